What follows belongs to an exercise in optimizing a design on an open flow for small area and a short achievable clock period; a production flow would make more cautious choices. At most, simulation tests tie the RTL to the original design; equivalence was not proved. Order is by start time. A run may have started before the one above it ended, and the first run may already hold edits. Some runs may be left out. An edit can pass the tests and still lose a function that they never use. Only the layout flow was run in runs 1 and 2; the RTL was not checked for function there. Power and IR drop assume default switching activity.

## flow/design.v

```verilog
module fifo_ptr_logic #(parameter AWIDTH=8) (
    input wire      clk,
    input wire      resn,
    input   wire    shift_in,
    input   wire    shift_out,
    output  reg     full,
    output  reg     almost_full,
    output  reg     empty,
    output  reg     almost_empty,
    output reg [AWIDTH-1:0] write_pointer,
    output reg [AWIDTH-1:0] read_pointer,
    output wire     reading,
    output wire     writing
);
    wire [AWIDTH-1:0] read_pointer_plus_one = (read_pointer + 1'd1);
    wire [AWIDTH-1:0] read_pointer_plus_two = (read_pointer + 2'd2);
    wire [AWIDTH-1:0] write_pointer_plus_one = (write_pointer + 1'd1);
    wire [AWIDTH-1:0] write_pointer_plus_two = (write_pointer + 2'd2);
    assign reading = shift_out && !empty;
	assign writing = shift_in && !full;
    always @(posedge clk) begin
        if (!resn) begin
			full <= 0;
			almost_full <= 0;
			empty <= 1;
			almost_empty <= 1;
			write_pointer <= {AWIDTH{1'b0}};
			read_pointer <= {AWIDTH{1'b0}}; 
        end
        else begin
            if (reading) begin
				read_pointer <= read_pointer + 1'b1;
			end
			if (writing) begin
				write_pointer <= write_pointer+ 1'b1;
			end
			if (writing && !reading &&    write_pointer_plus_one == read_pointer) begin
				full <= 1'b1;
			end
			else if (reading && full) begin 
				full <= 1'b0;
			end 
			if (writing && !reading &&  write_pointer_plus_two == read_pointer) begin
				almost_full <= 1'b1;
			end
			else if (reading && !writing && !full) begin 
				almost_full <= 1'b0;
			end 
			if (reading && !writing && read_pointer_plus_one ==write_pointer) begin 
				empty <= 1'b1;
			end
			else if (writing && empty) begin 
				empty <= 1'b0;
			end
			if (reading && !writing &&  read_pointer_plus_two == write_pointer) begin
				almost_empty <= 1'b1;
			end
			else if (writing && !reading && !empty) begin 
				almost_empty <= 1'b0;
			end 
        end
    end
endmodule
module mini_fwft_fifo #(parameter AWIDTH = 2,parameter DWIDTH=8) (
    input wire clk, 
    input wire resn,
    output reg full, 
    output reg almost_full,
    output reg empty, 
    output reg almost_empty,
    input wire write,
    input wire read,
    input  wire [DWIDTH-1:0] data_in,
    output reg [DWIDTH-1:0] data_out,
    output reg [AWIDTH:0] rd_data_count
);
    wire reading,writing;
    wire [AWIDTH-1:0] write_pointer, read_pointer;
    fifo_ptr_logic # (
        .AWIDTH(AWIDTH)
    )
    fifo_ptr_logic_inst (
        .clk(clk),
        .resn(resn),
        .shift_in(write),
        .shift_out(read),
        .full(full),
        .almost_full(almost_full),
        .empty(empty),
        .almost_empty(almost_empty),
        .reading(reading),
        .writing(writing),
        .write_pointer(write_pointer),
        .read_pointer(read_pointer)
    );
    reg [DWIDTH-1:0] mem [2**AWIDTH];
    wire write_in_to_out = (writing && empty) || (writing && reading && almost_empty);
    always @(posedge clk) begin
        if (!resn) begin
            rd_data_count <= 'b0;
        end else begin
            if (writing && !write_in_to_out) begin
                mem[write_pointer - 1'b1] <= data_in;
            end
            if (write_in_to_out) begin
                data_out            <= data_in;
            end
            else if (reading && !write_in_to_out) begin
                data_out <= mem[read_pointer];
            end
            if (writing && !reading) begin
                rd_data_count <= rd_data_count + 1;
            end
            else if (!writing && reading) begin
                rd_data_count <= rd_data_count - 1;
            end
        end
    end
endmodule
module rfg_axis_protocol  #(
    parameter DATA_WIDTH = 8,
    parameter ID_DEST_WIDTH = 8,
    parameter AXIS_MASTER_DEST = 0) (
    input wire                      aclk,
    input wire                      aresetn,
    output wire [DATA_WIDTH-1:0]    m_axis_tdata,
    output wire                     m_axis_tvalid,
    input  wire                     m_axis_tready,
    output wire                     m_axis_tlast,
    output reg  [ID_DEST_WIDTH-1:0] m_axis_tid,  
    output reg  [ID_DEST_WIDTH-1:0] m_axis_tdest,  
    input  wire [DATA_WIDTH-1:0]    s_axis_tdata,
    input  wire                     s_axis_tvalid,
    output reg                      s_axis_tready,
    input  wire [ID_DEST_WIDTH-1:0] s_axis_tid,  
    output reg [15:0]               rfg_address,
    output reg [7:0]                rfg_write_value,
    output reg                      rfg_write,
    output reg                      rfg_write_last,
    output wire                     rfg_read,
    input  wire                     rfg_read_valid,
    input  wire [7:0]               rfg_read_value,
    output reg                      debug_got_byte,
    output reg [3:0]                debug_state  
);
        reg [DATA_WIDTH-1:0]    switch_m_axis_tdata;
        reg                     switch_m_axis_tvalid;
        reg                     switch_m_axis_tlast;
        assign m_axis_tdata             = switch_m_axis_tdata;
        assign m_axis_tvalid            = switch_m_axis_tvalid;
        assign m_axis_tlast             = switch_m_axis_tlast;
        wire m_axis_write_valid         = switch_m_axis_tvalid && m_axis_tready;
        wire m_axis_write_stall         = switch_m_axis_tvalid && !m_axis_tready;
        wire m_axis_write_invalid       = !switch_m_axis_tvalid;
        wire m_axis_write_available     = m_axis_tready;
        wire axis_sink_byte_valid       = s_axis_tready && s_axis_tvalid;
        typedef struct packed {
            bit [7:4] vchannel;
            bit extended_address;
            bit address_increment;
            bit read;
            bit write;
        } header_t;
        header_t rfg_header;
        reg [15:0] rfg_length;
        reg [15:0] rfg_current_length;
        reg [15:0] rfg_master_length;
        wire rfg_header_write        = rfg_header[0];
        wire rfg_header_incr_address = rfg_header[1];
        reg read_buffer_write;
        reg read_buffer_read;
        wire read_buffer_full;
        wire read_buffer_almost_full;
        wire read_buffer_empty;
        wire read_buffer_almost_empty;
        reg [7:0] read_buffer_data_in;
        wire [7:0] read_buffer_data_out;
        mini_fwft_fifo # (
            .AWIDTH(2),
            .DWIDTH(8)
        )
        mini_fwft_fifo_inst (
            .clk(aclk),
            .resn(aresetn),
            .full(read_buffer_full),
            .almost_full(read_buffer_almost_full),
            .empty(read_buffer_empty),
            .almost_empty(read_buffer_almost_empty),
            .write(read_buffer_write),
            .read(!m_axis_write_stall),
            .data_in(read_buffer_data_in),
            .data_out(read_buffer_data_out),
            .rd_data_count()
        );
        typedef enum logic [3:0] {
            RFP_HEADER,
            RFP_ADDRESS,
            RFP_ADDRESSB,
            RFP_LENGTHA,
            RFP_LENGTHB,
            RFP_WRITE_VALUE,
            RFP_READ_VALUE,
            RFP_READ,
            RFP_FORWARD,
            RFP_READ_FINISH
        }   rf_protocol_states;
        rf_protocol_states rfp_state;
        assign rfg_read = !read_buffer_almost_full && rfp_state == RFP_READ;
        always @(posedge aclk) begin 
            if (aresetn==0) begin 
                rfp_state       <= RFP_HEADER;
                rfg_write       <= 1'b0;
                rfg_write_last  <= 1'b0;
                s_axis_tready <= 1'b0;
                switch_m_axis_tvalid <= 1'b0;
                switch_m_axis_tlast  <= 1'b0;
                read_buffer_write <= 1'b0;
                read_buffer_read  <= 1'b0;
                debug_got_byte <= 1'b0;
            end
            else begin 
                debug_state <= rfp_state;
                case (rfp_state)
                    RFP_READ,RFP_READ_FINISH: begin 
                        if (read_buffer_empty && m_axis_write_valid && rfp_state == RFP_READ_FINISH) begin 
                            begin switch_m_axis_tvalid <= 1'b0; switch_m_axis_tlast <= 1'b0; end
                        end
                        else if ((!read_buffer_empty && read_buffer_read && !m_axis_tvalid) || (!read_buffer_empty && m_axis_write_valid)) begin 
                            switch_m_axis_tvalid <= 1'b1;
                            switch_m_axis_tdata  <= read_buffer_data_out;
                            if (rfg_master_length==1) begin 
                                switch_m_axis_tlast <= 1'b1;
                            end
                        end
                        read_buffer_read <= m_axis_tready;
                        if (!m_axis_write_stall && !read_buffer_empty) begin 
                            rfg_master_length <= rfg_master_length -1'd1;
                        end
                    end
                    default: begin 
                        read_buffer_read <= 1'b1;
                    end
                endcase
                if (axis_sink_byte_valid) begin
                    debug_got_byte <= 1'b1;
                end
                case (rfp_state)
                    RFP_HEADER: begin 
                        s_axis_tready   <= 1'b1;
                        rfg_write       <= 1'b0;
                        rfg_write_last  <= 1'b0;
                        begin switch_m_axis_tvalid <= 1'b0; switch_m_axis_tlast <= 1'b0; end
                        if (axis_sink_byte_valid && (s_axis_tdata[0] || s_axis_tdata[1])) begin 
                            rfp_state     <= RFP_ADDRESS;
                            rfg_header    <= s_axis_tdata;
                            m_axis_tdest <= s_axis_tid;
                        end
                    end
                    RFP_ADDRESS: begin 
                        if (axis_sink_byte_valid && rfg_header.extended_address) begin 
                            rfp_state     <= RFP_ADDRESSB;
                            rfg_address[7:0]   <= s_axis_tdata;
                        end
                        else if (axis_sink_byte_valid) begin
                            rfp_state     <= RFP_LENGTHA;
                            rfg_address   <= {8'h00,s_axis_tdata};
                        end
                    end
                    RFP_ADDRESSB: begin
                        if (axis_sink_byte_valid) begin
                            rfg_address[15:8]   <= s_axis_tdata;
                            rfp_state           <= RFP_LENGTHA;
                        end
                    end
                    RFP_LENGTHA: begin 
                        if (axis_sink_byte_valid) begin 
                            rfp_state       <= RFP_LENGTHB;
                            rfg_length[7:0] <= s_axis_tdata;
                        end
                    end
                    RFP_LENGTHB: begin 
                        if (axis_sink_byte_valid) begin 
                            rfg_length[15:8]    <= s_axis_tdata;
                            rfg_current_length  <= {s_axis_tdata,rfg_length[7:0]};
                            rfg_master_length   <= {s_axis_tdata,rfg_length[7:0]};
                            m_axis_tid <= {4'h00,rfg_header.vchannel};
                            if (rfg_header.write) begin 
                                rfp_state   <= RFP_WRITE_VALUE;
                            end
                            else if (rfg_header.read) begin 
                                rfp_state   <= RFP_READ;
                            end
                            else begin 
                                rfp_state   <= RFP_HEADER;
                            end
                        end
                    end
                    RFP_READ_FINISH: begin 
                        if (rfg_read_valid) begin 
                            read_buffer_write       <= 1'b1;
                            read_buffer_data_in    <= rfg_read_value;
                        end else if (read_buffer_write && !read_buffer_full) begin
                            read_buffer_write       <= 1'b0;
                        end
                        if (read_buffer_empty && m_axis_write_valid) begin 
                            rfp_state               <= RFP_HEADER;
                        end
                    end
                    RFP_READ: begin 
                        if (rfg_current_length==1 && rfg_read  ) begin 
                            rfp_state               <= RFP_READ_FINISH;
                        end
                        if (rfg_read_valid) begin 
                            read_buffer_write       <= 1'b1;
                            read_buffer_data_in    <= rfg_read_value;
                        end
                        else if (!(read_buffer_write && read_buffer_full)) begin 
                            read_buffer_write       <= 1'b0;
                        end
                        if (  rfg_read) begin 
                            rfg_current_length  <= rfg_current_length - 1'd1; 
                        end
                        if (rfg_read && rfg_header.address_increment) begin
                            rfg_address <= rfg_address + 1'd1;
                        end
                    end
                    RFP_WRITE_VALUE: begin 
                        if (axis_sink_byte_valid) begin 
                            rfg_write       <= 1'b1;
                            rfg_write_value <= s_axis_tdata;
                            rfg_write_last  <= rfg_current_length == 1'b1;
                            if (rfg_current_length == 1 ) begin 
                                rfp_state           <= RFP_HEADER;
                            end
                            else begin
                                rfg_current_length  <= rfg_current_length - 1'd1; 
                            end
                        end
                        else begin
                            rfg_write       <= 1'b0; 
                            rfg_write_last  <= 1'b0;
                        end
                        if (rfg_write && rfg_header.address_increment) begin
                            rfg_address <= rfg_address + 1'd1;
                        end
                    end
                endcase
            end
        end
endmodule
module main_rfg(
    input  wire                clk,
    input  wire                resn,
    input  wire  [7:0]         rfg_address,
    input  wire  [7:0]         rfg_write_value,
    input  wire                rfg_write,
    input  wire                rfg_write_last,
    input  wire                rfg_read,
    output reg                 rfg_read_valid,
    output reg  [7:0]          rfg_read_value,
    input  wire [15:0]            hk_xadc_temperature,
    input  wire                  hk_xadc_temperature_write,
    input  wire [15:0]            hk_xadc_vccint,
    input  wire                  hk_xadc_vccint_write,
    output wire [31:0]            hk_conversion_trigger,
    output  reg                  hk_conversion_trigger_interrupt,
    input   wire                  hk_stat_conversions_counter_enable,
    output wire [7:0]            hk_ctrl,
    output wire [2:0]            hk_ctrl_select_adc,
    output reg [7:0]             hk_adcdac_mosi_fifo_m_axis_tdata,
    output reg                   hk_adcdac_mosi_fifo_m_axis_tvalid,
    input  wire                  hk_adcdac_mosi_fifo_m_axis_tready,
    output reg            hk_adcdac_mosi_fifo_m_axis_tlast,
    input  wire [7:0]            hk_adc_miso_fifo_s_axis_tdata,
    input  wire                  hk_adc_miso_fifo_s_axis_tvalid,
    output wire                  hk_adc_miso_fifo_s_axis_tready,
    input  wire [31:0]            hk_adc_miso_fifo_read_size,
    input  wire                  hk_adc_miso_fifo_read_size_write,
    output wire [7:0]            layer_0_cfg_ctrl,
    output wire                  layer_0_cfg_ctrl_hold,
    output wire                  layer_0_cfg_ctrl_reset,
    output wire                  layer_0_cfg_ctrl_disable_autoread,
    output wire                  layer_0_cfg_ctrl_cs,
    output wire                  layer_0_cfg_ctrl_disable_miso,
    output wire                  layer_0_cfg_ctrl_loopback,
    output wire [7:0]            layer_1_cfg_ctrl,
    output wire                  layer_1_cfg_ctrl_hold,
    output wire                  layer_1_cfg_ctrl_reset,
    output wire                  layer_1_cfg_ctrl_disable_autoread,
    output wire                  layer_1_cfg_ctrl_cs,
    output wire                  layer_1_cfg_ctrl_disable_miso,
    output wire                  layer_1_cfg_ctrl_loopback,
    output wire [7:0]            layer_2_cfg_ctrl,
    output wire                  layer_2_cfg_ctrl_hold,
    output wire                  layer_2_cfg_ctrl_reset,
    output wire                  layer_2_cfg_ctrl_disable_autoread,
    output wire                  layer_2_cfg_ctrl_cs,
    output wire                  layer_2_cfg_ctrl_disable_miso,
    output wire                  layer_2_cfg_ctrl_loopback,
    output wire [7:0]            layer_0_status,
    input  wire                  layer_0_status_interruptn,
    input  wire                  layer_0_status_frame_decoding,
    output wire [7:0]            layer_1_status,
    input  wire                  layer_1_status_interruptn,
    input  wire                  layer_1_status_frame_decoding,
    output wire [7:0]            layer_2_status,
    input  wire                  layer_2_status_interruptn,
    input  wire                  layer_2_status_frame_decoding,
    input   wire                  layer_0_stat_frame_counter_enable,
    input   wire                  layer_1_stat_frame_counter_enable,
    input   wire                  layer_2_stat_frame_counter_enable,
    input   wire                  layer_0_stat_idle_counter_enable,
    input   wire                  layer_1_stat_idle_counter_enable,
    input   wire                  layer_2_stat_idle_counter_enable,
    output reg [7:0]             layer_0_mosi_m_axis_tdata,
    output reg                   layer_0_mosi_m_axis_tvalid,
    input  wire                  layer_0_mosi_m_axis_tready,
    output reg            layer_0_mosi_m_axis_tlast,
    input  wire [31:0]            layer_0_mosi_write_size,
    input  wire                  layer_0_mosi_write_size_write,
    output reg [7:0]             layer_1_mosi_m_axis_tdata,
    output reg                   layer_1_mosi_m_axis_tvalid,
    input  wire                  layer_1_mosi_m_axis_tready,
    output reg            layer_1_mosi_m_axis_tlast,
    input  wire [31:0]            layer_1_mosi_write_size,
    input  wire                  layer_1_mosi_write_size_write,
    output reg [7:0]             layer_2_mosi_m_axis_tdata,
    output reg                   layer_2_mosi_m_axis_tvalid,
    input  wire                  layer_2_mosi_m_axis_tready,
    output reg            layer_2_mosi_m_axis_tlast,
    input  wire [31:0]            layer_2_mosi_write_size,
    input  wire                  layer_2_mosi_write_size_write,
    output reg [7:0]             layer_0_loopback_miso_m_axis_tdata,
    output reg                   layer_0_loopback_miso_m_axis_tvalid,
    input  wire                  layer_0_loopback_miso_m_axis_tready,
    input  wire [31:0]            layer_0_loopback_miso_write_size,
    input  wire                  layer_0_loopback_miso_write_size_write,
    output reg [7:0]             layer_1_loopback_miso_m_axis_tdata,
    output reg                   layer_1_loopback_miso_m_axis_tvalid,
    input  wire                  layer_1_loopback_miso_m_axis_tready,
    input  wire [31:0]            layer_1_loopback_miso_write_size,
    input  wire                  layer_1_loopback_miso_write_size_write,
    output reg [7:0]             layer_2_loopback_miso_m_axis_tdata,
    output reg                   layer_2_loopback_miso_m_axis_tvalid,
    input  wire                  layer_2_loopback_miso_m_axis_tready,
    input  wire [31:0]            layer_2_loopback_miso_write_size,
    input  wire                  layer_2_loopback_miso_write_size_write,
    input  wire [7:0]            layer_0_loopback_mosi_s_axis_tdata,
    input  wire                  layer_0_loopback_mosi_s_axis_tvalid,
    output wire                  layer_0_loopback_mosi_s_axis_tready,
    input  wire [31:0]            layer_0_loopback_mosi_read_size,
    input  wire                  layer_0_loopback_mosi_read_size_write,
    input  wire [7:0]            layer_1_loopback_mosi_s_axis_tdata,
    input  wire                  layer_1_loopback_mosi_s_axis_tvalid,
    output wire                  layer_1_loopback_mosi_s_axis_tready,
    input  wire [31:0]            layer_1_loopback_mosi_read_size,
    input  wire                  layer_1_loopback_mosi_read_size_write,
    input  wire [7:0]            layer_2_loopback_mosi_s_axis_tdata,
    input  wire                  layer_2_loopback_mosi_s_axis_tvalid,
    output wire                  layer_2_loopback_mosi_s_axis_tready,
    input  wire [31:0]            layer_2_loopback_mosi_read_size,
    input  wire                  layer_2_loopback_mosi_read_size_write,
    output wire [7:0]            layers_cfg_frame_tag_counter_ctrl,
    output wire                  layers_cfg_frame_tag_counter_ctrl_enable,
    output wire                  layers_cfg_frame_tag_counter_ctrl_force_count,
    output wire [31:0]            layers_cfg_frame_tag_counter_trigger,
    output  reg                  layers_cfg_frame_tag_counter_trigger_interrupt,
    input   wire                  layers_cfg_frame_tag_counter_trigger_enable,
    output wire [31:0]            layers_cfg_frame_tag_counter,
    input   wire                  layers_cfg_frame_tag_counter_enable,
    output wire [7:0]            layers_cfg_nodata_continue,
    output wire [7:0]            layers_sr_out,
    output wire                  layers_sr_out_ck1,
    output wire                  layers_sr_out_ck2,
    output wire                  layers_sr_out_sin,
    output wire                  layers_sr_out_ld0,
    output wire                  layers_sr_out_ld1,
    output wire                  layers_sr_out_ld2,
    output wire [7:0]            layers_sr_in,
    output wire                  layers_sr_in_rb,
    input  wire                  layers_sr_in_sout0,
    input  wire                  layers_sr_in_sout1,
    input  wire                  layers_sr_in_sout2,
    output wire [7:0]            layers_inj_ctrl,
    output wire                  layers_inj_ctrl_reset,
    output wire                  layers_inj_ctrl_suspend,
    output wire                  layers_inj_ctrl_synced,
    output wire                  layers_inj_ctrl_trigger,
    output wire                  layers_inj_ctrl_write,
    input  wire                  layers_inj_ctrl_done,
    input  wire                  layers_inj_ctrl_running,
    output wire [3:0]            layers_inj_waddr,
    output wire [7:0]            layers_inj_wdata,
    input  wire [7:0]            layers_readout_s_axis_tdata,
    input  wire                  layers_readout_s_axis_tvalid,
    output wire                  layers_readout_s_axis_tready,
    input  wire [31:0]            layers_readout_read_size,
    input  wire                  layers_readout_read_size_write,
    output wire [7:0]            io_ctrl,
    output wire                  io_ctrl_sample_clock_enable,
    output wire                  io_ctrl_timestamp_clock_enable,
    output wire                  io_ctrl_gecco_sample_clock_se,
    output wire                  io_ctrl_gecco_inj_enable,
    output wire [7:0]            io_led,
    output wire [7:0]            gecco_sr_ctrl,
    output wire                  gecco_sr_ctrl_ck,
    output wire                  gecco_sr_ctrl_sin,
    output wire                  gecco_sr_ctrl_ld,
    output wire [31:0]            hk_conversion_trigger_match,
    output wire [31:0]            layers_cfg_frame_tag_counter_trigger_match,
    output wire [7:0]             spi_layers_ckdivider_value,
    output wire [7:0]             spi_hk_ckdivider_value
    );
    reg [15:0] hk_xadc_temperature_reg;
    reg [15:0] hk_xadc_vccint_reg;
    reg hk_conversion_trigger_up;
    reg [31:0] hk_adc_miso_fifo_read_size_reg;
    reg [7:0] spi_layers_ckdivider_reg;
    reg [7:0] spi_hk_ckdivider_reg;
    assign spi_layers_ckdivider_value = spi_layers_ckdivider_reg;
    assign spi_hk_ckdivider_value = spi_hk_ckdivider_reg;
    reg [31:0] layer_0_mosi_write_size_reg;
    reg [31:0] layer_1_mosi_write_size_reg;
    reg [31:0] layer_2_mosi_write_size_reg;
    reg [31:0] layer_0_loopback_miso_write_size_reg;
    reg [31:0] layer_1_loopback_miso_write_size_reg;
    reg [31:0] layer_2_loopback_miso_write_size_reg;
    reg [31:0] layer_0_loopback_mosi_read_size_reg;
    reg [31:0] layer_1_loopback_mosi_read_size_reg;
    reg [31:0] layer_2_loopback_mosi_read_size_reg;
    reg layers_cfg_frame_tag_counter_trigger_up;
    reg [31:0] layers_readout_read_size_reg;
    reg [31:0] hk_firmware_id_reg;
    reg [31:0] hk_firmware_version_reg;
    reg [31:0] hk_conversion_trigger_reg;
    assign hk_conversion_trigger = hk_conversion_trigger_reg;
    reg [31:0] hk_stat_conversions_counter_reg;
    reg [7:0] hk_ctrl_reg;
    assign hk_ctrl = hk_ctrl_reg;
    reg [7:0] layer_0_cfg_ctrl_reg;
    assign layer_0_cfg_ctrl = layer_0_cfg_ctrl_reg;
    reg [7:0] layer_1_cfg_ctrl_reg;
    assign layer_1_cfg_ctrl = layer_1_cfg_ctrl_reg;
    reg [7:0] layer_2_cfg_ctrl_reg;
    assign layer_2_cfg_ctrl = layer_2_cfg_ctrl_reg;
    reg [7:0] layer_0_status_reg;
    assign layer_0_status = layer_0_status_reg;
    reg [7:0] layer_1_status_reg;
    assign layer_1_status = layer_1_status_reg;
    reg [7:0] layer_2_status_reg;
    assign layer_2_status = layer_2_status_reg;
    reg [31:0] layer_0_stat_frame_counter_reg;
    reg [31:0] layer_1_stat_frame_counter_reg;
    reg [31:0] layer_2_stat_frame_counter_reg;
    reg [31:0] layer_0_stat_idle_counter_reg;
    reg [31:0] layer_1_stat_idle_counter_reg;
    reg [31:0] layer_2_stat_idle_counter_reg;
    reg [7:0] layers_cfg_frame_tag_counter_ctrl_reg;
    assign layers_cfg_frame_tag_counter_ctrl = layers_cfg_frame_tag_counter_ctrl_reg;
    reg [31:0] layers_cfg_frame_tag_counter_trigger_reg;
    assign layers_cfg_frame_tag_counter_trigger = layers_cfg_frame_tag_counter_trigger_reg;
    reg [31:0] layers_cfg_frame_tag_counter_reg;
    assign layers_cfg_frame_tag_counter = layers_cfg_frame_tag_counter_reg;
    reg [7:0] layers_cfg_nodata_continue_reg;
    assign layers_cfg_nodata_continue = layers_cfg_nodata_continue_reg;
    reg [7:0] layers_sr_out_reg;
    assign layers_sr_out = layers_sr_out_reg;
    reg [7:0] layers_sr_in_reg;
    assign layers_sr_in = layers_sr_in_reg;
    reg [7:0] layers_inj_ctrl_reg;
    assign layers_inj_ctrl = layers_inj_ctrl_reg;
    reg [3:0] layers_inj_waddr_reg;
    assign layers_inj_waddr = layers_inj_waddr_reg;
    reg [7:0] layers_inj_wdata_reg;
    assign layers_inj_wdata = layers_inj_wdata_reg;
    reg [7:0] io_ctrl_reg;
    assign io_ctrl = io_ctrl_reg;
    reg [7:0] io_led_reg;
    assign io_led = io_led_reg;
    reg [7:0] gecco_sr_ctrl_reg;
    assign gecco_sr_ctrl = gecco_sr_ctrl_reg;
    reg [31:0] hk_conversion_trigger_match_reg;
    assign hk_conversion_trigger_match = hk_conversion_trigger_match_reg;
    reg [31:0] layers_cfg_frame_tag_counter_trigger_match_reg;
    assign layers_cfg_frame_tag_counter_trigger_match = layers_cfg_frame_tag_counter_trigger_match_reg;
    assign hk_ctrl_select_adc = hk_ctrl_reg[2:0];
    assign layer_0_cfg_ctrl_hold = layer_0_cfg_ctrl_reg[0];
    assign layer_0_cfg_ctrl_reset = layer_0_cfg_ctrl_reg[1];
    assign layer_0_cfg_ctrl_disable_autoread = layer_0_cfg_ctrl_reg[2];
    assign layer_0_cfg_ctrl_cs = layer_0_cfg_ctrl_reg[3];
    assign layer_0_cfg_ctrl_disable_miso = layer_0_cfg_ctrl_reg[4];
    assign layer_0_cfg_ctrl_loopback = layer_0_cfg_ctrl_reg[5];
    assign layer_1_cfg_ctrl_hold = layer_1_cfg_ctrl_reg[0];
    assign layer_1_cfg_ctrl_reset = layer_1_cfg_ctrl_reg[1];
    assign layer_1_cfg_ctrl_disable_autoread = layer_1_cfg_ctrl_reg[2];
    assign layer_1_cfg_ctrl_cs = layer_1_cfg_ctrl_reg[3];
    assign layer_1_cfg_ctrl_disable_miso = layer_1_cfg_ctrl_reg[4];
    assign layer_1_cfg_ctrl_loopback = layer_1_cfg_ctrl_reg[5];
    assign layer_2_cfg_ctrl_hold = layer_2_cfg_ctrl_reg[0];
    assign layer_2_cfg_ctrl_reset = layer_2_cfg_ctrl_reg[1];
    assign layer_2_cfg_ctrl_disable_autoread = layer_2_cfg_ctrl_reg[2];
    assign layer_2_cfg_ctrl_cs = layer_2_cfg_ctrl_reg[3];
    assign layer_2_cfg_ctrl_disable_miso = layer_2_cfg_ctrl_reg[4];
    assign layer_2_cfg_ctrl_loopback = layer_2_cfg_ctrl_reg[5];
    assign layers_cfg_frame_tag_counter_ctrl_enable = layers_cfg_frame_tag_counter_ctrl_reg[0];
    assign layers_cfg_frame_tag_counter_ctrl_force_count = layers_cfg_frame_tag_counter_ctrl_reg[1];
    assign layers_sr_out_ck1 = layers_sr_out_reg[0];
    assign layers_sr_out_ck2 = layers_sr_out_reg[1];
    assign layers_sr_out_sin = layers_sr_out_reg[2];
    assign layers_sr_out_ld0 = layers_sr_out_reg[3];
    assign layers_sr_out_ld1 = layers_sr_out_reg[4];
    assign layers_sr_out_ld2 = layers_sr_out_reg[5];
    assign layers_sr_in_rb = layers_sr_in_reg[0];
    assign layers_inj_ctrl_reset = layers_inj_ctrl_reg[0];
    assign layers_inj_ctrl_suspend = layers_inj_ctrl_reg[1];
    assign layers_inj_ctrl_synced = layers_inj_ctrl_reg[2];
    assign layers_inj_ctrl_trigger = layers_inj_ctrl_reg[3];
    assign layers_inj_ctrl_write = layers_inj_ctrl_reg[4];
    assign io_ctrl_sample_clock_enable = io_ctrl_reg[0];
    assign io_ctrl_timestamp_clock_enable = io_ctrl_reg[1];
    assign io_ctrl_gecco_sample_clock_se = io_ctrl_reg[2];
    assign io_ctrl_gecco_inj_enable = io_ctrl_reg[3];
    assign gecco_sr_ctrl_ck = gecco_sr_ctrl_reg[0];
    assign gecco_sr_ctrl_sin = gecco_sr_ctrl_reg[1];
    assign gecco_sr_ctrl_ld = gecco_sr_ctrl_reg[2];
    always@(posedge clk) begin
        if (!resn) begin
            hk_firmware_id_reg <= 32'h0000ff00;
            hk_firmware_version_reg <= 32'd2024112001;
            hk_xadc_temperature_reg <= 0;
            hk_xadc_vccint_reg <= 0;
            hk_conversion_trigger_reg <= 0;
            hk_conversion_trigger_up <= 1'b1;
            hk_stat_conversions_counter_reg <= 0;
            hk_ctrl_reg <= 0;
            hk_adcdac_mosi_fifo_m_axis_tvalid <= 1'b0;
            hk_adcdac_mosi_fifo_m_axis_tlast  <= 1'b0;
            hk_adc_miso_fifo_read_size_reg <= 0;
            spi_layers_ckdivider_reg <= 8'h4;
            spi_hk_ckdivider_reg <= 8'h4;
            layer_0_cfg_ctrl_reg <= 8'b00000111;
            layer_1_cfg_ctrl_reg <= 8'b00000111;
            layer_2_cfg_ctrl_reg <= 8'b00000111;
            layer_0_status_reg <= 0;
            layer_1_status_reg <= 0;
            layer_2_status_reg <= 0;
            layer_0_stat_frame_counter_reg <= 0;
            layer_1_stat_frame_counter_reg <= 0;
            layer_2_stat_frame_counter_reg <= 0;
            layer_0_stat_idle_counter_reg <= 0;
            layer_1_stat_idle_counter_reg <= 0;
            layer_2_stat_idle_counter_reg <= 0;
            layer_0_mosi_m_axis_tvalid <= 1'b0;
            layer_0_mosi_m_axis_tlast  <= 1'b0;
            layer_0_mosi_write_size_reg <= 0;
            layer_1_mosi_m_axis_tvalid <= 1'b0;
            layer_1_mosi_m_axis_tlast  <= 1'b0;
            layer_1_mosi_write_size_reg <= 0;
            layer_2_mosi_m_axis_tvalid <= 1'b0;
            layer_2_mosi_m_axis_tlast  <= 1'b0;
            layer_2_mosi_write_size_reg <= 0;
            layer_0_loopback_miso_m_axis_tvalid <= 1'b0;
            layer_0_loopback_miso_write_size_reg <= 0;
            layer_1_loopback_miso_m_axis_tvalid <= 1'b0;
            layer_1_loopback_miso_write_size_reg <= 0;
            layer_2_loopback_miso_m_axis_tvalid <= 1'b0;
            layer_2_loopback_miso_write_size_reg <= 0;
            layer_0_loopback_mosi_read_size_reg <= 0;
            layer_1_loopback_mosi_read_size_reg <= 0;
            layer_2_loopback_mosi_read_size_reg <= 0;
            layers_cfg_frame_tag_counter_ctrl_reg <= 8'h1;
            layers_cfg_frame_tag_counter_trigger_reg <= 0;
            layers_cfg_frame_tag_counter_trigger_up <= 1'b1;
            layers_cfg_frame_tag_counter_reg <= 0;
            layers_cfg_nodata_continue_reg <= 8'd5;
            layers_sr_out_reg <= 0;
            layers_sr_in_reg <= 0;
            layers_inj_ctrl_reg <= 8'b00000110;
            layers_inj_waddr_reg <= 0;
            layers_inj_wdata_reg <= 0;
            layers_readout_read_size_reg <= 0;
            io_ctrl_reg <= 8'b00001000;
            io_led_reg <= 0;
            gecco_sr_ctrl_reg <= 0;
            hk_conversion_trigger_match_reg <= 32'd10;
            layers_cfg_frame_tag_counter_trigger_match_reg <= 32'd4;
        end else begin
            layer_0_status_reg[0] <= layer_0_status_interruptn;
            layer_0_status_reg[1] <= layer_0_status_frame_decoding;
            layer_1_status_reg[0] <= layer_1_status_interruptn;
            layer_1_status_reg[1] <= layer_1_status_frame_decoding;
            layer_2_status_reg[0] <= layer_2_status_interruptn;
            layer_2_status_reg[1] <= layer_2_status_frame_decoding;
            layers_sr_in_reg[1] <= layers_sr_in_sout0;
            layers_sr_in_reg[2] <= layers_sr_in_sout1;
            layers_sr_in_reg[3] <= layers_sr_in_sout2;
            layers_inj_ctrl_reg[5] <= layers_inj_ctrl_done;
            layers_inj_ctrl_reg[6] <= layers_inj_ctrl_running;
            case({rfg_write,rfg_address})
                {1'b1,8'hc}: begin
                    hk_conversion_trigger_reg[7:0] <= rfg_write_value;
                end
                {1'b1,8'hd}: begin
                    hk_conversion_trigger_reg[15:8] <= rfg_write_value;
                end
                {1'b1,8'he}: begin
                    hk_conversion_trigger_reg[23:16] <= rfg_write_value;
                end
                {1'b1,8'hf}: begin
                    hk_conversion_trigger_reg[31:24] <= rfg_write_value;
                end
                {1'b1,8'h14}: begin
                    hk_ctrl_reg[7:0] <= rfg_write_value;
                end
                {1'b1,8'h1b}: begin
                    spi_layers_ckdivider_reg <= rfg_write_value;
                end
                {1'b1,8'h1c}: begin
                    spi_hk_ckdivider_reg <= rfg_write_value;
                end
                {1'b1,8'h1d}: begin
                    layer_0_cfg_ctrl_reg[7:0] <= rfg_write_value;
                end
                {1'b1,8'h1e}: begin
                    layer_1_cfg_ctrl_reg[7:0] <= rfg_write_value;
                end
                {1'b1,8'h1f}: begin
                    layer_2_cfg_ctrl_reg[7:0] <= rfg_write_value;
                end
                {1'b1,8'h23}: begin
                    layer_0_stat_frame_counter_reg[7:0] <= rfg_write_value;
                end
                {1'b1,8'h24}: begin
                    layer_0_stat_frame_counter_reg[15:8] <= rfg_write_value;
                end
                {1'b1,8'h25}: begin
                    layer_0_stat_frame_counter_reg[23:16] <= rfg_write_value;
                end
                {1'b1,8'h26}: begin
                    layer_0_stat_frame_counter_reg[31:24] <= rfg_write_value;
                end
                {1'b1,8'h27}: begin
                    layer_1_stat_frame_counter_reg[7:0] <= rfg_write_value;
                end
                {1'b1,8'h28}: begin
                    layer_1_stat_frame_counter_reg[15:8] <= rfg_write_value;
                end
                {1'b1,8'h29}: begin
                    layer_1_stat_frame_counter_reg[23:16] <= rfg_write_value;
                end
                {1'b1,8'h2a}: begin
                    layer_1_stat_frame_counter_reg[31:24] <= rfg_write_value;
                end
                {1'b1,8'h2b}: begin
                    layer_2_stat_frame_counter_reg[7:0] <= rfg_write_value;
                end
                {1'b1,8'h2c}: begin
                    layer_2_stat_frame_counter_reg[15:8] <= rfg_write_value;
                end
                {1'b1,8'h2d}: begin
                    layer_2_stat_frame_counter_reg[23:16] <= rfg_write_value;
                end
                {1'b1,8'h2e}: begin
                    layer_2_stat_frame_counter_reg[31:24] <= rfg_write_value;
                end
                {1'b1,8'h2f}: begin
                    layer_0_stat_idle_counter_reg[7:0] <= rfg_write_value;
                end
                {1'b1,8'h30}: begin
                    layer_0_stat_idle_counter_reg[15:8] <= rfg_write_value;
                end
                {1'b1,8'h31}: begin
                    layer_0_stat_idle_counter_reg[23:16] <= rfg_write_value;
                end
                {1'b1,8'h32}: begin
                    layer_0_stat_idle_counter_reg[31:24] <= rfg_write_value;
                end
                {1'b1,8'h33}: begin
                    layer_1_stat_idle_counter_reg[7:0] <= rfg_write_value;
                end
                {1'b1,8'h34}: begin
                    layer_1_stat_idle_counter_reg[15:8] <= rfg_write_value;
                end
                {1'b1,8'h35}: begin
                    layer_1_stat_idle_counter_reg[23:16] <= rfg_write_value;
                end
                {1'b1,8'h36}: begin
                    layer_1_stat_idle_counter_reg[31:24] <= rfg_write_value;
                end
                {1'b1,8'h37}: begin
                    layer_2_stat_idle_counter_reg[7:0] <= rfg_write_value;
                end
                {1'b1,8'h38}: begin
                    layer_2_stat_idle_counter_reg[15:8] <= rfg_write_value;
                end
                {1'b1,8'h39}: begin
                    layer_2_stat_idle_counter_reg[23:16] <= rfg_write_value;
                end
                {1'b1,8'h3a}: begin
                    layer_2_stat_idle_counter_reg[31:24] <= rfg_write_value;
                end
                {1'b1,8'h68}: begin
                    layers_cfg_frame_tag_counter_ctrl_reg[7:0] <= rfg_write_value;
                end
                {1'b1,8'h69}: begin
                    layers_cfg_frame_tag_counter_trigger_reg[7:0] <= rfg_write_value;
                end
                {1'b1,8'h6a}: begin
                    layers_cfg_frame_tag_counter_trigger_reg[15:8] <= rfg_write_value;
                end
                {1'b1,8'h6b}: begin
                    layers_cfg_frame_tag_counter_trigger_reg[23:16] <= rfg_write_value;
                end
                {1'b1,8'h6c}: begin
                    layers_cfg_frame_tag_counter_trigger_reg[31:24] <= rfg_write_value;
                end
                {1'b1,8'h6d}: begin
                    layers_cfg_frame_tag_counter_reg[7:0] <= rfg_write_value;
                end
                {1'b1,8'h6e}: begin
                    layers_cfg_frame_tag_counter_reg[15:8] <= rfg_write_value;
                end
                {1'b1,8'h6f}: begin
                    layers_cfg_frame_tag_counter_reg[23:16] <= rfg_write_value;
                end
                {1'b1,8'h70}: begin
                    layers_cfg_frame_tag_counter_reg[31:24] <= rfg_write_value;
                end
                {1'b1,8'h71}: begin
                    layers_cfg_nodata_continue_reg[7:0] <= rfg_write_value;
                end
                {1'b1,8'h72}: begin
                    layers_sr_out_reg[7:0] <= rfg_write_value;
                end
                {1'b1,8'h73}: begin
                    layers_sr_in_reg[7:0] <= rfg_write_value;
                end
                {1'b1,8'h74}: begin
                    layers_inj_ctrl_reg[7:0] <= rfg_write_value;
                end
                {1'b1,8'h75}: begin
                    layers_inj_waddr_reg[3:0] <= rfg_write_value[3:0];
                end
                {1'b1,8'h76}: begin
                    layers_inj_wdata_reg[7:0] <= rfg_write_value;
                end
                {1'b1,8'h7c}: begin
                    io_ctrl_reg[7:0] <= rfg_write_value;
                end
                {1'b1,8'h7d}: begin
                    io_led_reg[7:0] <= rfg_write_value;
                end
                {1'b1,8'h7e}: begin
                    gecco_sr_ctrl_reg[7:0] <= rfg_write_value;
                end
                {1'b1,8'h7f}: begin
                    hk_conversion_trigger_match_reg[7:0] <= rfg_write_value;
                end
                {1'b1,8'h80}: begin
                    hk_conversion_trigger_match_reg[15:8] <= rfg_write_value;
                end
                {1'b1,8'h81}: begin
                    hk_conversion_trigger_match_reg[23:16] <= rfg_write_value;
                end
                {1'b1,8'h82}: begin
                    hk_conversion_trigger_match_reg[31:24] <= rfg_write_value;
                end
                {1'b1,8'h83}: begin
                    layers_cfg_frame_tag_counter_trigger_match_reg[7:0] <= rfg_write_value;
                end
                {1'b1,8'h84}: begin
                    layers_cfg_frame_tag_counter_trigger_match_reg[15:8] <= rfg_write_value;
                end
                {1'b1,8'h85}: begin
                    layers_cfg_frame_tag_counter_trigger_match_reg[23:16] <= rfg_write_value;
                end
                {1'b1,8'h86}: begin
                    layers_cfg_frame_tag_counter_trigger_match_reg[31:24] <= rfg_write_value;
                end
                default: begin
                end
            endcase
            if(rfg_write && rfg_address==8'h15) begin
                hk_adcdac_mosi_fifo_m_axis_tvalid <= 1'b1;
                hk_adcdac_mosi_fifo_m_axis_tdata  <= rfg_write_value;
                hk_adcdac_mosi_fifo_m_axis_tlast  <= rfg_write_last;
            end else begin
                hk_adcdac_mosi_fifo_m_axis_tvalid <= 1'b0;
                hk_adcdac_mosi_fifo_m_axis_tlast  <= 1'b0;
            end
            if(rfg_write && rfg_address==8'h3b) begin
                layer_0_mosi_m_axis_tvalid <= 1'b1;
                layer_0_mosi_m_axis_tdata  <= rfg_write_value;
                layer_0_mosi_m_axis_tlast  <= rfg_write_last;
            end else begin
                layer_0_mosi_m_axis_tvalid <= 1'b0;
                layer_0_mosi_m_axis_tlast  <= 1'b0;
            end
            if(rfg_write && rfg_address==8'h40) begin
                layer_1_mosi_m_axis_tvalid <= 1'b1;
                layer_1_mosi_m_axis_tdata  <= rfg_write_value;
                layer_1_mosi_m_axis_tlast  <= rfg_write_last;
            end else begin
                layer_1_mosi_m_axis_tvalid <= 1'b0;
                layer_1_mosi_m_axis_tlast  <= 1'b0;
            end
            if(rfg_write && rfg_address==8'h45) begin
                layer_2_mosi_m_axis_tvalid <= 1'b1;
                layer_2_mosi_m_axis_tdata  <= rfg_write_value;
                layer_2_mosi_m_axis_tlast  <= rfg_write_last;
            end else begin
                layer_2_mosi_m_axis_tvalid <= 1'b0;
                layer_2_mosi_m_axis_tlast  <= 1'b0;
            end
            if(rfg_write && rfg_address==8'h4a) begin
                layer_0_loopback_miso_m_axis_tvalid <= 1'b1;
                layer_0_loopback_miso_m_axis_tdata  <= rfg_write_value;
            end else begin
                layer_0_loopback_miso_m_axis_tvalid <= 1'b0;
            end
            if(rfg_write && rfg_address==8'h4f) begin
                layer_1_loopback_miso_m_axis_tvalid <= 1'b1;
                layer_1_loopback_miso_m_axis_tdata  <= rfg_write_value;
            end else begin
                layer_1_loopback_miso_m_axis_tvalid <= 1'b0;
            end
            if(rfg_write && rfg_address==8'h54) begin
                layer_2_loopback_miso_m_axis_tvalid <= 1'b1;
                layer_2_loopback_miso_m_axis_tdata  <= rfg_write_value;
            end else begin
                layer_2_loopback_miso_m_axis_tvalid <= 1'b0;
            end
            if(hk_xadc_temperature_write) begin
                hk_xadc_temperature_reg <= hk_xadc_temperature ;
            end
            if(hk_xadc_vccint_write) begin
                hk_xadc_vccint_reg <= hk_xadc_vccint ;
            end
            if(hk_adc_miso_fifo_read_size_write) begin
                hk_adc_miso_fifo_read_size_reg <= hk_adc_miso_fifo_read_size ;
            end
            if(layer_0_mosi_write_size_write) begin
                layer_0_mosi_write_size_reg <= layer_0_mosi_write_size ;
            end
            if(layer_1_mosi_write_size_write) begin
                layer_1_mosi_write_size_reg <= layer_1_mosi_write_size ;
            end
            if(layer_2_mosi_write_size_write) begin
                layer_2_mosi_write_size_reg <= layer_2_mosi_write_size ;
            end
            if(layer_0_loopback_miso_write_size_write) begin
                layer_0_loopback_miso_write_size_reg <= layer_0_loopback_miso_write_size ;
            end
            if(layer_1_loopback_miso_write_size_write) begin
                layer_1_loopback_miso_write_size_reg <= layer_1_loopback_miso_write_size ;
            end
            if(layer_2_loopback_miso_write_size_write) begin
                layer_2_loopback_miso_write_size_reg <= layer_2_loopback_miso_write_size ;
            end
            if(layer_0_loopback_mosi_read_size_write) begin
                layer_0_loopback_mosi_read_size_reg <= layer_0_loopback_mosi_read_size ;
            end
            if(layer_1_loopback_mosi_read_size_write) begin
                layer_1_loopback_mosi_read_size_reg <= layer_1_loopback_mosi_read_size ;
            end
            if(layer_2_loopback_mosi_read_size_write) begin
                layer_2_loopback_mosi_read_size_reg <= layer_2_loopback_mosi_read_size ;
            end
            if(layers_readout_read_size_write) begin
                layers_readout_read_size_reg <= layers_readout_read_size ;
            end
            if(!(rfg_write && rfg_address==8'hc)) begin
                hk_conversion_trigger_reg <= hk_conversion_trigger_up ? hk_conversion_trigger_reg + 1 : hk_conversion_trigger_reg -1 ;
            end
            if(( (hk_conversion_trigger_up && hk_conversion_trigger_reg == (hk_conversion_trigger_match_reg - 1)) || (!hk_conversion_trigger_up && hk_conversion_trigger_reg==1 )) ) begin
                hk_conversion_trigger_interrupt <= 1'b1;
                hk_conversion_trigger_up <= !hk_conversion_trigger_up;
            end else begin
                hk_conversion_trigger_interrupt <= 1'b0;
            end
            if(hk_stat_conversions_counter_enable) begin
                hk_stat_conversions_counter_reg <= hk_stat_conversions_counter_reg + 1 ;
            end
            if(!(rfg_write && rfg_address==8'h23) && layer_0_stat_frame_counter_enable) begin
                layer_0_stat_frame_counter_reg <= layer_0_stat_frame_counter_reg + 1 ;
            end
            if(!(rfg_write && rfg_address==8'h27) && layer_1_stat_frame_counter_enable) begin
                layer_1_stat_frame_counter_reg <= layer_1_stat_frame_counter_reg + 1 ;
            end
            if(!(rfg_write && rfg_address==8'h2b) && layer_2_stat_frame_counter_enable) begin
                layer_2_stat_frame_counter_reg <= layer_2_stat_frame_counter_reg + 1 ;
            end
            if(!(rfg_write && rfg_address==8'h2f) && layer_0_stat_idle_counter_enable) begin
                layer_0_stat_idle_counter_reg <= layer_0_stat_idle_counter_reg + 1 ;
            end
            if(!(rfg_write && rfg_address==8'h33) && layer_1_stat_idle_counter_enable) begin
                layer_1_stat_idle_counter_reg <= layer_1_stat_idle_counter_reg + 1 ;
            end
            if(!(rfg_write && rfg_address==8'h37) && layer_2_stat_idle_counter_enable) begin
                layer_2_stat_idle_counter_reg <= layer_2_stat_idle_counter_reg + 1 ;
            end
            if(!(rfg_write && rfg_address==8'h69) && layers_cfg_frame_tag_counter_trigger_enable) begin
                layers_cfg_frame_tag_counter_trigger_reg <= layers_cfg_frame_tag_counter_trigger_up ? layers_cfg_frame_tag_counter_trigger_reg + 1 : layers_cfg_frame_tag_counter_trigger_reg -1 ;
            end
            if(( (layers_cfg_frame_tag_counter_trigger_up && layers_cfg_frame_tag_counter_trigger_reg == (layers_cfg_frame_tag_counter_trigger_match_reg - 1)) || (!layers_cfg_frame_tag_counter_trigger_up && layers_cfg_frame_tag_counter_trigger_reg==1 )) && layers_cfg_frame_tag_counter_trigger_enable) begin
                layers_cfg_frame_tag_counter_trigger_interrupt <= 1'b1;
                layers_cfg_frame_tag_counter_trigger_up <= !layers_cfg_frame_tag_counter_trigger_up;
            end else begin
                layers_cfg_frame_tag_counter_trigger_interrupt <= 1'b0;
            end
            if(!(rfg_write && rfg_address==8'h6d) && layers_cfg_frame_tag_counter_enable) begin
                layers_cfg_frame_tag_counter_reg <= layers_cfg_frame_tag_counter_reg + 1 ;
            end
        end
    end
    assign hk_adc_miso_fifo_s_axis_tready = rfg_read && rfg_address==8'h16;
    assign layer_0_loopback_mosi_s_axis_tready = rfg_read && rfg_address==8'h59;
    assign layer_1_loopback_mosi_s_axis_tready = rfg_read && rfg_address==8'h5e;
    assign layer_2_loopback_mosi_s_axis_tready = rfg_read && rfg_address==8'h63;
    assign layers_readout_s_axis_tready = rfg_read && rfg_address==8'h77;
    always@(posedge clk) begin
        if (!resn) begin
            rfg_read_valid <= 0;
            rfg_read_value <= 0;
        end else begin
            case({rfg_read,rfg_address})
                {1'b1,8'h0}: begin
                    rfg_read_value <= hk_firmware_id_reg[7:0];
                    rfg_read_valid <= 1 ;
                end
                {1'b1,8'h1}: begin
                    rfg_read_value <= hk_firmware_id_reg[15:8];
                    rfg_read_valid <= 1 ;
                end
                {1'b1,8'h2}: begin
                    rfg_read_value <= hk_firmware_id_reg[23:16];
                    rfg_read_valid <= 1 ;
                end
                {1'b1,8'h3}: begin
                    rfg_read_value <= hk_firmware_id_reg[31:24];
                    rfg_read_valid <= 1 ;
                end
                {1'b1,8'h4}: begin
                    rfg_read_value <= hk_firmware_version_reg[7:0];
                    rfg_read_valid <= 1 ;
                end
                {1'b1,8'h5}: begin
                    rfg_read_value <= hk_firmware_version_reg[15:8];
                    rfg_read_valid <= 1 ;
                end
                {1'b1,8'h6}: begin
                    rfg_read_value <= hk_firmware_version_reg[23:16];
                    rfg_read_valid <= 1 ;
                end
                {1'b1,8'h7}: begin
                    rfg_read_value <= hk_firmware_version_reg[31:24];
                    rfg_read_valid <= 1 ;
                end
                {1'b1,8'h8}: begin
                    rfg_read_value <= hk_xadc_temperature_reg[7:0];
                    rfg_read_valid <= 1 ;
                end
                {1'b1,8'h9}: begin
                    rfg_read_value <= hk_xadc_temperature_reg[15:8];
                    rfg_read_valid <= 1 ;
                end
                {1'b1,8'ha}: begin
                    rfg_read_value <= hk_xadc_vccint_reg[7:0];
                    rfg_read_valid <= 1 ;
                end
                {1'b1,8'hb}: begin
                    rfg_read_value <= hk_xadc_vccint_reg[15:8];
                    rfg_read_valid <= 1 ;
                end
                {1'b1,8'hc}: begin
                    rfg_read_value <= hk_conversion_trigger_reg[7:0];
                    rfg_read_valid <= 1 ;
                end
                {1'b1,8'hd}: begin
                    rfg_read_value <= hk_conversion_trigger_reg[15:8];
                    rfg_read_valid <= 1 ;
                end
                {1'b1,8'he}: begin
                    rfg_read_value <= hk_conversion_trigger_reg[23:16];
                    rfg_read_valid <= 1 ;
                end
                {1'b1,8'hf}: begin
                    rfg_read_value <= hk_conversion_trigger_reg[31:24];
                    rfg_read_valid <= 1 ;
                end
                {1'b1,8'h10}: begin
                    rfg_read_value <= hk_stat_conversions_counter_reg[7:0];
                    rfg_read_valid <= 1 ;
                end
                {1'b1,8'h11}: begin
                    rfg_read_value <= hk_stat_conversions_counter_reg[15:8];
                    rfg_read_valid <= 1 ;
                end
                {1'b1,8'h12}: begin
                    rfg_read_value <= hk_stat_conversions_counter_reg[23:16];
                    rfg_read_valid <= 1 ;
                end
                {1'b1,8'h13}: begin
                    rfg_read_value <= hk_stat_conversions_counter_reg[31:24];
                    rfg_read_valid <= 1 ;
                end
                {1'b1,8'h14}: begin
                    rfg_read_value <= hk_ctrl_reg[7:0];
                    rfg_read_valid <= 1 ;
                end
                {1'b1,8'h16}: begin
                    rfg_read_value <= hk_adc_miso_fifo_s_axis_tvalid ? hk_adc_miso_fifo_s_axis_tdata : 8'hff;
                    rfg_read_valid <= 1 ;
                end
                {1'b1,8'h17}: begin
                    rfg_read_value <= hk_adc_miso_fifo_read_size_reg[7:0];
                    rfg_read_valid <= 1 ;
                end
                {1'b1,8'h18}: begin
                    rfg_read_value <= hk_adc_miso_fifo_read_size_reg[15:8];
                    rfg_read_valid <= 1 ;
                end
                {1'b1,8'h19}: begin
                    rfg_read_value <= hk_adc_miso_fifo_read_size_reg[23:16];
                    rfg_read_valid <= 1 ;
                end
                {1'b1,8'h1a}: begin
                    rfg_read_value <= hk_adc_miso_fifo_read_size_reg[31:24];
                    rfg_read_valid <= 1 ;
                end
                {1'b1,8'h1b}: begin
                    rfg_read_value <= spi_layers_ckdivider_reg[7:0];
                    rfg_read_valid <= 1 ;
                end
                {1'b1,8'h1c}: begin
                    rfg_read_value <= spi_hk_ckdivider_reg[7:0];
                    rfg_read_valid <= 1 ;
                end
                {1'b1,8'h1d}: begin
                    rfg_read_value <= layer_0_cfg_ctrl_reg[7:0];
                    rfg_read_valid <= 1 ;
                end
                {1'b1,8'h1e}: begin
                    rfg_read_value <= layer_1_cfg_ctrl_reg[7:0];
                    rfg_read_valid <= 1 ;
                end
                {1'b1,8'h1f}: begin
                    rfg_read_value <= layer_2_cfg_ctrl_reg[7:0];
                    rfg_read_valid <= 1 ;
                end
                {1'b1,8'h20}: begin
                    rfg_read_value <= layer_0_status_reg[7:0];
                    rfg_read_valid <= 1 ;
                end
                {1'b1,8'h21}: begin
                    rfg_read_value <= layer_1_status_reg[7:0];
                    rfg_read_valid <= 1 ;
                end
                {1'b1,8'h22}: begin
                    rfg_read_value <= layer_2_status_reg[7:0];
                    rfg_read_valid <= 1 ;
                end
                {1'b1,8'h23}: begin
                    rfg_read_value <= layer_0_stat_frame_counter_reg[7:0];
                    rfg_read_valid <= 1 ;
                end
                {1'b1,8'h24}: begin
                    rfg_read_value <= layer_0_stat_frame_counter_reg[15:8];
                    rfg_read_valid <= 1 ;
                end
                {1'b1,8'h25}: begin
                    rfg_read_value <= layer_0_stat_frame_counter_reg[23:16];
                    rfg_read_valid <= 1 ;
                end
                {1'b1,8'h26}: begin
                    rfg_read_value <= layer_0_stat_frame_counter_reg[31:24];
                    rfg_read_valid <= 1 ;
                end
                {1'b1,8'h27}: begin
                    rfg_read_value <= layer_1_stat_frame_counter_reg[7:0];
                    rfg_read_valid <= 1 ;
                end
                {1'b1,8'h28}: begin
                    rfg_read_value <= layer_1_stat_frame_counter_reg[15:8];
                    rfg_read_valid <= 1 ;
                end
                {1'b1,8'h29}: begin
                    rfg_read_value <= layer_1_stat_frame_counter_reg[23:16];
                    rfg_read_valid <= 1 ;
                end
                {1'b1,8'h2a}: begin
                    rfg_read_value <= layer_1_stat_frame_counter_reg[31:24];
                    rfg_read_valid <= 1 ;
                end
                {1'b1,8'h2b}: begin
                    rfg_read_value <= layer_2_stat_frame_counter_reg[7:0];
                    rfg_read_valid <= 1 ;
                end
                {1'b1,8'h2c}: begin
                    rfg_read_value <= layer_2_stat_frame_counter_reg[15:8];
                    rfg_read_valid <= 1 ;
                end
                {1'b1,8'h2d}: begin
                    rfg_read_value <= layer_2_stat_frame_counter_reg[23:16];
                    rfg_read_valid <= 1 ;
                end
                {1'b1,8'h2e}: begin
                    rfg_read_value <= layer_2_stat_frame_counter_reg[31:24];
                    rfg_read_valid <= 1 ;
                end
                {1'b1,8'h2f}: begin
                    rfg_read_value <= layer_0_stat_idle_counter_reg[7:0];
                    rfg_read_valid <= 1 ;
                end
                {1'b1,8'h30}: begin
                    rfg_read_value <= layer_0_stat_idle_counter_reg[15:8];
                    rfg_read_valid <= 1 ;
                end
                {1'b1,8'h31}: begin
                    rfg_read_value <= layer_0_stat_idle_counter_reg[23:16];
                    rfg_read_valid <= 1 ;
                end
                {1'b1,8'h32}: begin
                    rfg_read_value <= layer_0_stat_idle_counter_reg[31:24];
                    rfg_read_valid <= 1 ;
                end
                {1'b1,8'h33}: begin
                    rfg_read_value <= layer_1_stat_idle_counter_reg[7:0];
                    rfg_read_valid <= 1 ;
                end
                {1'b1,8'h34}: begin
                    rfg_read_value <= layer_1_stat_idle_counter_reg[15:8];
                    rfg_read_valid <= 1 ;
                end
                {1'b1,8'h35}: begin
                    rfg_read_value <= layer_1_stat_idle_counter_reg[23:16];
                    rfg_read_valid <= 1 ;
                end
                {1'b1,8'h36}: begin
                    rfg_read_value <= layer_1_stat_idle_counter_reg[31:24];
                    rfg_read_valid <= 1 ;
                end
                {1'b1,8'h37}: begin
                    rfg_read_value <= layer_2_stat_idle_counter_reg[7:0];
                    rfg_read_valid <= 1 ;
                end
                {1'b1,8'h38}: begin
                    rfg_read_value <= layer_2_stat_idle_counter_reg[15:8];
                    rfg_read_valid <= 1 ;
                end
                {1'b1,8'h39}: begin
                    rfg_read_value <= layer_2_stat_idle_counter_reg[23:16];
                    rfg_read_valid <= 1 ;
                end
                {1'b1,8'h3a}: begin
                    rfg_read_value <= layer_2_stat_idle_counter_reg[31:24];
                    rfg_read_valid <= 1 ;
                end
                {1'b1,8'h3c}: begin
                    rfg_read_value <= layer_0_mosi_write_size_reg[7:0];
                    rfg_read_valid <= 1 ;
                end
                {1'b1,8'h3d}: begin
                    rfg_read_value <= layer_0_mosi_write_size_reg[15:8];
                    rfg_read_valid <= 1 ;
                end
                {1'b1,8'h3e}: begin
                    rfg_read_value <= layer_0_mosi_write_size_reg[23:16];
                    rfg_read_valid <= 1 ;
                end
                {1'b1,8'h3f}: begin
                    rfg_read_value <= layer_0_mosi_write_size_reg[31:24];
                    rfg_read_valid <= 1 ;
                end
                {1'b1,8'h41}: begin
                    rfg_read_value <= layer_1_mosi_write_size_reg[7:0];
                    rfg_read_valid <= 1 ;
                end
                {1'b1,8'h42}: begin
                    rfg_read_value <= layer_1_mosi_write_size_reg[15:8];
                    rfg_read_valid <= 1 ;
                end
                {1'b1,8'h43}: begin
                    rfg_read_value <= layer_1_mosi_write_size_reg[23:16];
                    rfg_read_valid <= 1 ;
                end
                {1'b1,8'h44}: begin
                    rfg_read_value <= layer_1_mosi_write_size_reg[31:24];
                    rfg_read_valid <= 1 ;
                end
                {1'b1,8'h46}: begin
                    rfg_read_value <= layer_2_mosi_write_size_reg[7:0];
                    rfg_read_valid <= 1 ;
                end
                {1'b1,8'h47}: begin
                    rfg_read_value <= layer_2_mosi_write_size_reg[15:8];
                    rfg_read_valid <= 1 ;
                end
                {1'b1,8'h48}: begin
                    rfg_read_value <= layer_2_mosi_write_size_reg[23:16];
                    rfg_read_valid <= 1 ;
                end
                {1'b1,8'h49}: begin
                    rfg_read_value <= layer_2_mosi_write_size_reg[31:24];
                    rfg_read_valid <= 1 ;
                end
                {1'b1,8'h4b}: begin
                    rfg_read_value <= layer_0_loopback_miso_write_size_reg[7:0];
                    rfg_read_valid <= 1 ;
                end
                {1'b1,8'h4c}: begin
                    rfg_read_value <= layer_0_loopback_miso_write_size_reg[15:8];
                    rfg_read_valid <= 1 ;
                end
                {1'b1,8'h4d}: begin
                    rfg_read_value <= layer_0_loopback_miso_write_size_reg[23:16];
                    rfg_read_valid <= 1 ;
                end
                {1'b1,8'h4e}: begin
                    rfg_read_value <= layer_0_loopback_miso_write_size_reg[31:24];
                    rfg_read_valid <= 1 ;
                end
                {1'b1,8'h50}: begin
                    rfg_read_value <= layer_1_loopback_miso_write_size_reg[7:0];
                    rfg_read_valid <= 1 ;
                end
                {1'b1,8'h51}: begin
                    rfg_read_value <= layer_1_loopback_miso_write_size_reg[15:8];
                    rfg_read_valid <= 1 ;
                end
                {1'b1,8'h52}: begin
                    rfg_read_value <= layer_1_loopback_miso_write_size_reg[23:16];
                    rfg_read_valid <= 1 ;
                end
                {1'b1,8'h53}: begin
                    rfg_read_value <= layer_1_loopback_miso_write_size_reg[31:24];
                    rfg_read_valid <= 1 ;
                end
                {1'b1,8'h55}: begin
                    rfg_read_value <= layer_2_loopback_miso_write_size_reg[7:0];
                    rfg_read_valid <= 1 ;
                end
                {1'b1,8'h56}: begin
                    rfg_read_value <= layer_2_loopback_miso_write_size_reg[15:8];
                    rfg_read_valid <= 1 ;
                end
                {1'b1,8'h57}: begin
                    rfg_read_value <= layer_2_loopback_miso_write_size_reg[23:16];
                    rfg_read_valid <= 1 ;
                end
                {1'b1,8'h58}: begin
                    rfg_read_value <= layer_2_loopback_miso_write_size_reg[31:24];
                    rfg_read_valid <= 1 ;
                end
                {1'b1,8'h59}: begin
                    rfg_read_value <= layer_0_loopback_mosi_s_axis_tvalid ? layer_0_loopback_mosi_s_axis_tdata : 8'hff;
                    rfg_read_valid <= 1 ;
                end
                {1'b1,8'h5a}: begin
                    rfg_read_value <= layer_0_loopback_mosi_read_size_reg[7:0];
                    rfg_read_valid <= 1 ;
                end
                {1'b1,8'h5b}: begin
                    rfg_read_value <= layer_0_loopback_mosi_read_size_reg[15:8];
                    rfg_read_valid <= 1 ;
                end
                {1'b1,8'h5c}: begin
                    rfg_read_value <= layer_0_loopback_mosi_read_size_reg[23:16];
                    rfg_read_valid <= 1 ;
                end
                {1'b1,8'h5d}: begin
                    rfg_read_value <= layer_0_loopback_mosi_read_size_reg[31:24];
                    rfg_read_valid <= 1 ;
                end
                {1'b1,8'h5e}: begin
                    rfg_read_value <= layer_1_loopback_mosi_s_axis_tvalid ? layer_1_loopback_mosi_s_axis_tdata : 8'hff;
                    rfg_read_valid <= 1 ;
                end
                {1'b1,8'h5f}: begin
                    rfg_read_value <= layer_1_loopback_mosi_read_size_reg[7:0];
                    rfg_read_valid <= 1 ;
                end
                {1'b1,8'h60}: begin
                    rfg_read_value <= layer_1_loopback_mosi_read_size_reg[15:8];
                    rfg_read_valid <= 1 ;
                end
                {1'b1,8'h61}: begin
                    rfg_read_value <= layer_1_loopback_mosi_read_size_reg[23:16];
                    rfg_read_valid <= 1 ;
                end
                {1'b1,8'h62}: begin
                    rfg_read_value <= layer_1_loopback_mosi_read_size_reg[31:24];
                    rfg_read_valid <= 1 ;
                end
                {1'b1,8'h63}: begin
                    rfg_read_value <= layer_2_loopback_mosi_s_axis_tvalid ? layer_2_loopback_mosi_s_axis_tdata : 8'hff;
                    rfg_read_valid <= 1 ;
                end
                {1'b1,8'h64}: begin
                    rfg_read_value <= layer_2_loopback_mosi_read_size_reg[7:0];
                    rfg_read_valid <= 1 ;
                end
                {1'b1,8'h65}: begin
                    rfg_read_value <= layer_2_loopback_mosi_read_size_reg[15:8];
                    rfg_read_valid <= 1 ;
                end
                {1'b1,8'h66}: begin
                    rfg_read_value <= layer_2_loopback_mosi_read_size_reg[23:16];
                    rfg_read_valid <= 1 ;
                end
                {1'b1,8'h67}: begin
                    rfg_read_value <= layer_2_loopback_mosi_read_size_reg[31:24];
                    rfg_read_valid <= 1 ;
                end
                {1'b1,8'h68}: begin
                    rfg_read_value <= layers_cfg_frame_tag_counter_ctrl_reg[7:0];
                    rfg_read_valid <= 1 ;
                end
                {1'b1,8'h69}: begin
                    rfg_read_value <= layers_cfg_frame_tag_counter_trigger_reg[7:0];
                    rfg_read_valid <= 1 ;
                end
                {1'b1,8'h6a}: begin
                    rfg_read_value <= layers_cfg_frame_tag_counter_trigger_reg[15:8];
                    rfg_read_valid <= 1 ;
                end
                {1'b1,8'h6b}: begin
                    rfg_read_value <= layers_cfg_frame_tag_counter_trigger_reg[23:16];
                    rfg_read_valid <= 1 ;
                end
                {1'b1,8'h6c}: begin
                    rfg_read_value <= layers_cfg_frame_tag_counter_trigger_reg[31:24];
                    rfg_read_valid <= 1 ;
                end
                {1'b1,8'h6d}: begin
                    rfg_read_value <= layers_cfg_frame_tag_counter_reg[7:0];
                    rfg_read_valid <= 1 ;
                end
                {1'b1,8'h6e}: begin
                    rfg_read_value <= layers_cfg_frame_tag_counter_reg[15:8];
                    rfg_read_valid <= 1 ;
                end
                {1'b1,8'h6f}: begin
                    rfg_read_value <= layers_cfg_frame_tag_counter_reg[23:16];
                    rfg_read_valid <= 1 ;
                end
                {1'b1,8'h70}: begin
                    rfg_read_value <= layers_cfg_frame_tag_counter_reg[31:24];
                    rfg_read_valid <= 1 ;
                end
                {1'b1,8'h71}: begin
                    rfg_read_value <= layers_cfg_nodata_continue_reg[7:0];
                    rfg_read_valid <= 1 ;
                end
                {1'b1,8'h72}: begin
                    rfg_read_value <= layers_sr_out_reg[7:0];
                    rfg_read_valid <= 1 ;
                end
                {1'b1,8'h73}: begin
                    rfg_read_value <= layers_sr_in_reg[7:0];
                    rfg_read_valid <= 1 ;
                end
                {1'b1,8'h74}: begin
                    rfg_read_value <= layers_inj_ctrl_reg[7:0];
                    rfg_read_valid <= 1 ;
                end
                {1'b1,8'h76}: begin
                    rfg_read_value <= layers_inj_wdata_reg[7:0];
                    rfg_read_valid <= 1 ;
                end
                {1'b1,8'h77}: begin
                    rfg_read_value <= layers_readout_s_axis_tvalid ? layers_readout_s_axis_tdata : 8'hff;
                    rfg_read_valid <= 1 ;
                end
                {1'b1,8'h78}: begin
                    rfg_read_value <= layers_readout_read_size_reg[7:0];
                    rfg_read_valid <= 1 ;
                end
                {1'b1,8'h79}: begin
                    rfg_read_value <= layers_readout_read_size_reg[15:8];
                    rfg_read_valid <= 1 ;
                end
                {1'b1,8'h7a}: begin
                    rfg_read_value <= layers_readout_read_size_reg[23:16];
                    rfg_read_valid <= 1 ;
                end
                {1'b1,8'h7b}: begin
                    rfg_read_value <= layers_readout_read_size_reg[31:24];
                    rfg_read_valid <= 1 ;
                end
                {1'b1,8'h7c}: begin
                    rfg_read_value <= io_ctrl_reg[7:0];
                    rfg_read_valid <= 1 ;
                end
                {1'b1,8'h7d}: begin
                    rfg_read_value <= io_led_reg[7:0];
                    rfg_read_valid <= 1 ;
                end
                {1'b1,8'h7e}: begin
                    rfg_read_value <= gecco_sr_ctrl_reg[7:0];
                    rfg_read_valid <= 1 ;
                end
                {1'b1,8'h7f}: begin
                    rfg_read_value <= hk_conversion_trigger_match_reg[7:0];
                    rfg_read_valid <= 1 ;
                end
                {1'b1,8'h80}: begin
                    rfg_read_value <= hk_conversion_trigger_match_reg[15:8];
                    rfg_read_valid <= 1 ;
                end
                {1'b1,8'h81}: begin
                    rfg_read_value <= hk_conversion_trigger_match_reg[23:16];
                    rfg_read_valid <= 1 ;
                end
                {1'b1,8'h82}: begin
                    rfg_read_value <= hk_conversion_trigger_match_reg[31:24];
                    rfg_read_valid <= 1 ;
                end
                {1'b1,8'h83}: begin
                    rfg_read_value <= layers_cfg_frame_tag_counter_trigger_match_reg[7:0];
                    rfg_read_valid <= 1 ;
                end
                {1'b1,8'h84}: begin
                    rfg_read_value <= layers_cfg_frame_tag_counter_trigger_match_reg[15:8];
                    rfg_read_valid <= 1 ;
                end
                {1'b1,8'h85}: begin
                    rfg_read_value <= layers_cfg_frame_tag_counter_trigger_match_reg[23:16];
                    rfg_read_valid <= 1 ;
                end
                {1'b1,8'h86}: begin
                    rfg_read_value <= layers_cfg_frame_tag_counter_trigger_match_reg[31:24];
                    rfg_read_valid <= 1 ;
                end
                default: begin
                rfg_read_valid <= 0 ;
                end
            endcase
        end
    end
endmodule
module rfg_host (
    input  wire        clk,
    input  wire        resn,
    input  wire [7:0]  s_axis_tdata,
    input  wire        s_axis_tvalid,
    output wire        s_axis_tready,
    input  wire [7:0]  s_axis_tid,
    output wire [7:0]  m_axis_tdata,
    output wire        m_axis_tvalid,
    input  wire        m_axis_tready,
    output wire        m_axis_tlast,
    output wire [7:0]  m_axis_tid,
    output wire [7:0]  m_axis_tdest,
    output wire        debug_got_byte,
    output wire [3:0]  debug_state,
    input  wire [15:0]   hk_xadc_temperature,
    input  wire          hk_xadc_temperature_write,
    input  wire [15:0]   hk_xadc_vccint,
    input  wire          hk_xadc_vccint_write,
    output wire [31:0]   hk_conversion_trigger,
    output wire          hk_conversion_trigger_interrupt,
    input  wire          hk_stat_conversions_counter_enable,
    output wire [7:0]    hk_ctrl,
    output wire [2:0]    hk_ctrl_select_adc,
    output wire [7:0]    hk_adcdac_mosi_fifo_m_axis_tdata,
    output wire          hk_adcdac_mosi_fifo_m_axis_tvalid,
    input  wire          hk_adcdac_mosi_fifo_m_axis_tready,
    output wire          hk_adcdac_mosi_fifo_m_axis_tlast,
    input  wire [7:0]    hk_adc_miso_fifo_s_axis_tdata,
    input  wire          hk_adc_miso_fifo_s_axis_tvalid,
    output wire          hk_adc_miso_fifo_s_axis_tready,
    input  wire [31:0]   hk_adc_miso_fifo_read_size,
    input  wire          hk_adc_miso_fifo_read_size_write,
    output wire [7:0]    layer_0_cfg_ctrl,
    output wire          layer_0_cfg_ctrl_hold,
    output wire          layer_0_cfg_ctrl_reset,
    output wire          layer_0_cfg_ctrl_disable_autoread,
    output wire          layer_0_cfg_ctrl_cs,
    output wire          layer_0_cfg_ctrl_disable_miso,
    output wire          layer_0_cfg_ctrl_loopback,
    output wire [7:0]    layer_1_cfg_ctrl,
    output wire          layer_1_cfg_ctrl_hold,
    output wire          layer_1_cfg_ctrl_reset,
    output wire          layer_1_cfg_ctrl_disable_autoread,
    output wire          layer_1_cfg_ctrl_cs,
    output wire          layer_1_cfg_ctrl_disable_miso,
    output wire          layer_1_cfg_ctrl_loopback,
    output wire [7:0]    layer_2_cfg_ctrl,
    output wire          layer_2_cfg_ctrl_hold,
    output wire          layer_2_cfg_ctrl_reset,
    output wire          layer_2_cfg_ctrl_disable_autoread,
    output wire          layer_2_cfg_ctrl_cs,
    output wire          layer_2_cfg_ctrl_disable_miso,
    output wire          layer_2_cfg_ctrl_loopback,
    output wire [7:0]    layer_0_status,
    input  wire          layer_0_status_interruptn,
    input  wire          layer_0_status_frame_decoding,
    output wire [7:0]    layer_1_status,
    input  wire          layer_1_status_interruptn,
    input  wire          layer_1_status_frame_decoding,
    output wire [7:0]    layer_2_status,
    input  wire          layer_2_status_interruptn,
    input  wire          layer_2_status_frame_decoding,
    input  wire          layer_0_stat_frame_counter_enable,
    input  wire          layer_1_stat_frame_counter_enable,
    input  wire          layer_2_stat_frame_counter_enable,
    input  wire          layer_0_stat_idle_counter_enable,
    input  wire          layer_1_stat_idle_counter_enable,
    input  wire          layer_2_stat_idle_counter_enable,
    output wire [7:0]    layer_0_mosi_m_axis_tdata,
    output wire          layer_0_mosi_m_axis_tvalid,
    input  wire          layer_0_mosi_m_axis_tready,
    output wire          layer_0_mosi_m_axis_tlast,
    input  wire [31:0]   layer_0_mosi_write_size,
    input  wire          layer_0_mosi_write_size_write,
    output wire [7:0]    layer_1_mosi_m_axis_tdata,
    output wire          layer_1_mosi_m_axis_tvalid,
    input  wire          layer_1_mosi_m_axis_tready,
    output wire          layer_1_mosi_m_axis_tlast,
    input  wire [31:0]   layer_1_mosi_write_size,
    input  wire          layer_1_mosi_write_size_write,
    output wire [7:0]    layer_2_mosi_m_axis_tdata,
    output wire          layer_2_mosi_m_axis_tvalid,
    input  wire          layer_2_mosi_m_axis_tready,
    output wire          layer_2_mosi_m_axis_tlast,
    input  wire [31:0]   layer_2_mosi_write_size,
    input  wire          layer_2_mosi_write_size_write,
    output wire [7:0]    layer_0_loopback_miso_m_axis_tdata,
    output wire          layer_0_loopback_miso_m_axis_tvalid,
    input  wire          layer_0_loopback_miso_m_axis_tready,
    input  wire [31:0]   layer_0_loopback_miso_write_size,
    input  wire          layer_0_loopback_miso_write_size_write,
    output wire [7:0]    layer_1_loopback_miso_m_axis_tdata,
    output wire          layer_1_loopback_miso_m_axis_tvalid,
    input  wire          layer_1_loopback_miso_m_axis_tready,
    input  wire [31:0]   layer_1_loopback_miso_write_size,
    input  wire          layer_1_loopback_miso_write_size_write,
    output wire [7:0]    layer_2_loopback_miso_m_axis_tdata,
    output wire          layer_2_loopback_miso_m_axis_tvalid,
    input  wire          layer_2_loopback_miso_m_axis_tready,
    input  wire [31:0]   layer_2_loopback_miso_write_size,
    input  wire          layer_2_loopback_miso_write_size_write,
    input  wire [7:0]    layer_0_loopback_mosi_s_axis_tdata,
    input  wire          layer_0_loopback_mosi_s_axis_tvalid,
    output wire          layer_0_loopback_mosi_s_axis_tready,
    input  wire [31:0]   layer_0_loopback_mosi_read_size,
    input  wire          layer_0_loopback_mosi_read_size_write,
    input  wire [7:0]    layer_1_loopback_mosi_s_axis_tdata,
    input  wire          layer_1_loopback_mosi_s_axis_tvalid,
    output wire          layer_1_loopback_mosi_s_axis_tready,
    input  wire [31:0]   layer_1_loopback_mosi_read_size,
    input  wire          layer_1_loopback_mosi_read_size_write,
    input  wire [7:0]    layer_2_loopback_mosi_s_axis_tdata,
    input  wire          layer_2_loopback_mosi_s_axis_tvalid,
    output wire          layer_2_loopback_mosi_s_axis_tready,
    input  wire [31:0]   layer_2_loopback_mosi_read_size,
    input  wire          layer_2_loopback_mosi_read_size_write,
    output wire [7:0]    layers_cfg_frame_tag_counter_ctrl,
    output wire          layers_cfg_frame_tag_counter_ctrl_enable,
    output wire          layers_cfg_frame_tag_counter_ctrl_force_count,
    output wire [31:0]   layers_cfg_frame_tag_counter_trigger,
    output wire          layers_cfg_frame_tag_counter_trigger_interrupt,
    input  wire          layers_cfg_frame_tag_counter_trigger_enable,
    output wire [31:0]   layers_cfg_frame_tag_counter,
    input  wire          layers_cfg_frame_tag_counter_enable,
    output wire [7:0]    layers_cfg_nodata_continue,
    output wire [7:0]    layers_sr_out,
    output wire          layers_sr_out_ck1,
    output wire          layers_sr_out_ck2,
    output wire          layers_sr_out_sin,
    output wire          layers_sr_out_ld0,
    output wire          layers_sr_out_ld1,
    output wire          layers_sr_out_ld2,
    output wire [7:0]    layers_sr_in,
    output wire          layers_sr_in_rb,
    input  wire          layers_sr_in_sout0,
    input  wire          layers_sr_in_sout1,
    input  wire          layers_sr_in_sout2,
    output wire [7:0]    layers_inj_ctrl,
    output wire          layers_inj_ctrl_reset,
    output wire          layers_inj_ctrl_suspend,
    output wire          layers_inj_ctrl_synced,
    output wire          layers_inj_ctrl_trigger,
    output wire          layers_inj_ctrl_write,
    input  wire          layers_inj_ctrl_done,
    input  wire          layers_inj_ctrl_running,
    output wire [3:0]    layers_inj_waddr,
    output wire [7:0]    layers_inj_wdata,
    input  wire [7:0]    layers_readout_s_axis_tdata,
    input  wire          layers_readout_s_axis_tvalid,
    output wire          layers_readout_s_axis_tready,
    input  wire [31:0]   layers_readout_read_size,
    input  wire          layers_readout_read_size_write,
    output wire [7:0]    io_ctrl,
    output wire          io_ctrl_sample_clock_enable,
    output wire          io_ctrl_timestamp_clock_enable,
    output wire          io_ctrl_gecco_sample_clock_se,
    output wire          io_ctrl_gecco_inj_enable,
    output wire [7:0]    io_led,
    output wire [7:0]    gecco_sr_ctrl,
    output wire          gecco_sr_ctrl_ck,
    output wire          gecco_sr_ctrl_sin,
    output wire          gecco_sr_ctrl_ld,
    output wire [31:0]   hk_conversion_trigger_match,
    output wire [31:0]   layers_cfg_frame_tag_counter_trigger_match,
    output wire [7:0]    spi_layers_ckdivider_value,
    output wire [7:0]    spi_hk_ckdivider_value
);
    wire [15:0] rfg_address;
    wire [7:0]  rfg_write_value;
    wire        rfg_write;
    wire        rfg_write_last;
    wire        rfg_read;
    wire        rfg_read_valid;
    wire [7:0]  rfg_read_value;
    rfg_axis_protocol rfg_protocol (
        .aclk(clk),
        .aresetn(resn),
        .m_axis_tdata(m_axis_tdata),
        .m_axis_tvalid(m_axis_tvalid),
        .m_axis_tready(m_axis_tready),
        .m_axis_tlast(m_axis_tlast),
        .m_axis_tid(m_axis_tid),
        .m_axis_tdest(m_axis_tdest),
        .s_axis_tdata(s_axis_tdata),
        .s_axis_tvalid(s_axis_tvalid),
        .s_axis_tready(s_axis_tready),
        .s_axis_tid(s_axis_tid),
        .rfg_address(rfg_address),
        .rfg_write_value(rfg_write_value),
        .rfg_write(rfg_write),
        .rfg_write_last(rfg_write_last),
        .rfg_read(rfg_read),
        .rfg_read_valid(rfg_read_valid),
        .rfg_read_value(rfg_read_value),
        .debug_got_byte(debug_got_byte),
        .debug_state(debug_state)
    );
    main_rfg main_rfg_I (
        .clk(clk),
        .resn(resn),
        .rfg_address(rfg_address[7:0]),
        .rfg_write_value(rfg_write_value),
        .rfg_write(rfg_write),
        .rfg_write_last(rfg_write_last),
        .rfg_read(rfg_read),
        .rfg_read_valid(rfg_read_valid),
        .rfg_read_value(rfg_read_value),
        .hk_xadc_temperature(hk_xadc_temperature),
        .hk_xadc_temperature_write(hk_xadc_temperature_write),
        .hk_xadc_vccint(hk_xadc_vccint),
        .hk_xadc_vccint_write(hk_xadc_vccint_write),
        .hk_conversion_trigger(hk_conversion_trigger),
        .hk_conversion_trigger_interrupt(hk_conversion_trigger_interrupt),
        .hk_stat_conversions_counter_enable(hk_stat_conversions_counter_enable),
        .hk_ctrl(hk_ctrl),
        .hk_ctrl_select_adc(hk_ctrl_select_adc),
        .hk_adcdac_mosi_fifo_m_axis_tdata(hk_adcdac_mosi_fifo_m_axis_tdata),
        .hk_adcdac_mosi_fifo_m_axis_tvalid(hk_adcdac_mosi_fifo_m_axis_tvalid),
        .hk_adcdac_mosi_fifo_m_axis_tready(hk_adcdac_mosi_fifo_m_axis_tready),
        .hk_adcdac_mosi_fifo_m_axis_tlast(hk_adcdac_mosi_fifo_m_axis_tlast),
        .hk_adc_miso_fifo_s_axis_tdata(hk_adc_miso_fifo_s_axis_tdata),
        .hk_adc_miso_fifo_s_axis_tvalid(hk_adc_miso_fifo_s_axis_tvalid),
        .hk_adc_miso_fifo_s_axis_tready(hk_adc_miso_fifo_s_axis_tready),
        .hk_adc_miso_fifo_read_size(hk_adc_miso_fifo_read_size),
        .hk_adc_miso_fifo_read_size_write(hk_adc_miso_fifo_read_size_write),
        .layer_0_cfg_ctrl(layer_0_cfg_ctrl),
        .layer_0_cfg_ctrl_hold(layer_0_cfg_ctrl_hold),
        .layer_0_cfg_ctrl_reset(layer_0_cfg_ctrl_reset),
        .layer_0_cfg_ctrl_disable_autoread(layer_0_cfg_ctrl_disable_autoread),
        .layer_0_cfg_ctrl_cs(layer_0_cfg_ctrl_cs),
        .layer_0_cfg_ctrl_disable_miso(layer_0_cfg_ctrl_disable_miso),
        .layer_0_cfg_ctrl_loopback(layer_0_cfg_ctrl_loopback),
        .layer_1_cfg_ctrl(layer_1_cfg_ctrl),
        .layer_1_cfg_ctrl_hold(layer_1_cfg_ctrl_hold),
        .layer_1_cfg_ctrl_reset(layer_1_cfg_ctrl_reset),
        .layer_1_cfg_ctrl_disable_autoread(layer_1_cfg_ctrl_disable_autoread),
        .layer_1_cfg_ctrl_cs(layer_1_cfg_ctrl_cs),
        .layer_1_cfg_ctrl_disable_miso(layer_1_cfg_ctrl_disable_miso),
        .layer_1_cfg_ctrl_loopback(layer_1_cfg_ctrl_loopback),
        .layer_2_cfg_ctrl(layer_2_cfg_ctrl),
        .layer_2_cfg_ctrl_hold(layer_2_cfg_ctrl_hold),
        .layer_2_cfg_ctrl_reset(layer_2_cfg_ctrl_reset),
        .layer_2_cfg_ctrl_disable_autoread(layer_2_cfg_ctrl_disable_autoread),
        .layer_2_cfg_ctrl_cs(layer_2_cfg_ctrl_cs),
        .layer_2_cfg_ctrl_disable_miso(layer_2_cfg_ctrl_disable_miso),
        .layer_2_cfg_ctrl_loopback(layer_2_cfg_ctrl_loopback),
        .layer_0_status(layer_0_status),
        .layer_0_status_interruptn(layer_0_status_interruptn),
        .layer_0_status_frame_decoding(layer_0_status_frame_decoding),
        .layer_1_status(layer_1_status),
        .layer_1_status_interruptn(layer_1_status_interruptn),
        .layer_1_status_frame_decoding(layer_1_status_frame_decoding),
        .layer_2_status(layer_2_status),
        .layer_2_status_interruptn(layer_2_status_interruptn),
        .layer_2_status_frame_decoding(layer_2_status_frame_decoding),
        .layer_0_stat_frame_counter_enable(layer_0_stat_frame_counter_enable),
        .layer_1_stat_frame_counter_enable(layer_1_stat_frame_counter_enable),
        .layer_2_stat_frame_counter_enable(layer_2_stat_frame_counter_enable),
        .layer_0_stat_idle_counter_enable(layer_0_stat_idle_counter_enable),
        .layer_1_stat_idle_counter_enable(layer_1_stat_idle_counter_enable),
        .layer_2_stat_idle_counter_enable(layer_2_stat_idle_counter_enable),
        .layer_0_mosi_m_axis_tdata(layer_0_mosi_m_axis_tdata),
        .layer_0_mosi_m_axis_tvalid(layer_0_mosi_m_axis_tvalid),
        .layer_0_mosi_m_axis_tready(layer_0_mosi_m_axis_tready),
        .layer_0_mosi_m_axis_tlast(layer_0_mosi_m_axis_tlast),
        .layer_0_mosi_write_size(layer_0_mosi_write_size),
        .layer_0_mosi_write_size_write(layer_0_mosi_write_size_write),
        .layer_1_mosi_m_axis_tdata(layer_1_mosi_m_axis_tdata),
        .layer_1_mosi_m_axis_tvalid(layer_1_mosi_m_axis_tvalid),
        .layer_1_mosi_m_axis_tready(layer_1_mosi_m_axis_tready),
        .layer_1_mosi_m_axis_tlast(layer_1_mosi_m_axis_tlast),
        .layer_1_mosi_write_size(layer_1_mosi_write_size),
        .layer_1_mosi_write_size_write(layer_1_mosi_write_size_write),
        .layer_2_mosi_m_axis_tdata(layer_2_mosi_m_axis_tdata),
        .layer_2_mosi_m_axis_tvalid(layer_2_mosi_m_axis_tvalid),
        .layer_2_mosi_m_axis_tready(layer_2_mosi_m_axis_tready),
        .layer_2_mosi_m_axis_tlast(layer_2_mosi_m_axis_tlast),
        .layer_2_mosi_write_size(layer_2_mosi_write_size),
        .layer_2_mosi_write_size_write(layer_2_mosi_write_size_write),
        .layer_0_loopback_miso_m_axis_tdata(layer_0_loopback_miso_m_axis_tdata),
        .layer_0_loopback_miso_m_axis_tvalid(layer_0_loopback_miso_m_axis_tvalid),
        .layer_0_loopback_miso_m_axis_tready(layer_0_loopback_miso_m_axis_tready),
        .layer_0_loopback_miso_write_size(layer_0_loopback_miso_write_size),
        .layer_0_loopback_miso_write_size_write(layer_0_loopback_miso_write_size_write),
        .layer_1_loopback_miso_m_axis_tdata(layer_1_loopback_miso_m_axis_tdata),
        .layer_1_loopback_miso_m_axis_tvalid(layer_1_loopback_miso_m_axis_tvalid),
        .layer_1_loopback_miso_m_axis_tready(layer_1_loopback_miso_m_axis_tready),
        .layer_1_loopback_miso_write_size(layer_1_loopback_miso_write_size),
        .layer_1_loopback_miso_write_size_write(layer_1_loopback_miso_write_size_write),
        .layer_2_loopback_miso_m_axis_tdata(layer_2_loopback_miso_m_axis_tdata),
        .layer_2_loopback_miso_m_axis_tvalid(layer_2_loopback_miso_m_axis_tvalid),
        .layer_2_loopback_miso_m_axis_tready(layer_2_loopback_miso_m_axis_tready),
        .layer_2_loopback_miso_write_size(layer_2_loopback_miso_write_size),
        .layer_2_loopback_miso_write_size_write(layer_2_loopback_miso_write_size_write),
        .layer_0_loopback_mosi_s_axis_tdata(layer_0_loopback_mosi_s_axis_tdata),
        .layer_0_loopback_mosi_s_axis_tvalid(layer_0_loopback_mosi_s_axis_tvalid),
        .layer_0_loopback_mosi_s_axis_tready(layer_0_loopback_mosi_s_axis_tready),
        .layer_0_loopback_mosi_read_size(layer_0_loopback_mosi_read_size),
        .layer_0_loopback_mosi_read_size_write(layer_0_loopback_mosi_read_size_write),
        .layer_1_loopback_mosi_s_axis_tdata(layer_1_loopback_mosi_s_axis_tdata),
        .layer_1_loopback_mosi_s_axis_tvalid(layer_1_loopback_mosi_s_axis_tvalid),
        .layer_1_loopback_mosi_s_axis_tready(layer_1_loopback_mosi_s_axis_tready),
        .layer_1_loopback_mosi_read_size(layer_1_loopback_mosi_read_size),
        .layer_1_loopback_mosi_read_size_write(layer_1_loopback_mosi_read_size_write),
        .layer_2_loopback_mosi_s_axis_tdata(layer_2_loopback_mosi_s_axis_tdata),
        .layer_2_loopback_mosi_s_axis_tvalid(layer_2_loopback_mosi_s_axis_tvalid),
        .layer_2_loopback_mosi_s_axis_tready(layer_2_loopback_mosi_s_axis_tready),
        .layer_2_loopback_mosi_read_size(layer_2_loopback_mosi_read_size),
        .layer_2_loopback_mosi_read_size_write(layer_2_loopback_mosi_read_size_write),
        .layers_cfg_frame_tag_counter_ctrl(layers_cfg_frame_tag_counter_ctrl),
        .layers_cfg_frame_tag_counter_ctrl_enable(layers_cfg_frame_tag_counter_ctrl_enable),
        .layers_cfg_frame_tag_counter_ctrl_force_count(layers_cfg_frame_tag_counter_ctrl_force_count),
        .layers_cfg_frame_tag_counter_trigger(layers_cfg_frame_tag_counter_trigger),
        .layers_cfg_frame_tag_counter_trigger_interrupt(layers_cfg_frame_tag_counter_trigger_interrupt),
        .layers_cfg_frame_tag_counter_trigger_enable(layers_cfg_frame_tag_counter_trigger_enable),
        .layers_cfg_frame_tag_counter(layers_cfg_frame_tag_counter),
        .layers_cfg_frame_tag_counter_enable(layers_cfg_frame_tag_counter_enable),
        .layers_cfg_nodata_continue(layers_cfg_nodata_continue),
        .layers_sr_out(layers_sr_out),
        .layers_sr_out_ck1(layers_sr_out_ck1),
        .layers_sr_out_ck2(layers_sr_out_ck2),
        .layers_sr_out_sin(layers_sr_out_sin),
        .layers_sr_out_ld0(layers_sr_out_ld0),
        .layers_sr_out_ld1(layers_sr_out_ld1),
        .layers_sr_out_ld2(layers_sr_out_ld2),
        .layers_sr_in(layers_sr_in),
        .layers_sr_in_rb(layers_sr_in_rb),
        .layers_sr_in_sout0(layers_sr_in_sout0),
        .layers_sr_in_sout1(layers_sr_in_sout1),
        .layers_sr_in_sout2(layers_sr_in_sout2),
        .layers_inj_ctrl(layers_inj_ctrl),
        .layers_inj_ctrl_reset(layers_inj_ctrl_reset),
        .layers_inj_ctrl_suspend(layers_inj_ctrl_suspend),
        .layers_inj_ctrl_synced(layers_inj_ctrl_synced),
        .layers_inj_ctrl_trigger(layers_inj_ctrl_trigger),
        .layers_inj_ctrl_write(layers_inj_ctrl_write),
        .layers_inj_ctrl_done(layers_inj_ctrl_done),
        .layers_inj_ctrl_running(layers_inj_ctrl_running),
        .layers_inj_waddr(layers_inj_waddr),
        .layers_inj_wdata(layers_inj_wdata),
        .layers_readout_s_axis_tdata(layers_readout_s_axis_tdata),
        .layers_readout_s_axis_tvalid(layers_readout_s_axis_tvalid),
        .layers_readout_s_axis_tready(layers_readout_s_axis_tready),
        .layers_readout_read_size(layers_readout_read_size),
        .layers_readout_read_size_write(layers_readout_read_size_write),
        .io_ctrl(io_ctrl),
        .io_ctrl_sample_clock_enable(io_ctrl_sample_clock_enable),
        .io_ctrl_timestamp_clock_enable(io_ctrl_timestamp_clock_enable),
        .io_ctrl_gecco_sample_clock_se(io_ctrl_gecco_sample_clock_se),
        .io_ctrl_gecco_inj_enable(io_ctrl_gecco_inj_enable),
        .io_led(io_led),
        .gecco_sr_ctrl(gecco_sr_ctrl),
        .gecco_sr_ctrl_ck(gecco_sr_ctrl_ck),
        .gecco_sr_ctrl_sin(gecco_sr_ctrl_sin),
        .gecco_sr_ctrl_ld(gecco_sr_ctrl_ld),
        .hk_conversion_trigger_match(hk_conversion_trigger_match),
        .layers_cfg_frame_tag_counter_trigger_match(layers_cfg_frame_tag_counter_trigger_match),
        .spi_layers_ckdivider_value(spi_layers_ckdivider_value),
        .spi_hk_ckdivider_value(spi_hk_ckdivider_value)
    );
endmodule
```

## flow/run.sh

```bash
#!/bin/bash
# synth_recipe.tcl (not shown) runs the flow's synth.tcl, then flattens the netlist and writes it again
# the make line also repeats each setting of config.mk as NAME=value (left out here)
make -C /OpenROAD-flow-scripts/flow DESIGN_CONFIG=/design/flow/config.mk WORK_HOME=/design/flow/orfs CLKGATE_MAP_FILE= SYNTH_SCRIPT=/design/flow/synth_recipe.tcl finish
```

## flow/config.mk

```make
export PLATFORM = sky130hd
export DESIGN_NAME = rfg_host
export DESIGN_NICKNAME = rfg_host
export VERILOG_FILES = /design/flow/design.v
export SDC_FILE = /design/flow/constraint.sdc
export NUM_CORES = 4
export LEC_CHECK = 0
export CAP_MARGIN = 20
export CORE_AREA = 10 10 510 510
export DIE_AREA = 0 0 520 520
export SLEW_MARGIN = 20
```

## flow/constraint.sdc

```tcl
create_clock -name core_clock -period 6.0 [get_ports {clk}]
set_input_delay 1.2000 -clock core_clock [delete_from_list [all_inputs] [get_ports {clk}]]
set_output_delay 1.2000 -clock core_clock [all_outputs]
set_load 0.01 [all_outputs]
```

==> impl_summary.log, run 1 <==
[metrics] most used cells in the layout excluding fill and tap cells: 941 x dfxtp_1, 914 x nor2_1, 902 x clkdlybuf4s50_1
[metrics] clock root cell: clkbuf_16
[metrics] core box area: between 0.2 and 0.25 mm^2
[metrics] Critical Path Sink Type: primary output
[metrics] clock edge transition at the registers on the reported setup and hold paths: approximately 60 ps
[metrics] Initial DRC Count: 11200
[metrics] GPL Wtd Cong: 1.12
[metrics] quantity of gates resized following cts: 0
[metrics] initial antenna violation count: 88
[metrics] number of setup violations in the final report: 0
[metrics] count of max-cap constraint violations: 0
[metrics] number of clock sinks seen by CTS: about 1100
[metrics] worst slew margin relative to its limit: 14.3%
[metrics] final std cell area, no fill: 0.0783 mm^2
[metrics] layout cells sized above 1: 9.80%
[metrics] full die area: 0.270 mm^2
[metrics] sum of net half-perimeters after detailed placement: 384 mm
[metrics] sequential share of the synthesized area: 41.8%
[metrics] port buffer count: slightly above 900
[metrics] Period minus WS final: 5570 ps
[metrics] maximum clock insertion buffer count: 3
[metrics] Pleak: ~28 nW
[metrics] path category of the worst min-delay check: flip-flop to flip-flop
[metrics] total clock buffers created by CTS: around 140
[metrics] register bit total from synthesis: 1136
[metrics] H-tree depth reported by CTS: 4
[metrics] slack of the worst reg-to-reg path: 490 ps
[metrics] number of vias in the routed layout: 67600
[metrics] gate count after technology mapping: 6920
[metrics] Final Hold Viols: 0
[metrics] area growth from synthesis to layout: 32.5%
[metrics] worst IR drop on VDD: 248 uV
[metrics] Buf/Inv on CP: 2
[metrics] Synth cell types: 98
[metrics] Die Span Y: 520 um
[metrics] global routing usage summed across all routing layers: about a third
[metrics] number of nets in the finished design: 8251
[metrics] Final Hold Slack: 421 ps
[metrics] path type of the worst setup path: flip-flop to primary output
[metrics] total congestion overflow after global routing: 0
[metrics] count of buffers added by post-CTS timing repair for setup: 0
[metrics] setup repair after global routing missed its margin: false
[metrics] router iterations before antenna repair: 8
[metrics] Die X: approximately 520 um
[metrics] Total Wirelength: 489 mm
[metrics] Syn. warnings: 4
[metrics] TritonCTS clock tree: built
[metrics] Crit-path slowest cell: dfxtp_1
[metrics] transition at the pin with the smallest max-transition slack: between 1000 and 1500 ps
[metrics] DRC violation count after routing: 0
[metrics] crit share post-route: between 90% and 100%
[metrics] power per cell area: 255 mW/mm^2
[metrics] final worst clock skew: 37.0 ps
[metrics] post-synthesis average cell area: 8.54 um^2
[metrics] Hold-fix buffers, CTS: 0
[metrics] post-detailed-route wirelength per cell: 43.5 um
[metrics] clk latency of the worst-skew pair: 840 ps
[metrics] run status: complete, no violations
[metrics] Boundary Pins: between 900 and 1000
[metrics] Synth Cell Area: roughly 0.059 mm^2
[metrics] largest fanout on the critical path: 21
[metrics] largest net degree at the start of global routing: 176
[metrics] vias in the first global route: between 60000 and 70000
[metrics] most frequently used flop master after synthesis: dfxtp_1
[metrics] kind of cell with the highest combined delay on the critical path: simple AND/OR/NAND/NOR gates
[metrics] maximum clock rate: 0.180 GHz
[metrics] WP data arrival: 4370 ps
[metrics] cells along the critical path: and3_1, nand4_1, inv_1, clkdlybuf4s50_1
[metrics] Row Count: around 180
[metrics] Async S/R FF share, synth: 0%
[metrics] Post-DP Area: 0.0732 mm^2
[metrics] final setup TNS: 0 ps
[metrics] pins over their slew limit: 0
[metrics] filler cell count in the final layout: between 20000 and 30000
[metrics] Vias per Instance: 6.01
[metrics] number of nets still failing antenna checks after routing: 0
[metrics] most common cell after layout, fill and taps aside: dfxtp_1
[metrics] global-route wire length before repair: 626 mm
[metrics] delay contributed by the slowest stage of the critical path: 1110 ps
[metrics] count of flip-flops with a built-in enable after synthesis: 194
[metrics] Worst Setup Start Kind: flip-flop
[metrics] starting density of the core: 23.8%
[metrics] critical path data required time: approximately 4800 ps
==> power breakdown <==
group	switching, W	internal [W]	leakage, nW
clock network	0.00377	0.00545	2.40
logic	0.00137	0.000848	15.9
registers	0.000544	0.00801	9.46
total	0.00569	0.0143	27.8
==> layout make-up <==
cell class / instances / area (um^2) / area share, %
Multi-Input combinational cell: 5105 / 31800 / 40.6
Sequential cell: 1136 / 24700 / 31.5
Timing Repair Buffer: 1283 / 12300 / 15.7
Tap cell: 3330 / 4170 / 5.32
Clock buffer: 184 / 3950 / 5.05
Clock inverter: 64 / 963 / 1.23
Inverter: 72 / 278 / 0.355
Antenna cell: 64 / 160 / 0.205
==> cells in the mapped netlist, types with 16 or more instances <==
master | count | area, um^2
a311oi_1 | 64 | 561
buf_4 | 72 | 541
o22ai_1 | 74 | 463
o211ai_1 | 26 | 195
a222oi_1 | 25 | 250
nor4_1 | 87 | 544
and2_1 | 61 | 382
edfxtp_1 | 194 | 5830
a32oi_1 | 34 | 298
a32o_1 | 22 | 220
nor3_1 | 163 | 816
xor2_1 | 104 | 911
and3_1 | 105 | 657
mux2i_1 | 465 | 4650
and4_1 | 36 | 315
nand2b_1 | 30 | 188
nand4_1 | 117 | 732
buf_1 | 56 | 210
a31oi_1 | 59 | 369
a21oi_1 | 457 | 2290
clkbuf_1 | 406 | 1520
ha_1 | 28 | 350
a211o_1 | 16 | 140
mux2_2 | 24 | 270
dfxtp_1 | 942 | 18900
or3_1 | 51 | 319
buf_2 | 89 | 445
a22o_1 | 47 | 412
a22oi_1 | 210 | 1580
nand3_1 | 329 | 1650
nand2_1 | 549 | 2060
inv_1 | 71 | 267
a221oi_1 | 28 | 245
o221ai_1 | 25 | 219
or4_1 | 31 | 233
o21ai_0 | 333 | 1670
a211oi_1 | 145 | 1090
xnor2_1 | 122 | 1070
a2111oi_0 | 22 | 193
nor3b_1 | 16 | 120
nor2_1 | 922 | 3460
==> metal layers <==
layer  GRT usage [%]  vias to the layer above  routed length, um  part of all wire [%]
met2            49.4                     5367             200000                    41
met3            10.5                     1370              53100                    11
met1            42.1                    33600             188000                    38
met5               0                        -                223                 0.046
li1                -                    27200                  -                     -
met4            26.5                       34              48400                   9.9
==> path summary, 6_finish.rpt <==
check	from	to	depth (start not counted)
min reg2reg	rfg_protocol.mini_fwft_fifo_inst.data_out[4]	rfg_protocol.switch_m_axis_tdata[4]	0
max	rfg_protocol.rfp_state[0]	hk_adc_miso_fifo_s_axis_tready	4
min	rfg_protocol.mini_fwft_fifo_inst.data_out[4]	rfg_protocol.switch_m_axis_tdata[4]	0
max reg2reg	rfg_protocol.rfp_state[0]	main_rfg_I.rfg_read_value[2]	9
==> through the flow <==
step	utilization [%]	setup slack [ps]	power [W]	cells
after floorplan	-	2560	0.00935	6941
after global placement	29.4	1160	0.0108	10900
after detailed placement	29.4	1120	0.0108	10900
after CTS	31.4	645	0.0199	11200
after global routing	31.4	622	0.0204	11200
final	31.5	433	0.0200	11200
==> cells by family after synthesis <==
family | Yosys count | share of synthesized area, %
muxes | 497 | 8.64
xor gates and xnor gates | 226 | 3.35
and+or+nand+nor | 2625 | 21.4
adders and majority gates | 28 | 0.593
AOI/OAI and AO/OA | 1707 | 19.0
other | 1 | 0.00635
buffers and inverters | 700 | 5.16
DFF | 1136 | 41.8
==> run 2: changes to the inputs <==
--- a/flow/config.mk
+++ b/flow/config.mk
@@ -7,5 +7,6 @@
 export LEC_CHECK = 0
 export CAP_MARGIN = 20
-export CORE_AREA = 10 10 510 510
-export DIE_AREA = 0 0 520 520
+export CORE_AREA = 10 10 330 330
+export DIE_AREA = 0 0 340 340
+export SETUP_SLACK_MARGIN = 3.0
 export SLEW_MARGIN = 20
==> run 2 against run 1 <==
Net effect:
- the run now fails in 5_1_grt
- synthesized cell count did not move
- synthesized area did not move
==> impl_summary.log, run 2 <==
[metrics] global routing usage summed across all routing layers: 72.7%
[metrics] clock root cell: clkbuf_16
[metrics] number of clock sinks seen by CTS: 1136 (unchanged)
[metrics] largest net degree at the start of global routing: 198
[metrics] Die Span Y: 340 um (-35%)
[metrics] port buffer count: 915 (unchanged)
[metrics] run status: stopped before the end
[metrics] post-synthesis average cell area: 8.54 um^2 (unchanged)
[metrics] sequential share of the synthesized area: 41.8% (unchanged)
[metrics] GPL Wtd Cong: 1.36 (+22%)
[metrics] Row Count: 117 (-36%)
[metrics] cell types occupying the most area after synthesis: dfxtp_1 32%, edfxtp_1 9.9%, mux2i_1 7.9%
[metrics] H-tree depth reported by CTS: 3 (-1)
[metrics] Boundary Pins: 945 (unchanged)
[metrics] sum of net half-perimeters after detailed placement: 284 mm (-26%)
[metrics] starting density of the core: 58.1% (+34 points)
[metrics] first error in the log: [ERROR GRT-0232] Routing congestion too high. Check the congestion heatmap in the GUI.
[metrics] total clock buffers created by CTS: 112 (-18%)
[metrics] count of flip-flops with a built-in enable after synthesis: 194 (unchanged)
[metrics] most frequently used flop master after synthesis: dfxtp_1
[metrics] cell with the most instances after synthesis: dfxtp_1
[metrics] Synth cell types: 98 (unchanged)
[metrics] Last stage: 5_1_grt
[metrics] gate count after technology mapping: 6920 (unchanged)
[metrics] Async S/R FF share, synth: 0% (unchanged)
[metrics] cell type with the highest aggregate area in the netlist: dfxtp_1
[metrics] leading cell types by count after synthesis: 942 x dfxtp_1, 922 x nor2_1, 549 x nand2_1, 465 x mux2i_1, 457 x a21oi_1
[metrics] Die X: 340 um (-35%)
[metrics] register bit total from synthesis: 1136 (unchanged)
[metrics] total congestion overflow after global routing: 6
[metrics] post-synth top area share: 31.9% (unchanged)
[metrics] Hold-fix buffers, CTS: 0 (unchanged)
[metrics] maximum clock insertion buffer count: 3 (unchanged)
[metrics] Syn. warnings: 4 (unchanged)
[metrics] Synth Cell Area: 0.0591 mm^2 (unchanged)
[run 2: cell counts after synthesis]
No cell type changed its count.
[run 2: worst max path at each step]
stage	startpoint	end	slack [ps]	cells after the start
floorplan	resn	rfg_protocol.m_axis_tdest[0]	3020	4
global placement	rfg_protocol.rfg_address[6]	layer_0_loopback_mosi_s_axis_tready	1490	6
detailed placement	rfg_protocol.rfg_address[6]	layer_0_loopback_mosi_s_axis_tready	1410	6
CTS	rfg_protocol.rfg_address[5]	layer_0_loopback_mosi_s_axis_tready	2220	8
[run 2: logic make-up after synthesis]
| kind of cell | Yosys count | synth area share, % |
|---|---|---|
| AOI/OAI and AO/OA | 1707 | 19.0 |
| xor gates and xnor gates | 226 | 3.35 |
| adders and majority gates | 28 | 0.593 |
| buffers and inverters | 700 | 5.16 |
| DFF | 1136 | 41.8 |
| muxes | 497 | 8.64 |
| other | 1 | 0.00635 |
| and+or+nand+nor | 2625 | 21.4 |
[run 2: repair_timing]
action,4_1_cts
setup buffers,195
pin swaps,85
resized for setup,890
gates cloned,10
endpoints found under the setup margin,804
[run 2: routing by layer]
metal | GRT usage (%) | GRT overflow
met1 | 70.4 | 1
met2 | 88.1 | 1
met3 | 61.3 | 2
met4 | 70.6 | 2
met5 | 40.6 | 0
[run 2: per-stage QoR]
stage               hold slack [ps]  utilization (%)  cells  cell area (um^2)  setup slack (ps)
floorplan                       400                -   6941             59200              3020
global placement                400             68.0   8808             69100              1490
detailed placement              405             68.0   8808             69200              1410
CTS                             422             75.7   9224             77000              2220
[run 2: power groups by stage]
stage                     sequential (W)  clock [W]  combinational (W)
after CTS                        0.00835    0.00714            0.00220
after detailed placement         0.00858          0            0.00192
after floorplan                  0.00833          0            0.00102
after global placement           0.00857          0            0.00185
==> run 3: changes to the inputs <==
==> flow/design.v (replaced) <==
module fifo_ptr_logic #(parameter AWIDTH=8) (
    input wire      clk,
    input wire      resn,
    input   wire    shift_in,
    input   wire    shift_out,
    output  reg     full,
    output  reg     almost_full,
    output  reg     empty,
    output  reg     almost_empty,
    output reg [AWIDTH-1:0] write_pointer,
    output reg [AWIDTH-1:0] read_pointer,
    output wire     reading,
    output wire     writing,
    output wire     almost_full_next
);
    wire [AWIDTH-1:0] read_pointer_plus_one  = read_pointer + 1'd1;
    wire [AWIDTH-1:0] read_pointer_plus_two  = read_pointer + 2'd2;
    wire [AWIDTH-1:0] write_pointer_plus_one = write_pointer + 1'd1;
    wire [AWIDTH-1:0] write_pointer_plus_two = write_pointer + 2'd2;
    assign reading = shift_out && !empty;
    assign writing = shift_in && !full;
    reg full_n, almost_full_n, empty_n, almost_empty_n;
    always @* begin
        full_n = full;
        if (writing && !reading && write_pointer_plus_one == read_pointer) full_n = 1'b1;
        else if (reading && full) full_n = 1'b0;
        almost_full_n = almost_full;
        if (writing && !reading && write_pointer_plus_two == read_pointer) almost_full_n = 1'b1;
        else if (reading && !writing && !full) almost_full_n = 1'b0;
        empty_n = empty;
        if (reading && !writing && read_pointer_plus_one == write_pointer) empty_n = 1'b1;
        else if (writing && empty) empty_n = 1'b0;
        almost_empty_n = almost_empty;
        if (reading && !writing && read_pointer_plus_two == write_pointer) almost_empty_n = 1'b1;
        else if (writing && !reading && !empty) almost_empty_n = 1'b0;
    end
    assign almost_full_next = resn && almost_full_n;
    always @(posedge clk) begin
        if (!resn) begin
            full <= 1'b0;
            almost_full <= 1'b0;
            empty <= 1'b1;
            almost_empty <= 1'b1;
            write_pointer <= {AWIDTH{1'b0}};
            read_pointer <= {AWIDTH{1'b0}};
        end else begin
            if (reading) read_pointer <= read_pointer_plus_one;
            if (writing) write_pointer <= write_pointer_plus_one;
            full <= full_n;
            almost_full <= almost_full_n;
            empty <= empty_n;
            almost_empty <= almost_empty_n;
        end
    end
endmodule
module mini_fwft_fifo #(parameter AWIDTH = 2,parameter DWIDTH=8) (
    input wire clk,
    input wire resn,
    output wire full,
    output wire almost_full,
    output wire empty,
    output wire almost_empty,
    output wire almost_full_next,
    input wire write,
    input wire read,
    input  wire [DWIDTH-1:0] data_in,
    output reg  [DWIDTH-1:0] data_out
);
    wire reading, writing;
    wire [AWIDTH-1:0] write_pointer, read_pointer;
    fifo_ptr_logic #(
        .AWIDTH(AWIDTH)
    ) fifo_ptr_logic_inst (
        .clk(clk),
        .resn(resn),
        .shift_in(write),
        .shift_out(read),
        .full(full),
        .almost_full(almost_full),
        .empty(empty),
        .almost_empty(almost_empty),
        .reading(reading),
        .writing(writing),
        .write_pointer(write_pointer),
        .read_pointer(read_pointer),
        .almost_full_next(almost_full_next)
    );
    reg [DWIDTH-1:0] mem [2**AWIDTH];
    wire write_in_to_out = (writing && empty) || (writing && reading && almost_empty);
    always @(posedge clk) begin
        if (resn) begin
            if (writing && !write_in_to_out) begin
                mem[write_pointer - 1'b1] <= data_in;
            end
            if (write_in_to_out) begin
                data_out <= data_in;
            end else if (reading) begin
                data_out <= mem[read_pointer];
            end
        end
    end
endmodule
module rfg_axis_protocol (
    input  wire        aclk,
    input  wire        aresetn,
    output reg  [7:0]  m_axis_tdata,
    output reg         m_axis_tvalid,
    input  wire        m_axis_tready,
    output reg         m_axis_tlast,
    output wire [7:0]  m_axis_tid,
    output reg  [7:0]  m_axis_tdest,
    input  wire [7:0]  s_axis_tdata,
    input  wire        s_axis_tvalid,
    output reg         s_axis_tready,
    input  wire [7:0]  s_axis_tid,
    output reg  [7:0]  rfg_address,        
    output wire [7:0]  rfg_address_next,
    output reg  [7:0]  rfg_write_value,
    output reg         rfg_write,
    output reg         rfg_write_last,
    output reg         rfg_read,
    output wire        rfg_read_next,
    input  wire        rfg_read_valid,
    input  wire [7:0]  rfg_read_value,
    output reg         debug_got_byte,
    output reg  [3:0]  debug_state
);
    localparam [3:0] RFP_HEADER      = 4'd0,
                     RFP_ADDRESS     = 4'd1,
                     RFP_ADDRESSB    = 4'd2,
                     RFP_LENGTHA     = 4'd3,
                     RFP_LENGTHB     = 4'd4,
                     RFP_WRITE_VALUE = 4'd5,
                     RFP_READ        = 4'd7,
                     RFP_READ_FINISH = 4'd9;
    reg [3:0]  rfp_state;
    reg [7:0]  rfg_header;       
    reg [7:0]  rfg_length_lo;
    reg [15:0] rfg_current_length;
    reg [15:0] rfg_master_length;
    reg        read_buffer_write;
    reg        read_buffer_read;
    reg [7:0]  read_buffer_data_in;
    wire       read_buffer_full, read_buffer_almost_full, read_buffer_empty, read_buffer_almost_empty;
    wire       read_buffer_almost_full_next;
    wire [7:0] read_buffer_data_out;
    assign m_axis_tid = {4'h0, rfg_header[7:4]};
    wire m_axis_write_valid   = m_axis_tvalid && m_axis_tready;
    wire m_axis_write_stall   = m_axis_tvalid && !m_axis_tready;
    wire axis_sink_byte_valid = s_axis_tready && s_axis_tvalid;
    mini_fwft_fifo #(
        .AWIDTH(2),
        .DWIDTH(8)
    ) mini_fwft_fifo_inst (
        .clk(aclk),
        .resn(aresetn),
        .full(read_buffer_full),
        .almost_full(read_buffer_almost_full),
        .empty(read_buffer_empty),
        .almost_empty(read_buffer_almost_empty),
        .almost_full_next(read_buffer_almost_full_next),
        .write(read_buffer_write),
        .read(!m_axis_write_stall),
        .data_in(read_buffer_data_in),
        .data_out(read_buffer_data_out)
    );
    reg [3:0]  state_n;
    reg [7:0]  header_n, addr_n, length_lo_n, tdest_n, wvalue_n, tdata_n, rbdin_n;
    reg [15:0] cur_len_n, mst_len_n;
    reg        write_n, write_last_n, tvalid_n, tlast_n, rbwrite_n, rbread_n;
    always @* begin
        state_n      = rfp_state;
        header_n     = rfg_header;
        addr_n       = rfg_address;
        length_lo_n  = rfg_length_lo;
        cur_len_n    = rfg_current_length;
        mst_len_n    = rfg_master_length;
        tdest_n      = m_axis_tdest;
        write_n      = rfg_write;
        write_last_n = rfg_write_last;
        wvalue_n     = rfg_write_value;
        tvalid_n     = m_axis_tvalid;
        tlast_n      = m_axis_tlast;
        tdata_n      = m_axis_tdata;
        rbwrite_n    = read_buffer_write;
        rbread_n     = read_buffer_read;
        rbdin_n      = read_buffer_data_in;
        if (rfp_state == RFP_READ || rfp_state == RFP_READ_FINISH) begin
            if (read_buffer_empty && m_axis_write_valid && rfp_state == RFP_READ_FINISH) begin
                tvalid_n = 1'b0;
                tlast_n  = 1'b0;
            end else if ((!read_buffer_empty && read_buffer_read && !m_axis_tvalid) || (!read_buffer_empty && m_axis_write_valid)) begin
                tvalid_n = 1'b1;
                tdata_n  = read_buffer_data_out;
                if (rfg_master_length == 16'd1) tlast_n = 1'b1;
            end
            rbread_n = m_axis_tready;
            if (!m_axis_write_stall && !read_buffer_empty) mst_len_n = rfg_master_length - 1'd1;
        end else begin
            rbread_n = 1'b1;
        end
        case (rfp_state)
            RFP_HEADER: begin
                write_n      = 1'b0;
                write_last_n = 1'b0;
                tvalid_n     = 1'b0;
                tlast_n      = 1'b0;
                if (axis_sink_byte_valid && (s_axis_tdata[0] || s_axis_tdata[1])) begin
                    state_n  = RFP_ADDRESS;
                    header_n = s_axis_tdata;
                    tdest_n  = s_axis_tid;
                end
            end
            RFP_ADDRESS: begin
                if (axis_sink_byte_valid) begin
                    addr_n  = s_axis_tdata;
                    state_n = rfg_header[3] ? RFP_ADDRESSB : RFP_LENGTHA;
                end
            end
            RFP_ADDRESSB: begin
                if (axis_sink_byte_valid) state_n = RFP_LENGTHA;
            end
            RFP_LENGTHA: begin
                if (axis_sink_byte_valid) begin
                    state_n     = RFP_LENGTHB;
                    length_lo_n = s_axis_tdata;
                end
            end
            RFP_LENGTHB: begin
                if (axis_sink_byte_valid) begin
                    cur_len_n = {s_axis_tdata, rfg_length_lo};
                    mst_len_n = {s_axis_tdata, rfg_length_lo};
                    if (rfg_header[0])      state_n = RFP_WRITE_VALUE;
                    else if (rfg_header[1]) state_n = RFP_READ;
                    else                    state_n = RFP_HEADER;
                end
            end
            RFP_READ_FINISH: begin
                if (rfg_read_valid) begin
                    rbwrite_n = 1'b1;
                    rbdin_n   = rfg_read_value;
                end else if (read_buffer_write && !read_buffer_full) begin
                    rbwrite_n = 1'b0;
                end
                if (read_buffer_empty && m_axis_write_valid) state_n = RFP_HEADER;
            end
            RFP_READ: begin
                if (rfg_current_length == 16'd1 && rfg_read) state_n = RFP_READ_FINISH;
                if (rfg_read_valid) begin
                    rbwrite_n = 1'b1;
                    rbdin_n   = rfg_read_value;
                end else if (!(read_buffer_write && read_buffer_full)) begin
                    rbwrite_n = 1'b0;
                end
                if (rfg_read) cur_len_n = rfg_current_length - 1'd1;
                if (rfg_read && rfg_header[2]) addr_n = rfg_address + 1'd1;
            end
            RFP_WRITE_VALUE: begin
                if (axis_sink_byte_valid) begin
                    write_n      = 1'b1;
                    wvalue_n     = s_axis_tdata;
                    write_last_n = rfg_current_length == 16'd1;
                    if (rfg_current_length == 16'd1) state_n = RFP_HEADER;
                    else cur_len_n = rfg_current_length - 1'd1;
                end else begin
                    write_n      = 1'b0;
                    write_last_n = 1'b0;
                end
                if (rfg_write && rfg_header[2]) addr_n = rfg_address + 1'd1;
            end
            default: ;
        endcase
    end
    assign rfg_address_next = addr_n;
    assign rfg_read_next    = aresetn && !read_buffer_almost_full_next && state_n == RFP_READ;
    always @(posedge aclk) begin
        if (!aresetn) begin
            rfp_state         <= RFP_HEADER;
            rfg_write         <= 1'b0;
            rfg_write_last    <= 1'b0;
            s_axis_tready     <= 1'b0;
            m_axis_tvalid     <= 1'b0;
            m_axis_tlast      <= 1'b0;
            read_buffer_write <= 1'b0;
            read_buffer_read  <= 1'b0;
            debug_got_byte    <= 1'b0;
        end else begin
            rfp_state         <= state_n;
            rfg_write         <= write_n;
            rfg_write_last    <= write_last_n;
            s_axis_tready     <= 1'b1;
            m_axis_tvalid     <= tvalid_n;
            m_axis_tlast      <= tlast_n;
            read_buffer_write <= rbwrite_n;
            read_buffer_read  <= rbread_n;
            debug_got_byte    <= debug_got_byte || axis_sink_byte_valid;
        end
        rfg_read <= rfg_read_next;
        debug_state         <= rfp_state;
        rfg_header          <= header_n;
        rfg_address         <= addr_n;
        rfg_length_lo       <= length_lo_n;
        rfg_current_length  <= cur_len_n;
        rfg_master_length   <= mst_len_n;
        m_axis_tdest        <= tdest_n;
        rfg_write_value     <= wvalue_n;
        m_axis_tdata        <= tdata_n;
        read_buffer_data_in <= rbdin_n;
    end
endmodule
module main_rfg(
    input  wire                clk,
    input  wire                resn,
    input  wire  [7:0]         rfg_address,
    input  wire  [7:0]         rfg_write_value,
    input  wire                rfg_write,
    input  wire                rfg_write_last,
    input  wire                rfg_read,
    input  wire                rfg_read_next,      
    input  wire  [7:0]         rfg_address_next,   
    output reg                 rfg_read_valid,
    output reg  [7:0]          rfg_read_value,
    input  wire [15:0]            hk_xadc_temperature,
    input  wire                  hk_xadc_temperature_write,
    input  wire [15:0]            hk_xadc_vccint,
    input  wire                  hk_xadc_vccint_write,
    output wire [31:0]            hk_conversion_trigger,
    output  wire                 hk_conversion_trigger_interrupt,
    input   wire                  hk_stat_conversions_counter_enable,
    output wire [7:0]            hk_ctrl,
    output wire [2:0]            hk_ctrl_select_adc,
    output wire [7:0]             hk_adcdac_mosi_fifo_m_axis_tdata,
    output reg                   hk_adcdac_mosi_fifo_m_axis_tvalid,
    input  wire                  hk_adcdac_mosi_fifo_m_axis_tready,
    output reg            hk_adcdac_mosi_fifo_m_axis_tlast,
    input  wire [7:0]            hk_adc_miso_fifo_s_axis_tdata,
    input  wire                  hk_adc_miso_fifo_s_axis_tvalid,
    output reg                   hk_adc_miso_fifo_s_axis_tready,
    input  wire [31:0]            hk_adc_miso_fifo_read_size,
    input  wire                  hk_adc_miso_fifo_read_size_write,
    output wire [7:0]            layer_0_cfg_ctrl,
    output wire                  layer_0_cfg_ctrl_hold,
    output wire                  layer_0_cfg_ctrl_reset,
    output wire                  layer_0_cfg_ctrl_disable_autoread,
    output wire                  layer_0_cfg_ctrl_cs,
    output wire                  layer_0_cfg_ctrl_disable_miso,
    output wire                  layer_0_cfg_ctrl_loopback,
    output wire [7:0]            layer_1_cfg_ctrl,
    output wire                  layer_1_cfg_ctrl_hold,
    output wire                  layer_1_cfg_ctrl_reset,
    output wire                  layer_1_cfg_ctrl_disable_autoread,
    output wire                  layer_1_cfg_ctrl_cs,
    output wire                  layer_1_cfg_ctrl_disable_miso,
    output wire                  layer_1_cfg_ctrl_loopback,
    output wire [7:0]            layer_2_cfg_ctrl,
    output wire                  layer_2_cfg_ctrl_hold,
    output wire                  layer_2_cfg_ctrl_reset,
    output wire                  layer_2_cfg_ctrl_disable_autoread,
    output wire                  layer_2_cfg_ctrl_cs,
    output wire                  layer_2_cfg_ctrl_disable_miso,
    output wire                  layer_2_cfg_ctrl_loopback,
    output wire [7:0]            layer_0_status,
    input  wire                  layer_0_status_interruptn,
    input  wire                  layer_0_status_frame_decoding,
    output wire [7:0]            layer_1_status,
    input  wire                  layer_1_status_interruptn,
    input  wire                  layer_1_status_frame_decoding,
    output wire [7:0]            layer_2_status,
    input  wire                  layer_2_status_interruptn,
    input  wire                  layer_2_status_frame_decoding,
    input   wire                  layer_0_stat_frame_counter_enable,
    input   wire                  layer_1_stat_frame_counter_enable,
    input   wire                  layer_2_stat_frame_counter_enable,
    input   wire                  layer_0_stat_idle_counter_enable,
    input   wire                  layer_1_stat_idle_counter_enable,
    input   wire                  layer_2_stat_idle_counter_enable,
    output wire [7:0]             layer_0_mosi_m_axis_tdata,
    output reg                   layer_0_mosi_m_axis_tvalid,
    input  wire                  layer_0_mosi_m_axis_tready,
    output reg            layer_0_mosi_m_axis_tlast,
    input  wire [31:0]            layer_0_mosi_write_size,
    input  wire                  layer_0_mosi_write_size_write,
    output wire [7:0]             layer_1_mosi_m_axis_tdata,
    output reg                   layer_1_mosi_m_axis_tvalid,
    input  wire                  layer_1_mosi_m_axis_tready,
    output reg            layer_1_mosi_m_axis_tlast,
    input  wire [31:0]            layer_1_mosi_write_size,
    input  wire                  layer_1_mosi_write_size_write,
    output wire [7:0]             layer_2_mosi_m_axis_tdata,
    output reg                   layer_2_mosi_m_axis_tvalid,
    input  wire                  layer_2_mosi_m_axis_tready,
    output reg            layer_2_mosi_m_axis_tlast,
    input  wire [31:0]            layer_2_mosi_write_size,
    input  wire                  layer_2_mosi_write_size_write,
    output wire [7:0]             layer_0_loopback_miso_m_axis_tdata,
    output reg                   layer_0_loopback_miso_m_axis_tvalid,
    input  wire                  layer_0_loopback_miso_m_axis_tready,
    input  wire [31:0]            layer_0_loopback_miso_write_size,
    input  wire                  layer_0_loopback_miso_write_size_write,
    output wire [7:0]             layer_1_loopback_miso_m_axis_tdata,
    output reg                   layer_1_loopback_miso_m_axis_tvalid,
    input  wire                  layer_1_loopback_miso_m_axis_tready,
    input  wire [31:0]            layer_1_loopback_miso_write_size,
    input  wire                  layer_1_loopback_miso_write_size_write,
    output wire [7:0]             layer_2_loopback_miso_m_axis_tdata,
    output reg                   layer_2_loopback_miso_m_axis_tvalid,
    input  wire                  layer_2_loopback_miso_m_axis_tready,
    input  wire [31:0]            layer_2_loopback_miso_write_size,
    input  wire                  layer_2_loopback_miso_write_size_write,
    input  wire [7:0]            layer_0_loopback_mosi_s_axis_tdata,
    input  wire                  layer_0_loopback_mosi_s_axis_tvalid,
    output reg                   layer_0_loopback_mosi_s_axis_tready,
    input  wire [31:0]            layer_0_loopback_mosi_read_size,
    input  wire                  layer_0_loopback_mosi_read_size_write,
    input  wire [7:0]            layer_1_loopback_mosi_s_axis_tdata,
    input  wire                  layer_1_loopback_mosi_s_axis_tvalid,
    output reg                   layer_1_loopback_mosi_s_axis_tready,
    input  wire [31:0]            layer_1_loopback_mosi_read_size,
    input  wire                  layer_1_loopback_mosi_read_size_write,
    input  wire [7:0]            layer_2_loopback_mosi_s_axis_tdata,
    input  wire                  layer_2_loopback_mosi_s_axis_tvalid,
    output reg                   layer_2_loopback_mosi_s_axis_tready,
    input  wire [31:0]            layer_2_loopback_mosi_read_size,
    input  wire                  layer_2_loopback_mosi_read_size_write,
    output wire [7:0]            layers_cfg_frame_tag_counter_ctrl,
    output wire                  layers_cfg_frame_tag_counter_ctrl_enable,
    output wire                  layers_cfg_frame_tag_counter_ctrl_force_count,
    output wire [31:0]            layers_cfg_frame_tag_counter_trigger,
    output  wire                 layers_cfg_frame_tag_counter_trigger_interrupt,
    input   wire                  layers_cfg_frame_tag_counter_trigger_enable,
    output wire [31:0]            layers_cfg_frame_tag_counter,
    input   wire                  layers_cfg_frame_tag_counter_enable,
    output wire [7:0]            layers_cfg_nodata_continue,
    output wire [7:0]            layers_sr_out,
    output wire                  layers_sr_out_ck1,
    output wire                  layers_sr_out_ck2,
    output wire                  layers_sr_out_sin,
    output wire                  layers_sr_out_ld0,
    output wire                  layers_sr_out_ld1,
    output wire                  layers_sr_out_ld2,
    output wire [7:0]            layers_sr_in,
    output wire                  layers_sr_in_rb,
    input  wire                  layers_sr_in_sout0,
    input  wire                  layers_sr_in_sout1,
    input  wire                  layers_sr_in_sout2,
    output wire [7:0]            layers_inj_ctrl,
    output wire                  layers_inj_ctrl_reset,
    output wire                  layers_inj_ctrl_suspend,
    output wire                  layers_inj_ctrl_synced,
    output wire                  layers_inj_ctrl_trigger,
    output wire                  layers_inj_ctrl_write,
    input  wire                  layers_inj_ctrl_done,
    input  wire                  layers_inj_ctrl_running,
    output wire [3:0]            layers_inj_waddr,
    output wire [7:0]            layers_inj_wdata,
    input  wire [7:0]            layers_readout_s_axis_tdata,
    input  wire                  layers_readout_s_axis_tvalid,
    output reg                   layers_readout_s_axis_tready,
    input  wire [31:0]            layers_readout_read_size,
    input  wire                  layers_readout_read_size_write,
    output wire [7:0]            io_ctrl,
    output wire                  io_ctrl_sample_clock_enable,
    output wire                  io_ctrl_timestamp_clock_enable,
    output wire                  io_ctrl_gecco_sample_clock_se,
    output wire                  io_ctrl_gecco_inj_enable,
    output wire [7:0]            io_led,
    output wire [7:0]            gecco_sr_ctrl,
    output wire                  gecco_sr_ctrl_ck,
    output wire                  gecco_sr_ctrl_sin,
    output wire                  gecco_sr_ctrl_ld,
    output wire [31:0]            hk_conversion_trigger_match,
    output wire [31:0]            layers_cfg_frame_tag_counter_trigger_match,
    output wire [7:0]             spi_layers_ckdivider_value,
    output wire [7:0]             spi_hk_ckdivider_value
    );
    wire [7:0] wd = rfg_write_value;
    reg [8:0]  a_hi;
    reg [15:0] a_lo;
    always @(posedge clk) begin
        a_hi <= 9'b1 << rfg_address_next[7:4];
        a_lo <= 16'b1 << rfg_address_next[3:0];
    end
    reg [7:0] hk_ctrl_reg, spi_layers_ckdivider_reg, spi_hk_ckdivider_reg;
    reg [7:0] layer_0_cfg_ctrl_reg, layer_1_cfg_ctrl_reg, layer_2_cfg_ctrl_reg;
    reg [7:0] layers_cfg_frame_tag_counter_ctrl_reg, layers_cfg_nodata_continue_reg, layers_sr_out_reg;
    reg [7:0] layers_sr_in_reg, layers_inj_ctrl_reg, layers_inj_wdata_reg;
    reg [3:0] layers_inj_waddr_reg;
    reg [7:0] io_ctrl_reg, io_led_reg, gecco_sr_ctrl_reg;
    reg [31:0] hk_conversion_trigger_match_reg, layers_cfg_frame_tag_counter_trigger_match_reg;
    reg [1:0] layer_0_status_reg, layer_1_status_reg, layer_2_status_reg;
    wire [7:0] wd_r0 = wd & {8{resn}};     
    wire [7:0] wd_r1 = wd | {8{!resn}};    
    function automatic [7:0] wd_rst(input [7:0] rst);
        wd_rst = (wd_r0 & ~rst) | (wd_r1 & rst);
    endfunction
    always @(posedge clk) if (!resn || (rfg_write && a_hi[1] && a_lo[4])) hk_ctrl_reg <= wd_rst(8'h0);
    always @(posedge clk) if (!resn || (rfg_write && a_hi[1] && a_lo[11])) spi_layers_ckdivider_reg <= wd_rst(8'h4);
    always @(posedge clk) if (!resn || (rfg_write && a_hi[1] && a_lo[12])) spi_hk_ckdivider_reg <= wd_rst(8'h4);
    always @(posedge clk) if (!resn || (rfg_write && a_hi[1] && a_lo[13])) layer_0_cfg_ctrl_reg <= wd_rst(8'b00000111);
    always @(posedge clk) if (!resn || (rfg_write && a_hi[1] && a_lo[14])) layer_1_cfg_ctrl_reg <= wd_rst(8'b00000111);
    always @(posedge clk) if (!resn || (rfg_write && a_hi[1] && a_lo[15])) layer_2_cfg_ctrl_reg <= wd_rst(8'b00000111);
    always @(posedge clk) if (!resn || (rfg_write && a_hi[6] && a_lo[8])) layers_cfg_frame_tag_counter_ctrl_reg <= wd_rst(8'h1);
    always @(posedge clk) if (!resn || (rfg_write && a_hi[7] && a_lo[1])) layers_cfg_nodata_continue_reg <= wd_rst(8'd5);
    always @(posedge clk) if (!resn || (rfg_write && a_hi[7] && a_lo[2])) layers_sr_out_reg <= wd_rst(8'h0);
    always @(posedge clk) if (!resn || (rfg_write && a_hi[7] && a_lo[5])) layers_inj_waddr_reg <= wd_rst(4'h0) & 4'hf;
    always @(posedge clk) if (!resn || (rfg_write && a_hi[7] && a_lo[6])) layers_inj_wdata_reg <= wd_rst(8'h0);
    always @(posedge clk) if (!resn || (rfg_write && a_hi[7] && a_lo[12])) io_ctrl_reg <= wd_rst(8'b00001000);
    always @(posedge clk) if (!resn || (rfg_write && a_hi[7] && a_lo[13])) io_led_reg <= wd_rst(8'h0);
    always @(posedge clk) if (!resn || (rfg_write && a_hi[7] && a_lo[14])) gecco_sr_ctrl_reg <= wd_rst(8'h0);
    always @(posedge clk) if (!resn || (rfg_write && a_hi[7] && a_lo[15])) hk_conversion_trigger_match_reg[7:0] <= wd_rst((32'd10) >> 0);
    always @(posedge clk) if (!resn || (rfg_write && a_hi[8] && a_lo[0])) hk_conversion_trigger_match_reg[15:8] <= wd_rst((32'd10) >> 8);
    always @(posedge clk) if (!resn || (rfg_write && a_hi[8] && a_lo[1])) hk_conversion_trigger_match_reg[23:16] <= wd_rst((32'd10) >> 16);
    always @(posedge clk) if (!resn || (rfg_write && a_hi[8] && a_lo[2])) hk_conversion_trigger_match_reg[31:24] <= wd_rst((32'd10) >> 24);
    always @(posedge clk) if (!resn || (rfg_write && a_hi[8] && a_lo[3])) layers_cfg_frame_tag_counter_trigger_match_reg[7:0] <= wd_rst((32'd4) >> 0);
    always @(posedge clk) if (!resn || (rfg_write && a_hi[8] && a_lo[4])) layers_cfg_frame_tag_counter_trigger_match_reg[15:8] <= wd_rst((32'd4) >> 8);
    always @(posedge clk) if (!resn || (rfg_write && a_hi[8] && a_lo[5])) layers_cfg_frame_tag_counter_trigger_match_reg[23:16] <= wd_rst((32'd4) >> 16);
    always @(posedge clk) if (!resn || (rfg_write && a_hi[8] && a_lo[6])) layers_cfg_frame_tag_counter_trigger_match_reg[31:24] <= wd_rst((32'd4) >> 24);
    always @(posedge clk) begin
        if (!resn) begin
            layers_sr_in_reg <= 8'h0;
            layers_inj_ctrl_reg <= 8'b00000110;
            layer_0_status_reg <= 2'b0;
            layer_1_status_reg <= 2'b0;
            layer_2_status_reg <= 2'b0;
        end else begin
            layer_0_status_reg <= {layer_0_status_frame_decoding, layer_0_status_interruptn};
            layer_1_status_reg <= {layer_1_status_frame_decoding, layer_1_status_interruptn};
            layer_2_status_reg <= {layer_2_status_frame_decoding, layer_2_status_interruptn};
            if (rfg_write && a_hi[7] && a_lo[3]) layers_sr_in_reg <= wd;
            else layers_sr_in_reg[3:1] <= {layers_sr_in_sout2, layers_sr_in_sout1, layers_sr_in_sout0};
            if (rfg_write && a_hi[7] && a_lo[4]) layers_inj_ctrl_reg <= wd;
            else layers_inj_ctrl_reg[6:5] <= {layers_inj_ctrl_running, layers_inj_ctrl_done};
        end
    end
    assign hk_ctrl = hk_ctrl_reg;
    assign spi_layers_ckdivider_value = spi_layers_ckdivider_reg;
    assign spi_hk_ckdivider_value = spi_hk_ckdivider_reg;
    assign layer_0_cfg_ctrl = layer_0_cfg_ctrl_reg;
    assign layer_1_cfg_ctrl = layer_1_cfg_ctrl_reg;
    assign layer_2_cfg_ctrl = layer_2_cfg_ctrl_reg;
    assign layer_0_status = {6'b0, layer_0_status_reg};
    assign layer_1_status = {6'b0, layer_1_status_reg};
    assign layer_2_status = {6'b0, layer_2_status_reg};
    assign layers_cfg_frame_tag_counter_ctrl = layers_cfg_frame_tag_counter_ctrl_reg;
    assign layers_cfg_nodata_continue = layers_cfg_nodata_continue_reg;
    assign layers_sr_out = layers_sr_out_reg;
    assign layers_sr_in = layers_sr_in_reg;
    assign layers_inj_ctrl = layers_inj_ctrl_reg;
    assign layers_inj_waddr = layers_inj_waddr_reg;
    assign layers_inj_wdata = layers_inj_wdata_reg;
    assign io_ctrl = io_ctrl_reg;
    assign io_led = io_led_reg;
    assign gecco_sr_ctrl = gecco_sr_ctrl_reg;
    assign hk_conversion_trigger_match = hk_conversion_trigger_match_reg;
    assign layers_cfg_frame_tag_counter_trigger_match = layers_cfg_frame_tag_counter_trigger_match_reg;
    assign hk_ctrl_select_adc = hk_ctrl_reg[2:0];
    assign layer_0_cfg_ctrl_hold = layer_0_cfg_ctrl_reg[0];
    assign layer_0_cfg_ctrl_reset = layer_0_cfg_ctrl_reg[1];
    assign layer_0_cfg_ctrl_disable_autoread = layer_0_cfg_ctrl_reg[2];
    assign layer_0_cfg_ctrl_cs = layer_0_cfg_ctrl_reg[3];
    assign layer_0_cfg_ctrl_disable_miso = layer_0_cfg_ctrl_reg[4];
    assign layer_0_cfg_ctrl_loopback = layer_0_cfg_ctrl_reg[5];
    assign layer_1_cfg_ctrl_hold = layer_1_cfg_ctrl_reg[0];
    assign layer_1_cfg_ctrl_reset = layer_1_cfg_ctrl_reg[1];
    assign layer_1_cfg_ctrl_disable_autoread = layer_1_cfg_ctrl_reg[2];
    assign layer_1_cfg_ctrl_cs = layer_1_cfg_ctrl_reg[3];
    assign layer_1_cfg_ctrl_disable_miso = layer_1_cfg_ctrl_reg[4];
    assign layer_1_cfg_ctrl_loopback = layer_1_cfg_ctrl_reg[5];
    assign layer_2_cfg_ctrl_hold = layer_2_cfg_ctrl_reg[0];
    assign layer_2_cfg_ctrl_reset = layer_2_cfg_ctrl_reg[1];
    assign layer_2_cfg_ctrl_disable_autoread = layer_2_cfg_ctrl_reg[2];
    assign layer_2_cfg_ctrl_cs = layer_2_cfg_ctrl_reg[3];
    assign layer_2_cfg_ctrl_disable_miso = layer_2_cfg_ctrl_reg[4];
    assign layer_2_cfg_ctrl_loopback = layer_2_cfg_ctrl_reg[5];
    assign layers_cfg_frame_tag_counter_ctrl_enable = layers_cfg_frame_tag_counter_ctrl_reg[0];
    assign layers_cfg_frame_tag_counter_ctrl_force_count = layers_cfg_frame_tag_counter_ctrl_reg[1];
    assign layers_sr_out_ck1 = layers_sr_out_reg[0];
    assign layers_sr_out_ck2 = layers_sr_out_reg[1];
    assign layers_sr_out_sin = layers_sr_out_reg[2];
    assign layers_sr_out_ld0 = layers_sr_out_reg[3];
    assign layers_sr_out_ld1 = layers_sr_out_reg[4];
    assign layers_sr_out_ld2 = layers_sr_out_reg[5];
    assign layers_sr_in_rb = layers_sr_in_reg[0];
    assign layers_inj_ctrl_reset = layers_inj_ctrl_reg[0];
    assign layers_inj_ctrl_suspend = layers_inj_ctrl_reg[1];
    assign layers_inj_ctrl_synced = layers_inj_ctrl_reg[2];
    assign layers_inj_ctrl_trigger = layers_inj_ctrl_reg[3];
    assign layers_inj_ctrl_write = layers_inj_ctrl_reg[4];
    assign io_ctrl_sample_clock_enable = io_ctrl_reg[0];
    assign io_ctrl_timestamp_clock_enable = io_ctrl_reg[1];
    assign io_ctrl_gecco_sample_clock_se = io_ctrl_reg[2];
    assign io_ctrl_gecco_inj_enable = io_ctrl_reg[3];
    assign gecco_sr_ctrl_ck = gecco_sr_ctrl_reg[0];
    assign gecco_sr_ctrl_sin = gecco_sr_ctrl_reg[1];
    assign gecco_sr_ctrl_ld = gecco_sr_ctrl_reg[2];
    wire [15:0] hk_xadc_temperature_val, hk_xadc_vccint_val;
    wire [31:0] hk_adc_miso_fifo_read_size_val;
    wire [31:0] layer_0_mosi_write_size_val, layer_1_mosi_write_size_val, layer_2_mosi_write_size_val;
    wire [31:0] layer_0_loopback_miso_write_size_val, layer_1_loopback_miso_write_size_val, layer_2_loopback_miso_write_size_val;
    wire [31:0] layer_0_loopback_mosi_read_size_val, layer_1_loopback_mosi_read_size_val, layer_2_loopback_mosi_read_size_val;
    wire [31:0] layers_readout_read_size_val;
    rfg_capture #(16) hk_xadc_temperature_cap (clk, resn, hk_xadc_temperature_write, hk_xadc_temperature, hk_xadc_temperature_val);
    rfg_capture #(16) hk_xadc_vccint_cap (clk, resn, hk_xadc_vccint_write, hk_xadc_vccint, hk_xadc_vccint_val);
    rfg_capture #(32) hk_adc_miso_fifo_read_size_cap (clk, resn, hk_adc_miso_fifo_read_size_write, hk_adc_miso_fifo_read_size, hk_adc_miso_fifo_read_size_val);
    rfg_capture #(32) layer_0_mosi_write_size_cap (clk, resn, layer_0_mosi_write_size_write, layer_0_mosi_write_size, layer_0_mosi_write_size_val);
    rfg_capture #(32) layer_1_mosi_write_size_cap (clk, resn, layer_1_mosi_write_size_write, layer_1_mosi_write_size, layer_1_mosi_write_size_val);
    rfg_capture #(32) layer_2_mosi_write_size_cap (clk, resn, layer_2_mosi_write_size_write, layer_2_mosi_write_size, layer_2_mosi_write_size_val);
    rfg_capture #(32) layer_0_loopback_miso_write_size_cap (clk, resn, layer_0_loopback_miso_write_size_write, layer_0_loopback_miso_write_size, layer_0_loopback_miso_write_size_val);
    rfg_capture #(32) layer_1_loopback_miso_write_size_cap (clk, resn, layer_1_loopback_miso_write_size_write, layer_1_loopback_miso_write_size, layer_1_loopback_miso_write_size_val);
    rfg_capture #(32) layer_2_loopback_miso_write_size_cap (clk, resn, layer_2_loopback_miso_write_size_write, layer_2_loopback_miso_write_size, layer_2_loopback_miso_write_size_val);
    rfg_capture #(32) layer_0_loopback_mosi_read_size_cap (clk, resn, layer_0_loopback_mosi_read_size_write, layer_0_loopback_mosi_read_size, layer_0_loopback_mosi_read_size_val);
    rfg_capture #(32) layer_1_loopback_mosi_read_size_cap (clk, resn, layer_1_loopback_mosi_read_size_write, layer_1_loopback_mosi_read_size, layer_1_loopback_mosi_read_size_val);
    rfg_capture #(32) layer_2_loopback_mosi_read_size_cap (clk, resn, layer_2_loopback_mosi_read_size_write, layer_2_loopback_mosi_read_size, layer_2_loopback_mosi_read_size_val);
    rfg_capture #(32) layers_readout_read_size_cap (clk, resn, layers_readout_read_size_write, layers_readout_read_size, layers_readout_read_size_val);
    wire [31:0] hk_stat_conversions_counter_val;
    wire [31:0] layer_0_stat_frame_counter_val, layer_1_stat_frame_counter_val, layer_2_stat_frame_counter_val;
    wire [31:0] layer_0_stat_idle_counter_val, layer_1_stat_idle_counter_val, layer_2_stat_idle_counter_val;
    rfg_counter hk_stat_conversions_counter_cnt (clk, resn, hk_stat_conversions_counter_enable, 4'b0000, wd, hk_stat_conversions_counter_val);
    rfg_counter layer_0_stat_frame_counter_cnt (clk, resn, layer_0_stat_frame_counter_enable,
        {(rfg_write && a_hi[2] && a_lo[6]), (rfg_write && a_hi[2] && a_lo[5]), (rfg_write && a_hi[2] && a_lo[4]), (rfg_write && a_hi[2] && a_lo[3])}, wd, layer_0_stat_frame_counter_val);
    rfg_counter layer_1_stat_frame_counter_cnt (clk, resn, layer_1_stat_frame_counter_enable,
        {(rfg_write && a_hi[2] && a_lo[10]), (rfg_write && a_hi[2] && a_lo[9]), (rfg_write && a_hi[2] && a_lo[8]), (rfg_write && a_hi[2] && a_lo[7])}, wd, layer_1_stat_frame_counter_val);
    rfg_counter layer_2_stat_frame_counter_cnt (clk, resn, layer_2_stat_frame_counter_enable,
        {(rfg_write && a_hi[2] && a_lo[14]), (rfg_write && a_hi[2] && a_lo[13]), (rfg_write && a_hi[2] && a_lo[12]), (rfg_write && a_hi[2] && a_lo[11])}, wd, layer_2_stat_frame_counter_val);
    rfg_counter layer_0_stat_idle_counter_cnt (clk, resn, layer_0_stat_idle_counter_enable,
        {(rfg_write && a_hi[3] && a_lo[2]), (rfg_write && a_hi[3] && a_lo[1]), (rfg_write && a_hi[3] && a_lo[0]), (rfg_write && a_hi[2] && a_lo[15])}, wd, layer_0_stat_idle_counter_val);
    rfg_counter layer_1_stat_idle_counter_cnt (clk, resn, layer_1_stat_idle_counter_enable,
        {(rfg_write && a_hi[3] && a_lo[6]), (rfg_write && a_hi[3] && a_lo[5]), (rfg_write && a_hi[3] && a_lo[4]), (rfg_write && a_hi[3] && a_lo[3])}, wd, layer_1_stat_idle_counter_val);
    rfg_counter layer_2_stat_idle_counter_cnt (clk, resn, layer_2_stat_idle_counter_enable,
        {(rfg_write && a_hi[3] && a_lo[10]), (rfg_write && a_hi[3] && a_lo[9]), (rfg_write && a_hi[3] && a_lo[8]), (rfg_write && a_hi[3] && a_lo[7])}, wd, layer_2_stat_idle_counter_val);
    rfg_counter layers_cfg_frame_tag_counter_cnt (clk, resn, layers_cfg_frame_tag_counter_enable,
        {(rfg_write && a_hi[7] && a_lo[0]), (rfg_write && a_hi[6] && a_lo[15]), (rfg_write && a_hi[6] && a_lo[14]), (rfg_write && a_hi[6] && a_lo[13])}, wd, layers_cfg_frame_tag_counter);
    rfg_updown_counter hk_conversion_trigger_cnt (clk, resn, 1'b1,
        {(rfg_write && a_hi[0] && a_lo[15]), (rfg_write && a_hi[0] && a_lo[14]), (rfg_write && a_hi[0] && a_lo[13]), (rfg_write && a_hi[0] && a_lo[12])}, wd, hk_conversion_trigger_match_reg,
        hk_conversion_trigger, hk_conversion_trigger_interrupt);
    rfg_updown_counter layers_cfg_frame_tag_counter_trigger_cnt (clk, resn, layers_cfg_frame_tag_counter_trigger_enable,
        {(rfg_write && a_hi[6] && a_lo[12]), (rfg_write && a_hi[6] && a_lo[11]), (rfg_write && a_hi[6] && a_lo[10]), (rfg_write && a_hi[6] && a_lo[9])}, wd, layers_cfg_frame_tag_counter_trigger_match_reg,
        layers_cfg_frame_tag_counter_trigger, layers_cfg_frame_tag_counter_trigger_interrupt);
    reg [7:0] fifo_wdata_reg;
    always @(posedge clk) fifo_wdata_reg <= rfg_write_value;
    assign hk_adcdac_mosi_fifo_m_axis_tdata   = fifo_wdata_reg;
    assign layer_0_mosi_m_axis_tdata          = fifo_wdata_reg;
    assign layer_1_mosi_m_axis_tdata          = fifo_wdata_reg;
    assign layer_2_mosi_m_axis_tdata          = fifo_wdata_reg;
    assign layer_0_loopback_miso_m_axis_tdata = fifo_wdata_reg;
    assign layer_1_loopback_miso_m_axis_tdata = fifo_wdata_reg;
    assign layer_2_loopback_miso_m_axis_tdata = fifo_wdata_reg;
    always @(posedge clk) begin
        if (!resn) begin
            hk_adcdac_mosi_fifo_m_axis_tvalid <= 1'b0;
            hk_adcdac_mosi_fifo_m_axis_tlast  <= 1'b0;
            layer_0_mosi_m_axis_tvalid <= 1'b0;
            layer_0_mosi_m_axis_tlast  <= 1'b0;
            layer_1_mosi_m_axis_tvalid <= 1'b0;
            layer_1_mosi_m_axis_tlast  <= 1'b0;
            layer_2_mosi_m_axis_tvalid <= 1'b0;
            layer_2_mosi_m_axis_tlast  <= 1'b0;
            layer_0_loopback_miso_m_axis_tvalid <= 1'b0;
            layer_1_loopback_miso_m_axis_tvalid <= 1'b0;
            layer_2_loopback_miso_m_axis_tvalid <= 1'b0;
        end else begin
            hk_adcdac_mosi_fifo_m_axis_tvalid <= (rfg_write && a_hi[1] && a_lo[5]);
            hk_adcdac_mosi_fifo_m_axis_tlast  <= (rfg_write && a_hi[1] && a_lo[5]) && rfg_write_last;
            layer_0_mosi_m_axis_tvalid <= (rfg_write && a_hi[3] && a_lo[11]);
            layer_0_mosi_m_axis_tlast  <= (rfg_write && a_hi[3] && a_lo[11]) && rfg_write_last;
            layer_1_mosi_m_axis_tvalid <= (rfg_write && a_hi[4] && a_lo[0]);
            layer_1_mosi_m_axis_tlast  <= (rfg_write && a_hi[4] && a_lo[0]) && rfg_write_last;
            layer_2_mosi_m_axis_tvalid <= (rfg_write && a_hi[4] && a_lo[5]);
            layer_2_mosi_m_axis_tlast  <= (rfg_write && a_hi[4] && a_lo[5]) && rfg_write_last;
            layer_0_loopback_miso_m_axis_tvalid <= (rfg_write && a_hi[4] && a_lo[10]);
            layer_1_loopback_miso_m_axis_tvalid <= (rfg_write && a_hi[4] && a_lo[15]);
            layer_2_loopback_miso_m_axis_tvalid <= (rfg_write && a_hi[5] && a_lo[4]);
        end
    end
    always @(posedge clk) begin
        hk_adc_miso_fifo_s_axis_tready      <= rfg_read_next && rfg_address_next == 8'h16;
        layer_0_loopback_mosi_s_axis_tready <= rfg_read_next && rfg_address_next == 8'h59;
        layer_1_loopback_mosi_s_axis_tready <= rfg_read_next && rfg_address_next == 8'h5e;
        layer_2_loopback_mosi_s_axis_tready <= rfg_read_next && rfg_address_next == 8'h63;
        layers_readout_s_axis_tready        <= rfg_read_next && rfg_address_next == 8'h77;
    end
    wire [7:0] rd_grp_0 =
        ({8{a_lo[1]}} & (8'hff)) |
        ({8{a_lo[4]}} & (8'h81)) |
        ({8{a_lo[5]}} & (8'h7f)) |
        ({8{a_lo[6]}} & (8'ha5)) |
        ({8{a_lo[7]}} & (8'h78)) |
        ({8{a_lo[8]}} & (hk_xadc_temperature_val[7:0])) |
        ({8{a_lo[9]}} & (hk_xadc_temperature_val[15:8])) |
        ({8{a_lo[10]}} & (hk_xadc_vccint_val[7:0])) |
        ({8{a_lo[11]}} & (hk_xadc_vccint_val[15:8])) |
        ({8{a_lo[12]}} & (hk_conversion_trigger[7:0])) |
        ({8{a_lo[13]}} & (hk_conversion_trigger[15:8])) |
        ({8{a_lo[14]}} & (hk_conversion_trigger[23:16])) |
        ({8{a_lo[15]}} & (hk_conversion_trigger[31:24]));
    wire rd_ok_0 = a_lo[0] | a_lo[1] | a_lo[2] | a_lo[3] | a_lo[4] | a_lo[5] | a_lo[6] | a_lo[7] | a_lo[8] | a_lo[9] | a_lo[10] | a_lo[11] | a_lo[12] | a_lo[13] | a_lo[14] | a_lo[15];
    wire [7:0] rd_grp_1 =
        ({8{a_lo[0]}} & (hk_stat_conversions_counter_val[7:0])) |
        ({8{a_lo[1]}} & (hk_stat_conversions_counter_val[15:8])) |
        ({8{a_lo[2]}} & (hk_stat_conversions_counter_val[23:16])) |
        ({8{a_lo[3]}} & (hk_stat_conversions_counter_val[31:24])) |
        ({8{a_lo[4]}} & (hk_ctrl_reg)) |
        ({8{a_lo[6]}} & (hk_adc_miso_fifo_s_axis_tvalid ? hk_adc_miso_fifo_s_axis_tdata : 8'hff)) |
        ({8{a_lo[7]}} & (hk_adc_miso_fifo_read_size_val[7:0])) |
        ({8{a_lo[8]}} & (hk_adc_miso_fifo_read_size_val[15:8])) |
        ({8{a_lo[9]}} & (hk_adc_miso_fifo_read_size_val[23:16])) |
        ({8{a_lo[10]}} & (hk_adc_miso_fifo_read_size_val[31:24])) |
        ({8{a_lo[11]}} & (spi_layers_ckdivider_reg)) |
        ({8{a_lo[12]}} & (spi_hk_ckdivider_reg)) |
        ({8{a_lo[13]}} & (layer_0_cfg_ctrl_reg)) |
        ({8{a_lo[14]}} & (layer_1_cfg_ctrl_reg)) |
        ({8{a_lo[15]}} & (layer_2_cfg_ctrl_reg));
    wire rd_ok_1 = a_lo[0] | a_lo[1] | a_lo[2] | a_lo[3] | a_lo[4] | a_lo[6] | a_lo[7] | a_lo[8] | a_lo[9] | a_lo[10] | a_lo[11] | a_lo[12] | a_lo[13] | a_lo[14] | a_lo[15];
    wire [7:0] rd_grp_2 =
        ({8{a_lo[0]}} & ({6'b0, layer_0_status_reg})) |
        ({8{a_lo[1]}} & ({6'b0, layer_1_status_reg})) |
        ({8{a_lo[2]}} & ({6'b0, layer_2_status_reg})) |
        ({8{a_lo[3]}} & (layer_0_stat_frame_counter_val[7:0])) |
        ({8{a_lo[4]}} & (layer_0_stat_frame_counter_val[15:8])) |
        ({8{a_lo[5]}} & (layer_0_stat_frame_counter_val[23:16])) |
        ({8{a_lo[6]}} & (layer_0_stat_frame_counter_val[31:24])) |
        ({8{a_lo[7]}} & (layer_1_stat_frame_counter_val[7:0])) |
        ({8{a_lo[8]}} & (layer_1_stat_frame_counter_val[15:8])) |
        ({8{a_lo[9]}} & (layer_1_stat_frame_counter_val[23:16])) |
        ({8{a_lo[10]}} & (layer_1_stat_frame_counter_val[31:24])) |
        ({8{a_lo[11]}} & (layer_2_stat_frame_counter_val[7:0])) |
        ({8{a_lo[12]}} & (layer_2_stat_frame_counter_val[15:8])) |
        ({8{a_lo[13]}} & (layer_2_stat_frame_counter_val[23:16])) |
        ({8{a_lo[14]}} & (layer_2_stat_frame_counter_val[31:24])) |
        ({8{a_lo[15]}} & (layer_0_stat_idle_counter_val[7:0]));
    wire rd_ok_2 = a_lo[0] | a_lo[1] | a_lo[2] | a_lo[3] | a_lo[4] | a_lo[5] | a_lo[6] | a_lo[7] | a_lo[8] | a_lo[9] | a_lo[10] | a_lo[11] | a_lo[12] | a_lo[13] | a_lo[14] | a_lo[15];
    wire [7:0] rd_grp_3 =
        ({8{a_lo[0]}} & (layer_0_stat_idle_counter_val[15:8])) |
        ({8{a_lo[1]}} & (layer_0_stat_idle_counter_val[23:16])) |
        ({8{a_lo[2]}} & (layer_0_stat_idle_counter_val[31:24])) |
        ({8{a_lo[3]}} & (layer_1_stat_idle_counter_val[7:0])) |
        ({8{a_lo[4]}} & (layer_1_stat_idle_counter_val[15:8])) |
        ({8{a_lo[5]}} & (layer_1_stat_idle_counter_val[23:16])) |
        ({8{a_lo[6]}} & (layer_1_stat_idle_counter_val[31:24])) |
        ({8{a_lo[7]}} & (layer_2_stat_idle_counter_val[7:0])) |
        ({8{a_lo[8]}} & (layer_2_stat_idle_counter_val[15:8])) |
        ({8{a_lo[9]}} & (layer_2_stat_idle_counter_val[23:16])) |
        ({8{a_lo[10]}} & (layer_2_stat_idle_counter_val[31:24])) |
        ({8{a_lo[12]}} & (layer_0_mosi_write_size_val[7:0])) |
        ({8{a_lo[13]}} & (layer_0_mosi_write_size_val[15:8])) |
        ({8{a_lo[14]}} & (layer_0_mosi_write_size_val[23:16])) |
        ({8{a_lo[15]}} & (layer_0_mosi_write_size_val[31:24]));
    wire rd_ok_3 = a_lo[0] | a_lo[1] | a_lo[2] | a_lo[3] | a_lo[4] | a_lo[5] | a_lo[6] | a_lo[7] | a_lo[8] | a_lo[9] | a_lo[10] | a_lo[12] | a_lo[13] | a_lo[14] | a_lo[15];
    wire [7:0] rd_grp_4 =
        ({8{a_lo[1]}} & (layer_1_mosi_write_size_val[7:0])) |
        ({8{a_lo[2]}} & (layer_1_mosi_write_size_val[15:8])) |
        ({8{a_lo[3]}} & (layer_1_mosi_write_size_val[23:16])) |
        ({8{a_lo[4]}} & (layer_1_mosi_write_size_val[31:24])) |
        ({8{a_lo[6]}} & (layer_2_mosi_write_size_val[7:0])) |
        ({8{a_lo[7]}} & (layer_2_mosi_write_size_val[15:8])) |
        ({8{a_lo[8]}} & (layer_2_mosi_write_size_val[23:16])) |
        ({8{a_lo[9]}} & (layer_2_mosi_write_size_val[31:24])) |
        ({8{a_lo[11]}} & (layer_0_loopback_miso_write_size_val[7:0])) |
        ({8{a_lo[12]}} & (layer_0_loopback_miso_write_size_val[15:8])) |
        ({8{a_lo[13]}} & (layer_0_loopback_miso_write_size_val[23:16])) |
        ({8{a_lo[14]}} & (layer_0_loopback_miso_write_size_val[31:24]));
    wire rd_ok_4 = a_lo[1] | a_lo[2] | a_lo[3] | a_lo[4] | a_lo[6] | a_lo[7] | a_lo[8] | a_lo[9] | a_lo[11] | a_lo[12] | a_lo[13] | a_lo[14];
    wire [7:0] rd_grp_5 =
        ({8{a_lo[0]}} & (layer_1_loopback_miso_write_size_val[7:0])) |
        ({8{a_lo[1]}} & (layer_1_loopback_miso_write_size_val[15:8])) |
        ({8{a_lo[2]}} & (layer_1_loopback_miso_write_size_val[23:16])) |
        ({8{a_lo[3]}} & (layer_1_loopback_miso_write_size_val[31:24])) |
        ({8{a_lo[5]}} & (layer_2_loopback_miso_write_size_val[7:0])) |
        ({8{a_lo[6]}} & (layer_2_loopback_miso_write_size_val[15:8])) |
        ({8{a_lo[7]}} & (layer_2_loopback_miso_write_size_val[23:16])) |
        ({8{a_lo[8]}} & (layer_2_loopback_miso_write_size_val[31:24])) |
        ({8{a_lo[9]}} & (layer_0_loopback_mosi_s_axis_tvalid ? layer_0_loopback_mosi_s_axis_tdata : 8'hff)) |
        ({8{a_lo[10]}} & (layer_0_loopback_mosi_read_size_val[7:0])) |
        ({8{a_lo[11]}} & (layer_0_loopback_mosi_read_size_val[15:8])) |
        ({8{a_lo[12]}} & (layer_0_loopback_mosi_read_size_val[23:16])) |
        ({8{a_lo[13]}} & (layer_0_loopback_mosi_read_size_val[31:24])) |
        ({8{a_lo[14]}} & (layer_1_loopback_mosi_s_axis_tvalid ? layer_1_loopback_mosi_s_axis_tdata : 8'hff)) |
        ({8{a_lo[15]}} & (layer_1_loopback_mosi_read_size_val[7:0]));
    wire rd_ok_5 = a_lo[0] | a_lo[1] | a_lo[2] | a_lo[3] | a_lo[5] | a_lo[6] | a_lo[7] | a_lo[8] | a_lo[9] | a_lo[10] | a_lo[11] | a_lo[12] | a_lo[13] | a_lo[14] | a_lo[15];
    wire [7:0] rd_grp_6 =
        ({8{a_lo[0]}} & (layer_1_loopback_mosi_read_size_val[15:8])) |
        ({8{a_lo[1]}} & (layer_1_loopback_mosi_read_size_val[23:16])) |
        ({8{a_lo[2]}} & (layer_1_loopback_mosi_read_size_val[31:24])) |
        ({8{a_lo[3]}} & (layer_2_loopback_mosi_s_axis_tvalid ? layer_2_loopback_mosi_s_axis_tdata : 8'hff)) |
        ({8{a_lo[4]}} & (layer_2_loopback_mosi_read_size_val[7:0])) |
        ({8{a_lo[5]}} & (layer_2_loopback_mosi_read_size_val[15:8])) |
        ({8{a_lo[6]}} & (layer_2_loopback_mosi_read_size_val[23:16])) |
        ({8{a_lo[7]}} & (layer_2_loopback_mosi_read_size_val[31:24])) |
        ({8{a_lo[8]}} & (layers_cfg_frame_tag_counter_ctrl_reg)) |
        ({8{a_lo[9]}} & (layers_cfg_frame_tag_counter_trigger[7:0])) |
        ({8{a_lo[10]}} & (layers_cfg_frame_tag_counter_trigger[15:8])) |
        ({8{a_lo[11]}} & (layers_cfg_frame_tag_counter_trigger[23:16])) |
        ({8{a_lo[12]}} & (layers_cfg_frame_tag_counter_trigger[31:24])) |
        ({8{a_lo[13]}} & (layers_cfg_frame_tag_counter[7:0])) |
        ({8{a_lo[14]}} & (layers_cfg_frame_tag_counter[15:8])) |
        ({8{a_lo[15]}} & (layers_cfg_frame_tag_counter[23:16]));
    wire rd_ok_6 = a_lo[0] | a_lo[1] | a_lo[2] | a_lo[3] | a_lo[4] | a_lo[5] | a_lo[6] | a_lo[7] | a_lo[8] | a_lo[9] | a_lo[10] | a_lo[11] | a_lo[12] | a_lo[13] | a_lo[14] | a_lo[15];
    wire [7:0] rd_grp_7 =
        ({8{a_lo[0]}} & (layers_cfg_frame_tag_counter[31:24])) |
        ({8{a_lo[1]}} & (layers_cfg_nodata_continue_reg)) |
        ({8{a_lo[2]}} & (layers_sr_out_reg)) |
        ({8{a_lo[3]}} & (layers_sr_in_reg)) |
        ({8{a_lo[4]}} & (layers_inj_ctrl_reg)) |
        ({8{a_lo[6]}} & (layers_inj_wdata_reg)) |
        ({8{a_lo[7]}} & (layers_readout_s_axis_tvalid ? layers_readout_s_axis_tdata : 8'hff)) |
        ({8{a_lo[8]}} & (layers_readout_read_size_val[7:0])) |
        ({8{a_lo[9]}} & (layers_readout_read_size_val[15:8])) |
        ({8{a_lo[10]}} & (layers_readout_read_size_val[23:16])) |
        ({8{a_lo[11]}} & (layers_readout_read_size_val[31:24])) |
        ({8{a_lo[12]}} & (io_ctrl_reg)) |
        ({8{a_lo[13]}} & (io_led_reg)) |
        ({8{a_lo[14]}} & (gecco_sr_ctrl_reg)) |
        ({8{a_lo[15]}} & (hk_conversion_trigger_match_reg[7:0]));
    wire rd_ok_7 = a_lo[0] | a_lo[1] | a_lo[2] | a_lo[3] | a_lo[4] | a_lo[6] | a_lo[7] | a_lo[8] | a_lo[9] | a_lo[10] | a_lo[11] | a_lo[12] | a_lo[13] | a_lo[14] | a_lo[15];
    wire [7:0] rd_grp_8 =
        ({8{a_lo[0]}} & (hk_conversion_trigger_match_reg[15:8])) |
        ({8{a_lo[1]}} & (hk_conversion_trigger_match_reg[23:16])) |
        ({8{a_lo[2]}} & (hk_conversion_trigger_match_reg[31:24])) |
        ({8{a_lo[3]}} & (layers_cfg_frame_tag_counter_trigger_match_reg[7:0])) |
        ({8{a_lo[4]}} & (layers_cfg_frame_tag_counter_trigger_match_reg[15:8])) |
        ({8{a_lo[5]}} & (layers_cfg_frame_tag_counter_trigger_match_reg[23:16])) |
        ({8{a_lo[6]}} & (layers_cfg_frame_tag_counter_trigger_match_reg[31:24]));
    wire rd_ok_8 = a_lo[0] | a_lo[1] | a_lo[2] | a_lo[3] | a_lo[4] | a_lo[5] | a_lo[6];
    wire [7:0] rd_value =
        ({8{a_hi[0]}} & rd_grp_0) |
        ({8{a_hi[1]}} & rd_grp_1) |
        ({8{a_hi[2]}} & rd_grp_2) |
        ({8{a_hi[3]}} & rd_grp_3) |
        ({8{a_hi[4]}} & rd_grp_4) |
        ({8{a_hi[5]}} & rd_grp_5) |
        ({8{a_hi[6]}} & rd_grp_6) |
        ({8{a_hi[7]}} & rd_grp_7) |
        ({8{a_hi[8]}} & rd_grp_8);
    wire rd_ok =
        (a_hi[0] & rd_ok_0) |
        (a_hi[1] & rd_ok_1) |
        (a_hi[2] & rd_ok_2) |
        (a_hi[3] & rd_ok_3) |
        (a_hi[4] & rd_ok_4) |
        (a_hi[5] & rd_ok_5) |
        (a_hi[6] & rd_ok_6) |
        (a_hi[7] & rd_ok_7) |
        (a_hi[8] & rd_ok_8);
    always @(posedge clk) begin
        if (!resn) rfg_read_valid <= 1'b0;
        else       rfg_read_valid <= rfg_read && rd_ok;
        rfg_read_value <= rd_value;
    end
endmodule
module rfg_capture #(parameter W = 32) (
    input  wire         clk,
    input  wire         resn,
    input  wire         write,
    input  wire [W-1:0] value,
    output wire [W-1:0] q
);
    reg [W-1:0] data;
    reg         valid;
    always @(posedge clk) begin
        if (write) data <= value;
        valid <= resn && (valid || write);
    end
    assign q = valid ? data : {W{1'b0}};
endmodule
module rfg_counter (
    input  wire        clk,
    input  wire        resn,
    input  wire        enable,
    input  wire [3:0]  write_byte,
    input  wire [7:0]  wd,
    output reg  [31:0] q
);
    wire count = resn && enable && !write_byte[0];
    wire [31:0] toggle;
    genvar i;
    assign toggle[0] = count;
    generate
        for (i = 1; i < 32; i = i + 1) begin : g_toggle
            assign toggle[i] = count && &q[i-1:0];
        end
    endgenerate
    wire [3:0] load = (write_byte | {4{!resn}}) & {4{!count}};
    wire [7:0] wdm = wd & {8{resn}};
    wire [31:0] load_bits = {{8{load[3]}}, {8{load[2]}}, {8{load[1]}}, {8{load[0]}}};
    always @(posedge clk)
        q <= (load_bits & {4{wdm}}) | (~load_bits & (q ^ toggle));
endmodule
module rfg_updown_counter (
    input  wire        clk,
    input  wire        resn,
    input  wire        enable,
    input  wire [3:0]  write_byte,
    input  wire [7:0]  wd,
    input  wire [31:0] match,
    output reg  [31:0] q,
    output reg         interrupt
);
    reg up;
    wire [31:0] x = up ? q : ~q;
    wire [31:0] toggle;
    genvar i;
    assign toggle[0] = 1'b1;
    generate
        for (i = 1; i < 32; i = i + 1) begin : g_toggle
            assign toggle[i] = &x[i-1:0];
        end
    endgenerate
    wire [31:0] step = q ^ toggle;
    wire at_top = step == match;
    wire at_one = q == 32'd1;
    wire turn = enable && (up ? at_top : at_one);
    wire count = resn && enable && !write_byte[0];
    wire [3:0] load = (write_byte | {4{!resn}}) & {4{!count}};
    wire [7:0] wdm = wd & {8{resn}};
    wire [31:0] load_bits = {{8{load[3]}}, {8{load[2]}}, {8{load[1]}}, {8{load[0]}}};
    wire [31:0] keep_bits = ~load_bits & {32{!count}};
    wire [31:0] count_bits = {32{count}};
    always @(posedge clk) begin
        interrupt <= turn;
        q <= (load_bits & {4{wdm}}) | (count_bits & step) | (keep_bits & q);
        if (!resn) up <= 1'b1;
        else if (turn) up <= !up;
    end
endmodule
module rfg_host (
    input  wire        clk,
    input  wire        resn,
    input  wire [7:0]  s_axis_tdata,
    input  wire        s_axis_tvalid,
    output wire        s_axis_tready,
    input  wire [7:0]  s_axis_tid,
    output wire [7:0]  m_axis_tdata,
    output wire        m_axis_tvalid,
    input  wire        m_axis_tready,
    output wire        m_axis_tlast,
    output wire [7:0]  m_axis_tid,
    output wire [7:0]  m_axis_tdest,
    output wire        debug_got_byte,
    output wire [3:0]  debug_state,
    input  wire [15:0]   hk_xadc_temperature,
    input  wire          hk_xadc_temperature_write,
    input  wire [15:0]   hk_xadc_vccint,
    input  wire          hk_xadc_vccint_write,
    output wire [31:0]   hk_conversion_trigger,
    output wire          hk_conversion_trigger_interrupt,
    input  wire          hk_stat_conversions_counter_enable,
    output wire [7:0]    hk_ctrl,
    output wire [2:0]    hk_ctrl_select_adc,
    output wire [7:0]    hk_adcdac_mosi_fifo_m_axis_tdata,
    output wire          hk_adcdac_mosi_fifo_m_axis_tvalid,
    input  wire          hk_adcdac_mosi_fifo_m_axis_tready,
    output wire          hk_adcdac_mosi_fifo_m_axis_tlast,
    input  wire [7:0]    hk_adc_miso_fifo_s_axis_tdata,
    input  wire          hk_adc_miso_fifo_s_axis_tvalid,
    output wire          hk_adc_miso_fifo_s_axis_tready,
    input  wire [31:0]   hk_adc_miso_fifo_read_size,
    input  wire          hk_adc_miso_fifo_read_size_write,
    output wire [7:0]    layer_0_cfg_ctrl,
    output wire          layer_0_cfg_ctrl_hold,
    output wire          layer_0_cfg_ctrl_reset,
    output wire          layer_0_cfg_ctrl_disable_autoread,
    output wire          layer_0_cfg_ctrl_cs,
    output wire          layer_0_cfg_ctrl_disable_miso,
    output wire          layer_0_cfg_ctrl_loopback,
    output wire [7:0]    layer_1_cfg_ctrl,
    output wire          layer_1_cfg_ctrl_hold,
    output wire          layer_1_cfg_ctrl_reset,
    output wire          layer_1_cfg_ctrl_disable_autoread,
    output wire          layer_1_cfg_ctrl_cs,
    output wire          layer_1_cfg_ctrl_disable_miso,
    output wire          layer_1_cfg_ctrl_loopback,
    output wire [7:0]    layer_2_cfg_ctrl,
    output wire          layer_2_cfg_ctrl_hold,
    output wire          layer_2_cfg_ctrl_reset,
    output wire          layer_2_cfg_ctrl_disable_autoread,
    output wire          layer_2_cfg_ctrl_cs,
    output wire          layer_2_cfg_ctrl_disable_miso,
    output wire          layer_2_cfg_ctrl_loopback,
    output wire [7:0]    layer_0_status,
    input  wire          layer_0_status_interruptn,
    input  wire          layer_0_status_frame_decoding,
    output wire [7:0]    layer_1_status,
    input  wire          layer_1_status_interruptn,
    input  wire          layer_1_status_frame_decoding,
    output wire [7:0]    layer_2_status,
    input  wire          layer_2_status_interruptn,
    input  wire          layer_2_status_frame_decoding,
    input  wire          layer_0_stat_frame_counter_enable,
    input  wire          layer_1_stat_frame_counter_enable,
    input  wire          layer_2_stat_frame_counter_enable,
    input  wire          layer_0_stat_idle_counter_enable,
    input  wire          layer_1_stat_idle_counter_enable,
    input  wire          layer_2_stat_idle_counter_enable,
    output wire [7:0]    layer_0_mosi_m_axis_tdata,
    output wire          layer_0_mosi_m_axis_tvalid,
    input  wire          layer_0_mosi_m_axis_tready,
    output wire          layer_0_mosi_m_axis_tlast,
    input  wire [31:0]   layer_0_mosi_write_size,
    input  wire          layer_0_mosi_write_size_write,
    output wire [7:0]    layer_1_mosi_m_axis_tdata,
    output wire          layer_1_mosi_m_axis_tvalid,
    input  wire          layer_1_mosi_m_axis_tready,
    output wire          layer_1_mosi_m_axis_tlast,
    input  wire [31:0]   layer_1_mosi_write_size,
    input  wire          layer_1_mosi_write_size_write,
    output wire [7:0]    layer_2_mosi_m_axis_tdata,
    output wire          layer_2_mosi_m_axis_tvalid,
    input  wire          layer_2_mosi_m_axis_tready,
    output wire          layer_2_mosi_m_axis_tlast,
    input  wire [31:0]   layer_2_mosi_write_size,
    input  wire          layer_2_mosi_write_size_write,
    output wire [7:0]    layer_0_loopback_miso_m_axis_tdata,
    output wire          layer_0_loopback_miso_m_axis_tvalid,
    input  wire          layer_0_loopback_miso_m_axis_tready,
    input  wire [31:0]   layer_0_loopback_miso_write_size,
    input  wire          layer_0_loopback_miso_write_size_write,
    output wire [7:0]    layer_1_loopback_miso_m_axis_tdata,
    output wire          layer_1_loopback_miso_m_axis_tvalid,
    input  wire          layer_1_loopback_miso_m_axis_tready,
    input  wire [31:0]   layer_1_loopback_miso_write_size,
    input  wire          layer_1_loopback_miso_write_size_write,
    output wire [7:0]    layer_2_loopback_miso_m_axis_tdata,
    output wire          layer_2_loopback_miso_m_axis_tvalid,
    input  wire          layer_2_loopback_miso_m_axis_tready,
    input  wire [31:0]   layer_2_loopback_miso_write_size,
    input  wire          layer_2_loopback_miso_write_size_write,
    input  wire [7:0]    layer_0_loopback_mosi_s_axis_tdata,
    input  wire          layer_0_loopback_mosi_s_axis_tvalid,
    output wire          layer_0_loopback_mosi_s_axis_tready,
    input  wire [31:0]   layer_0_loopback_mosi_read_size,
    input  wire          layer_0_loopback_mosi_read_size_write,
    input  wire [7:0]    layer_1_loopback_mosi_s_axis_tdata,
    input  wire          layer_1_loopback_mosi_s_axis_tvalid,
    output wire          layer_1_loopback_mosi_s_axis_tready,
    input  wire [31:0]   layer_1_loopback_mosi_read_size,
    input  wire          layer_1_loopback_mosi_read_size_write,
    input  wire [7:0]    layer_2_loopback_mosi_s_axis_tdata,
    input  wire          layer_2_loopback_mosi_s_axis_tvalid,
    output wire          layer_2_loopback_mosi_s_axis_tready,
    input  wire [31:0]   layer_2_loopback_mosi_read_size,
    input  wire          layer_2_loopback_mosi_read_size_write,
    output wire [7:0]    layers_cfg_frame_tag_counter_ctrl,
    output wire          layers_cfg_frame_tag_counter_ctrl_enable,
    output wire          layers_cfg_frame_tag_counter_ctrl_force_count,
    output wire [31:0]   layers_cfg_frame_tag_counter_trigger,
    output wire          layers_cfg_frame_tag_counter_trigger_interrupt,
    input  wire          layers_cfg_frame_tag_counter_trigger_enable,
    output wire [31:0]   layers_cfg_frame_tag_counter,
    input  wire          layers_cfg_frame_tag_counter_enable,
    output wire [7:0]    layers_cfg_nodata_continue,
    output wire [7:0]    layers_sr_out,
    output wire          layers_sr_out_ck1,
    output wire          layers_sr_out_ck2,
    output wire          layers_sr_out_sin,
    output wire          layers_sr_out_ld0,
    output wire          layers_sr_out_ld1,
    output wire          layers_sr_out_ld2,
    output wire [7:0]    layers_sr_in,
    output wire          layers_sr_in_rb,
    input  wire          layers_sr_in_sout0,
    input  wire          layers_sr_in_sout1,
    input  wire          layers_sr_in_sout2,
    output wire [7:0]    layers_inj_ctrl,
    output wire          layers_inj_ctrl_reset,
    output wire          layers_inj_ctrl_suspend,
    output wire          layers_inj_ctrl_synced,
    output wire          layers_inj_ctrl_trigger,
    output wire          layers_inj_ctrl_write,
    input  wire          layers_inj_ctrl_done,
    input  wire          layers_inj_ctrl_running,
    output wire [3:0]    layers_inj_waddr,
    output wire [7:0]    layers_inj_wdata,
    input  wire [7:0]    layers_readout_s_axis_tdata,
    input  wire          layers_readout_s_axis_tvalid,
    output wire          layers_readout_s_axis_tready,
    input  wire [31:0]   layers_readout_read_size,
    input  wire          layers_readout_read_size_write,
    output wire [7:0]    io_ctrl,
    output wire          io_ctrl_sample_clock_enable,
    output wire          io_ctrl_timestamp_clock_enable,
    output wire          io_ctrl_gecco_sample_clock_se,
    output wire          io_ctrl_gecco_inj_enable,
    output wire [7:0]    io_led,
    output wire [7:0]    gecco_sr_ctrl,
    output wire          gecco_sr_ctrl_ck,
    output wire          gecco_sr_ctrl_sin,
    output wire          gecco_sr_ctrl_ld,
    output wire [31:0]   hk_conversion_trigger_match,
    output wire [31:0]   layers_cfg_frame_tag_counter_trigger_match,
    output wire [7:0]    spi_layers_ckdivider_value,
    output wire [7:0]    spi_hk_ckdivider_value
);
    wire [7:0]  rfg_address;
    wire [7:0]  rfg_address_next;
    wire        rfg_read_next;
    wire [7:0]  rfg_write_value;
    wire        rfg_write;
    wire        rfg_write_last;
    wire        rfg_read;
    wire        rfg_read_valid;
    wire [7:0]  rfg_read_value;
    rfg_axis_protocol rfg_protocol (
        .aclk(clk),
        .aresetn(resn),
        .m_axis_tdata(m_axis_tdata),
        .m_axis_tvalid(m_axis_tvalid),
        .m_axis_tready(m_axis_tready),
        .m_axis_tlast(m_axis_tlast),
        .m_axis_tid(m_axis_tid),
        .m_axis_tdest(m_axis_tdest),
        .s_axis_tdata(s_axis_tdata),
        .s_axis_tvalid(s_axis_tvalid),
        .s_axis_tready(s_axis_tready),
        .s_axis_tid(s_axis_tid),
        .rfg_address(rfg_address),
        .rfg_address_next(rfg_address_next),
        .rfg_write_value(rfg_write_value),
        .rfg_write(rfg_write),
        .rfg_write_last(rfg_write_last),
        .rfg_read(rfg_read),
        .rfg_read_next(rfg_read_next),
        .rfg_read_valid(rfg_read_valid),
        .rfg_read_value(rfg_read_value),
        .debug_got_byte(debug_got_byte),
        .debug_state(debug_state)
    );
    main_rfg main_rfg_I (
        .clk(clk),
        .resn(resn),
        .rfg_address(rfg_address),
        .rfg_address_next(rfg_address_next),
        .rfg_write_value(rfg_write_value),
        .rfg_write(rfg_write),
        .rfg_write_last(rfg_write_last),
        .rfg_read(rfg_read),
        .rfg_read_next(rfg_read_next),
        .rfg_read_valid(rfg_read_valid),
        .rfg_read_value(rfg_read_value),
        .hk_xadc_temperature(hk_xadc_temperature),
        .hk_xadc_temperature_write(hk_xadc_temperature_write),
        .hk_xadc_vccint(hk_xadc_vccint),
        .hk_xadc_vccint_write(hk_xadc_vccint_write),
        .hk_conversion_trigger(hk_conversion_trigger),
        .hk_conversion_trigger_interrupt(hk_conversion_trigger_interrupt),
        .hk_stat_conversions_counter_enable(hk_stat_conversions_counter_enable),
        .hk_ctrl(hk_ctrl),
        .hk_ctrl_select_adc(hk_ctrl_select_adc),
        .hk_adcdac_mosi_fifo_m_axis_tdata(hk_adcdac_mosi_fifo_m_axis_tdata),
        .hk_adcdac_mosi_fifo_m_axis_tvalid(hk_adcdac_mosi_fifo_m_axis_tvalid),
        .hk_adcdac_mosi_fifo_m_axis_tready(hk_adcdac_mosi_fifo_m_axis_tready),
        .hk_adcdac_mosi_fifo_m_axis_tlast(hk_adcdac_mosi_fifo_m_axis_tlast),
        .hk_adc_miso_fifo_s_axis_tdata(hk_adc_miso_fifo_s_axis_tdata),
        .hk_adc_miso_fifo_s_axis_tvalid(hk_adc_miso_fifo_s_axis_tvalid),
        .hk_adc_miso_fifo_s_axis_tready(hk_adc_miso_fifo_s_axis_tready),
        .hk_adc_miso_fifo_read_size(hk_adc_miso_fifo_read_size),
        .hk_adc_miso_fifo_read_size_write(hk_adc_miso_fifo_read_size_write),
        .layer_0_cfg_ctrl(layer_0_cfg_ctrl),
        .layer_0_cfg_ctrl_hold(layer_0_cfg_ctrl_hold),
        .layer_0_cfg_ctrl_reset(layer_0_cfg_ctrl_reset),
        .layer_0_cfg_ctrl_disable_autoread(layer_0_cfg_ctrl_disable_autoread),
        .layer_0_cfg_ctrl_cs(layer_0_cfg_ctrl_cs),
        .layer_0_cfg_ctrl_disable_miso(layer_0_cfg_ctrl_disable_miso),
        .layer_0_cfg_ctrl_loopback(layer_0_cfg_ctrl_loopback),
        .layer_1_cfg_ctrl(layer_1_cfg_ctrl),
        .layer_1_cfg_ctrl_hold(layer_1_cfg_ctrl_hold),
        .layer_1_cfg_ctrl_reset(layer_1_cfg_ctrl_reset),
        .layer_1_cfg_ctrl_disable_autoread(layer_1_cfg_ctrl_disable_autoread),
        .layer_1_cfg_ctrl_cs(layer_1_cfg_ctrl_cs),
        .layer_1_cfg_ctrl_disable_miso(layer_1_cfg_ctrl_disable_miso),
        .layer_1_cfg_ctrl_loopback(layer_1_cfg_ctrl_loopback),
        .layer_2_cfg_ctrl(layer_2_cfg_ctrl),
        .layer_2_cfg_ctrl_hold(layer_2_cfg_ctrl_hold),
        .layer_2_cfg_ctrl_reset(layer_2_cfg_ctrl_reset),
        .layer_2_cfg_ctrl_disable_autoread(layer_2_cfg_ctrl_disable_autoread),
        .layer_2_cfg_ctrl_cs(layer_2_cfg_ctrl_cs),
        .layer_2_cfg_ctrl_disable_miso(layer_2_cfg_ctrl_disable_miso),
        .layer_2_cfg_ctrl_loopback(layer_2_cfg_ctrl_loopback),
        .layer_0_status(layer_0_status),
        .layer_0_status_interruptn(layer_0_status_interruptn),
        .layer_0_status_frame_decoding(layer_0_status_frame_decoding),
        .layer_1_status(layer_1_status),
        .layer_1_status_interruptn(layer_1_status_interruptn),
        .layer_1_status_frame_decoding(layer_1_status_frame_decoding),
        .layer_2_status(layer_2_status),
        .layer_2_status_interruptn(layer_2_status_interruptn),
        .layer_2_status_frame_decoding(layer_2_status_frame_decoding),
        .layer_0_stat_frame_counter_enable(layer_0_stat_frame_counter_enable),
        .layer_1_stat_frame_counter_enable(layer_1_stat_frame_counter_enable),
        .layer_2_stat_frame_counter_enable(layer_2_stat_frame_counter_enable),
        .layer_0_stat_idle_counter_enable(layer_0_stat_idle_counter_enable),
        .layer_1_stat_idle_counter_enable(layer_1_stat_idle_counter_enable),
        .layer_2_stat_idle_counter_enable(layer_2_stat_idle_counter_enable),
        .layer_0_mosi_m_axis_tdata(layer_0_mosi_m_axis_tdata),
        .layer_0_mosi_m_axis_tvalid(layer_0_mosi_m_axis_tvalid),
        .layer_0_mosi_m_axis_tready(layer_0_mosi_m_axis_tready),
        .layer_0_mosi_m_axis_tlast(layer_0_mosi_m_axis_tlast),
        .layer_0_mosi_write_size(layer_0_mosi_write_size),
        .layer_0_mosi_write_size_write(layer_0_mosi_write_size_write),
        .layer_1_mosi_m_axis_tdata(layer_1_mosi_m_axis_tdata),
        .layer_1_mosi_m_axis_tvalid(layer_1_mosi_m_axis_tvalid),
        .layer_1_mosi_m_axis_tready(layer_1_mosi_m_axis_tready),
        .layer_1_mosi_m_axis_tlast(layer_1_mosi_m_axis_tlast),
        .layer_1_mosi_write_size(layer_1_mosi_write_size),
        .layer_1_mosi_write_size_write(layer_1_mosi_write_size_write),
        .layer_2_mosi_m_axis_tdata(layer_2_mosi_m_axis_tdata),
        .layer_2_mosi_m_axis_tvalid(layer_2_mosi_m_axis_tvalid),
        .layer_2_mosi_m_axis_tready(layer_2_mosi_m_axis_tready),
        .layer_2_mosi_m_axis_tlast(layer_2_mosi_m_axis_tlast),
        .layer_2_mosi_write_size(layer_2_mosi_write_size),
        .layer_2_mosi_write_size_write(layer_2_mosi_write_size_write),
        .layer_0_loopback_miso_m_axis_tdata(layer_0_loopback_miso_m_axis_tdata),
        .layer_0_loopback_miso_m_axis_tvalid(layer_0_loopback_miso_m_axis_tvalid),
        .layer_0_loopback_miso_m_axis_tready(layer_0_loopback_miso_m_axis_tready),
        .layer_0_loopback_miso_write_size(layer_0_loopback_miso_write_size),
        .layer_0_loopback_miso_write_size_write(layer_0_loopback_miso_write_size_write),
        .layer_1_loopback_miso_m_axis_tdata(layer_1_loopback_miso_m_axis_tdata),
        .layer_1_loopback_miso_m_axis_tvalid(layer_1_loopback_miso_m_axis_tvalid),
        .layer_1_loopback_miso_m_axis_tready(layer_1_loopback_miso_m_axis_tready),
        .layer_1_loopback_miso_write_size(layer_1_loopback_miso_write_size),
        .layer_1_loopback_miso_write_size_write(layer_1_loopback_miso_write_size_write),
        .layer_2_loopback_miso_m_axis_tdata(layer_2_loopback_miso_m_axis_tdata),
        .layer_2_loopback_miso_m_axis_tvalid(layer_2_loopback_miso_m_axis_tvalid),
        .layer_2_loopback_miso_m_axis_tready(layer_2_loopback_miso_m_axis_tready),
        .layer_2_loopback_miso_write_size(layer_2_loopback_miso_write_size),
        .layer_2_loopback_miso_write_size_write(layer_2_loopback_miso_write_size_write),
        .layer_0_loopback_mosi_s_axis_tdata(layer_0_loopback_mosi_s_axis_tdata),
        .layer_0_loopback_mosi_s_axis_tvalid(layer_0_loopback_mosi_s_axis_tvalid),
        .layer_0_loopback_mosi_s_axis_tready(layer_0_loopback_mosi_s_axis_tready),
        .layer_0_loopback_mosi_read_size(layer_0_loopback_mosi_read_size),
        .layer_0_loopback_mosi_read_size_write(layer_0_loopback_mosi_read_size_write),
        .layer_1_loopback_mosi_s_axis_tdata(layer_1_loopback_mosi_s_axis_tdata),
        .layer_1_loopback_mosi_s_axis_tvalid(layer_1_loopback_mosi_s_axis_tvalid),
        .layer_1_loopback_mosi_s_axis_tready(layer_1_loopback_mosi_s_axis_tready),
        .layer_1_loopback_mosi_read_size(layer_1_loopback_mosi_read_size),
        .layer_1_loopback_mosi_read_size_write(layer_1_loopback_mosi_read_size_write),
        .layer_2_loopback_mosi_s_axis_tdata(layer_2_loopback_mosi_s_axis_tdata),
        .layer_2_loopback_mosi_s_axis_tvalid(layer_2_loopback_mosi_s_axis_tvalid),
        .layer_2_loopback_mosi_s_axis_tready(layer_2_loopback_mosi_s_axis_tready),
        .layer_2_loopback_mosi_read_size(layer_2_loopback_mosi_read_size),
        .layer_2_loopback_mosi_read_size_write(layer_2_loopback_mosi_read_size_write),
        .layers_cfg_frame_tag_counter_ctrl(layers_cfg_frame_tag_counter_ctrl),
        .layers_cfg_frame_tag_counter_ctrl_enable(layers_cfg_frame_tag_counter_ctrl_enable),
        .layers_cfg_frame_tag_counter_ctrl_force_count(layers_cfg_frame_tag_counter_ctrl_force_count),
        .layers_cfg_frame_tag_counter_trigger(layers_cfg_frame_tag_counter_trigger),
        .layers_cfg_frame_tag_counter_trigger_interrupt(layers_cfg_frame_tag_counter_trigger_interrupt),
        .layers_cfg_frame_tag_counter_trigger_enable(layers_cfg_frame_tag_counter_trigger_enable),
        .layers_cfg_frame_tag_counter(layers_cfg_frame_tag_counter),
        .layers_cfg_frame_tag_counter_enable(layers_cfg_frame_tag_counter_enable),
        .layers_cfg_nodata_continue(layers_cfg_nodata_continue),
        .layers_sr_out(layers_sr_out),
        .layers_sr_out_ck1(layers_sr_out_ck1),
        .layers_sr_out_ck2(layers_sr_out_ck2),
        .layers_sr_out_sin(layers_sr_out_sin),
        .layers_sr_out_ld0(layers_sr_out_ld0),
        .layers_sr_out_ld1(layers_sr_out_ld1),
        .layers_sr_out_ld2(layers_sr_out_ld2),
        .layers_sr_in(layers_sr_in),
        .layers_sr_in_rb(layers_sr_in_rb),
        .layers_sr_in_sout0(layers_sr_in_sout0),
        .layers_sr_in_sout1(layers_sr_in_sout1),
        .layers_sr_in_sout2(layers_sr_in_sout2),
        .layers_inj_ctrl(layers_inj_ctrl),
        .layers_inj_ctrl_reset(layers_inj_ctrl_reset),
        .layers_inj_ctrl_suspend(layers_inj_ctrl_suspend),
        .layers_inj_ctrl_synced(layers_inj_ctrl_synced),
        .layers_inj_ctrl_trigger(layers_inj_ctrl_trigger),
        .layers_inj_ctrl_write(layers_inj_ctrl_write),
        .layers_inj_ctrl_done(layers_inj_ctrl_done),
        .layers_inj_ctrl_running(layers_inj_ctrl_running),
        .layers_inj_waddr(layers_inj_waddr),
        .layers_inj_wdata(layers_inj_wdata),
        .layers_readout_s_axis_tdata(layers_readout_s_axis_tdata),
        .layers_readout_s_axis_tvalid(layers_readout_s_axis_tvalid),
        .layers_readout_s_axis_tready(layers_readout_s_axis_tready),
        .layers_readout_read_size(layers_readout_read_size),
        .layers_readout_read_size_write(layers_readout_read_size_write),
        .io_ctrl(io_ctrl),
        .io_ctrl_sample_clock_enable(io_ctrl_sample_clock_enable),
        .io_ctrl_timestamp_clock_enable(io_ctrl_timestamp_clock_enable),
        .io_ctrl_gecco_sample_clock_se(io_ctrl_gecco_sample_clock_se),
        .io_ctrl_gecco_inj_enable(io_ctrl_gecco_inj_enable),
        .io_led(io_led),
        .gecco_sr_ctrl(gecco_sr_ctrl),
        .gecco_sr_ctrl_ck(gecco_sr_ctrl_ck),
        .gecco_sr_ctrl_sin(gecco_sr_ctrl_sin),
        .gecco_sr_ctrl_ld(gecco_sr_ctrl_ld),
        .hk_conversion_trigger_match(hk_conversion_trigger_match),
        .layers_cfg_frame_tag_counter_trigger_match(layers_cfg_frame_tag_counter_trigger_match),
        .spi_layers_ckdivider_value(spi_layers_ckdivider_value),
        .spi_hk_ckdivider_value(spi_hk_ckdivider_value)
    );
endmodule
==> flow/flow/run.sh (new file) <==
#!/bin/bash
set -o pipefail
cp standard.sh standard_sh_copy.log
export BUFFER_PORTS_ARGS="-buffer_cell sky130_fd_sc_hd__buf_1"
bash standard.sh > standard.log 2>&1
==> flow/standard.sh (new file) <==
#!/bin/bash
# synth_recipe.tcl (not shown) runs the flow's synth.tcl, then flattens the netlist and writes it again
# the make line also repeats each setting of config.mk as NAME=value (left out here)
make -C /OpenROAD-flow-scripts/flow DESIGN_CONFIG=/design/flow/config.mk WORK_HOME=/design/flow/orfs CLKGATE_MAP_FILE= SYNTH_SCRIPT=/design/flow/synth_recipe.tcl "${@:-finish}"
--- a/flow/config.mk
+++ b/flow/config.mk
@@ -7,6 +7,8 @@
 export LEC_CHECK = 0
 export CAP_MARGIN = 20
-export CORE_AREA = 10 10 330 330
-export DIE_AREA = 0 0 340 340
-export SETUP_SLACK_MARGIN = 3.0
+export CORE_AREA = 10 10 380 380
+export CTS_CLUSTER_DIAMETER = 120
+export CTS_CLUSTER_SIZE = 25
+export DIE_AREA = 0 0 390 390
+export SETUP_SLACK_MARGIN = 3.3
 export SLEW_MARGIN = 20
removed: flow/run.sh
==> run 3 against run 2 <==
Net effect:
- now clean on timing, DRC and antenna
- synthesized area shrank 13%
- synthesized cell count decreased by 30%
==> impl_summary.log, run 3 <==
[metrics] run status: complete, no violations
[metrics] Post-DP Area: 0.0562 mm^2 (-19%)
[metrics] number of clock sinks seen by CTS: 1128 (-0.70%)
[metrics] largest net degree at the start of global routing: 69
[metrics] GPL Wtd Cong: 0.963 (-29%)
[metrics] count of max-cap constraint violations: 0
[metrics] Syn. warnings: 8 (+4)
[metrics] most used cells in the layout excluding fill and tap cells: 830 x buf_1, 660 x edfxtp_1, 517 x nand2_1
[metrics] number of vias in the routed layout: 45100
[metrics] number of setup violations in the final report: 0
[metrics] sum of net half-perimeters after detailed placement: 173 mm (-39%)
[metrics] Int Power: approximately 0.012 W
[metrics] DRC violation count after routing: 0
[metrics] maximum clock rate: 0.339 GHz
[metrics] Worst Setup Start Kind: flip-flop
[metrics] area growth from synthesis to layout: 17.4%
[metrics] routed metal-1 wire length: 93.9 mm
[metrics] Met3 Routed Length: 25.4 mm
[metrics] core box area: 0.136 mm^2
[metrics] full die area: ~0.15 mm^2
[metrics] critical path data required time: 6570 ps
[metrics] worst IR drop on VDD: 271 uV
[metrics] H-tree depth reported by CTS: 2 (-1)
[metrics] starting density of the core: 38.1% (-20 points)
[metrics] total clock buffers created by CTS: 52 (-54%)
[metrics] relative contribution of sequential cells to total power: between 50% and 60%
[metrics] path type of the worst setup path: flip-flop to flip-flop
[metrics] post-synthesis average cell area: 10.6 um^2 (+24%)
[metrics] Row Count: 135 (+15%)
[metrics] clock root cell: clkbuf_16
[metrics] Final Hold Viols: 0
[metrics] layout cells sized above 1: 12.9%
[metrics] final std cell area, no fill: between 0.06 and 0.07 mm^2
[metrics] delay contributed by the slowest stage of the critical path: between 800 and 900 ps
[metrics] post-synth top area share: 38.4% (+6.4 points)
[metrics] register bit total from synthesis: 1128 (-0.70%)
[metrics] post-detailed-route wirelength per cell: 32.4 um
[metrics] Total Wirelength: ~240 mm
[metrics] Synth Cell Area: 0.0517 mm^2 (-13%)
[metrics] number of nets still failing antenna checks after routing: 0
[metrics] leading cell types by count after synthesis: 660 x edfxtp_1, 526 x nand2_1, 468 x dfxtp_1, 394 x nor2_1, 269 x clkbuf_1
[metrics] largest fanout on the critical path: 7
[metrics] total congestion overflow after global routing: 0
[metrics] Boundary Pins: 945 (unchanged)
[metrics] clock network power share: 24.3%
[metrics] cells along the critical path: buf_8, a22o_1, a22oi_2, nand4_1, a222oi_1, nand4_1
[metrics] setup repair after global routing missed its margin: true
[metrics] cell types occupying the most area after synthesis: edfxtp_1 38%, dfxtp_1 18%, nand2_1 3.8%
[metrics] WP data arrival: 3530 ps
[metrics] port buffer count: 915 (unchanged)
[metrics] switching part of the total power: 34.2%
[metrics] cell type with the highest aggregate area in the netlist: edfxtp_1
[metrics] path category of the worst min-delay check: flip-flop to flip-flop
[metrics] kind of cell with the highest combined delay on the critical path: compound AO/OA/AOI/OAI gates
[metrics] maximum clock insertion buffer count: 3 (unchanged)
[metrics] sequential share of the synthesized area: 56.5% (+15 points)
[metrics] final setup TNS: 0 ps
[metrics] Initial DRC Count: 5622
[metrics] number of cells on the critical path: 6
[metrics] Synth cell types: 92 (-6.1%)
[metrics] clk latency of the worst-skew pair: around 730 ps
[metrics] Buf/Inv on CP: 1
[metrics] router iterations before antenna repair: 10
[metrics] vias in the first global route: 42800
[metrics] detailed-routed wire length on met2: 110 mm
[metrics] Crit-path slowest cell: a222oi_1
[metrics] Pleak: 20.9 nW
[metrics] Die Span Y: 390 um (+15%)
[metrics] transition at the pin with the smallest max-transition slack: 1220 ps
[metrics] Register-to-Register Path Depth: 6
[metrics] uppermost metal layer occupied by signal nets: met5
[metrics] Period minus WS final: 2950 ps
[metrics] Critical Path Sink Type: flip-flop
[metrics] crit share post-route: 49.2%
[metrics] Gate power share: approximately 23%
[metrics] cell repeated most along the worst path: nand4_1
[metrics] global-route wire length before repair: 330 mm
[metrics] power spent charging and discharging nets: 0.00616 W
[metrics] slack of the worst reg-to-reg path: just over 3000 ps
[metrics] power per cell area: 297 mW/mm^2
[metrics] most frequently used flop master after synthesis: edfxtp_1
[metrics] initial antenna violation count: 21
[metrics] TritonCTS clock tree: built
[metrics] count of flip-flops with a built-in enable after synthesis: 660 (+240%)
[metrics] global routing usage summed across all routing layers: 30.1%
[metrics] Async S/R FF share, synth: 0% (unchanged)
[metrics] most common cell after layout, fill and taps aside: buf_1
[metrics] gate count after technology mapping: 4870 (-30%)
[metrics] cell with the most instances after synthesis: edfxtp_1
[metrics] number of nets in the finished design: between 6000 and 7000
[metrics] Die X: 390 um (+15%)
[metrics] core occupancy in the finished layout: 44.7%
[metrics] Vias per Instance: 6.02
[metrics] final worst clock skew: 46.9 ps
[metrics] Hold Crit Depth: 0
[metrics] pins over their slew limit: 0
[metrics] worst slew margin relative to its limit: 18.8%
[metrics] clock edge transition at the registers on the reported setup and hold paths: 110 ps
[run 3: changes by cell type after synthesis, moves of 86 or more]
cell      delta
a21oi_1    -259
edfxtp_1   +466
clkbuf_1   -137
mux2i_1    -450
nor2_1     -528
dfxtp_1    -474
nand3_1    -139
nor3_1      -86
[run 3: per-stage QoR]
stage	worst slack, ps	hold WS, ps	total power (W)	cells
after detailed placement	1800	418	0.0132	7208
after global routing	3070	450	0.0185	7488
final	3050	431	0.0180	7491
after CTS	3100	433	0.0178	7415
after global placement	1810	412	0.0132	7208
after floorplan	2790	329	0.0113	4891
[run 3: area by class of cell]
cell class | count | area [um^2]
diodes | 7 | 17.5
clock buffers | 88 | 1480
clock inverters | 9 | 77.6
fillers | 13000 | 75100
inverters | 74 | 292
multi-input cells | 3241 | 21200
flip-flops and latches | 1128 | 29400
well taps | 1781 | 2230
repair buffers | 1163 | 5980
[run 3: logic make-up after synthesis]
family | share of synthesized area (%)
simple gates | 15.2
xor+xnor | 6.30
mux | 1.08
other cells | 0.00726
compound gates | 15.9
buf+inv | 4.70
fa+ha+maj | 0.412
flops | 56.5
[run 3: power groups by stage]
| stage | Clock (W) | Sequential, W | Combinational, W |
|---|---|---|---|
| floorplan | 0 | 0.00928 | 0.00198 |
| global placement | 0 | 0.00992 | 0.00329 |
| detailed placement | 0 | 0.00993 | 0.00331 |
| CTS | 0.00441 | 0.00960 | 0.00383 |
| global route | 0.00466 | 0.00963 | 0.00420 |
| finish | 0.00437 | 0.00958 | 0.00404 |
[run 3: worst reg2reg max path, cell delays in order, from the launching register on]
cell	delay, ps
dfxtp_4	440
buf_8	190
a22o_1	250
a22oi_2	580
nand4_1	310
a222oi_1	880
nand4_1	170
[run 3: timing repair]
item / 4_1_cts / 5_1_grt
hold buffers: 0 / 0
pin swaps: 53 / 54
buffers inserted: 109 / 68
resized for setup: 291 / 121
endpoints found under the setup margin: 491 / 152
cloned: 1 / 1
[run 3: worst paths after layout]
path / startpoint / end
worst max-delay path: main_rfg_I.a_lo[11] / main_rfg_I.rfg_read_value[5]
worst min-delay path: rfg_protocol.mini_fwft_fifo_inst.data_out[2] / rfg_protocol.m_axis_tdata[2]
worst max register to register: main_rfg_I.a_lo[11] / main_rfg_I.rfg_read_value[5]
worst min register to register: rfg_protocol.mini_fwft_fifo_inst.data_out[2] / rfg_protocol.m_axis_tdata[2]
[run 3: routing by layer]
metal	global-route usage, %	vias to the layer above
met3	7.47	539
met5	0	-
li1	-	19500
met2	47.9	2927
met1	38.4	22100
met4	13.8	18
==> run 4: changes to the inputs <==
--- a/flow/design.v
+++ b/flow/design.v
@@ -320,5 +320,5 @@
     input  wire  [7:0]         rfg_address_next,   
     output reg                 rfg_read_valid,
-    output reg  [7:0]          rfg_read_value,
+    output wire [7:0]          rfg_read_value,
     input  wire [15:0]            hk_xadc_temperature,
     input  wire                  hk_xadc_temperature_write,
@@ -701,5 +701,4 @@
         ({8{a_lo[3]}} & (hk_stat_conversions_counter_val[31:24])) |
         ({8{a_lo[4]}} & (hk_ctrl_reg)) |
-        ({8{a_lo[6]}} & (hk_adc_miso_fifo_s_axis_tvalid ? hk_adc_miso_fifo_s_axis_tdata : 8'hff)) |
         ({8{a_lo[7]}} & (hk_adc_miso_fifo_read_size_val[7:0])) |
         ({8{a_lo[8]}} & (hk_adc_miso_fifo_read_size_val[15:8])) |
@@ -770,10 +769,8 @@
         ({8{a_lo[7]}} & (layer_2_loopback_miso_write_size_val[23:16])) |
         ({8{a_lo[8]}} & (layer_2_loopback_miso_write_size_val[31:24])) |
-        ({8{a_lo[9]}} & (layer_0_loopback_mosi_s_axis_tvalid ? layer_0_loopback_mosi_s_axis_tdata : 8'hff)) |
         ({8{a_lo[10]}} & (layer_0_loopback_mosi_read_size_val[7:0])) |
         ({8{a_lo[11]}} & (layer_0_loopback_mosi_read_size_val[15:8])) |
         ({8{a_lo[12]}} & (layer_0_loopback_mosi_read_size_val[23:16])) |
         ({8{a_lo[13]}} & (layer_0_loopback_mosi_read_size_val[31:24])) |
-        ({8{a_lo[14]}} & (layer_1_loopback_mosi_s_axis_tvalid ? layer_1_loopback_mosi_s_axis_tdata : 8'hff)) |
         ({8{a_lo[15]}} & (layer_1_loopback_mosi_read_size_val[7:0]));
     wire rd_ok_5 = a_lo[0] | a_lo[1] | a_lo[2] | a_lo[3] | a_lo[5] | a_lo[6] | a_lo[7] | a_lo[8] | a_lo[9] | a_lo[10] | a_lo[11] | a_lo[12] | a_lo[13] | a_lo[14] | a_lo[15];
@@ -782,5 +779,4 @@
         ({8{a_lo[1]}} & (layer_1_loopback_mosi_read_size_val[23:16])) |
         ({8{a_lo[2]}} & (layer_1_loopback_mosi_read_size_val[31:24])) |
-        ({8{a_lo[3]}} & (layer_2_loopback_mosi_s_axis_tvalid ? layer_2_loopback_mosi_s_axis_tdata : 8'hff)) |
         ({8{a_lo[4]}} & (layer_2_loopback_mosi_read_size_val[7:0])) |
         ({8{a_lo[5]}} & (layer_2_loopback_mosi_read_size_val[15:8])) |
@@ -803,5 +799,4 @@
         ({8{a_lo[4]}} & (layers_inj_ctrl_reg)) |
         ({8{a_lo[6]}} & (layers_inj_wdata_reg)) |
-        ({8{a_lo[7]}} & (layers_readout_s_axis_tvalid ? layers_readout_s_axis_tdata : 8'hff)) |
         ({8{a_lo[8]}} & (layers_readout_read_size_val[7:0])) |
         ({8{a_lo[9]}} & (layers_readout_read_size_val[15:8])) |
@@ -822,4 +817,10 @@
         ({8{a_lo[6]}} & (layers_cfg_frame_tag_counter_trigger_match_reg[31:24]));
     wire rd_ok_8 = a_lo[0] | a_lo[1] | a_lo[2] | a_lo[3] | a_lo[4] | a_lo[5] | a_lo[6];
+    wire [7:0] rd_value_port =
+        ({8{a_hi[1] & a_lo[6]}} & (hk_adc_miso_fifo_s_axis_tvalid ? hk_adc_miso_fifo_s_axis_tdata : 8'hff)) |
+        ({8{a_hi[5] & a_lo[9]}} & (layer_0_loopback_mosi_s_axis_tvalid ? layer_0_loopback_mosi_s_axis_tdata : 8'hff)) |
+        ({8{a_hi[5] & a_lo[14]}} & (layer_1_loopback_mosi_s_axis_tvalid ? layer_1_loopback_mosi_s_axis_tdata : 8'hff)) |
+        ({8{a_hi[6] & a_lo[3]}} & (layer_2_loopback_mosi_s_axis_tvalid ? layer_2_loopback_mosi_s_axis_tdata : 8'hff)) |
+        ({8{a_hi[7] & a_lo[7]}} & (layers_readout_s_axis_tvalid ? layers_readout_s_axis_tdata : 8'hff));
     wire [7:0] rd_value =
         ({8{a_hi[0]}} & rd_grp_0) |
@@ -842,9 +843,12 @@
         (a_hi[7] & rd_ok_7) |
         (a_hi[8] & rd_ok_8);
+    reg [7:0] rd_value_reg, rd_value_port_reg;
     always @(posedge clk) begin
         if (!resn) rfg_read_valid <= 1'b0;
         else       rfg_read_valid <= rfg_read && rd_ok;
-        rfg_read_value <= rd_value;
+        rd_value_reg      <= rd_value;
+        rd_value_port_reg <= rd_value_port;
     end
+    assign rfg_read_value = rd_value_reg | rd_value_port_reg;
 endmodule
 module rfg_capture #(parameter W = 32) (
@@ -907,5 +911,6 @@
     endgenerate
     wire [31:0] step = q ^ toggle;
-    wire at_top = step == match;
+    wire [31:0] c = q ^ match;
+    wire at_top = c[0] && (c[31:1] == (q[30:0] & c[30:0]));
     wire at_one = q == 32'd1;
     wire turn = enable && (up ? at_top : at_one);
--- a/flow/config.mk
+++ b/flow/config.mk
@@ -7,8 +7,8 @@
 export LEC_CHECK = 0
 export CAP_MARGIN = 20
-export CORE_AREA = 10 10 380 380
+export CORE_AREA = 10 10 345 345
 export CTS_CLUSTER_DIAMETER = 120
 export CTS_CLUSTER_SIZE = 25
-export DIE_AREA = 0 0 390 390
-export SETUP_SLACK_MARGIN = 3.3
+export DIE_AREA = 0 0 355 355
+export SETUP_SLACK_MARGIN = 3.4
 export SLEW_MARGIN = 20
==> run 4 against run 3 <==
Net effect:
- non-clock buffer count up 65
- combinational power fell by 3%
- critical path type unchanged
- largest cell class unchanged
- synthesized area increased by 0.68%
- clock skew up 13 ps
- sequential cell count grew 8
- wire length up 1.7%
- count of clock-buffer cells in the layout is 2 higher
==> impl_summary.log, run 4 <==
[metrics] most used cells in the layout excluding fill and tap cells: 734 x buf_1, 660 x edfxtp_1, 518 x nand2_1
[metrics] post-detailed-route wirelength per cell: 34.1 um (+5.0%)
[metrics] routed metal-1 wire length: 88.5 mm (-5.8%)
[metrics] cell type with the highest aggregate area in the netlist: edfxtp_1
[metrics] router iterations before antenna repair: 12 (+2)
[metrics] cell types occupying the most area after synthesis: edfxtp_1 38%, dfxtp_1 18%, xnor2_1 3.9%
[metrics] Hold-fix buffers, CTS: 0 (unchanged)
[metrics] Final Hold Viols: 0 (unchanged)
[metrics] cell with the most instances after synthesis: edfxtp_1
[metrics] Worst Setup Start Kind: flip-flop
[metrics] area occupied by multi-input gates: 0.0213 mm^2 (+0.45%)
[metrics] kind of cell with the highest combined delay on the critical path: compound AO/OA/AOI/OAI gates
[metrics] count of flip-flops with a built-in enable after synthesis: 660 (unchanged)
[metrics] pins over their slew limit: 0 (unchanged)
[metrics] Buf/Inv on CP: 1 (unchanged)
[metrics] clock edge transition at the registers on the reported setup and hold paths: 110 ps (about the same)
[metrics] final setup TNS: 0 ps (unchanged)
[metrics] path category of the worst min-delay check: flip-flop to flip-flop
[metrics] transition at the pin with the smallest max-transition slack: 1180 ps (-36.9 ps)
[metrics] GPL Wtd Cong: 0.971 (+0.86%)
[metrics] clk latency of the worst-skew pair: 740 ps (about the same)
[metrics] most frequently used flop master after synthesis: edfxtp_1
[metrics] Cells after DPL: 6891 (-4.4%)
[metrics] Synth Cell Area: 0.0520 mm^2 (+0.68%)
[metrics] number of vias in the routed layout: 46300 (+2.6%)
[metrics] maximum clock rate: 0.327 GHz (-3.6%)
[metrics] worst slew margin relative to its limit: 21.3% (+2.5 points)
[metrics] Critical Path Sink Type: flip-flop
[metrics] worst slack at placement: 1850 ps (+51.7 ps)
[metrics] FF+latch area: 0.0297 mm^2 (+1.1%)
[metrics] Crit-path slowest cell: a222oi_1
[metrics] post-synth top area share: 38.1% (-0.26 points)
[metrics] uppermost metal layer occupied by signal nets: met5
[metrics] setup repair after global routing missed its margin: true
[metrics] number of clock sinks seen by CTS: 1136 (+0.71%)
[metrics] Synth cell types: 88 (-4.3%)
[metrics] WP data arrival: 3550 ps (+20 ps)
[metrics] detailed-routed wire length on met2: 108 mm (-1.8%)
[metrics] Row Count: 122 (-9.6%)
[metrics] Vias per Instance: 6.38 (+5.9%)
[metrics] path type of the worst setup path: flip-flop to flip-flop
[metrics] worst IR drop on VDD: 251 uV (-7.3%)
[metrics] layout cells sized above 1: 15.8% (+2.9 points)
[metrics] total clock buffers created by CTS: 52 (unchanged)
[metrics] global routing usage summed across all routing layers: 37.0% (+6.9 points)
[metrics] Die X: 355 um (-9.0%)
[metrics] non-filler cells in the finished layout: 7257 (-3.1%)
[metrics] most common cell after layout, fill and taps aside: buf_1
[metrics] Async S/R FF share, synth: 0% (unchanged)
[metrics] register bit total from synthesis: 1136 (+0.71%)
[metrics] delay contributed by the slowest stage of the critical path: 1030 ps (+150 ps)
[metrics] largest net degree at the start of global routing: 71 (+2.9%)
[metrics] gate count after technology mapping: 4830 (-0.82%)
[metrics] post-synthesis average cell area: 10.8 um^2 (+1.5%)
[metrics] clock root cell: clkbuf_16
[metrics] Boundary Pins: 945 (unchanged)
[metrics] full die area: 0.126 mm^2 (-17%)
[metrics] critical path data required time: 6490 ps (-80 ps)
[metrics] area growth from synthesis to layout: 19.3%
[metrics] initial antenna violation count: 34 (+62%)
[metrics] number of setup violations in the final report: 0 (unchanged)
[metrics] number of nets still failing antenna checks after routing: 0 (unchanged)
[metrics] cells along the critical path: buf_6, a22o_4, a221oi_4, nand4_1, a222oi_1, nand4_1
[metrics] final worst clock skew: 59.8 ps (+12.9 ps)
[metrics] DRC violation count after routing: 0 (unchanged)
[metrics] total congestion overflow after global routing: 0 (unchanged)
[metrics] Period minus WS final: 3060 ps (+111 ps)
[metrics] core occupancy in the finished layout: 55.9% (+11 points)
[metrics] core box area: 0.111 mm^2 (-18%)
[metrics] Die Span Y: 355 um (-9.0%)
[metrics] TritonCTS clock tree: built
[metrics] starting density of the core: 46.8% (+8.8 points)
[metrics] Syn. warnings: 8 (unchanged)
[metrics] H-tree depth reported by CTS: 2 (unchanged)
[metrics] vias in the first global route: 42200 (-1.3%)
[metrics] Met3 Routed Length: 36.4 mm (+43%)
[metrics] run status: complete, no violations
[metrics] power per cell area: 285 mW/mm^2 (-3.9%)
[metrics] Total Wirelength: 247 mm (+1.7%)
[metrics] cell repeated most along the worst path: nand4_1
[metrics] crit share post-route: 51.0% (+1.8 points)
[metrics] leading cell types by count after synthesis: 660 x edfxtp_1, 526 x nand2_1, 476 x dfxtp_1, 290 x nor2_1, 239 x a22oi_1
[metrics] global-route wire length before repair: 335 mm (+1.3%)
[metrics] number of nets in the finished design: 6278 (+1.8%)
[metrics] filler cell count in the final layout: 9755 (-25%)
[metrics] Pleak: 22.0 nW (+5.1%)
[metrics] Initial DRC Count: 7537 (+34%)
[metrics] count of max-cap constraint violations: 0 (unchanged)
[metrics] port buffer count: 915 (unchanged)
[metrics] largest fanout on the critical path: 5 (-2)
[metrics] maximum clock insertion buffer count: 3 (unchanged)
[metrics] sequential share of the synthesized area: 56.4% (-0.075 points)
[metrics] setup slack after layout: 2940 ps (-111 ps)
[metrics] sum of net half-perimeters after detailed placement: 173 mm (about the same)
==> run 4: changes by cell type in the layout (fill, tap and decap cells not counted), sizes merged, moves of 24 or more <==
cell	change
nor2	-104
buf	+26
inv	+69
nor3	+34
xor2	-28
xnor2	+43
ha	+62
a21oi	-79
o22ai	+24
nand2b	-27
clkbuf	+39
nor2b	+25
a22o	-32
==> run 4: cells by family (layout without fill, tap and decap cells) <==
family          count (synthesis)  count (layout)  synth area share, %
simple gates                 1572            1572                 14.8
flops                        1136            1136                 56.4
compound gates               1056            1056                 14.5
buf+inv                       566            1468                 4.98
xor+xnor                      384             384                 6.46
fa+ha+maj                      79              79                 1.90
mux                            36              36                0.909
other cells                     1              38              0.00721
==> run 4: path summary, 6_finish.rpt <==
path	from	to	slack [ps]	cells after the start
min reg2reg	rfg_protocol.mini_fwft_fifo_inst.data_out[7]	rfg_protocol.m_axis_tdata[7]	430	0
max reg2reg	main_rfg_I.a_lo[15]	main_rfg_I.rd_value_reg[0]	2940	6
max	main_rfg_I.a_lo[15]	main_rfg_I.rd_value_reg[0]	2940	6
min	rfg_protocol.mini_fwft_fifo_inst.data_out[7]	rfg_protocol.m_axis_tdata[7]	430	0
==> run 4: through the flow <==
stage               total power [W]  hold WS, ps  area (um^2)
CTS                          0.0173          431        60800
detailed placement           0.0126          407        56300
floorplan                    0.0109          346        52600
finish                       0.0177          435        62100
global route                 0.0181          435        62100
global placement             0.0126          401        56300
==> run 4: routing by layer <==
layer / track usage (%) / vias to the layer above
li1: - / 19500
met1: 47.0 / 22500
met2: 56.0 / 3537
met3: 13.3 / 654
met4: 17.4 / 20
met5: 0 / -
==> run 4: final cells by class <==
class	count	share of cell area (%)
clock buffers	90	2.34
multi-input cells	3149	34.3
diodes	16	0.0645
well taps	1488	3.00
flip-flops and latches	1136	47.9
repair buffers	1228	11.4
inverters	143	0.891
clock inverters	7	0.145
==> run 4: timing repair <==
item | in CTS | in global routing
setup buffers | 168 | 74
gates resized for setup | 514 | 189
gates cloned | 5 | 1
endpoints found under the setup margin | 756 | 350
pin swaps | 49 | 52
==> run 4: worst register-to-register path, cell delays in order (launching register included) <==
cell	delay (ps)
dfxtp_4	410
buf_6	140
a22o_4	250
a221oi_4	270
nand4_1	360
a222oi_1	1030
nand4_1	350
==> run 4: report_power, final <==
group	switching (W)	internal (W)	total, W
clock network	0.00265	0.00170	0.00435
registers	0.000650	0.00876	0.00941
logic	0.00263	0.00130	0.00393
==> run 5: changes to the inputs <==
--- a/flow/design.v
+++ b/flow/design.v
@@ -823,14 +823,26 @@
         ({8{a_hi[6] & a_lo[3]}} & (layer_2_loopback_mosi_s_axis_tvalid ? layer_2_loopback_mosi_s_axis_tdata : 8'hff)) |
         ({8{a_hi[7] & a_lo[7]}} & (layers_readout_s_axis_tvalid ? layers_readout_s_axis_tdata : 8'hff));
-    wire [7:0] rd_value =
-        ({8{a_hi[0]}} & rd_grp_0) |
-        ({8{a_hi[1]}} & rd_grp_1) |
-        ({8{a_hi[2]}} & rd_grp_2) |
-        ({8{a_hi[3]}} & rd_grp_3) |
-        ({8{a_hi[4]}} & rd_grp_4) |
-        ({8{a_hi[5]}} & rd_grp_5) |
-        ({8{a_hi[6]}} & rd_grp_6) |
-        ({8{a_hi[7]}} & rd_grp_7) |
-        ({8{a_hi[8]}} & rd_grp_8);
+    reg [7:0] rd_grp_reg_0, rd_grp_reg_1, rd_grp_reg_2, rd_grp_reg_3, rd_grp_reg_4, rd_grp_reg_5, rd_grp_reg_6, rd_grp_reg_7, rd_grp_reg_8;
+    always @(posedge clk) begin
+        rd_grp_reg_0 <= {8{a_hi[0]}} & rd_grp_0;
+        rd_grp_reg_1 <= {8{a_hi[1]}} & rd_grp_1;
+        rd_grp_reg_2 <= {8{a_hi[2]}} & rd_grp_2;
+        rd_grp_reg_3 <= {8{a_hi[3]}} & rd_grp_3;
+        rd_grp_reg_4 <= {8{a_hi[4]}} & rd_grp_4;
+        rd_grp_reg_5 <= {8{a_hi[5]}} & rd_grp_5;
+        rd_grp_reg_6 <= {8{a_hi[6]}} & rd_grp_6;
+        rd_grp_reg_7 <= {8{a_hi[7]}} & rd_grp_7;
+        rd_grp_reg_8 <= {8{a_hi[8]}} & rd_grp_8;
+    end
+    wire [7:0] rd_value_groups =
+        rd_grp_reg_0 |
+        rd_grp_reg_1 |
+        rd_grp_reg_2 |
+        rd_grp_reg_3 |
+        rd_grp_reg_4 |
+        rd_grp_reg_5 |
+        rd_grp_reg_6 |
+        rd_grp_reg_7 |
+        rd_grp_reg_8;
     wire rd_ok =
         (a_hi[0] & rd_ok_0) |
@@ -843,12 +855,11 @@
         (a_hi[7] & rd_ok_7) |
         (a_hi[8] & rd_ok_8);
-    reg [7:0] rd_value_reg, rd_value_port_reg;
+    reg [7:0] rd_value_port_reg;
     always @(posedge clk) begin
         if (!resn) rfg_read_valid <= 1'b0;
         else       rfg_read_valid <= rfg_read && rd_ok;
-        rd_value_reg      <= rd_value;
         rd_value_port_reg <= rd_value_port;
     end
-    assign rfg_read_value = rd_value_reg | rd_value_port_reg;
+    assign rfg_read_value = rd_value_groups | rd_value_port_reg;
 endmodule
 module rfg_capture #(parameter W = 32) (
--- a/flow/config.mk
+++ b/flow/config.mk
@@ -7,8 +7,8 @@
 export LEC_CHECK = 0
 export CAP_MARGIN = 20
-export CORE_AREA = 10 10 345 345
+export CORE_AREA = 10 10 365 365
 export CTS_CLUSTER_DIAMETER = 120
 export CTS_CLUSTER_SIZE = 25
-export DIE_AREA = 0 0 355 355
+export DIE_AREA = 0 0 375 375
 export SETUP_SLACK_MARGIN = 3.4
 export SLEW_MARGIN = 20
==> run 5 against run 4 <==
Net effect:
- register-to-register slack better by 430 ps
- utilization is 6.5 points lower
- clock skew is 14 ps lower
- die area is 12% higher
- wire length is 3.0% lower
- global-route usage is 4.8 points lower
- sequential share of layout area is 2.2 points higher
- critical path depth is 4 lower
- combinational power is 34% lower
- critical path type is now flip-flop to primary output
- highest routed layer unchanged
==> impl_summary.log, run 5 <==
[metrics] run status: complete, no violations
[metrics] final worst clock skew: 46.1 ps (-13.7 ps)
[metrics] most common cell after layout, fill and taps aside: buf_1
[metrics] clock edge transition at the registers on the reported setup and hold paths: 120 ps (about the same)
[metrics] final setup TNS: 0 ps (unchanged)
[metrics] clock root cell: clkbuf_16
[metrics] Synth cell types: 87 (-1.1%)
[metrics] post-synth top area share: 37.3% (-0.78 points)
[metrics] global-route wire length before repair: 327 mm (-2.3%)
[metrics] Vias per Instance: 6.14 (-3.7%)
[metrics] sequential share of the synthesized area: 57.7% (+1.3 points)
[metrics] path category of the worst min-delay check: flip-flop to flip-flop
[metrics] cell with the most instances after synthesis: edfxtp_1
[metrics] total congestion overflow after global routing: 0 (unchanged)
[metrics] Final Hold Viols: 0 (unchanged)
[metrics] filler cell count in the final layout: 11500 (+18%)
[metrics] total clock buffers created by CTS: 55 (+5.8%)
[metrics] maximum clock insertion buffer count: 3 (unchanged)
[metrics] leading cell types by count after synthesis: 660 x edfxtp_1, 540 x dfxtp_1, 429 x nand2_1, 357 x nor2_1, 242 x clkbuf_1
[metrics] DRC violation count after routing: 0 (unchanged)
[metrics] Synth Cell Area: 0.0531 mm^2 (+2.1%)
[metrics] clk latency of the worst-skew pair: 760 ps (+20 ps)
[metrics] GPL Wtd Cong: 0.972 (about the same)
[metrics] maximum clock rate: 0.367 GHz (+12%)
[metrics] number of nets in the finished design: 6260 (-0.29%)
[metrics] number of setup violations in the final report: 0 (unchanged)
[metrics] power per cell area: 274 mW/mm^2 (-3.7%)
[metrics] Async S/R FF share, synth: 0% (unchanged)
[metrics] pins over their slew limit: 0 (unchanged)
[metrics] largest fanout on the critical path: 2 (-3)
[metrics] Initial DRC Count: 6670 (-12%)
[metrics] number of clock sinks seen by CTS: 1200 (+5.6%)
[metrics] Boundary Pins: 945 (unchanged)
[metrics] starting density of the core: 42.4% (-4.5 points)
[metrics] full die area: 0.141 mm^2 (+12%)
[metrics] Die Span Y: 375 um (+5.6%)
[metrics] path type of the worst setup path: flip-flop to primary output
[metrics] most frequently used flop master after synthesis: edfxtp_1
[metrics] cell type with the highest aggregate area in the netlist: edfxtp_1
[metrics] number of vias in the routed layout: 45500 (-1.7%)
[metrics] Period minus WS final: 2720 ps (-337 ps)
[metrics] initial antenna violation count: 27 (-21%)
[metrics] setup repair after global routing missed its margin: true
[metrics] post-synthesis average cell area: 10.9 um^2 (+1.1%)
[metrics] post-detailed-route wirelength per cell: 32.4 um (-4.9%)
[metrics] area growth from synthesis to layout: 16.6%
[metrics] port buffer count: 915 (unchanged)
[metrics] Worst Setup Start Kind: flip-flop
[metrics] Row Count: 130 (+6.6%)
[metrics] largest net degree at the start of global routing: 71 (unchanged)
[metrics] gate count after technology mapping: 4877 (+0.97%)
[metrics] sum of net half-perimeters after detailed placement: 175 mm (+0.82%)
[metrics] core occupancy in the finished layout: 49.4% (-6.5 points)
[metrics] worst IR drop on VDD: 246 uV (-2.1%)
[metrics] Hold-fix buffers, CTS: 0 (unchanged)
[metrics] global routing usage summed across all routing layers: 32.2% (-4.8 points)
[metrics] count of max-cap constraint violations: 0 (unchanged)
[metrics] total power of the final layout: 0.0170 W (-3.9%)
[metrics] Final Hold Slack: 471 ps (+36.0 ps)
[metrics] transition at the pin with the smallest max-transition slack: 1080 ps (-101 ps)
[metrics] WP data arrival: 1520 ps (-2030 ps)
[metrics] Die X: 375 um (+5.6%)
[metrics] worst slew margin relative to its limit: 27.3% (+6.0 points)
[metrics] crit share post-route: 45.4% (-5.6 points)
[metrics] number of nets still failing antenna checks after routing: 0 (unchanged)
[metrics] critical path data required time: 4800 ps (-1690 ps)
[metrics] router iterations before antenna repair: 10 (-2)
[metrics] Critical Path Sink Type: primary output
[metrics] TritonCTS clock tree: built
[metrics] layout cells sized above 1: 13.4% (-2.4 points)
[metrics] register bit total from synthesis: 1200 (+5.6%)
[metrics] count of flip-flops with a built-in enable after synthesis: 660 (unchanged)
[metrics] most used cells in the layout excluding fill and tap cells: 736 x buf_1, 660 x edfxtp_1, 425 x nand2_1
[metrics] cell types occupying the most area after synthesis: edfxtp_1 37%, dfxtp_1 20%, xor2_1 3.3%
[metrics] vias in the first global route: 42100 (-0.23%)
[metrics] Syn. warnings: 8 (unchanged)
[metrics] core box area: 0.125 mm^2 (+13%)
[metrics] Pleak: 21.7 nW (-1.4%)
[metrics] Total Wirelength: 240 mm (-3.0%)
[metrics] H-tree depth reported by CTS: 2 (unchanged)
-- run 5: cell types whose count changed in the layout (fill, tap and decap cells not counted), sizes merged, moves of 44 or more --
cell / previous run / this run
a21oi: 119 / 241
buf: 1168 / 1094
dfxtp: 476 / 540
nand2: 526 / 429
nor2: 290 / 357
o21ai: 230 / 157
xor2: 154 / 198
-- run 5: area by class of cell --
type / instances / area (um^2) / share of cell area [%]
Clock inverter: 9 / 139 / 0.224
Multi-Input combinational cell: 3153 / 20700 / 33.4
Tap cell: 1650 / 2060 / 3.33
Antenna cell: 15 / 37.5 / 0.0606
Clock buffer: 92 / 1520 / 2.45
Timing Repair Buffer: 1152 / 5990 / 9.67
Sequential cell: 1200 / 31000 / 50.1
Inverter: 130 / 503 / 0.812
-- run 5: worst max-delay path, stage by stage (launching register included) --
cell	delay, ps
edfxtp_1	460
buf_6	170
buf_8	140
-- run 5: per-layer routing --
layer  routed length (um)  global-route usage, %  up-vias
met5                   50                      0        -
met2               107000                   50.1     3111
li1                     -                      -    19500
met1                91800                   42.4    22300
met4                13200                   14.2        8
met3                27900                   8.01      571
-- run 5: path summary, 6_finish.rpt --
kind / start / to / slack [ps] / cells after the start
max: main_rfg_I.io_ctrl_reg[3] / io_ctrl_gecco_inj_enable / 3280 / 2
min: rfg_protocol.mini_fwft_fifo_inst.data_out[1] / rfg_protocol.m_axis_tdata[1] / 470 / 0
max reg2reg: main_rfg_I.a_hi[5] / main_rfg_I.rd_value_port_reg[5] / 3370 / 5
min reg2reg: rfg_protocol.mini_fwft_fifo_inst.data_out[1] / rfg_protocol.m_axis_tdata[1] / 470 / 0
-- run 5: what timing repair did --
action	in CTS	in global routing
pin swaps	6	7
gates resized for setup	460	114
endpoints found under the setup margin	857	248
gates cloned	3	0
buffers inserted	122	44
-- run 5: cells by family after synthesis --
logic type / count (synthesis) / synth area share (%)
flops: 1200 / 57.7
other cells: 1 / 0.00706
fa+ha+maj: 79 / 1.86
simple gates: 1526 / 14.1
xor+xnor: 388 / 6.40
mux: 36 / 0.900
compound gates: 1100 / 14.4
buf+inv: 547 / 4.75
-- run 5: through the flow --
step                area (um^2)  worst slack [ps]  instances
floorplan                 53500              3240       4898
global placement          57500              1760       7114
detailed placement        57500              1710       7115
CTS                       61300              3250       7341
global route              61900              3250       7395
finish                    62000              3280       7401
-- run 5: report_power, final --
part	internal (W)	switching, W
sequential	0.00915	0.000651
clock	0.00179	0.00282
combinational	0.000882	0.00171
==> run 6: changes to the inputs <==
--- a/flow/config.mk
+++ b/flow/config.mk
@@ -7,8 +7,8 @@
 export LEC_CHECK = 0
 export CAP_MARGIN = 20
-export CORE_AREA = 10 10 365 365
+export CORE_AREA = 10 10 380 380
 export CTS_CLUSTER_DIAMETER = 120
 export CTS_CLUSTER_SIZE = 25
-export DIE_AREA = 0 0 375 375
-export SETUP_SLACK_MARGIN = 3.4
+export DIE_AREA = 0 0 390 390
+export SETUP_SLACK_MARGIN = 3.3
 export SLEW_MARGIN = 20
==> run 6 against run 5 <==
Net effect:
- largest power group unchanged
- global-route usage down 2.3 points
- count of clock-buffer cells in the layout up 5
- sequential share of layout area up 0.50 points
- sequential power about the same
- critical path depth down 1
- cell count up 0.42%
- final area down 1.6%
==> impl_summary.log, run 6 <==
[metrics] register bit total from synthesis: 1200 (unchanged)
[metrics] final setup TNS: 0 ps (unchanged)
[metrics] path type of the worst setup path: flip-flop to primary output
[metrics] full die area: 0.152 mm^2 (+8.2%)
[metrics] maximum clock rate: 0.361 GHz (-1.5%)
[metrics] Hold-fix buffers, CTS: 0 (unchanged)
[metrics] Async S/R FF share, synth: 0% (unchanged)
[metrics] start of the worst register-to-register path: main_rfg_I.a_lo[6]
[metrics] Die Span Y: 390 um (+4.0%)
[metrics] WP data arrival: 1570 ps (+50 ps)
[metrics] Initial DRC Count: 6631 (-0.58%)
[metrics] initial antenna violation count: 30 (+11%)
[metrics] endpoint of the worst register-to-register path: main_rfg_I.rd_value_port_reg[3]
[metrics] power per cell area: 282 mW/mm^2 (+2.8%)
[metrics] pins over their slew limit: 0 (unchanged)
[metrics] port buffer count: 915 (unchanged)
[metrics] H-tree depth reported by CTS: 2 (unchanged)
[metrics] DRC violation count after routing: 0 (unchanged)
[metrics] layout cells sized above 1: 10.0% (-3.4 points)
[metrics] Syn. warnings: 8 (unchanged)
[metrics] count of flip-flops with a built-in enable after synthesis: 660 (unchanged)
[metrics] filler cell count in the final layout: 13000 (+13%)
[metrics] Vias per Instance: 6.02 (-2.1%)
[metrics] largest fanout on the critical path: 3 (+1)
[metrics] count of max-cap constraint violations: 0 (unchanged)
[metrics] post-synthesis average cell area: 10.9 um^2 (unchanged)
[metrics] worst slew margin relative to its limit: 18.9% (-8.4 points)
[metrics] slack of the worst reg-to-reg path: 3240 ps (-130 ps)
[metrics] most frequently used flop master after synthesis: edfxtp_1
[metrics] cells along the critical path: clkbuf_2
[metrics] Row Count: 135 (+3.8%)
[metrics] global-route wire length before repair: 328 mm (+0.27%)
[metrics] path category of the worst min-delay check: flip-flop to flip-flop
[metrics] total clock buffers created by CTS: 57 (+3.6%)
[metrics] kind of cell with the highest combined delay on the critical path: flip-flops
[metrics] post-detailed-route wirelength per cell: 32.4 um (+0.15%)
[metrics] clock edge transition at the registers on the reported setup and hold paths: 110 ps (about the same)
[metrics] Total Wirelength: 241 mm (+0.57%)
[metrics] number of nets still failing antenna checks after routing: 0 (unchanged)
[metrics] global routing usage summed across all routing layers: 29.9% (-2.3 points)
[metrics] TritonCTS clock tree: built
[metrics] starting density of the core: 39.1% (-3.2 points)
[metrics] maximum clock insertion buffer count: 3 (unchanged)
[metrics] Worst Min Path Start: rfg_protocol.mini_fwft_fifo_inst.data_out[1]
[metrics] Register-to-Register Path Depth: 4 (-1)
[metrics] Worst Setup Start Kind: flip-flop
[metrics] GPL Wtd Cong: 0.977 (+0.56%)
[metrics] setup repair after global routing missed its margin: true
[metrics] post-synth top area share: 37.3% (unchanged)
[metrics] Synth Cell Area: 0.0531 mm^2 (unchanged)
[metrics] largest net degree at the start of global routing: 79 (+11%)
[metrics] Crit-path slowest cell: edfxtp_1
[metrics] most used cells in the layout excluding fill and tap cells: 797 x buf_1, 660 x edfxtp_1, 435 x dfxtp_1
[metrics] worst IR drop on VDD: 293 uV (+19%)
[metrics] cell with the most instances after synthesis: edfxtp_1
[metrics] transition at the pin with the smallest max-transition slack: 1220 ps (+136 ps)
[metrics] Worst Hold Endpoint: rfg_protocol.m_axis_tdata[1]
[metrics] number of setup violations in the final report: 0 (unchanged)
[metrics] final worst clock skew: 88.9 ps (+42.9 ps)
[metrics] number of clock sinks seen by CTS: 1200 (unchanged)
[metrics] clk latency of the worst-skew pair: 780 ps (+20 ps)
[metrics] sum of net half-perimeters after detailed placement: 180 mm (+3.2%)
[metrics] cell types occupying the most area after synthesis: edfxtp_1 37%, dfxtp_1 20%, xor2_1 3.3%
[metrics] number of nets in the finished design: 6161 (-1.6%)
[metrics] Cells after DPL: 7245 (+1.8%)
[metrics] gate count after technology mapping: 4877 (unchanged)
[metrics] sequential share of the synthesized area: 57.7% (unchanged)
[metrics] run status: complete, no violations
[metrics] Final Hold Viols: 0 (unchanged)
[metrics] leading cell types by count after synthesis: 660 x edfxtp_1, 540 x dfxtp_1, 429 x nand2_1, 357 x nor2_1, 242 x clkbuf_1
[metrics] Buf/Inv on CP: 1 (-1)
[metrics] crit share post-route: 46.1% (+0.71 points)
[metrics] Pleak: 21.0 nW (-3.4%)
[metrics] Die X: 390 um (+4.0%)
[metrics] most common cell after layout, fill and taps aside: buf_1
[metrics] Synth cell types: 87 (unchanged)
[metrics] total congestion overflow after global routing: 0 (unchanged)
[metrics] Hold Crit Depth: 0 (unchanged)
[metrics] core box area: 0.136 mm^2 (+8.3%)
[metrics] Boundary Pins: 945 (unchanged)
[metrics] Critical Path Sink Type: primary output
[metrics] router iterations before antenna repair: 9 (-1)
[metrics] non-filler cells in the finished layout: 7432 (+0.42%)
[metrics] number of vias in the routed layout: 44700 (-1.6%)
[metrics] area growth from synthesis to layout: 14.8%
[metrics] delay contributed by the slowest stage of the critical path: 600 ps (+140 ps)
[metrics] Period minus WS final: 2770 ps (+42.7 ps)
[metrics] critical path data required time: 4800 ps (about the same)
[metrics] vias in the first global route: 41800 (-0.81%)
[metrics] clock root cell: clkbuf_16
[metrics] cell type with the highest aggregate area in the netlist: edfxtp_1
==> run 6: cell types whose count changed in the layout (fill, tap and decap cells not counted), sizes merged <==
cell,change
buf,-71
bufinv,+1
diode,-6
clkinv,+6
or4b,-2
inv,-6
clkinvlp,+1
clkbuf,-23
==> run 6: timing repair <==
action	4_1_cts	5_1_grt
pin swaps	7	5
gates cloned	0	1
endpoints found under the setup margin	592	191
setup buffers	58	11
gates resized for setup	283	72
endpoints found under the hold margin	0	0
==> run 6: metrics by stage <==
| stage | worst slack [ps] | total power, W | utilization (%) | hold WS [ps] | area (um^2) |
|---|---|---|---|---|---|
| after floorplan | 3210 | 0.0110 | - | 326 | 53400 |
| after global placement | 1950 | 0.0123 | 42.4 | 401 | 57600 |
| after detailed placement | 1900 | 0.0124 | 42.4 | 405 | 57600 |
| after CTS | 3220 | 0.0171 | 44.6 | 429 | 60600 |
| after global routing | 3250 | 0.0177 | 44.9 | 443 | 61000 |
| final | 3230 | 0.0172 | 44.9 | 430 | 61000 |
==> run 6: worst reg2reg max path, stage by stage, from the launching register on <==
cell and delay [ps]:
dfxtp_4 810, nand2_1 470, o22ai_1 1030, a31oi_1 80, o221ai_1 240
==> run 6: worst max-delay path by stage <==
stage | cells past startpoint | end | slack [ps] | startpoint
after floorplan | 7 | main_rfg_I.layer_0_stat_idle_counter_cnt.q[31] | 3210 | resn
after global placement | 8 | main_rfg_I.layer_0_stat_idle_counter_cnt.q[31] | 1950 | resn
after detailed placement | 8 | main_rfg_I.layer_0_stat_idle_counter_cnt.q[31] | 1900 | resn
after CTS | 1 | gecco_sr_ctrl_ck | 3220 | main_rfg_I.gecco_sr_ctrl_reg[0]
after global routing | 1 | gecco_sr_ctrl[2] | 3250 | main_rfg_I.gecco_sr_ctrl_reg[2]
final | 1 | layer_0_cfg_ctrl[5] | 3230 | main_rfg_I.layer_0_cfg_ctrl_reg[5]
==> run 6: cell families after synthesis <==
kind of cell               share of synthesized area [%]
and+or+nand+nor                                     14.1
DFF                                                 57.7
AOI/OAI and AO/OA                                   14.4
buffers and inverters                               4.75
xor gates and xnor gates                            6.40
adders and majority gates                           1.86
muxes                                              0.900
other                                            0.00706
==> run 6: where the power goes <==
group / leakage (nW) / internal, W / switching, W / total (W)
registers: 10.9 / 0.00916 / 0.000670 / 0.00983
clock network: 0.860 / 0.00192 / 0.00289 / 0.00481
logic: 9.21 / 0.000838 / 0.00171 / 0.00255
total: 21.0 / 0.0119 / 0.00527 / 0.0172
==> run 6: final cells by class <==
cell class / count / area (um^2) / share of cell area, %
multi-input combinational: 3151 / 20500 / 33.6
inverter: 130 / 504 / 0.827
antenna: 9 / 22.5 / 0.0369
clock buffer: 97 / 1610 / 2.64
sequential: 1200 / 30800 / 50.6
timing repair buffer: 1053 / 5040 / 8.26
tap: 1781 / 2230 / 3.66
clock inverter: 11 / 223 / 0.365
==> run 6: routing by layer <==
| layer | routed length [um] | global-route usage, % | vias up | share of wire (%) |
|---|---|---|---|---|
| met5 | 115 | 0 | - | 0.048 |
| met4 | 12800 | 13.0 | 20 | 5.3 |
| met3 | 27100 | 6.77 | 486 | 11 |
| met2 | 107000 | 46.4 | 2927 | 45 |
| met1 | 93700 | 39.9 | 22000 | 39 |
| li1 | - | - | 19300 | - |
==> run 7: changes to the inputs <==
==> flow/config.mk (replaced) <==
export PLATFORM = sky130hd
export DESIGN_NAME = rfg_host
export DESIGN_NICKNAME = rfg_host
export VERILOG_FILES = /design/flow/design.v
export SDC_FILE = /design/flow/constraint.sdc
export NUM_CORES = 4
export LEC_CHECK = 0
export CAP_MARGIN = 10
export CORE_AREA = 10 10 365 365
export CTS_CLUSTER_DIAMETER = 120
export CTS_CLUSTER_SIZE = 25
export DIE_AREA = 0 0 375 375
export SETUP_SLACK_MARGIN = 3.4
export SLEW_MARGIN = 10
==> run 7 against run 6 <==
Net effect:
- cell count shrank 0.73%
- worst hold slack better by 57 ps
- combinational power hardly changed
- via count grew 1.2%
- worst setup slack improved by 54 ps
- register-to-register slack improved by 50 ps
- sequential power is essentially flat
- sequential cell count unchanged
- critical endpoint is now main_rfg_I.rd_grp_reg_6[3]
- largest cell class unchanged
==> impl_summary.log, run 7 <==
[metrics] clock root cell: clkbuf_16
[metrics] worst IR drop on VDD: 295 uV (+0.68%)
[metrics] area growth from synthesis to layout: 16.2%
[metrics] total congestion overflow after global routing: 0 (unchanged)
[metrics] worst slack at placement: 1730 ps (-168 ps)
[metrics] number of vias in the routed layout: 45300 (+1.2%)
[metrics] Worst Setup Start Kind: flip-flop
[metrics] layout cells sized above 1: 12.3% (+2.3 points)
[metrics] post-detailed-route wirelength per cell: 32.5 um (about the same)
[metrics] most frequently used flop master after synthesis: edfxtp_1
[metrics] cell with the most instances after synthesis: edfxtp_1
[metrics] transition at the pin with the smallest max-transition slack: 1300 ps (+87.0 ps)
[metrics] port buffer count: 915 (unchanged)
[metrics] number of setup violations in the final report: 0 (unchanged)
[metrics] Synth Cell Area: 0.0531 mm^2 (unchanged)
[metrics] Period minus WS final: 2710 ps (-53.6 ps)
[metrics] Final Hold Viols: 0 (unchanged)
[metrics] setup slack after layout: 3290 ps (+53.6 ps)
[metrics] number of nets still failing antenna checks after routing: 0 (unchanged)
[metrics] global routing usage summed across all routing layers: 32.1% (+2.2 points)
[metrics] Async S/R FF share, synth: 0% (unchanged)
[metrics] XOR/XNOR share of the synthesized area: 6.40% (unchanged)
[metrics] most used cells in the layout excluding fill and tap cells: 772 x buf_1, 660 x edfxtp_1, 424 x nand2_1
[metrics] Total Wirelength: 240 mm (-0.64%)
[metrics] power per cell area: 276 mW/mm^2 (-2.1%)
[metrics] worst slew margin relative to its limit: 12.4% (-6.6 points)
[metrics] compound-gate portion of the synthesized area: 14.4% (unchanged)
[metrics] critical path data required time: 6540 ps (+1740 ps)
[metrics] starting density of the core: 42.4% (+3.2 points)
[metrics] Initial DRC Count: 6612 (-0.29%)
[metrics] adder-cell area share of the yosys netlist: 1.86% (unchanged)
[metrics] Boundary Pins: 945 (unchanged)
[metrics] Die X: 375 um (-3.8%)
[metrics] final setup TNS: 0 ps (unchanged)
[metrics] Die Span Y: 375 um (-3.8%)
[metrics] gate count after technology mapping: 4877 (unchanged)
[metrics] H-tree depth reported by CTS: 2 (unchanged)
[metrics] cells along the critical path: buf_4, a22o_1, a221oi_1, nand3_1, a21oi_1, a21boi_0
[metrics] pins over their slew limit: 0 (unchanged)
[metrics] path type of the worst setup path: flip-flop to flip-flop
[metrics] Pleak: 21.5 nW (+2.4%)
[metrics] Row Count: 130 (-3.7%)
[metrics] filler cell count in the final layout: 11500 (-11%)
[metrics] count of flip-flops with a built-in enable after synthesis: 660 (unchanged)
[metrics] sequential share of the synthesized area: 57.7% (unchanged)
[metrics] Synth cell types: 87 (unchanged)
[metrics] number of nets in the finished design: 6233 (+1.2%)
[metrics] register bit total from synthesis: 1200 (unchanged)
[metrics] kind of cell with the highest combined delay on the critical path: compound AO/OA/AOI/OAI gates
[metrics] run status: complete, no violations
[metrics] vias in the first global route: 41900 (+0.36%)
[metrics] delay contributed by the slowest stage of the critical path: 780 ps (+180 ps)
[metrics] full die area: 0.141 mm^2 (-7.5%)
[metrics] total clock buffers created by CTS: 55 (-3.5%)
[metrics] Vias per Instance: 6.13 (+1.9%)
[metrics] cell types occupying the most area after synthesis: edfxtp_1 37%, dfxtp_1 20%, xor2_1 3.3%
[metrics] Syn. warnings: 8 (unchanged)
[metrics] post-synth top area share: 37.3% (unchanged)
[metrics] GPL Wtd Cong: 0.972 (-0.55%)
[metrics] largest fanout on the critical path: 25 (+22)
[metrics] Crit-path slowest cell: a21oi_1
[metrics] Critical Path Sink Type: flip-flop
[metrics] mux share of post-synthesis cell area: 0.900% (unchanged)
[metrics] router iterations before antenna repair: 6 (-3)
[metrics] largest net degree at the start of global routing: 71 (-10%)
[metrics] most common cell after layout, fill and taps aside: buf_1
[metrics] WP data arrival: 3260 ps (+1690 ps)
[metrics] cell type with the highest aggregate area in the netlist: edfxtp_1
[metrics] basic-gate share of the synthesized area counting and, or, nand and nor cells: 14.1% (unchanged)
[metrics] core box area: 0.125 mm^2 (-7.7%)
[metrics] global-route wire length before repair: 326 mm (-0.51%)
[metrics] Buf/Inv on CP: 1 (unchanged)
[metrics] leading cell types by count after synthesis: 660 x edfxtp_1, 540 x dfxtp_1, 429 x nand2_1, 357 x nor2_1, 242 x clkbuf_1
[metrics] main combinational cell family by area after synthesis: compound AO/OA/AOI/OAI gates
[metrics] maximum clock insertion buffer count: 3 (unchanged)
[metrics] crit share post-route: 45.2% (-0.89 points)
[metrics] setup repair after global routing missed its margin: true
[metrics] clk latency of the worst-skew pair: 740 ps (-40 ps)
[metrics] initial antenna violation count: 27 (-10%)
[metrics] count of max-cap constraint violations: 0 (unchanged)
[metrics] post-synthesis average cell area: 10.9 um^2 (unchanged)
[metrics] maximum clock rate: 0.369 GHz (+2.0%)
[metrics] number of clock sinks seen by CTS: 1200 (unchanged)
[metrics] final worst clock skew: 34.8 ps (-54.1 ps)
[metrics] sum of net half-perimeters after detailed placement: 175 mm (-3.1%)
[metrics] clock edge transition at the registers on the reported setup and hold paths: 100 ps (about the same)
[metrics] TritonCTS clock tree: built
[metrics] DRC violation count after routing: 0 (unchanged)
[metrics] path category of the worst min-delay check: flip-flop to flip-flop
## run 7: cell counts after synthesis
No cell type changed its count.
## run 7: final timing paths
| path | start | endpoint | slack, ps | cells past startpoint |
|---|---|---|---|---|
| worst max-delay path | main_rfg_I.a_lo[14] | main_rfg_I.rd_grp_reg_6[3] | 3290 | 6 |
| worst min-delay path | rfg_protocol.mini_fwft_fifo_inst.data_out[1] | rfg_protocol.m_axis_tdata[1] | 490 | 0 |
| worst max register to register | main_rfg_I.a_lo[14] | main_rfg_I.rd_grp_reg_6[3] | 3290 | 6 |
| worst min register to register | rfg_protocol.mini_fwft_fifo_inst.data_out[1] | rfg_protocol.m_axis_tdata[1] | 490 | 0 |
## run 7: logic make-up (layout without fill, tap and decap cells)
family | Yosys count | in the layout
muxes | 36 | 36
adders and majority gates | 79 | 79
DFF | 1200 | 1200
buffers and inverters | 547 | 1358
and+or+nand+nor | 1526 | 1528
other | 1 | 39
xor gates and xnor gates | 388 | 388
AOI/OAI and AO/OA | 1100 | 1100
## run 7: report_power, final
| part | total (W) | switching, W | leakage [nW] | internal (W) |
|---|---|---|---|---|
| logic | 0.00258 | 0.00171 | 9.74 | 0.000875 |
| registers | 0.00981 | 0.000657 | 10.9 | 0.00915 |
| clock network | 0.00464 | 0.00281 | 0.795 | 0.00183 |
## run 7: area by class of cell
class	instances	area (um^2)	share of cell area, %
flip-flops and latches	1200	31000	50.3
multi-input cells	3153	20600	33.5
repair buffers	1125	5770	9.34
well taps	1650	2060	3.35
clock buffers	93	1530	2.48
inverters	130	505	0.819
clock inverters	10	135	0.219
diodes	17	42.5	0.0689
## run 7: routing by layer
| layer | vias up | part of all wire (%) | track usage [%] |
|---|---|---|---|
| met3 | 560 | 11 | 7.72 |
| li1 | 19500 | - | - |
| met1 | 22300 | 39 | 42.4 |
| met2 | 2974 | 45 | 49.9 |
| met4 | 10 | 5.3 | 14.0 |
| met5 | - | 0.030 | 0 |
## run 7: timing repair
| item | 4_1_cts | 5_1_grt |
|---|---|---|
| setup endpoints to repair | 855 | 278 |
| gates cloned | 2 | 1 |
| gates resized for setup | 437 | 93 |
| pin swaps | 9 | 7 |
| hold buffers | 0 | 0 |
| buffers inserted | 115 | 26 |
## run 7: stage by stage
step | total power, W | area [um^2] | util (%) | hold WS, ps | std cells
after floorplan | 0.0110 | 53500 | - | 326 | 4898
after global placement | 0.0123 | 57500 | 45.8 | 462 | 7114
after CTS | 0.0169 | 61200 | 48.8 | 499 | 7334
final | 0.0170 | 61700 | 49.2 | 486 | 7378
after detailed placement | 0.0123 | 57500 | 45.8 | 472 | 7114
after global routing | 0.0175 | 61700 | 49.2 | 502 | 7373
==> run 8: changes to the inputs <==
--- a/flow/design.v
+++ b/flow/design.v
@@ -823,26 +823,18 @@
         ({8{a_hi[6] & a_lo[3]}} & (layer_2_loopback_mosi_s_axis_tvalid ? layer_2_loopback_mosi_s_axis_tdata : 8'hff)) |
         ({8{a_hi[7] & a_lo[7]}} & (layers_readout_s_axis_tvalid ? layers_readout_s_axis_tdata : 8'hff));
-    reg [7:0] rd_grp_reg_0, rd_grp_reg_1, rd_grp_reg_2, rd_grp_reg_3, rd_grp_reg_4, rd_grp_reg_5, rd_grp_reg_6, rd_grp_reg_7, rd_grp_reg_8;
+    reg [7:0] rd_pair_reg_0, rd_pair_reg_1, rd_pair_reg_2, rd_pair_reg_3, rd_pair_reg_4;
     always @(posedge clk) begin
-        rd_grp_reg_0 <= {8{a_hi[0]}} & rd_grp_0;
-        rd_grp_reg_1 <= {8{a_hi[1]}} & rd_grp_1;
-        rd_grp_reg_2 <= {8{a_hi[2]}} & rd_grp_2;
-        rd_grp_reg_3 <= {8{a_hi[3]}} & rd_grp_3;
-        rd_grp_reg_4 <= {8{a_hi[4]}} & rd_grp_4;
-        rd_grp_reg_5 <= {8{a_hi[5]}} & rd_grp_5;
-        rd_grp_reg_6 <= {8{a_hi[6]}} & rd_grp_6;
-        rd_grp_reg_7 <= {8{a_hi[7]}} & rd_grp_7;
-        rd_grp_reg_8 <= {8{a_hi[8]}} & rd_grp_8;
+        rd_pair_reg_0 <= ({8{a_hi[0]}} & rd_grp_0) | ({8{a_hi[1]}} & rd_grp_1);
+        rd_pair_reg_1 <= ({8{a_hi[2]}} & rd_grp_2) | ({8{a_hi[3]}} & rd_grp_3);
+        rd_pair_reg_2 <= ({8{a_hi[4]}} & rd_grp_4) | ({8{a_hi[5]}} & rd_grp_5);
+        rd_pair_reg_3 <= ({8{a_hi[6]}} & rd_grp_6) | ({8{a_hi[7]}} & rd_grp_7);
+        rd_pair_reg_4 <= ({8{a_hi[8]}} & rd_grp_8);
     end
     wire [7:0] rd_value_groups =
-        rd_grp_reg_0 |
-        rd_grp_reg_1 |
-        rd_grp_reg_2 |
-        rd_grp_reg_3 |
-        rd_grp_reg_4 |
-        rd_grp_reg_5 |
-        rd_grp_reg_6 |
-        rd_grp_reg_7 |
-        rd_grp_reg_8;
+        rd_pair_reg_0 |
+        rd_pair_reg_1 |
+        rd_pair_reg_2 |
+        rd_pair_reg_3 |
+        rd_pair_reg_4;
     wire rd_ok =
         (a_hi[0] & rd_ok_0) |
--- a/flow/config.mk
+++ b/flow/config.mk
@@ -6,5 +6,5 @@
 export NUM_CORES = 4
 export LEC_CHECK = 0
-export CAP_MARGIN = 10
+export CAP_MARGIN = 20
 export CORE_AREA = 10 10 365 365
 export CTS_CLUSTER_DIAMETER = 120
@@ -12,3 +12,3 @@
 export DIE_AREA = 0 0 375 375
 export SETUP_SLACK_MARGIN = 3.4
-export SLEW_MARGIN = 10
+export SLEW_MARGIN = 20
==> run 8 against run 7 <==
Net effect:
- via count is essentially flat
- worst hold slack improved by 5.1 ps
- count of clock-buffer cells in the layout fell by 1
- non-clock buffer count rose by 17
- utilization is 0.28 points lower
- global-route usage is 0.59 points lower
- critical path depth down 5
- sequential power shrank 1%
- cell count increased by 0.35%
- combinational power rose by 8.5%
- highest routed layer unchanged
==> impl_summary.log, run 8 <==
[metrics] run status: complete, no violations
[metrics] Period minus WS final: 2670 ps (-41.3 ps)
[metrics] Die Span Y: 375 um (unchanged)
[metrics] filler cell count in the final layout: 11500 (+0.078%)
[metrics] H-tree depth reported by CTS: 2 (unchanged)
[metrics] basic-gate share of the synthesized area counting and, or, nand and nor cells: 14.6% (+0.58 points)
[metrics] adder-cell area share of the yosys netlist: 1.88% (+0.017 points)
[metrics] setup slack after layout: 3330 ps (+41.3 ps)
[metrics] WP data arrival: 1470 ps (-1790 ps)
[metrics] compound-gate portion of the synthesized area: 14.6% (+0.24 points)
[metrics] most frequently used flop master after synthesis: edfxtp_1
[metrics] gate count after technology mapping: 4902 (+0.51%)
[metrics] count of max-cap constraint violations: 0 (unchanged)
[metrics] post-synth top area share: 37.7% (+0.35 points)
[metrics] Hold Crit Depth: 2 (+2)
[metrics] worst slack at placement: 2220 ps (+490 ps)
[metrics] Worst Hold Endpoint: rfg_protocol.read_buffer_data_in[3]
[metrics] Vias per Instance: 6.12 (-0.26%)
[metrics] Worst Setup Start Kind: flip-flop
[metrics] count of flip-flops with a built-in enable after synthesis: 660 (unchanged)
[metrics] most used cells in the layout excluding fill and tap cells: 791 x buf_1, 660 x edfxtp_1, 496 x nand2_1
[metrics] Syn. warnings: 8 (unchanged)
[metrics] Register-to-Register Path Depth: 6 (unchanged)
[metrics] final worst clock skew: 43.2 ps (+8.42 ps)
[metrics] Final Hold Viols: 0 (unchanged)
[metrics] XOR/XNOR share of the synthesized area: 6.36% (-0.040 points)
[metrics] cell type with the highest aggregate area in the netlist: edfxtp_1
[metrics] vias in the first global route: 42000 (+0.15%)
[metrics] number of nets in the finished design: 6264 (+0.50%)
[metrics] transition at the pin with the smallest max-transition slack: 1120 ps (-180 ps)
[metrics] endpoint of the worst register-to-register path: main_rfg_I.rd_value_port_reg[1]
[metrics] switching part of the total power: 31.1% (+0.69 points)
[metrics] cell types occupying the most area after synthesis: edfxtp_1 38%, dfxtp_1 19%, a22oi_1 4.2%
[metrics] Cells after DPL: 7128 (+0.20%)
[metrics] layout cells sized above 1: 12.8% (+0.46 points)
[metrics] TritonCTS clock tree: built
[metrics] maximum clock rate: 0.374 GHz (+1.5%)
[metrics] worst slew margin relative to its limit: 25.2% (+13 points)
[metrics] global-route wire length before repair: 322 mm (-1.4%)
[metrics] final setup TNS: 0 ps (unchanged)
[metrics] Total Wirelength: 235 mm (-1.9%)
[metrics] post-synthesis average cell area: 10.7 um^2 (-1.4%)
[metrics] number of clock sinks seen by CTS: 1168 (-2.7%)
[metrics] Synth Cell Area: 0.0526 mm^2 (-0.92%)
[metrics] Final Hold Slack: 491 ps (+5.10 ps)
[metrics] Worst Min Path Start: main_rfg_I.rd_pair_reg_0[3]
[metrics] Critical Path Sink Type: primary output
[metrics] start of the worst register-to-register path: main_rfg_I.a_lo[6]
[metrics] total clock buffers created by CTS: 53 (-3.6%)
[metrics] Pleak: 21.6 nW (+0.59%)
[metrics] DRC violation count after routing: 0 (unchanged)
[metrics] cell with the most instances after synthesis: edfxtp_1
[metrics] clock root cell: clkbuf_16
[metrics] mux share of post-synthesis cell area: 0.737% (-0.16 points)
[metrics] clock edge transition at the registers on the reported setup and hold paths: 100 ps (about the same)
[metrics] power per cell area: 277 mW/mm^2 (+0.23%)
[metrics] cells along the critical path: clkbuf_2
[metrics] Hold-fix buffers, CTS: 0 (unchanged)
[metrics] register bit total from synthesis: 1168 (-2.7%)
[metrics] global routing usage summed across all routing layers: 31.5% (-0.59 points)
[metrics] largest fanout on the critical path: 3 (-88%)
[metrics] port buffer count: 915 (unchanged)
[metrics] GPL Wtd Cong: 0.974 (+0.21%)
[metrics] Boundary Pins: 945 (unchanged)
[metrics] Row Count: 130 (unchanged)
[metrics] critical path data required time: 4800 ps (-1740 ps)
[metrics] path type of the worst setup path: flip-flop to primary output
[metrics] Crit-path slowest cell: edfxtp_1
[metrics] most common cell after layout, fill and taps aside: buf_1
[metrics] Synth cell types: 85 (-2.3%)
[metrics] post-detailed-route wirelength per cell: 31.8 um (-2.2%)
[metrics] area growth from synthesis to layout: 16.6%
[metrics] Die X: 375 um (unchanged)
[metrics] router iterations before antenna repair: 7 (+1)
[metrics] number of setup violations in the final report: 0 (unchanged)
[metrics] relative contribution of sequential cells to total power: 57.0% (-0.6 points)
[metrics] setup repair after global routing missed its margin: true
[metrics] delay contributed by the slowest stage of the critical path: 540 ps (-240 ps)
[metrics] path category of the worst min-delay check: flip-flop to flip-flop
[metrics] power spent charging and discharging nets: 0.00527 W (+1.9%)
[metrics] sequential share of the synthesized area: 57.0% (-0.68 points)
[metrics] Initial DRC Count: 6611 (-0.015%)
[metrics] core box area: 0.125 mm^2 (unchanged)
[metrics] pins over their slew limit: 0 (unchanged)
[metrics] main combinational cell family by area after synthesis: simple AND/OR/NAND/NOR gates
[metrics] maximum clock insertion buffer count: 3 (unchanged)
[metrics] leading cell types by count after synthesis: 660 x edfxtp_1, 508 x dfxtp_1, 499 x nand2_1, 324 x nor2_1, 296 x a22oi_1
[metrics] number of nets still failing antenna checks after routing: 0 (unchanged)
[metrics] slack of the worst reg-to-reg path: 3360 ps (+70 ps)
[metrics] total congestion overflow after global routing: 0 (unchanged)
[metrics] Gate power share: 16.5% (+1.3 points)
[metrics] worst IR drop on VDD: 265 uV (-10%)
[metrics] non-filler cells in the finished layout: 7404 (+0.35%)
[metrics] full die area: 0.141 mm^2 (unchanged)
[metrics] sum of net half-perimeters after detailed placement: 170 mm (-2.8%)
[metrics] Async S/R FF share, synth: 0% (unchanged)
[metrics] crit share post-route: 44.5% (-0.69 points)
[metrics] Int Power: 0.0117 W (-1.3%)
[metrics] largest net degree at the start of global routing: 71 (unchanged)
[metrics] clock network power share: 26.5% (-0.7 points)
[metrics] kind of cell with the highest combined delay on the critical path: flip-flops
[metrics] clk latency of the worst-skew pair: 740 ps (about the same)
[metrics] number of vias in the routed layout: 45300 (+0.093%)
[metrics] initial antenna violation count: 30 (+11%)
[metrics] starting density of the core: 42.0% (-0.39 points)
[metrics] Buf/Inv on CP: 1 (unchanged)
run 8: power groups by stage:
stage,clock network (W),registers [W],logic (W)
after floorplan,0,0.00946,0.00150
after detailed placement,0,0.00987,0.00254
after global placement,0,0.00986,0.00253
final,0.00449,0.00967,0.00280
after global routing,0.00481,0.00971,0.00295
after CTS,0.00455,0.00964,0.00269
run 8: kinds of logic (layout without fill, tap and decap cells):
| family | count (synthesis) | in the layout |
|---|---|---|
| multiplexers | 27 | 27 |
| AND/OR/NAND/NOR | 1584 | 1584 |
| XOR/XNOR | 382 | 382 |
| AO/OA/AOI/OAI | 1108 | 1108 |
| other | 1 | 36 |
| adder cells (fa/ha/maj) | 79 | 79 |
| buffers and inverters | 553 | 1370 |
| flip-flops | 1168 | 1168 |
run 8: area by class of cell:
type,count,area (um^2),share of cell area [%]
sequential,1168,30400,49.5
multi-input combinational,3202,21100,34.4
timing repair buffer,1142,5640,9.20
tap,1650,2060,3.36
clock buffer,92,1480,2.42
inverter,129,499,0.814
clock inverter,7,120,0.196
antenna,14,35.0,0.0571
run 8: timing repair:
action | 4_1_cts | 5_1_grt
pin swaps | 13 | 15
resized for setup | 374 | 109
cloned | 1 | 1
setup buffers | 128 | 33
endpoints found under the setup margin | 846 | 277
run 8: metrics by stage:
stage               power, W  instance area (um^2)  util [%]
global placement      0.0124                 57100      45.5
finish                0.0170                 61400      48.9
floorplan             0.0110                 53300         -
global route          0.0175                 61300      48.9
CTS                   0.0169                 60600      48.3
detailed placement    0.0124                 57100      45.5
run 8: worst max path at each step:
stage | endpoint | from | slack, ps | cells past startpoint
floorplan | main_rfg_I.layer_2_stat_idle_counter_cnt.q[25] | layer_2_stat_idle_counter_enable | 3180 | 7
global placement | main_rfg_I.layer_2_stat_idle_counter_cnt.q[26] | resn | 2230 | 6
detailed placement | main_rfg_I.hk_stat_conversions_counter_cnt.q[19] | resn | 2220 | 8
CTS | main_rfg_I.layer_0_stat_frame_counter_cnt.q[23] | main_rfg_I.a_hi[2] | 3200 | 4
global route | layers_cfg_frame_tag_counter_ctrl_enable | flip-flop | 3290 | 2
finish | io_ctrl[1] | main_rfg_I.io_ctrl_reg[1] | 3330 | 1
run 8: worst min-delay path, delay by kind of cell, from the launching register on:
kind             cells  cell delay (ps)
and+or+nand+nor      2               80
DFF                  1              320
run 8: per-layer routing:
metal  vias to the layer above  GRT usage, %  part of all wire [%]
met5                         -             0                 0.032
met4                        12          14.2                   5.0
met3                       539          8.07                    11
met2                      3015          50.2                    46
met1                     22100          40.1                    38
li1                      19600             -                     -
==> run 9: changes to the inputs <==
--- a/flow/design.v
+++ b/flow/design.v
@@ -136,5 +136,4 @@
     reg [3:0]  rfp_state;
     reg [7:0]  rfg_header;       
-    reg [7:0]  rfg_length_lo;
     reg [15:0] rfg_current_length;
     reg [15:0] rfg_master_length;
@@ -166,5 +165,5 @@
     );
     reg [3:0]  state_n;
-    reg [7:0]  header_n, addr_n, length_lo_n, tdest_n, wvalue_n, tdata_n, rbdin_n;
+    reg [7:0]  header_n, addr_n, tdest_n, wvalue_n, tdata_n, rbdin_n;
     reg [15:0] cur_len_n, mst_len_n;
     reg        write_n, write_last_n, tvalid_n, tlast_n, rbwrite_n, rbread_n;
@@ -173,5 +172,4 @@
         header_n     = rfg_header;
         addr_n       = rfg_address;
-        length_lo_n  = rfg_length_lo;
         cur_len_n    = rfg_current_length;
         mst_len_n    = rfg_master_length;
@@ -223,12 +221,13 @@
             RFP_LENGTHA: begin
                 if (axis_sink_byte_valid) begin
-                    state_n     = RFP_LENGTHB;
-                    length_lo_n = s_axis_tdata;
+                    state_n          = RFP_LENGTHB;
+                    cur_len_n[7:0]   = s_axis_tdata;
+                    mst_len_n[7:0]   = s_axis_tdata;
                 end
             end
             RFP_LENGTHB: begin
                 if (axis_sink_byte_valid) begin
-                    cur_len_n = {s_axis_tdata, rfg_length_lo};
-                    mst_len_n = {s_axis_tdata, rfg_length_lo};
+                    cur_len_n[15:8] = s_axis_tdata;
+                    mst_len_n[15:8] = s_axis_tdata;
                     if (rfg_header[0])      state_n = RFP_WRITE_VALUE;
                     else if (rfg_header[1]) state_n = RFP_READ;
@@ -300,5 +299,4 @@
         rfg_header          <= header_n;
         rfg_address         <= addr_n;
-        rfg_length_lo       <= length_lo_n;
         rfg_current_length  <= cur_len_n;
         rfg_master_length   <= mst_len_n;
==> run 9 against run 8 <==
Net effect:
- still clean on timing, DRC and antenna
- critical path depth unchanged
- worst hold slack got worse by 54 ps
- utilization decreased by 0.40 points
- non-clock buffer count decreased by 33
- register-to-register slack improved by 50 ps
- die area unchanged
- critical endpoint is now gecco_sr_ctrl[0]
- largest power group unchanged
- highest routed layer unchanged
==> impl_summary.log, run 9 <==
[metrics] run status: complete, no violations
[metrics] path category of the worst min-delay check: flip-flop to flip-flop
[metrics] gate count after technology mapping: 4836 (-1.3%)
[metrics] Boundary Pins: 945 (unchanged)
[metrics] core occupancy in the finished layout: 48.5% (-0.40 points)
[metrics] main combinational cell family by area after synthesis: simple AND/OR/NAND/NOR gates
[metrics] Die X: 375 um (unchanged)
[metrics] endpoint of the worst register-to-register path: main_rfg_I.layer_2_loopback_mosi_s_axis_tready
[metrics] port buffer count: 915 (unchanged)
[metrics] Register-to-Register Path Depth: 8 (+2)
[metrics] cell types occupying the most area after synthesis: edfxtp_1 37%, dfxtp_1 19%, a22oi_1 4.3%
[metrics] worst slew margin relative to its limit: 27.7% (+2.6 points)
[metrics] sum of net half-perimeters after detailed placement: 168 mm (-1.1%)
[metrics] Die Span Y: 375 um (unchanged)
[metrics] kind of cell with the highest combined delay on the critical path: flip-flops
[metrics] slack of the worst reg-to-reg path: 3410 ps (+50 ps)
[metrics] transition at the pin with the smallest max-transition slack: 1080 ps (-38.6 ps)
[metrics] final setup TNS: 0 ps (unchanged)
[metrics] setup slack after layout: 3250 ps (-78.9 ps)
[metrics] initial antenna violation count: 20 (-33%)
[metrics] number of nets in the finished design: 6180 (-1.3%)
[metrics] number of setup violations in the final report: 0 (unchanged)
[metrics] router iterations before antenna repair: 8 (+1)
[metrics] global-route wire length before repair: 318 mm (-1.0%)
[metrics] delay contributed by the slowest stage of the critical path: 610 ps (+70 ps)
[metrics] register bit total from synthesis: 1160 (-0.68%)
[metrics] number of clock sinks seen by CTS: 1160 (-0.68%)
[metrics] compound-gate portion of the synthesized area: 14.5% (-0.081 points)
[metrics] starting density of the core: 41.9% (-0.096 points)
[metrics] Crit-path slowest cell: edfxtp_1
[metrics] Synth cell types: 100 (+18%)
[metrics] cell type with the highest aggregate area in the netlist: edfxtp_1
[metrics] post-detailed-route wirelength per cell: 31.9 um (+0.57%)
[metrics] H-tree depth reported by CTS: 2 (unchanged)
[metrics] maximum clock rate: 0.363 GHz (-2.9%)
[metrics] pins over their slew limit: 0 (unchanged)
[metrics] Pleak: 21.9 nW (+1.4%)
[metrics] power per cell area: 295 mW/mm^2 (+6.6%)
[metrics] DRC violation count after routing: 0 (unchanged)
[metrics] Period minus WS final: 2750 ps (+78.9 ps)
[metrics] Synth Cell Area: 0.0525 mm^2 (-0.23%)
[metrics] XOR/XNOR share of the synthesized area: 6.34% (-0.019 points)
[metrics] Critical Path Sink Type: primary output
[metrics] Syn. warnings: 8 (unchanged)
[metrics] clock edge transition at the registers on the reported setup and hold paths: 110 ps (about the same)
[metrics] Total Wirelength: 234 mm (-0.69%)
[metrics] Row Count: 130 (unchanged)
[metrics] WP data arrival: 1550 ps (+80 ps)
[metrics] most used cells in the layout excluding fill and tap cells: 702 x buf_1, 652 x edfxtp_1, 486 x nand2_1
[metrics] layout cells sized above 1: 13.7% (+0.87 points)
[metrics] maximum clock insertion buffer count: 3 (unchanged)
[metrics] TritonCTS clock tree: built
[metrics] clock root cell: clkbuf_16
[metrics] basic-gate share of the synthesized area counting and, or, nand and nor cells: 14.8% (+0.14 points)
[metrics] total congestion overflow after global routing: 0 (unchanged)
[metrics] cells along the critical path: buf_2
[metrics] leading cell types by count after synthesis: 652 x edfxtp_1, 508 x dfxtp_1, 493 x nand2_1, 302 x a22oi_1, 297 x nor2_1
[metrics] Vias per Instance: 6.05 (-1.1%)
[metrics] startpoint of the worst setup timing path: main_rfg_I.gecco_sr_ctrl_reg[0]
[metrics] sequential share of the synthesized area: 56.7% (-0.33 points)
[metrics] start of the worst register-to-register path: rfg_protocol.rfp_state[2]
[metrics] worst slack at placement: 1830 ps (-388 ps)
[metrics] full die area: 0.141 mm^2 (unchanged)
[metrics] global routing usage summed across all routing layers: 31.3% (-0.17 points)
[metrics] largest net degree at the start of global routing: 65 (-8.5%)
[metrics] Final Hold Viols: 0 (unchanged)
[metrics] number of cells on the critical path: 1 (unchanged)
[metrics] adder-cell area share of the yosys netlist: 1.88% (+0.0043 points)
[metrics] Buf/Inv on CP: 1 (unchanged)
[metrics] filler cell count in the final layout: 11700 (+1.1%)
[metrics] post-synth top area share: 37.3% (-0.37 points)
[metrics] most common cell after layout, fill and taps aside: buf_1
[metrics] worst IR drop on VDD: 233 uV (-12%)
[metrics] capture point of the critical path: gecco_sr_ctrl[0]
[metrics] GPL Wtd Cong: 0.963 (-1.1%)
[metrics] final worst clock skew: 35.9 ps (-7.32 ps)
[metrics] Async S/R FF share, synth: 0% (unchanged)
[metrics] clk latency of the worst-skew pair: 740 ps (about the same)
[metrics] critical path data required time: 4800 ps (about the same)
[metrics] post-synthesis average cell area: 10.9 um^2 (+1.1%)
[metrics] path type of the worst setup path: flip-flop to primary output
[metrics] area growth from synthesis to layout: 15.9%
[metrics] total clock buffers created by CTS: 54 (+1.9%)
[metrics] count of max-cap constraint violations: 0 (unchanged)
[metrics] Worst Setup Start Kind: flip-flop
[metrics] vias in the first global route: 41300 (-1.7%)
[metrics] number of vias in the routed layout: 44200 (-2.4%)
[metrics] Final Hold Slack: 437 ps (-54.3 ps)
[metrics] number of nets still failing antenna checks after routing: 0 (unchanged)
[metrics] most frequently used flop master after synthesis: edfxtp_1
[metrics] setup repair after global routing missed its margin: true
[metrics] Initial DRC Count: 6330 (-4.3%)
[metrics] core box area: 0.125 mm^2 (unchanged)
[metrics] count of flip-flops with a built-in enable after synthesis: 652 (-1.2%)
[metrics] cell with the most instances after synthesis: edfxtp_1
[metrics] largest fanout on the critical path: 3 (unchanged)
[metrics] crit share post-route: 45.9% (+1.3 points)
[metrics] mux share of post-synthesis cell area: 1.04% (+0.30 points)
[run 9: cell count changes in the layout (fill, tap and decap cells not counted), sizes merged, moves of 11 or more]
cell | before | now
buf | 1100 | 1059
nor2 | 324 | 297
nor4 | 83 | 58
and3 | 51 | 71
nor3 | 63 | 83
o21ai | 216 | 196
mux2i | 5 | 24
xnor2 | 182 | 170
a221oi | 29 | 40
and4 | 21 | 32
[run 9: stage by stage]
step / power (W) / cell area, um^2 / cells
4_1_cts: 0.0178 / 60300 / 7267
3_3_place_gp: 0.0132 / 56800 / 7068
3_5_place_dp: 0.0132 / 56800 / 7068
5_1_grt: 0.0184 / 60900 / 7308
6_report: 0.0179 / 60900 / 7311
2_1_floorplan: 0.0114 / 52900 / 4857
[run 9: routing by layer]
| metal | share of wire (%) | up-vias | global-route usage (%) |
|---|---|---|---|
| met4 | 5.5 | 8 | 14.3 |
| met5 | 0.021 | - | 0 |
| met3 | 11 | 441 | 8.15 |
| met2 | 45 | 2664 | 48.4 |
| li1 | - | 19300 | - |
| met1 | 39 | 21800 | 41.0 |
[run 9: power by group]
group	switching, W	total [W]	leakage (nW)	internal, W
logic	0.00234	0.00351	10.5	0.00117
clock network	0.00275	0.00454	0.785	0.00179
registers	0.000915	0.00989	10.6	0.00897
[run 9: area by class of cell]
cell class | count | area (um^2) | share of cell area, %
Inverter | 129 | 502 | 0.824
Tap cell | 1650 | 2060 | 3.39
Sequential cell | 1160 | 30100 | 49.5
Antenna cell | 9 | 22.5 | 0.0370
Clock buffer | 86 | 1520 | 2.50
Clock inverter | 10 | 103 | 0.169
Timing Repair Buffer | 1109 | 5610 | 9.21
Multi-Input combinational cell | 3158 | 20900 | 34.3
[run 9: cells by family after synthesis]
group / Yosys count
compound gates: 1090
xor+xnor: 380
fa+ha+maj: 79
buf+inv: 540
flops: 1160
mux: 42
other cells: 1
simple gates: 1544
[run 9: worst min path at each step]
stage | slack, ps | startpoint | endpoint | cells past startpoint
floorplan | 350 | rfg_protocol.rfg_write_value[1] | main_rfg_I.fifo_wdata_reg[1] | 0
global placement | 410 | rfg_protocol.mini_fwft_fifo_inst.data_out[0] | rfg_protocol.m_axis_tdata[0] | 0
detailed placement | 410 | rfg_protocol.mini_fwft_fifo_inst.data_out[6] | rfg_protocol.m_axis_tdata[6] | 0
CTS | 430 | rfg_protocol.mini_fwft_fifo_inst.data_out[6] | rfg_protocol.m_axis_tdata[6] | 0
global route | 440 | rfg_protocol.mini_fwft_fifo_inst.data_out[3] | rfg_protocol.m_axis_tdata[3] | 0
finish | 440 | rfg_protocol.mini_fwft_fifo_inst.data_out[6] | rfg_protocol.m_axis_tdata[6] | 0
[run 9: worst register-to-register path, stage by stage, from the launching register on]
cell,delay [ps]
dfxtp_4,530
nor2b_1,270
a2111o_1,300
or2_4,190
a221oi_4,80
buf_4,200
buf_4,160
nor4_4,320
nor4b_4,390
[run 9: timing repair]
item	in CTS	in global routing
cloned	2	1
endpoints found under the setup margin	655	268
gates resized for setup	474	113
pin swaps	13	15
setup buffers	101	34
hold buffers	0	0
==> run 10: changes to the inputs <==
--- a/flow/config.mk
+++ b/flow/config.mk
@@ -6,9 +6,9 @@
 export NUM_CORES = 4
 export LEC_CHECK = 0
-export CAP_MARGIN = 20
-export CORE_AREA = 10 10 365 365
+export CAP_MARGIN = 10
+export CORE_AREA = 10 10 350 350
 export CTS_CLUSTER_DIAMETER = 120
 export CTS_CLUSTER_SIZE = 25
-export DIE_AREA = 0 0 375 375
+export DIE_AREA = 0 0 360 360
 export SETUP_SLACK_MARGIN = 3.4
 export SLEW_MARGIN = 20
==> run 10 against run 9 <==
Net effect:
- still clean on timing, DRC and antenna
- fmax is 2.4% higher
- first-iteration DRC count fell by 2.9%
- cell count decreased by 2.2%
- worst hold slack got worse by 1.6 ps
- total power shrank 1.7%
- global-route usage increased by 1.6 points
- die area fell by 7.8%
==> impl_summary.log, run 10 <==
[metrics] number of nets still failing antenna checks after routing: 0 (unchanged)
[metrics] worst slack at placement: 1830 ps (-9.78 ps)
[metrics] basic-gate share of the synthesized area counting and, or, nand and nor cells: 14.8% (unchanged)
[metrics] starting density of the core: 45.9% (+4.0 points)
[metrics] path category of the worst min-delay check: flip-flop to flip-flop
[metrics] WP data arrival: 1490 ps (-60 ps)
[metrics] Final Hold Viols: 0 (unchanged)
[metrics] post-synth top area share: 37.3% (unchanged)
[metrics] global routing usage summed across all routing layers: 33.0% (+1.6 points)
[metrics] Async S/R FF share, synth: 0% (unchanged)
[metrics] power per cell area: 293 mW/mm^2 (-0.48%)
[metrics] area occupied by multi-input gates: 0.0209 mm^2 (about the same)
[metrics] path type of the worst setup path: flip-flop to primary output
[metrics] cells along the critical path: buf_6
[metrics] Worst Setup Start Kind: flip-flop
[metrics] area growth from synthesis to layout: 14.5%
[metrics] most frequently used flop master after synthesis: edfxtp_1
[metrics] total clock buffers created by CTS: 52 (-3.7%)
[metrics] XOR/XNOR share of the synthesized area: 6.34% (unchanged)
[metrics] full die area: 0.130 mm^2 (-7.8%)
[metrics] core occupancy in the finished layout: 52.5% (+4.0 points)
[metrics] post-detailed-route wirelength per cell: 31.7 um (-0.82%)
[metrics] sum of net half-perimeters after detailed placement: 163 mm (-2.8%)
[metrics] largest net degree at the start of global routing: 110 (+69%)
[metrics] transition at the pin with the smallest max-transition slack: 1220 ps (+140 ps)
[metrics] Synth Cell Area: 0.0525 mm^2 (unchanged)
[metrics] clock edge transition at the registers on the reported setup and hold paths: 110 ps (about the same)
[metrics] most common cell after layout, fill and taps aside: buf_1
[metrics] number of setup violations in the final report: 0 (unchanged)
[metrics] pins over their slew limit: 0 (unchanged)
[metrics] GPL Wtd Cong: 0.946 (-1.8%)
[metrics] setup slack after layout: 3310 ps (+63.3 ps)
[metrics] Vias per Instance: 6.20 (+2.6%)
[metrics] Period minus WS final: 2690 ps (-63.3 ps)
[metrics] final worst clock skew: 29.9 ps (-6.01 ps)
[metrics] final setup TNS: 0 ps (unchanged)
[metrics] worst IR drop on VDD: 230 uV (-1.4%)
[metrics] layout cells sized above 1: 11.1% (-2.5 points)
[metrics] Crit-path slowest cell: edfxtp_1
[metrics] leading cell types by count after synthesis: 652 x edfxtp_1, 508 x dfxtp_1, 493 x nand2_1, 302 x a22oi_1, 297 x nor2_1
[metrics] count of max-cap constraint violations: 0 (unchanged)
[metrics] cell types occupying the most area after synthesis: edfxtp_1 37%, dfxtp_1 19%, a22oi_1 4.3%
[metrics] clk latency of the worst-skew pair: 710 ps (-30 ps)
[metrics] global-route wire length before repair: 312 mm (-2.0%)
[metrics] H-tree depth reported by CTS: 2 (unchanged)
[metrics] count of flip-flops with a built-in enable after synthesis: 652 (unchanged)
[metrics] mux share of post-synthesis cell area: 1.04% (unchanged)
[metrics] kind of cell with the highest combined delay on the critical path: flip-flops
[metrics] sequential share of the synthesized area: 56.7% (unchanged)
[metrics] initial antenna violation count: 30 (+50%)
[metrics] Total Wirelength: 227 mm (-3.0%)
[metrics] filler cell count in the final layout: 10500 (-9.9%)
[metrics] run status: complete, no violations
[metrics] maximum clock rate: 0.372 GHz (+2.4%)
[metrics] number of vias in the routed layout: 44300 (+0.28%)
[metrics] delay contributed by the slowest stage of the critical path: 570 ps (-40 ps)
[metrics] Critical Path Sink Type: primary output
[metrics] TritonCTS clock tree: built
[metrics] Synth cell types: 100 (unchanged)
[metrics] port buffer count: 915 (unchanged)
[metrics] cell with the most instances after synthesis: edfxtp_1
[metrics] most used cells in the layout excluding fill and tap cells: 801 x buf_1, 652 x edfxtp_1, 487 x nand2_1
[metrics] vias in the first global route: 41300 (+0.056%)
[metrics] Die Span Y: 360 um (-4.0%)
[metrics] register bit total from synthesis: 1160 (unchanged)
[metrics] maximum clock insertion buffer count: 3 (unchanged)
[metrics] setup repair after global routing missed its margin: true
[metrics] Pleak: 21.3 nW (-2.8%)
[metrics] Syn. warnings: 8 (unchanged)
[metrics] Buf/Inv on CP: 1 (unchanged)
[metrics] post-synthesis average cell area: 10.9 um^2 (unchanged)
[metrics] Row Count: 124 (-4.6%)
[metrics] largest fanout on the critical path: 3 (unchanged)
[metrics] Initial DRC Count: 6144 (-2.9%)
[metrics] DRC violation count after routing: 0 (unchanged)
[metrics] router iterations before antenna repair: 10 (+2)
[metrics] core box area: 0.115 mm^2 (-8.7%)
[metrics] cell type with the highest aggregate area in the netlist: edfxtp_1
[metrics] Die X: 360 um (-4.0%)
[metrics] adder-cell area share of the yosys netlist: 1.88% (unchanged)
[metrics] main combinational cell family by area after synthesis: simple AND/OR/NAND/NOR gates
[metrics] worst slew margin relative to its limit: 18.3% (-9.4 points)
[metrics] clock root cell: clkbuf_16
[metrics] total congestion overflow after global routing: 0 (unchanged)
[metrics] Boundary Pins: 945 (unchanged)
[metrics] gate count after technology mapping: 4836 (unchanged)
[metrics] compound-gate portion of the synthesized area: 14.5% (unchanged)
[metrics] critical path data required time: 4800 ps (about the same)
[metrics] number of clock sinks seen by CTS: 1160 (unchanged)
[metrics] crit share post-route: 44.8% (-1.1 points)
[metrics] number of nets in the finished design: 6149 (-0.50%)
[metrics] FF+latch area: 0.0301 mm^2 (-0.16%)
## run 10: changes by cell type in the layout (fill, tap and decap cells not counted), moves of 9 or more
cell	before	now
a21oi_2	12	3
buf_1	702	801
buf_2	117	56
buf_4	190	144
buf_6	42	30
clkbuf_1	29	41
clkbuf_2	45	34
dfxtp_2	47	60
dfxtp_4	89	72
## run 10: kinds of logic after synthesis
family	after synthesis
simple gates	1544
flops	1160
compound gates	1090
buf+inv	540
xor+xnor	380
fa+ha+maj	79
mux	42
other cells	1
## run 10: final timing paths
kind              cells past startpoint                        endpoint  slack (ps)                                           from
setup / recovery                      1  hk_conversion_trigger_match[2]        3310  main_rfg_I.hk_conversion_trigger_match_reg[2]
hold / removal                        0    rfg_protocol.m_axis_tdata[1]         440   rfg_protocol.mini_fwft_fifo_inst.data_out[1]
setup reg to reg                      4     main_rfg_I.rd_pair_reg_3[4]        3340                             main_rfg_I.a_lo[1]
hold reg to reg                       0    rfg_protocol.m_axis_tdata[1]         440   rfg_protocol.mini_fwft_fifo_inst.data_out[1]
## run 10: layer usage
layer / vias to the layer above / part of all wire [%] / global-route usage (%)
met1: 21800 / 38 / 42.8
li1: 19300 / - / -
met5: - / 0.17 / 1.40
met3: 478 / 11 / 8.39
met2: 2781 / 45 / 51.3
met4: 24 / 5.6 / 15.3
## run 10: area by class of cell
cell class                 instances  share of cell area, %
sequential                      1160                   50.1
timing repair buffer            1080                   8.62
inverter                         129                  0.835
tap                             1512                   3.15
multi-input combinational       3158                   34.8
antenna                           12                 0.0500
clock buffer                      94                   2.46
clock inverter                     4                 0.0645
## run 10: through the flow
step | hold WS, ps | std cells | instance area, um^2 | total power [W]
after CTS | 432 | 7097 | 59400 | 0.0175
final | 436 | 7149 | 60100 | 0.0176
after global placement | 405 | 6934 | 56700 | 0.0131
after global routing | 447 | 7145 | 60100 | 0.0181
after floorplan | 346 | 4857 | 52900 | 0.0114
after detailed placement | 408 | 6934 | 56700 | 0.0132
## run 10: timing repair
action,in CTS,in global routing
setup endpoints to repair,723,305
hold buffers,0,0
endpoints found under the hold margin,0,0
buffers inserted,65,38
resized for setup,317,99
pin swaps,7,12
cloned,0,2
## run 10: power breakdown
part / leakage, nW / switching, W / internal, W
clock network: 0.721 / 0.00264 / 0.00170
logic: 9.95 / 0.00234 / 0.00112
registers: 10.6 / 0.000847 / 0.00898
==> run 11: changes to the inputs <==
--- a/flow/config.mk
+++ b/flow/config.mk
@@ -7,8 +7,8 @@
 export LEC_CHECK = 0
 export CAP_MARGIN = 10
-export CORE_AREA = 10 10 350 350
+export CORE_AREA = 10 10 365 365
 export CTS_CLUSTER_DIAMETER = 120
 export CTS_CLUSTER_SIZE = 25
-export DIE_AREA = 0 0 360 360
+export DIE_AREA = 0 0 375 375
 export SETUP_SLACK_MARGIN = 3.4
 export SLEW_MARGIN = 20
==> run 11 against run 10 <==
Net effect:
- highest routed layer unchanged
- via count shrank 0.28%
- cell count grew 2.3%
- worst setup slack lost 63 ps
==> impl_summary.log, run 11 <==
[metrics] kind of cell with the highest combined delay on the critical path: flip-flops
[metrics] worst IR drop on VDD: 233 uV (+1.4%)
[metrics] capture point of the critical path: gecco_sr_ctrl[0]
[metrics] starting density of the core: 41.9% (-4.0 points)
[metrics] total clock buffers created by CTS: 54 (+3.8%)
[metrics] Synth Cell Area: 0.0525 mm^2 (unchanged)
[metrics] most used cells in the layout excluding fill and tap cells: 702 x buf_1, 652 x edfxtp_1, 486 x nand2_1
[metrics] run status: complete, no violations
[metrics] layout cells sized above 1: 13.7% (+2.5 points)
[metrics] cell types occupying the most area after synthesis: edfxtp_1 37%, dfxtp_1 19%, a22oi_1 4.3%
[metrics] DRC violation count after routing: 0 (unchanged)
[metrics] TritonCTS clock tree: built
[metrics] register bit total from synthesis: 1160 (unchanged)
[metrics] largest net degree at the start of global routing: 65 (-41%)
[metrics] count of max-cap constraint violations: 0 (unchanged)
[metrics] Boundary Pins: 945 (unchanged)
[metrics] transition at the pin with the smallest max-transition slack: 1080 ps (-140 ps)
[metrics] Die Span Y: 375 um (+4.2%)
[metrics] pins over their slew limit: 0 (unchanged)
[metrics] Row Count: 130 (+4.8%)
[metrics] sequential share of the synthesized area: 56.7% (unchanged)
[metrics] clock root cell: clkbuf_16
[metrics] Final Hold Viols: 0 (unchanged)
[metrics] setup repair after global routing missed its margin: true
[metrics] Worst Setup Start Kind: flip-flop
[metrics] number of clock sinks seen by CTS: 1160 (unchanged)
[metrics] Syn. warnings: 8 (unchanged)
[metrics] number of nets still failing antenna checks after routing: 0 (unchanged)
[metrics] path type of the worst setup path: flip-flop to primary output
[metrics] most common cell after layout, fill and taps aside: buf_1
[metrics] count of flip-flops with a built-in enable after synthesis: 652 (unchanged)
[metrics] Buf/Inv on CP: 1 (unchanged)
[metrics] GPL Wtd Cong: 0.963 (+1.8%)
[metrics] power per cell area: 295 mW/mm^2 (+0.48%)
[metrics] Register-to-Register Path Depth: 8 (+4)
[metrics] clock edge transition at the registers on the reported setup and hold paths: 110 ps (about the same)
[metrics] Pleak: 21.9 nW (+2.9%)
[metrics] Async S/R FF share, synth: 0% (unchanged)
[metrics] largest fanout on the critical path: 3 (unchanged)
[metrics] full die area: 0.141 mm^2 (+8.5%)
[metrics] port buffer count: 915 (unchanged)
[metrics] area occupied by multi-input gates: 0.0209 mm^2 (about the same)
[metrics] number of setup violations in the final report: 0 (unchanged)
[metrics] critical path data required time: 4800 ps (about the same)
[metrics] vias in the first global route: 41300 (-0.056%)
[metrics] initial antenna violation count: 20 (-33%)
[metrics] Worst Min Path Start: rfg_protocol.mini_fwft_fifo_inst.data_out[6]
[metrics] delay contributed by the slowest stage of the critical path: 610 ps (+40 ps)
[metrics] post-detailed-route wirelength per cell: 31.9 um (+0.82%)
[metrics] most frequently used flop master after synthesis: edfxtp_1
[metrics] global routing usage summed across all routing layers: 31.3% (-1.6 points)
[metrics] worst slew margin relative to its limit: 27.7% (+9.4 points)
[metrics] Critical Path Sink Type: primary output
[metrics] post-synthesis average cell area: 10.9 um^2 (unchanged)
[metrics] cell type with the highest aggregate area in the netlist: edfxtp_1
[metrics] router iterations before antenna repair: 8 (-2)
[metrics] sum of net half-perimeters after detailed placement: 168 mm (+2.9%)
[metrics] startpoint of the worst setup timing path: main_rfg_I.gecco_sr_ctrl_reg[0]
[metrics] gate count after technology mapping: 4836 (unchanged)
[metrics] H-tree depth reported by CTS: 2 (unchanged)
[metrics] filler cell count in the final layout: 11700 (+11%)
[metrics] worst slack at placement: 1830 ps (+9.78 ps)
[metrics] endpoint of the worst register-to-register path: main_rfg_I.layer_2_loopback_mosi_s_axis_tready
[metrics] total congestion overflow after global routing: 0 (unchanged)
[metrics] maximum clock rate: 0.363 GHz (-2.3%)
[metrics] FF+latch area: 0.0301 mm^2 (+0.16%)
[metrics] leading cell types by count after synthesis: 652 x edfxtp_1, 508 x dfxtp_1, 493 x nand2_1, 302 x a22oi_1, 297 x nor2_1
[metrics] Vias per Instance: 6.05 (-2.5%)
[metrics] setup slack after layout: 3250 ps (-63.3 ps)
[metrics] Period minus WS final: 2750 ps (+63.3 ps)
[metrics] Synth cell types: 100 (unchanged)
[metrics] start of the worst register-to-register path: rfg_protocol.rfp_state[2]
[metrics] path category of the worst min-delay check: flip-flop to flip-flop
[metrics] cells along the critical path: buf_2
[metrics] WP data arrival: 1550 ps (+60 ps)
[metrics] Total Wirelength: 234 mm (+3.1%)
[metrics] global-route wire length before repair: 318 mm (+2.1%)
[metrics] slack of the worst reg-to-reg path: 3410 ps (+70 ps)
[metrics] maximum clock insertion buffer count: 3 (unchanged)
[metrics] number of vias in the routed layout: 44200 (-0.28%)
[metrics] cell with the most instances after synthesis: edfxtp_1
[metrics] post-synth top area share: 37.3% (unchanged)
[metrics] Initial DRC Count: 6330 (+3.0%)
[metrics] crit share post-route: 45.9% (+1.1 points)
[metrics] number of cells on the critical path: 1 (unchanged)
[metrics] final worst clock skew: 35.9 ps (+6.01 ps)
[metrics] clk latency of the worst-skew pair: 740 ps (+30 ps)
[metrics] final setup TNS: 0 ps (unchanged)
[metrics] number of nets in the finished design: 6180 (+0.50%)
[metrics] total power of the final layout: 0.0179 W (+1.8%)
[metrics] core box area: 0.125 mm^2 (+9.5%)
[metrics] Crit-path slowest cell: edfxtp_1
[metrics] Die X: 375 um (+4.2%)
[metrics] area growth from synthesis to layout: 15.9%
run 11: changes by cell type in the layout (fill, tap and decap cells not counted), moves of 4 or more:
cell | before | now
buf_6 | 30 | 42
dfxtp_2 | 60 | 47
dfxtp_4 | 72 | 89
dfxtp_1 | 376 | 372
a21oi_4 | 13 | 6
buf_2 | 56 | 117
clkbuf_1 | 41 | 29
buf_4 | 144 | 190
and2_2 | 9 | 5
clkbuf_2 | 34 | 45
buf_1 | 801 | 702
buf_12 | 10 | 6
a21oi_2 | 3 | 12
run 11: how the worst min path moves through the flow:
stage | endpoint | depth (start not counted) | slack, ps
after floorplan | main_rfg_I.fifo_wdata_reg[1] | 0 | 350
after global placement | rfg_protocol.m_axis_tdata[0] | 0 | 410
after detailed placement | rfg_protocol.m_axis_tdata[6] | 0 | 410
after CTS | rfg_protocol.m_axis_tdata[6] | 0 | 430
after global routing | rfg_protocol.m_axis_tdata[3] | 0 | 440
final | rfg_protocol.m_axis_tdata[6] | 0 | 440
run 11: cells by family after synthesis:
family / share of synthesized area (%)
AND/OR/NAND/NOR: 14.8
flip-flops: 56.7
AO/OA/AOI/OAI: 14.5
buffers and inverters: 4.78
XOR/XNOR: 6.34
adder cells (fa/ha/maj): 1.88
multiplexers: 1.04
other: 0.00714
run 11: layer usage:
| layer | GRT usage (%) | vias to the layer above | wire length, um |
|---|---|---|---|
| li1 | - | 19300 | - |
| met5 | 0 | - | 48 |
| met3 | 8.15 | 441 | 26100 |
| met2 | 48.4 | 2664 | 104000 |
| met1 | 41.0 | 21800 | 90600 |
| met4 | 14.3 | 8 | 12800 |
run 11: what timing repair did:
action                                  CTS  global route
resized for setup                       474           113
pin swaps                                13            15
endpoints found under the setup margin  655           268
gates cloned                              2             1
setup buffers                           101            34
hold buffers                              0             0
run 11: stage by stage:
step	hold slack, ps	utilization (%)	instances	cell area, um^2
2_1_floorplan	346	-	4857	52900
3_3_place_gp	409	45.3	7068	56800
3_5_place_dp	411	45.3	7068	56800
4_1_cts	433	48.1	7267	60300
5_1_grt	444	48.5	7308	60900
6_report	437	48.5	7311	60900
run 11: area by class of cell:
class / instances / area share (%)
Antenna cell: 9 / 0.0370
Clock buffer: 86 / 2.50
Clock inverter: 10 / 0.169
Inverter: 129 / 0.824
Multi-Input combinational cell: 3158 / 34.3
Sequential cell: 1160 / 49.5
Tap cell: 1650 / 3.39
Timing Repair Buffer: 1109 / 9.21
run 11: report_power, final:
part	switching, W	leakage [nW]	internal [W]
sequential	0.000915	10.6	0.00897
combinational	0.00234	10.5	0.00117
clock	0.00275	0.785	0.00179
total	0.00601	21.9	0.0119
==> run 12: changes to the inputs <==
--- a/flow/config.mk
+++ b/flow/config.mk
@@ -7,8 +7,8 @@
 export LEC_CHECK = 0
 export CAP_MARGIN = 10
-export CORE_AREA = 10 10 365 365
+export CORE_AREA = 10 10 335 335
 export CTS_CLUSTER_DIAMETER = 120
 export CTS_CLUSTER_SIZE = 25
-export DIE_AREA = 0 0 375 375
+export DIE_AREA = 0 0 345 345
 export SETUP_SLACK_MARGIN = 3.4
 export SLEW_MARGIN = 20
==> run 12 against run 11 <==
Net effect:
- still clean on timing, DRC and antenna
- clock skew is 14 ps higher
- synthesized cell count stayed put
- total power is 2.0% lower
- die area is 15% lower
- worst setup slack better by 45 ps
- synthesized area stayed put
- fmax is 1.7% higher
- clock power is 4.8% lower
- count of clock-buffer cells in the layout is 7 higher
- critical path type unchanged
- critical endpoint is now layers_cfg_nodata_continue[2]
- highest routed layer unchanged
==> impl_summary.log, run 12 <==
[metrics] run status: complete, no violations
[metrics] Critical Path Sink Type: primary output
[metrics] Async S/R FF share, synth: 0% (unchanged)
[metrics] Die X: 345 um (-8.0%)
[metrics] cell types occupying the most area after synthesis: edfxtp_1 37%, dfxtp_1 19%, a22oi_1 4.3%
[metrics] cells along the critical path: clkbuf_2
[metrics] crit share post-route: 45.1% (-0.75 points)
[metrics] most frequently used flop master after synthesis: edfxtp_1
[metrics] number of clock sinks seen by CTS: 1160 (unchanged)
[metrics] delay contributed by the slowest stage of the critical path: 570 ps (-40 ps)
[metrics] cell with the most instances after synthesis: edfxtp_1
[metrics] Crit-path slowest cell: edfxtp_1
[metrics] register bit total from synthesis: 1160 (unchanged)
[metrics] filler cell count in the final layout: 9389 (-19%)
[metrics] Die Span Y: 345 um (-8.0%)
[metrics] most common cell after layout, fill and taps aside: buf_1
[metrics] global-route wire length before repair: 307 mm (-3.5%)
[metrics] Period minus WS final: 2710 ps (-44.9 ps)
[metrics] clock root cell: clkbuf_16
[metrics] port buffer count: 915 (unchanged)
[metrics] TritonCTS clock tree: built
[metrics] number of setup violations in the final report: 0 (unchanged)
[metrics] Pleak: 21.3 nW (-2.8%)
[metrics] post-synth top area share: 37.3% (unchanged)
[metrics] Vias per Instance: 6.27 (+3.7%)
[metrics] area growth from synthesis to layout: 14.1%
[metrics] sequential share of the synthesized area: 56.7% (unchanged)
[metrics] number of nets in the finished design: 6146 (-0.55%)
[metrics] cell type with the highest aggregate area in the netlist: edfxtp_1
[metrics] final worst clock skew: 50.3 ps (+14.4 ps)
[metrics] startpoint of the worst setup timing path: main_rfg_I.layers_cfg_nodata_continue_reg[2]
[metrics] full die area: 0.119 mm^2 (-15%)
[metrics] setup repair after global routing missed its margin: true
[metrics] maximum clock insertion buffer count: 3 (unchanged)
[metrics] power per cell area: 293 mW/mm^2 (-0.50%)
[metrics] total clock buffers created by CTS: 52 (-3.7%)
[metrics] Synth cell types: 100 (unchanged)
[metrics] layout cells sized above 1: 10.9% (-2.7 points)
[metrics] Syn. warnings: 8 (unchanged)
[metrics] count of flip-flops with a built-in enable after synthesis: 652 (unchanged)
[metrics] leading cell types by count after synthesis: 652 x edfxtp_1, 508 x dfxtp_1, 493 x nand2_1, 302 x a22oi_1, 297 x nor2_1
[metrics] Worst Setup Start Kind: flip-flop
[metrics] number of vias in the routed layout: 44000 (-0.40%)
[metrics] H-tree depth reported by CTS: 2 (unchanged)
[metrics] Hold-fix buffers, CTS: 0 (unchanged)
[metrics] largest fanout on the critical path: 2 (-1)
[metrics] global routing usage summed across all routing layers: 35.2% (+3.8 points)
[metrics] gate count after technology mapping: 4836 (unchanged)
[metrics] Total Wirelength: 222 mm (-4.8%)
[metrics] clock edge transition at the registers on the reported setup and hold paths: 110 ps (about the same)
[metrics] critical path data required time: 4800 ps (about the same)
[metrics] sum of net half-perimeters after detailed placement: 159 mm (-5.3%)
[metrics] worst slew margin relative to its limit: 31.4% (+3.7 points)
[metrics] vias in the first global route: 41200 (-0.065%)
[metrics] count of max-cap constraint violations: 0 (unchanged)
[metrics] path type of the worst setup path: flip-flop to primary output
[metrics] most used cells in the layout excluding fill and tap cells: 805 x buf_1, 652 x edfxtp_1, 485 x nand2_1
[metrics] GPL Wtd Cong: 0.949 (-1.5%)
[metrics] clk latency of the worst-skew pair: 740 ps (about the same)
[metrics] post-synthesis average cell area: 10.9 um^2 (unchanged)
[metrics] transition at the pin with the smallest max-transition slack: 1030 ps (-55.3 ps)
[metrics] initial antenna violation count: 28 (+40%)
[metrics] maximum clock rate: 0.370 GHz (+1.7%)
[metrics] DRC violation count after routing: 0 (unchanged)
[metrics] pins over their slew limit: 0 (unchanged)
[metrics] number of nets still failing antenna checks after routing: 0 (unchanged)
[metrics] starting density of the core: 50.0% (+8.1 points)
[metrics] Row Count: 119 (-8.5%)
[metrics] post-detailed-route wirelength per cell: 31.7 um (-0.90%)
[metrics] kind of cell with the highest combined delay on the critical path: flip-flops
[metrics] Synth Cell Area: 0.0525 mm^2 (unchanged)
[metrics] worst IR drop on VDD: 300 uV (+29%)
[metrics] Boundary Pins: 945 (unchanged)
[metrics] Final Hold Slack: 483 ps (+46.1 ps)
[metrics] Initial DRC Count: 5999 (-5.2%)
[metrics] total congestion overflow after global routing: 0 (unchanged)
[metrics] Buf/Inv on CP: 1 (unchanged)
[metrics] path category of the worst min-delay check: flip-flop to flip-flop
[metrics] Worst Min Path Start: main_rfg_I.layers_sr_in_reg[7]
[metrics] final setup TNS: 0 ps (unchanged)
[metrics] Final Hold Viols: 0 (unchanged)
[metrics] router iterations before antenna repair: 9 (+1)
[metrics] largest net degree at the start of global routing: 72 (+11%)
[metrics] WP data arrival: 1510 ps (-40 ps)
[metrics] start of the worst register-to-register path: main_rfg_I.hk_conversion_trigger_match_reg[7]
[metrics] core box area: 0.105 mm^2 (-16%)
[run 12: cell counts after synthesis]
No cell type changed its count.
[run 12: cell type report]
class                      count  area [um^2]  area share, %
sequential                  1160        30100           50.2
multi-input combinational   3158        20900           34.8
timing repair buffer        1077         5160           8.61
tap                         1391         1740           2.90
clock buffer                  93         1460           2.43
inverter                     129          512          0.854
clock inverter                 4         61.3          0.102
antenna                       11         27.5         0.0459
[run 12: logic make-up after synthesis]
kind of cell             Yosys count  share of synthesized area, %
AO/OA/AOI/OAI                   1090                          14.5
XOR/XNOR                         380                          6.34
adder cells (fa/ha/maj)           79                          1.88
buffers and inverters            540                          4.78
flip-flops                      1160                          56.7
multiplexers                      42                          1.04
other                              1                       0.00714
AND/OR/NAND/NOR                 1544                          14.8
[run 12: metal layers]
layer	track usage, %	routed length [um]
met1	46.2	84800
met2	54.9	101000
met3	7.60	24000
met4	16.9	12500
met5	0	146
[run 12: timing repair]
action	CTS	global route
cloned	1	1
setup endpoints to repair	723	306
pin swaps	15	13
gates resized for setup	345	75
setup buffers	63	27
[run 12: final timing paths]
check,endpoint,slack [ps],cells past startpoint
worst max-delay path,layers_cfg_nodata_continue[2],3290,1
worst min-delay path,main_rfg_I.layers_sr_in_reg[7],480,2
worst max register to register,main_rfg_I.rd_pair_reg_3[7],3390,6
worst min register to register,main_rfg_I.layers_sr_in_reg[7],480,2
[run 12: through the flow]
step           total power [W]  util [%]  worst slack, ps  cell area [um^2]  cells
2_1_floorplan           0.0114         -             3270             52900   4857
3_3_place_gp            0.0131      53.8             1970             56600   6823
3_5_place_dp            0.0131      53.8             1950             56600   6823
6_report                0.0176      57.0             3290             59900   7023
4_1_cts                 0.0174      56.5             3310             59400   6984
5_1_grt                 0.0181      57.0             3290             59900   7021
[run 12: report_power, final]
| group | total, W | leakage (nW) | internal, W | switching (W) |
|---|---|---|---|---|
| Combinational | 0.00342 | 9.96 | 0.00114 | 0.00228 |
| Clock | 0.00432 | 0.718 | 0.00168 | 0.00264 |
| Sequential | 0.00984 | 10.6 | 0.00898 | 0.000860 |
| Total | 0.0176 | 21.3 | 0.0118 | 0.00578 |
==> run 13: changes to the inputs <==
--- a/flow/config.mk
+++ b/flow/config.mk
@@ -7,8 +7,9 @@
 export LEC_CHECK = 0
 export CAP_MARGIN = 10
-export CORE_AREA = 10 10 335 335
+export CORE_AREA = 10 10 350 350
 export CTS_CLUSTER_DIAMETER = 120
 export CTS_CLUSTER_SIZE = 25
-export DIE_AREA = 0 0 345 345
+export DIE_AREA = 0 0 360 360
+export GPL_TIMING_DRIVEN = 0
 export SETUP_SLACK_MARGIN = 3.4
 export SLEW_MARGIN = 20
==> run 13 against run 12 <==
Net effect:
- total power increased by 4.5%
- worst setup slack worse by 120 ps
- cell count increased by 7.5%
- wire length grew 18%
- non-clock buffer count up 397
- synthesized cell count is the same
- count of clock-buffer cells in the layout is 1 lower
- global-route usage increased by 3.2 points
- clock skew down 2.8 ps
- critical path depth is 1 higher
- synthesized area unchanged
- critical path type unchanged
- largest cell class unchanged
- highest routed layer unchanged
==> impl_summary.log, run 13 <==
[metrics] run status: complete, no violations
[metrics] cell type with the highest aggregate area in the netlist: edfxtp_1
[metrics] gate count after technology mapping: 4836 (unchanged)
[metrics] Row Count: 124 (+4.2%)
[metrics] clk latency of the worst-skew pair: 750 ps (about the same)
[metrics] post-synth top area share: 37.3% (unchanged)
[metrics] initial antenna violation count: 35 (+25%)
[metrics] H-tree depth reported by CTS: 2 (unchanged)
[metrics] sum of net half-perimeters after detailed placement: 198 mm (+24%)
[metrics] Critical Path Sink Type: primary output
[metrics] sequential share of the synthesized area: 56.7% (unchanged)
[metrics] Final Hold Viols: 0 (unchanged)
[metrics] most frequently used flop master after synthesis: edfxtp_1
[metrics] Die Span Y: 360 um (+4.3%)
[metrics] Hold-fix buffers, CTS: 0 (unchanged)
[metrics] most used cells in the layout excluding fill and tap cells: 677 x buf_1, 652 x edfxtp_1, 457 x nand2_1
[metrics] maximum clock rate: 0.353 GHz (-4.4%)
[metrics] largest fanout on the critical path: 3 (+1)
[metrics] post-synthesis average cell area: 10.9 um^2 (unchanged)
[metrics] core box area: 0.115 mm^2 (+8.9%)
[metrics] cell with the most instances after synthesis: edfxtp_1
[metrics] total congestion overflow after global routing: 0 (unchanged)
[metrics] Total Wirelength: 262 mm (+18%)
[metrics] Async S/R FF share, synth: 0% (unchanged)
[metrics] area growth from synthesis to layout: 20.6%
[metrics] filler cell count in the final layout: 10400 (+10%)
[metrics] layout cells sized above 1: 17.7% (+6.8 points)
[metrics] Worst Setup Start Kind: flip-flop
[metrics] clock root cell: clkbuf_16
[metrics] Boundary Pins: 945 (unchanged)
[metrics] setup slack after layout: 3170 ps (-124 ps)
[metrics] Cells after DPL: 7288 (+6.8%)
[metrics] Die X: 360 um (+4.3%)
[metrics] slack of the worst reg-to-reg path: 3230 ps (-160 ps)
[metrics] count of max-cap constraint violations: 0 (unchanged)
[metrics] full die area: 0.130 mm^2 (+8.9%)
[metrics] total power of the final layout: 0.0184 W (+4.5%)
[metrics] number of clock sinks seen by CTS: 1160 (unchanged)
[metrics] register bit total from synthesis: 1160 (unchanged)
[metrics] most common cell after layout, fill and taps aside: buf_1
[metrics] Final Hold Slack: 382 ps (-102 ps)
[metrics] Synth cell types: 100 (unchanged)
[metrics] number of nets still failing antenna checks after routing: 0 (unchanged)
[metrics] worst slew margin relative to its limit: 19.6% (-12 points)
[metrics] pins over their slew limit: 0 (unchanged)
[metrics] post-detailed-route wirelength per cell: 34.7 um (+9.5%)
[metrics] Vias per Instance: 6.30 (+0.41%)
[metrics] worst slack at placement: 915 ps (-1030 ps)
[metrics] core occupancy in the finished layout: 55.3% (-1.7 points)
[metrics] number of nets in the finished design: 6543 (+6.5%)
[metrics] DRC violation count after routing: 0 (unchanged)
[metrics] Syn. warnings: 8 (unchanged)
[metrics] GPL Wtd Cong: 1.04 (+9.6%)
[metrics] Pleak: 23.5 nW (+11%)
[metrics] path type of the worst setup path: flip-flop to primary output
[metrics] TritonCTS clock tree: built
[metrics] vias in the first global route: 44200 (+7.2%)
[metrics] critical path data required time: 4800 ps (about the same)
[metrics] Period minus WS final: 2830 ps (+124 ps)
[metrics] leading cell types by count after synthesis: 652 x edfxtp_1, 508 x dfxtp_1, 493 x nand2_1, 302 x a22oi_1, 297 x nor2_1
[metrics] worst IR drop on VDD: 253 uV (-16%)
[metrics] Initial DRC Count: 7547 (+26%)
[metrics] port buffer count: 914 (-0.11%)
[metrics] largest net degree at the start of global routing: 34 (-53%)
[metrics] crit share post-route: 47.2% (+2.1 points)
[metrics] final worst clock skew: 47.4 ps (-2.82 ps)
[metrics] starting density of the core: 45.9% (-4.1 points)
[metrics] count of flip-flops with a built-in enable after synthesis: 652 (unchanged)
[metrics] clock edge transition at the registers on the reported setup and hold paths: 110 ps (about the same)
[metrics] cell types occupying the most area after synthesis: edfxtp_1 37%, dfxtp_1 19%, a22oi_1 4.3%
[metrics] global-route wire length before repair: 353 mm (+15%)
[metrics] WP data arrival: 1630 ps (+120 ps)
[metrics] number of vias in the routed layout: 47500 (+7.9%)
[metrics] number of setup violations in the final report: 0 (unchanged)
[metrics] Synth Cell Area: 0.0525 mm^2 (unchanged)
[metrics] maximum clock insertion buffer count: 3 (unchanged)
[metrics] setup repair after global routing missed its margin: true
[metrics] router iterations before antenna repair: 8 (-1)
[metrics] power per cell area: 290 mW/mm^2 (-1.1%)
[metrics] transition at the pin with the smallest max-transition slack: 1210 ps (+177 ps)
[metrics] path category of the worst min-delay check: flip-flop to flip-flop
[metrics] non-filler cells in the finished layout: 7548 (+7.5%)
[metrics] total clock buffers created by CTS: 53 (+1.9%)
[metrics] global routing usage summed across all routing layers: 38.3% (+3.2 points)
## run 13: cell count changes in the layout (fill, tap and decap cells not counted), moves of 8 or more
cell / previous run / this run
clkbuf_2: 22 / 140
nand2_2: 7 / 22
clkbuf_8: 0 / 13
buf_6: 37 / 133
buf_4: 136 / 239
dfxtp_1: 377 / 388
clkbuf_4: 1 / 23
nand2_1: 485 / 457
o21ai_0: 187 / 179
buf_1: 805 / 677
nand2_4: 1 / 14
buf_2: 62 / 144
dfxtp_4: 77 / 67
clkbuf_1: 41 / 124
## run 13: layout make-up
class	instances	area, um^2	area share [%]
well taps	1512	1890	2.99
diodes	17	42.5	0.0672
flip-flops and latches	1160	30100	47.5
inverters	129	505	0.798
plain buffers	411	2790	4.40
clock buffers	92	1470	2.33
clock inverters	7	93.8	0.148
repair buffers	1063	5550	8.76
multi-input cells	3157	20900	33.0
## run 13: final timing paths
| check | start | endpoint | cells past startpoint |
|---|---|---|---|
| max reg2reg | main_rfg_I.a_lo[4] | main_rfg_I.rd_pair_reg_1[1] | 7 |
| min reg2reg | rfg_protocol.rfg_write_value[1] | main_rfg_I.fifo_wdata_reg[1] | 0 |
| max | main_rfg_I.io_ctrl_reg[3] | io_ctrl[3] | 2 |
| min | rfg_protocol.rfg_write_value[1] | main_rfg_I.fifo_wdata_reg[1] | 0 |
## run 13: timing repair
| item | CTS | global route |
|---|---|---|
| gates resized for setup | 751 | 234 |
| endpoints found under the setup margin | 1131 | 454 |
| pin swaps | 6 | 13 |
| setup buffers | 99 | 45 |
## run 13: critical path, cell delays in order, from the launching register on
cell,delay (ps)
edfxtp_1,570
buf_4,210
buf_6,110
## run 13: cells by family after synthesis
| kind of cell | synth area share, % |
|---|---|
| adders and majority gates | 1.88 |
| muxes | 1.04 |
| xor gates and xnor gates | 6.34 |
| other | 0.00714 |
| buffers and inverters | 4.78 |
| AOI/OAI and AO/OA | 14.5 |
| and+or+nand+nor | 14.8 |
| DFF | 56.7 |
## run 13: where the power goes
| group | switching [W] | internal, W |
|---|---|---|
| clock | 0.00274 | 0.00172 |
| combinational | 0.00312 | 0.00128 |
| sequential | 0.000545 | 0.00896 |
| total | 0.00641 | 0.0120 |
## run 13: per-layer routing
metal  wire length (um)  up-vias  track usage [%]
li1                   -    20100                -
met1              95600    23300             49.1
met2             112000     3433             56.6
met3              34100      745             11.3
met4              20000       28             23.9
met5                192        -                0
## run 13: stage by stage
| stage | cell area, um^2 | TNS (ps) |
|---|---|---|
| 2_1_floorplan | 52900 | 0 |
| 3_3_place_gp | 58200 | -795 |
| 3_5_place_dp | 58400 | 0 |
| 4_1_cts | 62400 | 0 |
| 5_1_grt | 63300 | 0 |
| 6_report | 63300 | 0 |
==> run 14: changes to the inputs <==
--- a/flow/config.mk
+++ b/flow/config.mk
@@ -7,9 +7,8 @@
 export LEC_CHECK = 0
 export CAP_MARGIN = 10
-export CORE_AREA = 10 10 350 350
+export CORE_AREA = 10 10 320 320
 export CTS_CLUSTER_DIAMETER = 120
 export CTS_CLUSTER_SIZE = 25
-export DIE_AREA = 0 0 360 360
-export GPL_TIMING_DRIVEN = 0
+export DIE_AREA = 0 0 330 330
 export SETUP_SLACK_MARGIN = 3.4
 export SLEW_MARGIN = 20
==> run 14 against run 13 <==
Net effect:
- synthesized cell count unchanged
- still clean on timing, DRC and antenna
- clock skew down 20 ps
- worst hold slack better by 100 ps
- final area down 6.5%
- cell count down 9.1%
- via count down 6.5%
- sequential cell count unchanged
- count of clock-buffer cells in the layout down 1
- wire length down 17%
- global-route usage down 0.57 points
- synthesized area unchanged
==> impl_summary.log, run 14 <==
[metrics] GPL Wtd Cong: 0.974 (-6.4%)
[metrics] count of max-cap constraint violations: 0 (unchanged)
[metrics] most frequently used flop master after synthesis: edfxtp_1
[metrics] Final Hold Viols: 0 (unchanged)
[metrics] maximum clock insertion buffer count: 3 (unchanged)
[metrics] Buf/Inv on CP: 1 (-1)
[metrics] kind of cell with the highest combined delay on the critical path: flip-flops
[metrics] Critical Path Sink Type: primary output
[metrics] port buffer count: 915 (+0.11%)
[metrics] Register-to-Register Path Depth: 7 (unchanged)
[metrics] critical path data required time: 4800 ps (about the same)
[metrics] Synth cell types: 100 (unchanged)
[metrics] start of the worst register-to-register path: main_rfg_I.a_lo[11]
[metrics] cell with the most instances after synthesis: edfxtp_1
[metrics] final worst clock skew: 27.3 ps (-20.2 ps)
[metrics] Crit-path slowest cell: edfxtp_1
[metrics] Async S/R FF share, synth: 0% (unchanged)
[metrics] sequential share of the synthesized area: 56.7% (unchanged)
[metrics] WP data arrival: 1500 ps (-130 ps)
[metrics] slack of the worst reg-to-reg path: 3350 ps (+120 ps)
[metrics] leading cell types by count after synthesis: 652 x edfxtp_1, 508 x dfxtp_1, 493 x nand2_1, 302 x a22oi_1, 297 x nor2_1
[metrics] total clock buffers created by CTS: 52 (-1.9%)
[metrics] Pleak: 20.9 nW (-11%)
[metrics] number of cells on the critical path: 1 (-1)
[metrics] global routing usage summed across all routing layers: 37.7% (-0.57 points)
[metrics] sum of net half-perimeters after detailed placement: 157 mm (-21%)
[metrics] capture point of the critical path: layers_cfg_frame_tag_counter_ctrl[0]
[metrics] crit share post-route: 45.0% (-2.2 points)
[metrics] endpoint of the worst register-to-register path: main_rfg_I.rd_pair_reg_3[1]
[metrics] cell type with the highest aggregate area in the netlist: edfxtp_1
[metrics] Worst Min Path Start: main_rfg_I.rd_pair_reg_0[3]
[metrics] most used cells in the layout excluding fill and tap cells: 844 x buf_1, 652 x edfxtp_1, 486 x nand2_1
[metrics] area growth from synthesis to layout: 12.8%
[metrics] most common cell after layout, fill and taps aside: buf_1
[metrics] power per cell area: 294 mW/mm^2 (+1.4%)
[metrics] core box area: 0.0952 mm^2 (-17%)
[metrics] final setup TNS: 0 ps (unchanged)
[metrics] Period minus WS final: 2700 ps (-132 ps)
[metrics] transition at the pin with the smallest max-transition slack: 1140 ps (-62.0 ps)
[metrics] Total Wirelength: 218 mm (-17%)
[metrics] H-tree depth reported by CTS: 2 (unchanged)
[metrics] full die area: 0.109 mm^2 (-16%)
[metrics] Syn. warnings: 8 (unchanged)
[metrics] path type of the worst setup path: flip-flop to primary output
[metrics] setup repair after global routing missed its margin: true
[metrics] Worst Setup Start Kind: flip-flop
[metrics] number of setup violations in the final report: 0 (unchanged)
[metrics] delay contributed by the slowest stage of the critical path: 590 ps (+20 ps)
[metrics] clock edge transition at the registers on the reported setup and hold paths: 110 ps (about the same)
[metrics] post-synth top area share: 37.3% (unchanged)
[metrics] Die Span Y: 330 um (-8.3%)
[metrics] starting density of the core: 55.2% (+9.3 points)
[metrics] run status: complete, no violations
[metrics] Synth Cell Area: 0.0525 mm^2 (unchanged)
[metrics] total power of the final layout: 0.0174 W (-5.2%)
[metrics] DRC violation count after routing: 0 (unchanged)
[metrics] filler cell count in the final layout: 8114 (-22%)
[metrics] count of flip-flops with a built-in enable after synthesis: 652 (unchanged)
[metrics] clk latency of the worst-skew pair: 710 ps (-40 ps)
[metrics] Row Count: 113 (-8.9%)
[metrics] post-synthesis average cell area: 10.9 um^2 (unchanged)
[metrics] gate count after technology mapping: 4836 (unchanged)
[metrics] number of nets still failing antenna checks after routing: 0 (unchanged)
[metrics] worst slew margin relative to its limit: 23.0% (+3.4 points)
[metrics] clock root cell: clkbuf_16
[metrics] number of clock sinks seen by CTS: 1160 (unchanged)
[metrics] initial antenna violation count: 23 (-34%)
[metrics] Hold-fix buffers, CTS: 0 (unchanged)
[metrics] Boundary Pins: 945 (unchanged)
[metrics] number of vias in the routed layout: 44400 (-6.5%)
[metrics] layout cells sized above 1: 9.66% (-8.1 points)
[metrics] cell types occupying the most area after synthesis: edfxtp_1 37%, dfxtp_1 19%, a22oi_1 4.3%
[metrics] global-route wire length before repair: 298 mm (-16%)
[metrics] Vias per Instance: 6.48 (+2.9%)
[metrics] largest net degree at the start of global routing: 62 (+82%)
[metrics] worst IR drop on VDD: 267 uV (+5.2%)
[metrics] number of nets in the finished design: 6108 (-6.6%)
[metrics] largest fanout on the critical path: 3 (unchanged)
[metrics] TritonCTS clock tree: built
[metrics] total congestion overflow after global routing: 0 (unchanged)
[metrics] router iterations before antenna repair: 6 (-2)
[metrics] vias in the first global route: 40500 (-8.4%)
[metrics] Initial DRC Count: 6524 (-14%)
[metrics] register bit total from synthesis: 1160 (unchanged)
[metrics] post-detailed-route wirelength per cell: 31.8 um (-8.3%)
[metrics] Die X: 330 um (-8.3%)
[metrics] pins over their slew limit: 0 (unchanged)
[metrics] path category of the worst min-delay check: flip-flop to flip-flop
[metrics] maximum clock rate: 0.371 GHz (+4.9%)
[metrics] cells along the critical path: buf_1
## run 14: logic make-up (layout without fill, tap and decap cells)
kind of cell	after synthesis	after routing	synth area share (%)
simple gates	1544	1546	14.8
flops	1160	1160	56.7
compound gates	1090	1090	14.5
buf+inv	540	1262	4.78
xor+xnor	380	380	6.34
fa+ha+maj	79	79	1.88
mux	42	42	1.04
other cells	1	34	0.00714
## run 14: power breakdown
part | switching [W] | internal, W
Clock | 0.00259 | 0.00167
Sequential | 0.000890 | 0.00898
Combinational | 0.00218 | 0.00111
Total | 0.00566 | 0.0118
## run 14: through the flow
stage | area [um^2] | instances | hold WS (ps) | worst slack (ps) | utilization (%)
global route | 59200 | 6855 | 498 | 3300 | 62.2
finish | 59200 | 6858 | 483 | 3300 | 62.3
CTS | 58800 | 6822 | 482 | 3310 | 61.8
global placement | 56300 | 6680 | 456 | 1750 | 59.2
detailed placement | 56300 | 6680 | 466 | 1740 | 59.2
floorplan | 52900 | 4857 | 346 | 3270 | -
## run 14: metal layers
metal	GRT usage (%)	vias to the layer above	share of wire [%]
li1	-	19200	-
met1	49.6	21700	37
met2	58.5	2989	45
met3	9.89	481	13
met4	16.8	14	5.1
met5	0	-	0.060
## run 14: how the worst min path moves through the flow
stage	cells past startpoint	slack [ps]	to
finish	2	480	rfg_protocol.read_buffer_data_in[3]
global route	2	500	rfg_protocol.read_buffer_data_in[3]
CTS	2	480	main_rfg_I.layers_inj_ctrl_reg[7]
detailed placement	2	470	rfg_protocol.read_buffer_data_in[6]
global placement	1	460	rfg_protocol.m_axis_tlast
floorplan	0	350	main_rfg_I.fifo_wdata_reg[1]
## run 14: final cells by class
type	instances	area [um^2]	share of cell area, %
antenna	12	30.0	0.0507
clock buffer	91	1450	2.44
clock inverter	4	46.3	0.0782
inverter	129	517	0.872
multi-input combinational	3159	20800	35.2
sequential	1160	30100	50.8
tap	1265	1580	2.67
timing repair buffer	1038	4680	7.90
## run 14: worst reg2reg max path, stage by stage, from the launching register on
cell	delay, ps
dfxtp_4	510
buf_4	400
a22o_1	340
a221oi_1	210
nand3_1	270
a21oi_1	280
o21ai_0	250
a22o_1	300
## run 14: repair_timing
item | in CTS | in global routing
gates cloned | 1 | 2
buffers inserted | 46 | 22
pin swaps | 8 | 11
setup endpoints to repair | 668 | 165
resized for setup | 286 | 62
==> run 15: changes to the inputs <==
--- a/flow/config.mk
+++ b/flow/config.mk
@@ -7,8 +7,8 @@
 export LEC_CHECK = 0
 export CAP_MARGIN = 10
-export CORE_AREA = 10 10 320 320
-export CTS_CLUSTER_DIAMETER = 120
-export CTS_CLUSTER_SIZE = 25
-export DIE_AREA = 0 0 330 330
+export CORE_AREA = 10 10 335 335
+export CTS_CLUSTER_DIAMETER = 80
+export CTS_CLUSTER_SIZE = 20
+export DIE_AREA = 0 0 345 345
 export SETUP_SLACK_MARGIN = 3.4
 export SLEW_MARGIN = 20
==> run 15 against run 14 <==
Net effect:
- worst hold slack got worse by 3.6 ps
- global-route usage fell by 2.5 points
- critical path type unchanged
- total power rose by 6.7%
- final area rose by 1.8%
- clock power rose by 25%
- sequential power barely moved
- critical endpoint is now hk_conversion_trigger_match[0]
- synthesized area did not move
- count of clock-buffer cells in the layout rose by 23
- sequential cell count did not move
- largest cell class unchanged
==> impl_summary.log, run 15 <==
[metrics] run status: complete, no violations
[metrics] switching part of the total power: 32.5% (about the same)
[metrics] post-synth top area share: 37.3% (unchanged)
[metrics] gate count after technology mapping: 4836 (unchanged)
[metrics] Synth cell types: 100 (unchanged)
[metrics] router iterations before antenna repair: 9 (+3)
[metrics] Vias per Instance: 6.25 (-3.5%)
[metrics] cell types occupying the most area after synthesis: edfxtp_1 37%, dfxtp_1 19%, a22oi_1 4.3%
[metrics] Boundary Pins: 945 (unchanged)
[metrics] most used cells in the layout excluding fill and tap cells: 841 x buf_1, 652 x edfxtp_1, 486 x nand2_1
[metrics] area growth from synthesis to layout: 14.8%
[metrics] Async S/R FF share, synth: 0% (unchanged)
[metrics] Die X: 345 um (+4.5%)
[metrics] GPL Wtd Cong: 0.949 (-2.5%)
[metrics] power per cell area: 308 mW/mm^2 (+4.8%)
[metrics] relative contribution of sequential cells to total power: 53.1% (-3.6 points)
[metrics] transition at the pin with the smallest max-transition slack: 1040 ps (-100 ps)
[metrics] count of max-cap constraint violations: 0 (unchanged)
[metrics] global-route wire length before repair: 308 mm (+3.1%)
[metrics] Buf/Inv on CP: 1 (unchanged)
[metrics] initial antenna violation count: 31 (+35%)
[metrics] sum of net half-perimeters after detailed placement: 159 mm (+1.5%)
[metrics] Total Wirelength: 223 mm (+2.5%)
[metrics] layout cells sized above 1: 10.1% (+0.46 points)
[metrics] Initial DRC Count: 6069 (-7.0%)
[metrics] cells along the critical path: buf_6
[metrics] largest fanout on the critical path: 2 (-1)
[metrics] WP data arrival: 1440 ps (-60 ps)
[metrics] number of clock sinks seen by CTS: 1160 (unchanged)
[metrics] Final Hold Viols: 0 (unchanged)
[metrics] Crit-path slowest cell: edfxtp_1
[metrics] clock network power share: 28.6% (+4.1 points)
[metrics] clk latency of the worst-skew pair: 690 ps (-20 ps)
[metrics] port buffer count: 915 (unchanged)
[metrics] vias in the first global route: 41300 (+1.9%)
[metrics] core box area: 0.105 mm^2 (+10%)
[metrics] cell type with the highest aggregate area in the netlist: edfxtp_1
[metrics] largest net degree at the start of global routing: 72 (+16%)
[metrics] total power of the final layout: 0.0186 W (+6.7%)
[metrics] critical path data required time: 4800 ps (about the same)
[metrics] path type of the worst setup path: flip-flop to primary output
[metrics] final worst clock skew: 26.8 ps (-0.546 ps)
[metrics] count of flip-flops with a built-in enable after synthesis: 652 (unchanged)
[metrics] pins over their slew limit: 0 (unchanged)
[metrics] final setup TNS: 0 ps (unchanged)
[metrics] power spent charging and discharging nets: 0.00603 W (+6.6%)
[metrics] most common cell after layout, fill and taps aside: buf_1
[metrics] Row Count: 119 (+5.3%)
[metrics] Worst Setup Start Kind: flip-flop
[metrics] Synth Cell Area: 0.0525 mm^2 (unchanged)
[metrics] register bit total from synthesis: 1160 (unchanged)
[metrics] Critical Path Sink Type: primary output
[metrics] total clock buffers created by CTS: 71 (+37%)
[metrics] DRC violation count after routing: 0 (unchanged)
[metrics] Gate power share: 18.3% (-0.6 points)
[metrics] cell with the most instances after synthesis: edfxtp_1
[metrics] Die Span Y: 345 um (+4.5%)
[metrics] path category of the worst min-delay check: flip-flop to flip-flop
[metrics] clock root cell: clkbuf_16
[metrics] Pleak: 21.4 nW (+2.4%)
[metrics] leading cell types by count after synthesis: 652 x edfxtp_1, 508 x dfxtp_1, 493 x nand2_1, 302 x a22oi_1, 297 x nor2_1
[metrics] starting density of the core: 50.0% (-5.2 points)
[metrics] Int Power: 0.0125 W (+6.7%)
[metrics] sequential share of the synthesized area: 56.7% (unchanged)
[metrics] worst slew margin relative to its limit: 30.4% (+7.4 points)
[metrics] setup repair after global routing missed its margin: true
[metrics] Syn. warnings: 8 (unchanged)
[metrics] number of setup violations in the final report: 0 (unchanged)
[metrics] crit share post-route: 43.9% (-1.0 points)
[metrics] post-synthesis average cell area: 10.9 um^2 (unchanged)
[metrics] clock edge transition at the registers on the reported setup and hold paths: 80 ps (-30 ps)
[metrics] delay contributed by the slowest stage of the critical path: 550 ps (-40 ps)
[metrics] global routing usage summed across all routing layers: 35.2% (-2.5 points)
[metrics] worst IR drop on VDD: 249 uV (-6.5%)
[metrics] kind of cell with the highest combined delay on the critical path: flip-flops
[metrics] maximum clock rate: 0.379 GHz (+2.3%)
[metrics] number of vias in the routed layout: 44000 (-0.91%)
[metrics] most frequently used flop master after synthesis: edfxtp_1
[metrics] number of nets in the finished design: 6145 (+0.61%)
[metrics] total congestion overflow after global routing: 0 (unchanged)
[metrics] post-detailed-route wirelength per cell: 31.7 um (-0.22%)
[metrics] Period minus WS final: 2640 ps (-61.0 ps)
[metrics] TritonCTS clock tree: built
[metrics] maximum clock insertion buffer count: 3 (unchanged)
[metrics] H-tree depth reported by CTS: 3 (+1)
[metrics] full die area: 0.119 mm^2 (+9.3%)
[metrics] number of nets still failing antenna checks after routing: 0 (unchanged)
-- run 15: cell families (layout without fill, tap and decap cells) --
kind of cell               Yosys count  after routing  share of synthesized area [%]
and+or+nand+nor                   1544           1545                           14.8
DFF                               1160           1160                           56.7
AOI/OAI and AO/OA                 1090           1090                           14.5
buffers and inverters              540           1316                           4.78
xor gates and xnor gates           380            380                           6.34
adders and majority gates           79             79                           1.88
muxes                               42             42                           1.04
other                                1             39                        0.00714
-- run 15: final timing paths --
kind              cells after the start                        endpoint  slack (ps)                                           from
setup / recovery                      1  hk_conversion_trigger_match[0]        3360  main_rfg_I.hk_conversion_trigger_match_reg[0]
hold / removal                        2  main_rfg_I.layers_sr_in_reg[6]         480                 main_rfg_I.layers_sr_in_reg[6]
setup reg to reg                      6     main_rfg_I.rd_pair_reg_2[1]        3400                             main_rfg_I.a_lo[2]
hold reg to reg                       2  main_rfg_I.layers_sr_in_reg[6]         480                 main_rfg_I.layers_sr_in_reg[6]
-- run 15: cell type report --
type | count | area [um^2]
sequential | 1160 | 30000
timing repair buffer | 1057 | 4930
antenna | 17 | 42.5
multi-input combinational | 3158 | 20800
clock buffer | 114 | 1990
inverter | 129 | 513
clock inverter | 16 | 233
tap | 1391 | 1740
fill | 9332 | 44800
-- run 15: power groups by stage --
stage / combinational [W] / sequential [W] / clock (W)
final: 0.00340 / 0.00986 / 0.00531
after floorplan: 0.00190 / 0.00948 / 0
after global placement: 0.00307 / 0.0100 / 0
after detailed placement: 0.00310 / 0.0100 / 0
after CTS: 0.00325 / 0.00982 / 0.00534
after global routing: 0.00355 / 0.00989 / 0.00562
-- run 15: timing repair --
action	CTS	global route
gates cloned	1	2
hold buffers	0	0
buffers inserted	49	20
pin swaps	17	12
resized for setup	238	78
endpoints found under the setup margin	683	240
-- run 15: metal layers --
layer,vias up,global-route usage (%),wire [um]
met5,-,0,196
met4,22,17.2,12500
met3,498,8.45,24600
met2,2711,54.9,101000
met1,21500,45.7,84600
li1,19300,-,-
-- run 15: stage by stage --
step / hold WS [ps] / instance area [um^2] / utilization, % / setup WS [ps] / std cells
2_1_floorplan: 346 / 52900 / - / 3270 / 4857
3_3_place_gp: 461 / 56600 / 53.8 / 1970 / 6823
3_5_place_dp: 466 / 56600 / 53.8 / 1950 / 6823
4_1_cts: 479 / 59800 / 56.9 / 3350 / 7003
5_1_grt: 510 / 60300 / 57.3 / 3320 / 7037
6_report: 480 / 60300 / 57.4 / 3360 / 7042
-- run 15: tightest hold or removal path, delay by kind of cell, from the launching register on --
kind / cells / cell delay (ps)
AOI/OAI and AO/OA: 1 / 50
DFF: 1 / 330
and+or+nand+nor: 1 / 60
==> run 16: changes to the inputs <==
--- a/flow/config.mk
+++ b/flow/config.mk
@@ -7,8 +7,8 @@
 export LEC_CHECK = 0
 export CAP_MARGIN = 10
-export CORE_AREA = 10 10 335 335
-export CTS_CLUSTER_DIAMETER = 80
-export CTS_CLUSTER_SIZE = 20
-export DIE_AREA = 0 0 345 345
+export CORE_AREA = 10 10 305 305
+export CTS_CLUSTER_DIAMETER = 120
+export CTS_CLUSTER_SIZE = 25
+export DIE_AREA = 0 0 315 315
 export SETUP_SLACK_MARGIN = 3.4
 export SLEW_MARGIN = 20
==> run 16 against run 15 <==
Net effect:
- worst setup slack lost 44 ps
- wire length shrank 4.0%
- utilization grew 11 points
- global-route usage grew 5.5 points
- worst hold slack lost 26 ps
- largest power group unchanged
- register-to-register slack lost 50 ps
- sequential power shrank 0.6%
- fmax shrank 1.6%
==> impl_summary.log, run 16 <==
[metrics] run status: complete, no violations
[metrics] critical path data required time: 4800 ps (about the same)
[metrics] number of vias in the routed layout: 44600 (+1.4%)
[metrics] Boundary Pins: 945 (unchanged)
[metrics] sequential share of the synthesized area: 56.7% (unchanged)
[metrics] final setup TNS: 0 ps (unchanged)
[metrics] total clock buffers created by CTS: 52 (-27%)
[metrics] area growth from synthesis to layout: 12.8%
[metrics] number of nets in the finished design: 6132 (-0.21%)
[metrics] clock root cell: clkbuf_16
[metrics] Critical Path Sink Type: primary output
[metrics] maximum clock rate: 0.373 GHz (-1.6%)
[metrics] Initial DRC Count: 7793 (+28%)
[metrics] full die area: 0.0992 mm^2 (-17%)
[metrics] Crit-path slowest cell: edfxtp_1
[metrics] count of max-cap constraint violations: 0 (unchanged)
[metrics] Post-DP Area: 0.0563 mm^2 (-0.55%)
[metrics] layout cells sized above 1: 9.64% (-0.48 points)
[metrics] cell type with the highest aggregate area in the netlist: edfxtp_1
[metrics] Final Hold Slack: 454 ps (-26.1 ps)
[metrics] Worst Setup Start Kind: flip-flop
[metrics] post-synth top area share: 37.3% (unchanged)
[metrics] clk latency of the worst-skew pair: 690 ps (about the same)
[metrics] final worst clock skew: 46.6 ps (+19.8 ps)
[metrics] worst IR drop on VDD: 297 uV (+19%)
[metrics] Total Wirelength: 214 mm (-4.0%)
[metrics] initial antenna violation count: 27 (-13%)
[metrics] Period minus WS final: 2680 ps (+43.9 ps)
[metrics] Buf/Inv on CP: 1 (unchanged)
[metrics] kind of cell with the highest combined delay on the critical path: flip-flops
[metrics] Die X: 315 um (-8.7%)
[metrics] Register-to-Register Path Depth: 6 (unchanged)
[metrics] router iterations before antenna repair: 9 (unchanged)
[metrics] number of clock sinks seen by CTS: 1160 (unchanged)
[metrics] cells along the critical path: clkbuf_2
[metrics] WP data arrival: 1480 ps (+40 ps)
[metrics] path type of the worst setup path: flip-flop to primary output
[metrics] cell with the most instances after synthesis: edfxtp_1
[metrics] delay contributed by the slowest stage of the critical path: 590 ps (+40 ps)
[metrics] crit share post-route: 44.7% (+0.73 points)
[metrics] most common cell after layout, fill and taps aside: buf_1
[metrics] vias in the first global route: 41300 (+0.14%)
[metrics] pins over their slew limit: 0 (unchanged)
[metrics] path category of the worst min-delay check: flip-flop to flip-flop
[metrics] TritonCTS clock tree: built
[metrics] GPL Wtd Cong: 1.03 (+9.0%)
[metrics] leading cell types by count after synthesis: 652 x edfxtp_1, 508 x dfxtp_1, 493 x nand2_1, 302 x a22oi_1, 297 x nor2_1
[metrics] largest fanout on the critical path: 2 (unchanged)
[metrics] clock edge transition at the registers on the reported setup and hold paths: 100 ps (+20 ps)
[metrics] number of cells on the critical path: 1 (unchanged)
[metrics] Die Span Y: 315 um (-8.7%)
[metrics] Pleak: 21.0 nW (-1.9%)
[metrics] startpoint of the worst setup timing path: main_rfg_I.io_ctrl_reg[5]
[metrics] slack of the worst reg-to-reg path: 3350 ps (-50 ps)
[metrics] count of flip-flops with a built-in enable after synthesis: 652 (unchanged)
[metrics] capture point of the critical path: io_ctrl[5]
[metrics] post-synthesis average cell area: 10.9 um^2 (unchanged)
[metrics] worst slew margin relative to its limit: 26.0% (-4.5 points)
[metrics] power per cell area: 295 mW/mm^2 (-4.4%)
[metrics] setup repair after global routing missed its margin: true
[metrics] gate count after technology mapping: 4836 (unchanged)
[metrics] global routing usage summed across all routing layers: 40.7% (+5.5 points)
[metrics] endpoint of the worst register-to-register path: main_rfg_I.layer_0_stat_frame_counter_cnt.q[26]
[metrics] Syn. warnings: 8 (unchanged)
[metrics] number of setup violations in the final report: 0 (unchanged)
[metrics] Vias per Instance: 6.59 (+5.5%)
[metrics] transition at the pin with the smallest max-transition slack: 1110 ps (+66.9 ps)
[metrics] most frequently used flop master after synthesis: edfxtp_1
[metrics] cell types occupying the most area after synthesis: edfxtp_1 37%, dfxtp_1 19%, a22oi_1 4.3%
[metrics] filler cell count in the final layout: 6827 (-27%)
[metrics] register bit total from synthesis: 1160 (unchanged)
[metrics] global-route wire length before repair: 294 mm (-4.3%)
[metrics] Synth cell types: 100 (unchanged)
[metrics] starting density of the core: 60.6% (+11 points)
[metrics] port buffer count: 915 (unchanged)
[metrics] final std cell area, no fill: 0.0592 mm^2 (-1.8%)
[metrics] largest net degree at the start of global routing: 86 (+19%)
[metrics] Final Hold Viols: 0 (unchanged)
[metrics] Async S/R FF share, synth: 0% (unchanged)
[metrics] number of nets still failing antenna checks after routing: 0 (unchanged)
[metrics] most used cells in the layout excluding fill and tap cells: 860 x buf_1, 652 x edfxtp_1, 486 x nand2_1
[metrics] Synth Cell Area: 0.0525 mm^2 (unchanged)
[metrics] DRC violation count after routing: 0 (unchanged)
[metrics] sum of net half-perimeters after detailed placement: 155 mm (-2.3%)
[metrics] post-detailed-route wirelength per cell: 31.7 um (-0.11%)
[metrics] maximum clock insertion buffer count: 3 (unchanged)
[metrics] Row Count: 108 (-9.2%)
[metrics] total congestion overflow after global routing: 0 (unchanged)
[metrics] core box area: 0.0866 mm^2 (-18%)
[metrics] H-tree depth reported by CTS: 2 (-1)
[metrics] start of the worst register-to-register path: rfg_protocol.rfg_write_value[2]
run 16: changes by cell type in the layout (fill, tap and decap cells not counted), moves of 3 or more:
| cell | previous run | this run |
|---|---|---|
| buf_6 | 32 | 11 |
| clkbuf_16 | 75 | 55 |
| buf_1 | 841 | 860 |
| buf_4 | 114 | 129 |
| buf_2 | 35 | 24 |
| dfxtp_2 | 65 | 76 |
| diode_2 | 17 | 10 |
| inv_6 | 7 | 0 |
| dfxtp_1 | 397 | 391 |
| dfxtp_4 | 46 | 41 |
| clkbuf_4 | 0 | 4 |
| clkinv_8 | 4 | 1 |
| inv_2 | 2 | 5 |
run 16: timing repair:
item,in CTS,in global routing
resized for setup,197,95
hold buffers,0,0
endpoints found under the setup margin,723,259
buffers inserted,46,35
pin swaps,12,14
gates cloned,0,3
run 16: power breakdown:
group	switching, W	internal [W]	leakage [nW]
sequential	0.000818	0.00898	10.6
clock	0.00253	0.00173	0.720
combinational	0.00227	0.00112	9.66
total	0.00562	0.0118	21.0
run 16: layout make-up:
cell class	count	area, um^2	area share [%]
sequential	1160	30000	50.6
inverter	129	503	0.849
multi-input combinational	3158	20900	35.3
clock buffer	92	1470	2.49
antenna	10	25.0	0.0422
clock inverter	2	46.3	0.0782
timing repair buffer	1063	4850	8.18
tap	1155	1450	2.44
run 16: worst min path at each step:
stage	to	slack, ps	start	cells past startpoint
after floorplan	main_rfg_I.fifo_wdata_reg[1]	350	rfg_protocol.rfg_write_value[1]	0
after global placement	rfg_protocol.m_axis_tdata[1]	410	rfg_protocol.mini_fwft_fifo_inst.data_out[1]	0
after detailed placement	rfg_protocol.m_axis_tdata[7]	430	rfg_protocol.mini_fwft_fifo_inst.data_out[7]	0
after CTS	rfg_protocol.m_axis_tdata[7]	450	rfg_protocol.mini_fwft_fifo_inst.data_out[7]	0
after global routing	rfg_protocol.m_axis_tdata[5]	460	rfg_protocol.mini_fwft_fifo_inst.data_out[5]	0
final	rfg_protocol.m_axis_tdata[7]	450	rfg_protocol.mini_fwft_fifo_inst.data_out[7]	0
run 16: cell families after synthesis:
logic type,count (synthesis),synth area share [%]
AND/OR/NAND/NOR,1544,14.8
flip-flops,1160,56.7
AO/OA/AOI/OAI,1090,14.5
buffers and inverters,540,4.78
XOR/XNOR,380,6.34
adder cells (fa/ha/maj),79,1.88
multiplexers,42,1.04
other,1,0.00714
run 16: metal layers:
layer,GRT usage (%),vias to the layer above,wire length (um)
met2,61.6,3401,94000
met5,0,-,162
met1,52.1,21300,74300
met4,22.6,24,14900
li1,-,19300,-
met3,12.0,646,31100
run 16: metrics by stage:
stage	worst slack, ps	utilization, %	cells	total power (W)
floorplan	3270	-	4857	0.0114
global placement	1770	64.9	6581	0.0130
detailed placement	1780	64.9	6581	0.0130
CTS	3350	67.6	6721	0.0172
global route	3320	68.4	6767	0.0178
finish	3320	68.4	6769	0.0174
==> run 17: changes to the inputs <==
--- a/flow/config.mk
+++ b/flow/config.mk
@@ -7,8 +7,8 @@
 export LEC_CHECK = 0
 export CAP_MARGIN = 10
-export CORE_AREA = 10 10 305 305
-export CTS_CLUSTER_DIAMETER = 120
-export CTS_CLUSTER_SIZE = 25
-export DIE_AREA = 0 0 315 315
+export CORE_AREA = 10 10 320 320
+export CTS_CLUSTER_DIAMETER = 80
+export CTS_CLUSTER_SIZE = 20
+export DIE_AREA = 0 0 330 330
 export SETUP_SLACK_MARGIN = 3.4
 export SLEW_MARGIN = 20
==> run 17 against run 16 <==
Net effect:
- synthesized cell count is the same
- combinational power shrank 3%
- critical path depth grew 5
- register-to-register slack lost 100 ps
- synthesized area is the same
- non-clock buffer count shrank 36
- highest routed layer unchanged
- still clean
==> impl_summary.log, run 17 <==
[metrics] router iterations before antenna repair: 7 (-2)
[metrics] Pleak: 21.0 nW (+0.42%)
[metrics] global-route wire length before repair: 299 mm (+1.5%)
[metrics] initial antenna violation count: 21 (-22%)
[metrics] WP data arrival: 3330 ps (+1850 ps)
[metrics] Synth Cell Area: 0.0525 mm^2 (unchanged)
[metrics] count of flip-flops with a built-in enable after synthesis: 652 (unchanged)
[metrics] cell with the most instances after synthesis: edfxtp_1
[metrics] number of nets in the finished design: 6115 (-0.28%)
[metrics] largest fanout on the critical path: 48 (+46)
[metrics] Worst Min Path Start: main_rfg_I.layers_inj_ctrl_reg[7]
[metrics] sum of net half-perimeters after detailed placement: 157 mm (+0.81%)
[metrics] total clock buffers created by CTS: 70 (+35%)
[metrics] Die Span Y: 330 um (+4.8%)
[metrics] maximum clock insertion buffer count: 3 (unchanged)
[metrics] GPL Wtd Cong: 0.974 (-5.9%)
[metrics] start of the worst register-to-register path: main_rfg_I.a_lo[15]
[metrics] worst slew margin relative to its limit: 25.2% (-0.82 points)
[metrics] clock root cell: clkbuf_16
[metrics] number of nets still failing antenna checks after routing: 0 (unchanged)
[metrics] clk latency of the worst-skew pair: 690 ps (about the same)
[metrics] Crit-path slowest cell: a22oi_1
[metrics] Register-to-Register Path Depth: 6 (unchanged)
[metrics] cell repeated most along the worst path: nand4_1
[metrics] Period minus WS final: 2750 ps (+71.1 ps)
[metrics] area growth from synthesis to layout: 13.7%
[metrics] most used cells in the layout excluding fill and tap cells: 856 x buf_1, 652 x edfxtp_1, 485 x nand2_1
[metrics] Boundary Pins: 945 (unchanged)
[metrics] crit share post-route: 45.9% (+1.2 points)
[metrics] number of setup violations in the final report: 0 (unchanged)
[metrics] global routing usage summed across all routing layers: 37.9% (-2.8 points)
[metrics] critical path data required time: 6570 ps (+1770 ps)
[metrics] final worst clock skew: 25.7 ps (-20.9 ps)
[metrics] Vias per Instance: 6.48 (-1.7%)
[metrics] Initial DRC Count: 6593 (-15%)
[metrics] Async S/R FF share, synth: 0% (unchanged)
[metrics] total congestion overflow after global routing: 0 (unchanged)
[metrics] Hold-fix buffers, CTS: 0 (unchanged)
[metrics] leading cell types by count after synthesis: 652 x edfxtp_1, 508 x dfxtp_1, 493 x nand2_1, 302 x a22oi_1, 297 x nor2_1
[metrics] port buffer count: 915 (unchanged)
[metrics] most frequently used flop master after synthesis: edfxtp_1
[metrics] TritonCTS clock tree: built
[metrics] Worst Setup Start Kind: flip-flop
[metrics] starting density of the core: 55.2% (-5.4 points)
[metrics] clock edge transition at the registers on the reported setup and hold paths: 90 ps (about the same)
[metrics] core box area: 0.0952 mm^2 (+9.9%)
[metrics] cell type with the highest aggregate area in the netlist: edfxtp_1
[metrics] Worst Hold Endpoint: main_rfg_I.layers_inj_ctrl_reg[7]
[metrics] layout cells sized above 1: 9.49% (-0.14 points)
[metrics] most common cell after layout, fill and taps aside: buf_1
[metrics] Hold Crit Depth: 2 (+2)
[metrics] slack of the worst reg-to-reg path: 3250 ps (-100 ps)
[metrics] worst IR drop on VDD: 229 uV (-23%)
[metrics] cells along the critical path: buf_4, a22oi_1, nand4_1, a21oi_1, nand4_1, a22o_1
[metrics] Final Hold Viols: 0 (unchanged)
[metrics] worst slack at placement: 1740 ps (-39.2 ps)
[metrics] cell types occupying the most area after synthesis: edfxtp_1 37%, dfxtp_1 19%, a22oi_1 4.3%
[metrics] sequential share of the synthesized area: 56.7% (unchanged)
[metrics] pins over their slew limit: 0 (unchanged)
[metrics] number of clock sinks seen by CTS: 1160 (unchanged)
[metrics] setup repair after global routing missed its margin: true
[metrics] Critical Path Sink Type: flip-flop
[metrics] count of max-cap constraint violations: 0 (unchanged)
[metrics] H-tree depth reported by CTS: 3 (+1)
[metrics] endpoint of the worst register-to-register path: main_rfg_I.rd_pair_reg_3[1]
[metrics] maximum clock rate: 0.363 GHz (-2.6%)
[metrics] Syn. warnings: 8 (unchanged)
[metrics] vias in the first global route: 40900 (-0.99%)
[metrics] register bit total from synthesis: 1160 (unchanged)
[metrics] number of vias in the routed layout: 44600 (-0.067%)
[metrics] power per cell area: 306 mW/mm^2 (+3.8%)
[metrics] delay contributed by the slowest stage of the critical path: 680 ps (+90 ps)
[metrics] path category of the worst min-delay check: flip-flop to flip-flop
[metrics] Total Wirelength: 218 mm (+1.7%)
[metrics] path type of the worst setup path: flip-flop to flip-flop
[metrics] largest net degree at the start of global routing: 62 (-28%)
[metrics] post-synth top area share: 37.3% (unchanged)
[metrics] transition at the pin with the smallest max-transition slack: 1110 ps (+2.11 ps)
[metrics] DRC violation count after routing: 0 (unchanged)
[metrics] Row Count: 113 (+4.6%)
[metrics] run status: complete, no violations
[metrics] kind of cell with the highest combined delay on the critical path: compound AO/OA/AOI/OAI gates
[metrics] filler cell count in the final layout: 8076 (+18%)
[metrics] post-detailed-route wirelength per cell: 31.7 um (about the same)
[metrics] final setup TNS: 0 ps (unchanged)
[metrics] setup slack after layout: 3250 ps (-71.1 ps)
[metrics] Die X: 330 um (+4.8%)
[metrics] full die area: 0.109 mm^2 (+9.8%)
[metrics] post-synthesis average cell area: 10.9 um^2 (unchanged)
[metrics] gate count after technology mapping: 4836 (unchanged)
[metrics] Buf/Inv on CP: 1 (unchanged)
[metrics] Synth cell types: 100 (unchanged)
==> run 17: cell counts after synthesis <==
Identical to the previous run, type by type.
==> run 17: logic make-up (layout without fill, tap and decap cells) <==
logic type      count (synthesis)  in the layout  synth area share [%]
simple gates                 1544           1546                  14.8
flops                        1160           1160                  56.7
compound gates               1090           1090                  14.5
buf+inv                       540           1284                  4.78
xor+xnor                      380            380                  6.34
fa+ha+maj                      79             79                  1.88
mux                            42             42                  1.04
other cells                     1             36               0.00714
==> run 17: routing by layer <==
layer | wire length [um] | vias up | GRT usage (%) | share of wire, %
met1 | 79800 | 21800 | 49.0 | 37
met5 | 117 | - | 0 | 0.054
met4 | 11600 | 12 | 17.2 | 5.3
li1 | - | 19300 | - | -
met2 | 98300 | 3005 | 58.6 | 45
met3 | 28200 | 539 | 11.0 | 13
==> run 17: stage by stage <==
stage	area (um^2)	instances	total power (W)	hold slack [ps]	utilization, %
6_report	59700	6882	0.0183	480	62.8
5_1_grt	59700	6876	0.0187	497	62.8
4_1_cts	59200	6842	0.0181	479	62.2
3_5_place_dp	56300	6680	0.0130	466	59.2
3_3_place_gp	56300	6680	0.0130	456	59.2
2_1_floorplan	52900	4857	0.0114	346	-
==> run 17: final cells by class <==
| cell class | instances | area, um^2 | share of cell area [%] |
|---|---|---|---|
| Sequential cell | 1160 | 30100 | 50.3 |
| Multi-Input combinational cell | 3159 | 20800 | 34.9 |
| Timing Repair Buffer | 1027 | 4590 | 7.69 |
| Clock buffer | 118 | 1990 | 3.34 |
| Tap cell | 1265 | 1580 | 2.65 |
| Inverter | 129 | 529 | 0.886 |
| Clock inverter | 10 | 109 | 0.182 |
| Antenna cell | 14 | 35.0 | 0.0587 |
==> run 17: timing repair <==
action	in CTS	in global routing
gates cloned	1	2
setup endpoints to repair	621	189
buffers inserted	33	23
pin swaps	9	14
endpoints found under the hold margin	0	0
resized for setup	224	91
==> run 17: worst max-delay path by stage <==
stage	slack, ps	from	depth (start not counted)	to
after floorplan	3270	resn	8	main_rfg_I.layer_2_stat_idle_counter_cnt.q[28]
final	3250	main_rfg_I.a_lo[15]	6	main_rfg_I.rd_pair_reg_3[1]
after CTS	3230	main_rfg_I.a_lo[7]	4	main_rfg_I.layer_2_stat_idle_counter_cnt.q[27]
after detailed placement	1740	resn	7	main_rfg_I.layer_2_stat_idle_counter_cnt.q[29]
after global placement	1750	resn	7	main_rfg_I.layer_2_stat_idle_counter_cnt.q[29]
after global routing	3320	main_rfg_I.io_led_reg[1]	1	io_led[1]
==> run 17: power by group <==
group | leakage, nW | internal, W | total (W) | switching, W
Combinational | 9.46 | 0.00110 | 0.00327 | 0.00217
Clock | 1.00 | 0.00232 | 0.00512 | 0.00280
Sequential | 10.6 | 0.00898 | 0.00988 | 0.000896
==> run 17: worst reg2reg max path, cell delays in order (launching register included) <==
cell and delay, ps:
dfxtp_4 480, buf_4 410, a22oi_1 710, nand4_1 380, a21oi_1 330, nand4_1 150
a22o_1 210

-- re-timing with driven ports --
How much do the figures lean on ideal ports? The routed layouts below were timed once more, with nothing changed but the port constraints.
Step 1 sets driving cells, clkbuf_16 on the clock port and buf_2 on the other inputs (assumed; they add their load-dependent delay and slew).
Step 2 times the ports against the registers' clock, not the clock port: input delays grow and output delays shrink by t, the midpoint of the rising clock arrivals with the driver on.
Three values: no drivers, after step 1, after step 2; two values: the first two.
run | t (ns) | setup WS [ns] | cell pins on the clock port's net
run 1 | 0.909 | 0.433 / 0.343 / 0.488 | 1
run 3 | 0.784 | 3.049 / 3.049 / 2.462 | 1
run 4 | 0.786 | 2.938 / 2.938 / 2.615 | 1
run 5 | 0.802 | 3.275 / 3.205 / 2.437 | 1
run 6 | 0.793 | 3.233 / 3.165 / 2.553 | 1
run 7 | 0.790 | 3.286 / 3.227 / 2.498 | 1
run 8 | 0.791 | 3.328 / 3.249 / 2.697 | 1
run 9 | 0.799 | 3.249 / 3.166 / 2.597 | 1
run 10 | 0.774 | 3.312 / 3.237 / 2.598 | 1
run 11 | 0.799 | 3.249 / 3.166 / 2.597 | 1
run 12 | 0.791 | 3.294 / 3.213 / 2.618 | 1
run 13 | 0.804 | 3.170 / 3.091 / 2.494 | 1
run 14 | 0.774 | 3.302 / 3.200 / 2.426 | 1
run 15 | 0.760 | 3.363 / 3.234 / 2.473 | 1
run 16 | 0.736 | 3.320 / 3.236 / 2.501 | 1
run 17 | 0.750 | 3.248 / 3.241 / 2.515 | 1
After both steps every run listed still meets setup and hold. The setup slack of run 15, which loses most, moves by -0.129 ns with the drivers and by -0.890 ns with both steps.
